Context: an optimization exercise on an open-source flow, tuned for small area and a short achievable clock period. The choices shown serve that exercise and are no tape-out recipe.
RTL that was checked went through simulation tests only; none was proved equivalent to the original.
Order is by start time. A run may have started before the one above it ended, and the first run may already hold edits.
The series may have gaps, and a smaller design here may also do less where the tests do not look.
No functional check of the RTL was part of runs 2 to 4, 12, 13, 15, 16, 19 to 22, 28 and 29.
Power and IR drop assume default switching activity.

File: flow/config.mk
export PLATFORM = sky130hd
export DESIGN_NAME = Convolution_with_pipeline
export DESIGN_NICKNAME = Convolution_with_pipeline
export VERILOG_FILES = /design/flow/design.v
export SDC_FILE = /design/flow/constraint.sdc
export NUM_CORES = 4
export LEC_CHECK = 0
export CAP_MARGIN = 20
export CORE_MARGIN = 2
export CORE_UTILIZATION = 40
export SLEW_MARGIN = 20
File: flow/design.v
module Convolution_with_pipeline(
    clk,
    rst_n,
	in_valid,
	weight_valid,
	In_IFM_1,
	In_IFM_2,
	In_IFM_3,
	In_IFM_4,
    In_IFM_5,
	In_IFM_6,
	In_IFM_7,
	In_IFM_8,
	In_IFM_9,
    In_Weight_1,
    In_Weight_2,
    In_Weight_3,
	In_Weight_4,
    In_Weight_5,
    In_Weight_6,
    In_Weight_7,
    In_Weight_8,
    In_Weight_9,
    out_valid, 
	Out_OFM	
);
input clk, rst_n, in_valid, weight_valid;
input [7:0]In_IFM_1;
input [7:0]In_IFM_2;
input [7:0]In_IFM_3;
input [7:0]In_IFM_4;
input [7:0]In_IFM_5;
input [7:0]In_IFM_6;
input [7:0]In_IFM_7;
input [7:0]In_IFM_8;
input [7:0]In_IFM_9;		
input [7:0]In_Weight_1;
input [7:0]In_Weight_2;
input [7:0]In_Weight_3;
input [7:0]In_Weight_4;
input [7:0]In_Weight_5;
input [7:0]In_Weight_6;
input [7:0]In_Weight_7;
input [7:0]In_Weight_8;
input [7:0]In_Weight_9;
output reg out_valid;
output reg [20:0] Out_OFM;
reg [7:0]IFM_1;
reg [7:0]IFM_2;
reg [7:0]IFM_3;
reg [7:0]IFM_4;
reg [7:0]IFM_5;
reg [7:0]IFM_6;
reg [7:0]IFM_7;
reg [7:0]IFM_8;
reg [7:0]IFM_9;		
reg [7:0]Weight_1;
reg [7:0]Weight_2;
reg [7:0]Weight_3;
reg [7:0]Weight_4;
reg [7:0]Weight_5;
reg [7:0]Weight_6;
reg [7:0]Weight_7;
reg [7:0]Weight_8;
reg [7:0]Weight_9;
reg [16:0]multiple1;
reg [16:0]multiple2;
reg [16:0]multiple3;
reg [16:0]multiple4;
reg [16:0]multiple5;
reg [16:0]multiple6;
reg [16:0]multiple7;
reg [16:0]multiple8;
reg [16:0]multiple9;
reg [2:0] state_cs, state_ns;
parameter IDLE = 3'd0;
parameter IN_DATA = 3'd1;
parameter EXE = 3'd2;
reg [4:0] count_out;
always@(posedge clk or negedge rst_n) begin
	if(!rst_n)
		state_cs <= IDLE;
	else
		state_cs <= state_ns;
end
always@(*) begin
	case(state_cs)
		IDLE:
		begin
			if(in_valid)
				state_ns = IN_DATA;
			else
				state_ns = IDLE;
		end
		IN_DATA:
		begin
			begin
					state_ns = EXE;
			end
		end
		EXE:
		begin
			if(count_out == 24)
				state_ns = IDLE;
			else 
				state_ns = EXE;
		end
		default:
			state_ns = IDLE;
	endcase
end
always@(posedge clk or negedge rst_n) begin
	if(!rst_n) begin
		Weight_1 <= 0 ;
        Weight_2 <= 0 ;
        Weight_3 <= 0 ;
        Weight_4 <= 0 ;
		Weight_5 <= 0 ;
        Weight_6 <= 0 ;
        Weight_7 <= 0 ;
        Weight_8 <= 0 ;
		Weight_9 <= 0 ;
	end
	else if(weight_valid) begin
		Weight_1 <= In_Weight_1;
        Weight_2 <= In_Weight_2;
        Weight_3 <= In_Weight_3;
        Weight_4 <= In_Weight_4;
		Weight_5 <= In_Weight_5;
        Weight_6 <= In_Weight_6;
        Weight_7 <= In_Weight_7;
        Weight_8 <= In_Weight_8;
		Weight_9 <= In_Weight_9;
	end
end
always@(posedge clk or negedge rst_n) begin
	if(!rst_n) begin
		IFM_1  <= 0;
        IFM_2  <= 0;
        IFM_3  <= 0;
        IFM_4  <= 0;
		IFM_5  <= 0;
        IFM_6  <= 0;
        IFM_7  <= 0;
        IFM_8  <= 0;
		IFM_9  <= 0;
	end
	else if(in_valid) begin
		IFM_1  <= In_IFM_1 ;
        IFM_2  <= In_IFM_2 ;
        IFM_3  <= In_IFM_3 ;
        IFM_4  <= In_IFM_4 ;
		IFM_5  <= In_IFM_5 ;
        IFM_6  <= In_IFM_6 ;
        IFM_7  <= In_IFM_7 ;
        IFM_8  <= In_IFM_8 ;
		IFM_9  <= In_IFM_9 ;
	end
end
always@(posedge clk or negedge rst_n) begin
	if(!rst_n)
		count_out <= 0;
	else if(state_cs == EXE) begin
		count_out <= count_out + 1;
	end
	else
		count_out <= 0;
end
always@(posedge clk or negedge rst_n) begin
	if(!rst_n)
		out_valid <= 0;
	else if(state_cs == EXE)
		out_valid <= 1;
	else begin
		out_valid <= 0;
	end		
end
always@(posedge clk or negedge rst_n) begin
	if(!rst_n) begin
		multiple1 <= 0;
		multiple2 <= 0;
		multiple3 <= 0;
		multiple4 <= 0;
		multiple5 <= 0;
		multiple6 <= 0;
		multiple7 <= 0;
		multiple8 <= 0;
		multiple9 <= 0;	
	end
	else if(state_cs == IN_DATA) begin
		multiple1 <= IFM_1*Weight_1;
		multiple2 <= IFM_2*Weight_2;
		multiple3 <= IFM_3*Weight_3;
		multiple4 <= IFM_4*Weight_4;
		multiple5 <= IFM_5*Weight_5;
		multiple6 <= IFM_6*Weight_6;
		multiple7 <= IFM_7*Weight_7;
		multiple8 <= IFM_8*Weight_8;
		multiple9 <= IFM_9*Weight_9;
	end
	else if(state_cs == EXE) begin
		multiple1 <= IFM_1*Weight_1;
		multiple2 <= IFM_2*Weight_2;
		multiple3 <= IFM_3*Weight_3;
		multiple4 <= IFM_4*Weight_4;
		multiple5 <= IFM_5*Weight_5;
		multiple6 <= IFM_6*Weight_6;
		multiple7 <= IFM_7*Weight_7;
		multiple8 <= IFM_8*Weight_8;
		multiple9 <= IFM_9*Weight_9;
	end
	else begin
		multiple1 <= 0;
		multiple2 <= 0;
		multiple3 <= 0;
		multiple4 <= 0;
		multiple5 <= 0;
		multiple6 <= 0;
		multiple7 <= 0;
		multiple8 <= 0;
		multiple9 <= 0;	
	end
end
always@(posedge clk or negedge rst_n) begin
	if(!rst_n) begin
		Out_OFM <= 0;	
	end
	else if(state_cs == EXE) begin
		Out_OFM <= (multiple1+multiple2+multiple3+multiple4+multiple5+multiple6+multiple7+multiple8+multiple9);
	end
	else
		Out_OFM <= 0;
end
endmodule
File: flow/constraint.sdc
create_clock -name core_clock -period 5.0 [get_ports {clk}]
set_input_delay 1.0000 -clock core_clock [delete_from_list [all_inputs] [get_ports {clk}]]
set_output_delay 1.0000 -clock core_clock [all_outputs]
set_load 0.01 [all_outputs]
File: flow/run.sh
#!/bin/bash
# synth_recipe.tcl (not shown) runs the flow's synth.tcl, then flattens the netlist and writes it again
# the make line also repeats each setting of config.mk as NAME=value (left out here)
make -C /OpenROAD-flow-scripts/flow DESIGN_CONFIG=/design/flow/config.mk WORK_HOME=/design/flow/orfs CLKGATE_MAP_FILE= SYNTH_SCRIPT=/design/flow/synth_recipe.tcl finish
==> qor.csv, run 1 <==
metric,value,unit
clk_latency,0.59,ns
ctsResizeCount,0,
ys_async_sr_fraction,1.00,
synth_top_area_cell,sky130_fd_sc_hd__fa_1,
highest-signal-layer,met4,
cts.reportedPaths.clkPinSlew,0.06,ns
hold_path_class,in2async,
drtIter0Drc,878,
global_route_total_usage_across_every_layer,0.186,
final_hold_viol_count,0,
run_status,no timing/DRC/antenna violations,
top_level_ports,170,
final_common_cell,sky130_fd_sc_hd__inv_1,
tightest_slew,0.825,ns
multi_input_area,0.0225,mm^2
initial_utilization,0.405,
floorplan.die_area,0.0842,mm^2
cts_made_buffers,41,
sink_count,316,
finalSetupViolations,0,
clock-root-buffer,sky130_fd_sc_hd__clkbuf_16,
cts_htree_levels,2,
ctsLongestPathBuffers,3,
grt_first_pass_wirelength,126,mm
min_period_over_period,0.909,
rsz0062_at_grt,false,
drt.antenna.violating_nets,0,
route.layer.met1.wl,35.2,mm
synth-adder-area-share,0.398,
combinational_family_with_the_most_area_after_synthesis,adder cells,
antenna_found_initial,2,
synth_simple_gate_area_share,0.154,
fin_setup_tns,0,ns
synth_compound_area_frac,0.0600,
num-nets-final,4287,
synth.cell_area,0.0327,mm^2
antenna_cells_inserted,0,
post_synth_xor_area_fraction,0.0254,
layout_common_cells,"580 x sky130_fd_sc_hd__inv_1, 539 x sky130_fd_sc_hd__and2_1, 434 x sky130_fd_sc_hd__fa_1",
cp.arrival,5.04,ns
clock_skew,0.0177,ns
setup.worst_path.end_class,flip-flop,
final_max_slew_viol_count,0,
cts_tree,built,
post_synthesis_average_cell_area,10.3,um^2
synth_top_cell_area_share,0.265,
via_count,21700,
critical_path_class,reg2reg,
synth.lib_cells_used.distinct,70,
met2WireLength,36.7,mm
drt_pass1_iterations,5,
headroom_to_the_max_slew_limit,0.450,
met3WireLength,2.19,mm
critical_path_cell_sequence,"fa_1, fa_1, fa_1, inv_1, fa_1, inv_1, ha_1, inv_1, fa_1, nor2b_1, o31a_1, o221ai_2, nor4_1, nor4_1, nor3_1",
drt-wirelength-per-cell,16.9,um
cp_max_fanout,4,
timing.critical_path.slowest_stage_cell,sky130_fd_sc_hd__fa_1,
layout-drive-gt1-share,0.0740,
synthesis.instances,3167,
coreArea,0.0808,mm^2
max_cap_viol_count,0,
fmax,0.220,GHz
buffer_count_from_post_cts_setup_fixing,0,
hold_ws,0.337,ns
detail_route.vias_per_cell,4.88,
synth-main-ff-cell,sky130_fd_sc_hd__dfrtp_1,
setup.worst_path.start_class,flip-flop,
die-height,290,um
yosys_synthesis_warning_count,1,
detail_route.drc_violations,0,
first_global_vias,23200,
fill_cells,7586,
die_w,290,um
post-route-min-period,4.54,ns
buffer_ports.inserted,168,
syn_to_final_growth,13.7,%
aggregate_global_routing_overflow,0,
drt-total-wl,75.3,mm
dpl_hpwl,60.7,mm
cpPeakStageDelay,0.58,ns
grt_start_max_net_pins,130,
post_synth_edffs,0,
ys_seq_elements,316,
gp_congestion,0.867,
placement_rows,104,
post_synth_mux_area_share,0.0501,
path_common_cell,sky130_fd_sc_hd__fa_1,
holdBufCountCts,0,
synth.yosys.seq_area_share,0.242,
area.sequential,0.00791,mm^2
worstPathRequired,5.49,ns
ys_top_cells_by_area,"sky130_fd_sc_hd__fa_1 27%, sky130_fd_sc_hd__dfrtp_1 24%, sky130_fd_sc_hd__ha_1 13%",
-- path summary, 6_finish.rpt --
path | end | slack, ns | from | cells after the start
max in group asynchronous | IFM_8[6] | 3.51 | rst_n | 2
worst min register to register | state_cs[0] | 0.45 | state_cs[0] | 1
min in group core_clock | state_cs[0] | 0.45 | state_cs[0] | 1
worst max-delay path | Out_OFM[18] | 0.46 | multiple7[2] | 15
worst max register to register | Out_OFM[18] | 0.46 | multiple7[2] | 15
worst min-delay path | Weight_2[4] | 0.34 | rst_n | 1
-- layout make-up --
cell class	instances	share of cell area
inverters	581	0.0586
well taps	1060	0.0356
repair buffers	184	0.0491
flip-flops and latches	316	0.212
clock buffers	53	0.0304
clock inverters	23	0.00927
multi-input cells	2234	0.605
-- synthesized netlist by cell type, types with 18 or more instances --
cell type	number
sky130_fd_sc_hd__a21oi_1	75
sky130_fd_sc_hd__nand2_1	125
sky130_fd_sc_hd__o21ai_0	47
sky130_fd_sc_hd__clkbuf_1	32
sky130_fd_sc_hd__xor2_1	44
sky130_fd_sc_hd__dfrtp_1	316
sky130_fd_sc_hd__nor2_1	143
sky130_fd_sc_hd__a21o_1	25
sky130_fd_sc_hd__fa_1	434
sky130_fd_sc_hd__o21a_1	24
sky130_fd_sc_hd__o21bai_1	18
sky130_fd_sc_hd__ha_1	347
sky130_fd_sc_hd__mux2_2	144
sky130_fd_sc_hd__nor3_1	24
sky130_fd_sc_hd__and2_1	540
sky130_fd_sc_hd__xnor2_1	51
sky130_fd_sc_hd__inv_1	580
sky130_fd_sc_hd__a211oi_1	26
-- through the flow --
stage                util  instance area (um^2)  setup WS [ns]  instances
global placement    0.442                 35800          0.523       4375
finish              0.461                 37200          0.457       4451
floorplan               -                 32700          0.850       3167
global route        0.461                 37200          0.143       4451
detailed placement  0.442                 35800          0.482       4375
CTS                 0.461                 37200          0.473       4451
-- registers in the layout (all words and copies together) (netlist names), 16 cells and up --
register / flops
multiple8: 16
multiple3: 16
multiple4: 16
multiple1: 16
multiple2: 16
multiple9: 16
multiple7: 16
multiple6: 16
multiple5: 16
Out_OFM: 20
-- metal layers --
| metal | global-route usage | vias up |
|---|---|---|
| met1 | 0.259 | 11000 |
| li1 | - | 10400 |
| met3 | 0.0232 | 68 |
| met2 | 0.313 | 278 |
| met5 | 0 | - |
| met4 | 0.0391 | 0 |
-- kinds of logic after synthesis --
| logic type | after synthesis |
|---|---|
| XOR/XNOR | 95 |
| AND/OR/NAND/NOR | 916 |
| buffers and inverters | 617 |
| adder cells (fa/ha/maj) | 781 |
| AO/OA/AOI/OAI | 295 |
| multiplexers | 146 |
| flip-flops | 316 |
| other | 1 |
-- critical path: cells and delay by family (launching register included) --
| family | cells | cell delay, ns |
|---|---|---|
| adders and majority gates | 6 | 2.60 |
| and+or+nand+nor | 4 | 0.84 |
| AOI/OAI and AO/OA | 2 | 0.46 |
| DFF | 1 | 0.38 |
| buffers and inverters | 3 | 0.18 |
Power of run 1 is left out: the tool's default activity adds up to more than one toggle a clock period on the data nets, which glitch-free logic cannot reach.
--- run 2: outline of the changes from run 1 ---
flow/design.v: 234 -> 3030 lines; modules unchanged: 0
  Convolution_with_pipeline: edited, 234 -> 3030 lines, shown in part
==> module Convolution_with_pipeline as of run 2, first 30 of 3030 lines <==
module Convolution_with_pipeline(clk, rst_n, in_valid, weight_valid, In_IFM_1, In_IFM_2, In_IFM_3, In_IFM_4, In_IFM_5, In_IFM_6, In_IFM_7, In_IFM_8, In_IFM_9, In_Weight_1, In_Weight_2, In_Weight_3, In_Weight_4, In_Weight_5, In_Weight_6, In_Weight_7, In_Weight_8, In_Weight_9, out_valid, Out_OFM);
input clk, rst_n, in_valid, weight_valid;
input [7:0] In_IFM_1;
input [7:0] In_IFM_2;
input [7:0] In_IFM_3;
input [7:0] In_IFM_4;
input [7:0] In_IFM_5;
input [7:0] In_IFM_6;
input [7:0] In_IFM_7;
input [7:0] In_IFM_8;
input [7:0] In_IFM_9;
input [7:0] In_Weight_1;
input [7:0] In_Weight_2;
input [7:0] In_Weight_3;
input [7:0] In_Weight_4;
input [7:0] In_Weight_5;
input [7:0] In_Weight_6;
input [7:0] In_Weight_7;
input [7:0] In_Weight_8;
input [7:0] In_Weight_9;
output out_valid;
output [20:0] Out_OFM;
reg v1, v2, v3;
always @(posedge clk or negedge rst_n)
  if (!rst_n) begin v1 <= 1'b0; v2 <= 1'b0; v3 <= 1'b0; end
  else begin v1 <= in_valid; v2 <= v1; v3 <= v2; end
assign out_valid = v3;
reg [7:0] x0, w0;
reg [7:0] x1, w1;
reg [7:0] x2, w2;
==> run 2 against run 1 <==
  * Synthesized cell count down 36%
  * Global-route usage is 6.2 points higher
  * Final area down 26%
  * Highest routed layer unchanged
  * Utilization grew 0.80 points
  * Setup slack lost 0.12 ns
==> qor.csv, run 2 <==
metric,value,unit,change
p_clk_frac,0.163,,
synth_top_cells_by_count,"549 x sky130_fd_sc_hd__fa_1, 526 x sky130_fd_sc_hd__inv_1, 444 x sky130_fd_sc_hd__and2_1",,"was 580 x sky130_fd_sc_hd__inv_1, 540 x sky130_fd_sc_hd__and2_1, 434 x sky130_fd_sc_hd__fa_1"
post_synth_mux_area_share,0,,was 0.0501
syn_to_final_growth,16.5,%,was 13.7%
worstPathRequired,4.00,ns,was 5.49 ns
regToRegStartpoint,w3[2],,was multiple7[2]
final_design_area_no_fill,0.0275,mm^2,was 0.0372 mm^2
die-height,247,um,was 290 um
hold_path.startpoint,r2[0],,
finalSetupViolations,0,,unchanged
floorplan.die_area,0.0610,mm^2,was 0.0842 mm^2
synth_top_cell_area_share,0.466,,was 0.265
placement.cell_area,0.0262,mm^2,was 0.0358 mm^2
min_period_over_period,0.933,,was 0.909
ys_top_cells_by_area,"sky130_fd_sc_hd__fa_1 47%, sky130_fd_sc_hd__dfxtp_1 19%, sky130_fd_sc_hd__and2_1 12%",,"was sky130_fd_sc_hd__fa_1 27%, sky130_fd_sc_hd__dfrtp_1 24%, sky130_fd_sc_hd__ha_1 13%"
cts.reportedPaths.clkPinSlew,0.06,ns,about the same
rsz0062_at_grt,false,,unchanged
combinational_family_with_the_most_area_after_synthesis,adder cells,,unchanged
power_switching_share,0.436,,
first_global_vias,16300,,"was 23,200"
sink_count,304,,was 316
vdd.ir_drop.worst,0.545,mV,
ctsLongestPathBuffers,3,,unchanged
drtIter0Drc,910,,was 878
path_common_cell,sky130_fd_sc_hd__fa_1,,unchanged
final_common_cell,sky130_fd_sc_hd__fa_1,,was sky130_fd_sc_hd__inv_1
synth.yosys.seq_area_share,0.289,,was 0.242
synth_simple_gate_area_share,0.145,,was 0.154
clock-root-buffer,sky130_fd_sc_hd__clkbuf_16,,unchanged
synthesis.instances,2028,,"was 3,167"
drt_pass1_iterations,5,,unchanged
dpl_hpwl,59.8,mm,was 60.7 mm
layout_common_cells,"549 x sky130_fd_sc_hd__fa_1, 526 x sky130_fd_sc_hd__inv_1, 444 x sky130_fd_sc_hd__and2_1",,"was 580 x sky130_fd_sc_hd__inv_1, 539 x sky130_fd_sc_hd__and2_1, 434 x sky130_fd_sc_hd__fa_1"
post_synth_edffs,72,,was 0
grt_start_max_net_pins,44,,was 130
buffer_ports.inserted,168,,unchanged
comb_power_share,0.602,,
cts_tree,built,,unchanged
grt_first_pass_wirelength,107,mm,was 126 mm
synth_top_area_cell,sky130_fd_sc_hd__fa_1,,unchanged
aggregate_global_routing_overflow,0,,unchanged
synth-adder-area-share,0.470,,was 0.398
top_register,r2,,was Out_OFM
synth.cell_area,0.0236,mm^2,was 0.0327 mm^2
coreArea,0.0587,mm^2,was 0.0808 mm^2
cp.arrival,3.66,ns,was 5.04 ns
tightest_slew,0.686,ns,was 0.825 ns
cpPeakStageDelay,0.55,ns,was 0.58 ns
global_route_total_usage_across_every_layer,0.248,,was 0.186
clock_skew,0.0287,ns,was 0.0177 ns
post-route-min-period,4.66,ns,was 4.54 ns
antenna_found_initial,0,,was 2
fin_setup_tns,0,ns,unchanged
final_max_slew_viol_count,0,,unchanged
die_w,247,um,was 290 um
synth.lib_cells_used.distinct,33,,was 70
setup.worst_path.end_class,output port,,was flip-flop
power_density,624,mW/mm^2,
critical_path_class,reg2out,,was reg2reg
yosys_synthesis_warning_count,1,,unchanged
gp_congestion,0.975,,was 0.867
hold_ws,0.328,ns,was 0.337 ns
fmax,0.214,GHz,was 0.220 GHz
final_hold_viol_count,0,,unchanged
cp_max_fanout,3,,was 4
holdBufCountCts,0,,unchanged
setup.worst_path.start_class,flip-flop,,unchanged
fill_cells,5297,,"was 7,586"
reg_top3,"r2: 124 flops, r3: 33 flops",,
timing.critical_path.slowest_stage_cell,sky130_fd_sc_hd__clkdlybuf4s50_1,,was sky130_fd_sc_hd__fa_1
ys_seq_elements,304,,was 316
cts_made_buffers,37,,was 41
cts_htree_levels,2,,unchanged
crit_path_start,r3[16],,was multiple7[2]
internal-power,9670,uW,
utilization,0.469,,was 0.461
leakagePower,0.0124,uW,
clk_latency,0.58,ns,was 0.59 ns
critical_path_cell_sequence,"fa_1, fa_1, inv_1, ha_1, nor2b_1, and3_1, a311o_1, a22o_1, xnor2_1, clkdlybuf4s50_1",,"was fa_1, fa_1, fa_1, inv_1, fa_1, inv_1, ha_1, inv_1, fa_1, nor2b_1, o31a_1, o221ai_2, nor4_1, nor4_1, nor3_1"
placedCellCount,2968,,"was 4,375"
detail_route.vias_per_cell,4.71,,was 4.88
drt.antenna.violating_nets,0,,unchanged
initial_utilization,0.402,,was 0.405
final-instance-count-excl-fill,3036,,"was 4,451"
hold_path_class,reg2reg,,was in2async
cp_top_delay_family,adder cells,,unchanged
ys_async_sr_fraction,0.00987,,was 1.00
via_count,14300,,"was 21,700"
post_synth_xor_area_fraction,0.00594,,was 0.0254
layout-drive-gt1-share,0.0296,,was 0.0740
placement_rows,89,,was 104
run_status,no timing/DRC/antenna violations,,unchanged
buffer_count_from_post_cts_setup_fixing,0,,unchanged
total_switching_power,7480,uW,
detail_route.drc_violations,0,,unchanged
ctsResizeCount,0,,unchanged
post_synthesis_average_cell_area,11.6,um^2,was 10.3 um^2
largest_register_ffs,124,,was 20
synth.most_common_cell,sky130_fd_sc_hd__fa_1,,was sky130_fd_sc_hd__inv_1
num-nets-final,2940,,"was 4,287"
top_level_ports,170,,unchanged
max_cap_viol_count,0,,unchanged
power.share.sequential,0.235,,
headroom_to_the_max_slew_limit,0.543,,was 0.450
drt-wirelength-per-cell,23.5,um,was 16.9 um
synth-main-ff-cell,sky130_fd_sc_hd__dfxtp_1,,was sky130_fd_sc_hd__dfrtp_1
synth_compound_area_frac,0.00509,,was 0.0600
drt-total-wl,71.4,mm,was 75.3 mm
timing.critical_path.buf_inv,2,,was 3
-- run 2: changes by cell type after synthesis, sizes merged, moves of 96 or more --
| cell | delta |
|---|---|
| and2 | -96 |
| dfrtp | -313 |
| dfxtp | +229 |
| fa | +115 |
| ha | -338 |
| mux2 | -144 |
| nor2 | -136 |
-- run 2: per-stage QoR --
step / total power (uW) / setup slack, ns
2_1_floorplan: 10200 / 1.55
3_3_place_gp: 14400 / 0.913
3_5_place_dp: 14600 / 0.922
4_1_cts: 17400 / 0.296
5_1_grt: 19000 / 0.183
6_report: 17200 / 0.337
-- run 2: cells by family after synthesis --
family	after synthesis
XOR/XNOR	16
adder cells (fa/ha/maj)	558
other	1
flip-flops	304
buffers and inverters	528
AO/OA/AOI/OAI	18
AND/OR/NAND/NOR	603
-- run 2: final timing paths --
path,to,slack [ns],cells after the start
max in group asynchronous,v2,4.23,1
hold reg to reg,r3[0],0.33,0
setup reg to reg,r2[55],1.65,8
min in group asynchronous,v1,0.62,1
setup / recovery,Out_OFM[17],0.34,10
hold / removal,r3[0],0.33,0
-- run 2: worst register-to-register path, delay by kind of cell, from the launching register on --
family | cells | cell delay (ns)
buffers and inverters | 3 | 0.18
flip-flops | 1 | 0.64
adder cells (fa/ha/maj) | 4 | 2.10
AND/OR/NAND/NOR | 1 | 0.28
-- run 2: layer usage --
layer  global-route usage  share of wire
met1                0.321           0.41
met2                0.423           0.50
met3               0.0383          0.055
met4               0.0921          0.040
met5                    0              0
-- run 2: power by group through the flow --
stage | Sequential (uW) | Clock (uW) | Combinational [uW]
global route | 4100 | 2960 | 11900
global placement | 4060 | 0 | 10300
CTS | 4030 | 2870 | 10500
floorplan | 3840 | 0 | 6360
detailed placement | 4080 | 0 | 10500
finish | 4030 | 2800 | 10300
-- run 2: layout make-up --
| type | instances | area [um^2] | share of cell area |
|---|---|---|---|
| multi-input cells | 1196 | 14800 | 0.538 |
| flip-flops and latches | 304 | 6820 | 0.248 |
| inverters | 526 | 1970 | 0.0718 |
| repair buffers | 169 | 1690 | 0.0613 |
| clock buffers | 52 | 1090 | 0.0398 |
| well taps | 773 | 967 | 0.0352 |
| clock inverters | 15 | 163 | 0.00591 |
| diodes | 1 | 2.50 | 0.0000910 |
==> run 3: changes to the inputs <==
--- a/flow/design.v
+++ b/flow/design.v
@@ -1154,582 +1154,582 @@
 wire c1129;
 wire s1130;
 wire c1131;
-wire p0_0_0 = ~(x0[0] & w0[0]);
-wire p0_0_1 = ~(x0[0] & w0[1]);
-wire p0_0_2 = ~(x0[0] & w0[2]);
-wire p0_0_3 = ~(x0[0] & w0[3]);
-wire p0_0_4 = ~(x0[0] & w0[4]);
-wire p0_0_5 = ~(x0[0] & w0[5]);
-wire p0_0_6 = ~(x0[0] & w0[6]);
-wire p0_0_7 = ~(x0[0] & w0[7]);
-wire p0_1_0 = ~(x0[1] & w0[0]);
-wire p0_1_1 = ~(x0[1] & w0[1]);
-wire p0_1_2 = ~(x0[1] & w0[2]);
-wire p0_1_3 = ~(x0[1] & w0[3]);
-wire p0_1_4 = ~(x0[1] & w0[4]);
-wire p0_1_5 = ~(x0[1] & w0[5]);
-wire p0_1_6 = ~(x0[1] & w0[6]);
-wire p0_1_7 = ~(x0[1] & w0[7]);
-wire p0_2_0 = ~(x0[2] & w0[0]);
-wire p0_2_1 = ~(x0[2] & w0[1]);
-wire p0_2_2 = ~(x0[2] & w0[2]);
-wire p0_2_3 = ~(x0[2] & w0[3]);
-wire p0_2_4 = ~(x0[2] & w0[4]);
-wire p0_2_5 = ~(x0[2] & w0[5]);
-wire p0_2_6 = ~(x0[2] & w0[6]);
-wire p0_2_7 = ~(x0[2] & w0[7]);
-wire p0_3_0 = ~(x0[3] & w0[0]);
-wire p0_3_1 = ~(x0[3] & w0[1]);
-wire p0_3_2 = ~(x0[3] & w0[2]);
-wire p0_3_3 = ~(x0[3] & w0[3]);
-wire p0_3_4 = ~(x0[3] & w0[4]);
-wire p0_3_5 = ~(x0[3] & w0[5]);
-wire p0_3_6 = ~(x0[3] & w0[6]);
-wire p0_3_7 = ~(x0[3] & w0[7]);
-wire p0_4_0 = ~(x0[4] & w0[0]);
-wire p0_4_1 = ~(x0[4] & w0[1]);
-wire p0_4_2 = ~(x0[4] & w0[2]);
-wire p0_4_3 = ~(x0[4] & w0[3]);
-wire p0_4_4 = ~(x0[4] & w0[4]);
-wire p0_4_5 = ~(x0[4] & w0[5]);
-wire p0_4_6 = ~(x0[4] & w0[6]);
-wire p0_4_7 = ~(x0[4] & w0[7]);
-wire p0_5_0 = ~(x0[5] & w0[0]);
-wire p0_5_1 = ~(x0[5] & w0[1]);
-wire p0_5_2 = ~(x0[5] & w0[2]);
-wire p0_5_3 = ~(x0[5] & w0[3]);
-wire p0_5_4 = ~(x0[5] & w0[4]);
-wire p0_5_5 = ~(x0[5] & w0[5]);
-wire p0_5_6 = ~(x0[5] & w0[6]);
-wire p0_5_7 = ~(x0[5] & w0[7]);
-wire p0_6_0 = ~(x0[6] & w0[0]);
-wire p0_6_1 = ~(x0[6] & w0[1]);
-wire p0_6_2 = ~(x0[6] & w0[2]);
-wire p0_6_3 = ~(x0[6] & w0[3]);
-wire p0_6_4 = ~(x0[6] & w0[4]);
-wire p0_6_5 = ~(x0[6] & w0[5]);
-wire p0_6_6 = ~(x0[6] & w0[6]);
-wire p0_6_7 = ~(x0[6] & w0[7]);
-wire p0_7_0 = ~(x0[7] & w0[0]);
-wire p0_7_1 = ~(x0[7] & w0[1]);
-wire p0_7_2 = ~(x0[7] & w0[2]);
-wire p0_7_3 = ~(x0[7] & w0[3]);
-wire p0_7_4 = ~(x0[7] & w0[4]);
-wire p0_7_5 = ~(x0[7] & w0[5]);
-wire p0_7_6 = ~(x0[7] & w0[6]);
-wire p0_7_7 = ~(x0[7] & w0[7]);
-wire p1_0_0 = ~(x1[0] & w1[0]);
-wire p1_0_1 = ~(x1[0] & w1[1]);
-wire p1_0_2 = ~(x1[0] & w1[2]);
-wire p1_0_3 = ~(x1[0] & w1[3]);
-wire p1_0_4 = ~(x1[0] & w1[4]);
-wire p1_0_5 = ~(x1[0] & w1[5]);
-wire p1_0_6 = ~(x1[0] & w1[6]);
-wire p1_0_7 = ~(x1[0] & w1[7]);
-wire p1_1_0 = ~(x1[1] & w1[0]);
-wire p1_1_1 = ~(x1[1] & w1[1]);
-wire p1_1_2 = ~(x1[1] & w1[2]);
-wire p1_1_3 = ~(x1[1] & w1[3]);
-wire p1_1_4 = ~(x1[1] & w1[4]);
-wire p1_1_5 = ~(x1[1] & w1[5]);
-wire p1_1_6 = ~(x1[1] & w1[6]);
-wire p1_1_7 = ~(x1[1] & w1[7]);
-wire p1_2_0 = ~(x1[2] & w1[0]);
-wire p1_2_1 = ~(x1[2] & w1[1]);
-wire p1_2_2 = ~(x1[2] & w1[2]);
-wire p1_2_3 = ~(x1[2] & w1[3]);
-wire p1_2_4 = ~(x1[2] & w1[4]);
-wire p1_2_5 = ~(x1[2] & w1[5]);
-wire p1_2_6 = ~(x1[2] & w1[6]);
-wire p1_2_7 = ~(x1[2] & w1[7]);
-wire p1_3_0 = ~(x1[3] & w1[0]);
-wire p1_3_1 = ~(x1[3] & w1[1]);
-wire p1_3_2 = ~(x1[3] & w1[2]);
-wire p1_3_3 = ~(x1[3] & w1[3]);
-wire p1_3_4 = ~(x1[3] & w1[4]);
-wire p1_3_5 = ~(x1[3] & w1[5]);
-wire p1_3_6 = ~(x1[3] & w1[6]);
-wire p1_3_7 = ~(x1[3] & w1[7]);
-wire p1_4_0 = ~(x1[4] & w1[0]);
-wire p1_4_1 = ~(x1[4] & w1[1]);
-wire p1_4_2 = ~(x1[4] & w1[2]);
-wire p1_4_3 = ~(x1[4] & w1[3]);
-wire p1_4_4 = ~(x1[4] & w1[4]);
-wire p1_4_5 = ~(x1[4] & w1[5]);
-wire p1_4_6 = ~(x1[4] & w1[6]);
-wire p1_4_7 = ~(x1[4] & w1[7]);
-wire p1_5_0 = ~(x1[5] & w1[0]);
-wire p1_5_1 = ~(x1[5] & w1[1]);
-wire p1_5_2 = ~(x1[5] & w1[2]);
-wire p1_5_3 = ~(x1[5] & w1[3]);
-wire p1_5_4 = ~(x1[5] & w1[4]);
-wire p1_5_5 = ~(x1[5] & w1[5]);
-wire p1_5_6 = ~(x1[5] & w1[6]);
-wire p1_5_7 = ~(x1[5] & w1[7]);
-wire p1_6_0 = ~(x1[6] & w1[0]);
-wire p1_6_1 = ~(x1[6] & w1[1]);
-wire p1_6_2 = ~(x1[6] & w1[2]);
-wire p1_6_3 = ~(x1[6] & w1[3]);
-wire p1_6_4 = ~(x1[6] & w1[4]);
-wire p1_6_5 = ~(x1[6] & w1[5]);
-wire p1_6_6 = ~(x1[6] & w1[6]);
-wire p1_6_7 = ~(x1[6] & w1[7]);
-wire p1_7_0 = ~(x1[7] & w1[0]);
-wire p1_7_1 = ~(x1[7] & w1[1]);
-wire p1_7_2 = ~(x1[7] & w1[2]);
-wire p1_7_3 = ~(x1[7] & w1[3]);
-wire p1_7_4 = ~(x1[7] & w1[4]);
-wire p1_7_5 = ~(x1[7] & w1[5]);
-wire p1_7_6 = ~(x1[7] & w1[6]);
-wire p1_7_7 = ~(x1[7] & w1[7]);
-wire p2_0_0 = ~(x2[0] & w2[0]);
-wire p2_0_1 = ~(x2[0] & w2[1]);
-wire p2_0_2 = ~(x2[0] & w2[2]);
-wire p2_0_3 = ~(x2[0] & w2[3]);
-wire p2_0_4 = ~(x2[0] & w2[4]);
-wire p2_0_5 = ~(x2[0] & w2[5]);
-wire p2_0_6 = ~(x2[0] & w2[6]);
-wire p2_0_7 = ~(x2[0] & w2[7]);
-wire p2_1_0 = ~(x2[1] & w2[0]);
-wire p2_1_1 = ~(x2[1] & w2[1]);
-wire p2_1_2 = ~(x2[1] & w2[2]);
-wire p2_1_3 = ~(x2[1] & w2[3]);
-wire p2_1_4 = ~(x2[1] & w2[4]);
-wire p2_1_5 = ~(x2[1] & w2[5]);
-wire p2_1_6 = ~(x2[1] & w2[6]);
-wire p2_1_7 = ~(x2[1] & w2[7]);
-wire p2_2_0 = ~(x2[2] & w2[0]);
-wire p2_2_1 = ~(x2[2] & w2[1]);
-wire p2_2_2 = ~(x2[2] & w2[2]);
-wire p2_2_3 = ~(x2[2] & w2[3]);
-wire p2_2_4 = ~(x2[2] & w2[4]);
-wire p2_2_5 = ~(x2[2] & w2[5]);
-wire p2_2_6 = ~(x2[2] & w2[6]);
-wire p2_2_7 = ~(x2[2] & w2[7]);
-wire p2_3_0 = ~(x2[3] & w2[0]);
-wire p2_3_1 = ~(x2[3] & w2[1]);
-wire p2_3_2 = ~(x2[3] & w2[2]);
-wire p2_3_3 = ~(x2[3] & w2[3]);
-wire p2_3_4 = ~(x2[3] & w2[4]);
-wire p2_3_5 = ~(x2[3] & w2[5]);
-wire p2_3_6 = ~(x2[3] & w2[6]);
-wire p2_3_7 = ~(x2[3] & w2[7]);
-wire p2_4_0 = ~(x2[4] & w2[0]);
-wire p2_4_1 = ~(x2[4] & w2[1]);
-wire p2_4_2 = ~(x2[4] & w2[2]);
-wire p2_4_3 = ~(x2[4] & w2[3]);
-wire p2_4_4 = ~(x2[4] & w2[4]);
-wire p2_4_5 = ~(x2[4] & w2[5]);
-wire p2_4_6 = ~(x2[4] & w2[6]);
-wire p2_4_7 = ~(x2[4] & w2[7]);
-wire p2_5_0 = ~(x2[5] & w2[0]);
-wire p2_5_1 = ~(x2[5] & w2[1]);
-wire p2_5_2 = ~(x2[5] & w2[2]);
-wire p2_5_3 = ~(x2[5] & w2[3]);
-wire p2_5_4 = ~(x2[5] & w2[4]);
-wire p2_5_5 = ~(x2[5] & w2[5]);
-wire p2_5_6 = ~(x2[5] & w2[6]);
-wire p2_5_7 = ~(x2[5] & w2[7]);
-wire p2_6_0 = ~(x2[6] & w2[0]);
-wire p2_6_1 = ~(x2[6] & w2[1]);
-wire p2_6_2 = ~(x2[6] & w2[2]);
-wire p2_6_3 = ~(x2[6] & w2[3]);
-wire p2_6_4 = ~(x2[6] & w2[4]);
-wire p2_6_5 = ~(x2[6] & w2[5]);
-wire p2_6_6 = ~(x2[6] & w2[6]);
-wire p2_6_7 = ~(x2[6] & w2[7]);
-wire p2_7_0 = ~(x2[7] & w2[0]);
-wire p2_7_1 = ~(x2[7] & w2[1]);
-wire p2_7_2 = ~(x2[7] & w2[2]);
-wire p2_7_3 = ~(x2[7] & w2[3]);
-wire p2_7_4 = ~(x2[7] & w2[4]);
-wire p2_7_5 = ~(x2[7] & w2[5]);
-wire p2_7_6 = ~(x2[7] & w2[6]);
-wire p2_7_7 = ~(x2[7] & w2[7]);
-wire p3_0_0 = ~(x3[0] & w3[0]);
-wire p3_0_1 = ~(x3[0] & w3[1]);
-wire p3_0_2 = ~(x3[0] & w3[2]);
-wire p3_0_3 = ~(x3[0] & w3[3]);
-wire p3_0_4 = ~(x3[0] & w3[4]);
-wire p3_0_5 = ~(x3[0] & w3[5]);
-wire p3_0_6 = ~(x3[0] & w3[6]);
-wire p3_0_7 = ~(x3[0] & w3[7]);
-wire p3_1_0 = ~(x3[1] & w3[0]);
-wire p3_1_1 = ~(x3[1] & w3[1]);
-wire p3_1_2 = ~(x3[1] & w3[2]);
-wire p3_1_3 = ~(x3[1] & w3[3]);
-wire p3_1_4 = ~(x3[1] & w3[4]);
-wire p3_1_5 = ~(x3[1] & w3[5]);
-wire p3_1_6 = ~(x3[1] & w3[6]);
-wire p3_1_7 = ~(x3[1] & w3[7]);
-wire p3_2_0 = ~(x3[2] & w3[0]);
-wire p3_2_1 = ~(x3[2] & w3[1]);
-wire p3_2_2 = ~(x3[2] & w3[2]);
-wire p3_2_3 = ~(x3[2] & w3[3]);
-wire p3_2_4 = ~(x3[2] & w3[4]);
-wire p3_2_5 = ~(x3[2] & w3[5]);
-wire p3_2_6 = ~(x3[2] & w3[6]);
-wire p3_2_7 = ~(x3[2] & w3[7]);
-wire p3_3_0 = ~(x3[3] & w3[0]);
-wire p3_3_1 = ~(x3[3] & w3[1]);
-wire p3_3_2 = ~(x3[3] & w3[2]);
-wire p3_3_3 = ~(x3[3] & w3[3]);
-wire p3_3_4 = ~(x3[3] & w3[4]);
-wire p3_3_5 = ~(x3[3] & w3[5]);
-wire p3_3_6 = ~(x3[3] & w3[6]);
-wire p3_3_7 = ~(x3[3] & w3[7]);
-wire p3_4_0 = ~(x3[4] & w3[0]);
-wire p3_4_1 = ~(x3[4] & w3[1]);
-wire p3_4_2 = ~(x3[4] & w3[2]);
-wire p3_4_3 = ~(x3[4] & w3[3]);
-wire p3_4_4 = ~(x3[4] & w3[4]);
-wire p3_4_5 = ~(x3[4] & w3[5]);
-wire p3_4_6 = ~(x3[4] & w3[6]);
-wire p3_4_7 = ~(x3[4] & w3[7]);
-wire p3_5_0 = ~(x3[5] & w3[0]);
-wire p3_5_1 = ~(x3[5] & w3[1]);
-wire p3_5_2 = ~(x3[5] & w3[2]);
-wire p3_5_3 = ~(x3[5] & w3[3]);
-wire p3_5_4 = ~(x3[5] & w3[4]);
-wire p3_5_5 = ~(x3[5] & w3[5]);
-wire p3_5_6 = ~(x3[5] & w3[6]);
-wire p3_5_7 = ~(x3[5] & w3[7]);
-wire p3_6_0 = ~(x3[6] & w3[0]);
-wire p3_6_1 = ~(x3[6] & w3[1]);
-wire p3_6_2 = ~(x3[6] & w3[2]);
-wire p3_6_3 = ~(x3[6] & w3[3]);
-wire p3_6_4 = ~(x3[6] & w3[4]);
-wire p3_6_5 = ~(x3[6] & w3[5]);
-wire p3_6_6 = ~(x3[6] & w3[6]);
-wire p3_6_7 = ~(x3[6] & w3[7]);
-wire p3_7_0 = ~(x3[7] & w3[0]);
-wire p3_7_1 = ~(x3[7] & w3[1]);
-wire p3_7_2 = ~(x3[7] & w3[2]);
-wire p3_7_3 = ~(x3[7] & w3[3]);
-wire p3_7_4 = ~(x3[7] & w3[4]);
-wire p3_7_5 = ~(x3[7] & w3[5]);
-wire p3_7_6 = ~(x3[7] & w3[6]);
-wire p3_7_7 = ~(x3[7] & w3[7]);
-wire p4_0_0 = ~(x4[0] & w4[0]);
-wire p4_0_1 = ~(x4[0] & w4[1]);
-wire p4_0_2 = ~(x4[0] & w4[2]);
-wire p4_0_3 = ~(x4[0] & w4[3]);
-wire p4_0_4 = ~(x4[0] & w4[4]);
-wire p4_0_5 = ~(x4[0] & w4[5]);
-wire p4_0_6 = ~(x4[0] & w4[6]);
-wire p4_0_7 = ~(x4[0] & w4[7]);
-wire p4_1_0 = ~(x4[1] & w4[0]);
-wire p4_1_1 = ~(x4[1] & w4[1]);
-wire p4_1_2 = ~(x4[1] & w4[2]);
-wire p4_1_3 = ~(x4[1] & w4[3]);
-wire p4_1_4 = ~(x4[1] & w4[4]);
-wire p4_1_5 = ~(x4[1] & w4[5]);
-wire p4_1_6 = ~(x4[1] & w4[6]);
-wire p4_1_7 = ~(x4[1] & w4[7]);
-wire p4_2_0 = ~(x4[2] & w4[0]);
-wire p4_2_1 = ~(x4[2] & w4[1]);
-wire p4_2_2 = ~(x4[2] & w4[2]);
-wire p4_2_3 = ~(x4[2] & w4[3]);
-wire p4_2_4 = ~(x4[2] & w4[4]);
-wire p4_2_5 = ~(x4[2] & w4[5]);
-wire p4_2_6 = ~(x4[2] & w4[6]);
-wire p4_2_7 = ~(x4[2] & w4[7]);
-wire p4_3_0 = ~(x4[3] & w4[0]);
-wire p4_3_1 = ~(x4[3] & w4[1]);
-wire p4_3_2 = ~(x4[3] & w4[2]);
-wire p4_3_3 = ~(x4[3] & w4[3]);
-wire p4_3_4 = ~(x4[3] & w4[4]);
-wire p4_3_5 = ~(x4[3] & w4[5]);
-wire p4_3_6 = ~(x4[3] & w4[6]);
-wire p4_3_7 = ~(x4[3] & w4[7]);
-wire p4_4_0 = ~(x4[4] & w4[0]);
-wire p4_4_1 = ~(x4[4] & w4[1]);
-wire p4_4_2 = ~(x4[4] & w4[2]);
-wire p4_4_3 = ~(x4[4] & w4[3]);
-wire p4_4_4 = ~(x4[4] & w4[4]);
-wire p4_4_5 = ~(x4[4] & w4[5]);
-wire p4_4_6 = ~(x4[4] & w4[6]);
-wire p4_4_7 = ~(x4[4] & w4[7]);
-wire p4_5_0 = ~(x4[5] & w4[0]);
-wire p4_5_1 = ~(x4[5] & w4[1]);
-wire p4_5_2 = ~(x4[5] & w4[2]);
-wire p4_5_3 = ~(x4[5] & w4[3]);
-wire p4_5_4 = ~(x4[5] & w4[4]);
-wire p4_5_5 = ~(x4[5] & w4[5]);
-wire p4_5_6 = ~(x4[5] & w4[6]);
-wire p4_5_7 = ~(x4[5] & w4[7]);
-wire p4_6_0 = ~(x4[6] & w4[0]);
-wire p4_6_1 = ~(x4[6] & w4[1]);
-wire p4_6_2 = ~(x4[6] & w4[2]);
-wire p4_6_3 = ~(x4[6] & w4[3]);
-wire p4_6_4 = ~(x4[6] & w4[4]);
-wire p4_6_5 = ~(x4[6] & w4[5]);
-wire p4_6_6 = ~(x4[6] & w4[6]);
-wire p4_6_7 = ~(x4[6] & w4[7]);
-wire p4_7_0 = ~(x4[7] & w4[0]);
-wire p4_7_1 = ~(x4[7] & w4[1]);
-wire p4_7_2 = ~(x4[7] & w4[2]);
-wire p4_7_3 = ~(x4[7] & w4[3]);
-wire p4_7_4 = ~(x4[7] & w4[4]);
-wire p4_7_5 = ~(x4[7] & w4[5]);
-wire p4_7_6 = ~(x4[7] & w4[6]);
-wire p4_7_7 = ~(x4[7] & w4[7]);
-wire p5_0_0 = ~(x5[0] & w5[0]);
-wire p5_0_1 = ~(x5[0] & w5[1]);
-wire p5_0_2 = ~(x5[0] & w5[2]);
-wire p5_0_3 = ~(x5[0] & w5[3]);
-wire p5_0_4 = ~(x5[0] & w5[4]);
-wire p5_0_5 = ~(x5[0] & w5[5]);
-wire p5_0_6 = ~(x5[0] & w5[6]);
-wire p5_0_7 = ~(x5[0] & w5[7]);
-wire p5_1_0 = ~(x5[1] & w5[0]);
-wire p5_1_1 = ~(x5[1] & w5[1]);
-wire p5_1_2 = ~(x5[1] & w5[2]);
-wire p5_1_3 = ~(x5[1] & w5[3]);
-wire p5_1_4 = ~(x5[1] & w5[4]);
-wire p5_1_5 = ~(x5[1] & w5[5]);
-wire p5_1_6 = ~(x5[1] & w5[6]);
-wire p5_1_7 = ~(x5[1] & w5[7]);
-wire p5_2_0 = ~(x5[2] & w5[0]);
-wire p5_2_1 = ~(x5[2] & w5[1]);
-wire p5_2_2 = ~(x5[2] & w5[2]);
-wire p5_2_3 = ~(x5[2] & w5[3]);
-wire p5_2_4 = ~(x5[2] & w5[4]);
-wire p5_2_5 = ~(x5[2] & w5[5]);
-wire p5_2_6 = ~(x5[2] & w5[6]);
-wire p5_2_7 = ~(x5[2] & w5[7]);
-wire p5_3_0 = ~(x5[3] & w5[0]);
-wire p5_3_1 = ~(x5[3] & w5[1]);
-wire p5_3_2 = ~(x5[3] & w5[2]);
-wire p5_3_3 = ~(x5[3] & w5[3]);
-wire p5_3_4 = ~(x5[3] & w5[4]);
-wire p5_3_5 = ~(x5[3] & w5[5]);
-wire p5_3_6 = ~(x5[3] & w5[6]);
-wire p5_3_7 = ~(x5[3] & w5[7]);
-wire p5_4_0 = ~(x5[4] & w5[0]);
-wire p5_4_1 = ~(x5[4] & w5[1]);
-wire p5_4_2 = ~(x5[4] & w5[2]);
-wire p5_4_3 = ~(x5[4] & w5[3]);
-wire p5_4_4 = ~(x5[4] & w5[4]);
-wire p5_4_5 = ~(x5[4] & w5[5]);
-wire p5_4_6 = ~(x5[4] & w5[6]);
-wire p5_4_7 = ~(x5[4] & w5[7]);
-wire p5_5_0 = ~(x5[5] & w5[0]);
-wire p5_5_1 = ~(x5[5] & w5[1]);
-wire p5_5_2 = ~(x5[5] & w5[2]);
-wire p5_5_3 = ~(x5[5] & w5[3]);
-wire p5_5_4 = ~(x5[5] & w5[4]);
-wire p5_5_5 = ~(x5[5] & w5[5]);
-wire p5_5_6 = ~(x5[5] & w5[6]);
-wire p5_5_7 = ~(x5[5] & w5[7]);
-wire p5_6_0 = ~(x5[6] & w5[0]);
-wire p5_6_1 = ~(x5[6] & w5[1]);
-wire p5_6_2 = ~(x5[6] & w5[2]);
-wire p5_6_3 = ~(x5[6] & w5[3]);
-wire p5_6_4 = ~(x5[6] & w5[4]);
-wire p5_6_5 = ~(x5[6] & w5[5]);
-wire p5_6_6 = ~(x5[6] & w5[6]);
-wire p5_6_7 = ~(x5[6] & w5[7]);
-wire p5_7_0 = ~(x5[7] & w5[0]);
-wire p5_7_1 = ~(x5[7] & w5[1]);
-wire p5_7_2 = ~(x5[7] & w5[2]);
-wire p5_7_3 = ~(x5[7] & w5[3]);
-wire p5_7_4 = ~(x5[7] & w5[4]);
-wire p5_7_5 = ~(x5[7] & w5[5]);
-wire p5_7_6 = ~(x5[7] & w5[6]);
-wire p5_7_7 = ~(x5[7] & w5[7]);
-wire p6_0_0 = ~(x6[0] & w6[0]);
-wire p6_0_1 = ~(x6[0] & w6[1]);
-wire p6_0_2 = ~(x6[0] & w6[2]);
-wire p6_0_3 = ~(x6[0] & w6[3]);
-wire p6_0_4 = ~(x6[0] & w6[4]);
-wire p6_0_5 = ~(x6[0] & w6[5]);
-wire p6_0_6 = ~(x6[0] & w6[6]);
-wire p6_0_7 = ~(x6[0] & w6[7]);
-wire p6_1_0 = ~(x6[1] & w6[0]);
-wire p6_1_1 = ~(x6[1] & w6[1]);
-wire p6_1_2 = ~(x6[1] & w6[2]);
-wire p6_1_3 = ~(x6[1] & w6[3]);
-wire p6_1_4 = ~(x6[1] & w6[4]);
-wire p6_1_5 = ~(x6[1] & w6[5]);
-wire p6_1_6 = ~(x6[1] & w6[6]);
-wire p6_1_7 = ~(x6[1] & w6[7]);
-wire p6_2_0 = ~(x6[2] & w6[0]);
-wire p6_2_1 = ~(x6[2] & w6[1]);
-wire p6_2_2 = ~(x6[2] & w6[2]);
-wire p6_2_3 = ~(x6[2] & w6[3]);
-wire p6_2_4 = ~(x6[2] & w6[4]);
-wire p6_2_5 = ~(x6[2] & w6[5]);
-wire p6_2_6 = ~(x6[2] & w6[6]);
-wire p6_2_7 = ~(x6[2] & w6[7]);
-wire p6_3_0 = ~(x6[3] & w6[0]);
-wire p6_3_1 = ~(x6[3] & w6[1]);
-wire p6_3_2 = ~(x6[3] & w6[2]);
-wire p6_3_3 = ~(x6[3] & w6[3]);
-wire p6_3_4 = ~(x6[3] & w6[4]);
-wire p6_3_5 = ~(x6[3] & w6[5]);
-wire p6_3_6 = ~(x6[3] & w6[6]);
-wire p6_3_7 = ~(x6[3] & w6[7]);
-wire p6_4_0 = ~(x6[4] & w6[0]);
-wire p6_4_1 = ~(x6[4] & w6[1]);
-wire p6_4_2 = ~(x6[4] & w6[2]);
-wire p6_4_3 = ~(x6[4] & w6[3]);
-wire p6_4_4 = ~(x6[4] & w6[4]);
-wire p6_4_5 = ~(x6[4] & w6[5]);
-wire p6_4_6 = ~(x6[4] & w6[6]);
-wire p6_4_7 = ~(x6[4] & w6[7]);
-wire p6_5_0 = ~(x6[5] & w6[0]);
-wire p6_5_1 = ~(x6[5] & w6[1]);
-wire p6_5_2 = ~(x6[5] & w6[2]);
-wire p6_5_3 = ~(x6[5] & w6[3]);
-wire p6_5_4 = ~(x6[5] & w6[4]);
-wire p6_5_5 = ~(x6[5] & w6[5]);
-wire p6_5_6 = ~(x6[5] & w6[6]);
-wire p6_5_7 = ~(x6[5] & w6[7]);
-wire p6_6_0 = ~(x6[6] & w6[0]);
-wire p6_6_1 = ~(x6[6] & w6[1]);
-wire p6_6_2 = ~(x6[6] & w6[2]);
-wire p6_6_3 = ~(x6[6] & w6[3]);
-wire p6_6_4 = ~(x6[6] & w6[4]);
-wire p6_6_5 = ~(x6[6] & w6[5]);
-wire p6_6_6 = ~(x6[6] & w6[6]);
-wire p6_6_7 = ~(x6[6] & w6[7]);
-wire p6_7_0 = ~(x6[7] & w6[0]);
-wire p6_7_1 = ~(x6[7] & w6[1]);
-wire p6_7_2 = ~(x6[7] & w6[2]);
-wire p6_7_3 = ~(x6[7] & w6[3]);
-wire p6_7_4 = ~(x6[7] & w6[4]);
-wire p6_7_5 = ~(x6[7] & w6[5]);
-wire p6_7_6 = ~(x6[7] & w6[6]);
-wire p6_7_7 = ~(x6[7] & w6[7]);
-wire p7_0_0 = ~(x7[0] & w7[0]);
-wire p7_0_1 = ~(x7[0] & w7[1]);
-wire p7_0_2 = ~(x7[0] & w7[2]);
-wire p7_0_3 = ~(x7[0] & w7[3]);
-wire p7_0_4 = ~(x7[0] & w7[4]);
-wire p7_0_5 = ~(x7[0] & w7[5]);
-wire p7_0_6 = ~(x7[0] & w7[6]);
-wire p7_0_7 = ~(x7[0] & w7[7]);
-wire p7_1_0 = ~(x7[1] & w7[0]);
-wire p7_1_1 = ~(x7[1] & w7[1]);
-wire p7_1_2 = ~(x7[1] & w7[2]);
-wire p7_1_3 = ~(x7[1] & w7[3]);
-wire p7_1_4 = ~(x7[1] & w7[4]);
-wire p7_1_5 = ~(x7[1] & w7[5]);
-wire p7_1_6 = ~(x7[1] & w7[6]);
-wire p7_1_7 = ~(x7[1] & w7[7]);
-wire p7_2_0 = ~(x7[2] & w7[0]);
-wire p7_2_1 = ~(x7[2] & w7[1]);
-wire p7_2_2 = ~(x7[2] & w7[2]);
-wire p7_2_3 = ~(x7[2] & w7[3]);
-wire p7_2_4 = ~(x7[2] & w7[4]);
-wire p7_2_5 = ~(x7[2] & w7[5]);
-wire p7_2_6 = ~(x7[2] & w7[6]);
-wire p7_2_7 = ~(x7[2] & w7[7]);
-wire p7_3_0 = ~(x7[3] & w7[0]);
-wire p7_3_1 = ~(x7[3] & w7[1]);
-wire p7_3_2 = ~(x7[3] & w7[2]);
-wire p7_3_3 = ~(x7[3] & w7[3]);
-wire p7_3_4 = ~(x7[3] & w7[4]);
-wire p7_3_5 = ~(x7[3] & w7[5]);
-wire p7_3_6 = ~(x7[3] & w7[6]);
-wire p7_3_7 = ~(x7[3] & w7[7]);
-wire p7_4_0 = ~(x7[4] & w7[0]);
-wire p7_4_1 = ~(x7[4] & w7[1]);
-wire p7_4_2 = ~(x7[4] & w7[2]);
-wire p7_4_3 = ~(x7[4] & w7[3]);
-wire p7_4_4 = ~(x7[4] & w7[4]);
-wire p7_4_5 = ~(x7[4] & w7[5]);
-wire p7_4_6 = ~(x7[4] & w7[6]);
-wire p7_4_7 = ~(x7[4] & w7[7]);
-wire p7_5_0 = ~(x7[5] & w7[0]);
-wire p7_5_1 = ~(x7[5] & w7[1]);
-wire p7_5_2 = ~(x7[5] & w7[2]);
-wire p7_5_3 = ~(x7[5] & w7[3]);
-wire p7_5_4 = ~(x7[5] & w7[4]);
-wire p7_5_5 = ~(x7[5] & w7[5]);
-wire p7_5_6 = ~(x7[5] & w7[6]);
-wire p7_5_7 = ~(x7[5] & w7[7]);
-wire p7_6_0 = ~(x7[6] & w7[0]);
-wire p7_6_1 = ~(x7[6] & w7[1]);
-wire p7_6_2 = ~(x7[6] & w7[2]);
-wire p7_6_3 = ~(x7[6] & w7[3]);
-wire p7_6_4 = ~(x7[6] & w7[4]);
-wire p7_6_5 = ~(x7[6] & w7[5]);
-wire p7_6_6 = ~(x7[6] & w7[6]);
-wire p7_6_7 = ~(x7[6] & w7[7]);
-wire p7_7_0 = ~(x7[7] & w7[0]);
-wire p7_7_1 = ~(x7[7] & w7[1]);
-wire p7_7_2 = ~(x7[7] & w7[2]);
-wire p7_7_3 = ~(x7[7] & w7[3]);
-wire p7_7_4 = ~(x7[7] & w7[4]);
-wire p7_7_5 = ~(x7[7] & w7[5]);
-wire p7_7_6 = ~(x7[7] & w7[6]);
-wire p7_7_7 = ~(x7[7] & w7[7]);
-wire p8_0_0 = ~(x8[0] & w8[0]);
-wire p8_0_1 = ~(x8[0] & w8[1]);
-wire p8_0_2 = ~(x8[0] & w8[2]);
-wire p8_0_3 = ~(x8[0] & w8[3]);
-wire p8_0_4 = ~(x8[0] & w8[4]);
-wire p8_0_5 = ~(x8[0] & w8[5]);
-wire p8_0_6 = ~(x8[0] & w8[6]);
-wire p8_0_7 = ~(x8[0] & w8[7]);
-wire p8_1_0 = ~(x8[1] & w8[0]);
-wire p8_1_1 = ~(x8[1] & w8[1]);
-wire p8_1_2 = ~(x8[1] & w8[2]);
-wire p8_1_3 = ~(x8[1] & w8[3]);
-wire p8_1_4 = ~(x8[1] & w8[4]);
-wire p8_1_5 = ~(x8[1] & w8[5]);
-wire p8_1_6 = ~(x8[1] & w8[6]);
-wire p8_1_7 = ~(x8[1] & w8[7]);
-wire p8_2_0 = ~(x8[2] & w8[0]);
-wire p8_2_1 = ~(x8[2] & w8[1]);
-wire p8_2_2 = ~(x8[2] & w8[2]);
-wire p8_2_3 = ~(x8[2] & w8[3]);
-wire p8_2_4 = ~(x8[2] & w8[4]);
-wire p8_2_5 = ~(x8[2] & w8[5]);
-wire p8_2_6 = ~(x8[2] & w8[6]);
-wire p8_2_7 = ~(x8[2] & w8[7]);
-wire p8_3_0 = ~(x8[3] & w8[0]);
-wire p8_3_1 = ~(x8[3] & w8[1]);
-wire p8_3_2 = ~(x8[3] & w8[2]);
-wire p8_3_3 = ~(x8[3] & w8[3]);
-wire p8_3_4 = ~(x8[3] & w8[4]);
-wire p8_3_5 = ~(x8[3] & w8[5]);
-wire p8_3_6 = ~(x8[3] & w8[6]);
-wire p8_3_7 = ~(x8[3] & w8[7]);
-wire p8_4_0 = ~(x8[4] & w8[0]);
-wire p8_4_1 = ~(x8[4] & w8[1]);
-wire p8_4_2 = ~(x8[4] & w8[2]);
-wire p8_4_3 = ~(x8[4] & w8[3]);
-wire p8_4_4 = ~(x8[4] & w8[4]);
-wire p8_4_5 = ~(x8[4] & w8[5]);
-wire p8_4_6 = ~(x8[4] & w8[6]);
-wire p8_4_7 = ~(x8[4] & w8[7]);
-wire p8_5_0 = ~(x8[5] & w8[0]);
-wire p8_5_1 = ~(x8[5] & w8[1]);
-wire p8_5_2 = ~(x8[5] & w8[2]);
-wire p8_5_3 = ~(x8[5] & w8[3]);
-wire p8_5_4 = ~(x8[5] & w8[4]);
-wire p8_5_5 = ~(x8[5] & w8[5]);
-wire p8_5_6 = ~(x8[5] & w8[6]);
-wire p8_5_7 = ~(x8[5] & w8[7]);
-wire p8_6_0 = ~(x8[6] & w8[0]);
-wire p8_6_1 = ~(x8[6] & w8[1]);
-wire p8_6_2 = ~(x8[6] & w8[2]);
-wire p8_6_3 = ~(x8[6] & w8[3]);
-wire p8_6_4 = ~(x8[6] & w8[4]);
-wire p8_6_5 = ~(x8[6] & w8[5]);
-wire p8_6_6 = ~(x8[6] & w8[6]);
-wire p8_6_7 = ~(x8[6] & w8[7]);
-wire p8_7_0 = ~(x8[7] & w8[0]);
-wire p8_7_1 = ~(x8[7] & w8[1]);
-wire p8_7_2 = ~(x8[7] & w8[2]);
-wire p8_7_3 = ~(x8[7] & w8[3]);
-wire p8_7_4 = ~(x8[7] & w8[4]);
-wire p8_7_5 = ~(x8[7] & w8[5]);
-wire p8_7_6 = ~(x8[7] & w8[6]);
-wire p8_7_7 = ~(x8[7] & w8[7]);
+wire p0_0_0 = x0[0] & w0[0];
+wire p0_0_1 = x0[0] & w0[1];
+wire p0_0_2 = x0[0] & w0[2];
+wire p0_0_3 = x0[0] & w0[3];
+wire p0_0_4 = x0[0] & w0[4];
+wire p0_0_5 = x0[0] & w0[5];
+wire p0_0_6 = x0[0] & w0[6];
+wire p0_0_7 = x0[0] & w0[7];
+wire p0_1_0 = x0[1] & w0[0];
+wire p0_1_1 = x0[1] & w0[1];
+wire p0_1_2 = x0[1] & w0[2];
+wire p0_1_3 = x0[1] & w0[3];
+wire p0_1_4 = x0[1] & w0[4];
+wire p0_1_5 = x0[1] & w0[5];
+wire p0_1_6 = x0[1] & w0[6];
+wire p0_1_7 = x0[1] & w0[7];
+wire p0_2_0 = x0[2] & w0[0];
+wire p0_2_1 = x0[2] & w0[1];
+wire p0_2_2 = x0[2] & w0[2];
+wire p0_2_3 = x0[2] & w0[3];
+wire p0_2_4 = x0[2] & w0[4];
+wire p0_2_5 = x0[2] & w0[5];
+wire p0_2_6 = x0[2] & w0[6];
+wire p0_2_7 = x0[2] & w0[7];
+wire p0_3_0 = x0[3] & w0[0];
+wire p0_3_1 = x0[3] & w0[1];
+wire p0_3_2 = x0[3] & w0[2];
+wire p0_3_3 = x0[3] & w0[3];
+wire p0_3_4 = x0[3] & w0[4];
+wire p0_3_5 = x0[3] & w0[5];
+wire p0_3_6 = x0[3] & w0[6];
+wire p0_3_7 = x0[3] & w0[7];
+wire p0_4_0 = x0[4] & w0[0];
+wire p0_4_1 = x0[4] & w0[1];
+wire p0_4_2 = x0[4] & w0[2];
+wire p0_4_3 = x0[4] & w0[3];
+wire p0_4_4 = x0[4] & w0[4];
+wire p0_4_5 = x0[4] & w0[5];
+wire p0_4_6 = x0[4] & w0[6];
+wire p0_4_7 = x0[4] & w0[7];
+wire p0_5_0 = x0[5] & w0[0];
+wire p0_5_1 = x0[5] & w0[1];
+wire p0_5_2 = x0[5] & w0[2];
+wire p0_5_3 = x0[5] & w0[3];
+wire p0_5_4 = x0[5] & w0[4];
+wire p0_5_5 = x0[5] & w0[5];
+wire p0_5_6 = x0[5] & w0[6];
+wire p0_5_7 = x0[5] & w0[7];
+wire p0_6_0 = x0[6] & w0[0];
+wire p0_6_1 = x0[6] & w0[1];
+wire p0_6_2 = x0[6] & w0[2];
+wire p0_6_3 = x0[6] & w0[3];
+wire p0_6_4 = x0[6] & w0[4];
+wire p0_6_5 = x0[6] & w0[5];
+wire p0_6_6 = x0[6] & w0[6];
+wire p0_6_7 = x0[6] & w0[7];
+wire p0_7_0 = x0[7] & w0[0];
+wire p0_7_1 = x0[7] & w0[1];
+wire p0_7_2 = x0[7] & w0[2];
+wire p0_7_3 = x0[7] & w0[3];
+wire p0_7_4 = x0[7] & w0[4];
+wire p0_7_5 = x0[7] & w0[5];
+wire p0_7_6 = x0[7] & w0[6];
+wire p0_7_7 = x0[7] & w0[7];
+wire p1_0_0 = x1[0] & w1[0];
+wire p1_0_1 = x1[0] & w1[1];
+wire p1_0_2 = x1[0] & w1[2];
+wire p1_0_3 = x1[0] & w1[3];
+wire p1_0_4 = x1[0] & w1[4];
+wire p1_0_5 = x1[0] & w1[5];
+wire p1_0_6 = x1[0] & w1[6];
+wire p1_0_7 = x1[0] & w1[7];
+wire p1_1_0 = x1[1] & w1[0];
+wire p1_1_1 = x1[1] & w1[1];
+wire p1_1_2 = x1[1] & w1[2];
+wire p1_1_3 = x1[1] & w1[3];
+wire p1_1_4 = x1[1] & w1[4];
+wire p1_1_5 = x1[1] & w1[5];
+wire p1_1_6 = x1[1] & w1[6];
+wire p1_1_7 = x1[1] & w1[7];
+wire p1_2_0 = x1[2] & w1[0];
+wire p1_2_1 = x1[2] & w1[1];
+wire p1_2_2 = x1[2] & w1[2];
+wire p1_2_3 = x1[2] & w1[3];
+wire p1_2_4 = x1[2] & w1[4];
+wire p1_2_5 = x1[2] & w1[5];
+wire p1_2_6 = x1[2] & w1[6];
+wire p1_2_7 = x1[2] & w1[7];
+wire p1_3_0 = x1[3] & w1[0];
+wire p1_3_1 = x1[3] & w1[1];
+wire p1_3_2 = x1[3] & w1[2];
+wire p1_3_3 = x1[3] & w1[3];
+wire p1_3_4 = x1[3] & w1[4];
+wire p1_3_5 = x1[3] & w1[5];
+wire p1_3_6 = x1[3] & w1[6];
+wire p1_3_7 = x1[3] & w1[7];
+wire p1_4_0 = x1[4] & w1[0];
+wire p1_4_1 = x1[4] & w1[1];
+wire p1_4_2 = x1[4] & w1[2];
+wire p1_4_3 = x1[4] & w1[3];
+wire p1_4_4 = x1[4] & w1[4];
+wire p1_4_5 = x1[4] & w1[5];
+wire p1_4_6 = x1[4] & w1[6];
+wire p1_4_7 = x1[4] & w1[7];
+wire p1_5_0 = x1[5] & w1[0];
+wire p1_5_1 = x1[5] & w1[1];
+wire p1_5_2 = x1[5] & w1[2];
+wire p1_5_3 = x1[5] & w1[3];
+wire p1_5_4 = x1[5] & w1[4];
+wire p1_5_5 = x1[5] & w1[5];
+wire p1_5_6 = x1[5] & w1[6];
+wire p1_5_7 = x1[5] & w1[7];
+wire p1_6_0 = x1[6] & w1[0];
+wire p1_6_1 = x1[6] & w1[1];
+wire p1_6_2 = x1[6] & w1[2];
+wire p1_6_3 = x1[6] & w1[3];
+wire p1_6_4 = x1[6] & w1[4];
+wire p1_6_5 = x1[6] & w1[5];
+wire p1_6_6 = x1[6] & w1[6];
+wire p1_6_7 = x1[6] & w1[7];
+wire p1_7_0 = x1[7] & w1[0];
+wire p1_7_1 = x1[7] & w1[1];
+wire p1_7_2 = x1[7] & w1[2];
+wire p1_7_3 = x1[7] & w1[3];
+wire p1_7_4 = x1[7] & w1[4];
+wire p1_7_5 = x1[7] & w1[5];
+wire p1_7_6 = x1[7] & w1[6];
+wire p1_7_7 = x1[7] & w1[7];
+wire p2_0_0 = x2[0] & w2[0];
+wire p2_0_1 = x2[0] & w2[1];
+wire p2_0_2 = x2[0] & w2[2];
+wire p2_0_3 = x2[0] & w2[3];
+wire p2_0_4 = x2[0] & w2[4];
+wire p2_0_5 = x2[0] & w2[5];
+wire p2_0_6 = x2[0] & w2[6];
+wire p2_0_7 = x2[0] & w2[7];
+wire p2_1_0 = x2[1] & w2[0];
+wire p2_1_1 = x2[1] & w2[1];
+wire p2_1_2 = x2[1] & w2[2];
+wire p2_1_3 = x2[1] & w2[3];
+wire p2_1_4 = x2[1] & w2[4];
+wire p2_1_5 = x2[1] & w2[5];
+wire p2_1_6 = x2[1] & w2[6];
+wire p2_1_7 = x2[1] & w2[7];
+wire p2_2_0 = x2[2] & w2[0];
+wire p2_2_1 = x2[2] & w2[1];
+wire p2_2_2 = x2[2] & w2[2];
+wire p2_2_3 = x2[2] & w2[3];
+wire p2_2_4 = x2[2] & w2[4];
+wire p2_2_5 = x2[2] & w2[5];
+wire p2_2_6 = x2[2] & w2[6];
+wire p2_2_7 = x2[2] & w2[7];
+wire p2_3_0 = x2[3] & w2[0];
+wire p2_3_1 = x2[3] & w2[1];
+wire p2_3_2 = x2[3] & w2[2];
+wire p2_3_3 = x2[3] & w2[3];
+wire p2_3_4 = x2[3] & w2[4];
+wire p2_3_5 = x2[3] & w2[5];
+wire p2_3_6 = x2[3] & w2[6];
+wire p2_3_7 = x2[3] & w2[7];
+wire p2_4_0 = x2[4] & w2[0];
+wire p2_4_1 = x2[4] & w2[1];
+wire p2_4_2 = x2[4] & w2[2];
+wire p2_4_3 = x2[4] & w2[3];
+wire p2_4_4 = x2[4] & w2[4];
+wire p2_4_5 = x2[4] & w2[5];
+wire p2_4_6 = x2[4] & w2[6];
+wire p2_4_7 = x2[4] & w2[7];
+wire p2_5_0 = x2[5] & w2[0];
+wire p2_5_1 = x2[5] & w2[1];
+wire p2_5_2 = x2[5] & w2[2];
+wire p2_5_3 = x2[5] & w2[3];
+wire p2_5_4 = x2[5] & w2[4];
+wire p2_5_5 = x2[5] & w2[5];
+wire p2_5_6 = x2[5] & w2[6];
+wire p2_5_7 = x2[5] & w2[7];
+wire p2_6_0 = x2[6] & w2[0];
+wire p2_6_1 = x2[6] & w2[1];
+wire p2_6_2 = x2[6] & w2[2];
+wire p2_6_3 = x2[6] & w2[3];
+wire p2_6_4 = x2[6] & w2[4];
+wire p2_6_5 = x2[6] & w2[5];
+wire p2_6_6 = x2[6] & w2[6];
+wire p2_6_7 = x2[6] & w2[7];
+wire p2_7_0 = x2[7] & w2[0];
+wire p2_7_1 = x2[7] & w2[1];
+wire p2_7_2 = x2[7] & w2[2];
+wire p2_7_3 = x2[7] & w2[3];
+wire p2_7_4 = x2[7] & w2[4];
+wire p2_7_5 = x2[7] & w2[5];
+wire p2_7_6 = x2[7] & w2[6];
+wire p2_7_7 = x2[7] & w2[7];
+wire p3_0_0 = x3[0] & w3[0];
+wire p3_0_1 = x3[0] & w3[1];
+wire p3_0_2 = x3[0] & w3[2];
+wire p3_0_3 = x3[0] & w3[3];
+wire p3_0_4 = x3[0] & w3[4];
+wire p3_0_5 = x3[0] & w3[5];
+wire p3_0_6 = x3[0] & w3[6];
+wire p3_0_7 = x3[0] & w3[7];
+wire p3_1_0 = x3[1] & w3[0];
+wire p3_1_1 = x3[1] & w3[1];
+wire p3_1_2 = x3[1] & w3[2];
+wire p3_1_3 = x3[1] & w3[3];
+wire p3_1_4 = x3[1] & w3[4];
+wire p3_1_5 = x3[1] & w3[5];
+wire p3_1_6 = x3[1] & w3[6];
+wire p3_1_7 = x3[1] & w3[7];
+wire p3_2_0 = x3[2] & w3[0];
+wire p3_2_1 = x3[2] & w3[1];
+wire p3_2_2 = x3[2] & w3[2];
+wire p3_2_3 = x3[2] & w3[3];
+wire p3_2_4 = x3[2] & w3[4];
+wire p3_2_5 = x3[2] & w3[5];
+wire p3_2_6 = x3[2] & w3[6];
+wire p3_2_7 = x3[2] & w3[7];
+wire p3_3_0 = x3[3] & w3[0];
+wire p3_3_1 = x3[3] & w3[1];
+wire p3_3_2 = x3[3] & w3[2];
+wire p3_3_3 = x3[3] & w3[3];
+wire p3_3_4 = x3[3] & w3[4];
+wire p3_3_5 = x3[3] & w3[5];
+wire p3_3_6 = x3[3] & w3[6];
+wire p3_3_7 = x3[3] & w3[7];
+wire p3_4_0 = x3[4] & w3[0];
+wire p3_4_1 = x3[4] & w3[1];
+wire p3_4_2 = x3[4] & w3[2];
+wire p3_4_3 = x3[4] & w3[3];
+wire p3_4_4 = x3[4] & w3[4];
+wire p3_4_5 = x3[4] & w3[5];
+wire p3_4_6 = x3[4] & w3[6];
+wire p3_4_7 = x3[4] & w3[7];
+wire p3_5_0 = x3[5] & w3[0];
+wire p3_5_1 = x3[5] & w3[1];
+wire p3_5_2 = x3[5] & w3[2];
+wire p3_5_3 = x3[5] & w3[3];
+wire p3_5_4 = x3[5] & w3[4];
+wire p3_5_5 = x3[5] & w3[5];
+wire p3_5_6 = x3[5] & w3[6];
+wire p3_5_7 = x3[5] & w3[7];
+wire p3_6_0 = x3[6] & w3[0];
+wire p3_6_1 = x3[6] & w3[1];
+wire p3_6_2 = x3[6] & w3[2];
+wire p3_6_3 = x3[6] & w3[3];
+wire p3_6_4 = x3[6] & w3[4];
+wire p3_6_5 = x3[6] & w3[5];
+wire p3_6_6 = x3[6] & w3[6];
+wire p3_6_7 = x3[6] & w3[7];
+wire p3_7_0 = x3[7] & w3[0];
+wire p3_7_1 = x3[7] & w3[1];
+wire p3_7_2 = x3[7] & w3[2];
+wire p3_7_3 = x3[7] & w3[3];
+wire p3_7_4 = x3[7] & w3[4];
+wire p3_7_5 = x3[7] & w3[5];
+wire p3_7_6 = x3[7] & w3[6];
+wire p3_7_7 = x3[7] & w3[7];
+wire p4_0_0 = x4[0] & w4[0];
+wire p4_0_1 = x4[0] & w4[1];
+wire p4_0_2 = x4[0] & w4[2];
+wire p4_0_3 = x4[0] & w4[3];
+wire p4_0_4 = x4[0] & w4[4];
+wire p4_0_5 = x4[0] & w4[5];
+wire p4_0_6 = x4[0] & w4[6];
+wire p4_0_7 = x4[0] & w4[7];
+wire p4_1_0 = x4[1] & w4[0];
+wire p4_1_1 = x4[1] & w4[1];
+wire p4_1_2 = x4[1] & w4[2];
+wire p4_1_3 = x4[1] & w4[3];
+wire p4_1_4 = x4[1] & w4[4];
+wire p4_1_5 = x4[1] & w4[5];
+wire p4_1_6 = x4[1] & w4[6];
+wire p4_1_7 = x4[1] & w4[7];
+wire p4_2_0 = x4[2] & w4[0];
+wire p4_2_1 = x4[2] & w4[1];
+wire p4_2_2 = x4[2] & w4[2];
+wire p4_2_3 = x4[2] & w4[3];
+wire p4_2_4 = x4[2] & w4[4];
+wire p4_2_5 = x4[2] & w4[5];
+wire p4_2_6 = x4[2] & w4[6];
+wire p4_2_7 = x4[2] & w4[7];
+wire p4_3_0 = x4[3] & w4[0];
+wire p4_3_1 = x4[3] & w4[1];
+wire p4_3_2 = x4[3] & w4[2];
+wire p4_3_3 = x4[3] & w4[3];
+wire p4_3_4 = x4[3] & w4[4];
+wire p4_3_5 = x4[3] & w4[5];
+wire p4_3_6 = x4[3] & w4[6];
+wire p4_3_7 = x4[3] & w4[7];
+wire p4_4_0 = x4[4] & w4[0];
+wire p4_4_1 = x4[4] & w4[1];
+wire p4_4_2 = x4[4] & w4[2];
+wire p4_4_3 = x4[4] & w4[3];
+wire p4_4_4 = x4[4] & w4[4];
+wire p4_4_5 = x4[4] & w4[5];
+wire p4_4_6 = x4[4] & w4[6];
+wire p4_4_7 = x4[4] & w4[7];
+wire p4_5_0 = x4[5] & w4[0];
+wire p4_5_1 = x4[5] & w4[1];
+wire p4_5_2 = x4[5] & w4[2];
+wire p4_5_3 = x4[5] & w4[3];
+wire p4_5_4 = x4[5] & w4[4];
+wire p4_5_5 = x4[5] & w4[5];
+wire p4_5_6 = x4[5] & w4[6];
+wire p4_5_7 = x4[5] & w4[7];
+wire p4_6_0 = x4[6] & w4[0];
+wire p4_6_1 = x4[6] & w4[1];
+wire p4_6_2 = x4[6] & w4[2];
+wire p4_6_3 = x4[6] & w4[3];
+wire p4_6_4 = x4[6] & w4[4];
+wire p4_6_5 = x4[6] & w4[5];
+wire p4_6_6 = x4[6] & w4[6];
+wire p4_6_7 = x4[6] & w4[7];
+wire p4_7_0 = x4[7] & w4[0];
+wire p4_7_1 = x4[7] & w4[1];
+wire p4_7_2 = x4[7] & w4[2];
+wire p4_7_3 = x4[7] & w4[3];
+wire p4_7_4 = x4[7] & w4[4];
+wire p4_7_5 = x4[7] & w4[5];
+wire p4_7_6 = x4[7] & w4[6];
+wire p4_7_7 = x4[7] & w4[7];
+wire p5_0_0 = x5[0] & w5[0];
+wire p5_0_1 = x5[0] & w5[1];
+wire p5_0_2 = x5[0] & w5[2];
+wire p5_0_3 = x5[0] & w5[3];
+wire p5_0_4 = x5[0] & w5[4];
+wire p5_0_5 = x5[0] & w5[5];
+wire p5_0_6 = x5[0] & w5[6];
+wire p5_0_7 = x5[0] & w5[7];
+wire p5_1_0 = x5[1] & w5[0];
+wire p5_1_1 = x5[1] & w5[1];
+wire p5_1_2 = x5[1] & w5[2];
+wire p5_1_3 = x5[1] & w5[3];
+wire p5_1_4 = x5[1] & w5[4];
+wire p5_1_5 = x5[1] & w5[5];
+wire p5_1_6 = x5[1] & w5[6];
+wire p5_1_7 = x5[1] & w5[7];
+wire p5_2_0 = x5[2] & w5[0];
+wire p5_2_1 = x5[2] & w5[1];
+wire p5_2_2 = x5[2] & w5[2];
+wire p5_2_3 = x5[2] & w5[3];
+wire p5_2_4 = x5[2] & w5[4];
+wire p5_2_5 = x5[2] & w5[5];
+wire p5_2_6 = x5[2] & w5[6];
+wire p5_2_7 = x5[2] & w5[7];
+wire p5_3_0 = x5[3] & w5[0];
+wire p5_3_1 = x5[3] & w5[1];
+wire p5_3_2 = x5[3] & w5[2];
+wire p5_3_3 = x5[3] & w5[3];
+wire p5_3_4 = x5[3] & w5[4];
+wire p5_3_5 = x5[3] & w5[5];
+wire p5_3_6 = x5[3] & w5[6];
+wire p5_3_7 = x5[3] & w5[7];
+wire p5_4_0 = x5[4] & w5[0];
+wire p5_4_1 = x5[4] & w5[1];
+wire p5_4_2 = x5[4] & w5[2];
+wire p5_4_3 = x5[4] & w5[3];
+wire p5_4_4 = x5[4] & w5[4];
+wire p5_4_5 = x5[4] & w5[5];
+wire p5_4_6 = x5[4] & w5[6];
+wire p5_4_7 = x5[4] & w5[7];
+wire p5_5_0 = x5[5] & w5[0];
+wire p5_5_1 = x5[5] & w5[1];
+wire p5_5_2 = x5[5] & w5[2];
+wire p5_5_3 = x5[5] & w5[3];
+wire p5_5_4 = x5[5] & w5[4];
+wire p5_5_5 = x5[5] & w5[5];
+wire p5_5_6 = x5[5] & w5[6];
+wire p5_5_7 = x5[5] & w5[7];
+wire p5_6_0 = x5[6] & w5[0];
+wire p5_6_1 = x5[6] & w5[1];
+wire p5_6_2 = x5[6] & w5[2];
+wire p5_6_3 = x5[6] & w5[3];
+wire p5_6_4 = x5[6] & w5[4];
+wire p5_6_5 = x5[6] & w5[5];
+wire p5_6_6 = x5[6] & w5[6];
+wire p5_6_7 = x5[6] & w5[7];
+wire p5_7_0 = x5[7] & w5[0];
+wire p5_7_1 = x5[7] & w5[1];
+wire p5_7_2 = x5[7] & w5[2];
+wire p5_7_3 = x5[7] & w5[3];
+wire p5_7_4 = x5[7] & w5[4];
+wire p5_7_5 = x5[7] & w5[5];
+wire p5_7_6 = x5[7] & w5[6];
+wire p5_7_7 = x5[7] & w5[7];
+wire p6_0_0 = x6[0] & w6[0];
+wire p6_0_1 = x6[0] & w6[1];
+wire p6_0_2 = x6[0] & w6[2];
+wire p6_0_3 = x6[0] & w6[3];
+wire p6_0_4 = x6[0] & w6[4];
+wire p6_0_5 = x6[0] & w6[5];
+wire p6_0_6 = x6[0] & w6[6];
+wire p6_0_7 = x6[0] & w6[7];
+wire p6_1_0 = x6[1] & w6[0];
+wire p6_1_1 = x6[1] & w6[1];
+wire p6_1_2 = x6[1] & w6[2];
+wire p6_1_3 = x6[1] & w6[3];
+wire p6_1_4 = x6[1] & w6[4];
+wire p6_1_5 = x6[1] & w6[5];
+wire p6_1_6 = x6[1] & w6[6];
+wire p6_1_7 = x6[1] & w6[7];
+wire p6_2_0 = x6[2] & w6[0];
+wire p6_2_1 = x6[2] & w6[1];
+wire p6_2_2 = x6[2] & w6[2];
+wire p6_2_3 = x6[2] & w6[3];
+wire p6_2_4 = x6[2] & w6[4];
+wire p6_2_5 = x6[2] & w6[5];
+wire p6_2_6 = x6[2] & w6[6];
+wire p6_2_7 = x6[2] & w6[7];
+wire p6_3_0 = x6[3] & w6[0];
+wire p6_3_1 = x6[3] & w6[1];
+wire p6_3_2 = x6[3] & w6[2];
+wire p6_3_3 = x6[3] & w6[3];
+wire p6_3_4 = x6[3] & w6[4];
+wire p6_3_5 = x6[3] & w6[5];
+wire p6_3_6 = x6[3] & w6[6];
+wire p6_3_7 = x6[3] & w6[7];
+wire p6_4_0 = x6[4] & w6[0];
+wire p6_4_1 = x6[4] & w6[1];
+wire p6_4_2 = x6[4] & w6[2];
+wire p6_4_3 = x6[4] & w6[3];
+wire p6_4_4 = x6[4] & w6[4];
+wire p6_4_5 = x6[4] & w6[5];
+wire p6_4_6 = x6[4] & w6[6];
+wire p6_4_7 = x6[4] & w6[7];
+wire p6_5_0 = x6[5] & w6[0];
+wire p6_5_1 = x6[5] & w6[1];
+wire p6_5_2 = x6[5] & w6[2];
+wire p6_5_3 = x6[5] & w6[3];
+wire p6_5_4 = x6[5] & w6[4];
+wire p6_5_5 = x6[5] & w6[5];
+wire p6_5_6 = x6[5] & w6[6];
+wire p6_5_7 = x6[5] & w6[7];
+wire p6_6_0 = x6[6] & w6[0];
+wire p6_6_1 = x6[6] & w6[1];
+wire p6_6_2 = x6[6] & w6[2];
+wire p6_6_3 = x6[6] & w6[3];
+wire p6_6_4 = x6[6] & w6[4];
+wire p6_6_5 = x6[6] & w6[5];
+wire p6_6_6 = x6[6] & w6[6];
+wire p6_6_7 = x6[6] & w6[7];
+wire p6_7_0 = x6[7] & w6[0];
+wire p6_7_1 = x6[7] & w6[1];
+wire p6_7_2 = x6[7] & w6[2];
+wire p6_7_3 = x6[7] & w6[3];
+wire p6_7_4 = x6[7] & w6[4];
+wire p6_7_5 = x6[7] & w6[5];
+wire p6_7_6 = x6[7] & w6[6];
+wire p6_7_7 = x6[7] & w6[7];
+wire p7_0_0 = x7[0] & w7[0];
+wire p7_0_1 = x7[0] & w7[1];
+wire p7_0_2 = x7[0] & w7[2];
+wire p7_0_3 = x7[0] & w7[3];
+wire p7_0_4 = x7[0] & w7[4];
+wire p7_0_5 = x7[0] & w7[5];
+wire p7_0_6 = x7[0] & w7[6];
+wire p7_0_7 = x7[0] & w7[7];
+wire p7_1_0 = x7[1] & w7[0];
+wire p7_1_1 = x7[1] & w7[1];
+wire p7_1_2 = x7[1] & w7[2];
+wire p7_1_3 = x7[1] & w7[3];
+wire p7_1_4 = x7[1] & w7[4];
+wire p7_1_5 = x7[1] & w7[5];
+wire p7_1_6 = x7[1] & w7[6];
+wire p7_1_7 = x7[1] & w7[7];
+wire p7_2_0 = x7[2] & w7[0];
+wire p7_2_1 = x7[2] & w7[1];
+wire p7_2_2 = x7[2] & w7[2];
+wire p7_2_3 = x7[2] & w7[3];
+wire p7_2_4 = x7[2] & w7[4];
+wire p7_2_5 = x7[2] & w7[5];
+wire p7_2_6 = x7[2] & w7[6];
+wire p7_2_7 = x7[2] & w7[7];
+wire p7_3_0 = x7[3] & w7[0];
+wire p7_3_1 = x7[3] & w7[1];
+wire p7_3_2 = x7[3] & w7[2];
+wire p7_3_3 = x7[3] & w7[3];
+wire p7_3_4 = x7[3] & w7[4];
+wire p7_3_5 = x7[3] & w7[5];
+wire p7_3_6 = x7[3] & w7[6];
+wire p7_3_7 = x7[3] & w7[7];
+wire p7_4_0 = x7[4] & w7[0];
+wire p7_4_1 = x7[4] & w7[1];
+wire p7_4_2 = x7[4] & w7[2];
+wire p7_4_3 = x7[4] & w7[3];
+wire p7_4_4 = x7[4] & w7[4];
+wire p7_4_5 = x7[4] & w7[5];
+wire p7_4_6 = x7[4] & w7[6];
+wire p7_4_7 = x7[4] & w7[7];
+wire p7_5_0 = x7[5] & w7[0];
+wire p7_5_1 = x7[5] & w7[1];
+wire p7_5_2 = x7[5] & w7[2];
+wire p7_5_3 = x7[5] & w7[3];
+wire p7_5_4 = x7[5] & w7[4];
+wire p7_5_5 = x7[5] & w7[5];
+wire p7_5_6 = x7[5] & w7[6];
+wire p7_5_7 = x7[5] & w7[7];
+wire p7_6_0 = x7[6] & w7[0];
+wire p7_6_1 = x7[6] & w7[1];
+wire p7_6_2 = x7[6] & w7[2];
+wire p7_6_3 = x7[6] & w7[3];
+wire p7_6_4 = x7[6] & w7[4];
+wire p7_6_5 = x7[6] & w7[5];
+wire p7_6_6 = x7[6] & w7[6];
+wire p7_6_7 = x7[6] & w7[7];
+wire p7_7_0 = x7[7] & w7[0];
+wire p7_7_1 = x7[7] & w7[1];
+wire p7_7_2 = x7[7] & w7[2];
+wire p7_7_3 = x7[7] & w7[3];
+wire p7_7_4 = x7[7] & w7[4];
+wire p7_7_5 = x7[7] & w7[5];
+wire p7_7_6 = x7[7] & w7[6];
+wire p7_7_7 = x7[7] & w7[7];
+wire p8_0_0 = x8[0] & w8[0];
+wire p8_0_1 = x8[0] & w8[1];
+wire p8_0_2 = x8[0] & w8[2];
+wire p8_0_3 = x8[0] & w8[3];
+wire p8_0_4 = x8[0] & w8[4];
+wire p8_0_5 = x8[0] & w8[5];
+wire p8_0_6 = x8[0] & w8[6];
+wire p8_0_7 = x8[0] & w8[7];
+wire p8_1_0 = x8[1] & w8[0];
+wire p8_1_1 = x8[1] & w8[1];
+wire p8_1_2 = x8[1] & w8[2];
+wire p8_1_3 = x8[1] & w8[3];
+wire p8_1_4 = x8[1] & w8[4];
+wire p8_1_5 = x8[1] & w8[5];
+wire p8_1_6 = x8[1] & w8[6];
+wire p8_1_7 = x8[1] & w8[7];
+wire p8_2_0 = x8[2] & w8[0];
+wire p8_2_1 = x8[2] & w8[1];
+wire p8_2_2 = x8[2] & w8[2];
+wire p8_2_3 = x8[2] & w8[3];
+wire p8_2_4 = x8[2] & w8[4];
+wire p8_2_5 = x8[2] & w8[5];
+wire p8_2_6 = x8[2] & w8[6];
+wire p8_2_7 = x8[2] & w8[7];
+wire p8_3_0 = x8[3] & w8[0];
+wire p8_3_1 = x8[3] & w8[1];
+wire p8_3_2 = x8[3] & w8[2];
+wire p8_3_3 = x8[3] & w8[3];
+wire p8_3_4 = x8[3] & w8[4];
+wire p8_3_5 = x8[3] & w8[5];
+wire p8_3_6 = x8[3] & w8[6];
+wire p8_3_7 = x8[3] & w8[7];
+wire p8_4_0 = x8[4] & w8[0];
+wire p8_4_1 = x8[4] & w8[1];
+wire p8_4_2 = x8[4] & w8[2];
+wire p8_4_3 = x8[4] & w8[3];
+wire p8_4_4 = x8[4] & w8[4];
+wire p8_4_5 = x8[4] & w8[5];
+wire p8_4_6 = x8[4] & w8[6];
+wire p8_4_7 = x8[4] & w8[7];
+wire p8_5_0 = x8[5] & w8[0];
+wire p8_5_1 = x8[5] & w8[1];
+wire p8_5_2 = x8[5] & w8[2];
+wire p8_5_3 = x8[5] & w8[3];
+wire p8_5_4 = x8[5] & w8[4];
+wire p8_5_5 = x8[5] & w8[5];
+wire p8_5_6 = x8[5] & w8[6];
+wire p8_5_7 = x8[5] & w8[7];
+wire p8_6_0 = x8[6] & w8[0];
+wire p8_6_1 = x8[6] & w8[1];
+wire p8_6_2 = x8[6] & w8[2];
+wire p8_6_3 = x8[6] & w8[3];
+wire p8_6_4 = x8[6] & w8[4];
+wire p8_6_5 = x8[6] & w8[5];
+wire p8_6_6 = x8[6] & w8[6];
+wire p8_6_7 = x8[6] & w8[7];
+wire p8_7_0 = x8[7] & w8[0];
+wire p8_7_1 = x8[7] & w8[1];
+wire p8_7_2 = x8[7] & w8[2];
+wire p8_7_3 = x8[7] & w8[3];
+wire p8_7_4 = x8[7] & w8[4];
+wire p8_7_5 = x8[7] & w8[5];
+wire p8_7_6 = x8[7] & w8[6];
+wire p8_7_7 = x8[7] & w8[7];
 assign s1 = p0_0_0 ^ p1_0_0 ^ p2_0_0;
 assign c2 = (p0_0_0 & p1_0_0) | (p0_0_0 & p2_0_0) | (p1_0_0 & p2_0_0);
 assign s3 = p3_0_0 ^ p4_0_0 ^ p5_0_0;
@@ -2979,39 +2979,39 @@
   r3[31] <= c1084;
   r3[32] <= c1086;
 end
-wire t1087 = ~r3[0];
-wire t1088 = ~r3[1];
-wire t1089 = ~r3[2];
-wire t1090 = ~r3[3];
-wire t1091 = ~r3[4];
-wire t1092 = ~r3[5];
-wire t1093 = ~r3[6];
-wire t1094 = ~r3[7];
-wire t1095 = ~r3[8];
-wire t1096 = ~r3[9];
-wire t1097 = ~r3[10];
-wire t1098 = ~r3[11];
-wire t1099 = ~r3[12];
-wire t1100 = ~r3[13];
-wire t1101 = ~r3[14];
-wire t1102 = ~r3[15];
-wire t1103 = ~r3[16];
-wire t1104 = ~r3[17];
-wire t1105 = ~r3[18];
-wire t1106 = ~r3[19];
-wire t1107 = ~r3[20];
-wire t1108 = ~r3[21];
-wire t1109 = ~r3[22];
-wire t1110 = ~r3[23];
-wire t1111 = ~r3[24];
-wire t1112 = ~r3[25];
-wire t1113 = ~r3[26];
-wire t1114 = ~r3[27];
-wire t1115 = ~r3[28];
-wire t1116 = ~r3[29];
-wire t1117 = ~r3[30];
-wire t1118 = ~r3[31];
-wire t1119 = ~r3[32];
+wire t1087 = r3[0];
+wire t1088 = r3[1];
+wire t1089 = r3[2];
+wire t1090 = r3[3];
+wire t1091 = r3[4];
+wire t1092 = r3[5];
+wire t1093 = r3[6];
+wire t1094 = r3[7];
+wire t1095 = r3[8];
+wire t1096 = r3[9];
+wire t1097 = r3[10];
+wire t1098 = r3[11];
+wire t1099 = r3[12];
+wire t1100 = r3[13];
+wire t1101 = r3[14];
+wire t1102 = r3[15];
+wire t1103 = r3[16];
+wire t1104 = r3[17];
+wire t1105 = r3[18];
+wire t1106 = r3[19];
+wire t1107 = r3[20];
+wire t1108 = r3[21];
+wire t1109 = r3[22];
+wire t1110 = r3[23];
+wire t1111 = r3[24];
+wire t1112 = r3[25];
+wire t1113 = r3[26];
+wire t1114 = r3[27];
+wire t1115 = r3[28];
+wire t1116 = r3[29];
+wire t1117 = r3[30];
+wire t1118 = r3[31];
+wire t1119 = r3[32];
 assign s1120 = t1097 ^ t1098 ^ t1099;
 assign c1121 = (t1097 & t1098) | (t1097 & t1099) | (t1098 & t1099);
 assign s1122 = t1103 ^ t1104 ^ t1105;
==> run 3 against run 2 <==
  * Still clean
  * Clock power is 3% higher
  * Wire length is 7.6% lower
  * Global-route usage is 1.5 points lower
  * First-iteration DRC count is 11% lower
  * Final area is 1.9% lower
  * Maximum frequency is 5.3% higher
  * Critical path type unchanged
  * Largest cell class unchanged
  * Highest routed layer unchanged
==> qor.csv, run 3 <==
metric,value,unit,change
largest_register_ffs,124,,unchanged
die_w,244,um,was 247 um
finalSetupViolations,0,,unchanged
buffer_ports.inserted,168,,unchanged
place_ws,1.13,ns,was 0.922 ns
vdd.ir_drop.worst,0.736,mV,was 0.545 mV
placement_rows,88,,was 89
clock_skew,0.0116,ns,was 0.0287 ns
r2r_end,r2[40],,was r2[55]
antenna_cells_inserted,0,,was 1
fmax,0.226,GHz,was 0.214 GHz
ctsLongestPathBuffers,3,,unchanged
drt.antenna.violating_nets,0,,unchanged
crit_path_start,r3[16],,unchanged
sink_count,304,,unchanged
top_register,r2,,unchanged
die-height,244,um,was 247 um
hold_path_class,reg2reg,,unchanged
yosys_synthesis_warning_count,1,,unchanged
aggregate_global_routing_overflow,0,,unchanged
cts.reportedPaths.clkPinSlew,0.06,ns,about the same
drtIter0Drc,810,,was 910
drt-total-wl,66.0,mm,was 71.4 mm
global_route_total_usage_across_every_layer,0.234,,was 0.248
drt-wirelength-per-cell,21.8,um,was 23.5 um
reg2reg_depth,7,,was 8
synth.lib_cells_used.distinct,44,,was 33
fin_setup_tns,0,ns,unchanged
first_global_vias,16500,,"was 16,300"
final-instance-count-excl-fill,3022,,"was 3,036"
layout-drive-gt1-share,0.0332,,was 0.0296
syn_to_final_growth,16.8,%,was 16.5%
drt_pass1_iterations,5,,unchanged
cts_made_buffers,37,,unchanged
grt_start_max_net_pins,38,,was 44
clk_latency,0.56,ns,was 0.58 ns
buffer_count_from_post_cts_setup_fixing,0,,unchanged
timing.critical_path.depth,7,,was 10
post-route-min-period,4.43,ns,was 4.66 ns
headroom_to_the_max_slew_limit,0.601,,was 0.543
grt_first_pass_wirelength,102,mm,was 107 mm
placedCellCount,2954,,"was 2,968"
reg_top3,"r2: 124 flops, r3: 33 flops",,unchanged
top_level_ports,170,,unchanged
ys_async_sr_fraction,0.00987,,unchanged
cpPeakStageDelay,0.58,ns,was 0.55 ns
post_synth_edffs,72,,unchanged
post_synthesis_average_cell_area,11.3,um^2,was 11.6 um^2
timing.critical_path.buf_inv,1,,was 2
num-nets-final,2934,,"was 2,940"
fill_cells,5321,,"was 5,297"
setup.worst_path.end_class,output port,,unchanged
cts_tree,built,,unchanged
worstPathRequired,4.00,ns,about the same
synth.cell_area,0.0231,mm^2,was 0.0236 mm^2
layout_common_cells,"549 x sky130_fd_sc_hd__fa_1, 515 x sky130_fd_sc_hd__inv_1, 376 x sky130_fd_sc_hd__nand2_1",,"was 549 x sky130_fd_sc_hd__fa_1, 526 x sky130_fd_sc_hd__inv_1, 444 x sky130_fd_sc_hd__and2_1"
coreArea,0.0574,mm^2,was 0.0587 mm^2
synth_top_cells_by_count,"549 x sky130_fd_sc_hd__fa_1, 515 x sky130_fd_sc_hd__inv_1, 376 x sky130_fd_sc_hd__nand2_1",,"was 549 x sky130_fd_sc_hd__fa_1, 526 x sky130_fd_sc_hd__inv_1, 444 x sky130_fd_sc_hd__and2_1"
synth_top_area_cell,sky130_fd_sc_hd__fa_1,,unchanged
cp_top_delay_family,adder cells,,unchanged
rsz0062_at_grt,false,,unchanged
synth-main-ff-cell,sky130_fd_sc_hd__dfxtp_1,,unchanged
setup.worst_path.start_class,flip-flop,,unchanged
max_cap_viol_count,0,,unchanged
floorplan.die_area,0.0597,mm^2,was 0.0610 mm^2
timing.critical_path.slowest_stage_cell,sky130_fd_sc_hd__clkdlybuf4s50_1,,unchanged
holdBufCountCts,0,,unchanged
power_density,649,mW/mm^2,was 624 mW/mm^2
leakagePower,0.0122,uW,was 0.0124 uW
ys_top_cells_by_area,"sky130_fd_sc_hd__fa_1 48%, sky130_fd_sc_hd__dfxtp_1 20%, sky130_fd_sc_hd__edfxtp_1 9.4%",,"was sky130_fd_sc_hd__fa_1 47%, sky130_fd_sc_hd__dfxtp_1 19%, sky130_fd_sc_hd__and2_1 12%"
crit_end,Out_OFM[17],,unchanged
regToRegStartpoint,w3[5],,was w3[2]
synth.most_common_cell,sky130_fd_sc_hd__fa_1,,unchanged
final_common_cell,sky130_fd_sc_hd__fa_1,,unchanged
ctsResizeCount,0,,unchanged
run_status,no timing/DRC/antenna violations,,unchanged
antenna_found_initial,2,,was 0
final_max_slew_viol_count,0,,unchanged
gp_congestion,0.904,,was 0.975
ys_seq_elements,304,,unchanged
detail_route.drc_violations,0,,unchanged
via_count,14300,,about the same
tightest_slew,0.598,ns,was 0.686 ns
synthesis.instances,2036,,"was 2,028"
synth.yosys.seq_area_share,0.295,,was 0.289
r2r_setup_slk,1.79,ns,was 1.65 ns
critical_path_cell_sequence,"fa_1, ha_1, nand2_1, or4b_4, a31oi_1, xnor2_1, clkdlybuf4s50_1",,"was fa_1, fa_1, inv_1, ha_1, nor2b_1, and3_1, a311o_1, a22o_1, xnor2_1, clkdlybuf4s50_1"
cp_max_fanout,7,,was 3
dpl_hpwl,57.6,mm,was 59.8 mm
synth_top_cell_area_share,0.476,,was 0.466
cp.arrival,3.43,ns,was 3.66 ns
detail_route.vias_per_cell,4.73,,was 4.71
fin_ws,0.572,ns,was 0.337 ns
min_period_over_period,0.886,,was 0.933
clock-root-buffer,sky130_fd_sc_hd__clkbuf_16,,unchanged
cts_htree_levels,2,,unchanged
final_hold_viol_count,0,,unchanged
initial_utilization,0.403,,was 0.402
critical_path_class,reg2out,,unchanged
-- run 3: changes by cell type in the layout (fill, tap and decap cells not counted), sizes merged, moves of 2 or more --
cell and delta:
a31oi +2, nand2 +239, nand3 +4, nor2 -6, nor4 -2, and2 -239, inv -13, clkbuf +3
-- run 3: cell type report --
type / instances / area (um^2) / share of cell area
clock inverter: 13 / 156 / 0.00580
inverter: 515 / 1930 / 0.0717
clock buffer: 55 / 1160 / 0.0429
multi-input combinational: 1201 / 14300 / 0.529
timing repair buffer: 169 / 1690 / 0.0625
tap: 765 / 957 / 0.0355
sequential: 304 / 6820 / 0.253
-- run 3: worst min-delay path by stage --
stage,start,depth (start not counted),slack (ns),end
2_1_floorplan,r2[0],0,0.31,r3[0]
3_3_place_gp,r2[1],0,0.32,r3[1]
3_5_place_dp,r2[2],0,0.31,r3[2]
4_1_cts,r2[2],0,0.33,r3[2]
5_1_grt,r2[2],0,0.33,r3[2]
6_report,r2[2],0,0.33,r3[2]
-- run 3: logic make-up (layout without fill, tap and decap cells) --
kind of cell             count (synthesis)  after routing  synth area share
AND/OR/NAND/NOR                        599            599             0.122
flip-flops                             304            304             0.295
other                                    1              1          0.000162
adder cells (fa/ha/maj)                558            558             0.481
buffers and inverters                  531            752            0.0869
AO/OA/AOI/OAI                           28             28           0.00910
XOR/XNOR                                15             15           0.00569
-- run 3: worst reg2reg max path, cell delays in order (launching register included) --
cell and delay (ns):
sky130_fd_sc_hd__edfxtp_1 0.58, sky130_fd_sc_hd__and2_1 0.28, sky130_fd_sc_hd__fa_1 0.51, sky130_fd_sc_hd__inv_1 0.06, sky130_fd_sc_hd__fa_1 0.43, sky130_fd_sc_hd__fa_1 0.56
sky130_fd_sc_hd__inv_1 0.08, sky130_fd_sc_hd__fa_1 0.56
-- run 3: metrics by stage --
| stage | power, uW | hold WS (ns) | cell area (um^2) | util |
|---|---|---|---|---|
| floorplan | 10300 | 0.310 | 23100 | - |
| global placement | 14700 | 0.317 | 25700 | 0.447 |
| detailed placement | 14900 | 0.312 | 25700 | 0.447 |
| CTS | 17800 | 0.325 | 27000 | 0.470 |
| global route | 19300 | 0.333 | 27000 | 0.470 |
| finish | 17500 | 0.325 | 27000 | 0.470 |
-- run 3: metal layers --
layer  global-route usage  vias up  part of all wire  wire, um
met2                0.404      490              0.50     33300
li1                     -     6151                 -         -
met5                    0        -                 0         0
met3               0.0363      114             0.058      3840
met4               0.0646        0             0.027      1760
met1                0.306     7546              0.41     27100
-- run 3: where the power goes --
group | internal (uW) | total (uW) | switching, uW | leakage (uW)
Clock | 1760 | 2870 | 1110 | 0.000646
Sequential | 3490 | 4040 | 547 | 0.00266
Combinational | 4630 | 10600 | 5950 | 0.00892
--- run 4: outline of the changes from run 3 ---
flow/design.v: 3030 -> 1822 lines; modules unchanged: 0
  Convolution_with_pipeline: edited, 3030 -> 1818 lines, not shown
  cv_fa: new, 4 lines
==> module cv_fa as of run 4 <==
module cv_fa(input a, input b, input c, output s, output co);
assign s = a ^ b ^ c;
assign co = (a & b) | (a & c) | (b & c);
endmodule
--- a/flow/config.mk
+++ b/flow/config.mk
@@ -8,4 +8,6 @@
 export CAP_MARGIN = 20
 export CORE_MARGIN = 2
 export CORE_UTILIZATION = 40
+export SETUP_SLACK_MARGIN = 1.5
 export SLEW_MARGIN = 20
+export SYNTH_HIERARCHICAL = 1
==> run 4 against run 3 <==
  * Synthesized area is 14% lower
  * Maximum frequency is 17% higher
  * Synthesized cell count is 21% lower
  * Cell count is 19% lower
  * Critical path depth is 1 higher
  * Utilization is 5.0 points higher
  * Largest cell class unchanged
  * Setup slack better by 0.64 ns
  * Worst hold slack better by 0.028 ns
  * Wire length is 9.7% lower
  * Global-route usage is 0.95 points higher
  * Register-to-register slack worse by 0.58 ns
  * Sequential share of layout area is 3.6 points lower
==> qor.csv, run 4 <==
metric,value,unit,change
layout_common_cells,"518 x sky130_fd_sc_hd__nand2_1, 288 x sky130_fd_sc_hd__fa_2, 261 x sky130_fd_sc_hd__fa_1",,"was 549 x sky130_fd_sc_hd__fa_1, 515 x sky130_fd_sc_hd__inv_1, 376 x sky130_fd_sc_hd__nand2_1"
synthesis.instances,1613,,"was 2,036"
final_common_cell,sky130_fd_sc_hd__nand2_1,,was sky130_fd_sc_hd__fa_1
post-route-min-period,3.79,ns,was 4.43 ns
global_route_total_usage_across_every_layer,0.243,,was 0.234
detail_route.drc_violations,0,,unchanged
timing.critical_path.slowest_stage_cell,sky130_fd_sc_hd__fa_2,,was sky130_fd_sc_hd__clkdlybuf4s50_1
worstPathRequired,5.42,ns,was 4.00 ns
synth.yosys.seq_area_share,0.270,,was 0.295
r2r_setup_slk,1.21,ns,was 1.79 ns
min_period_over_period,0.758,,was 0.886
initial_utilization,0.405,,was 0.403
clock_skew,0.0270,ns,was 0.0116 ns
synth_top_cell_area_share,0.554,,was 0.476
grt_first_pass_wirelength,88.5,mm,was 102 mm
gp_congestion,0.967,,was 0.904
antenna_found_initial,0,,was 2
num-nets-final,2473,,"was 2,934"
setup.worst_path.start_class,flip-flop,,unchanged
antenna_cells_inserted,0,,unchanged
cts_htree_levels,1,,was 2
drt-total-wl,59.6,mm,was 66.0 mm
reg2reg_depth,8,,was 7
clk_latency,0.57,ns,was 0.56 ns
cts.reportedPaths.clkPinSlew,0.06,ns,about the same
synth_top_area_cell,sky130_fd_sc_hd__fa_1,,unchanged
layout-drive-gt1-share,0.330,,was 0.0332
holdBufCountCts,0,,unchanged
coreArea,0.0490,mm^2,was 0.0574 mm^2
cpPeakStageDelay,0.57,ns,was 0.58 ns
drtIter0Drc,1032,,was 810
dpl_hpwl,50.4,mm,was 57.6 mm
grt_start_max_net_pins,73,,was 38
post_synth_edffs,72,,unchanged
floorplan.die_area,0.0514,mm^2,was 0.0597 mm^2
post_synthesis_average_cell_area,12.3,um^2,was 11.3 um^2
ys_async_sr_fraction,0.0130,,was 0.00987
placement_rows,81,,was 88
ys_top_cells_by_area,"sky130_fd_sc_hd__fa_1 55%, sky130_fd_sc_hd__dfxtp_1 16%, sky130_fd_sc_hd__nand2_1 11%",,"was sky130_fd_sc_hd__fa_1 48%, sky130_fd_sc_hd__dfxtp_1 20%, sky130_fd_sc_hd__edfxtp_1 9.4%"
tightest_slew,0.803,ns,was 0.598 ns
final_hold_viol_count,0,,unchanged
cp.arrival,4.21,ns,was 3.43 ns
drt-wirelength-per-cell,24.3,um,was 21.8 um
synth.lib_cells_used.distinct,49,,was 44
crit_end,r2[6],,was Out_OFM[17]
hold_path_class,reg2reg,,unchanged
max_cap_viol_count,0,,unchanged
detail_route.vias_per_cell,5.07,,was 4.73
drt.antenna.violating_nets,0,,unchanged
synth-main-ff-cell,sky130_fd_sc_hd__dfxtp_1,,unchanged
syn_to_final_growth,28.4,%,was 16.8%
buffer_ports.inserted,168,,unchanged
clock-root-buffer,sky130_fd_sc_hd__clkbuf_16,,unchanged
top_level_ports,170,,unchanged
largest_register_ffs,64,,was 124
headroom_to_the_max_slew_limit,0.465,,was 0.601
fin_setup_tns,0,ns,unchanged
ys_seq_elements,231,,was 304
top_register,r2,,unchanged
run_status,no timing/DRC/antenna violations,,unchanged
synth.cell_area,0.0198,mm^2,was 0.0231 mm^2
cp_max_fanout,8,,was 7
setup.worst_path.end_class,flip-flop,,was output port
via_count,12400,,"was 14,300"
drt_pass1_iterations,5,,unchanged
critical_path_cell_sequence,"buf_12, nand2_1, fa_1, fa_1, fa_2, fa_2, fa_2, fa_1",,"was fa_1, ha_1, nand2_1, or4b_4, a31oi_1, xnor2_1, clkdlybuf4s50_1"
ctsLongestPathBuffers,3,,unchanged
sink_count,231,,was 304
final_max_slew_viol_count,0,,unchanged
regToRegStartpoint,w1[4],,was w3[5]
fmax,0.264,GHz,was 0.226 GHz
crit_path_start,w1[4],,was r3[16]
r2r_end,r2[6],,was r2[40]
synth_top_cells_by_count,"583 x sky130_fd_sc_hd__nand2_1, 549 x sky130_fd_sc_hd__fa_1, 156 x sky130_fd_sc_hd__dfxtp_1",,"was 549 x sky130_fd_sc_hd__fa_1, 515 x sky130_fd_sc_hd__inv_1, 376 x sky130_fd_sc_hd__nand2_1"
finalSetupViolations,0,,unchanged
synth.most_common_cell,sky130_fd_sc_hd__nand2_1,,was sky130_fd_sc_hd__fa_1
critical_path_class,reg2reg,,was reg2out
cts_made_buffers,27,,was 37
cts_tree,built,,unchanged
fill_cells,4162,,"was 5,321"
reg_top3,"r2: 64 flops, r3: 20 flops",,"was r2: 124 flops, r3: 33 flops"
rsz0062_at_grt,true,,was false
first_global_vias,14200,,"was 16,500"
die_w,227,um,was 244 um
aggregate_global_routing_overflow,0,,unchanged
yosys_synthesis_warning_count,7,,was 1
die-height,227,um,was 244 um
## run 4: cell count changes after synthesis, sizes merged, moves of 5 or more
cell and delta:
and2 -204, inv -492, nand2 +207, dfxtp -73, nor2 +5, clkbuf +131
## run 4: layout make-up
class	instances	area [um^2]	area share
repair buffers	272	3170	0.125
clock buffers	33	739	0.0291
clock inverters	17	183	0.00718
flip-flops and latches	231	5520	0.217
multi-input cells	1212	14900	0.586
inverters	23	86.3	0.00339
well taps	664	831	0.0327
## run 4: worst min path at each step
stage          startpoint  endpoint  slack (ns)  depth (start not counted)
4_1_cts                v1        v2        0.36                          0
3_5_place_dp           v1        v2        0.34                          0
6_report               v1        v2        0.35                          0
2_1_floorplan          v1        v2        0.33                          0
5_1_grt             r2[0]     r3[0]        0.37                          1
3_3_place_gp           v2        v3        0.34                          0
## run 4: Yosys stat by module, one instance, submodules excluded
module	cells inside	times used	flip-flops and latches
Convolution_with_pipeline	1064	1	231
cv_fa	1	549	0
## run 4: metrics by stage
step	setup WS [ns]	std cells	cell area (um^2)	utilization	hold WS, ns
finish	1.21	2452	25400	0.520	0.353
global route	1.14	2452	25400	0.520	0.374
CTS	1.26	2439	24800	0.506	0.356
detailed placement	1.05	2298	21800	0.445	0.338
global placement	1.09	2298	21800	0.445	0.338
floorplan	1.47	1613	20100	-	0.331
## run 4: cell families after synthesis
kind of cell / Yosys count / synth area share
adder cells (fa/ha/maj): 558 / 0.560
AO/OA/AOI/OAI: 25 / 0.00903
XOR/XNOR: 12 / 0.00530
flip-flops: 231 / 0.270
buffers and inverters: 170 / 0.0328
AND/OR/NAND/NOR: 616 / 0.122
other: 1 / 0.000189
## run 4: worst max-delay path: cells and delay by family (launching register included)
| kind | cells | cell delay, ns |
|---|---|---|
| buffers and inverters | 1 | 0.14 |
| and+or+nand+nor | 1 | 0.08 |
| DFF | 1 | 0.39 |
| adders and majority gates | 6 | 3.03 |
## run 4: layer usage
| layer | track usage | part of all wire | vias up |
|---|---|---|---|
| met5 | 0 | 0 | - |
| met2 | 0.411 | 0.50 | 574 |
| met3 | 0.0407 | 0.072 | 119 |
| met1 | 0.313 | 0.38 | 6563 |
| li1 | - | - | 5177 |
| met4 | 0.101 | 0.054 | 0 |
## run 4: what timing repair did
action,4_1_cts,5_1_grt
setup buffers,91,13
endpoints found under the hold margin,0,0
endpoints found under the setup margin,54,48
resized for setup,328,183
pin swaps,145,153
Power of run 4 is not shown: the default activity estimate is doubtful for this run.
==> run 5: too many edits to list; what changed since run 4 <==
flow/design.v: 1822 -> 1973 lines; modules unchanged: 1
  Convolution_with_pipeline: edited, 1818 -> 1969 lines, shown in part
==> module Convolution_with_pipeline as of run 5, first 22 of 1969 lines <==
module Convolution_with_pipeline(clk, rst_n, in_valid, weight_valid, In_IFM_1, In_IFM_2, In_IFM_3, In_IFM_4, In_IFM_5, In_IFM_6, In_IFM_7, In_IFM_8, In_IFM_9, In_Weight_1, In_Weight_2, In_Weight_3, In_Weight_4, In_Weight_5, In_Weight_6, In_Weight_7, In_Weight_8, In_Weight_9, out_valid, Out_OFM);
input clk, rst_n, in_valid, weight_valid;
input [7:0] In_IFM_1;
input [7:0] In_IFM_2;
input [7:0] In_IFM_3;
input [7:0] In_IFM_4;
input [7:0] In_IFM_5;
input [7:0] In_IFM_6;
input [7:0] In_IFM_7;
input [7:0] In_IFM_8;
input [7:0] In_IFM_9;
input [7:0] In_Weight_1;
input [7:0] In_Weight_2;
input [7:0] In_Weight_3;
input [7:0] In_Weight_4;
input [7:0] In_Weight_5;
input [7:0] In_Weight_6;
input [7:0] In_Weight_7;
input [7:0] In_Weight_8;
input [7:0] In_Weight_9;
output out_valid;
output [20:0] Out_OFM;
--- a/flow/config.mk
+++ b/flow/config.mk
@@ -8,6 +8,6 @@
 export CAP_MARGIN = 20
 export CORE_MARGIN = 2
 export CORE_UTILIZATION = 40
-export SETUP_SLACK_MARGIN = 1.5
+export SETUP_SLACK_MARGIN = 2.3
 export SLEW_MARGIN = 20
 export SYNTH_HIERARCHICAL = 1
==> run 5 against run 4 <==
  * Final area is 12% higher
  * Via count increased by 21%
  * Non-clock buffer count is 36 lower
  * Sequential share of layout area rose by 0.36 points
  * Maximum frequency grew 26%
  * Critical endpoint is now r1[66]
==> qor.csv, run 5 <==
metric,value,unit,change
rsz0062_at_grt,true,,unchanged
ys_seq_elements,310,,was 231
clk_latency,0.58,ns,was 0.57 ns
hold_path_class,reg2reg,,unchanged
post_synthesis_average_cell_area,12.5,um^2,was 12.3 um^2
synth.most_common_cell,sky130_fd_sc_hd__nand2_1,,unchanged
post-route-min-period,3.01,ns,was 3.79 ns
synth_top_area_cell,sky130_fd_sc_hd__fa_1,,unchanged
cts_tree,built,,unchanged
cts_made_buffers,39,,was 27
r2r_setup_slk,2.10,ns,was 1.21 ns
synth_top_cells_by_count,"583 x sky130_fd_sc_hd__nand2_1, 549 x sky130_fd_sc_hd__fa_1, 307 x sky130_fd_sc_hd__dfxtp_1",,"was 583 x sky130_fd_sc_hd__nand2_1, 549 x sky130_fd_sc_hd__fa_1, 156 x sky130_fd_sc_hd__dfxtp_1"
holdBufCountCts,0,,unchanged
ys_async_sr_fraction,0.00968,,was 0.0130
worstPathRequired,5.45,ns,was 5.42 ns
power_density,714,mW/mm^2,
reg2reg_depth,5,,was 8
post_synth_edffs,0,,was 72
path_common_cell,sky130_fd_sc_hd__fa_2,,
placement_rows,84,,was 81
critical_path_class,in2reg,,was reg2reg
fill_cells,4347,,"was 4,162"
largest_register_ffs,176,,was 64
layout_common_cells,"388 x sky130_fd_sc_hd__nand2_1, 339 x sky130_fd_sc_hd__fa_2, 285 x sky130_fd_sc_hd__dfxtp_1",,"was 518 x sky130_fd_sc_hd__nand2_1, 288 x sky130_fd_sc_hd__fa_2, 261 x sky130_fd_sc_hd__fa_1"
die-height,235,um,was 227 um
grt_first_pass_wirelength,115,mm,was 88.5 mm
top_level_ports,170,,unchanged
final_common_cell,sky130_fd_sc_hd__nand2_1,,unchanged
via_count,15100,,"was 12,400"
detail_route.drc_violations,0,,unchanged
ctsLongestPathBuffers,3,,unchanged
regToRegStartpoint,r1[70],,was w1[4]
crit_end,r1[66],,was r2[6]
synth.yosys.seq_area_share,0.293,,was 0.270
cts_htree_levels,2,,was 1
layout-drive-gt1-share,0.423,,was 0.330
coreArea,0.0526,mm^2,was 0.0490 mm^2
final_max_slew_viol_count,0,,unchanged
fmax,0.332,GHz,was 0.264 GHz
final_hold_viol_count,0,,unchanged
cp_max_fanout,6,,was 8
gp_congestion,0.921,,was 0.967
reg_top3,"r1: 176 flops, r2: 39 flops, r3: 20 flops",,"was r2: 64 flops, r3: 20 flops"
drtIter0Drc,1437,,"was 1,032"
vdd.ir_drop.worst,0.771,mV,
buffer_ports.inserted,168,,unchanged
clock_skew,0.0239,ns,was 0.0270 ns
cpPeakStageDelay,0.65,ns,was 0.57 ns
cp.arrival,3.46,ns,was 4.21 ns
fin_setup_tns,0,ns,unchanged
synth.lib_cells_used.distinct,50,,was 49
timing.critical_path.slowest_stage_cell,sky130_fd_sc_hd__fa_2,,unchanged
critical_path_cell_sequence,"buf_16, buf_8, buf_16, mux2_4, nand2_2, fa_2, fa_2, fa_2",,"was buf_12, nand2_1, fa_1, fa_1, fa_2, fa_2, fa_2, fa_1"
num-nets-final,2659,,"was 2,473"
antenna_cells_inserted,0,,unchanged
syn_to_final_growth,33.5,%,was 28.4%
drt_pass1_iterations,5,,unchanged
first_global_vias,17200,,"was 14,200"
headroom_to_the_max_slew_limit,0.244,,was 0.465
yosys_synthesis_warning_count,7,,unchanged
synth_top_cell_area_share,0.517,,was 0.554
synth.cell_area,0.0213,mm^2,was 0.0198 mm^2
drt.antenna.violating_nets,0,,unchanged
leakagePower,0.0104,uW,
max_cap_viol_count,0,,unchanged
min_period_over_period,0.602,,was 0.758
final-instance-count-excl-fill,2672,,"was 2,452"
synthesis.instances,1700,,"was 1,613"
initial_utilization,0.405,,about the same
run_status,no timing/DRC/antenna violations,,unchanged
floorplan.die_area,0.0550,mm^2,was 0.0514 mm^2
die_w,235,um,was 227 um
clock-root-buffer,sky130_fd_sc_hd__clkbuf_16,,unchanged
cts.reportedPaths.clkPinSlew,0.06,ns,about the same
aggregate_global_routing_overflow,0,,unchanged
finalSetupViolations,0,,unchanged
r2r_end,r2[16],,was r2[6]
synth-main-ff-cell,sky130_fd_sc_hd__dfxtp_1,,unchanged
crit_path_start,weight_valid,,was w1[4]
drt-wirelength-per-cell,29.9,um,was 24.3 um
ys_top_cells_by_area,"sky130_fd_sc_hd__fa_1 52%, sky130_fd_sc_hd__dfxtp_1 29%, sky130_fd_sc_hd__nand2_1 10%",,"was sky130_fd_sc_hd__fa_1 55%, sky130_fd_sc_hd__dfxtp_1 16%, sky130_fd_sc_hd__nand2_1 11%"
tightest_slew,1.13,ns,was 0.803 ns
dpl_hpwl,56.5,mm,was 50.4 mm
top_register,r1,,was r2
grt_start_max_net_pins,22,,was 73
drt-total-wl,79.9,mm,was 59.6 mm
antenna_found_initial,2,,was 0
placedCellCount,2475,,"was 2,298"
detail_route.vias_per_cell,5.63,,was 5.07
setup.worst_path.start_class,primary input,,was flip-flop
setup.worst_path.end_class,flip-flop,,unchanged
sink_count,310,,was 231
global_route_total_usage_across_every_layer,0.300,,was 0.243
-- run 5: cell count changes after synthesis --
cell / before / now
sky130_fd_sc_hd__mux2_2: 0 / 72
sky130_fd_sc_hd__buf_2: 0 / 7
sky130_fd_sc_hd__clkbuf_1: 142 / 1
sky130_fd_sc_hd__buf_1: 2 / 72
sky130_fd_sc_hd__edfxtp_1: 72 / 0
sky130_fd_sc_hd__dfxtp_1: 156 / 307
-- run 5: cell type report --
type	count	area [um^2]	area share
timing repair buffer	236	2540	0.0896
inverter	23	86.3	0.00304
multi-input combinational	1343	17300	0.609
tap	688	861	0.0303
clock buffer	52	1090	0.0386
sequential	310	6260	0.220
clock inverter	20	251	0.00886
-- run 5: stage by stage --
| step | power (uW) | area (um^2) | worst slack, ns | utilization | hold slack [ns] |
|---|---|---|---|---|---|
| 6_report | 20300 | 28400 | 1.99 | 0.540 | 0.326 |
| 5_1_grt | 22100 | 28400 | 2.01 | 0.540 | 0.327 |
| 4_1_cts | 19800 | 27700 | 2.04 | 0.528 | 0.326 |
| 3_5_place_dp | 16000 | 24200 | 0.981 | 0.460 | 0.312 |
| 3_3_place_gp | 15600 | 24200 | 1.00 | 0.460 | 0.315 |
| 2_1_floorplan | 11600 | 22000 | 1.73 | - | 0.310 |
-- run 5: cell families (layout without fill, tap and decap cells) --
logic type,count (synthesis),count (layout),share of synthesized area
adder cells (fa/ha/maj),558,558,0.522
AO/OA/AOI/OAI,25,25,0.00842
buffers and inverters,106,331,0.0197
flip-flops,310,310,0.293
other,1,1,0.000176
AND/OR/NAND/NOR,616,616,0.114
XOR/XNOR,12,12,0.00494
multiplexers,72,131,0.0381
-- run 5: routing by layer --
layer / global-route usage / wire length (um)
met5: 0 / 10
met4: 0.171 / 5960
met3: 0.0709 / 7290
met2: 0.490 / 37400
met1: 0.365 / 29200
-- run 5: worst max-delay path: cells and delay by family --
kind | cells | cell delay (ns)
fa+ha+maj | 3 | 1.57
buf+inv | 3 | 0.42
mux | 1 | 0.37
simple gates | 1 | 0.10
-- run 5: worst min path at each step --
stage | startpoint | slack [ns] | end | cells past startpoint
floorplan | r1[0] | 0.31 | r2[0] | 0
global placement | r1[1] | 0.32 | r2[1] | 0
detailed placement | r1[2] | 0.31 | r2[2] | 0
CTS | r1[2] | 0.33 | r2[2] | 0
global route | r1[2] | 0.33 | r2[2] | 0
finish | r1[2] | 0.33 | r2[2] | 0
-- run 5: repair_timing --
item,in CTS,in global routing
cloned,76,1
pin swaps,173,169
setup endpoints to repair,193,152
endpoints found under the hold margin,0,0
gates resized for setup,496,207
setup buffers,39,9
-- run 5: where the power goes --
| group | internal, uW | total (uW) | switching (uW) | leakage, uW |
|---|---|---|---|---|
| Sequential | 3750 | 4350 | 603 | 0.00261 |
| Combinational | 6110 | 12900 | 6820 | 0.00717 |
| Clock | 1770 | 2990 | 1220 | 0.000655 |
-- run 5: modules after synthesis, one instance, submodules excluded --
| module | cells | flip-flops and latches | copies in the design | area, um^2 |
|---|---|---|---|---|
| Convolution_with_pipeline | 1151 | 310 | 1 | 10300 |
| cv_fa | 1 | 0 | 549 | 20.0 |
==> run 6: changes to the inputs <==
==> flow/flow/run.sh (new file) <==
#!/bin/bash
# The standard layout, with plain buffers on the ports instead of the
# delay cells buffer_ports picks by default. Each tool's log stays in orfs/logs;
# make's own output goes to standard.log.
set -euo pipefail
export BUFFER_PORTS_ARGS="-buffer_cell sky130_fd_sc_hd__buf_2"
bash standard.sh > standard.log 2>&1
==> flow/standard.sh (new file) <==
#!/bin/bash
# synth_recipe.tcl (not shown) runs the flow's synth.tcl, then flattens the netlist and writes it again
# the make line also repeats each setting of config.mk as NAME=value (left out here)
make -C /OpenROAD-flow-scripts/flow DESIGN_CONFIG=/design/flow/config.mk WORK_HOME=/design/flow/orfs CLKGATE_MAP_FILE= SYNTH_SCRIPT=/design/flow/synth_recipe.tcl "${@:-finish}"
removed: flow/run.sh
==> run 6 against run 5 <==
  * Combinational power down 4%
  * Largest cell class unchanged
  * First-iteration DRC count down 14%
  * Non-clock buffer count down 6
  * Flip-flop and latch count unchanged
  * Utilization down 1.7 points
  * Sequential power about the same
==> qor.csv, run 6 <==
metric,value,unit,change
setup.worst_path.start_class,primary input,,unchanged
r2r_end,r2[16],,unchanged
headroom_to_the_max_slew_limit,0.317,,was 0.244
floorplan.die_area,0.0550,mm^2,unchanged
fin_ws,2.04,ns,was 1.99 ns
initial_utilization,0.405,,unchanged
worstPathRequired,5.45,ns,about the same
synth_top_cell_area_share,0.517,,unchanged
vdd.ir_drop.worst,0.476,mV,was 0.771 mV
synth.most_common_cell,sky130_fd_sc_hd__nand2_1,,unchanged
finalSetupViolations,0,,unchanged
placement.cell_area,0.0234,mm^2,was 0.0242 mm^2
cts_htree_levels,2,,unchanged
layout_common_cells,"368 x sky130_fd_sc_hd__nand2_1, 301 x sky130_fd_sc_hd__fa_2, 286 x sky130_fd_sc_hd__dfxtp_1",,"was 388 x sky130_fd_sc_hd__nand2_1, 339 x sky130_fd_sc_hd__fa_2, 285 x sky130_fd_sc_hd__dfxtp_1"
fin_setup_tns,0,ns,unchanged
hold_path_class,in2async,,was reg2reg
p_clk_frac,0.148,,was 0.147
global_route_total_usage_across_every_layer,0.295,,was 0.300
post_synth_edffs,0,,unchanged
drt_pass1_iterations,5,,unchanged
synthesis.instances,1700,,unchanged
clock_skew,0.0185,ns,was 0.0239 ns
cts_tree,built,,unchanged
placement_rows,84,,unchanged
die_w,235,um,unchanged
internal-power,11300,uW,"was 11,600 uW"
regToRegStartpoint,r1[69],,was r1[70]
num-nets-final,2647,,"was 2,659"
detail_route.vias_per_cell,5.55,,was 5.63
post_synthesis_average_cell_area,12.5,um^2,unchanged
power.share.sequential,0.220,,was 0.215
sink_count,310,,unchanged
drtIter0Drc,1231,,"was 1,437"
clock-root-buffer,sky130_fd_sc_hd__clkbuf_16,,unchanged
fmax,0.338,GHz,was 0.332 GHz
via_count,14700,,"was 15,100"
buffer_ports.inserted,168,,unchanged
ys_seq_elements,310,,unchanged
setup.worst_path.end_class,flip-flop,,unchanged
power_density,716,mW/mm^2,was 714 mW/mm^2
aggregate_global_routing_overflow,0,,unchanged
drt-total-wl,78.6,mm,was 79.9 mm
final_design_area_no_fill,0.0275,mm^2,was 0.0284 mm^2
leakagePower,0.0102,uW,was 0.0104 uW
final_hold_viol_count,0,,unchanged
synth-main-ff-cell,sky130_fd_sc_hd__dfxtp_1,,unchanged
cts.reportedPaths.clkPinSlew,0.06,ns,about the same
place_ws,0.981,ns,about the same
grt_start_max_net_pins,16,,was 22
reg2reg_depth,5,,unchanged
drt.antenna.violating_nets,0,,unchanged
drt-wirelength-per-cell,29.6,um,was 29.9 um
synth.cell_area,0.0213,mm^2,unchanged
synth_top_area_cell,sky130_fd_sc_hd__fa_1,,unchanged
top_register,r1,,unchanged
run_status,no timing/DRC/antenna violations,,unchanged
max_cap_viol_count,0,,unchanged
dpl_hpwl,56.2,mm,was 56.5 mm
cp_max_fanout,7,,was 6
antenna_found_initial,1,,was 2
rsz0062_at_grt,true,,unchanged
layout-drive-gt1-share,0.491,,was 0.423
min_period_over_period,0.592,,was 0.602
synth_top_cells_by_count,"583 x sky130_fd_sc_hd__nand2_1, 549 x sky130_fd_sc_hd__fa_1, 307 x sky130_fd_sc_hd__dfxtp_1",,unchanged
gp_congestion,0.920,,was 0.921
clk_latency,0.57,ns,was 0.58 ns
first_global_vias,16400,,"was 17,200"
critical_path_class,in2reg,,unchanged
synth.lib_cells_used.distinct,50,,unchanged
design_power,19700,uW,"was 20,300 uW"
ctsLongestPathBuffers,3,,unchanged
ys_top_cells_by_area,"sky130_fd_sc_hd__fa_1 52%, sky130_fd_sc_hd__dfxtp_1 29%, sky130_fd_sc_hd__nand2_1 10%",,unchanged
cp.arrival,3.41,ns,was 3.46 ns
reg_top3,"r1: 176 flops, r2: 39 flops, r3: 20 flops",,unchanged
crit_end,r1[66],,unchanged
largest_register_ffs,176,,unchanged
cts_made_buffers,38,,was 39
die-height,235,um,unchanged
detail_route.drc_violations,0,,unchanged
yosys_synthesis_warning_count,7,,unchanged
power_switching_share,0.425,,was 0.426
grt_first_pass_wirelength,112,mm,was 115 mm
coreArea,0.0526,mm^2,unchanged
r2r_setup_slk,2.13,ns,was 2.10 ns
final_max_slew_viol_count,0,,unchanged
synth.yosys.seq_area_share,0.293,,unchanged
ys_async_sr_fraction,0.00968,,unchanged
final_common_cell,sky130_fd_sc_hd__nand2_1,,unchanged
comb_power_share,0.632,,was 0.638
syn_to_final_growth,29.4,%,was 33.5%
post-route-min-period,2.96,ns,was 3.01 ns
total_switching_power,8380,uW,was 8640 uW
tightest_slew,1.02,ns,was 1.13 ns
crit_path_start,weight_valid,,unchanged
top_level_ports,170,,unchanged
run 6: stage by stage:
step	hold WS, ns	cells	utilization
final	0.214	2658	0.523
after global routing	0.204	2657	0.523
after CTS	0.192	2641	0.509
after detailed placement	0.313	2478	0.444
after global placement	0.312	2478	0.444
after floorplan	0.310	1700	-
run 6: worst max-delay path: stages:
cell and delay [ns]:
sky130_fd_sc_hd__buf_16 0.18, sky130_fd_sc_hd__buf_16 0.16, sky130_fd_sc_hd__mux2_4 0.36, sky130_fd_sc_hd__nand2_2 0.09
sky130_fd_sc_hd__fa_2 0.46, sky130_fd_sc_hd__fa_2 0.68, sky130_fd_sc_hd__fa_2 0.47
run 6: worst min-delay path by stage:
stage	endpoint	slack [ns]
after floorplan	r2[0]	0.31
after global placement	r2[1]	0.31
after detailed placement	r2[2]	0.31
after CTS	v2	0.19
after global routing	v2	0.20
final	v2	0.21
run 6: power groups by stage:
stage / Combinational (uW) / Clock [uW] / Sequential [uW]
3_5_place_dp: 11300 / 0 / 4340
3_3_place_gp: 11000 / 0 / 4330
6_report: 12400 / 2910 / 4340
4_1_cts: 12100 / 2940 / 4330
5_1_grt: 13800 / 3040 / 4430
2_1_floorplan: 7420 / 0 / 4180
run 6: layer usage:
metal | global-route usage | up-vias | wire length, um
met3 | 0.0541 | 285 | 6320
met4 | 0.168 | 0 | 5420
met5 | 0 | - | 0
met1 | 0.367 | 7740 | 29800
met2 | 0.486 | 926 | 37100
li1 | - | 5798 | -
run 6: cell type report:
type,count,area [um^2]
clock buffers,51,1080
diodes,1,2.50
repair buffers,230,1820
inverters,23,86.3
fillers,4345,25000
clock inverters,17,220
flip-flops and latches,310,6250
multi-input cells,1338,17200
well taps,688,861
run 6: kinds of logic after synthesis:
| group | Yosys count | synth area share |
|---|---|---|
| mux | 72 | 0.0381 |
| buf+inv | 106 | 0.0197 |
| fa+ha+maj | 558 | 0.522 |
| simple gates | 616 | 0.114 |
| compound gates | 25 | 0.00842 |
| flops | 310 | 0.293 |
| xor+xnor | 12 | 0.00494 |
| other cells | 1 | 0.000176 |
run 6: Yosys stat by module, one instance, submodules excluded:
module	area, um^2	flip-flops and latches
Convolution_with_pipeline	10300	310
cv_fa	20.0	0
run 6: what timing repair did:
| action | 4_1_cts | 5_1_grt |
|---|---|---|
| gates cloned | 68 | 2 |
| pin swaps | 145 | 181 |
| setup endpoints to repair | 191 | 130 |
| hold endpoints to repair | 0 | 0 |
| hold buffers | 0 | 0 |
| gates resized for setup | 315 | 196 |
| buffers inserted | 27 | 14 |
==> run 7: changes to the inputs <==
--- a/flow/config.mk
+++ b/flow/config.mk
@@ -5,9 +5,10 @@
 export SDC_FILE = /design/flow/constraint.sdc
 export NUM_CORES = 4
 export LEC_CHECK = 0
+export ABC_CLOCK_PERIOD_IN_PS = 2000
 export CAP_MARGIN = 20
 export CORE_MARGIN = 2
 export CORE_UTILIZATION = 40
-export SETUP_SLACK_MARGIN = 2.3
+export SETUP_SLACK_MARGIN = 2.1
 export SLEW_MARGIN = 20
 export SYNTH_HIERARCHICAL = 1
==> run 7 against run 6 <==
  * Die area unchanged
  * Largest power group unchanged
  * Sequential share of layout area is 1.5 points higher
  * Critical endpoint is now r1[23]
  * Largest cell class unchanged
  * Non-clock buffer count fell by 36
  * Still clean
  * Wire length down 6.9%
  * Synthesized area did not move
==> qor.csv, run 7 <==
metric,value,unit,change
run_status,no timing/DRC/antenna violations,,unchanged
global_route_total_usage_across_every_layer,0.265,,was 0.295
drt.antenna.violating_nets,0,,unchanged
synth.lib_cells_used.distinct,50,,unchanged
synth.cell_area,0.0213,mm^2,unchanged
post-route-min-period,2.94,ns,was 2.96 ns
yosys_synthesis_warning_count,7,,unchanged
syn_to_final_growth,20.9,%,was 29.4%
vdd.ir_drop.worst,0.568,mV,was 0.476 mV
hold_ws,0.219,ns,was 0.214 ns
drt-wirelength-per-cell,28.1,um,was 29.6 um
power_density,719,mW/mm^2,was 716 mW/mm^2
floorplan.die_area,0.0550,mm^2,unchanged
finalSetupViolations,0,,unchanged
post_synth_edffs,0,,unchanged
rsz0062_at_grt,true,,unchanged
ys_seq_elements,310,,unchanged
largest_register_ffs,176,,unchanged
die_w,235,um,unchanged
first_global_vias,15600,,"was 16,400"
cts_tree,built,,unchanged
cts_made_buffers,38,,unchanged
setup.worst_path.end_class,flip-flop,,unchanged
final_hold_viol_count,0,,unchanged
sink_count,310,,unchanged
die-height,235,um,unchanged
cp.arrival,3.38,ns,was 3.41 ns
clock-root-buffer,sky130_fd_sc_hd__clkbuf_16,,unchanged
drt-total-wl,73.2,mm,was 78.6 mm
ys_top_cells_by_area,"sky130_fd_sc_hd__fa_1 52%, sky130_fd_sc_hd__dfxtp_1 29%, sky130_fd_sc_hd__nand2_1 10%",,unchanged
clk_latency,0.57,ns,about the same
final_common_cell,sky130_fd_sc_hd__nand2_1,,unchanged
max_cap_viol_count,0,,unchanged
fmax,0.341,GHz,was 0.338 GHz
fin_setup_tns,0,ns,unchanged
buffer_ports.inserted,168,,unchanged
detail_route.drc_violations,0,,unchanged
ctsLongestPathBuffers,3,,unchanged
area.sequential,0.00623,mm^2,was 0.00625 mm^2
setup.worst_path.start_class,primary input,,unchanged
hold_path_class,in2async,,unchanged
final_max_slew_viol_count,0,,unchanged
gp_congestion,0.947,,was 0.920
critical_path_class,in2reg,,unchanged
post_synthesis_average_cell_area,12.5,um^2,unchanged
tightest_slew,1.09,ns,was 1.02 ns
fill_cells,4620,,"was 4,345"
ys_async_sr_fraction,0.00968,,unchanged
drt_pass1_iterations,5,,unchanged
initial_utilization,0.405,,unchanged
synth.yosys.seq_area_share,0.293,,unchanged
min_period_over_period,0.587,,was 0.592
layout-drive-gt1-share,0.305,,was 0.491
layout_common_cells,"517 x sky130_fd_sc_hd__nand2_1, 408 x sky130_fd_sc_hd__fa_1, 302 x sky130_fd_sc_hd__dfxtp_1",,"was 368 x sky130_fd_sc_hd__nand2_1, 301 x sky130_fd_sc_hd__fa_2, 286 x sky130_fd_sc_hd__dfxtp_1"
coreArea,0.0526,mm^2,unchanged
worstPathRequired,5.44,ns,was 5.45 ns
synth-main-ff-cell,sky130_fd_sc_hd__dfxtp_1,,unchanged
aggregate_global_routing_overflow,0,,unchanged
leakagePower,0.00954,uW,was 0.0102 uW
cts_htree_levels,2,,unchanged
top_register,r1,,unchanged
detail_route.vias_per_cell,5.38,,was 5.55
clock_skew,0.0278,ns,was 0.0185 ns
cp_max_fanout,6,,was 7
placement_rows,84,,unchanged
synthesis.instances,1700,,unchanged
dpl_hpwl,55.4,mm,was 56.2 mm
synth_top_area_cell,sky130_fd_sc_hd__fa_1,,unchanged
antenna_found_initial,2,,was 1
synth.most_common_cell,sky130_fd_sc_hd__nand2_1,,unchanged
synth_top_cell_area_share,0.517,,unchanged
drtIter0Drc,1208,,"was 1,231"
place_ws,1.23,ns,was 0.981 ns
reg_top3,"r1: 176 flops, r2: 39 flops, r3: 20 flops",,unchanged
via_count,14000,,"was 14,700"
multi_input_area,0.0158,mm^2,was 0.0172 mm^2
fin_ws,2.06,ns,was 2.04 ns
grt_first_pass_wirelength,103,mm,was 112 mm
synth_top_cells_by_count,"583 x sky130_fd_sc_hd__nand2_1, 549 x sky130_fd_sc_hd__fa_1, 307 x sky130_fd_sc_hd__dfxtp_1",,unchanged
utilization,0.489,,was 0.523
num-nets-final,2590,,"was 2,647"
cts.reportedPaths.clkPinSlew,0.06,ns,about the same
holdBufCountCts,0,,unchanged
design_power,18500,uW,"was 19,700 uW"
grt_start_max_net_pins,14,,was 16
top_level_ports,170,,unchanged
headroom_to_the_max_slew_limit,0.275,,was 0.317
-- run 7: cell counts after synthesis --
No cell type changed its count.
-- run 7: through the flow --
| stage | area (um^2) | instances |
|---|---|---|
| 2_1_floorplan | 22000 | 1700 |
| 3_3_place_gp | 23300 | 2476 |
| 3_5_place_dp | 23300 | 2476 |
| 4_1_cts | 25300 | 2582 |
| 5_1_grt | 25700 | 2602 |
| 6_report | 25700 | 2603 |
-- run 7: critical path, cell delays in order --
cell                      delay [ns]
sky130_fd_sc_hd__buf_16         0.16
sky130_fd_sc_hd__buf_16         0.17
sky130_fd_sc_hd__mux2_4         0.39
sky130_fd_sc_hd__nand2_1        0.12
sky130_fd_sc_hd__fa_1           0.46
sky130_fd_sc_hd__fa_1           0.61
sky130_fd_sc_hd__fa_1           0.43
-- run 7: timing repair --
action | in CTS | in global routing
endpoints found under the setup margin | 126 | 47
pin swaps | 16 | 43
gates cloned | 29 | 18
resized for setup | 48 | 50
setup buffers | 7 | 2
-- run 7: per-module statistics from Yosys, one instance, submodules excluded --
module                     flip-flops and latches  copies in the design  cells inside
cv_fa                                           0                   549             1
Convolution_with_pipeline                     310                     1          1151
-- run 7: layout make-up --
type | count | area share
sequential | 310 | 0.242
inverter | 23 | 0.00336
clock buffer | 54 | 0.0441
clock inverter | 16 | 0.00735
antenna | 1 | 0.0000974
tap | 688 | 0.0335
timing repair buffer | 194 | 0.0543
multi-input combinational | 1317 | 0.615
-- run 7: routing by layer --
metal | track usage | routed length, um | vias to the layer above
met5 | 0 | 20 | -
met4 | 0.0994 | 3950 | 2
met1 | 0.349 | 28700 | 7382
li1 | - | - | 5649
met2 | 0.432 | 34000 | 766
met3 | 0.0554 | 6540 | 217
-- run 7: kinds of logic (layout without fill, tap and decap cells) --
family,Yosys count,after routing,synth area share
other,1,2,0.000176
XOR/XNOR,12,12,0.00494
flip-flops,310,310,0.293
AND/OR/NAND/NOR,616,616,0.114
buffers and inverters,106,287,0.0197
multiplexers,72,105,0.0381
adder cells (fa/ha/maj),558,558,0.522
AO/OA/AOI/OAI,25,25,0.00842
-- run 7: path summary, 6_finish.rpt --
| check | from | end | slack [ns] | cells past startpoint |
|---|---|---|---|---|
| max | weight_valid | r1[23] | 2.06 | 7 |
| min | rst_n | v1 | 0.22 | 1 |
| max reg2reg | r1[51] | r2[13] | 2.14 | 5 |
| min reg2reg | r1[1] | r2[1] | 0.32 | 0 |
| max in group asynchronous | rst_n | v2 | 4.68 | 1 |
| min in group core_clock | r1[1] | r2[1] | 0.32 | 0 |
-- run 7: power by group --
| group | internal (uW) | leakage (uW) | total [uW] | switching, uW |
|---|---|---|---|---|
| logic | 5160 | 0.00628 | 11200 | 6040 |
| registers | 3730 | 0.00261 | 4340 | 606 |
| clock network | 1750 | 0.000648 | 2930 | 1180 |
| total | 10600 | 0.00954 | 18500 | 7830 |
==> run 8: changes to the inputs <==
--- a/flow/config.mk
+++ b/flow/config.mk
@@ -5,10 +5,11 @@
 export SDC_FILE = /design/flow/constraint.sdc
 export NUM_CORES = 4
 export LEC_CHECK = 0
-export ABC_CLOCK_PERIOD_IN_PS = 2000
 export CAP_MARGIN = 20
 export CORE_MARGIN = 2
 export CORE_UTILIZATION = 40
-export SETUP_SLACK_MARGIN = 2.1
+export CTS_BUF_LIST = sky130_fd_sc_hd__clkbuf_8
+export CTS_CLUSTER_SIZE = 30
+export SETUP_SLACK_MARGIN = 2.3
 export SLEW_MARGIN = 20
 export SYNTH_HIERARCHICAL = 1
==> run 8 against run 7 <==
  * Highest routed layer unchanged
  * Synthesized area unchanged
  * Final area rose by 3.5%
  * Largest power group unchanged
  * Via count increased by 4.1%
  * Sequential power is essentially flat
  * Synthesized cell count is the same
  * Largest cell class unchanged
==> qor.csv, run 8 <==
metric,value,unit,change
critical_path_class,in2reg,,unchanged
drt-total-wl,76.3,mm,was 73.2 mm
hold_path_class,in2async,,unchanged
finalSetupViolations,0,,unchanged
coreArea,0.0526,mm^2,unchanged
critical_path_cell_sequence,"buf_16, buf_12, buf_16, mux2_4, nand2_4, fa_2, fa_2, fa_2",,"was buf_16, buf_16, mux2_4, nand2_1, fa_1, fa_1, fa_1"
cp_max_fanout,8,,was 6
synth-main-ff-cell,sky130_fd_sc_hd__dfxtp_1,,unchanged
holdBufCountCts,0,,unchanged
synth_top_cell_area_share,0.517,,unchanged
comb_power_share,0.633,,was 0.606
sink_count,310,,unchanged
setup.worst_path.end_class,flip-flop,,unchanged
grt_start_max_net_pins,17,,was 14
power_density,722,mW/mm^2,was 719 mW/mm^2
syn_to_final_growth,25.1,%,was 20.9%
fill_cells,4455,,"was 4,620"
reg_top3,"r1: 176 flops, r2: 39 flops, r3: 20 flops",,unchanged
synth.cell_area,0.0213,mm^2,unchanged
largest_register_ffs,176,,unchanged
synth.yosys.seq_area_share,0.293,,unchanged
cp_top_delay_family,adder cells,,unchanged
utilization,0.506,,was 0.489
vdd.ir_drop.worst,0.479,mV,was 0.568 mV
drt-wirelength-per-cell,28.7,um,was 28.1 um
rsz0062_at_grt,true,,unchanged
power.share.sequential,0.226,,was 0.235
die-height,235,um,unchanged
run_status,no timing/DRC/antenna violations,,unchanged
timing.critical_path.slowest_stage_cell,sky130_fd_sc_hd__fa_2,,was sky130_fd_sc_hd__fa_1
fmax,0.344,GHz,was 0.341 GHz
cts.reportedPaths.clkPinSlew,0.06,ns,about the same
final_common_cell,sky130_fd_sc_hd__nand2_1,,unchanged
ctsLongestPathBuffers,3,,unchanged
grt_first_pass_wirelength,108,mm,was 103 mm
final_hold_viol_count,0,,unchanged
internal-power,11000,uW,"was 10,600 uW"
max_cap_viol_count,0,,unchanged
cts_made_buffers,57,,was 38
design_power,19200,uW,"was 18,500 uW"
floorplan.die_area,0.0550,mm^2,unchanged
num-nets-final,2638,,"was 2,590"
power_switching_share,0.429,,was 0.424
timing.critical_path.depth,8,,was 7
dpl_hpwl,56.2,mm,was 55.4 mm
drtIter0Drc,1197,,"was 1,208"
aggregate_global_routing_overflow,0,,unchanged
fin_setup_tns,0,ns,unchanged
min_period_over_period,0.581,,was 0.587
synthesis.instances,1700,,unchanged
ys_async_sr_fraction,0.00968,,unchanged
ys_seq_elements,310,,unchanged
synth.lib_cells_used.distinct,50,,unchanged
path_common_cell,sky130_fd_sc_hd__fa_2,,was sky130_fd_sc_hd__fa_1
total_switching_power,8240,uW,was 7830 uW
clock_skew,0.0460,ns,was 0.0278 ns
buffer_ports.inserted,168,,unchanged
antenna_cells_inserted,0,,was 1
setup.worst_path.start_class,primary input,,unchanged
layout-drive-gt1-share,0.414,,was 0.305
synth.most_common_cell,sky130_fd_sc_hd__nand2_1,,unchanged
worstPathRequired,5.56,ns,was 5.44 ns
gp_congestion,0.920,,was 0.947
first_global_vias,16100,,"was 15,600"
detail_route.drc_violations,0,,unchanged
antenna_found_initial,1,,was 2
initial_utilization,0.405,,unchanged
via_count,14600,,"was 14,000"
reg2reg_depth,5,,unchanged
drt_pass1_iterations,5,,unchanged
post_synth_edffs,0,,unchanged
leakagePower,0.00991,uW,was 0.00954 uW
hold_ws,0.0977,ns,was 0.219 ns
headroom_to_the_max_slew_limit,0.311,,was 0.275
clk_latency,0.69,ns,was 0.57 ns
synth_top_area_cell,sky130_fd_sc_hd__fa_1,,unchanged
post-route-min-period,2.90,ns,was 2.94 ns
global_route_total_usage_across_every_layer,0.282,,was 0.265
top_register,r1,,unchanged
drt.antenna.violating_nets,0,,unchanged
layout_common_cells,"444 x sky130_fd_sc_hd__nand2_1, 314 x sky130_fd_sc_hd__fa_1, 287 x sky130_fd_sc_hd__dfxtp_1",,"was 517 x sky130_fd_sc_hd__nand2_1, 408 x sky130_fd_sc_hd__fa_1, 302 x sky130_fd_sc_hd__dfxtp_1"
clock-root-buffer,sky130_fd_sc_hd__clkbuf_8,,was sky130_fd_sc_hd__clkbuf_16
tightest_slew,1.03,ns,was 1.09 ns
timing.critical_path.buf_inv,3,,was 2
post_synthesis_average_cell_area,12.5,um^2,unchanged
synth_top_cells_by_count,"583 x sky130_fd_sc_hd__nand2_1, 549 x sky130_fd_sc_hd__fa_1, 307 x sky130_fd_sc_hd__dfxtp_1",,unchanged
yosys_synthesis_warning_count,7,,unchanged
placement_rows,84,,unchanged
ys_top_cells_by_area,"sky130_fd_sc_hd__fa_1 52%, sky130_fd_sc_hd__dfxtp_1 29%, sky130_fd_sc_hd__nand2_1 10%",,unchanged
final_max_slew_viol_count,0,,unchanged
cp.arrival,3.47,ns,was 3.38 ns
detail_route.vias_per_cell,5.48,,was 5.38
cts_htree_levels,2,,unchanged
top_level_ports,170,,unchanged
cpPeakStageDelay,0.65,ns,was 0.61 ns
p_clk_frac,0.140,,was 0.159
cts_tree,built,,unchanged
die_w,235,um,unchanged
[run 8: metrics by stage]
| step | cell area [um^2] | setup WS, ns | cells |
|---|---|---|---|
| floorplan | 22000 | 1.73 | 1700 |
| global placement | 23400 | 0.995 | 2478 |
| detailed placement | 23400 | 0.981 | 2478 |
| CTS | 26000 | 2.15 | 2651 |
| global route | 26600 | 2.08 | 2662 |
| finish | 26600 | 2.10 | 2662 |
[run 8: routing by layer]
metal | wire length [um] | part of all wire | vias to the layer above | global-route usage
met4 | 4230 | 0.056 | 2 | 0.120
met3 | 6520 | 0.086 | 238 | 0.0524
li1 | - | - | 5781 | -
met1 | 29200 | 0.38 | 7701 | 0.361
met5 | 16 | 0.00021 | - | 0
met2 | 36300 | 0.48 | 873 | 0.472
[run 8: timing repair]
| action | in CTS | in global routing |
|---|---|---|
| setup buffers | 15 | 8 |
| endpoints found under the setup margin | 184 | 97 |
| resized for setup | 156 | 164 |
| pin swaps | 97 | 146 |
| gates cloned | 57 | 3 |
[run 8: worst reg2reg max path: stages, from the launching register on]
cell and delay (ns):
sky130_fd_sc_hd__dfxtp_2 0.33, sky130_fd_sc_hd__fa_2 0.43, sky130_fd_sc_hd__fa_1 0.53, sky130_fd_sc_hd__fa_1 0.45
sky130_fd_sc_hd__fa_2 0.57, sky130_fd_sc_hd__fa_2 0.45
[run 8: worst paths after layout]
path | start | end | slack [ns]
hold / removal | rst_n | v2 | 0.1
setup reg to reg | r1[70] | r2[16] | 2.11
max in group asynchronous | rst_n | v1 | 4.80
setup / recovery | weight_valid | r1[66] | 2.10
min in group core_clock | r1[1] | r2[1] | 0.33
hold reg to reg | r1[1] | r2[1] | 0.33
[run 8: kinds of logic (layout without fill, tap and decap cells)]
group	Yosys count	after routing	synth area share
and+or+nand+nor	616	616	0.114
xor gates and xnor gates	12	12	0.00494
buffers and inverters	106	334	0.0197
DFF	310	310	0.293
adders and majority gates	558	558	0.522
other	1	1	0.000176
AOI/OAI and AO/OA	25	25	0.00842
muxes	72	118	0.0381
[run 8: final cells by class]
class / instances / area [um^2] / area share
multi-input cells: 1330 / 16600 / 0.623
flip-flops and latches: 310 / 6250 / 0.235
repair buffers: 210 / 1590 / 0.0598
clock buffers: 70 / 963 / 0.0362
well taps: 688 / 861 / 0.0324
clock inverters: 31 / 279 / 0.0105
inverters: 23 / 86.3 / 0.00325
[run 8: Yosys stat by module, one instance, submodules excluded]
module	cell area [um^2]	flip-flops and latches	cells
cv_fa	20.0	0	1
Convolution_with_pipeline	10300	310	1151
[run 8: power by group through the flow]
stage               clock, uW  sequential [uW]  combinational [uW]
floorplan                   0             4180                7420
CTS                      2750             4320               11800
finish                   2700             4340               12200
global placement            0             4330               11000
global route             2850             4430               13500
detailed placement          0             4340               11300
==> run 9: changes to the inputs <==
--- a/flow/flow/run.sh
+++ b/flow/flow/run.sh
@@ -4,4 +4,5 @@
 # make's own output goes to standard.log.
 set -euo pipefail
 export BUFFER_PORTS_ARGS="-buffer_cell sky130_fd_sc_hd__buf_2"
+export CTS_ARGS="-sink_clustering_enable -repair_clock_nets -dont_use_dummy_load -sink_clustering_size 30 -sink_clustering_max_diameter 150"
 bash standard.sh > standard.log 2>&1
--- a/flow/config.mk
+++ b/flow/config.mk
@@ -8,8 +8,6 @@
 export CAP_MARGIN = 20
 export CORE_MARGIN = 2
 export CORE_UTILIZATION = 40
-export CTS_BUF_LIST = sky130_fd_sc_hd__clkbuf_8
-export CTS_CLUSTER_SIZE = 30
-export SETUP_SLACK_MARGIN = 2.3
+export SETUP_SLACK_MARGIN = 2.1
 export SLEW_MARGIN = 20
 export SYNTH_HIERARCHICAL = 1
==> run 9 against run 8 <==
  * Die area unchanged
  * Cell count decreased by 3.5%
  * Largest power group unchanged
  * Via count decreased by 2.2%
  * Sequential share of layout area increased by 1.1 points
  * Clock skew decreased by 0.0090 ns
  * Combinational power decreased by 7%
  * Utilization decreased by 2.4 points
  * Global-route usage decreased by 1.1 points
==> qor.csv, run 9 <==
metric,value,unit,change
cts_htree_levels,1,,was 2
critical_path_class,in2reg,,unchanged
largest_register_ffs,176,,unchanged
floorplan.die_area,0.0550,mm^2,unchanged
leakagePower,0.00934,uW,was 0.00991 uW
vdd.ir_drop.worst,0.627,mV,was 0.479 mV
synth.lib_cells_used.distinct,50,,unchanged
drtIter0Drc,1223,,"was 1,197"
clk_latency,0.54,ns,was 0.69 ns
met3WireLength,5.98,mm,was 6.52 mm
clock-root-buffer,sky130_fd_sc_hd__clkbuf_16,,was sky130_fd_sc_hd__clkbuf_8
top_level_ports,170,,unchanged
synth_top_area_cell,sky130_fd_sc_hd__fa_1,,unchanged
dpl_hpwl,55.4,mm,was 56.2 mm
global_route_total_usage_across_every_layer,0.271,,was 0.282
reg_top3,"r1: 176 flops, r2: 39 flops, r3: 20 flops",,unchanged
cp_max_fanout,7,,was 8
final_max_slew_viol_count,0,,unchanged
setup.worst_path.end_class,flip-flop,,unchanged
die_w,235,um,unchanged
finalSetupViolations,0,,unchanged
ys_top_cells_by_area,"sky130_fd_sc_hd__fa_1 52%, sky130_fd_sc_hd__dfxtp_1 29%, sky130_fd_sc_hd__nand2_1 10%",,unchanged
headroom_to_the_max_slew_limit,0.274,,was 0.311
sink_count,310,,unchanged
drt-total-wl,75.4,mm,was 76.3 mm
gp_congestion,0.947,,was 0.920
buffer_ports.inserted,168,,unchanged
synth_top_cells_by_count,"583 x sky130_fd_sc_hd__nand2_1, 549 x sky130_fd_sc_hd__fa_1, 307 x sky130_fd_sc_hd__dfxtp_1",,unchanged
final_common_cell,sky130_fd_sc_hd__nand2_1,,unchanged
fmax,0.330,GHz,was 0.344 GHz
cp.arrival,3.45,ns,was 3.47 ns
final_hold_viol_count,0,,unchanged
ys_seq_elements,310,,unchanged
met2WireLength,34.8,mm,was 36.3 mm
setup.worst_path.start_class,primary input,,unchanged
cts_made_buffers,14,,was 57
detail_route.vias_per_cell,5.55,,was 5.48
drt.antenna.violating_nets,0,,unchanged
detail_route.drc_violations,0,,unchanged
layout-drive-gt1-share,0.332,,was 0.414
post_synthesis_average_cell_area,12.5,um^2,unchanged
internal-power,9530,uW,"was 11,000 uW"
timing.critical_path.slowest_stage_cell,sky130_fd_sc_hd__fa_2,,unchanged
run_status,no timing/DRC/antenna violations,,unchanged
placement_rows,84,,unchanged
synth-main-ff-cell,sky130_fd_sc_hd__dfxtp_1,,unchanged
power_switching_share,0.442,,was 0.429
cts_tree,built,,unchanged
layout_common_cells,"484 x sky130_fd_sc_hd__nand2_1, 378 x sky130_fd_sc_hd__fa_1, 296 x sky130_fd_sc_hd__dfxtp_1",,"was 444 x sky130_fd_sc_hd__nand2_1, 314 x sky130_fd_sc_hd__fa_1, 287 x sky130_fd_sc_hd__dfxtp_1"
ctsLongestPathBuffers,3,,unchanged
power_density,675,mW/mm^2,was 722 mW/mm^2
cts.reportedPaths.clkPinSlew,0.11,ns,was 0.06 ns
comb_power_share,0.668,,was 0.633
syn_to_final_growth,19.1,%,was 25.1%
post-route-min-period,3.03,ns,was 2.90 ns
cp_top_delay_family,adder cells,,unchanged
drt_pass1_iterations,5,,unchanged
initial_utilization,0.405,,unchanged
synth_top_cell_area_share,0.517,,unchanged
fill_cells,4625,,"was 4,455"
synthesis.instances,1700,,unchanged
power.share.sequential,0.254,,was 0.226
synth.yosys.seq_area_share,0.293,,unchanged
grt_first_pass_wirelength,105,mm,was 108 mm
route.layer.met1.wl,29.3,mm,was 29.2 mm
ys_async_sr_fraction,0.00968,,unchanged
fin_ws,1.97,ns,was 2.10 ns
worstPathRequired,5.42,ns,was 5.56 ns
critical_path_cell_sequence,"buf_16, buf_12, buf_16, mux2_4, nand2_4, fa_2, fa_2, fa_1",,"was buf_16, buf_12, buf_16, mux2_4, nand2_4, fa_2, fa_2, fa_2"
timing.critical_path.buf_inv,3,,unchanged
p_clk_frac,0.078,,was 0.140
max_cap_viol_count,0,,unchanged
grt_start_max_net_pins,31,,was 17
top_register,r1,,unchanged
area.sequential,0.00624,mm^2,was 0.00625 mm^2
aggregate_global_routing_overflow,0,,unchanged
synth.cell_area,0.0213,mm^2,unchanged
synth.most_common_cell,sky130_fd_sc_hd__nand2_1,,unchanged
coreArea,0.0526,mm^2,unchanged
clock_skew,0.0370,ns,was 0.0460 ns
hold_path_class,in2async,,unchanged
drt-wirelength-per-cell,29.3,um,was 28.7 um
place_ws,1.23,ns,was 0.981 ns
rsz0062_at_grt,true,,unchanged
fin_setup_tns,0,ns,unchanged
num-nets-final,2589,,"was 2,638"
utilization,0.482,,was 0.506
yosys_synthesis_warning_count,7,,unchanged
highest-signal-layer,met4,,was met5
cpPeakStageDelay,0.64,ns,was 0.65 ns
min_period_over_period,0.606,,was 0.581
antenna_found_initial,1,,unchanged
die-height,235,um,unchanged
tightest_slew,1.09,ns,was 1.03 ns
via_count,14300,,"was 14,600"
post_synth_edffs,0,,unchanged
first_global_vias,15700,,"was 16,100"
total_switching_power,7560,uW,was 8240 uW
multi_input_area,0.0162,mm^2,was 0.0166 mm^2
run 9: cell count changes in the layout (fill, tap and decap cells not counted), sizes merged:
| cell | change |
|---|---|
| diode | +1 |
| mux2 | +1 |
| buf | -12 |
| bufinv | -5 |
| clkinv | -7 |
| inv | -19 |
| clkbuf | -51 |
run 9: cell type report:
cell class / instances / share of cell area
diodes: 1 / 0.0000988
clock buffers: 14 / 0.0138
inverters: 23 / 0.00341
multi-input cells: 1331 / 0.641
flip-flops and latches: 310 / 0.246
well taps: 688 / 0.0340
repair buffers: 203 / 0.0611
run 9: layer usage:
metal,track usage,vias to the layer above
li1,-,5637
met1,0.350,7476
met2,0.444,880
met3,0.0486,274
met4,0.131,0
met5,0,-
run 9: per-module statistics from Yosys (local to each module, per instance):
module                     cells  times used
Convolution_with_pipeline   1151           1
cv_fa                          1         549
run 9: logic make-up after synthesis:
group,synth area share
simple gates,0.114
xor+xnor,0.00494
mux,0.0381
buf+inv,0.0197
other cells,0.000176
compound gates,0.00842
flops,0.293
fa+ha+maj,0.522
run 9: repair_timing:
item                                    4_1_cts  5_1_grt
pin swaps                                    52       90
hold buffers                                  0        0
endpoints found under the setup margin      143       72
buffers inserted                             12        4
gates cloned                                 43       20
gates resized for setup                      86      115
run 9: worst paths after layout:
path | depth (start not counted) | endpoint | from | slack, ns
setup / recovery | 8 | r1[23] | weight_valid | 1.97
hold / removal | 1 | v3 | rst_n | 0.23
setup reg to reg | 5 | r2[13] | r1[57] | 2.13
hold reg to reg | 0 | r2[2] | r1[2] | 0.34
max in group asynchronous | 1 | v1 | rst_n | 4.66
min in group core_clock | 0 | r2[2] | r1[2] | 0.34
run 9: stage by stage:
| stage | hold WS [ns] | power [uW] | std cells | area [um^2] |
|---|---|---|---|---|
| after CTS | 0.216 | 16900 | 2545 | 24700 |
| after floorplan | 0.310 | 11500 | 1700 | 22000 |
| after global placement | 0.312 | 14900 | 2476 | 23300 |
| after global routing | 0.221 | 18800 | 2569 | 25300 |
| after detailed placement | 0.312 | 15300 | 2476 | 23300 |
| final | 0.234 | 17100 | 2570 | 25300 |
run 9: power groups by stage:
stage / Clock [uW] / Combinational [uW] / Sequential, uW
detailed placement: 0 / 10900 / 4350
CTS: 1370 / 11200 / 4320
floorplan: 0 / 7360 / 4180
finish: 1340 / 11400 / 4340
global route: 1450 / 12900 / 4430
global placement: 0 / 10600 / 4340
==> run 10: changes to the inputs <==
==> flow/flow/run.sh (replaced) <==
#!/bin/bash
# The standard layout, with plain buffers on the ports instead of the
# delay cells buffer_ports picks by default. Each tool's log stays in orfs/logs;
# make's own output goes to standard.log.
set -euo pipefail
export BUFFER_PORTS_ARGS="-buffer_cell sky130_fd_sc_hd__buf_2"
export CTS_ARGS="-sink_clustering_enable -repair_clock_nets -dont_use_dummy_load"
bash standard.sh > standard.log 2>&1
==> run 10 against run 9 <==
  * Flip-flop and latch count unchanged
  * Wire length decreased by 4.7%
  * Worst hold slack got worse by 0.016 ns
  * Sequential share of layout area decreased by 0.25 points
==> qor.csv, run 10 <==
metric,value,unit,change
leakagePower,0.00944,uW,was 0.00934 uW
fmax,0.327,GHz,was 0.330 GHz
die_w,235,um,unchanged
r2r_end,r2[22],,was r2[13]
cp_top_delay_family,adder cells,,unchanged
post_synth_edffs,0,,unchanged
hold_path_class,in2async,,unchanged
tightest_slew,1.09,ns,about the same
fin_setup_tns,0,ns,unchanged
via_count,14000,,"was 14,300"
headroom_to_the_max_slew_limit,0.274,,about the same
floorplan.die_area,0.0550,mm^2,unchanged
synthesis.instances,1700,,unchanged
placement.cell_area,0.0233,mm^2,unchanged
largest_register_ffs,176,,unchanged
syn_to_final_growth,20.1,%,was 19.1%
post-route-min-period,3.06,ns,was 3.03 ns
clk_latency,0.56,ns,was 0.54 ns
detail_route.drc_violations,0,,unchanged
synth.lib_cells_used.distinct,50,,unchanged
critical_path_cell_sequence,"buf_16, buf_8, buf_16, mux2_4, nand2_2, fa_2, fa_2, fa_2",,"was buf_16, buf_12, buf_16, mux2_4, nand2_4, fa_2, fa_2, fa_1"
vdd.ir_drop.worst,0.558,mV,was 0.627 mV
post_synthesis_average_cell_area,12.5,um^2,unchanged
cp.arrival,3.45,ns,about the same
sink_count,310,,unchanged
antenna_found_initial,2,,was 1
design_power,18000,uW,"was 17,100 uW"
setup.worst_path.end_class,flip-flop,,unchanged
first_global_vias,15700,,about the same
cts.reportedPaths.clkPinSlew,0.06,ns,was 0.11 ns
synth-main-ff-cell,sky130_fd_sc_hd__dfxtp_1,,unchanged
top_level_ports,170,,unchanged
ys_async_sr_fraction,0.00968,,unchanged
detail_route.vias_per_cell,5.43,,was 5.55
run_status,no timing/DRC/antenna violations,,unchanged
synth_top_cell_area_share,0.517,,unchanged
ys_seq_elements,310,,unchanged
min_period_over_period,0.612,,was 0.606
cp_max_fanout,14,,was 7
synth_top_area_cell,sky130_fd_sc_hd__fa_1,,unchanged
num-nets-final,2596,,"was 2,589"
final_max_slew_viol_count,0,,unchanged
final_hold_viol_count,0,,unchanged
aggregate_global_routing_overflow,0,,unchanged
path_common_cell,sky130_fd_sc_hd__fa_2,,
regToRegStartpoint,r1[108],,was r1[57]
synth.most_common_cell,sky130_fd_sc_hd__nand2_1,,unchanged
coreArea,0.0526,mm^2,unchanged
drtIter0Drc,1135,,"was 1,223"
fill_cells,4617,,"was 4,625"
drt_pass1_iterations,6,,was 5
final_design_area_no_fill,0.0255,mm^2,was 0.0253 mm^2
yosys_synthesis_warning_count,7,,unchanged
hold_ws,0.219,ns,was 0.234 ns
global_route_total_usage_across_every_layer,0.265,,was 0.271
timing.critical_path.slowest_stage_cell,sky130_fd_sc_hd__fa_2,,unchanged
cts_tree,built,,unchanged
timing.critical_path.buf_inv,3,,unchanged
critical_path_class,in2reg,,unchanged
reg_top3,"r1: 176 flops, r2: 39 flops, r3: 20 flops",,unchanged
dpl_hpwl,55.4,mm,unchanged
buffer_ports.inserted,168,,unchanged
synth.cell_area,0.0213,mm^2,unchanged
rsz0062_at_grt,true,,unchanged
layout_common_cells,"507 x sky130_fd_sc_hd__nand2_1, 357 x sky130_fd_sc_hd__fa_1, 302 x sky130_fd_sc_hd__dfxtp_1",,"was 484 x sky130_fd_sc_hd__nand2_1, 378 x sky130_fd_sc_hd__fa_1, 296 x sky130_fd_sc_hd__dfxtp_1"
worstPathRequired,5.39,ns,was 5.42 ns
ctsLongestPathBuffers,3,,unchanged
final_common_cell,sky130_fd_sc_hd__nand2_1,,unchanged
drt-wirelength-per-cell,27.9,um,was 29.3 um
layout-drive-gt1-share,0.331,,was 0.332
cts_htree_levels,2,,was 1
gp_congestion,0.947,,unchanged
grt_start_max_net_pins,15,,was 31
cpPeakStageDelay,0.57,ns,was 0.64 ns
synth_top_cells_by_count,"583 x sky130_fd_sc_hd__nand2_1, 549 x sky130_fd_sc_hd__fa_1, 307 x sky130_fd_sc_hd__dfxtp_1",,unchanged
synth.yosys.seq_area_share,0.293,,unchanged
drt-total-wl,71.9,mm,was 75.4 mm
r2r_setup_slk,2.10,ns,was 2.13 ns
clock_skew,0.0588,ns,was 0.0370 ns
setup.worst_path.start_class,primary input,,unchanged
top_register,r1,,unchanged
initial_utilization,0.405,,unchanged
finalSetupViolations,0,,unchanged
die-height,235,um,unchanged
ys_top_cells_by_area,"sky130_fd_sc_hd__fa_1 52%, sky130_fd_sc_hd__dfxtp_1 29%, sky130_fd_sc_hd__nand2_1 10%",,unchanged
max_cap_viol_count,0,,unchanged
utilization,0.486,,was 0.482
cts_made_buffers,38,,was 14
placement_rows,84,,unchanged
grt_first_pass_wirelength,103,mm,was 105 mm
power_density,704,mW/mm^2,was 675 mW/mm^2
timing.critical_path.depth,8,,unchanged
drt.antenna.violating_nets,0,,unchanged
reg2reg_depth,5,,unchanged
holdBufCountCts,0,,unchanged
clock-root-buffer,sky130_fd_sc_hd__clkbuf_16,,unchanged
-- run 10: cell counts after synthesis --
Identical to the previous run, type by type.
-- run 10: area by class of cell --
type,instances,area (um^2),share of cell area
multi-input combinational,1319,16100,0.630
sequential,310,6230,0.244
timing repair buffer,198,1330,0.0522
clock buffer,38,951,0.0372
tap,688,861,0.0337
inverter,23,86.3,0.00338
antenna,2,5.00,0.000196
-- run 10: worst max-delay path by stage --
stage                  from       to
5_1_grt        weight_valid   r1[86]
6_report       weight_valid  r1[161]
3_3_place_gp   weight_valid  r1[124]
3_5_place_dp   weight_valid  r1[124]
2_1_floorplan  weight_valid  r1[107]
4_1_cts        weight_valid   r1[13]
-- run 10: repair_timing --
action | in CTS | in global routing
gates cloned | 29 | 14
setup endpoints to repair | 135 | 104
pin swaps | 37 | 51
setup buffers | 15 | 4
gates resized for setup | 89 | 96
-- run 10: per-layer routing --
metal | vias to the layer above | wire length (um) | track usage
met5 | - | 0 | 0
met4 | 0 | 3530 | 0.103
met3 | 203 | 6100 | 0.0586
met2 | 749 | 34100 | 0.438
met1 | 7418 | 28100 | 0.341
li1 | 5639 | - | -
-- run 10: metrics by stage --
| stage | instances | setup WS (ns) |
|---|---|---|
| final | 2578 | 1.94 |
| after global routing | 2577 | 1.93 |
| after CTS | 2558 | 1.99 |
| after detailed placement | 2476 | 1.23 |
| after global placement | 2476 | 1.26 |
| after floorplan | 1700 | 1.73 |
-- run 10: cells by family after synthesis --
logic type / after synthesis / synth area share
buffers and inverters: 106 / 0.0197
other: 1 / 0.000176
xor gates and xnor gates: 12 / 0.00494
DFF: 310 / 0.293
adders and majority gates: 558 / 0.522
muxes: 72 / 0.0381
and+or+nand+nor: 616 / 0.114
AOI/OAI and AO/OA: 25 / 0.00842
-- run 10: worst register-to-register path, delay by kind of cell (launching register included) --
family | cells | cell delay (ns)
adder cells (fa/ha/maj) | 5 | 2.32
flip-flops | 1 | 0.47
-- run 10: report_power, final --
part           internal [uW]  leakage [uW]  switching [uW]
Clock                   1330      0.000468            1030
Combinational           5210       0.00636            6070
Sequential              3730       0.00261             604
-- run 10: per-module statistics from Yosys, one instance, submodules excluded --
module                     area (um^2)  times used  flip-flops and latches  cells
Convolution_with_pipeline        10300           1                     310   1151
cv_fa                             20.0         549                       0      1
==> run 11: changes to the inputs <==
--- a/flow/flow/run.sh
+++ b/flow/flow/run.sh
@@ -4,5 +4,5 @@
 # make's own output goes to standard.log.
 set -euo pipefail
 export BUFFER_PORTS_ARGS="-buffer_cell sky130_fd_sc_hd__buf_2"
-export CTS_ARGS="-sink_clustering_enable -repair_clock_nets -dont_use_dummy_load"
+export CTS_ARGS="-sink_clustering_enable -repair_clock_nets -dont_use_dummy_load -sink_clustering_size 20 -sink_clustering_max_diameter 100"
 bash standard.sh > standard.log 2>&1
--- a/flow/config.mk
+++ b/flow/config.mk
@@ -7,7 +7,8 @@
 export LEC_CHECK = 0
 export CAP_MARGIN = 20
 export CORE_MARGIN = 2
-export CORE_UTILIZATION = 40
+export CORE_UTILIZATION = 50
+export PLACE_DENSITY = 0.7
 export SETUP_SLACK_MARGIN = 2.1
 export SLEW_MARGIN = 20
 export SYNTH_HIERARCHICAL = 1
==> run 11 against run 10 <==
  * Die area is 20% lower
  * Register-to-register slack worse by 0.03 ns
  * Clock skew is 0.018 ns lower
  * Combinational power hardly changed
  * Synthesized cell count stayed put
  * Sequential share of layout area is 0.82 points higher
  * Final area is 3.3% lower
  * Largest cell class unchanged
==> qor.csv, run 11 <==
metric,value,unit,change
drt.antenna.violating_nets,0,,unchanged
ys_seq_elements,310,,unchanged
reg2reg_depth,5,,unchanged
initial_utilization,0.507,,was 0.405
r2r_end,r2[16],,was r2[22]
final_max_slew_viol_count,0,,unchanged
hold_ws,0.235,ns,was 0.219 ns
drtIter0Drc,1424,,"was 1,135"
r2r_setup_slk,2.07,ns,was 2.10 ns
post_synth_edffs,0,,unchanged
tightest_slew,1.01,ns,was 1.09 ns
synth-main-ff-cell,sky130_fd_sc_hd__dfxtp_1,,unchanged
ys_top_cells_by_area,"sky130_fd_sc_hd__fa_1 52%, sky130_fd_sc_hd__dfxtp_1 29%, sky130_fd_sc_hd__nand2_1 10%",,unchanged
post-route-min-period,2.98,ns,was 3.06 ns
die-height,210,um,was 235 um
sink_count,310,,unchanged
fmax,0.336,GHz,was 0.327 GHz
placement_rows,75,,was 84
clock-root-buffer,sky130_fd_sc_hd__clkbuf_16,,unchanged
grt_start_max_net_pins,21,,was 15
final-instance-count-excl-fill,2406,,"was 2,578"
top_level_ports,170,,unchanged
hold_path_class,in2async,,unchanged
ys_async_sr_fraction,0.00968,,unchanged
setup.worst_path.end_class,flip-flop,,unchanged
via_count,14200,,"was 14,000"
final_hold_viol_count,0,,unchanged
cts_tree,built,,unchanged
global_route_total_usage_across_every_layer,0.306,,was 0.265
vdd.ir_drop.worst,0.674,mV,was 0.558 mV
buffer_ports.inserted,168,,unchanged
synth.cell_area,0.0213,mm^2,unchanged
layout_common_cells,"511 x sky130_fd_sc_hd__nand2_1, 402 x sky130_fd_sc_hd__fa_1, 303 x sky130_fd_sc_hd__dfxtp_1",,"was 507 x sky130_fd_sc_hd__nand2_1, 357 x sky130_fd_sc_hd__fa_1, 302 x sky130_fd_sc_hd__dfxtp_1"
num-nets-final,2575,,"was 2,596"
worstPathRequired,5.39,ns,about the same
drt_pass1_iterations,5,,was 6
holdBufCountCts,0,,unchanged
critical_path_class,in2reg,,unchanged
layout-drive-gt1-share,0.295,,was 0.331
internal-power,9630,uW,"was 10,300 uW"
cp.arrival,3.37,ns,was 3.45 ns
total_switching_power,7560,uW,was 7700 uW
coreArea,0.0419,mm^2,was 0.0526 mm^2
final_common_cell,sky130_fd_sc_hd__nand2_1,,unchanged
drt-total-wl,70.2,mm,was 71.9 mm
synth.most_common_cell,sky130_fd_sc_hd__nand2_1,,unchanged
crit_end,r1[87],,was r1[161]
syn_to_final_growth,16.2,%,was 20.1%
detail_route.vias_per_cell,5.91,,was 5.43
setup.worst_path.start_class,primary input,,unchanged
design_power,17200,uW,"was 18,000 uW"
first_global_vias,15100,,"was 15,700"
synth.yosys.seq_area_share,0.293,,unchanged
grt_first_pass_wirelength,96.7,mm,was 103 mm
antenna_found_initial,1,,was 2
power_density,696,mW/mm^2,was 704 mW/mm^2
gp_congestion,0.964,,was 0.947
synth_top_area_cell,sky130_fd_sc_hd__fa_1,,unchanged
crit_path_start,weight_valid,,unchanged
regToRegStartpoint,r1[69],,was r1[108]
largest_register_ffs,176,,unchanged
fin_setup_tns,0,ns,unchanged
ctsLongestPathBuffers,3,,unchanged
synth_top_cell_area_share,0.517,,unchanged
top_register,r1,,unchanged
clk_latency,0.54,ns,was 0.56 ns
rsz0062_at_grt,true,,unchanged
yosys_synthesis_warning_count,7,,unchanged
power_switching_share,0.440,,was 0.429
die_w,210,um,was 235 um
finalSetupViolations,0,,unchanged
power.share.sequential,0.250,,was 0.241
leakagePower,0.00916,uW,was 0.00944 uW
comb_power_share,0.659,,was 0.627
synth_top_cells_by_count,"583 x sky130_fd_sc_hd__nand2_1, 549 x sky130_fd_sc_hd__fa_1, 307 x sky130_fd_sc_hd__dfxtp_1",,unchanged
floorplan.die_area,0.0442,mm^2,was 0.0550 mm^2
detail_route.drc_violations,0,,unchanged
run_status,no timing/DRC/antenna violations,,unchanged
cts.reportedPaths.clkPinSlew,0.09,ns,was 0.06 ns
aggregate_global_routing_overflow,0,,unchanged
max_cap_viol_count,0,,unchanged
clock_skew,0.0406,ns,was 0.0588 ns
reg_top3,"r1: 176 flops, r2: 39 flops, r3: 20 flops",,unchanged
cts_made_buffers,20,,was 38
synthesis.instances,1700,,unchanged
placedCellCount,2327,,"was 2,476"
cts_htree_levels,1,,was 2
headroom_to_the_max_slew_limit,0.325,,was 0.274
cp_max_fanout,8,,was 14
antenna_cells_inserted,0,,was 2
dpl_hpwl,52.5,mm,was 55.4 mm
min_period_over_period,0.595,,was 0.612
post_synthesis_average_cell_area,12.5,um^2,unchanged
drt-wirelength-per-cell,29.2,um,was 27.9 um
p_clk_frac,0.091,,was 0.131
synth.lib_cells_used.distinct,50,,unchanged
run 11: cell counts after synthesis:
Identical to the previous run, type by type.
run 11: layer usage:
layer / share of wire / vias to the layer above / track usage / wire (um)
li1: - / 5568 / - / -
met4: 0.053 / 4 / 0.0981 / 3690
met2: 0.46 / 999 / 0.486 / 32500
met5: 0.0020 / - / 0 / 138
met1: 0.37 / 7460 / 0.418 / 26200
met3: 0.11 / 199 / 0.0766 / 7720
run 11: logic make-up (layout without fill, tap and decap cells):
| group | count (synthesis) | count (layout) | share of synthesized area |
|---|---|---|---|
| simple gates | 616 | 616 | 0.114 |
| fa+ha+maj | 558 | 558 | 0.522 |
| flops | 310 | 310 | 0.293 |
| buf+inv | 106 | 241 | 0.0197 |
| mux | 72 | 104 | 0.0381 |
| compound gates | 25 | 25 | 0.00842 |
| xor+xnor | 12 | 12 | 0.00494 |
| other cells | 1 | 1 | 0.000176 |
run 11: final cells by class:
cell class              instances  area (um^2)
flip-flops and latches        310         6230
well taps                     539          674
clock buffers                  20          500
multi-input cells            1316        15800
inverters                      23         86.3
repair buffers                198         1390
fillers                      3316        17200
run 11: power by group through the flow:
| stage | clock network, uW | registers [uW] | logic (uW) |
|---|---|---|---|
| 2_1_floorplan | 0 | 4180 | 7360 |
| 3_3_place_gp | 0 | 4300 | 10600 |
| 3_5_place_dp | 0 | 4310 | 11000 |
| 4_1_cts | 1600 | 4270 | 11200 |
| 5_1_grt | 1690 | 4370 | 12700 |
| 6_report | 1570 | 4290 | 11300 |
run 11: what timing repair did:
item | in CTS | in global routing
pin swaps | 16 | 56
hold endpoints to repair | 0 | 0
endpoints found under the setup margin | 165 | 46
resized for setup | 37 | 71
setup buffers | 13 | 2
cloned | 15 | 29
run 11: modules after synthesis (local to each module, per instance):
module	cells	flops+latches	cell area, um^2
Convolution_with_pipeline	1151	310	10300
cv_fa	1	0	20.0
run 11: worst min path at each step:
stage            end  slack [ns]  start  cells past startpoint
6_report          v1        0.23  rst_n                      1
5_1_grt           v1        0.22  rst_n                      1
4_1_cts           v1        0.22  rst_n                      1
3_5_place_dp   r2[0]        0.32  r1[0]                      0
3_3_place_gp   r2[1]        0.31  r1[1]                      0
2_1_floorplan  r2[0]        0.31  r1[0]                      0
run 11: through the flow:
step,setup WS [ns],utilization,area (um^2)
after global placement,1.12,0.551,23100
after detailed placement,1.08,0.551,23100
after global routing,2.03,0.589,24700
final,2.02,0.589,24700
after CTS,2.01,0.575,24100
after floorplan,1.73,-,22000
run 11: worst max-delay path: stages:
cell and delay [ns]:
sky130_fd_sc_hd__buf_16 0.14, sky130_fd_sc_hd__buf_16 0.17, sky130_fd_sc_hd__mux2_4 0.33, sky130_fd_sc_hd__nand2_4 0.07
sky130_fd_sc_hd__fa_2 0.62, sky130_fd_sc_hd__fa_2 0.46, sky130_fd_sc_hd__fa_1 0.53
## Run 12: large edit since run 11, in outline
flow/design.v: 1973 -> 1853 lines; modules unchanged: 1
  Convolution_with_pipeline: edited, 1969 -> 1849 lines, shown in part
==> module Convolution_with_pipeline as of run 12, first 17 of 1849 lines <==
module Convolution_with_pipeline(clk, rst_n, in_valid, weight_valid, In_IFM_1, In_IFM_2, In_IFM_3, In_IFM_4, In_IFM_5, In_IFM_6, In_IFM_7, In_IFM_8, In_IFM_9, In_Weight_1, In_Weight_2, In_Weight_3, In_Weight_4, In_Weight_5, In_Weight_6, In_Weight_7, In_Weight_8, In_Weight_9, out_valid, Out_OFM);
input clk, rst_n, in_valid, weight_valid;
input [7:0] In_IFM_1;
input [7:0] In_IFM_2;
input [7:0] In_IFM_3;
input [7:0] In_IFM_4;
input [7:0] In_IFM_5;
input [7:0] In_IFM_6;
input [7:0] In_IFM_7;
input [7:0] In_IFM_8;
input [7:0] In_IFM_9;
input [7:0] In_Weight_1;
input [7:0] In_Weight_2;
input [7:0] In_Weight_3;
input [7:0] In_Weight_4;
input [7:0] In_Weight_5;
input [7:0] In_Weight_6;
--- a/flow/config.mk
+++ b/flow/config.mk
@@ -7,8 +7,8 @@
 export LEC_CHECK = 0
 export CAP_MARGIN = 20
 export CORE_MARGIN = 2
-export CORE_UTILIZATION = 50
-export PLACE_DENSITY = 0.7
-export SETUP_SLACK_MARGIN = 2.1
+export CORE_UTILIZATION = 60
+export PLACE_DENSITY = 0.75
+export SETUP_SLACK_MARGIN = 1.7
 export SLEW_MARGIN = 20
 export SYNTH_HIERARCHICAL = 1
==> run 12 against run 11 <==
  * Critical path depth unchanged
  * Clock power fell by 15%
  * Sequential power decreased by about 20%
  * Utilization rose by 11 points
  * Clock skew increased by 0.0044 ns
  * Synthesized area shrank 3.9%
  * Critical endpoint is now r2[63]
  * Sequential share of layout area grew 0.68 points
  * First-iteration DRC count decreased by 4.7%
  * Still clean
  * Highest routed layer is now met4
==> qor.csv, run 12 <==
metric,value,unit,change
cp_max_fanout,4,,was 8
utilization,0.699,,was 0.589
met2WireLength,27.4,mm,was 32.5 mm
design_power,14500,uW,"was 17,200 uW"
min_period_over_period,0.670,,was 0.595
synth-main-ff-cell,sky130_fd_sc_hd__dfxtp_1,,unchanged
ys_seq_elements,262,,was 310
fin_setup_tns,0,ns,unchanged
drt_pass1_iterations,6,,was 5
first_global_vias,14400,,"was 15,100"
coreArea,0.0335,mm^2,was 0.0419 mm^2
leakagePower,0.00852,uW,was 0.00916 uW
sink_count,262,,was 310
synthesis.instances,1644,,"was 1,700"
run_status,no timing/DRC/antenna violations,,unchanged
via_count,13200,,"was 14,200"
cts_made_buffers,17,,was 20
initial_utilization,0.610,,was 0.507
cts_htree_levels,1,,unchanged
die_w,189,um,was 210 um
fmax,0.298,GHz,was 0.336 GHz
route.layer.met1.wl,19.3,mm,was 26.2 mm
power_density,617,mW/mm^2,was 696 mW/mm^2
top_level_ports,170,,unchanged
reg_top3,"r2: 88 flops, r3: 27 flops",,"was r1: 176 flops, r2: 39 flops, r3: 20 flops"
p_clk_frac,0.092,,was 0.091
num-nets-final,2494,,"was 2,575"
cts_tree,built,,unchanged
tightest_slew,0.759,ns,was 1.01 ns
post_synthesis_average_cell_area,12.4,um^2,was 12.5 um^2
placement_rows,67,,was 75
grt_start_max_net_pins,46,,was 21
comb_power_share,0.670,,was 0.659
critical_path_cell_sequence,"buf_4, nand2_1, fa_1, fa_2, fa_1, fa_1, fa_1",,"was buf_16, buf_16, mux2_4, nand2_4, fa_2, fa_2, fa_1"
setup.worst_path.end_class,flip-flop,,unchanged
post-route-min-period,3.35,ns,was 2.98 ns
rsz0062_at_grt,true,,unchanged
floorplan.die_area,0.0356,mm^2,was 0.0442 mm^2
buffer_ports.inserted,168,,unchanged
layout-drive-gt1-share,0.253,,was 0.295
hold_ws,0.268,ns,was 0.235 ns
finalSetupViolations,0,,unchanged
dpl_hpwl,46.5,mm,was 52.5 mm
internal-power,8120,uW,was 9630 uW
global_route_total_usage_across_every_layer,0.333,,was 0.306
total_switching_power,6350,uW,was 7560 uW
final_max_slew_viol_count,0,,unchanged
holdBufCountCts,0,,unchanged
layout_common_cells,"578 x sky130_fd_sc_hd__nand2_1, 493 x sky130_fd_sc_hd__fa_1, 167 x sky130_fd_sc_hd__buf_2",,"was 511 x sky130_fd_sc_hd__nand2_1, 402 x sky130_fd_sc_hd__fa_1, 303 x sky130_fd_sc_hd__dfxtp_1"
antenna_found_initial,1,,unchanged
ys_top_cells_by_area,"sky130_fd_sc_hd__fa_1 54%, sky130_fd_sc_hd__dfxtp_1 18%, sky130_fd_sc_hd__nand2_1 11%",,"was sky130_fd_sc_hd__fa_1 52%, sky130_fd_sc_hd__dfxtp_1 29%, sky130_fd_sc_hd__nand2_1 10%"
synth.most_common_cell,sky130_fd_sc_hd__nand2_1,,unchanged
power.share.sequential,0.238,,was 0.250
syn_to_final_growth,14.6,%,was 16.2%
timing.critical_path.slowest_stage_cell,sky130_fd_sc_hd__fa_1,,was sky130_fd_sc_hd__fa_2
final_common_cell,sky130_fd_sc_hd__nand2_1,,unchanged
drt-wirelength-per-cell,25.4,um,was 29.2 um
top_register,r2,,was r1
max_cap_viol_count,0,,unchanged
detail_route.drc_violations,0,,unchanged
synth.lib_cells_used.distinct,49,,was 50
cts.reportedPaths.clkPinSlew,0.09,ns,about the same
grt_first_pass_wirelength,85.4,mm,was 96.7 mm
fill_cells,2307,,"was 3,316"
critical_path_class,reg2reg,,was in2reg
aggregate_global_routing_overflow,0,,unchanged
yosys_synthesis_warning_count,7,,unchanged
synth_top_area_cell,sky130_fd_sc_hd__fa_1,,unchanged
synth_top_cell_area_share,0.538,,was 0.517
synth.cell_area,0.0204,mm^2,was 0.0213 mm^2
highest-signal-layer,met4,,was met5
ctsLongestPathBuffers,3,,unchanged
synth.yosys.seq_area_share,0.293,,about the same
clk_latency,0.51,ns,was 0.54 ns
detail_route.vias_per_cell,5.89,,was 5.91
antenna_cells_inserted,0,,unchanged
drt-total-wl,56.8,mm,was 70.2 mm
post_synth_edffs,72,,was 0
met3WireLength,6.17,mm,was 7.72 mm
drtIter0Drc,1357,,"was 1,424"
vdd.ir_drop.worst,0.663,mV,was 0.674 mV
cp.arrival,3.74,ns,was 3.37 ns
drt.antenna.violating_nets,0,,unchanged
clock_skew,0.0450,ns,was 0.0406 ns
ys_async_sr_fraction,0.0115,,was 0.00968
final_hold_viol_count,0,,unchanged
path_common_cell,sky130_fd_sc_hd__fa_1,,
gp_congestion,1.00,,was 0.964
hold_path_class,in2async,,unchanged
cpPeakStageDelay,0.58,ns,was 0.62 ns
power_switching_share,0.439,,was 0.440
setup.worst_path.start_class,flip-flop,,was primary input
worstPathRequired,5.39,ns,about the same
largest_register_ffs,88,,was 176
synth_top_cells_by_count,"583 x sky130_fd_sc_hd__nand2_1, 549 x sky130_fd_sc_hd__fa_1, 187 x sky130_fd_sc_hd__dfxtp_1",,"was 583 x sky130_fd_sc_hd__nand2_1, 549 x sky130_fd_sc_hd__fa_1, 307 x sky130_fd_sc_hd__dfxtp_1"
clock-root-buffer,sky130_fd_sc_hd__clkbuf_16,,unchanged
headroom_to_the_max_slew_limit,0.494,,was 0.325
die-height,189,um,was 210 um
==> run 12: changes by cell type after synthesis, sizes merged <==
cell    change
buf        -77
clkbuf    +141
dfxtp     -120
edfxtp     +72
mux2       -72
==> run 12: repair_timing <==
item | in CTS | in global routing
setup endpoints to repair | 44 | 52
setup buffers | 66 | 37
resized for setup | 79 | 99
pin swaps | 14 | 60
==> run 12: kinds of logic after synthesis <==
family | count (synthesis) | share of synthesized area
and+or+nand+nor | 616 | 0.118
adders and majority gates | 558 | 0.543
DFF | 262 | 0.293
buffers and inverters | 170 | 0.0318
AOI/OAI and AO/OA | 25 | 0.00875
xor gates and xnor gates | 12 | 0.00514
other | 1 | 0.000183
==> run 12: cell type report <==
cell class	count	area (um^2)	share of cell area
repair buffers	272	2090	0.0893
clock buffers	17	425	0.0182
well taps	448	561	0.0239
inverters	23	86.3	0.00368
multi-input cells	1212	14200	0.606
flip-flops and latches	262	6070	0.259
==> run 12: power groups by stage <==
stage	clock [uW]	sequential (uW)	combinational, uW
after detailed placement	0	3540	8630
after CTS	1350	3430	9100
final	1330	3440	9700
after global routing	1420	3500	10600
after floorplan	0	3250	5520
after global placement	0	3520	8160
==> run 12: per-layer routing <==
metal	GRT usage	up-vias
met5	0	-
met4	0.177	0
met3	0.0615	171
met2	0.531	976
met1	0.443	6787
li1	-	5218
==> run 12: path summary, 6_finish.rpt <==
check | start | endpoint | slack, ns | cells past startpoint
setup / recovery | w1[6] | r2[63] | 1.65 | 7
setup reg to reg | w1[6] | r2[63] | 1.65 | 7
max in group asynchronous | rst_n | v1 | 4.63 | 1
hold reg to reg | r2[4] | r3[4] | 0.33 | 0
hold / removal | rst_n | v3 | 0.27 | 1
min in group core_clock | r2[4] | r3[4] | 0.33 | 0
==> run 12: worst max-delay path: cells and delay by family (launching register included) <==
| family | cells | cell delay, ns |
|---|---|---|
| simple gates | 1 | 0.08 |
| flops | 1 | 0.53 |
| buf+inv | 1 | 0.18 |
| fa+ha+maj | 5 | 2.44 |
==> run 12: Yosys stat by module (local to each module, per instance) <==
module                     cells  area [um^2]  copies in the design  flops+latches
Convolution_with_pipeline   1095         9450                     1            262
cv_fa                          1         20.0                   549              0
==> run 12: metrics by stage <==
step,cells,worst slack [ns],cell area (um^2)
2_1_floorplan,1644,1.83,20400
3_3_place_gp,2114,1.54,21300
3_5_place_dp,2114,1.49,21300
4_1_cts,2197,1.68,22800
5_1_grt,2234,1.58,23400
6_report,2234,1.65,23400
==> run 13: changes to the inputs <==
--- a/flow/config.mk
+++ b/flow/config.mk
@@ -9,6 +9,6 @@
 export CORE_MARGIN = 2
 export CORE_UTILIZATION = 60
 export PLACE_DENSITY = 0.75
-export SETUP_SLACK_MARGIN = 1.7
+export SETUP_SLACK_MARGIN = 1.9
 export SLEW_MARGIN = 20
 export SYNTH_HIERARCHICAL = 1
==> run 13 against run 12 <==
  * Setup slack worse by 0.042 ns
  * Worst hold slack worse by 0.0052 ns
  * Final area up 5.8%
  * Largest power group unchanged
==> qor.csv, run 13 <==
metric,value,unit,change
run_status,no timing/DRC/antenna violations,,unchanged
synth_compound_area_frac,0.00875,,unchanged
first_global_vias,15100,,"was 14,400"
num-nets-final,2529,,"was 2,494"
area.sequential,0.00612,mm^2,was 0.00607 mm^2
layout_common_cells,"514 x sky130_fd_sc_hd__nand2_1, 290 x sky130_fd_sc_hd__fa_1, 259 x sky130_fd_sc_hd__fa_2",,"was 578 x sky130_fd_sc_hd__nand2_1, 493 x sky130_fd_sc_hd__fa_1, 167 x sky130_fd_sc_hd__buf_2"
cts_tree,built,,unchanged
detail_route.drc_violations,0,,unchanged
cts.reportedPaths.clkPinSlew,0.08,ns,was 0.09 ns
drtIter0Drc,1582,,"was 1,357"
fill_cells,1998,,"was 2,307"
post_synth_edffs,72,,unchanged
setup.worst_path.end_class,output port,,was flip-flop
min_period_over_period,0.679,,was 0.670
vdd.ir_drop.worst,0.862,mV,was 0.663 mV
final_design_area_no_fill,0.0248,mm^2,was 0.0234 mm^2
ctsLongestPathBuffers,3,,unchanged
timing.critical_path.slowest_stage_cell,sky130_fd_sc_hd__dfxtp_4,,was sky130_fd_sc_hd__fa_1
die-height,189,um,unchanged
final_hold_viol_count,0,,unchanged
fmax,0.295,GHz,was 0.298 GHz
antenna_found_initial,0,,was 1
post-route-min-period,3.39,ns,was 3.35 ns
drt-wirelength-per-cell,27.4,um,was 25.4 um
grt_start_max_net_pins,53,,was 46
power.share.sequential,0.227,,was 0.238
ys_seq_elements,262,,unchanged
aggregate_global_routing_overflow,0,,unchanged
final_max_slew_viol_count,0,,unchanged
clk_latency,0.52,ns,was 0.51 ns
drt.antenna.violating_nets,0,,unchanged
combinational_family_with_the_most_area_after_synthesis,adder cells,,unchanged
max_cap_viol_count,0,,unchanged
synthesis.instances,1644,,unchanged
placement_rows,67,,unchanged
dpl_hpwl,45.9,mm,was 46.5 mm
finalSetupViolations,0,,unchanged
reg_top3,"r2: 88 flops, r3: 27 flops",,unchanged
final_common_cell,sky130_fd_sc_hd__nand2_1,,unchanged
clock_skew,0.0335,ns,was 0.0450 ns
post_synthesis_average_cell_area,12.4,um^2,unchanged
post_synth_mux_area_share,0,,unchanged
critical_path_class,reg2out,,was reg2reg
synth-main-ff-cell,sky130_fd_sc_hd__dfxtp_1,,unchanged
synth.cell_area,0.0204,mm^2,unchanged
yosys_synthesis_warning_count,7,,unchanged
cpPeakStageDelay,0.40,ns,was 0.58 ns
syn_to_final_growth,21.2,%,was 14.6%
sink_count,262,,unchanged
synth.yosys.seq_area_share,0.293,,unchanged
synth_top_area_cell,sky130_fd_sc_hd__fa_1,,unchanged
synth_top_cells_by_count,"583 x sky130_fd_sc_hd__nand2_1, 549 x sky130_fd_sc_hd__fa_1, 187 x sky130_fd_sc_hd__dfxtp_1",,unchanged
comb_power_share,0.686,,was 0.670
initial_utilization,0.610,,unchanged
cts_made_buffers,17,,unchanged
headroom_to_the_max_slew_limit,0.415,,was 0.494
synth_simple_gate_area_share,0.118,,unchanged
global_route_total_usage_across_every_layer,0.345,,was 0.333
holdBufCountCts,0,,unchanged
gp_congestion,0.997,,was 1.00
total_switching_power,6720,uW,was 6350 uW
detail_route.vias_per_cell,6.01,,was 5.89
leakagePower,0.00884,uW,was 0.00852 uW
ys_async_sr_fraction,0.0115,,unchanged
ys_top_cells_by_area,"sky130_fd_sc_hd__fa_1 54%, sky130_fd_sc_hd__dfxtp_1 18%, sky130_fd_sc_hd__nand2_1 11%",,unchanged
drt-total-wl,62.1,mm,was 56.8 mm
top_level_ports,170,,unchanged
power_switching_share,0.439,,about the same
layout-drive-gt1-share,0.431,,was 0.253
via_count,13600,,"was 13,200"
reg2reg_depth,6,,was 7
fin_setup_tns,0,ns,unchanged
synth_top_cell_area_share,0.538,,unchanged
rsz0062_at_grt,true,,unchanged
synth.lib_cells_used.distinct,49,,unchanged
antenna_cells_inserted,0,,unchanged
buffer_ports.inserted,168,,unchanged
fin_ws,1.61,ns,was 1.65 ns
synth.most_common_cell,sky130_fd_sc_hd__nand2_1,,unchanged
placement.cell_area,0.0213,mm^2,unchanged
grt_first_pass_wirelength,88.9,mm,was 85.4 mm
p_clk_frac,0.087,,was 0.092
floorplan.die_area,0.0356,mm^2,unchanged
coreArea,0.0335,mm^2,unchanged
place_ws,1.57,ns,was 1.49 ns
critical_path_cell_sequence,"inv_2, ha_4, buf_6, inv_2, o32ai_4, buf_6, or3_1, o221ai_1, buf_2",,"was buf_4, nand2_1, fa_1, fa_2, fa_1, fa_1, fa_1"
die_w,189,um,unchanged
clock-root-buffer,sky130_fd_sc_hd__clkbuf_16,,unchanged
cp_max_fanout,7,,was 4
cts_htree_levels,1,,unchanged
multi_input_area,0.0151,mm^2,was 0.0142 mm^2
post_synth_xor_area_fraction,0.00514,,unchanged
setup.worst_path.start_class,flip-flop,,unchanged
drt_pass1_iterations,8,,was 6
tightest_slew,0.878,ns,was 0.759 ns
internal-power,8590,uW,was 8120 uW
power_density,618,mW/mm^2,was 617 mW/mm^2
hold_path_class,in2async,,unchanged
largest_register_ffs,88,,unchanged
cp.arrival,2.39,ns,was 3.74 ns
top_register,r2,,unchanged
synth-adder-area-share,0.543,,unchanged
worstPathRequired,4.00,ns,was 5.39 ns
run 13: cell types whose count changed in the layout (fill, tap and decap cells not counted), moves of 13 or more:
cell and delta:
sky130_fd_sc_hd__nand2_4 +18, sky130_fd_sc_hd__nand2_1 -64, sky130_fd_sc_hd__buf_6 +29, sky130_fd_sc_hd__dfxtp_1 -13, sky130_fd_sc_hd__nand2_2 +46, sky130_fd_sc_hd__fa_2 +203, sky130_fd_sc_hd__fa_1 -203, sky130_fd_sc_hd__dfxtp_4 +15
run 13: logic make-up after synthesis:
family,after synthesis
DFF,262
and+or+nand+nor,616
adders and majority gates,558
AOI/OAI and AO/OA,25
xor gates and xnor gates,12
other,1
buffers and inverters,170
run 13: final cells by class:
type                            count  share of cell area
Clock buffer                       17              0.0172
Inverter                           23             0.00348
Multi-Input combinational cell   1212               0.608
Sequential cell                   262               0.247
Tap cell                          448              0.0226
Timing Repair Buffer              307               0.102
run 13: worst max-delay path: cells and delay by family (launching register included):
kind,cells,cell delay (ns)
and+or+nand+nor,1,0.34
adders and majority gates,1,0.25
DFF,1,0.40
buffers and inverters,5,0.59
AOI/OAI and AO/OA,2,0.31
run 13: timing repair:
item,4_1_cts,5_1_grt
pin swaps,131,174
gates resized for setup,308,234
setup endpoints to repair,87,76
setup buffers,110,28
run 13: stage by stage:
stage           util  hold slack [ns]  std cells  total power [uW]
2_1_floorplan      -            0.310       1644              8790
3_3_place_gp   0.635            0.312       2114             11700
3_5_place_dp   0.635            0.312       2114             12100
4_1_cts        0.710            0.248       2241             14300
5_1_grt        0.739            0.263       2269             16400
6_report       0.739            0.263       2269             15300
run 13: path summary, 6_finish.rpt:
path | start | end | slack [ns]
setup / recovery | r3[23] | Out_OFM[16] | 1.61
hold / removal | rst_n | v1 | 0.26
min in group core_clock | r2[5] | r3[5] | 0.33
setup reg to reg | w5[2] | r2[27] | 1.61
hold reg to reg | r2[5] | r3[5] | 0.33
max in group asynchronous | rst_n | v3 | 4.63
run 13: per-module statistics from Yosys, one instance, submodules excluded:
module / area (um^2) / flip-flops and latches / times used
Convolution_with_pipeline: 9450 / 262 / 1
cv_fa: 20.0 / 0 / 549
run 13: power by group through the flow:
| stage | clock network, uW | registers, uW | logic [uW] |
|---|---|---|---|
| CTS | 1340 | 3420 | 9550 |
| finish | 1330 | 3480 | 10500 |
| global route | 1410 | 3520 | 11500 |
| global placement | 0 | 3520 | 8130 |
| detailed placement | 0 | 3550 | 8520 |
| floorplan | 0 | 3250 | 5530 |
run 13: metal layers:
| layer | global-route usage | part of all wire |
|---|---|---|
| met1 | 0.435 | 0.32 |
| met2 | 0.556 | 0.48 |
| met3 | 0.0717 | 0.11 |
| met4 | 0.212 | 0.085 |
| met5 | 0 | 0 |
==> run 14: changes to the inputs <==
==> flow/design.v: back to that of run 5 <==
--- a/flow/config.mk
+++ b/flow/config.mk
@@ -9,6 +9,6 @@
 export CORE_MARGIN = 2
 export CORE_UTILIZATION = 60
 export PLACE_DENSITY = 0.75
-export SETUP_SLACK_MARGIN = 1.9
+export SETUP_SLACK_MARGIN = 2.1
 export SLEW_MARGIN = 20
 export SYNTH_HIERARCHICAL = 1
==> run 14 against run 13 <==
  * Critical path depth down 2
  * Largest power group unchanged
  * Die area up 3.9%
  * Final area down 0.52%
  * Combinational power up 13%
  * Still clean on timing, DRC and antenna
  * Critical endpoint is now r1[124]
  * Worst hold slack worse by 0.014 ns
  * Highest routed layer is now met5
  * Critical path type is now in2reg
  * First-iteration DRC count down 9.1%
  * Flip-flop and latch count up 48
  * Sequential share of layout area up 0.55 points
==> qor.csv, run 14 <==
metric,value,unit,change
drt-total-wl,69.6,mm,was 62.1 mm
worstPathRequired,5.41,ns,was 4.00 ns
final_common_cell,sky130_fd_sc_hd__nand2_1,,unchanged
ys_seq_elements,310,,was 262
antenna_cells_inserted,0,,unchanged
via_count,14600,,"was 13,600"
setup.worst_path.start_class,primary input,,was flip-flop
ys_top_cells_by_area,"sky130_fd_sc_hd__fa_1 52%, sky130_fd_sc_hd__dfxtp_1 29%, sky130_fd_sc_hd__nand2_1 10%",,"was sky130_fd_sc_hd__fa_1 54%, sky130_fd_sc_hd__dfxtp_1 18%, sky130_fd_sc_hd__nand2_1 11%"
drtIter0Drc,1438,,"was 1,582"
ys_async_sr_fraction,0.00968,,was 0.0115
final_hold_viol_count,0,,unchanged
cp_max_fanout,9,,was 7
coreArea,0.0347,mm^2,was 0.0335 mm^2
post_synth_edffs,0,,was 72
layout_common_cells,"511 x sky130_fd_sc_hd__nand2_1, 411 x sky130_fd_sc_hd__fa_1, 304 x sky130_fd_sc_hd__dfxtp_1",,"was 514 x sky130_fd_sc_hd__nand2_1, 290 x sky130_fd_sc_hd__fa_1, 259 x sky130_fd_sc_hd__fa_2"
reg_top3,"r1: 176 flops, r2: 39 flops, r3: 20 flops",,"was r2: 88 flops, r3: 27 flops"
clock_skew,0.0226,ns,was 0.0335 ns
synth_top_area_cell,sky130_fd_sc_hd__fa_1,,unchanged
antenna_found_initial,1,,was 0
drt-wirelength-per-cell,29.9,um,was 27.4 um
synth_top_cells_by_count,"583 x sky130_fd_sc_hd__nand2_1, 549 x sky130_fd_sc_hd__fa_1, 307 x sky130_fd_sc_hd__dfxtp_1",,"was 583 x sky130_fd_sc_hd__nand2_1, 549 x sky130_fd_sc_hd__fa_1, 187 x sky130_fd_sc_hd__dfxtp_1"
min_period_over_period,0.589,,was 0.679
synthesis.instances,1700,,"was 1,644"
aggregate_global_routing_overflow,0,,unchanged
grt_start_max_net_pins,21,,was 53
dpl_hpwl,51.3,mm,was 45.9 mm
fin_setup_tns,0,ns,unchanged
vdd.ir_drop.worst,0.714,mV,was 0.862 mV
max_cap_viol_count,0,,unchanged
top_level_ports,170,,unchanged
drt_pass1_iterations,6,,was 8
global_route_total_usage_across_every_layer,0.382,,was 0.345
buffer_ports.inserted,168,,unchanged
drt.antenna.violating_nets,0,,unchanged
cts.reportedPaths.clkPinSlew,0.08,ns,about the same
synth-main-ff-cell,sky130_fd_sc_hd__dfxtp_1,,unchanged
num-nets-final,2583,,"was 2,529"
fmax,0.340,GHz,was 0.295 GHz
synth.yosys.seq_area_share,0.293,,about the same
layout-drive-gt1-share,0.293,,was 0.431
power_density,720,mW/mm^2,was 618 mW/mm^2
cp.arrival,3.35,ns,was 2.39 ns
post-route-min-period,2.94,ns,was 3.39 ns
initial_utilization,0.613,,was 0.610
ctsLongestPathBuffers,3,,unchanged
design_power,17800,uW,"was 15,300 uW"
crit_path_start,weight_valid,,was r3[23]
largest_register_ffs,176,,was 88
headroom_to_the_max_slew_limit,0.271,,was 0.415
yosys_synthesis_warning_count,7,,unchanged
synth.most_common_cell,sky130_fd_sc_hd__nand2_1,,unchanged
first_global_vias,15800,,"was 15,100"
top_register,r1,,was r2
clock-root-buffer,sky130_fd_sc_hd__clkbuf_16,,unchanged
cts_tree,built,,unchanged
sink_count,310,,was 262
critical_path_class,in2reg,,was reg2out
synth_top_cell_area_share,0.517,,was 0.538
gp_congestion,0.980,,was 0.997
placement_rows,68,,was 67
post_synthesis_average_cell_area,12.5,um^2,was 12.4 um^2
final_max_slew_viol_count,0,,unchanged
hold_path_class,in2async,,unchanged
syn_to_final_growth,16.0,%,was 21.2%
setup.worst_path.end_class,flip-flop,,was output port
finalSetupViolations,0,,unchanged
run_status,no timing/DRC/antenna violations,,unchanged
synth.lib_cells_used.distinct,50,,was 49
rsz0062_at_grt,true,,unchanged
final_design_area_no_fill,0.0247,mm^2,was 0.0248 mm^2
detail_route.vias_per_cell,6.27,,was 6.01
cts_htree_levels,1,,unchanged
placement.cell_area,0.0230,mm^2,was 0.0213 mm^2
tightest_slew,1.09,ns,was 0.878 ns
grt_first_pass_wirelength,99.7,mm,was 88.9 mm
clk_latency,0.53,ns,was 0.52 ns
cts_made_buffers,19,,was 17
synth.cell_area,0.0213,mm^2,was 0.0204 mm^2
floorplan.die_area,0.0370,mm^2,was 0.0356 mm^2
die-height,192,um,was 189 um
die_w,192,um,was 189 um
detail_route.drc_violations,0,,unchanged
leakagePower,0.00920,uW,was 0.00884 uW
regToRegStartpoint,r1[69],,was w5[2]
run 14: power breakdown:
part	switching (uW)	internal, uW
sequential	582	3720
combinational	6490	5440
clock	844	678
total	7920	9840
run 14: repair_timing:
item                                    in CTS  in global routing
hold buffers                                 0                  0
pin swaps                                   35                 44
endpoints found under the hold margin        0                  0
gates resized for setup                     58                 48
endpoints found under the setup margin     166                 43
setup buffers                               20                  5
cloned                                      27                 16
run 14: kinds of logic after synthesis:
kind of cell | Yosys count | synth area share
AND/OR/NAND/NOR | 616 | 0.114
flip-flops | 310 | 0.293
multiplexers | 72 | 0.0381
buffers and inverters | 106 | 0.0197
AO/OA/AOI/OAI | 25 | 0.00842
XOR/XNOR | 12 | 0.00494
adder cells (fa/ha/maj) | 558 | 0.522
other | 1 | 0.000176
run 14: layout make-up:
cell class	instances	area, um^2
fill	2316	10100
timing repair buffer	208	1480
multi-input combinational	1315	15800
clock buffer	19	475
tap	455	569
sequential	310	6220
inverter	23	86.3
run 14: final timing paths:
kind / end / slack (ns) / depth (start not counted)
max reg2reg: r2[16] / 2.07 / 5
min reg2reg: r2[0] / 0.33 / 0
max in group asynchronous: v2 / 4.65 / 1
min in group core_clock: r2[0] / 0.33 / 0
max: r1[124] / 2.06 / 7
min: v1 / 0.25 / 1
run 14: modules after synthesis (local to each module, per instance):
module / copies in the design / flops+latches
Convolution_with_pipeline: 1 / 310
cv_fa: 549 / 0
run 14: critical path, cell delays in order:
cell and delay (ns):
sky130_fd_sc_hd__buf_16 0.15, sky130_fd_sc_hd__buf_8 0.17, sky130_fd_sc_hd__mux2_4 0.40, sky130_fd_sc_hd__nand2_1 0.15
sky130_fd_sc_hd__fa_1 0.47, sky130_fd_sc_hd__fa_2 0.59, sky130_fd_sc_hd__fa_1 0.41
run 14: per-stage QoR:
step	utilization	worst slack, ns	cells	hold WS [ns]
floorplan	-	1.73	1700	0.310
global placement	0.663	1.03	2243	0.310
detailed placement	0.663	1.03	2243	0.313
CTS	0.700	2.09	2309	0.230
global route	0.710	2.05	2330	0.239
finish	0.710	2.06	2330	0.249
run 14: routing by layer:
| layer | global-route usage | up-vias | part of all wire |
|---|---|---|---|
| li1 | - | 5595 | - |
| met1 | 0.510 | 7527 | 0.36 |
| met2 | 0.604 | 1149 | 0.45 |
| met3 | 0.0849 | 328 | 0.11 |
| met4 | 0.182 | 2 | 0.077 |
| met5 | 0 | - | 0.00016 |
==> run 15: too many edits to list; what changed since run 14 <==
flow/design.v: 1973 -> 2103 lines; modules unchanged: 1
  Convolution_with_pipeline: edited, 1969 -> 2099 lines, shown in part
==> module Convolution_with_pipeline as of run 15, first 22 of 2099 lines <==
module Convolution_with_pipeline(clk, rst_n, in_valid, weight_valid, In_IFM_1, In_IFM_2, In_IFM_3, In_IFM_4, In_IFM_5, In_IFM_6, In_IFM_7, In_IFM_8, In_IFM_9, In_Weight_1, In_Weight_2, In_Weight_3, In_Weight_4, In_Weight_5, In_Weight_6, In_Weight_7, In_Weight_8, In_Weight_9, out_valid, Out_OFM);
input clk, rst_n, in_valid, weight_valid;
input [7:0] In_IFM_1;
input [7:0] In_IFM_2;
input [7:0] In_IFM_3;
input [7:0] In_IFM_4;
input [7:0] In_IFM_5;
input [7:0] In_IFM_6;
input [7:0] In_IFM_7;
input [7:0] In_IFM_8;
input [7:0] In_IFM_9;
input [7:0] In_Weight_1;
input [7:0] In_Weight_2;
input [7:0] In_Weight_3;
input [7:0] In_Weight_4;
input [7:0] In_Weight_5;
input [7:0] In_Weight_6;
input [7:0] In_Weight_7;
input [7:0] In_Weight_8;
input [7:0] In_Weight_9;
output out_valid;
output [20:0] Out_OFM;
--- a/flow/config.mk
+++ b/flow/config.mk
@@ -9,6 +9,6 @@
 export CORE_MARGIN = 2
 export CORE_UTILIZATION = 60
 export PLACE_DENSITY = 0.75
-export SETUP_SLACK_MARGIN = 2.1
+export SETUP_SLACK_MARGIN = 2.3
 export SLEW_MARGIN = 20
 export SYNTH_HIERARCHICAL = 1
==> run 15 against run 14 <==
  * Still clean
  * Setup slack got worse by 0.58 ns
  * Total power grew 0.52%
  * Worst hold slack got worse by 0.022 ns
  * Largest power group unchanged
==> qor.csv, run 15 <==
metric,value,unit,change
timing.critical_path.slowest_stage_cell,sky130_fd_sc_hd__fa_2,,unchanged
synthesis.instances,1793,,"was 1,700"
layout-drive-gt1-share,0.235,,was 0.293
synth_top_cell_area_share,0.466,,was 0.517
top_register,r1,,unchanged
post_synth_edffs,0,,unchanged
post-route-min-period,3.52,ns,was 2.94 ns
worstPathRequired,4.00,ns,was 5.41 ns
yosys_synthesis_warning_count,7,,unchanged
via_count,13600,,"was 14,600"
setup.worst_path.end_class,output port,,was flip-flop
detail_route.vias_per_cell,5.62,,was 6.27
sink_count,439,,was 310
die-height,203,um,was 192 um
design_power,17900,uW,"was 17,800 uW"
internal-power,10600,uW,was 9840 uW
synth_simple_gate_area_share,0.0952,,was 0.114
area.sequential,0.00881,mm^2,was 0.00622 mm^2
cts.reportedPaths.clkPinSlew,0.09,ns,was 0.08 ns
placement_rows,72,,was 68
buffer_ports.inserted,168,,unchanged
antenna_cells_inserted,0,,unchanged
combinational_family_with_the_most_area_after_synthesis,adder cells,,unchanged
dpl_hpwl,52.8,mm,was 51.3 mm
final_common_cell,sky130_fd_sc_hd__fa_1,,was sky130_fd_sc_hd__nand2_1
critical_path_class,reg2out,,was in2reg
syn_to_final_growth,10.9,%,was 16.0%
final_max_slew_viol_count,0,,unchanged
route.layer.met1.wl,24.6,mm,was 25.0 mm
cpPeakStageDelay,0.43,ns,was 0.59 ns
reg_top3,"r1: 256 flops, r2: 83 flops, r3: 25 flops",,"was r1: 176 flops, r2: 39 flops, r3: 20 flops"
critical_path_cell_sequence,"inv_2, fa_2, fa_2, a221oi_4, nor3_2, xnor2_1, buf_2",,"was buf_16, buf_8, mux2_4, nand2_1, fa_1, fa_2, fa_1"
synth.most_common_cell,sky130_fd_sc_hd__nand2_1,,unchanged
detail_route.drc_violations,0,,unchanged
ys_async_sr_fraction,0.00683,,was 0.00968
cts_made_buffers,25,,was 19
coreArea,0.0387,mm^2,was 0.0347 mm^2
grt_first_pass_wirelength,98.5,mm,was 99.7 mm
drt_pass1_iterations,5,,was 6
global_route_total_usage_across_every_layer,0.335,,was 0.382
antenna_found_initial,3,,was 1
min_period_over_period,0.705,,was 0.589
post_synth_xor_area_fraction,0.00518,,was 0.00494
drt-wirelength-per-cell,26.6,um,was 29.9 um
die_w,203,um,was 192 um
first_global_vias,15900,,"was 15,800"
ys_seq_elements,439,,was 310
initial_utilization,0.610,,was 0.613
power_density,681,mW/mm^2,was 720 mW/mm^2
synth-adder-area-share,0.471,,was 0.522
num-nets-final,2610,,"was 2,583"
synth.yosys.seq_area_share,0.372,,was 0.293
r2r_setup_slk,2.05,ns,was 2.07 ns
timing.critical_path.buf_inv,2,,unchanged
layout_common_cells,"527 x sky130_fd_sc_hd__fa_1, 446 x sky130_fd_sc_hd__nand2_1, 430 x sky130_fd_sc_hd__dfxtp_1",,"was 511 x sky130_fd_sc_hd__nand2_1, 411 x sky130_fd_sc_hd__fa_1, 304 x sky130_fd_sc_hd__dfxtp_1"
path_common_cell,sky130_fd_sc_hd__fa_2,,was sky130_fd_sc_hd__fa_1
synth.lib_cells_used.distinct,27,,was 50
run_status,no timing/DRC/antenna violations,,unchanged
synth_top_area_cell,sky130_fd_sc_hd__fa_1,,unchanged
power.share.sequential,0.321,,was 0.242
post_synthesis_average_cell_area,13.2,um^2,was 12.5 um^2
holdBufCountCts,0,,unchanged
multi_input_area,0.0151,mm^2,was 0.0158 mm^2
gp_congestion,0.908,,was 0.980
synth-main-ff-cell,sky130_fd_sc_hd__dfxtp_1,,unchanged
drtIter0Drc,1086,,"was 1,438"
clock-root-buffer,sky130_fd_sc_hd__clkbuf_16,,unchanged
setup.worst_path.start_class,flip-flop,,was primary input
largest_register_ffs,256,,was 176
drt.antenna.violating_nets,0,,unchanged
cp.arrival,2.52,ns,was 3.35 ns
met2WireLength,31.0,mm,was 31.3 mm
ys_top_cells_by_area,"sky130_fd_sc_hd__fa_1 47%, sky130_fd_sc_hd__dfxtp_1 37%, sky130_fd_sc_hd__nand2_1 9.2%",,"was sky130_fd_sc_hd__fa_1 52%, sky130_fd_sc_hd__dfxtp_1 29%, sky130_fd_sc_hd__nand2_1 10%"
post_synth_mux_area_share,0.0343,,was 0.0381
cp_max_fanout,2,,was 9
clock_skew,0.0381,ns,was 0.0226 ns
power_switching_share,0.404,,was 0.446
synth_compound_area_frac,0.00280,,was 0.00841
floorplan.die_area,0.0410,mm^2,was 0.0370 mm^2
fill_cells,2758,,"was 2,316"
total_switching_power,7210,uW,was 7920 uW
clk_latency,0.58,ns,was 0.53 ns
comb_power_share,0.565,,was 0.672
final_hold_viol_count,0,,unchanged
fmax,0.284,GHz,was 0.340 GHz
vdd.ir_drop.worst,0.881,mV,was 0.714 mV
max_cap_viol_count,0,,unchanged
reg2reg_depth,7,,was 5
synth_top_cells_by_count,"577 x sky130_fd_sc_hd__nand2_1, 551 x sky130_fd_sc_hd__fa_1, 436 x sky130_fd_sc_hd__dfxtp_1",,"was 583 x sky130_fd_sc_hd__nand2_1, 549 x sky130_fd_sc_hd__fa_1, 307 x sky130_fd_sc_hd__dfxtp_1"
aggregate_global_routing_overflow,0,,unchanged
ctsLongestPathBuffers,3,,unchanged
hold_path_class,in2async,,unchanged
leakagePower,0.00986,uW,was 0.00920 uW
cp_top_delay_family,adder cells,,unchanged
cts_tree,built,,unchanged
met3WireLength,6.27,mm,was 7.85 mm
fin_setup_tns,0,ns,unchanged
top_level_ports,170,,unchanged
regToRegStartpoint,r2[9],,was r1[69]
drt-total-wl,64.4,mm,was 69.6 mm
rsz0062_at_grt,true,,unchanged
grt_start_max_net_pins,25,,was 21
finalSetupViolations,0,,unchanged
highest-signal-layer,met4,,was met5
p_clk_frac,0.114,,was 0.086
cts_htree_levels,1,,unchanged
r2r_end,r3[8],,was r2[16]
synth.cell_area,0.0236,mm^2,was 0.0213 mm^2
## run 15: cell count changes after synthesis, moves of 3 or more
cell / previous run / this run
sky130_fd_sc_hd__nor3_1: 4 / 1
sky130_fd_sc_hd__nand2_1: 583 / 577
sky130_fd_sc_hd__o221ai_1: 3 / 0
sky130_fd_sc_hd__inv_1: 23 / 18
sky130_fd_sc_hd__xnor2_1: 7 / 10
sky130_fd_sc_hd__nor2_1: 7 / 4
sky130_fd_sc_hd__buf_4: 1 / 11
sky130_fd_sc_hd__dfxtp_1: 307 / 436
sky130_fd_sc_hd__or3_1: 3 / 0
sky130_fd_sc_hd__a21oi_1: 7 / 2
## run 15: kinds of logic after synthesis
family	after synthesis
buffers and inverters	109
and+or+nand+nor	590
AOI/OAI and AO/OA	9
muxes	72
adders and majority gates	559
xor gates and xnor gates	14
other	1
DFF	439
## run 15: how the worst max path moves through the flow
stage / startpoint / to / slack (ns) / cells past startpoint
4_1_cts: r3[10] / Out_OFM[18] / 1.41 / 6
5_1_grt: r3[10] / Out_OFM[18] / 1.35 / 6
3_5_place_dp: weight_valid / r1[39] / 1.51 / 6
2_1_floorplan: r2[9] / r3[8] / 2.19 / 7
6_report: r3[20] / Out_OFM[18] / 1.48 / 7
3_3_place_gp: weight_valid / r1[250] / 1.53 / 6
## run 15: power groups by stage
stage / Combinational (uW) / Sequential [uW] / Clock, uW
floorplan: 6490 / 5460 / 0
global placement: 9190 / 5760 / 0
detailed placement: 9670 / 5790 / 0
CTS: 10100 / 5730 / 2070
global route: 11500 / 5850 / 2200
finish: 10100 / 5730 / 2040
## run 15: cell type report
type                       instances  share of cell area
multi-input combinational       1245               0.576
sequential                       439               0.336
timing repair buffer             174              0.0364
tap                              518              0.0247
clock buffer                      25              0.0239
inverter                          18             0.00258
## run 15: metrics by stage
step | setup WS [ns] | std cells | hold slack (ns) | utilization | area (um^2)
finish | 1.48 | 2419 | 0.227 | 0.677 | 26200
global route | 1.35 | 2419 | 0.214 | 0.677 | 26200
CTS | 1.41 | 2418 | 0.204 | 0.676 | 26200
detailed placement | 1.51 | 2390 | 0.312 | 0.656 | 25400
global placement | 1.53 | 2390 | 0.310 | 0.656 | 25400
floorplan | 2.19 | 1793 | 0.310 | - | 24400
## run 15: metal layers
metal / up-vias / GRT usage
li1: 5603 / -
met1: 7191 / 0.436
met2: 658 / 0.551
met3: 144 / 0.0926
met4: 0 / 0.111
met5: - / 0
## run 15: repair_timing
action	in CTS	in global routing
cloned	1	0
pin swaps	15	11
gates resized for setup	29	7
setup endpoints to repair	83	31
buffers inserted	2	1
## run 15: modules after synthesis, one instance, submodules excluded
module,cells,cell area (um^2),copies in the design
Convolution_with_pipeline,1244,12700,1
cv_fa,1,20.0,549
--- run 16: outline of the changes from run 15 ---
flow/design.v: 2103 -> 1988 lines; modules unchanged: 1
  Convolution_with_pipeline: edited, 2099 -> 1984 lines, shown in part
==> module Convolution_with_pipeline as of run 16, first 22 of 1984 lines <==
module Convolution_with_pipeline(clk, rst_n, in_valid, weight_valid, In_IFM_1, In_IFM_2, In_IFM_3, In_IFM_4, In_IFM_5, In_IFM_6, In_IFM_7, In_IFM_8, In_IFM_9, In_Weight_1, In_Weight_2, In_Weight_3, In_Weight_4, In_Weight_5, In_Weight_6, In_Weight_7, In_Weight_8, In_Weight_9, out_valid, Out_OFM);
input clk, rst_n, in_valid, weight_valid;
input [7:0] In_IFM_1;
input [7:0] In_IFM_2;
input [7:0] In_IFM_3;
input [7:0] In_IFM_4;
input [7:0] In_IFM_5;
input [7:0] In_IFM_6;
input [7:0] In_IFM_7;
input [7:0] In_IFM_8;
input [7:0] In_IFM_9;
input [7:0] In_Weight_1;
input [7:0] In_Weight_2;
input [7:0] In_Weight_3;
input [7:0] In_Weight_4;
input [7:0] In_Weight_5;
input [7:0] In_Weight_6;
input [7:0] In_Weight_7;
input [7:0] In_Weight_8;
input [7:0] In_Weight_9;
output out_valid;
output [20:0] Out_OFM;
--- a/flow/config.mk
+++ b/flow/config.mk
@@ -9,6 +9,6 @@
 export CORE_MARGIN = 2
 export CORE_UTILIZATION = 60
 export PLACE_DENSITY = 0.75
-export SETUP_SLACK_MARGIN = 2.3
+export SETUP_SLACK_MARGIN = 2.2
 export SLEW_MARGIN = 20
 export SYNTH_HIERARCHICAL = 1
==> run 16 against run 15 <==
  * Die area is 9.5% lower
  * Worst hold slack gained 0.041 ns
  * Largest power group unchanged
  * Clock skew is 0.0070 ns higher
  * Critical path type unchanged
  * Global-route usage grew 12 points
  * Via count increased by 15%
  * Flip-flop and latch count fell by 115
  * Wire length grew 25%
==> qor.csv, run 16 <==
metric,value,unit,change
run_status,no timing/DRC/antenna violations,,unchanged
final_common_cell,sky130_fd_sc_hd__fa_2,,was sky130_fd_sc_hd__fa_1
placement_rows,69,,was 72
finalSetupViolations,0,,unchanged
clock-root-buffer,sky130_fd_sc_hd__clkbuf_16,,unchanged
num-nets-final,2631,,"was 2,610"
synth_top_cells_by_count,"577 x sky130_fd_sc_hd__nand2_1, 551 x sky130_fd_sc_hd__fa_1, 321 x sky130_fd_sc_hd__dfxtp_1",,"was 577 x sky130_fd_sc_hd__nand2_1, 551 x sky130_fd_sc_hd__fa_1, 436 x sky130_fd_sc_hd__dfxtp_1"
clk_latency,0.55,ns,was 0.58 ns
ctsLongestPathBuffers,3,,unchanged
layout-drive-gt1-share,0.530,,was 0.235
drt-wirelength-per-cell,33.8,um,was 26.6 um
ys_seq_elements,324,,was 439
largest_register_ffs,176,,was 256
via_count,15600,,"was 13,600"
final_max_slew_viol_count,0,,unchanged
worstPathRequired,4.00,ns,about the same
dpl_hpwl,50.5,mm,was 52.8 mm
utilization,0.768,,was 0.677
cts.reportedPaths.clkPinSlew,0.10,ns,was 0.09 ns
ys_top_cells_by_area,"sky130_fd_sc_hd__fa_1 52%, sky130_fd_sc_hd__dfxtp_1 30%, sky130_fd_sc_hd__nand2_1 10%",,"was sky130_fd_sc_hd__fa_1 47%, sky130_fd_sc_hd__dfxtp_1 37%, sky130_fd_sc_hd__nand2_1 9.2%"
post_synth_mux_area_share,0.0380,,was 0.0343
antenna_found_initial,3,,unchanged
first_global_vias,17500,,"was 15,900"
drt_pass1_iterations,6,,was 5
critical_path_class,reg2out,,unchanged
global_route_total_usage_across_every_layer,0.455,,was 0.335
aggregate_global_routing_overflow,0,,unchanged
die-height,193,um,was 203 um
synth_compound_area_frac,0.00311,,was 0.00280
post_synth_edffs,0,,unchanged
max_cap_viol_count,0,,unchanged
setup.worst_path.end_class,output port,,unchanged
yosys_synthesis_warning_count,7,,unchanged
power_density,597,mW/mm^2,was 681 mW/mm^2
drt.antenna.violating_nets,0,,unchanged
synth.lib_cells_used.distinct,27,,unchanged
top_level_ports,170,,unchanged
synth_simple_gate_area_share,0.105,,was 0.0952
floorplan.die_area,0.0371,mm^2,was 0.0410 mm^2
grt_first_pass_wirelength,116,mm,was 98.5 mm
die_w,193,um,was 203 um
drtIter0Drc,1790,,"was 1,086"
setup.worst_path.start_class,flip-flop,,unchanged
cp_max_fanout,2,,unchanged
fin_setup_tns,0,ns,unchanged
synthesis.instances,1678,,"was 1,793"
gp_congestion,0.970,,was 0.908
fmax,0.277,GHz,was 0.284 GHz
min_period_over_period,0.723,,was 0.705
detail_route.vias_per_cell,6.53,,was 5.62
ys_async_sr_fraction,0.00926,,was 0.00683
synth-main-ff-cell,sky130_fd_sc_hd__dfxtp_1,,unchanged
hold_ws,0.268,ns,was 0.227 ns
combinational_family_with_the_most_area_after_synthesis,adder cells,,unchanged
cts_htree_levels,1,,unchanged
synth.cell_area,0.0213,mm^2,was 0.0236 mm^2
post_synth_xor_area_fraction,0.00574,,was 0.00518
syn_to_final_growth,27.1,%,was 10.9%
synth.most_common_cell,sky130_fd_sc_hd__nand2_1,,unchanged
top_register,r1,,unchanged
post-route-min-period,3.62,ns,was 3.52 ns
detail_route.drc_violations,0,,unchanged
clock_skew,0.0451,ns,was 0.0381 ns
synth-adder-area-share,0.521,,was 0.471
leakagePower,0.0102,uW,was 0.00986 uW
synth.yosys.seq_area_share,0.305,,was 0.372
cp.arrival,2.62,ns,was 2.52 ns
final_hold_viol_count,0,,unchanged
reg_top3,"r1: 176 flops, r2: 48 flops, r3: 25 flops",,"was r1: 256 flops, r2: 83 flops, r3: 25 flops"
hold_path_class,in2async,,unchanged
post_synthesis_average_cell_area,12.7,um^2,was 13.2 um^2
cts_made_buffers,20,,was 25
sink_count,324,,was 439
coreArea,0.0353,mm^2,was 0.0387 mm^2
grt_start_max_net_pins,21,,was 25
buffer_ports.inserted,168,,unchanged
vdd.ir_drop.worst,0.593,mV,was 0.881 mV
cts_tree,built,,unchanged
drt-total-wl,80.6,mm,was 64.4 mm
rsz0062_at_grt,true,,unchanged
synth_top_cell_area_share,0.517,,was 0.466
layout_common_cells,"347 x sky130_fd_sc_hd__fa_2, 324 x sky130_fd_sc_hd__nand2_1, 320 x sky130_fd_sc_hd__dfxtp_1",,"was 527 x sky130_fd_sc_hd__fa_1, 446 x sky130_fd_sc_hd__nand2_1, 430 x sky130_fd_sc_hd__dfxtp_1"
initial_utilization,0.605,,was 0.610
synth_top_area_cell,sky130_fd_sc_hd__fa_1,,unchanged
==> run 16: layer usage <==
| layer | global-route usage | up-vias | part of all wire |
|---|---|---|---|
| met5 | 0.00687 | - | 0.00035 |
| met1 | 0.528 | 7876 | 0.32 |
| li1 | - | 5676 | - |
| met2 | 0.704 | 1421 | 0.45 |
| met4 | 0.345 | 4 | 0.11 |
| met3 | 0.149 | 596 | 0.13 |
==> run 16: cell type report <==
cell class | instances | area [um^2]
clock buffers | 20 | 500
flip-flops and latches | 324 | 6500
diodes | 1 | 2.50
fillers | 1988 | 8180
multi-input cells | 1304 | 17300
inverters | 18 | 67.6
repair buffers | 256 | 2160
well taps | 461 | 577
==> run 16: what timing repair did <==
item | CTS | global route
endpoints found under the setup margin | 171 | 154
hold buffers | 0 | 0
cloned | 78 | 1
setup buffers | 51 | 16
resized for setup | 442 | 136
hold endpoints to repair | 0 | 0
pin swaps | 269 | 147
==> run 16: final timing paths <==
check	startpoint	endpoint	slack, ns	cells after the start
min	rst_n	v3	0.27	1
max reg2reg	r1[69]	r2[19]	2.36	4
min in group core_clock	r1[1]	r2[1]	0.34	0
max in group asynchronous	rst_n	v1	4.63	1
min reg2reg	r1[1]	r2[1]	0.34	0
max	r3[20]	Out_OFM[16]	1.38	7
==> run 16: power breakdown <==
group	switching [uW]	internal, uW
combinational	5380	4670
clock	909	715
sequential	679	3830
==> run 16: cells by family (layout without fill, tap and decap cells) <==
kind of cell,after synthesis,in the layout
compound gates,9,9
xor+xnor,14,14
fa+ha+maj,559,559
buf+inv,109,294
flops,324,324
mux,72,131
other cells,1,2
simple gates,590,590
==> run 16: metrics by stage <==
stage                     cells  setup slack [ns]  cell area, um^2  total power, uW
final                      2384              1.38            27100            16200
after global routing       2383              1.36            27100            17200
after CTS                  2366              1.43            26500            15400
after detailed placement   2217              1.12            23100            13100
after global placement     2217              1.16            23100            12700
after floorplan            1678              1.76            22200            10000
==> run 16: Yosys stat by module (local to each module, per instance) <==
| module | flip-flops and latches | copies in the design | cells inside | cell area [um^2] |
|---|---|---|---|---|
| cv_fa | 0 | 549 | 1 | 20.0 |
| Convolution_with_pipeline | 324 | 1 | 1129 | 10400 |
==> run 16: worst max-delay path, cell delays in order (launching register included) <==
cell,delay (ns)
sky130_fd_sc_hd__dfxtp_4,0.38
sky130_fd_sc_hd__inv_2,0.04
sky130_fd_sc_hd__fa_2,0.43
sky130_fd_sc_hd__fa_2,0.41
sky130_fd_sc_hd__a221oi_4,0.36
sky130_fd_sc_hd__buf_4,0.17
sky130_fd_sc_hd__xor2_1,0.13
sky130_fd_sc_hd__buf_2,0.15
==> run 17: changes to the inputs <==
==> flow/design.v: back to that of run 5 <==
--- a/flow/flow/run.sh
+++ b/flow/flow/run.sh
@@ -5,4 +5,5 @@
 set -euo pipefail
 export BUFFER_PORTS_ARGS="-buffer_cell sky130_fd_sc_hd__buf_2"
 export CTS_ARGS="-sink_clustering_enable -repair_clock_nets -dont_use_dummy_load -sink_clustering_size 20 -sink_clustering_max_diameter 100"
+export RECOVER_POWER=100
 bash standard.sh > standard.log 2>&1
--- a/flow/config.mk
+++ b/flow/config.mk
@@ -9,6 +9,6 @@
 export CORE_MARGIN = 2
 export CORE_UTILIZATION = 60
 export PLACE_DENSITY = 0.75
-export SETUP_SLACK_MARGIN = 2.2
+export SETUP_SLACK_MARGIN = 2.1
 export SLEW_MARGIN = 20
 export SYNTH_HIERARCHICAL = 1
==> run 17 against run 16 <==
  * Die area is 0.38% lower
  * Clock skew is 0.023 ns lower
  * Register-to-register slack worse by 0.42 ns
  * First-iteration DRC count is 18% lower
  * Flip-flop and latch count is 14 lower
  * Combinational power is 15% higher
  * Setup slack worse by 0.13 ns
  * Clock power is 6% lower
==> qor.csv, run 17 <==
metric,value,unit,change
r2r_end,r3[17],,was r2[19]
worstPathRequired,5.41,ns,was 4.00 ns
cts_tree,built,,unchanged
fin_ws,1.25,ns,was 1.38 ns
fmax,0.267,GHz,was 0.277 GHz
coreArea,0.0347,mm^2,was 0.0353 mm^2
path_common_cell,sky130_fd_sc_hd__fa_1,,was sky130_fd_sc_hd__fa_2
critical_path_cell_sequence,"buf_16, clkbuf_1, mux2_1, clkbuf_4, nand2_1, fa_1, fa_1, fa_1",,"was inv_2, fa_2, fa_2, a221oi_4, buf_4, xor2_1, buf_2"
final-instance-count-excl-fill,2330,,"was 2,384"
regToRegStartpoint,r2[23],,was r1[69]
design_power,17400,uW,"was 16,200 uW"
syn_to_final_growth,13.8,%,was 27.1%
synthesis.instances,1700,,"was 1,678"
top_level_ports,170,,unchanged
cts.reportedPaths.clkPinSlew,0.08,ns,was 0.10 ns
headroom_to_the_max_slew_limit,0.339,,
drt.antenna.violating_nets,0,,unchanged
critical_path_class,in2reg,,was reg2out
die-height,192,um,was 193 um
timing.critical_path.slowest_stage_cell,sky130_fd_sc_hd__clkbuf_1,,was sky130_fd_sc_hd__fa_2
antenna_cells_inserted,0,,was 1
largest_register_ffs,176,,unchanged
drtIter0Drc,1475,,"was 1,790"
run_status,no timing/DRC/antenna violations,,unchanged
final_max_slew_viol_count,0,,unchanged
layout_common_cells,"514 x sky130_fd_sc_hd__nand2_1, 445 x sky130_fd_sc_hd__fa_1, 304 x sky130_fd_sc_hd__dfxtp_1",,"was 347 x sky130_fd_sc_hd__fa_2, 324 x sky130_fd_sc_hd__nand2_1, 320 x sky130_fd_sc_hd__dfxtp_1"
finalSetupViolations,0,,unchanged
aggregate_global_routing_overflow,0,,unchanged
ys_seq_elements,310,,was 324
drt-total-wl,69.5,mm,was 80.6 mm
cp_max_fanout,8,,was 2
synth.yosys.seq_area_share,0.293,,was 0.305
layout-drive-gt1-share,0.216,,was 0.530
post_synthesis_average_cell_area,12.5,um^2,was 12.7 um^2
gp_congestion,0.980,,was 0.970
leakagePower,0.00886,uW,was 0.0102 uW
antenna_found_initial,1,,was 3
grt_start_max_net_pins,21,,unchanged
cts_htree_levels,1,,unchanged
cts_made_buffers,19,,was 20
crit_path_start,weight_valid,,was r3[20]
vdd.ir_drop.worst,0.685,mV,was 0.593 mV
fin_setup_tns,0,ns,unchanged
power_density,721,mW/mm^2,was 597 mW/mm^2
synth.most_common_cell,sky130_fd_sc_hd__nand2_1,,unchanged
synth-main-ff-cell,sky130_fd_sc_hd__dfxtp_1,,unchanged
detail_route.vias_per_cell,6.27,,was 6.53
placement.cell_area,0.0230,mm^2,was 0.0231 mm^2
place_ws,1.03,ns,was 1.12 ns
dpl_hpwl,51.3,mm,was 50.5 mm
synth.cell_area,0.0213,mm^2,about the same
synth.lib_cells_used.distinct,50,,was 27
drt_pass1_iterations,5,,was 6
ys_async_sr_fraction,0.00968,,was 0.00926
buffer_ports.inserted,168,,unchanged
max_cap_viol_count,0,,unchanged
setup.worst_path.end_class,flip-flop,,was output port
ctsLongestPathBuffers,3,,unchanged
crit_end,r1[12],,was Out_OFM[16]
final_hold_viol_count,0,,unchanged
cpPeakStageDelay,0.65,ns,was 0.43 ns
grt_first_pass_wirelength,99.7,mm,was 116 mm
final_common_cell,sky130_fd_sc_hd__nand2_1,,was sky130_fd_sc_hd__fa_2
r2r_setup_slk,1.94,ns,was 2.36 ns
die_w,192,um,was 193 um
clock-root-buffer,sky130_fd_sc_hd__clkbuf_16,,unchanged
reg2reg_depth,8,,was 4
floorplan.die_area,0.0370,mm^2,was 0.0371 mm^2
post_synth_edffs,0,,unchanged
num-nets-final,2583,,"was 2,631"
holdBufCountCts,0,,unchanged
detail_route.drc_violations,0,,unchanged
ys_top_cells_by_area,"sky130_fd_sc_hd__fa_1 52%, sky130_fd_sc_hd__dfxtp_1 29%, sky130_fd_sc_hd__nand2_1 10%",,"was sky130_fd_sc_hd__fa_1 52%, sky130_fd_sc_hd__dfxtp_1 30%, sky130_fd_sc_hd__nand2_1 10%"
reg_top3,"r1: 176 flops, r2: 39 flops, r3: 20 flops",,"was r1: 176 flops, r2: 48 flops, r3: 25 flops"
min_period_over_period,0.750,,was 0.723
initial_utilization,0.613,,was 0.605
first_global_vias,15800,,"was 17,500"
placement_rows,68,,was 69
fill_cells,2436,,"was 1,988"
sink_count,310,,was 324
drt-wirelength-per-cell,29.8,um,was 33.8 um
post-route-min-period,3.75,ns,was 3.62 ns
clock_skew,0.0220,ns,was 0.0451 ns
rsz0062_at_grt,true,,unchanged
global_route_total_usage_across_every_layer,0.382,,was 0.455
cp.arrival,4.16,ns,was 2.62 ns
setup.worst_path.start_class,primary input,,was flip-flop
synth_top_cell_area_share,0.517,,about the same
top_register,r1,,unchanged
tightest_slew,0.991,ns,
hold_path_class,in2async,,unchanged
clk_latency,0.53,ns,was 0.55 ns
synth_top_area_cell,sky130_fd_sc_hd__fa_1,,unchanged
final_design_area_no_fill,0.0242,mm^2,was 0.0271 mm^2
synth_top_cells_by_count,"583 x sky130_fd_sc_hd__nand2_1, 549 x sky130_fd_sc_hd__fa_1, 307 x sky130_fd_sc_hd__dfxtp_1",,"was 577 x sky130_fd_sc_hd__nand2_1, 551 x sky130_fd_sc_hd__fa_1, 321 x sky130_fd_sc_hd__dfxtp_1"
yosys_synthesis_warning_count,7,,unchanged
via_count,14600,,"was 15,600"
placedCellCount,2243,,"was 2,217"
==> run 17: kinds of logic (layout without fill, tap and decap cells) <==
family / count (synthesis) / in the layout / synth area share
and+or+nand+nor: 616 / 616 / 0.114
adders and majority gates: 558 / 558 / 0.522
DFF: 310 / 310 / 0.293
buffers and inverters: 106 / 250 / 0.0197
muxes: 72 / 103 / 0.0381
AOI/OAI and AO/OA: 25 / 25 / 0.00842
xor gates and xnor gates: 12 / 12 / 0.00494
other: 1 / 1 / 0.000176
==> run 17: repair_timing <==
action	4_1_cts	5_1_grt
buffers inserted	20	5
gates cloned	27	16
pin swaps	35	44
setup endpoints to repair	166	43
gates resized for setup	58	48
==> run 17: cell type report <==
cell class / count / area, um^2 / area share
repair buffers: 208 / 1340 / 0.0552
multi-input cells: 1315 / 15500 / 0.641
flip-flops and latches: 310 / 6220 / 0.257
well taps: 455 / 569 / 0.0235
clock buffers: 19 / 475 / 0.0197
inverters: 23 / 86.3 / 0.00357
==> run 17: worst min path at each step <==
stage | endpoint | slack [ns] | start | cells past startpoint
final | v1 | 0.26 | rst_n | 1
after global routing | v1 | 0.26 | rst_n | 1
after CTS | v1 | 0.23 | rst_n | 1
after detailed placement | r2[1] | 0.31 | r1[1] | 0
after global placement | r2[0] | 0.31 | r1[0] | 0
after floorplan | r2[0] | 0.31 | r1[0] | 0
==> run 17: per-stage QoR <==
step,utilization,hold WS (ns)
6_report,0.697,0.261
5_1_grt,0.697,0.265
4_1_cts,0.700,0.230
3_5_place_dp,0.663,0.313
3_3_place_gp,0.663,0.310
2_1_floorplan,-,0.310
==> run 17: report_power, final <==
| part | internal [uW] | switching [uW] | total, uW | leakage, uW |
|---|---|---|---|---|
| combinational | 5240 | 6380 | 11600 | 0.00602 |
| clock | 678 | 838 | 1520 | 0.000234 |
| sequential | 3720 | 582 | 4300 | 0.00261 |
==> run 17: Yosys stat by module, one instance, submodules excluded <==
module                     copies in the design  cells
Convolution_with_pipeline                     1   1151
cv_fa                                       549      1
==> run 17: layer usage <==
metal,vias up,track usage,share of wire
met5,-,0,0.00016
met4,2,0.182,0.077
met3,332,0.0849,0.12
met2,1163,0.604,0.45
met1,7518,0.510,0.35
li1,5601,-,-
==> run 17: critical path, delay by kind of cell <==
| kind | cells | cell delay [ns] |
|---|---|---|
| buf+inv | 3 | 1.01 |
| simple gates | 1 | 0.08 |
| fa+ha+maj | 3 | 1.52 |
| mux | 1 | 0.52 |
==> run 18: changes to the inputs <==
==> flow/flow/run.sh (replaced) <==
#!/bin/bash
# The standard layout, with plain buffers on the ports instead of the
# delay cells buffer_ports picks by default. Each tool's log stays in orfs/logs;
# make's own output goes to standard.log.
set -euo pipefail
export BUFFER_PORTS_ARGS="-buffer_cell sky130_fd_sc_hd__buf_1"
export CTS_ARGS="-sink_clustering_enable -repair_clock_nets -dont_use_dummy_load -sink_clustering_size 20 -sink_clustering_max_diameter 100"
bash standard.sh > standard.log 2>&1
==> run 18 against run 17 <==
  * Flip-flop and latch count stayed put
  * Worst hold slack better by 0.0065 ns
  * Wire length rose by 6.6%
  * Critical path depth down 3
  * Cell count rose by 0.69%
  * Highest routed layer is now met4
  * Global-route usage increased by 1.0 points
  * Die area did not move
  * Largest cell class unchanged
  * Clock power is essentially flat
  * Combinational power rose by 4%
  * Largest power group unchanged
  * First-iteration DRC count grew 9.3%
  * Non-clock buffer count shrank 6
  * Still clean
==> qor.csv, run 18 <==
metric,value,unit,change
top_register,r1,,unchanged
final_hold_viol_count,0,,unchanged
fin_ws,1.91,ns,was 1.25 ns
clk_latency,0.53,ns,about the same
drt.antenna.violating_nets,0,,unchanged
reg_top3,"r1: 176 flops, r2: 39 flops, r3: 20 flops",,unchanged
cts_htree_levels,1,,unchanged
drtIter0Drc,1612,,"was 1,475"
tightest_slew,1.02,ns,was 0.991 ns
die_w,192,um,unchanged
synth.cell_area,0.0213,mm^2,unchanged
final_common_cell,sky130_fd_sc_hd__nand2_1,,unchanged
synth-main-ff-cell,sky130_fd_sc_hd__dfxtp_1,,unchanged
leakagePower,0.00888,uW,was 0.00886 uW
cp_top_delay_family,adder cells,,unchanged
clock-root-buffer,sky130_fd_sc_hd__clkbuf_16,,unchanged
ctsLongestPathBuffers,3,,unchanged
place_ws,1.16,ns,was 1.03 ns
headroom_to_the_max_slew_limit,0.318,,was 0.339
reg2reg_depth,5,,was 8
timing.critical_path.slowest_stage_cell,sky130_fd_sc_hd__buf_1,,was sky130_fd_sc_hd__clkbuf_1
ys_async_sr_fraction,0.00968,,unchanged
synth_top_area_cell,sky130_fd_sc_hd__fa_1,,unchanged
synthesis.instances,1700,,unchanged
rsz0062_at_grt,true,,unchanged
worstPathRequired,5.40,ns,was 5.41 ns
ys_seq_elements,310,,unchanged
initial_utilization,0.613,,unchanged
post_synthesis_average_cell_area,12.5,um^2,unchanged
hold_ws,0.268,ns,was 0.261 ns
gp_congestion,0.971,,was 0.980
r2r_end,r2[13],,was r3[17]
crit_end,r1[7],,was r1[12]
top_level_ports,170,,unchanged
finalSetupViolations,0,,unchanged
floorplan.die_area,0.0370,mm^2,unchanged
first_global_vias,15900,,"was 15,800"
max_cap_viol_count,0,,unchanged
largest_register_ffs,176,,unchanged
placement_rows,68,,unchanged
critical_path_cell_sequence,"buf_1, nand2_1, fa_1, fa_2, fa_1",,"was buf_16, clkbuf_1, mux2_1, clkbuf_4, nand2_1, fa_1, fa_1, fa_1"
cts.reportedPaths.clkPinSlew,0.08,ns,about the same
cp.arrival,3.49,ns,was 4.16 ns
regToRegStartpoint,r1[60],,was r2[23]
cts_tree,built,,unchanged
ys_top_cells_by_area,"sky130_fd_sc_hd__fa_1 52%, sky130_fd_sc_hd__dfxtp_1 29%, sky130_fd_sc_hd__nand2_1 10%",,unchanged
run_status,no timing/DRC/antenna violations,,unchanged
crit_path_start,In_IFM_1[1],,was weight_valid
hold_path_class,in2async,,unchanged
post_synth_edffs,0,,unchanged
dpl_hpwl,51.7,mm,was 51.3 mm
layout_common_cells,"507 x sky130_fd_sc_hd__nand2_1, 394 x sky130_fd_sc_hd__fa_1, 297 x sky130_fd_sc_hd__dfxtp_1",,"was 514 x sky130_fd_sc_hd__nand2_1, 445 x sky130_fd_sc_hd__fa_1, 304 x sky130_fd_sc_hd__dfxtp_1"
coreArea,0.0347,mm^2,unchanged
fin_setup_tns,0,ns,unchanged
final_max_slew_viol_count,0,,unchanged
detail_route.vias_per_cell,6.37,,was 6.27
synth_top_cells_by_count,"583 x sky130_fd_sc_hd__nand2_1, 549 x sky130_fd_sc_hd__fa_1, 307 x sky130_fd_sc_hd__dfxtp_1",,unchanged
synth.yosys.seq_area_share,0.293,,unchanged
power_density,724,mW/mm^2,was 721 mW/mm^2
holdBufCountCts,0,,unchanged
setup.worst_path.start_class,primary input,,unchanged
aggregate_global_routing_overflow,0,,unchanged
buffer_ports.inserted,168,,unchanged
timing.critical_path.depth,5,,was 8
drt-total-wl,74.0,mm,was 69.5 mm
via_count,15000,,"was 14,600"
final_design_area_no_fill,0.0248,mm^2,was 0.0242 mm^2
setup.worst_path.end_class,flip-flop,,unchanged
drt_pass1_iterations,6,,was 5
placement.cell_area,0.0228,mm^2,was 0.0230 mm^2
sink_count,310,,unchanged
clock_skew,0.0196,ns,was 0.0220 ns
die-height,192,um,unchanged
detail_route.drc_violations,0,,unchanged
global_route_total_usage_across_every_layer,0.392,,was 0.382
cpPeakStageDelay,0.66,ns,was 0.65 ns
timing.critical_path.buf_inv,1,,was 3
cp_max_fanout,8,,unchanged
grt_first_pass_wirelength,101,mm,was 99.7 mm
fmax,0.324,GHz,was 0.267 GHz
design_power,18000,uW,"was 17,400 uW"
layout-drive-gt1-share,0.226,,was 0.216
path_common_cell,sky130_fd_sc_hd__fa_1,,unchanged
drt-wirelength-per-cell,31.6,um,was 29.8 um
syn_to_final_growth,16.6,%,was 13.8%
vdd.ir_drop.worst,0.682,mV,was 0.685 mV
cts_made_buffers,19,,unchanged
antenna_found_initial,2,,was 1
post-route-min-period,3.09,ns,was 3.75 ns
yosys_synthesis_warning_count,7,,unchanged
min_period_over_period,0.618,,was 0.750
synth.lib_cells_used.distinct,50,,unchanged
synth_top_cell_area_share,0.517,,unchanged
critical_path_class,in2reg,,unchanged
grt_start_max_net_pins,21,,unchanged
num-nets-final,2597,,"was 2,583"
r2r_setup_slk,2.10,ns,was 1.94 ns
synth.most_common_cell,sky130_fd_sc_hd__nand2_1,,unchanged
==> run 18: cell count changes in the layout (fill, tap and decap cells not counted), moves of 26 or more <==
cell | before | now
sky130_fd_sc_hd__mux2_1 | 72 | 0
sky130_fd_sc_hd__clkbuf_1 | 32 | 0
sky130_fd_sc_hd__mux2_2 | 0 | 26
sky130_fd_sc_hd__mux2_4 | 31 | 97
sky130_fd_sc_hd__fa_2 | 104 | 155
sky130_fd_sc_hd__fa_1 | 445 | 394
sky130_fd_sc_hd__buf_2 | 145 | 0
sky130_fd_sc_hd__buf_1 | 0 | 166
==> run 18: area by class of cell <==
| cell class | instances | area [um^2] |
|---|---|---|
| well taps | 455 | 569 |
| repair buffers | 202 | 1270 |
| diodes | 2 | 5.00 |
| fillers | 2351 | 9920 |
| inverters | 23 | 86.3 |
| clock buffers | 19 | 475 |
| flip-flops and latches | 310 | 6230 |
| multi-input cells | 1335 | 16200 |
==> run 18: logic make-up after synthesis <==
kind of cell / count (synthesis) / synth area share
AOI/OAI and AO/OA: 25 / 0.00842
xor gates and xnor gates: 12 / 0.00494
adders and majority gates: 558 / 0.522
buffers and inverters: 106 / 0.0197
DFF: 310 / 0.293
muxes: 72 / 0.0381
other: 1 / 0.000176
and+or+nand+nor: 616 / 0.114
==> run 18: power breakdown <==
part / total, uW / internal, uW / switching, uW
clock: 1540 / 679 / 862
combinational: 12100 / 5470 / 6620
sequential: 4320 / 3730 / 594
==> run 18: what timing repair did <==
item | 4_1_cts | 5_1_grt
setup buffers | 5 | 9
resized for setup | 73 | 72
pin swaps | 32 | 60
setup endpoints to repair | 151 | 97
gates cloned | 37 | 32
==> run 18: metrics by stage <==
step,cells,util
2_1_floorplan,1700,-
4_1_cts,2303,0.693
3_5_place_dp,2242,0.657
3_3_place_gp,2242,0.657
5_1_grt,2345,0.714
6_report,2346,0.714
==> run 18: metal layers <==
layer	routed length (um)	part of all wire	vias to the layer above	global-route usage
met4	6810	0.092	0	0.220
met3	9620	0.13	407	0.0980
met2	32300	0.44	1315	0.606
met1	25300	0.34	7574	0.513
met5	0	0	-	0
li1	-	-	5655	-
==> run 18: Yosys stat by module (local to each module, per instance) <==
| module | area, um^2 | times used | flops+latches |
|---|---|---|---|
| cv_fa | 20.0 | 549 | 0 |
| Convolution_with_pipeline | 10300 | 1 | 310 |
==> run 18: how the worst min path moves through the flow <==
stage | from | to | slack [ns] | depth (start not counted)
after floorplan | r1[0] | r2[0] | 0.31 | 0
after global placement | r1[1] | r2[1] | 0.31 | 0
after detailed placement | r1[1] | r2[1] | 0.31 | 0
after CTS | rst_n | v2 | 0.26 | 1
after global routing | rst_n | v2 | 0.27 | 1
final | rst_n | v2 | 0.27 | 1
--- run 19: outline of the changes from run 18 ---
flow/design.v: 1973 -> 2336 lines; modules unchanged: 1
  Convolution_with_pipeline: edited, 1969 -> 2326 lines, not shown
  cv_g: new, 3 lines
  cv_p: new, 3 lines
==> module cv_g as of run 19 <==
module cv_g(input an, input bn, output g);
assign g = ~(an | bn);
endmodule
==> module cv_p as of run 19 <==
module cv_p(input an, input bn, output p);
assign p = an ^ bn;
endmodule
==> flow/flow/run.sh (replaced) <==
#!/bin/bash
# The standard layout, with plain buffers on the ports instead of the
# delay cells buffer_ports picks by default. Each tool's log stays in orfs/logs;
# make's own output goes to standard.log.
set -euo pipefail
export BUFFER_PORTS_ARGS="-buffer_cell sky130_fd_sc_hd__buf_2"
export CTS_ARGS="-sink_clustering_enable -repair_clock_nets -dont_use_dummy_load -sink_clustering_size 20 -sink_clustering_max_diameter 100"
bash standard.sh > standard.log 2>&1
--- a/flow/config.mk
+++ b/flow/config.mk
@@ -9,6 +9,6 @@
 export CORE_MARGIN = 2
 export CORE_UTILIZATION = 60
 export PLACE_DENSITY = 0.75
-export SETUP_SLACK_MARGIN = 2.1
+export SETUP_SLACK_MARGIN = 2.3
 export SLEW_MARGIN = 20
 export SYNTH_HIERARCHICAL = 1
==> run 19 against run 18 <==
  * Cell count up 7.8%
  * Clock skew down 0.0028 ns
  * Non-clock buffer count down 20
  * Worst hold slack worse by 0.062 ns
  * Final area up 8.4%
==> qor.csv, run 19 <==
metric,value,unit,change
run_status,no timing/DRC/antenna violations,,unchanged
max_cap_viol_count,0,,unchanged
worstPathRequired,4.00,ns,was 5.40 ns
cp_max_fanout,3,,was 8
buffer_ports.inserted,168,,unchanged
synth_top_area_cell,sky130_fd_sc_hd__fa_1,,unchanged
initial_utilization,0.607,,was 0.613
syn_to_final_growth,11.8,%,was 16.6%
synth.lib_cells_used.distinct,46,,was 50
detail_route.drc_violations,0,,unchanged
cts_made_buffers,25,,was 19
finalSetupViolations,0,,unchanged
floorplan.die_area,0.0417,mm^2,was 0.0370 mm^2
top_register,r1,,unchanged
headroom_to_the_max_slew_limit,0.627,,was 0.318
synth_top_cells_by_count,"587 x sky130_fd_sc_hd__nand2_1, 549 x sky130_fd_sc_hd__fa_1, 436 x sky130_fd_sc_hd__dfxtp_1",,"was 583 x sky130_fd_sc_hd__nand2_1, 549 x sky130_fd_sc_hd__fa_1, 307 x sky130_fd_sc_hd__dfxtp_1"
placement_rows,73,,was 68
antenna_cells_inserted,0,,was 2
cts.reportedPaths.clkPinSlew,0.08,ns,about the same
drt.antenna.violating_nets,0,,unchanged
timing.critical_path.slowest_stage_cell,sky130_fd_sc_hd__dfxtp_2,,was sky130_fd_sc_hd__buf_1
fin_ws,1.25,ns,was 1.91 ns
grt_start_max_net_pins,38,,was 21
largest_register_ffs,256,,was 176
cts_htree_levels,1,,unchanged
post_synth_edffs,0,,unchanged
global_route_total_usage_across_every_layer,0.334,,was 0.392
top_level_ports,170,,unchanged
met3WireLength,5.35,mm,was 9.62 mm
rsz0062_at_grt,true,,unchanged
route.layer.met1.wl,26.6,mm,was 25.3 mm
gp_congestion,0.958,,was 0.971
highest-signal-layer,met4,,unchanged
via_count,14500,,"was 15,000"
layout_common_cells,"528 x sky130_fd_sc_hd__fa_1, 471 x sky130_fd_sc_hd__nand2_1, 427 x sky130_fd_sc_hd__dfxtp_1",,"was 507 x sky130_fd_sc_hd__nand2_1, 394 x sky130_fd_sc_hd__fa_1, 297 x sky130_fd_sc_hd__dfxtp_1"
synth.most_common_cell,sky130_fd_sc_hd__nand2_1,,unchanged
ys_top_cells_by_area,"sky130_fd_sc_hd__fa_1 46%, sky130_fd_sc_hd__dfxtp_1 36%, sky130_fd_sc_hd__nand2_1 9.2%",,"was sky130_fd_sc_hd__fa_1 52%, sky130_fd_sc_hd__dfxtp_1 29%, sky130_fd_sc_hd__nand2_1 10%"
aggregate_global_routing_overflow,0,,unchanged
die_w,204,um,was 192 um
synthesis.instances,1865,,"was 1,700"
dpl_hpwl,54.2,mm,was 51.7 mm
ys_async_sr_fraction,0.00683,,was 0.00968
cts_tree,built,,unchanged
synth.cell_area,0.0241,mm^2,was 0.0213 mm^2
die-height,204,um,was 192 um
num-nets-final,2707,,"was 2,597"
setup.worst_path.end_class,output port,,was flip-flop
synth_top_cell_area_share,0.457,,was 0.517
ctsLongestPathBuffers,3,,unchanged
layout-drive-gt1-share,0.230,,was 0.226
tightest_slew,0.558,ns,was 1.02 ns
post-route-min-period,3.75,ns,was 3.09 ns
yosys_synthesis_warning_count,7,,unchanged
final_max_slew_viol_count,0,,unchanged
synth-main-ff-cell,sky130_fd_sc_hd__dfxtp_1,,unchanged
reg_top3,"r1: 256 flops, r2: 83 flops, r3: 25 flops",,"was r1: 176 flops, r2: 39 flops, r3: 20 flops"
fin_setup_tns,0,ns,unchanged
fmax,0.267,GHz,was 0.324 GHz
first_global_vias,16100,,"was 15,900"
sink_count,439,,was 310
critical_path_cell_sequence,"xor2_1, ha_2, or2_4, ha_4, o21a_1, nor2_4, o211ai_2, nor4b_1, or3_1, buf_2",,"was buf_1, nand2_1, fa_1, fa_2, fa_1"
coreArea,0.0396,mm^2,was 0.0347 mm^2
met2WireLength,32.0,mm,was 32.3 mm
drt-total-wl,66.7,mm,was 74.0 mm
clock-root-buffer,sky130_fd_sc_hd__clkbuf_16,,unchanged
cp.arrival,2.75,ns,was 3.49 ns
critical_path_class,reg2out,,was in2reg
detail_route.vias_per_cell,5.73,,was 6.37
post_synthesis_average_cell_area,12.9,um^2,was 12.5 um^2
drtIter0Drc,1141,,"was 1,612"
antenna_found_initial,2,,unchanged
clk_latency,0.58,ns,was 0.53 ns
min_period_over_period,0.749,,was 0.618
cpPeakStageDelay,0.33,ns,was 0.66 ns
setup.worst_path.start_class,flip-flop,,was primary input
final_hold_viol_count,0,,unchanged
ys_seq_elements,439,,was 310
place_ws,1.38,ns,was 1.16 ns
grt_first_pass_wirelength,100,mm,was 101 mm
clock_skew,0.0169,ns,was 0.0196 ns
holdBufCountCts,0,,unchanged
synth.yosys.seq_area_share,0.366,,was 0.293
drt_pass1_iterations,5,,was 6
hold_path_class,in2async,,unchanged
drt-wirelength-per-cell,26.3,um,was 31.6 um
final_common_cell,sky130_fd_sc_hd__fa_1,,was sky130_fd_sc_hd__nand2_1
-- run 19: logic make-up after synthesis --
logic type / count (synthesis) / share of synthesized area
other cells: 2 / 0.000312
xor+xnor: 34 / 0.0124
buf+inv: 98 / 0.0175
simple gates: 633 / 0.101
mux: 74 / 0.0345
compound gates: 33 / 0.0104
flops: 439 / 0.366
fa+ha+maj: 552 / 0.458
-- run 19: final timing paths --
path | startpoint | to | slack [ns] | depth (start not counted)
setup reg to reg | r2[11] | r3[10] | 1.60 | 11
min in group core_clock | v1 | v2 | 0.36 | 0
max in group asynchronous | rst_n | v1 | 4.69 | 1
setup / recovery | r3[11] | Out_OFM[18] | 1.25 | 10
hold / removal | rst_n | v3 | 0.21 | 1
hold reg to reg | v1 | v2 | 0.36 | 0
-- run 19: what timing repair did --
item,CTS,global route
gates cloned,0,1
pin swaps,22,19
setup buffers,6,6
endpoints found under the setup margin,217,28
gates resized for setup,42,19
-- run 19: final cells by class --
class / count / area, um^2
Multi-Input combinational cell: 1353 / 15700
Sequential cell: 439 / 8810
Timing Repair Buffer: 182 / 1020
Fill cell: 2821 / 12800
Clock buffer: 25 / 626
Inverter: 6 / 22.5
Tap cell: 525 / 657
-- run 19: stage by stage --
stage / instance area, um^2 / utilization / instances / hold slack (ns)
final: 26900 / 0.678 / 2530 / 0.206
after global routing: 26900 / 0.678 / 2530 / 0.199
after CTS: 26700 / 0.674 / 2523 / 0.195
after detailed placement: 25900 / 0.653 / 2492 / 0.342
after global placement: 25900 / 0.653 / 2492 / 0.340
after floorplan: 24900 / - / 1890 / 0.310
-- run 19: worst max-delay path: cells and delay by family, from the launching register on --
family                     cells  cell delay (ns)
and+or+nand+nor                4             0.87
AOI/OAI and AO/OA              2             0.34
adders and majority gates      2             0.34
DFF                            1             0.33
xor gates and xnor gates       1             0.16
buffers and inverters          1             0.15
-- run 19: Yosys stat by module, one instance, submodules excluded --
| module | cells | flip-flops and latches |
|---|---|---|
| Convolution_with_pipeline | 1276 | 439 |
| cv_p | 1 | 0 |
| cv_fa | 1 | 0 |
| cv_g | 1 | 0 |
-- run 19: layer usage --
layer  track usage  up-vias
li1              -     5893
met1         0.464     7688
met2         0.549      756
met3        0.0534      157
met4         0.106        0
met5             0        -
Power of run 19 is not shown: the default activity estimate is doubtful for this run.
--- run 20: outline of the changes from run 19 ---
flow/design.v: 2336 -> 2246 lines; modules unchanged: 3
  Convolution_with_pipeline: edited, 2326 -> 2236 lines, shown in part
==> module Convolution_with_pipeline, changes in run 20, first 40 of 2082 lines <==
@@ -585,15 +585,15 @@
 wire g1116, p1117;
 wire g1118, p1119;
 wire g1120, p1121;
-wire G1122, P1123;
-wire G1124, P1125;
-wire G1126, P1127;
-wire G1128, P1129;
-wire G1130, P1131;
-wire G1132, P1133;
-wire G1134, P1135;
-wire G1136, P1137;
-wire G1138, P1139;
+wire g1122, p1123;
+wire g1124, p1125;
+wire g1126, p1127;
+wire g1128, p1129;
+wire g1130, p1131;
+wire g1132, p1133;
+wire g1134, p1135;
+wire g1136, p1137;
+wire g1138, p1139;
 wire G1140, P1141;
 wire G1142, P1143;
 wire G1144, P1145;
@@ -614,17 +614,17 @@
 wire G1174, P1175;
 wire G1176, P1177;
 wire G1178, P1179;
-wire g1181, p1182;
-wire g1183, p1184;
-wire g1185, p1186;
-wire g1187, p1188;
-wire g1189, p1190;
-wire g1191, p1192;
-wire g1193, p1194;
-wire g1195, p1196;
-wire g1197, p1198;
-wire g1199, p1200;
-wire g1201;
--- a/flow/config.mk
+++ b/flow/config.mk
@@ -9,6 +9,6 @@
 export CORE_MARGIN = 2
 export CORE_UTILIZATION = 60
 export PLACE_DENSITY = 0.75
-export SETUP_SLACK_MARGIN = 2.3
+export SETUP_SLACK_MARGIN = 2.1
 export SLEW_MARGIN = 20
 export SYNTH_HIERARCHICAL = 1
==> run 20 against run 19 <==
  * Flip-flop and latch count down 129
  * Die area decreased by 11%
  * First-iteration DRC count decreased by 4.5%
  * Utilization is 2.4 points higher
  * Synthesized cell count shrank 7.2%
  * Still clean on timing, DRC and antenna
  * Cell count fell by 6.1%
  * Clock skew increased by 0.0048 ns
  * Critical path depth decreased by 2
  * Global-route usage grew 5.7 points
  * Critical path type is now in2reg
  * Sequential share of layout area decreased by 7.7 points
  * Critical endpoint is now r1[7]
  * Via count down 0.13%
==> qor.csv, run 20 <==
metric,value,unit,change
run_status,no timing/DRC/antenna violations,,unchanged
finalSetupViolations,0,,unchanged
cts_tree,built,,unchanged
r2r_setup_slk,2.11,ns,was 1.60 ns
setup.worst_path.start_class,primary input,,was flip-flop
layout-drive-gt1-share,0.290,,was 0.230
drtIter0Drc,1090,,"was 1,141"
clock_skew,0.0216,ns,was 0.0169 ns
setup.worst_path.end_class,flip-flop,,was output port
leakagePower,0.00923,uW,
vdd.ir_drop.worst,0.788,mV,
hold_path_class,in2async,,unchanged
detail_route.drc_violations,0,,unchanged
synth.cell_area,0.0214,mm^2,was 0.0241 mm^2
fmax,0.324,GHz,was 0.267 GHz
reg2reg_depth,5,,was 11
r2r_end,r2[22],,was r3[10]
syn_to_final_growth,15.8,%,was 11.8%
drt_pass1_iterations,8,,was 5
max_cap_viol_count,0,,unchanged
tightest_slew,0.548,ns,was 0.558 ns
synth-main-ff-cell,sky130_fd_sc_hd__dfxtp_1,,unchanged
drt-total-wl,69.3,mm,was 66.7 mm
clk_latency,0.53,ns,was 0.58 ns
global_route_total_usage_across_every_layer,0.392,,was 0.334
cts_htree_levels,1,,unchanged
ys_seq_elements,310,,was 439
fin_ws,1.91,ns,was 1.25 ns
drt.antenna.violating_nets,0,,unchanged
regToRegStartpoint,r1[75],,was r2[11]
min_period_over_period,0.618,,was 0.749
die-height,193,um,was 204 um
die_w,193,um,was 204 um
num-nets-final,2613,,"was 2,707"
post-route-min-period,3.09,ns,was 3.75 ns
post_synthesis_average_cell_area,12.4,um^2,was 12.9 um^2
antenna_found_initial,2,,unchanged
ctsLongestPathBuffers,3,,unchanged
timing.critical_path.slowest_stage_cell,sky130_fd_sc_hd__fa_2,,was sky130_fd_sc_hd__dfxtp_2
synth_top_cell_area_share,0.514,,was 0.457
rsz0062_at_grt,true,,unchanged
largest_register_ffs,176,,was 256
synthesis.instances,1731,,"was 1,865"
synth.yosys.seq_area_share,0.291,,was 0.366
cp_max_fanout,6,,was 3
final_common_cell,sky130_fd_sc_hd__nand2_1,,was sky130_fd_sc_hd__fa_1
synth_top_area_cell,sky130_fd_sc_hd__fa_1,,unchanged
grt_most_used_layer,met2,,unchanged
critical_path_class,in2reg,,was reg2out
crit_end,r1[7],,was Out_OFM[18]
cpPeakStageDelay,0.66,ns,was 0.33 ns
aggregate_global_routing_overflow,0,,unchanged
final_max_slew_viol_count,0,,unchanged
gr-usage-met1,0.517,,was 0.464
dpl_hpwl,52.7,mm,was 54.2 mm
first_global_vias,15900,,"was 16,100"
ys_async_sr_fraction,0.00968,,was 0.00683
gp_congestion,0.961,,was 0.958
sink_count,310,,was 439
top_register,r1,,unchanged
top_level_ports,170,,unchanged
final-instance-count-excl-fill,2376,,"was 2,530"
clock-root-buffer,sky130_fd_sc_hd__clkbuf_16,,unchanged
reg_top3,"r1: 176 flops, r2: 39 flops, r3: 20 flops",,"was r1: 256 flops, r2: 83 flops, r3: 25 flops"
coreArea,0.0353,mm^2,was 0.0396 mm^2
headroom_to_the_max_slew_limit,0.633,,was 0.627
fin_setup_tns,0,ns,unchanged
grtUsageMet2,0.615,,was 0.549
groute.layer.met3.usage,0.107,,was 0.0534
synth.most_common_cell,sky130_fd_sc_hd__nand2_1,,unchanged
ys_top_cells_by_area,"sky130_fd_sc_hd__fa_1 51%, sky130_fd_sc_hd__dfxtp_1 29%, sky130_fd_sc_hd__nand2_1 10%",,"was sky130_fd_sc_hd__fa_1 46%, sky130_fd_sc_hd__dfxtp_1 36%, sky130_fd_sc_hd__nand2_1 9.2%"
crit_path_start,weight_valid,,was r3[11]
post_synth_edffs,0,,unchanged
place_ws,1.02,ns,was 1.38 ns
detail_route.vias_per_cell,6.09,,was 5.73
critical_path_cell_sequence,"buf_16, buf_16, buf_6, mux2_4, nand2_2, fa_1, fa_2, fa_1",,"was xor2_1, ha_2, or2_4, ha_4, o21a_1, nor2_4, o211ai_2, nor4b_1, or3_1, buf_2"
grt_start_max_net_pins,21,,was 38
placedCellCount,2305,,"was 2,492"
yosys_synthesis_warning_count,7,,unchanged
cp.arrival,3.49,ns,was 2.75 ns
synth_top_cells_by_count,"585 x sky130_fd_sc_hd__nand2_1, 549 x sky130_fd_sc_hd__fa_1, 307 x sky130_fd_sc_hd__dfxtp_1",,"was 587 x sky130_fd_sc_hd__nand2_1, 549 x sky130_fd_sc_hd__fa_1, 436 x sky130_fd_sc_hd__dfxtp_1"
floorplan.die_area,0.0372,mm^2,was 0.0417 mm^2
final_hold_viol_count,0,,unchanged
synth.lib_cells_used.distinct,39,,was 46
worstPathRequired,5.40,ns,was 4.00 ns
cts_made_buffers,19,,was 25
buffer_ports.inserted,168,,unchanged
power_density,719,mW/mm^2,
layout_common_cells,"521 x sky130_fd_sc_hd__nand2_1, 388 x sky130_fd_sc_hd__fa_1, 304 x sky130_fd_sc_hd__dfxtp_1",,"was 528 x sky130_fd_sc_hd__fa_1, 471 x sky130_fd_sc_hd__nand2_1, 427 x sky130_fd_sc_hd__dfxtp_1"
via_count,14500,,about the same
cts.reportedPaths.clkPinSlew,0.09,ns,was 0.08 ns
initial_utilization,0.606,,was 0.607
drt-wirelength-per-cell,29.2,um,was 26.3 um
placement_rows,69,,was 73
grt_first_pass_wirelength,102,mm,was 100 mm
run 20: through the flow:
stage	utilization	cell area [um^2]	hold WS, ns	total power [uW]
finish	0.702	24800	0.243	17800
global route	0.702	24800	0.232	19400
CTS	0.695	24500	0.231	17500
detailed placement	0.657	23200	0.315	15700
global placement	0.657	23200	0.311	15200
floorplan	-	22200	0.310	12000
run 20: cell families (layout without fill, tap and decap cells):
| logic type | count (synthesis) | in the layout | share of synthesized area |
|---|---|---|---|
| AOI/OAI and AO/OA | 47 | 47 | 0.0147 |
| xor gates and xnor gates | 36 | 36 | 0.0147 |
| adders and majority gates | 550 | 550 | 0.514 |
| buffers and inverters | 84 | 219 | 0.0150 |
| DFF | 310 | 310 | 0.291 |
| muxes | 72 | 96 | 0.0379 |
| other | 2 | 27 | 0.000351 |
| and+or+nand+nor | 630 | 630 | 0.113 |
run 20: power breakdown:
part	total (uW)	switching, uW	leakage (uW)	internal [uW]
Sequential	4320	580	0.00261	3750
Combinational	11900	6520	0.00638	5420
Clock	1550	870	0.000234	679
run 20: worst max-delay path, delay by kind of cell:
family	cells	cell delay, ns
adders and majority gates	3	1.59
buffers and inverters	3	0.44
and+or+nand+nor	1	0.09
muxes	1	0.36
run 20: cell type report:
| cell class | instances | area [um^2] |
|---|---|---|
| clock buffers | 19 | 475 |
| diodes | 2 | 5.00 |
| inverters | 2 | 7.51 |
| repair buffers | 198 | 1340 |
| well taps | 461 | 577 |
| fillers | 2440 | 10500 |
| multi-input cells | 1384 | 16200 |
| flip-flops and latches | 310 | 6220 |
run 20: per-module statistics from Yosys (local to each module, per instance):
module,flip-flops and latches,cell area (um^2),times used
Convolution_with_pipeline,310,10200,1
cv_fa,0,20.0,549
cv_g,0,3.75,19
cv_p,0,8.76,20
run 20: timing repair:
action,in CTS,in global routing
gates cloned,27,4
hold buffers,0,0
setup buffers,18,1
endpoints found under the setup margin,168,101
pin swaps,37,64
gates resized for setup,97,60
run 20: how the worst min path moves through the flow:
stage                from     to  cells after the start
CTS                 rst_n     v1                      1
global route        rst_n     v1                      1
detailed placement  r1[1]  r2[1]                      0
finish              rst_n     v1                      1
global placement    r1[1]  r2[1]                      0
floorplan           r1[0]  r2[0]                      0
run 20: per-layer routing:
| layer | routed length, um | part of all wire |
|---|---|---|
| met3 | 7850 | 0.11 |
| met1 | 25700 | 0.37 |
| met5 | 0 | 0 |
| met4 | 4030 | 0.058 |
| met2 | 31700 | 0.46 |
## Run 21: large edit since run 20, in outline
flow/design.v: 2246 -> 2379 lines; modules unchanged: 3
  Convolution_with_pipeline: edited, 2236 -> 2366 lines, shown in part
  cv_x: new, 3 lines
==> module Convolution_with_pipeline, changes in run 21, first 27 of 2122 lines <==
@@ -585,15 +585,15 @@
 wire g1116, p1117;
 wire g1118, p1119;
 wire g1120, p1121;
-wire g1122, p1123;
-wire g1124, p1125;
-wire g1126, p1127;
-wire g1128, p1129;
-wire g1130, p1131;
-wire g1132, p1133;
-wire g1134, p1135;
-wire g1136, p1137;
-wire g1138, p1139;
+wire G1122, P1123;
+wire G1124, P1125;
+wire G1126, P1127;
+wire G1128, P1129;
+wire G1130, P1131;
+wire G1132, P1133;
+wire G1134, P1135;
+wire G1136, P1137;
+wire G1138, P1139;
 wire G1140, P1141;
 wire G1142, P1143;
 wire G1144, P1145;
@@ -614,22 +614,27 @@
 wire G1174, P1175;
==> module cv_x as of run 21 <==
module cv_x(input a, input b, output y);
assign y = a ^ b;
endmodule
--- a/flow/config.mk
+++ b/flow/config.mk
@@ -5,10 +5,11 @@
 export SDC_FILE = /design/flow/constraint.sdc
 export NUM_CORES = 4
 export LEC_CHECK = 0
+export ABC_CLOCK_PERIOD_IN_PS = 1000
 export CAP_MARGIN = 20
 export CORE_MARGIN = 2
 export CORE_UTILIZATION = 60
 export PLACE_DENSITY = 0.75
-export SETUP_SLACK_MARGIN = 2.1
+export SETUP_SLACK_MARGIN = 2.3
 export SLEW_MARGIN = 20
 export SYNTH_HIERARCHICAL = 1
==> run 21 against run 20 <==
  * Combinational power fell by 5%
  * Via count is 2.8% lower
  * Setup slack got worse by 0.35 ns
  * Critical path type is now reg2out
  * Die area is 12% higher
  * First-iteration DRC count shrank 0.55%
  * Still clean
  * Largest cell class unchanged
  * Cell count grew 5.0%
  * Sequential power grew 33%
==> qor.csv, run 21 <==
metric,value,unit,change
post-route-min-period,3.44,ns,was 3.09 ns
hold_ws,0.215,ns,was 0.243 ns
detail_route.drc_violations,0,,unchanged
cp.arrival,2.44,ns,was 3.49 ns
die_w,204,um,was 193 um
aggregate_global_routing_overflow,0,,unchanged
ys_async_sr_fraction,0.00683,,was 0.00968
ctsLongestPathBuffers,3,,unchanged
antenna_found_initial,3,,was 2
detail_route.vias_per_cell,5.64,,was 6.09
synth_top_cells_by_count,"577 x sky130_fd_sc_hd__nand2_1, 549 x sky130_fd_sc_hd__fa_1, 436 x sky130_fd_sc_hd__dfxtp_1",,"was 585 x sky130_fd_sc_hd__nand2_1, 549 x sky130_fd_sc_hd__fa_1, 307 x sky130_fd_sc_hd__dfxtp_1"
drt-wirelength-per-cell,25.5,um,was 29.2 um
synth.cell_area,0.0239,mm^2,was 0.0214 mm^2
holdBufCountCts,0,,unchanged
synth_top_cell_area_share,0.459,,was 0.514
cts_htree_levels,1,,unchanged
clock-root-buffer,sky130_fd_sc_hd__clkbuf_16,,unchanged
via_count,14100,,"was 14,500"
post_synthesis_average_cell_area,13.0,um^2,was 12.4 um^2
die-height,204,um,was 193 um
global_route_total_usage_across_every_layer,0.325,,was 0.392
drtIter0Drc,1084,,"was 1,090"
cts_made_buffers,25,,was 19
drt.antenna.violating_nets,0,,unchanged
fmax,0.291,GHz,was 0.324 GHz
grt_first_pass_wirelength,96.6,mm,was 102 mm
syn_to_final_growth,10.7,%,was 15.8%
first_global_vias,15900,,about the same
setup.worst_path.end_class,output port,,was flip-flop
synth.yosys.seq_area_share,0.368,,was 0.291
sink_count,439,,was 310
r2r_setup_slk,1.84,ns,was 2.11 ns
setup.worst_path.start_class,flip-flop,,was primary input
drt-total-wl,63.7,mm,was 69.3 mm
layout_common_cells,"529 x sky130_fd_sc_hd__fa_1, 454 x sky130_fd_sc_hd__nand2_1, 429 x sky130_fd_sc_hd__dfxtp_1",,"was 521 x sky130_fd_sc_hd__nand2_1, 388 x sky130_fd_sc_hd__fa_1, 304 x sky130_fd_sc_hd__dfxtp_1"
layout-drive-gt1-share,0.223,,was 0.290
hold_path_class,in2async,,unchanged
worstPathRequired,4.00,ns,was 5.40 ns
power_density,721,mW/mm^2,was 719 mW/mm^2
final_hold_viol_count,0,,unchanged
cts_tree,built,,unchanged
grt_start_max_net_pins,23,,was 21
crit_path_start,r3[11],,was weight_valid
r2r_end,r3[9],,was r2[22]
crit_end,Out_OFM[17],,was r1[7]
num-nets-final,2667,,"was 2,613"
highest-signal-layer,met5,,was met4
route.layer.met1.wl,23.7,mm,was 25.7 mm
met2WireLength,31.8,mm,was 31.7 mm
final_common_cell,sky130_fd_sc_hd__fa_1,,was sky130_fd_sc_hd__nand2_1
synth.most_common_cell,sky130_fd_sc_hd__nand2_1,,unchanged
run_status,no timing/DRC/antenna violations,,unchanged
critical_path_class,reg2out,,was in2reg
final_max_slew_viol_count,0,,unchanged
synthesis.instances,1839,,"was 1,731"
clock_skew,0.0254,ns,was 0.0216 ns
synth-main-ff-cell,sky130_fd_sc_hd__dfxtp_1,,unchanged
fin_setup_tns,0,ns,unchanged
clk_latency,0.57,ns,was 0.53 ns
ys_seq_elements,439,,was 310
synth_top_area_cell,sky130_fd_sc_hd__fa_1,,unchanged
placement_rows,73,,was 69
gp_congestion,0.913,,was 0.961
rsz0062_at_grt,true,,unchanged
ys_top_cells_by_area,"sky130_fd_sc_hd__fa_1 46%, sky130_fd_sc_hd__dfxtp_1 36%, sky130_fd_sc_hd__nand2_1 9.0%",,"was sky130_fd_sc_hd__fa_1 51%, sky130_fd_sc_hd__dfxtp_1 29%, sky130_fd_sc_hd__nand2_1 10%"
vdd.ir_drop.worst,0.745,mV,was 0.788 mV
buffer_ports.inserted,168,,unchanged
min_period_over_period,0.687,,was 0.618
synth.lib_cells_used.distinct,26,,was 39
largest_register_ffs,256,,was 176
drt_pass1_iterations,5,,was 8
dpl_hpwl,52.6,mm,was 52.7 mm
cts.reportedPaths.clkPinSlew,0.09,ns,about the same
top_register,r1,,unchanged
coreArea,0.0395,mm^2,was 0.0353 mm^2
max_cap_viol_count,0,,unchanged
met3WireLength,5.31,mm,was 7.85 mm
post_synth_edffs,0,,unchanged
cp_max_fanout,3,,was 6
leakagePower,0.0101,uW,was 0.00923 uW
finalSetupViolations,0,,unchanged
floorplan.die_area,0.0415,mm^2,was 0.0372 mm^2
initial_utilization,0.606,,about the same
top_level_ports,170,,unchanged
reg_top3,"r1: 256 flops, r2: 83 flops, r3: 25 flops",,"was r1: 176 flops, r2: 39 flops, r3: 20 flops"
reg2reg_depth,10,,was 5
yosys_synthesis_warning_count,7,,unchanged
regToRegStartpoint,r2[11],,was r1[75]
==> run 21: changes by cell type after synthesis, moves of 4 or more <==
cell	before	now
sky130_fd_sc_hd__dfxtp_1	307	436
sky130_fd_sc_hd__buf_4	1	21
sky130_fd_sc_hd__xor2_1	25	41
sky130_fd_sc_hd__a21oi_1	16	3
sky130_fd_sc_hd__xnor2_1	11	0
sky130_fd_sc_hd__nand2_1	585	577
sky130_fd_sc_hd__buf_2	1	8
sky130_fd_sc_hd__a21o_1	5	11
sky130_fd_sc_hd__buf_1	78	72
sky130_fd_sc_hd__nor2_1	26	21
sky130_fd_sc_hd__o21ai_0	9	4
sky130_fd_sc_hd__nand3_1	4	0
==> run 21: per-module statistics from Yosys (local to each module, per instance) <==
| module | copies in the design | area [um^2] | cells | flip-flops and latches |
|---|---|---|---|---|
| cv_g | 19 | 3.75 | 1 | 0 |
| cv_fa | 549 | 20.0 | 1 | 0 |
| Convolution_with_pipeline | 1 | 12500 | 1230 | 439 |
| cv_p | 21 | 8.76 | 1 | 0 |
| cv_x | 20 | 8.76 | 1 | 0 |
==> run 21: worst min path at each step <==
stage	depth (start not counted)	slack (ns)	endpoint
3_3_place_gp	0	0.31	r2[1]
4_1_cts	1	0.20	v1
3_5_place_dp	0	0.33	r2[1]
2_1_floorplan	0	0.31	r2[0]
5_1_grt	1	0.20	v1
6_report	1	0.21	v1
==> run 21: layer usage <==
layer,track usage,vias to the layer above
met4,0.122,4
met3,0.0554,129
met2,0.548,705
met1,0.427,7453
met5,0,-
li1,-,5779
==> run 21: repair_timing <==
action,4_1_cts,5_1_grt
setup endpoints to repair,103,19
setup buffers,6,3
pin swaps,17,8
gates resized for setup,22,7
gates cloned,1,0
==> run 21: per-stage QoR <==
step | area [um^2] | setup WS (ns) | utilization | cells | power (uW)
3_3_place_gp | 25700 | 1.51 | 0.650 | 2458 | 16200
5_1_grt | 26500 | 1.47 | 0.671 | 2494 | 20700
3_5_place_dp | 25700 | 1.50 | 0.650 | 2458 | 16700
4_1_cts | 26500 | 1.55 | 0.669 | 2490 | 19000
6_report | 26500 | 1.56 | 0.671 | 2494 | 19100
2_1_floorplan | 24800 | 2.12 | - | 1864 | 13100
==> run 21: layout make-up <==
type | count | area (um^2)
well taps | 525 | 657
multi-input cells | 1322 | 15400
flip-flops and latches | 439 | 8810
inverters | 2 | 7.51
diodes | 1 | 2.50
repair buffers | 180 | 992
fillers | 2830 | 13000
clock buffers | 25 | 626
==> run 21: logic make-up after synthesis <==
group,share of synthesized area
AOI/OAI and AO/OA,0.00951
xor gates and xnor gates,0.0150
adders and majority gates,0.459
buffers and inverters,0.0199
DFF,0.368
muxes,0.0339
other,0.000314
and+or+nand+nor,0.0950
==> run 21: worst max-delay path, stage by stage (launching register included) <==
cell,delay (ns)
sky130_fd_sc_hd__dfxtp_2,0.34
sky130_fd_sc_hd__xor2_2,0.19
sky130_fd_sc_hd__a211oi_2,0.21
sky130_fd_sc_hd__nor2_2,0.05
sky130_fd_sc_hd__buf_6,0.14
sky130_fd_sc_hd__o41a_1,0.37
sky130_fd_sc_hd__a31o_1,0.25
sky130_fd_sc_hd__xor2_1,0.17
sky130_fd_sc_hd__buf_2,0.16
==> run 21: power by group <==
group / switching, uW / internal, uW / total (uW)
Combinational: 5930 / 5390 / 11300
Clock: 1140 / 889 / 2030
Sequential: 802 / 4960 / 5760
Total: 7880 / 11200 / 19100
## Run 22: large edit since run 21, in outline
flow/design.v: 2379 -> 2287 lines; modules unchanged: 4
  Convolution_with_pipeline: edited, 2366 -> 2274 lines, shown in part
==> module Convolution_with_pipeline, changes in run 22, first 43 of 2160 lines <==
@@ -585,15 +585,15 @@
 wire g1116, p1117;
 wire g1118, p1119;
 wire g1120, p1121;
-wire G1122, P1123;
-wire G1124, P1125;
-wire G1126, P1127;
-wire G1128, P1129;
-wire G1130, P1131;
-wire G1132, P1133;
-wire G1134, P1135;
-wire G1136, P1137;
-wire G1138, P1139;
+wire g1122, p1123;
+wire g1124, p1125;
+wire g1126, p1127;
+wire g1128, p1129;
+wire g1130, p1131;
+wire g1132, p1133;
+wire g1134, p1135;
+wire g1136, p1137;
+wire g1138, p1139;
 wire G1140, P1141;
 wire G1142, P1143;
 wire G1144, P1145;
@@ -614,27 +614,22 @@
 wire G1174, P1175;
 wire G1176, P1177;
 wire G1178, P1179;
-wire x1180;
-wire x1181;
-wire x1182;
-wire x1183;
-wire x1184;
-wire x1185;
-wire x1186;
-wire x1187;
-wire x1188;
-wire x1189;
-wire g1191, p1192;
-wire g1193, p1194;
-wire g1195, p1196;
-wire g1197, p1198;
--- a/flow/config.mk
+++ b/flow/config.mk
@@ -10,6 +10,6 @@
 export CORE_MARGIN = 2
 export CORE_UTILIZATION = 60
 export PLACE_DENSITY = 0.75
-export SETUP_SLACK_MARGIN = 2.3
+export SETUP_SLACK_MARGIN = 2.1
 export SLEW_MARGIN = 20
 export SYNTH_HIERARCHICAL = 1
==> run 22 against run 21 <==
  * Die area down 11%
  * Critical path depth down 1
  * Maximum frequency up 16%
  * Still clean on timing, DRC and antenna
==> qor.csv, run 22 <==
metric,value,unit,change
tightest_slew,0.648,ns,
cp.arrival,3.36,ns,was 2.44 ns
drt.antenna.violating_nets,0,,unchanged
drt-total-wl,69.0,mm,was 63.7 mm
fin_setup_tns,0,ns,unchanged
largest_register_ffs,176,,was 256
final_max_slew_viol_count,0,,unchanged
first_global_vias,15500,,"was 15,900"
layout_common_cells,"517 x sky130_fd_sc_hd__nand2_1, 400 x sky130_fd_sc_hd__fa_1, 296 x sky130_fd_sc_hd__dfxtp_1",,"was 529 x sky130_fd_sc_hd__fa_1, 454 x sky130_fd_sc_hd__nand2_1, 429 x sky130_fd_sc_hd__dfxtp_1"
detail_route.drc_violations,0,,unchanged
sink_count,310,,was 439
leakagePower,0.00939,uW,was 0.0101 uW
post_synthesis_average_cell_area,12.5,um^2,was 13.0 um^2
num-nets-final,2605,,"was 2,667"
layout-drive-gt1-share,0.297,,was 0.223
total_switching_power,8050,uW,was 7880 uW
worstPathRequired,5.40,ns,was 4.00 ns
aggregate_global_routing_overflow,0,,unchanged
comb_power_share,0.673,,was 0.592
placement_rows,69,,was 73
top_register,r1,,unchanged
cp_max_fanout,8,,was 3
holdBufCountCts,0,,unchanged
ctsLongestPathBuffers,3,,unchanged
synth_top_cells_by_count,"581 x sky130_fd_sc_hd__nand2_1, 549 x sky130_fd_sc_hd__fa_1, 307 x sky130_fd_sc_hd__dfxtp_1",,"was 577 x sky130_fd_sc_hd__nand2_1, 549 x sky130_fd_sc_hd__fa_1, 436 x sky130_fd_sc_hd__dfxtp_1"
max_cap_viol_count,0,,unchanged
antenna_found_initial,2,,was 3
power.share.sequential,0.242,,was 0.302
grt_start_max_net_pins,21,,was 23
critical_path_class,in2reg,,was reg2out
synth_top_area_cell,sky130_fd_sc_hd__fa_1,,unchanged
via_count,14400,,"was 14,100"
gp_congestion,0.939,,was 0.913
drt-wirelength-per-cell,29.1,um,was 25.5 um
synth.cell_area,0.0213,mm^2,was 0.0239 mm^2
internal-power,10000,uW,"was 11,200 uW"
synthesis.instances,1707,,"was 1,839"
reg_top3,"r1: 176 flops, r2: 39 flops, r3: 20 flops",,"was r1: 256 flops, r2: 83 flops, r3: 25 flops"
die_w,192,um,was 204 um
detail_route.vias_per_cell,6.09,,was 5.64
r2r_setup_slk,2.11,ns,was 1.84 ns
dpl_hpwl,50.5,mm,was 52.6 mm
rsz0062_at_grt,true,,unchanged
drtIter0Drc,1370,,"was 1,084"
power_density,723,mW/mm^2,was 721 mW/mm^2
ys_async_sr_fraction,0.00968,,was 0.00683
post-route-min-period,2.96,ns,was 3.44 ns
headroom_to_the_max_slew_limit,0.566,,
run_status,no timing/DRC/antenna violations,,unchanged
drt_pass1_iterations,5,,unchanged
fmax,0.338,GHz,was 0.291 GHz
cts.reportedPaths.clkPinSlew,0.08,ns,was 0.09 ns
final_hold_viol_count,0,,unchanged
placement.cell_area,0.0231,mm^2,was 0.0257 mm^2
ys_seq_elements,310,,was 439
cts_made_buffers,19,,was 25
synth.lib_cells_used.distinct,35,,was 26
initial_utilization,0.605,,was 0.606
finalSetupViolations,0,,unchanged
top_level_ports,170,,unchanged
setup.worst_path.end_class,flip-flop,,was output port
post_synth_edffs,0,,unchanged
final_design_area_no_fill,0.0250,mm^2,was 0.0265 mm^2
clk_latency,0.54,ns,was 0.57 ns
grt_first_pass_wirelength,96.8,mm,was 96.6 mm
cts_htree_levels,1,,unchanged
yosys_synthesis_warning_count,7,,unchanged
coreArea,0.0352,mm^2,was 0.0395 mm^2
synth-main-ff-cell,sky130_fd_sc_hd__dfxtp_1,,unchanged
global_route_total_usage_across_every_layer,0.372,,was 0.325
p_clk_frac,0.085,,was 0.106
cts_tree,built,,unchanged
clock-root-buffer,sky130_fd_sc_hd__clkbuf_16,,unchanged
power_switching_share,0.446,,was 0.412
vdd.ir_drop.worst,0.811,mV,was 0.745 mV
synth.yosys.seq_area_share,0.292,,was 0.368
clock_skew,0.0256,ns,was 0.0254 ns
hold_path_class,in2async,,unchanged
min_period_over_period,0.592,,was 0.687
die-height,192,um,was 204 um
fill_cells,2392,,"was 2,830"
ys_top_cells_by_area,"sky130_fd_sc_hd__fa_1 52%, sky130_fd_sc_hd__dfxtp_1 29%, sky130_fd_sc_hd__nand2_1 10%",,"was sky130_fd_sc_hd__fa_1 46%, sky130_fd_sc_hd__dfxtp_1 36%, sky130_fd_sc_hd__nand2_1 9.0%"
final_common_cell,sky130_fd_sc_hd__nand2_1,,was sky130_fd_sc_hd__fa_1
setup.worst_path.start_class,primary input,,was flip-flop
floorplan.die_area,0.0370,mm^2,was 0.0415 mm^2
syn_to_final_growth,17.2,%,was 10.7%
buffer_ports.inserted,168,,unchanged
synth.most_common_cell,sky130_fd_sc_hd__nand2_1,,unchanged
synth_top_cell_area_share,0.516,,was 0.459
[run 22: cell count changes after synthesis, moves of 3 or more]
cell	delta
sky130_fd_sc_hd__a21o_1	+3
sky130_fd_sc_hd__a21oi_1	+3
sky130_fd_sc_hd__buf_4	-20
sky130_fd_sc_hd__dfxtp_1	-129
sky130_fd_sc_hd__nand2_1	+4
[run 22: modules after synthesis, one instance, submodules excluded]
module	area [um^2]	times used
cv_fa	20.0	549
cv_g	3.75	19
cv_x	8.76	19
Convolution_with_pipeline	9900	1
cv_p	8.76	20
[run 22: timing repair]
action	4_1_cts	5_1_grt
gates resized for setup	72	86
setup endpoints to repair	178	52
cloned	30	22
buffers inserted	13	2
pin swaps	41	48
[run 22: per-layer routing]
layer / global-route usage / up-vias / share of wire
li1: - / 5651 / -
met1: 0.497 / 7406 / 0.35
met2: 0.592 / 1092 / 0.46
met3: 0.0975 / 280 / 0.12
met4: 0.141 / 2 / 0.064
met5: 0 / - / 0.00020
[run 22: layout make-up]
cell class	instances	area [um^2]	area share
inverters	2	7.51	0.000301
clock buffers	19	475	0.0190
repair buffers	198	1410	0.0566
diodes	1	2.50	0.000100
well taps	461	577	0.0231
flip-flops and latches	310	6240	0.250
multi-input cells	1377	16300	0.651
[run 22: final timing paths]
check | start | to | depth (start not counted)
setup / recovery | weight_valid | r1[23] | 7
hold / removal | rst_n | v3 | 1
setup reg to reg | r1[51] | r2[13] | 5
min in group core_clock | r1[0] | r2[0] | 0
max in group asynchronous | rst_n | v2 | 1
hold reg to reg | r1[0] | r2[0] | 0
[run 22: logic make-up (layout without fill, tap and decap cells)]
kind of cell,after synthesis,in the layout,share of synthesized area
simple gates,615,615,0.110
buf+inv,83,219,0.0152
flops,310,310,0.292
fa+ha+maj,549,549,0.516
xor+xnor,39,39,0.0160
compound gates,37,37,0.0125
other cells,2,26,0.000353
mux,72,112,0.0381
[run 22: stage by stage]
step                cells  hold slack, ns   util  setup slack (ns)  total power, uW
finish               2368           0.255  0.709              2.04            18000
global route         2367           0.250  0.709              2.04            19400
CTS                  2343           0.252  0.692              2.04            17500
detailed placement   2281           0.313  0.656             0.945            15600
global placement     2281           0.310  0.656             0.987            15000
floorplan            1730           0.310      -              1.73            11700
[run 22: worst max-delay path: stages]
cell and delay (ns):
sky130_fd_sc_hd__buf_16 0.15, sky130_fd_sc_hd__buf_16 0.17, sky130_fd_sc_hd__mux2_4 0.40, sky130_fd_sc_hd__nand2_2 0.10, sky130_fd_sc_hd__fa_1 0.45, sky130_fd_sc_hd__fa_1 0.63, sky130_fd_sc_hd__fa_1 0.45
[run 22: power by group through the flow]
stage	clock network, uW	registers [uW]	logic [uW]
6_report	1540	4360	12100
5_1_grt	1630	4440	13300
4_1_cts	1540	4330	11600
3_5_place_dp	0	4360	11300
3_3_place_gp	0	4340	10700
2_1_floorplan	0	4210	7490
==> run 23: changes to the inputs <==
==> flow/design.v: back to that of run 5 <==
--- a/flow/config.mk
+++ b/flow/config.mk
@@ -5,11 +5,10 @@
 export SDC_FILE = /design/flow/constraint.sdc
 export NUM_CORES = 4
 export LEC_CHECK = 0
-export ABC_CLOCK_PERIOD_IN_PS = 1000
 export CAP_MARGIN = 20
 export CORE_MARGIN = 2
 export CORE_UTILIZATION = 60
 export PLACE_DENSITY = 0.75
-export SETUP_SLACK_MARGIN = 2.1
+export SETUP_SLACK_MARGIN = 2.2
 export SLEW_MARGIN = 20
 export SYNTH_HIERARCHICAL = 1
==> run 23 against run 22 <==
  * Setup slack lost 0.025 ns
  * Sequential power shrank 0.9%
  * Critical path type unchanged
  * Final area grew 0.78%
  * Register-to-register slack lost 0.02 ns
  * Clock power is essentially flat
  * Clock skew grew 0.0018 ns
  * Synthesized cell count shrank 0.41%
  * Combinational power is essentially flat
  * Worst hold slack lost 0.010 ns
  * Utilization grew 1.6 points
  * Wire length grew 4.2%
  * Synthesized area shrank 0.18%
==> qor.csv, run 23 <==
metric,value,unit,change
run_status,no timing/DRC/antenna violations,,unchanged
num-nets-final,2598,,"was 2,605"
clock-root-buffer,sky130_fd_sc_hd__clkbuf_16,,unchanged
headroom_to_the_max_slew_limit,0.265,,was 0.566
ctsLongestPathBuffers,3,,unchanged
layout-drive-gt1-share,0.354,,was 0.297
ys_top_cells_by_area,"sky130_fd_sc_hd__fa_1 52%, sky130_fd_sc_hd__dfxtp_1 29%, sky130_fd_sc_hd__nand2_1 10%",,unchanged
largest_register_ffs,176,,unchanged
reg2reg_depth,5,,unchanged
path_common_cell,sky130_fd_sc_hd__fa_2,,was sky130_fd_sc_hd__fa_1
leakagePower,0.00932,uW,was 0.00939 uW
cts.reportedPaths.clkPinSlew,0.08,ns,about the same
rsz0062_at_grt,true,,unchanged
vdd.ir_drop.worst,0.713,mV,was 0.811 mV
die_w,192,um,about the same
detail_route.drc_violations,0,,unchanged
critical_path_class,in2reg,,unchanged
regToRegStartpoint,r1[69],,was r1[51]
setup.worst_path.start_class,primary input,,unchanged
sink_count,310,,unchanged
cp_top_delay_family,adder cells,,unchanged
yosys_synthesis_warning_count,7,,unchanged
r2r_setup_slk,2.09,ns,was 2.11 ns
critical_path_cell_sequence,"buf_16, buf_8, mux2_4, nand2_1, fa_2, fa_2, fa_1",,"was buf_16, buf_16, mux2_4, nand2_2, fa_1, fa_1, fa_1"
r2r_end,r2[16],,was r2[13]
synth.most_common_cell,sky130_fd_sc_hd__nand2_1,,unchanged
synth.lib_cells_used.distinct,50,,was 35
cts_made_buffers,19,,unchanged
power_density,723,mW/mm^2,about the same
antenna_cells_inserted,0,,was 1
p_clk_frac,0.084,,was 0.085
total_switching_power,8080,uW,was 8050 uW
gp_congestion,0.980,,was 0.939
dpl_hpwl,51.3,mm,was 50.5 mm
die-height,192,um,about the same
first_global_vias,16600,,"was 15,500"
drt_pass1_iterations,6,,was 5
coreArea,0.0347,mm^2,was 0.0352 mm^2
timing.critical_path.slowest_stage_cell,sky130_fd_sc_hd__fa_2,,was sky130_fd_sc_hd__fa_1
hold_path_class,in2async,,unchanged
grt_start_max_net_pins,21,,unchanged
fmax,0.335,GHz,was 0.338 GHz
global_route_total_usage_across_every_layer,0.411,,was 0.372
floorplan.die_area,0.0370,mm^2,about the same
initial_utilization,0.613,,was 0.605
power_switching_share,0.444,,was 0.446
clk_latency,0.53,ns,was 0.54 ns
cp_max_fanout,7,,was 8
cpPeakStageDelay,0.67,ns,was 0.63 ns
post-route-min-period,2.99,ns,was 2.96 ns
comb_power_share,0.679,,was 0.673
synthesis.instances,1700,,"was 1,707"
detail_route.vias_per_cell,6.32,,was 6.09
final_hold_viol_count,0,,unchanged
top_level_ports,170,,unchanged
drt.antenna.violating_nets,0,,unchanged
aggregate_global_routing_overflow,0,,unchanged
min_period_over_period,0.597,,was 0.592
buffer_ports.inserted,168,,unchanged
setup.worst_path.end_class,flip-flop,,unchanged
post_synth_edffs,0,,unchanged
drt-wirelength-per-cell,30.7,um,was 29.1 um
placement_rows,68,,was 69
fin_setup_tns,0,ns,unchanged
fin_ws,2.01,ns,was 2.04 ns
synth_top_cells_by_count,"583 x sky130_fd_sc_hd__nand2_1, 549 x sky130_fd_sc_hd__fa_1, 307 x sky130_fd_sc_hd__dfxtp_1",,"was 581 x sky130_fd_sc_hd__nand2_1, 549 x sky130_fd_sc_hd__fa_1, 307 x sky130_fd_sc_hd__dfxtp_1"
post_synthesis_average_cell_area,12.5,um^2,about the same
synth-main-ff-cell,sky130_fd_sc_hd__dfxtp_1,,unchanged
tightest_slew,1.10,ns,was 0.648 ns
max_cap_viol_count,0,,unchanged
ys_seq_elements,310,,unchanged
internal-power,10100,uW,was 10000 uW
placedCellCount,2243,,"was 2,281"
clock_skew,0.0273,ns,was 0.0256 ns
synth_top_cell_area_share,0.517,,was 0.516
reg_top3,"r1: 176 flops, r2: 39 flops, r3: 20 flops",,unchanged
synth_top_area_cell,sky130_fd_sc_hd__fa_1,,unchanged
cts_tree,built,,unchanged
drtIter0Drc,1635,,"was 1,370"
place_ws,1.03,ns,was 0.945 ns
grt_first_pass_wirelength,106,mm,was 96.8 mm
fill_cells,2265,,"was 2,392"
ys_async_sr_fraction,0.00968,,unchanged
synth.cell_area,0.0213,mm^2,about the same
final_common_cell,sky130_fd_sc_hd__nand2_1,,unchanged
final-instance-count-excl-fill,2345,,"was 2,368"
synth.yosys.seq_area_share,0.293,,was 0.292
design_power,18200,uW,"was 18,000 uW"
antenna_found_initial,0,,was 2
cts_htree_levels,1,,unchanged
drt-total-wl,71.9,mm,was 69.0 mm
timing.critical_path.buf_inv,2,,unchanged
layout_common_cells,"486 x sky130_fd_sc_hd__nand2_1, 343 x sky130_fd_sc_hd__fa_1, 295 x sky130_fd_sc_hd__dfxtp_1",,"was 517 x sky130_fd_sc_hd__nand2_1, 400 x sky130_fd_sc_hd__fa_1, 296 x sky130_fd_sc_hd__dfxtp_1"
top_register,r1,,unchanged
finalSetupViolations,0,,unchanged
via_count,14800,,"was 14,400"
hold_ws,0.245,ns,was 0.255 ns
cp.arrival,3.38,ns,was 3.36 ns
worstPathRequired,5.40,ns,about the same
final_max_slew_viol_count,0,,unchanged
syn_to_final_growth,18.3,%,was 17.2%
power.share.sequential,0.237,,was 0.242
[run 23: changes by cell type in the layout (fill, tap and decap cells not counted), moves of 4 or more]
cell                        before  now
sky130_fd_sc_hd__xnor2_1         0    7
sky130_fd_sc_hd__clkbuf_16      23   19
sky130_fd_sc_hd__fa_2          149  206
sky130_fd_sc_hd__buf_6           3   10
sky130_fd_sc_hd__nand2_1       517  486
sky130_fd_sc_hd__ha_1            0    7
sky130_fd_sc_hd__xor2_1         35    5
sky130_fd_sc_hd__a21o_1         14    0
sky130_fd_sc_hd__nand2_2        61   93
sky130_fd_sc_hd__conb_1         25    1
sky130_fd_sc_hd__buf_4           9   16
sky130_fd_sc_hd__fa_1          400  343
sky130_fd_sc_hd__nor2_1         23    7
sky130_fd_sc_hd__inv_1           2   23
[run 23: worst max-delay path by stage]
stage / startpoint / to / depth (start not counted)
after global routing: weight_valid / r1[48] / 7
after detailed placement: weight_valid / r1[13] / 7
after floorplan: weight_valid / r1[107] / 7
final: weight_valid / r1[66] / 7
after CTS: weight_valid / r1[48] / 7
after global placement: weight_valid / r1[13] / 7
[run 23: area by class of cell]
class / count / area, um^2 / area share
inverter: 23 / 86.3 / 0.00343
timing repair buffer: 213 / 1560 / 0.0619
sequential: 310 / 6240 / 0.248
tap: 455 / 569 / 0.0226
multi-input combinational: 1325 / 16200 / 0.645
clock buffer: 19 / 475 / 0.0189
[run 23: logic make-up after synthesis]
family / Yosys count / share of synthesized area
other: 1 / 0.000176
buffers and inverters: 106 / 0.0197
muxes: 72 / 0.0381
adders and majority gates: 558 / 0.522
DFF: 310 / 0.293
xor gates and xnor gates: 12 / 0.00494
AOI/OAI and AO/OA: 25 / 0.00842
and+or+nand+nor: 616 / 0.114
[run 23: Yosys stat by module, one instance, submodules excluded]
module | copies in the design | area, um^2
Convolution_with_pipeline | 1 | 10300
cv_fa | 549 | 20.0
[run 23: through the flow]
step / util / instance area [um^2]
final: 0.725 / 25200
after global routing: 0.725 / 25200
after global placement: 0.663 / 23000
after CTS: 0.717 / 24900
after floorplan: - / 22000
after detailed placement: 0.663 / 23000
[run 23: per-layer routing]
metal  part of all wire  global-route usage  vias up  wire length [um]
met1               0.34               0.511     7610             24600
met3               0.12               0.112      383              8650
met5                  0                   0        -                 0
li1                   -                   -     5636                 -
met2               0.45               0.648     1201             32600
met4              0.084               0.251        0              6040
[run 23: timing repair]
item	CTS	global route
gates cloned	52	0
setup buffers	28	3
resized for setup	148	89
pin swaps	92	67
hold endpoints to repair	0	0
setup endpoints to repair	185	101
hold buffers	0	0
[run 23: power by group through the flow]
stage / clock (uW) / sequential, uW / combinational (uW)
floorplan: 0 / 4180 / 7360
global placement: 0 / 4290 / 10800
detailed placement: 0 / 4310 / 11300
CTS: 1540 / 4290 / 11900
global route: 1600 / 4390 / 13600
finish: 1520 / 4320 / 12400
==> run 24: changes to the inputs <==
--- a/flow/config.mk
+++ b/flow/config.mk
@@ -9,6 +9,6 @@
 export CORE_MARGIN = 2
 export CORE_UTILIZATION = 60
 export PLACE_DENSITY = 0.75
-export SETUP_SLACK_MARGIN = 2.2
+export SETUP_SLACK_MARGIN = 1.8
 export SLEW_MARGIN = 20
 export SYNTH_HIERARCHICAL = 1
==> run 24 against run 23 <==
  * Non-clock buffer count down 42
  * Wire length down 15%
  * First-iteration DRC count down 21%
  * Critical path type unchanged
  * Final area down 7.5%
  * Still clean on timing, DRC and antenna
  * Sequential share of layout area up 1.9 points
  * Largest cell class unchanged
==> qor.csv, run 24 <==
metric,value,unit,change
gp_congestion,0.976,,was 0.980
ys_seq_elements,310,,unchanged
setup.worst_path.start_class,primary input,,unchanged
post-route-min-period,3.13,ns,was 2.99 ns
final_hold_viol_count,0,,unchanged
top_level_ports,170,,unchanged
post_synth_xor_area_fraction,0.00494,,unchanged
clock_skew,0.0152,ns,was 0.0273 ns
worstPathRequired,5.41,ns,was 5.40 ns
placement_rows,68,,unchanged
reg2reg_depth,5,,unchanged
synth_simple_gate_area_share,0.114,,unchanged
final_design_area_no_fill,0.0233,mm^2,was 0.0252 mm^2
clock-root-buffer,sky130_fd_sc_hd__clkbuf_16,,unchanged
tightest_slew,0.954,ns,was 1.10 ns
post_synth_edffs,0,,unchanged
cts_tree,built,,unchanged
synth.lib_cells_used.distinct,50,,unchanged
layout_common_cells,"554 x sky130_fd_sc_hd__nand2_1, 538 x sky130_fd_sc_hd__fa_1, 307 x sky130_fd_sc_hd__dfxtp_1",,"was 486 x sky130_fd_sc_hd__nand2_1, 343 x sky130_fd_sc_hd__fa_1, 295 x sky130_fd_sc_hd__dfxtp_1"
drt_pass1_iterations,7,,was 6
max_cap_viol_count,0,,unchanged
area.sequential,0.00622,mm^2,was 0.00624 mm^2
ys_async_sr_fraction,0.00968,,unchanged
yosys_synthesis_warning_count,7,,unchanged
cp.arrival,3.54,ns,was 3.38 ns
r2r_end,r2[18],,was r2[16]
placement.cell_area,0.0227,mm^2,was 0.0230 mm^2
via_count,13500,,"was 14,800"
top_register,r1,,unchanged
finalSetupViolations,0,,unchanged
synth.most_common_cell,sky130_fd_sc_hd__nand2_1,,unchanged
cts.reportedPaths.clkPinSlew,0.08,ns,about the same
sink_count,310,,unchanged
headroom_to_the_max_slew_limit,0.364,,was 0.265
power_density,738,mW/mm^2,was 723 mW/mm^2
reg_top3,"r1: 176 flops, r2: 39 flops, r3: 20 flops",,unchanged
hold_path_class,in2async,,unchanged
fill_cells,2566,,"was 2,265"
synth_top_cell_area_share,0.517,,unchanged
layout-drive-gt1-share,0.170,,was 0.354
final_max_slew_viol_count,0,,unchanged
synth_compound_area_frac,0.00841,,unchanged
cts_made_buffers,19,,unchanged
post_synthesis_average_cell_area,12.5,um^2,unchanged
final_common_cell,sky130_fd_sc_hd__nand2_1,,unchanged
synth.yosys.seq_area_share,0.293,,unchanged
grt_first_pass_wirelength,92.7,mm,was 106 mm
min_period_over_period,0.626,,was 0.597
fin_setup_tns,0,ns,unchanged
synth-adder-area-share,0.522,,unchanged
combinational_family_with_the_most_area_after_synthesis,adder cells,,unchanged
drtIter0Drc,1290,,"was 1,635"
syn_to_final_growth,9.42,%,was 18.3%
met2WireLength,28.5,mm,was 32.6 mm
highest-signal-layer,met4,,unchanged
global_route_total_usage_across_every_layer,0.354,,was 0.411
vdd.ir_drop.worst,0.889,mV,was 0.713 mV
buffer_count_from_post_cts_setup_fixing,0,,was 28
met3WireLength,6.77,mm,was 8.65 mm
clk_latency,0.53,ns,about the same
cts_htree_levels,1,,unchanged
synth_top_cells_by_count,"583 x sky130_fd_sc_hd__nand2_1, 549 x sky130_fd_sc_hd__fa_1, 307 x sky130_fd_sc_hd__dfxtp_1",,unchanged
synth-main-ff-cell,sky130_fd_sc_hd__dfxtp_1,,unchanged
detail_route.vias_per_cell,5.97,,was 6.32
critical_path_class,in2reg,,unchanged
ctsLongestPathBuffers,3,,unchanged
coreArea,0.0347,mm^2,unchanged
drt.antenna.violating_nets,0,,unchanged
synthesis.instances,1700,,unchanged
dpl_hpwl,51.7,mm,was 51.3 mm
buffer_ports.inserted,168,,unchanged
drt-total-wl,61.3,mm,was 71.9 mm
run_status,no timing/DRC/antenna violations,,unchanged
num-nets-final,2515,,"was 2,598"
leakagePower,0.00873,uW,was 0.00932 uW
detail_route.drc_violations,0,,unchanged
route.layer.met1.wl,23.5,mm,was 24.6 mm
fmax,0.320,GHz,was 0.335 GHz
aggregate_global_routing_overflow,0,,unchanged
synth_top_area_cell,sky130_fd_sc_hd__fa_1,,unchanged
cp_max_fanout,28,,was 7
post_synth_mux_area_share,0.0381,,unchanged
synth.cell_area,0.0213,mm^2,unchanged
antenna_found_initial,0,,unchanged
grt_start_max_net_pins,29,,was 21
multi_input_area,0.0150,mm^2,was 0.0162 mm^2
floorplan.die_area,0.0370,mm^2,unchanged
die-height,192,um,unchanged
setup.worst_path.end_class,flip-flop,,unchanged
initial_utilization,0.613,,unchanged
die_w,192,um,unchanged
drt-wirelength-per-cell,27.1,um,was 30.7 um
rsz0062_at_grt,false,,was true
first_global_vias,15100,,"was 16,600"
r2r_setup_slk,1.90,ns,was 2.09 ns
largest_register_ffs,176,,unchanged
regToRegStartpoint,r1[69],,unchanged
ys_top_cells_by_area,"sky130_fd_sc_hd__fa_1 52%, sky130_fd_sc_hd__dfxtp_1 29%, sky130_fd_sc_hd__nand2_1 10%",,unchanged
antenna_cells_inserted,0,,unchanged
==> run 24: changes by cell type in the layout (fill, tap and decap cells not counted), moves of 4 or more <==
cell                      delta
sky130_fd_sc_hd__fa_1      +195
sky130_fd_sc_hd__fa_2      -195
sky130_fd_sc_hd__nand2_1    +68
sky130_fd_sc_hd__nand2_2    -64
sky130_fd_sc_hd__mux2_4     -24
sky130_fd_sc_hd__mux2_2     -17
sky130_fd_sc_hd__buf_4      -16
sky130_fd_sc_hd__dfxtp_1    +12
sky130_fd_sc_hd__dfxtp_2    -11
sky130_fd_sc_hd__buf_16     -10
sky130_fd_sc_hd__buf_6      -10
sky130_fd_sc_hd__buf_12      -4
sky130_fd_sc_hd__nand2_4     -4
==> run 24: layout make-up <==
class | count | share of cell area
multi-input cells | 1284 | 0.644
flip-flops and latches | 310 | 0.267
repair buffers | 171 | 0.0403
well taps | 455 | 0.0245
clock buffers | 19 | 0.0204
inverters | 23 | 0.00371
==> run 24: Yosys stat by module (local to each module, per instance) <==
module / cells inside / times used
cv_fa: 1 / 549
Convolution_with_pipeline: 1151 / 1
==> run 24: power by group <==
group,switching (uW),internal (uW)
sequential,576,3720
clock,854,679
combinational,6260,5090
==> run 24: worst max path at each step <==
stage                       startpoint  endpoint  slack (ns)  depth (start not counted)
after detailed placement  weight_valid    r1[13]        1.04                          7
after floorplan           weight_valid   r1[107]        1.73                          7
final                     weight_valid   r1[124]        1.87                          7
after CTS                 weight_valid   r1[124]        1.83                          7
after global placement    weight_valid     r1[5]        1.08                          7
after global routing      weight_valid   r1[161]        1.83                          6
==> run 24: critical path, stage by stage <==
cell                      delay (ns)
sky130_fd_sc_hd__buf_16         0.21
sky130_fd_sc_hd__buf_16         0.22
sky130_fd_sc_hd__mux2_4         0.39
sky130_fd_sc_hd__nand2_1        0.10
sky130_fd_sc_hd__fa_1           0.43
sky130_fd_sc_hd__fa_1           0.70
sky130_fd_sc_hd__fa_1           0.43
==> run 24: per-layer routing <==
layer	vias up	GRT usage
li1	5378	-
met1	7039	0.488
met2	921	0.561
met3	162	0.0826
met4	0	0.127
met5	-	0
==> run 24: through the flow <==
step	worst slack, ns	power [uW]	util	hold slack (ns)	instances
floorplan	1.73	11500	-	0.310	1700
global placement	1.08	15100	0.655	0.315	2242
detailed placement	1.04	15700	0.655	0.312	2242
CTS	1.83	17300	0.670	0.228	2262
global route	1.83	18700	0.670	0.235	2262
finish	1.87	17200	0.670	0.244	2262
==> run 24: timing repair <==
action                                  CTS  global route
hold endpoints to repair                  0             0
hold buffers                              0             0
gates cloned                              1             0
gates resized for setup                   4             4
endpoints found under the setup margin   83            13
==> run 24: cells by family (layout without fill, tap and decap cells) <==
kind of cell,after synthesis,in the layout
fa+ha+maj,558,558
flops,310,310
other cells,1,1
buf+inv,106,213
compound gates,25,25
simple gates,616,616
mux,72,72
xor+xnor,12,12
==> run 25: changes to the inputs <==
--- a/flow/config.mk
+++ b/flow/config.mk
@@ -9,6 +9,6 @@
 export CORE_MARGIN = 2
 export CORE_UTILIZATION = 60
 export PLACE_DENSITY = 0.75
-export SETUP_SLACK_MARGIN = 1.8
+export SETUP_SLACK_MARGIN = 1.9
 export SLEW_MARGIN = 20
 export SYNTH_HIERARCHICAL = 1
==> run 25 against run 24 <==
  * Still clean
  * Non-clock buffer count rose by 4
  * Utilization increased by 0.80 points
  * Clock skew rose by 0.027 ns
  * Clock power hardly changed
  * Sequential power fell by 0.9%
  * Via count fell by 0.64%
==> qor.csv, run 25 <==
metric,value,unit,change
run_status,no timing/DRC/antenna violations,,unchanged
top_level_ports,170,,unchanged
yosys_synthesis_warning_count,7,,unchanged
ys_top_cells_by_area,"sky130_fd_sc_hd__fa_1 52%, sky130_fd_sc_hd__dfxtp_1 29%, sky130_fd_sc_hd__nand2_1 10%",,unchanged
reg2reg_depth,5,,unchanged
hold_path_class,in2async,,unchanged
top_register,r1,,unchanged
antenna_found_initial,0,,unchanged
regToRegStartpoint,r1[69],,unchanged
drt_pass1_iterations,6,,was 7
tightest_slew,1.01,ns,was 0.954 ns
min_period_over_period,0.628,,was 0.626
drtIter0Drc,1454,,"was 1,290"
grt_start_max_net_pins,22,,was 29
finalSetupViolations,0,,unchanged
sink_count,310,,unchanged
synth.cell_area,0.0213,mm^2,unchanged
global_route_total_usage_across_every_layer,0.348,,was 0.354
cpPeakStageDelay,0.68,ns,was 0.70 ns
floorplan.die_area,0.0370,mm^2,unchanged
reg_top3,"r1: 176 flops, r2: 39 flops, r3: 20 flops",,unchanged
grt_most_used_layer,met2,,unchanged
fin_ws,1.86,ns,was 1.87 ns
groute.layer.met3.usage,0.0838,,was 0.0826
cp_max_fanout,11,,was 28
timing.critical_path.depth,7,,unchanged
clock_skew,0.0426,ns,was 0.0152 ns
comb_power_share,0.657,,was 0.661
timing.critical_path.buf_inv,2,,unchanged
synthesis.instances,1700,,unchanged
first_global_vias,14800,,"was 15,100"
synth_top_cells_by_count,"583 x sky130_fd_sc_hd__nand2_1, 549 x sky130_fd_sc_hd__fa_1, 307 x sky130_fd_sc_hd__dfxtp_1",,unchanged
cts.reportedPaths.clkPinSlew,0.08,ns,about the same
die_w,192,um,unchanged
detail_route.drc_violations,0,,unchanged
power_density,717,mW/mm^2,was 738 mW/mm^2
total_switching_power,7440,uW,was 7690 uW
vdd.ir_drop.worst,0.515,mV,was 0.889 mV
cp_top_delay_family,adder cells,,unchanged
clk_latency,0.54,ns,was 0.53 ns
syn_to_final_growth,10.7,%,was 9.42%
initial_utilization,0.613,,unchanged
final_max_slew_viol_count,0,,unchanged
place_ws,1.09,ns,was 1.04 ns
setup.worst_path.start_class,primary input,,unchanged
num-nets-final,2519,,"was 2,515"
synth.lib_cells_used.distinct,50,,unchanged
holdBufCountCts,0,,unchanged
ctsLongestPathBuffers,3,,unchanged
cts_tree,built,,unchanged
area.sequential,0.00622,mm^2,unchanged
ys_seq_elements,310,,unchanged
via_count,13400,,"was 13,500"
worstPathRequired,5.40,ns,was 5.41 ns
synth_top_cell_area_share,0.517,,unchanged
critical_path_class,in2reg,,unchanged
r2r_end,r2[16],,was r2[18]
leakagePower,0.00879,uW,was 0.00873 uW
cts_made_buffers,19,,unchanged
final_common_cell,sky130_fd_sc_hd__nand2_1,,unchanged
buffer_ports.inserted,168,,unchanged
fmax,0.319,GHz,was 0.320 GHz
p_clk_frac,0.090,,was 0.089
post_synthesis_average_cell_area,12.5,um^2,unchanged
synth-main-ff-cell,sky130_fd_sc_hd__dfxtp_1,,unchanged
path_common_cell,sky130_fd_sc_hd__fa_1,,unchanged
clock-root-buffer,sky130_fd_sc_hd__clkbuf_16,,unchanged
detail_route.vias_per_cell,5.92,,was 5.97
multi_input_area,0.0151,mm^2,was 0.0150 mm^2
layout_common_cells,"543 x sky130_fd_sc_hd__nand2_1, 484 x sky130_fd_sc_hd__fa_1, 307 x sky130_fd_sc_hd__dfxtp_1",,"was 554 x sky130_fd_sc_hd__nand2_1, 538 x sky130_fd_sc_hd__fa_1, 307 x sky130_fd_sc_hd__dfxtp_1"
placement_rows,68,,unchanged
timing.critical_path.slowest_stage_cell,sky130_fd_sc_hd__fa_1,,unchanged
headroom_to_the_max_slew_limit,0.324,,was 0.364
synth.most_common_cell,sky130_fd_sc_hd__nand2_1,,unchanged
power.share.sequential,0.253,,was 0.250
cts_htree_levels,1,,unchanged
dpl_hpwl,51.2,mm,was 51.7 mm
synth_top_area_cell,sky130_fd_sc_hd__fa_1,,unchanged
synth.yosys.seq_area_share,0.293,,unchanged
r2r_setup_slk,1.99,ns,was 1.90 ns
largest_register_ffs,176,,unchanged
rsz0062_at_grt,false,,unchanged
ys_async_sr_fraction,0.00968,,unchanged
aggregate_global_routing_overflow,0,,unchanged
power_switching_share,0.441,,was 0.448
crit_path_start,weight_valid,,unchanged
gp_congestion,0.950,,was 0.976
fill_cells,2526,,"was 2,566"
cp.arrival,3.54,ns,about the same
crit_end,r1[68],,was r1[124]
internal-power,9440,uW,was 9490 uW
final_hold_viol_count,0,,unchanged
coreArea,0.0347,mm^2,unchanged
critical_path_cell_sequence,"buf_16, clkbuf_16, mux2_4, nand2_1, fa_2, fa_1, fa_1",,"was buf_16, buf_16, mux2_4, nand2_1, fa_1, fa_1, fa_1"
fin_setup_tns,0,ns,unchanged
gr-usage-met1,0.486,,was 0.488
grt_first_pass_wirelength,91.3,mm,was 92.7 mm
antenna_cells_inserted,0,,unchanged
drt-total-wl,61.8,mm,was 61.3 mm
max_cap_viol_count,0,,unchanged
grtUsageMet2,0.547,,was 0.561
post_synth_edffs,0,,unchanged
die-height,192,um,unchanged
buffer_count_from_post_cts_setup_fixing,0,,unchanged
post-route-min-period,3.14,ns,was 3.13 ns
drt.antenna.violating_nets,0,,unchanged
setup.worst_path.end_class,flip-flop,,unchanged
layout-drive-gt1-share,0.208,,was 0.170
drt-wirelength-per-cell,27.3,um,was 27.1 um
==> run 25: cell counts after synthesis <==
No cell type changed its count.
==> run 25: cells by family after synthesis <==
kind of cell,Yosys count,share of synthesized area
simple gates,616,0.114
fa+ha+maj,558,0.522
flops,310,0.293
buf+inv,106,0.0197
mux,72,0.0381
compound gates,25,0.00842
xor+xnor,12,0.00494
other cells,1,0.000176
==> run 25: what timing repair did <==
action,in CTS,in global routing
gates cloned,1,4
resized for setup,11,4
setup endpoints to repair,145,10
==> run 25: layout make-up <==
cell class                 count  area share
inverter                      23     0.00367
clock buffer                  19      0.0202
tap                          455      0.0242
sequential                   310       0.264
multi-input combinational   1284       0.643
timing repair buffer         175      0.0444
==> run 25: stage by stage <==
stage                     total power (uW)  std cells  cell area (um^2)  utilization  hold slack, ns
after global placement               14900       2242             22900        0.659           0.312
final                                16900       2266             23500        0.678           0.241
after CTS                            17000       2262             23400        0.675           0.224
after detailed placement             15400       2242             22900        0.659           0.313
after global routing                 18500       2266             23500        0.678           0.234
after floorplan                      11500       1700             21900            -           0.310
==> run 25: Yosys stat by module, one instance, submodules excluded <==
module,cells inside,flops+latches
Convolution_with_pipeline,1151,310
cv_fa,1,0
==> run 25: power groups by stage <==
stage	clock, uW	sequential (uW)	combinational, uW
after floorplan	0	4180	7340
final	1520	4260	11100
after CTS	1540	4270	11100
after global routing	1620	4350	12600
after detailed placement	0	4320	11100
after global placement	0	4300	10600
==> run 25: how the worst min path moves through the flow <==
stage	to	depth (start not counted)	slack [ns]	startpoint
after floorplan	r2[0]	0	0.31	r1[0]
after global routing	v2	1	0.23	rst_n
final	v2	1	0.24	rst_n
after CTS	v2	1	0.22	rst_n
after detailed placement	r2[1]	0	0.31	r1[1]
after global placement	r2[1]	0	0.31	r1[1]
==> run 25: routing by layer <==
metal  wire, um  part of all wire
met3       7270              0.12
met1      23700              0.38
met5          0                 0
met2      28400              0.46
met4       2390             0.039
==> run 26: changes to the inputs <==
--- a/flow/config.mk
+++ b/flow/config.mk
@@ -9,6 +9,6 @@
 export CORE_MARGIN = 2
 export CORE_UTILIZATION = 60
 export PLACE_DENSITY = 0.75
-export SETUP_SLACK_MARGIN = 1.9
+export SETUP_SLACK_MARGIN = 2.0
 export SLEW_MARGIN = 20
 export SYNTH_HIERARCHICAL = 1
==> run 26 against run 25 <==
  * Critical endpoint is now r2[16]
  * Setup slack improved by 0.16 ns
  * Still clean on timing, DRC and antenna
  * Largest cell class unchanged
  * Clock skew is 0.020 ns lower
  * Synthesized cell count is the same
  * Total power increased by 1.7%
  * Worst hold slack better by 0.015 ns
  * Via count is 2.3% higher
  * Wire length rose by 1.8%
==> qor.csv, run 26 <==
metric,value,unit,change
top_register,r1,,unchanged
timing.critical_path.depth,5,,was 7
clock_skew,0.0225,ns,was 0.0426 ns
headroom_to_the_max_slew_limit,0.303,,was 0.324
final_design_area_no_fill,0.0238,mm^2,was 0.0235 mm^2
layout_common_cells,"537 x sky130_fd_sc_hd__nand2_1, 442 x sky130_fd_sc_hd__fa_1, 307 x sky130_fd_sc_hd__dfxtp_1",,"was 543 x sky130_fd_sc_hd__nand2_1, 484 x sky130_fd_sc_hd__fa_1, 307 x sky130_fd_sc_hd__dfxtp_1"
die_w,192,um,unchanged
post_synthesis_average_cell_area,12.5,um^2,unchanged
max_cap_viol_count,0,,unchanged
vdd.ir_drop.worst,0.611,mV,was 0.515 mV
buffer_ports.inserted,168,,unchanged
layout-drive-gt1-share,0.240,,was 0.208
r2r_setup_slk,2.02,ns,was 1.99 ns
hold_path_class,in2async,,unchanged
fill_cells,2481,,"was 2,526"
met2WireLength,29.5,mm,was 28.4 mm
run_status,no timing/DRC/antenna violations,,unchanged
design_power,17200,uW,"was 16,900 uW"
multi_input_area,0.0154,mm^2,was 0.0151 mm^2
route.layer.met1.wl,23.9,mm,was 23.7 mm
reg2reg_depth,5,,unchanged
floorplan.die_area,0.0370,mm^2,unchanged
aggregate_global_routing_overflow,0,,unchanged
clk_latency,0.54,ns,about the same
crit_end,r2[16],,was r1[68]
post-route-min-period,2.98,ns,was 3.14 ns
leakagePower,0.00888,uW,was 0.00879 uW
synth.cell_area,0.0213,mm^2,unchanged
top_level_ports,170,,unchanged
largest_register_ffs,176,,unchanged
drtIter0Drc,1294,,"was 1,454"
cts_made_buffers,19,,unchanged
syn_to_final_growth,12.1,%,was 10.7%
sink_count,310,,unchanged
tightest_slew,1.05,ns,was 1.01 ns
drt_pass1_iterations,6,,unchanged
fmax,0.336,GHz,was 0.319 GHz
cp_top_delay_family,adder cells,,unchanged
ctsLongestPathBuffers,3,,unchanged
placement.cell_area,0.0230,mm^2,was 0.0229 mm^2
gp_congestion,0.981,,was 0.950
timing.critical_path.slowest_stage_cell,sky130_fd_sc_hd__fa_2,,was sky130_fd_sc_hd__fa_1
cp_max_fanout,1,,was 11
num-nets-final,2532,,"was 2,519"
drt.antenna.violating_nets,0,,unchanged
power_switching_share,0.444,,was 0.441
dpl_hpwl,51.2,mm,about the same
final_common_cell,sky130_fd_sc_hd__nand2_1,,unchanged
timing.critical_path.buf_inv,0,,was 2
synthesis.instances,1700,,unchanged
post_synth_edffs,0,,unchanged
synth.yosys.seq_area_share,0.293,,unchanged
ys_async_sr_fraction,0.00968,,unchanged
coreArea,0.0347,mm^2,unchanged
area.sequential,0.00622,mm^2,unchanged
yosys_synthesis_warning_count,7,,unchanged
synth_top_cells_by_count,"583 x sky130_fd_sc_hd__nand2_1, 549 x sky130_fd_sc_hd__fa_1, 307 x sky130_fd_sc_hd__dfxtp_1",,unchanged
power_density,720,mW/mm^2,was 717 mW/mm^2
total_switching_power,7620,uW,was 7440 uW
setup.worst_path.end_class,flip-flop,,unchanged
ys_top_cells_by_area,"sky130_fd_sc_hd__fa_1 52%, sky130_fd_sc_hd__dfxtp_1 29%, sky130_fd_sc_hd__nand2_1 10%",,unchanged
cp.arrival,3.39,ns,was 3.54 ns
met3WireLength,7.02,mm,was 7.27 mm
finalSetupViolations,0,,unchanged
fin_setup_tns,0,ns,unchanged
r2r_end,r2[16],,unchanged
placement_rows,68,,unchanged
grt_first_pass_wirelength,94.0,mm,was 91.3 mm
final_hold_viol_count,0,,unchanged
initial_utilization,0.613,,unchanged
ys_seq_elements,310,,unchanged
critical_path_cell_sequence,"fa_2, fa_1, fa_1, fa_2, fa_2",,"was buf_16, clkbuf_16, mux2_4, nand2_1, fa_2, fa_1, fa_1"
final_max_slew_viol_count,0,,unchanged
p_clk_frac,0.090,,about the same
worstPathRequired,5.41,ns,was 5.40 ns
setup.worst_path.start_class,flip-flop,,was primary input
drt-wirelength-per-cell,27.6,um,was 27.3 um
grt_start_max_net_pins,21,,was 22
cts_htree_levels,1,,unchanged
cpPeakStageDelay,0.60,ns,was 0.68 ns
detail_route.drc_violations,0,,unchanged
first_global_vias,15100,,"was 14,800"
min_period_over_period,0.596,,was 0.628
detail_route.vias_per_cell,6.02,,was 5.92
rsz0062_at_grt,true,,was false
highest-signal-layer,met4,,unchanged
path_common_cell,sky130_fd_sc_hd__fa_2,,was sky130_fd_sc_hd__fa_1
synth-main-ff-cell,sky130_fd_sc_hd__dfxtp_1,,unchanged
global_route_total_usage_across_every_layer,0.357,,was 0.348
synth.lib_cells_used.distinct,50,,unchanged
clock-root-buffer,sky130_fd_sc_hd__clkbuf_16,,unchanged
reg_top3,"r1: 176 flops, r2: 39 flops, r3: 20 flops",,unchanged
antenna_cells_inserted,0,,unchanged
synth_top_area_cell,sky130_fd_sc_hd__fa_1,,unchanged
synth.most_common_cell,sky130_fd_sc_hd__nand2_1,,unchanged
die-height,192,um,unchanged
antenna_found_initial,1,,was 0
via_count,13700,,"was 13,400"
regToRegStartpoint,r1[69],,unchanged
cts_tree,built,,unchanged
power.share.sequential,0.248,,was 0.253
critical_path_class,reg2reg,,was in2reg
synth_top_cell_area_share,0.517,,unchanged
cts.reportedPaths.clkPinSlew,0.09,ns,was 0.08 ns
comb_power_share,0.662,,was 0.657
internal-power,9550,uW,was 9440 uW
drt-total-wl,62.9,mm,was 61.8 mm
crit_path_start,r1[69],,was weight_valid
[run 26: cell counts after synthesis]
Identical to the previous run, type by type.
[run 26: layout make-up]
type                            count  share of cell area
Timing Repair Buffer              180              0.0467
Sequential cell                   310               0.261
Inverter                           23             0.00362
Multi-Input combinational cell   1292               0.645
Tap cell                          455              0.0239
Clock buffer                       19              0.0200
[run 26: metal layers]
metal | up-vias | track usage
li1 | 5440 | -
met4 | 0 | 0.104
met3 | 179 | 0.0862
met5 | - | 0
met1 | 7238 | 0.491
met2 | 858 | 0.573
[run 26: repair_timing]
item                       CTS  global route
cloned                       6             9
setup buffers                2             1
pin swaps                    5             7
resized for setup           18             4
setup endpoints to repair  132            21
hold buffers                 0             0
[run 26: worst register-to-register path, stage by stage (launching register included)]
cell                      delay (ns)
sky130_fd_sc_hd__dfxtp_1        0.36
sky130_fd_sc_hd__fa_2           0.43
sky130_fd_sc_hd__fa_1           0.55
sky130_fd_sc_hd__fa_1           0.48
sky130_fd_sc_hd__fa_2           0.60
sky130_fd_sc_hd__fa_2           0.43
[run 26: worst min path at each step]
stage          slack [ns]  cells after the start  startpoint    end
2_1_floorplan        0.31                      0       r1[0]  r2[0]
3_3_place_gp         0.31                      0       r1[1]  r2[1]
3_5_place_dp         0.31                      0       r1[1]  r2[1]
4_1_cts              0.25                      1       rst_n     v1
5_1_grt              0.25                      1       rst_n     v3
6_report             0.26                      1       rst_n     v3
[run 26: through the flow]
stage	instances	setup slack [ns]	util	hold slack [ns]
3_5_place_dp	2242	1.12	0.663	0.315
4_1_cts	2269	2.00	0.682	0.249
6_report	2279	2.02	0.687	0.256
3_3_place_gp	2242	1.15	0.663	0.312
2_1_floorplan	1700	1.73	-	0.310
5_1_grt	2279	2.00	0.687	0.249
[run 26: kinds of logic after synthesis]
family	count (synthesis)	synth area share
flip-flops	310	0.293
AND/OR/NAND/NOR	616	0.114
other	1	0.000176
XOR/XNOR	12	0.00494
buffers and inverters	106	0.0197
multiplexers	72	0.0381
AO/OA/AOI/OAI	25	0.00842
adder cells (fa/ha/maj)	558	0.522
[run 26: modules after synthesis (local to each module, per instance)]
module	cells inside	cell area, um^2	flip-flops and latches
Convolution_with_pipeline	1151	10300	310
cv_fa	1	20.0	0
[run 26: power by group through the flow]
stage                     Combinational (uW)  Sequential [uW]  Clock (uW)
after floorplan                         7360             4180           0
after global placement                 10700             4300           0
after detailed placement               11300             4310           0
after CTS                              11400             4270        1550
after global routing                   12800             4360        1620
final                                  11400             4260        1540
==> run 27: changes to the inputs <==
--- a/flow/config.mk
+++ b/flow/config.mk
@@ -8,6 +8,7 @@
 export CAP_MARGIN = 20
 export CORE_MARGIN = 2
 export CORE_UTILIZATION = 60
+export GPL_ROUTABILITY_DRIVEN = 0
 export PLACE_DENSITY = 0.75
 export SETUP_SLACK_MARGIN = 2.0
 export SLEW_MARGIN = 20
==> run 27 against run 26 <==
  * Still clean
  * Flip-flop and latch count did not move
  * Cell count barely moved
  * Sequential share of layout area barely moved
  * Via count rose by 0.89%
  * Clock power barely moved
  * Die area did not move
  * First-iteration DRC count rose by 6.3%
  * Clock skew rose by 0.0053 ns
  * Combinational power barely moved
  * Critical path depth rose by 2
  * Maximum frequency fell by 0.85%
  * Largest power group unchanged
==> qor.csv, run 27 <==
metric,value,unit,change
setup.worst_path.end_class,flip-flop,,unchanged
timing.critical_path.slowest_stage_cell,sky130_fd_sc_hd__fa_2,,unchanged
synth.most_common_cell,sky130_fd_sc_hd__nand2_1,,unchanged
ys_top_cells_by_area,"sky130_fd_sc_hd__fa_1 52%, sky130_fd_sc_hd__dfxtp_1 29%, sky130_fd_sc_hd__nand2_1 10%",,unchanged
r2r_setup_slk,2.00,ns,was 2.02 ns
buffer_ports.inserted,168,,unchanged
detail_route.vias_per_cell,6.07,,was 6.02
coreArea,0.0347,mm^2,unchanged
clk_latency,0.53,ns,was 0.54 ns
dpl_hpwl,51.5,mm,was 51.2 mm
critical_path_class,in2reg,,was reg2reg
largest_register_ffs,176,,unchanged
cpPeakStageDelay,0.65,ns,was 0.60 ns
multi_input_area,0.0153,mm^2,was 0.0154 mm^2
final-instance-count-excl-fill,2280,,"was 2,279"
top_level_ports,170,,unchanged
placement_rows,68,,unchanged
finalSetupViolations,0,,unchanged
synthesis.instances,1700,,unchanged
synth_top_area_cell,sky130_fd_sc_hd__fa_1,,unchanged
layout_common_cells,"536 x sky130_fd_sc_hd__nand2_1, 441 x sky130_fd_sc_hd__fa_1, 305 x sky130_fd_sc_hd__dfxtp_1",,"was 537 x sky130_fd_sc_hd__nand2_1, 442 x sky130_fd_sc_hd__fa_1, 307 x sky130_fd_sc_hd__dfxtp_1"
antenna_cells_inserted,0,,unchanged
die-height,192,um,unchanged
worstPathRequired,5.40,ns,was 5.41 ns
die_w,192,um,unchanged
layout-drive-gt1-share,0.243,,was 0.240
post_synth_edffs,0,,unchanged
post_synthesis_average_cell_area,12.5,um^2,unchanged
cts_tree,built,,unchanged
fill_cells,2457,,"was 2,481"
synth_top_cell_area_share,0.517,,unchanged
regToRegStartpoint,r1[88],,was r1[69]
comb_power_share,0.666,,was 0.662
r2r_end,r2[19],,was r2[16]
synth.lib_cells_used.distinct,50,,unchanged
power_density,730,mW/mm^2,was 720 mW/mm^2
max_cap_viol_count,0,,unchanged
drt_pass1_iterations,8,,was 6
grt_first_pass_wirelength,94.6,mm,was 94.0 mm
drt-wirelength-per-cell,27.7,um,was 27.6 um
ys_async_sr_fraction,0.00968,,unchanged
cts_htree_levels,1,,unchanged
reg_top3,"r1: 176 flops, r2: 39 flops, r3: 20 flops",,unchanged
ys_seq_elements,310,,unchanged
clock_skew,0.0278,ns,was 0.0225 ns
cts.reportedPaths.clkPinSlew,0.08,ns,was 0.09 ns
utilization,0.687,,about the same
synth-main-ff-cell,sky130_fd_sc_hd__dfxtp_1,,unchanged
holdBufCountCts,0,,unchanged
tightest_slew,1.01,ns,was 1.05 ns
global_route_total_usage_across_every_layer,0.359,,was 0.357
yosys_synthesis_warning_count,7,,unchanged
initial_utilization,0.613,,unchanged
power.share.sequential,0.247,,was 0.248
headroom_to_the_max_slew_limit,0.325,,was 0.303
cts_made_buffers,19,,unchanged
top_register,r1,,unchanged
first_global_vias,15300,,"was 15,100"
via_count,13800,,"was 13,700"
synth_top_cells_by_count,"583 x sky130_fd_sc_hd__nand2_1, 549 x sky130_fd_sc_hd__fa_1, 307 x sky130_fd_sc_hd__dfxtp_1",,unchanged
path_common_cell,sky130_fd_sc_hd__fa_2,,unchanged
syn_to_final_growth,12.2,%,was 12.1%
final_hold_viol_count,0,,unchanged
drt.antenna.violating_nets,0,,unchanged
aggregate_global_routing_overflow,0,,unchanged
vdd.ir_drop.worst,0.832,mV,was 0.611 mV
cp_max_fanout,9,,was 1
detail_route.drc_violations,0,,unchanged
sink_count,310,,unchanged
ctsLongestPathBuffers,3,,unchanged
clock-root-buffer,sky130_fd_sc_hd__clkbuf_16,,unchanged
total_switching_power,7750,uW,was 7620 uW
setup.worst_path.start_class,primary input,,was flip-flop
antenna_found_initial,0,,was 1
placedCellCount,2243,,"was 2,242"
grt_start_max_net_pins,21,,unchanged
critical_path_cell_sequence,"buf_16, buf_4, mux2_4, nand2_1, fa_2, fa_2, fa_1",,"was fa_2, fa_1, fa_1, fa_2, fa_2"
min_period_over_period,0.601,,was 0.596
floorplan.die_area,0.0370,mm^2,unchanged
internal-power,9660,uW,was 9550 uW
area.sequential,0.00622,mm^2,about the same
post-route-min-period,3.00,ns,was 2.98 ns
power_switching_share,0.445,,was 0.444
run_status,no timing/DRC/antenna violations,,unchanged
hold_path_class,in2async,,unchanged
cp.arrival,3.41,ns,was 3.39 ns
drtIter0Drc,1376,,"was 1,294"
fin_setup_tns,0,ns,unchanged
synth.yosys.seq_area_share,0.293,,unchanged
final_max_slew_viol_count,0,,unchanged
final_common_cell,sky130_fd_sc_hd__nand2_1,,unchanged
num-nets-final,2533,,"was 2,532"
fmax,0.333,GHz,was 0.336 GHz
p_clk_frac,0.088,,was 0.090
rsz0062_at_grt,true,,unchanged
leakagePower,0.00890,uW,was 0.00888 uW
reg2reg_depth,5,,unchanged
drt-total-wl,63.2,mm,was 62.9 mm
synth.cell_area,0.0213,mm^2,unchanged
## run 27: cell counts after synthesis
Identical to the previous run, type by type.
## run 27: per-module statistics from Yosys, one instance, submodules excluded
module                     cells inside  cell area (um^2)  flops+latches
Convolution_with_pipeline          1151             10300            310
cv_fa                                 1              20.0              0
## run 27: power by group through the flow
stage          logic [uW]  clock network [uW]  registers [uW]
2_1_floorplan        7360                   0            4180
3_3_place_gp        10700                   0            4300
3_5_place_dp        11300                   0            4330
4_1_cts             11400                1540            4290
5_1_grt             13000                1630            4380
6_report            11600                1530            4290
## run 27: cell type report
| class | count | share of cell area |
|---|---|---|
| clock buffers | 19 | 0.0199 |
| inverters | 23 | 0.00362 |
| multi-input cells | 1286 | 0.642 |
| flip-flops and latches | 310 | 0.261 |
| well taps | 455 | 0.0239 |
| repair buffers | 187 | 0.0501 |
## run 27: logic make-up after synthesis
family | after synthesis | synth area share
multiplexers | 72 | 0.0381
AO/OA/AOI/OAI | 25 | 0.00842
flip-flops | 310 | 0.293
buffers and inverters | 106 | 0.0197
XOR/XNOR | 12 | 0.00494
AND/OR/NAND/NOR | 616 | 0.114
other | 1 | 0.000176
adder cells (fa/ha/maj) | 558 | 0.522
## run 27: how the worst max path moves through the flow
stage	end	cells after the start	slack, ns	from
2_1_floorplan	r1[107]	7	1.73	weight_valid
3_3_place_gp	r1[13]	7	1.03	weight_valid
3_5_place_dp	r1[13]	7	0.98	weight_valid
4_1_cts	r1[13]	7	1.96	weight_valid
5_1_grt	r1[66]	7	1.98	weight_valid
6_report	r1[66]	7	2.00	weight_valid
## run 27: what timing repair did
action | in CTS | in global routing
pin swaps | 2 | 6
cloned | 3 | 7
endpoints found under the setup margin | 153 | 34
resized for setup | 15 | 12
setup buffers | 0 | 8
## run 27: per-stage QoR
stage | hold slack [ns] | cell area [um^2] | power, uW | setup slack (ns)
finish | 0.237 | 23900 | 17400 | 2.00
global route | 0.232 | 23900 | 19000 | 1.98
CTS | 0.232 | 23600 | 17300 | 1.96
detailed placement | 0.316 | 23000 | 15600 | 0.978
global placement | 0.312 | 23000 | 15000 | 1.03
floorplan | 0.310 | 22000 | 11500 | 1.73
## run 27: layer usage
metal,part of all wire,track usage,vias up
met1,0.37,0.488,7219
met2,0.46,0.570,986
met5,0,0,-
met4,0.050,0.130,0
li1,-,-,5423
met3,0.12,0.0893,209
## run 27: worst max-delay path, delay by kind of cell
| kind | cells | cell delay [ns] |
|---|---|---|
| buffers and inverters | 2 | 0.31 |
| multiplexers | 1 | 0.38 |
| adder cells (fa/ha/maj) | 3 | 1.59 |
| AND/OR/NAND/NOR | 1 | 0.12 |
==> run 28: changes to the inputs <==
--- a/flow/design.v
+++ b/flow/design.v
@@ -575,602 +575,746 @@
 wire s1095, c1096;
 wire s1097, c1098;
 reg [7:0] w0, w1, w2, w3, w4, w5, w6, w7, w8;
-always @(posedge clk) if (weight_valid) begin
-  w0 <= In_Weight_1;
-  w1 <= In_Weight_2;
-  w2 <= In_Weight_3;
-  w3 <= In_Weight_4;
-  w4 <= In_Weight_5;
-  w5 <= In_Weight_6;
-  w6 <= In_Weight_7;
-  w7 <= In_Weight_8;
-  w8 <= In_Weight_9;
+wire [7:0] wen0, xn0;
+cv_sel us0_0 (.s(weight_valid), .a(In_Weight_1[0]), .b(w0[0]), .yn(wen0[0]));
+cv_inv ui0_0 (.a(In_IFM_1[0]), .y(xn0[0]));
+cv_sel us0_1 (.s(weight_valid), .a(In_Weight_1[1]), .b(w0[1]), .yn(wen0[1]));
+cv_inv ui0_1 (.a(In_IFM_1[1]), .y(xn0[1]));
+cv_sel us0_2 (.s(weight_valid), .a(In_Weight_1[2]), .b(w0[2]), .yn(wen0[2]));
+cv_inv ui0_2 (.a(In_IFM_1[2]), .y(xn0[2]));
+cv_sel us0_3 (.s(weight_valid), .a(In_Weight_1[3]), .b(w0[3]), .yn(wen0[3]));
+cv_inv ui0_3 (.a(In_IFM_1[3]), .y(xn0[3]));
+cv_sel us0_4 (.s(weight_valid), .a(In_Weight_1[4]), .b(w0[4]), .yn(wen0[4]));
+cv_inv ui0_4 (.a(In_IFM_1[4]), .y(xn0[4]));
+cv_sel us0_5 (.s(weight_valid), .a(In_Weight_1[5]), .b(w0[5]), .yn(wen0[5]));
+cv_inv ui0_5 (.a(In_IFM_1[5]), .y(xn0[5]));
+cv_sel us0_6 (.s(weight_valid), .a(In_Weight_1[6]), .b(w0[6]), .yn(wen0[6]));
+cv_inv ui0_6 (.a(In_IFM_1[6]), .y(xn0[6]));
+cv_sel us0_7 (.s(weight_valid), .a(In_Weight_1[7]), .b(w0[7]), .yn(wen0[7]));
+cv_inv ui0_7 (.a(In_IFM_1[7]), .y(xn0[7]));
+wire [7:0] wen1, xn1;
+cv_sel us1_0 (.s(weight_valid), .a(In_Weight_2[0]), .b(w1[0]), .yn(wen1[0]));
+cv_inv ui1_0 (.a(In_IFM_2[0]), .y(xn1[0]));
+cv_sel us1_1 (.s(weight_valid), .a(In_Weight_2[1]), .b(w1[1]), .yn(wen1[1]));
+cv_inv ui1_1 (.a(In_IFM_2[1]), .y(xn1[1]));
+cv_sel us1_2 (.s(weight_valid), .a(In_Weight_2[2]), .b(w1[2]), .yn(wen1[2]));
+cv_inv ui1_2 (.a(In_IFM_2[2]), .y(xn1[2]));
+cv_sel us1_3 (.s(weight_valid), .a(In_Weight_2[3]), .b(w1[3]), .yn(wen1[3]));
+cv_inv ui1_3 (.a(In_IFM_2[3]), .y(xn1[3]));
+cv_sel us1_4 (.s(weight_valid), .a(In_Weight_2[4]), .b(w1[4]), .yn(wen1[4]));
+cv_inv ui1_4 (.a(In_IFM_2[4]), .y(xn1[4]));
+cv_sel us1_5 (.s(weight_valid), .a(In_Weight_2[5]), .b(w1[5]), .yn(wen1[5]));
+cv_inv ui1_5 (.a(In_IFM_2[5]), .y(xn1[5]));
+cv_sel us1_6 (.s(weight_valid), .a(In_Weight_2[6]), .b(w1[6]), .yn(wen1[6]));
+cv_inv ui1_6 (.a(In_IFM_2[6]), .y(xn1[6]));
+cv_sel us1_7 (.s(weight_valid), .a(In_Weight_2[7]), .b(w1[7]), .yn(wen1[7]));
+cv_inv ui1_7 (.a(In_IFM_2[7]), .y(xn1[7]));
+wire [7:0] wen2, xn2;
+cv_sel us2_0 (.s(weight_valid), .a(In_Weight_3[0]), .b(w2[0]), .yn(wen2[0]));
+cv_inv ui2_0 (.a(In_IFM_3[0]), .y(xn2[0]));
+cv_sel us2_1 (.s(weight_valid), .a(In_Weight_3[1]), .b(w2[1]), .yn(wen2[1]));
+cv_inv ui2_1 (.a(In_IFM_3[1]), .y(xn2[1]));
+cv_sel us2_2 (.s(weight_valid), .a(In_Weight_3[2]), .b(w2[2]), .yn(wen2[2]));
+cv_inv ui2_2 (.a(In_IFM_3[2]), .y(xn2[2]));
+cv_sel us2_3 (.s(weight_valid), .a(In_Weight_3[3]), .b(w2[3]), .yn(wen2[3]));
+cv_inv ui2_3 (.a(In_IFM_3[3]), .y(xn2[3]));
+cv_sel us2_4 (.s(weight_valid), .a(In_Weight_3[4]), .b(w2[4]), .yn(wen2[4]));
+cv_inv ui2_4 (.a(In_IFM_3[4]), .y(xn2[4]));
+cv_sel us2_5 (.s(weight_valid), .a(In_Weight_3[5]), .b(w2[5]), .yn(wen2[5]));
+cv_inv ui2_5 (.a(In_IFM_3[5]), .y(xn2[5]));
+cv_sel us2_6 (.s(weight_valid), .a(In_Weight_3[6]), .b(w2[6]), .yn(wen2[6]));
+cv_inv ui2_6 (.a(In_IFM_3[6]), .y(xn2[6]));
+cv_sel us2_7 (.s(weight_valid), .a(In_Weight_3[7]), .b(w2[7]), .yn(wen2[7]));
+cv_inv ui2_7 (.a(In_IFM_3[7]), .y(xn2[7]));
+wire [7:0] wen3, xn3;
+cv_sel us3_0 (.s(weight_valid), .a(In_Weight_4[0]), .b(w3[0]), .yn(wen3[0]));
+cv_inv ui3_0 (.a(In_IFM_4[0]), .y(xn3[0]));
+cv_sel us3_1 (.s(weight_valid), .a(In_Weight_4[1]), .b(w3[1]), .yn(wen3[1]));
+cv_inv ui3_1 (.a(In_IFM_4[1]), .y(xn3[1]));
+cv_sel us3_2 (.s(weight_valid), .a(In_Weight_4[2]), .b(w3[2]), .yn(wen3[2]));
+cv_inv ui3_2 (.a(In_IFM_4[2]), .y(xn3[2]));
+cv_sel us3_3 (.s(weight_valid), .a(In_Weight_4[3]), .b(w3[3]), .yn(wen3[3]));
+cv_inv ui3_3 (.a(In_IFM_4[3]), .y(xn3[3]));
+cv_sel us3_4 (.s(weight_valid), .a(In_Weight_4[4]), .b(w3[4]), .yn(wen3[4]));
+cv_inv ui3_4 (.a(In_IFM_4[4]), .y(xn3[4]));
+cv_sel us3_5 (.s(weight_valid), .a(In_Weight_4[5]), .b(w3[5]), .yn(wen3[5]));
+cv_inv ui3_5 (.a(In_IFM_4[5]), .y(xn3[5]));
+cv_sel us3_6 (.s(weight_valid), .a(In_Weight_4[6]), .b(w3[6]), .yn(wen3[6]));
+cv_inv ui3_6 (.a(In_IFM_4[6]), .y(xn3[6]));
+cv_sel us3_7 (.s(weight_valid), .a(In_Weight_4[7]), .b(w3[7]), .yn(wen3[7]));
+cv_inv ui3_7 (.a(In_IFM_4[7]), .y(xn3[7]));
+wire [7:0] wen4, xn4;
+cv_sel us4_0 (.s(weight_valid), .a(In_Weight_5[0]), .b(w4[0]), .yn(wen4[0]));
+cv_inv ui4_0 (.a(In_IFM_5[0]), .y(xn4[0]));
+cv_sel us4_1 (.s(weight_valid), .a(In_Weight_5[1]), .b(w4[1]), .yn(wen4[1]));
+cv_inv ui4_1 (.a(In_IFM_5[1]), .y(xn4[1]));
+cv_sel us4_2 (.s(weight_valid), .a(In_Weight_5[2]), .b(w4[2]), .yn(wen4[2]));
+cv_inv ui4_2 (.a(In_IFM_5[2]), .y(xn4[2]));
+cv_sel us4_3 (.s(weight_valid), .a(In_Weight_5[3]), .b(w4[3]), .yn(wen4[3]));
+cv_inv ui4_3 (.a(In_IFM_5[3]), .y(xn4[3]));
+cv_sel us4_4 (.s(weight_valid), .a(In_Weight_5[4]), .b(w4[4]), .yn(wen4[4]));
+cv_inv ui4_4 (.a(In_IFM_5[4]), .y(xn4[4]));
+cv_sel us4_5 (.s(weight_valid), .a(In_Weight_5[5]), .b(w4[5]), .yn(wen4[5]));
+cv_inv ui4_5 (.a(In_IFM_5[5]), .y(xn4[5]));
+cv_sel us4_6 (.s(weight_valid), .a(In_Weight_5[6]), .b(w4[6]), .yn(wen4[6]));
+cv_inv ui4_6 (.a(In_IFM_5[6]), .y(xn4[6]));
+cv_sel us4_7 (.s(weight_valid), .a(In_Weight_5[7]), .b(w4[7]), .yn(wen4[7]));
+cv_inv ui4_7 (.a(In_IFM_5[7]), .y(xn4[7]));
+wire [7:0] wen5, xn5;
+cv_sel us5_0 (.s(weight_valid), .a(In_Weight_6[0]), .b(w5[0]), .yn(wen5[0]));
+cv_inv ui5_0 (.a(In_IFM_6[0]), .y(xn5[0]));
+cv_sel us5_1 (.s(weight_valid), .a(In_Weight_6[1]), .b(w5[1]), .yn(wen5[1]));
+cv_inv ui5_1 (.a(In_IFM_6[1]), .y(xn5[1]));
+cv_sel us5_2 (.s(weight_valid), .a(In_Weight_6[2]), .b(w5[2]), .yn(wen5[2]));
+cv_inv ui5_2 (.a(In_IFM_6[2]), .y(xn5[2]));
+cv_sel us5_3 (.s(weight_valid), .a(In_Weight_6[3]), .b(w5[3]), .yn(wen5[3]));
+cv_inv ui5_3 (.a(In_IFM_6[3]), .y(xn5[3]));
+cv_sel us5_4 (.s(weight_valid), .a(In_Weight_6[4]), .b(w5[4]), .yn(wen5[4]));
+cv_inv ui5_4 (.a(In_IFM_6[4]), .y(xn5[4]));
+cv_sel us5_5 (.s(weight_valid), .a(In_Weight_6[5]), .b(w5[5]), .yn(wen5[5]));
+cv_inv ui5_5 (.a(In_IFM_6[5]), .y(xn5[5]));
+cv_sel us5_6 (.s(weight_valid), .a(In_Weight_6[6]), .b(w5[6]), .yn(wen5[6]));
+cv_inv ui5_6 (.a(In_IFM_6[6]), .y(xn5[6]));
+cv_sel us5_7 (.s(weight_valid), .a(In_Weight_6[7]), .b(w5[7]), .yn(wen5[7]));
+cv_inv ui5_7 (.a(In_IFM_6[7]), .y(xn5[7]));
+wire [7:0] wen6, xn6;
+cv_sel us6_0 (.s(weight_valid), .a(In_Weight_7[0]), .b(w6[0]), .yn(wen6[0]));
+cv_inv ui6_0 (.a(In_IFM_7[0]), .y(xn6[0]));
+cv_sel us6_1 (.s(weight_valid), .a(In_Weight_7[1]), .b(w6[1]), .yn(wen6[1]));
+cv_inv ui6_1 (.a(In_IFM_7[1]), .y(xn6[1]));
+cv_sel us6_2 (.s(weight_valid), .a(In_Weight_7[2]), .b(w6[2]), .yn(wen6[2]));
+cv_inv ui6_2 (.a(In_IFM_7[2]), .y(xn6[2]));
+cv_sel us6_3 (.s(weight_valid), .a(In_Weight_7[3]), .b(w6[3]), .yn(wen6[3]));
+cv_inv ui6_3 (.a(In_IFM_7[3]), .y(xn6[3]));
+cv_sel us6_4 (.s(weight_valid), .a(In_Weight_7[4]), .b(w6[4]), .yn(wen6[4]));
+cv_inv ui6_4 (.a(In_IFM_7[4]), .y(xn6[4]));
+cv_sel us6_5 (.s(weight_valid), .a(In_Weight_7[5]), .b(w6[5]), .yn(wen6[5]));
+cv_inv ui6_5 (.a(In_IFM_7[5]), .y(xn6[5]));
+cv_sel us6_6 (.s(weight_valid), .a(In_Weight_7[6]), .b(w6[6]), .yn(wen6[6]));
+cv_inv ui6_6 (.a(In_IFM_7[6]), .y(xn6[6]));
+cv_sel us6_7 (.s(weight_valid), .a(In_Weight_7[7]), .b(w6[7]), .yn(wen6[7]));
+cv_inv ui6_7 (.a(In_IFM_7[7]), .y(xn6[7]));
+wire [7:0] wen7, xn7;
+cv_sel us7_0 (.s(weight_valid), .a(In_Weight_8[0]), .b(w7[0]), .yn(wen7[0]));
+cv_inv ui7_0 (.a(In_IFM_8[0]), .y(xn7[0]));
+cv_sel us7_1 (.s(weight_valid), .a(In_Weight_8[1]), .b(w7[1]), .yn(wen7[1]));
+cv_inv ui7_1 (.a(In_IFM_8[1]), .y(xn7[1]));
+cv_sel us7_2 (.s(weight_valid), .a(In_Weight_8[2]), .b(w7[2]), .yn(wen7[2]));
+cv_inv ui7_2 (.a(In_IFM_8[2]), .y(xn7[2]));
+cv_sel us7_3 (.s(weight_valid), .a(In_Weight_8[3]), .b(w7[3]), .yn(wen7[3]));
+cv_inv ui7_3 (.a(In_IFM_8[3]), .y(xn7[3]));
+cv_sel us7_4 (.s(weight_valid), .a(In_Weight_8[4]), .b(w7[4]), .yn(wen7[4]));
+cv_inv ui7_4 (.a(In_IFM_8[4]), .y(xn7[4]));
+cv_sel us7_5 (.s(weight_valid), .a(In_Weight_8[5]), .b(w7[5]), .yn(wen7[5]));
+cv_inv ui7_5 (.a(In_IFM_8[5]), .y(xn7[5]));
+cv_sel us7_6 (.s(weight_valid), .a(In_Weight_8[6]), .b(w7[6]), .yn(wen7[6]));
+cv_inv ui7_6 (.a(In_IFM_8[6]), .y(xn7[6]));
+cv_sel us7_7 (.s(weight_valid), .a(In_Weight_8[7]), .b(w7[7]), .yn(wen7[7]));
+cv_inv ui7_7 (.a(In_IFM_8[7]), .y(xn7[7]));
+wire [7:0] wen8, xn8;
+cv_sel us8_0 (.s(weight_valid), .a(In_Weight_9[0]), .b(w8[0]), .yn(wen8[0]));
+cv_inv ui8_0 (.a(In_IFM_9[0]), .y(xn8[0]));
+cv_sel us8_1 (.s(weight_valid), .a(In_Weight_9[1]), .b(w8[1]), .yn(wen8[1]));
+cv_inv ui8_1 (.a(In_IFM_9[1]), .y(xn8[1]));
+cv_sel us8_2 (.s(weight_valid), .a(In_Weight_9[2]), .b(w8[2]), .yn(wen8[2]));
+cv_inv ui8_2 (.a(In_IFM_9[2]), .y(xn8[2]));
+cv_sel us8_3 (.s(weight_valid), .a(In_Weight_9[3]), .b(w8[3]), .yn(wen8[3]));
+cv_inv ui8_3 (.a(In_IFM_9[3]), .y(xn8[3]));
+cv_sel us8_4 (.s(weight_valid), .a(In_Weight_9[4]), .b(w8[4]), .yn(wen8[4]));
+cv_inv ui8_4 (.a(In_IFM_9[4]), .y(xn8[4]));
+cv_sel us8_5 (.s(weight_valid), .a(In_Weight_9[5]), .b(w8[5]), .yn(wen8[5]));
+cv_inv ui8_5 (.a(In_IFM_9[5]), .y(xn8[5]));
+cv_sel us8_6 (.s(weight_valid), .a(In_Weight_9[6]), .b(w8[6]), .yn(wen8[6]));
+cv_inv ui8_6 (.a(In_IFM_9[6]), .y(xn8[6]));
+cv_sel us8_7 (.s(weight_valid), .a(In_Weight_9[7]), .b(w8[7]), .yn(wen8[7]));
+cv_inv ui8_7 (.a(In_IFM_9[7]), .y(xn8[7]));
+always @(posedge clk) begin
+  w0 <= ~wen0;
+  w1 <= ~wen1;
+  w2 <= ~wen2;
+  w3 <= ~wen3;
+  w4 <= ~wen4;
+  w5 <= ~wen5;
+  w6 <= ~wen6;
+  w7 <= ~wen7;
+  w8 <= ~wen8;
 end
-wire [7:0] we0 = weight_valid ? In_Weight_1 : w0;
-wire [7:0] we1 = weight_valid ? In_Weight_2 : w1;
-wire [7:0] we2 = weight_valid ? In_Weight_3 : w2;
-wire [7:0] we3 = weight_valid ? In_Weight_4 : w3;
-wire [7:0] we4 = weight_valid ? In_Weight_5 : w4;
-wire [7:0] we5 = weight_valid ? In_Weight_6 : w5;
-wire [7:0] we6 = weight_valid ? In_Weight_7 : w6;
-wire [7:0] we7 = weight_valid ? In_Weight_8 : w7;
-wire [7:0] we8 = weight_valid ? In_Weight_9 : w8;
-wire p0_0_0 = ~(In_IFM_1[0] & we0[0]);
-wire p0_0_1 = ~(In_IFM_1[0] & we0[1]);
-wire p0_0_2 = ~(In_IFM_1[0] & we0[2]);
-wire p0_0_3 = ~(In_IFM_1[0] & we0[3]);
-wire p0_0_4 = ~(In_IFM_1[0] & we0[4]);
-wire p0_0_5 = ~(In_IFM_1[0] & we0[5]);
-wire p0_0_6 = ~(In_IFM_1[0] & we0[6]);
-wire p0_0_7 = ~(In_IFM_1[0] & we0[7]);
-wire p0_1_0 = ~(In_IFM_1[1] & we0[0]);
-wire p0_1_1 = ~(In_IFM_1[1] & we0[1]);
-wire p0_1_2 = ~(In_IFM_1[1] & we0[2]);
-wire p0_1_3 = ~(In_IFM_1[1] & we0[3]);
-wire p0_1_4 = ~(In_IFM_1[1] & we0[4]);
-wire p0_1_5 = ~(In_IFM_1[1] & we0[5]);
-wire p0_1_6 = ~(In_IFM_1[1] & we0[6]);
-wire p0_1_7 = ~(In_IFM_1[1] & we0[7]);
-wire p0_2_0 = ~(In_IFM_1[2] & we0[0]);
-wire p0_2_1 = ~(In_IFM_1[2] & we0[1]);
-wire p0_2_2 = ~(In_IFM_1[2] & we0[2]);
-wire p0_2_3 = ~(In_IFM_1[2] & we0[3]);
-wire p0_2_4 = ~(In_IFM_1[2] & we0[4]);
-wire p0_2_5 = ~(In_IFM_1[2] & we0[5]);
-wire p0_2_6 = ~(In_IFM_1[2] & we0[6]);
-wire p0_2_7 = ~(In_IFM_1[2] & we0[7]);
-wire p0_3_0 = ~(In_IFM_1[3] & we0[0]);
-wire p0_3_1 = ~(In_IFM_1[3] & we0[1]);
-wire p0_3_2 = ~(In_IFM_1[3] & we0[2]);
-wire p0_3_3 = ~(In_IFM_1[3] & we0[3]);
-wire p0_3_4 = ~(In_IFM_1[3] & we0[4]);
-wire p0_3_5 = ~(In_IFM_1[3] & we0[5]);
-wire p0_3_6 = ~(In_IFM_1[3] & we0[6]);
-wire p0_3_7 = ~(In_IFM_1[3] & we0[7]);
-wire p0_4_0 = ~(In_IFM_1[4] & we0[0]);
-wire p0_4_1 = ~(In_IFM_1[4] & we0[1]);
-wire p0_4_2 = ~(In_IFM_1[4] & we0[2]);
-wire p0_4_3 = ~(In_IFM_1[4] & we0[3]);
-wire p0_4_4 = ~(In_IFM_1[4] & we0[4]);
-wire p0_4_5 = ~(In_IFM_1[4] & we0[5]);
-wire p0_4_6 = ~(In_IFM_1[4] & we0[6]);
-wire p0_4_7 = ~(In_IFM_1[4] & we0[7]);
-wire p0_5_0 = ~(In_IFM_1[5] & we0[0]);
-wire p0_5_1 = ~(In_IFM_1[5] & we0[1]);
-wire p0_5_2 = ~(In_IFM_1[5] & we0[2]);
-wire p0_5_3 = ~(In_IFM_1[5] & we0[3]);
-wire p0_5_4 = ~(In_IFM_1[5] & we0[4]);
-wire p0_5_5 = ~(In_IFM_1[5] & we0[5]);
-wire p0_5_6 = ~(In_IFM_1[5] & we0[6]);
-wire p0_5_7 = ~(In_IFM_1[5] & we0[7]);
-wire p0_6_0 = ~(In_IFM_1[6] & we0[0]);
-wire p0_6_1 = ~(In_IFM_1[6] & we0[1]);
-wire p0_6_2 = ~(In_IFM_1[6] & we0[2]);
-wire p0_6_3 = ~(In_IFM_1[6] & we0[3]);
-wire p0_6_4 = ~(In_IFM_1[6] & we0[4]);
-wire p0_6_5 = ~(In_IFM_1[6] & we0[5]);
-wire p0_6_6 = ~(In_IFM_1[6] & we0[6]);
-wire p0_6_7 = ~(In_IFM_1[6] & we0[7]);
-wire p0_7_0 = ~(In_IFM_1[7] & we0[0]);
-wire p0_7_1 = ~(In_IFM_1[7] & we0[1]);
-wire p0_7_2 = ~(In_IFM_1[7] & we0[2]);
-wire p0_7_3 = ~(In_IFM_1[7] & we0[3]);
-wire p0_7_4 = ~(In_IFM_1[7] & we0[4]);
-wire p0_7_5 = ~(In_IFM_1[7] & we0[5]);
-wire p0_7_6 = ~(In_IFM_1[7] & we0[6]);
-wire p0_7_7 = ~(In_IFM_1[7] & we0[7]);
-wire p1_0_0 = ~(In_IFM_2[0] & we1[0]);
-wire p1_0_1 = ~(In_IFM_2[0] & we1[1]);
-wire p1_0_2 = ~(In_IFM_2[0] & we1[2]);
-wire p1_0_3 = ~(In_IFM_2[0] & we1[3]);
-wire p1_0_4 = ~(In_IFM_2[0] & we1[4]);
-wire p1_0_5 = ~(In_IFM_2[0] & we1[5]);
-wire p1_0_6 = ~(In_IFM_2[0] & we1[6]);
-wire p1_0_7 = ~(In_IFM_2[0] & we1[7]);
-wire p1_1_0 = ~(In_IFM_2[1] & we1[0]);
-wire p1_1_1 = ~(In_IFM_2[1] & we1[1]);
-wire p1_1_2 = ~(In_IFM_2[1] & we1[2]);
-wire p1_1_3 = ~(In_IFM_2[1] & we1[3]);
-wire p1_1_4 = ~(In_IFM_2[1] & we1[4]);
-wire p1_1_5 = ~(In_IFM_2[1] & we1[5]);
-wire p1_1_6 = ~(In_IFM_2[1] & we1[6]);
-wire p1_1_7 = ~(In_IFM_2[1] & we1[7]);
-wire p1_2_0 = ~(In_IFM_2[2] & we1[0]);
-wire p1_2_1 = ~(In_IFM_2[2] & we1[1]);
-wire p1_2_2 = ~(In_IFM_2[2] & we1[2]);
-wire p1_2_3 = ~(In_IFM_2[2] & we1[3]);
-wire p1_2_4 = ~(In_IFM_2[2] & we1[4]);
-wire p1_2_5 = ~(In_IFM_2[2] & we1[5]);
-wire p1_2_6 = ~(In_IFM_2[2] & we1[6]);
-wire p1_2_7 = ~(In_IFM_2[2] & we1[7]);
-wire p1_3_0 = ~(In_IFM_2[3] & we1[0]);
-wire p1_3_1 = ~(In_IFM_2[3] & we1[1]);
-wire p1_3_2 = ~(In_IFM_2[3] & we1[2]);
-wire p1_3_3 = ~(In_IFM_2[3] & we1[3]);
-wire p1_3_4 = ~(In_IFM_2[3] & we1[4]);
-wire p1_3_5 = ~(In_IFM_2[3] & we1[5]);
-wire p1_3_6 = ~(In_IFM_2[3] & we1[6]);
-wire p1_3_7 = ~(In_IFM_2[3] & we1[7]);
-wire p1_4_0 = ~(In_IFM_2[4] & we1[0]);
-wire p1_4_1 = ~(In_IFM_2[4] & we1[1]);
-wire p1_4_2 = ~(In_IFM_2[4] & we1[2]);
-wire p1_4_3 = ~(In_IFM_2[4] & we1[3]);
-wire p1_4_4 = ~(In_IFM_2[4] & we1[4]);
-wire p1_4_5 = ~(In_IFM_2[4] & we1[5]);
-wire p1_4_6 = ~(In_IFM_2[4] & we1[6]);
-wire p1_4_7 = ~(In_IFM_2[4] & we1[7]);
-wire p1_5_0 = ~(In_IFM_2[5] & we1[0]);
-wire p1_5_1 = ~(In_IFM_2[5] & we1[1]);
-wire p1_5_2 = ~(In_IFM_2[5] & we1[2]);
-wire p1_5_3 = ~(In_IFM_2[5] & we1[3]);
-wire p1_5_4 = ~(In_IFM_2[5] & we1[4]);
-wire p1_5_5 = ~(In_IFM_2[5] & we1[5]);
-wire p1_5_6 = ~(In_IFM_2[5] & we1[6]);
-wire p1_5_7 = ~(In_IFM_2[5] & we1[7]);
-wire p1_6_0 = ~(In_IFM_2[6] & we1[0]);
-wire p1_6_1 = ~(In_IFM_2[6] & we1[1]);
-wire p1_6_2 = ~(In_IFM_2[6] & we1[2]);
-wire p1_6_3 = ~(In_IFM_2[6] & we1[3]);
-wire p1_6_4 = ~(In_IFM_2[6] & we1[4]);
-wire p1_6_5 = ~(In_IFM_2[6] & we1[5]);
-wire p1_6_6 = ~(In_IFM_2[6] & we1[6]);
-wire p1_6_7 = ~(In_IFM_2[6] & we1[7]);
-wire p1_7_0 = ~(In_IFM_2[7] & we1[0]);
-wire p1_7_1 = ~(In_IFM_2[7] & we1[1]);
-wire p1_7_2 = ~(In_IFM_2[7] & we1[2]);
-wire p1_7_3 = ~(In_IFM_2[7] & we1[3]);
-wire p1_7_4 = ~(In_IFM_2[7] & we1[4]);
-wire p1_7_5 = ~(In_IFM_2[7] & we1[5]);
-wire p1_7_6 = ~(In_IFM_2[7] & we1[6]);
-wire p1_7_7 = ~(In_IFM_2[7] & we1[7]);
-wire p2_0_0 = ~(In_IFM_3[0] & we2[0]);
-wire p2_0_1 = ~(In_IFM_3[0] & we2[1]);
-wire p2_0_2 = ~(In_IFM_3[0] & we2[2]);
-wire p2_0_3 = ~(In_IFM_3[0] & we2[3]);
-wire p2_0_4 = ~(In_IFM_3[0] & we2[4]);
-wire p2_0_5 = ~(In_IFM_3[0] & we2[5]);
-wire p2_0_6 = ~(In_IFM_3[0] & we2[6]);
-wire p2_0_7 = ~(In_IFM_3[0] & we2[7]);
-wire p2_1_0 = ~(In_IFM_3[1] & we2[0]);
-wire p2_1_1 = ~(In_IFM_3[1] & we2[1]);
-wire p2_1_2 = ~(In_IFM_3[1] & we2[2]);
-wire p2_1_3 = ~(In_IFM_3[1] & we2[3]);
-wire p2_1_4 = ~(In_IFM_3[1] & we2[4]);
-wire p2_1_5 = ~(In_IFM_3[1] & we2[5]);
-wire p2_1_6 = ~(In_IFM_3[1] & we2[6]);
-wire p2_1_7 = ~(In_IFM_3[1] & we2[7]);
-wire p2_2_0 = ~(In_IFM_3[2] & we2[0]);
-wire p2_2_1 = ~(In_IFM_3[2] & we2[1]);
-wire p2_2_2 = ~(In_IFM_3[2] & we2[2]);
-wire p2_2_3 = ~(In_IFM_3[2] & we2[3]);
-wire p2_2_4 = ~(In_IFM_3[2] & we2[4]);
-wire p2_2_5 = ~(In_IFM_3[2] & we2[5]);
-wire p2_2_6 = ~(In_IFM_3[2] & we2[6]);
-wire p2_2_7 = ~(In_IFM_3[2] & we2[7]);
-wire p2_3_0 = ~(In_IFM_3[3] & we2[0]);
-wire p2_3_1 = ~(In_IFM_3[3] & we2[1]);
-wire p2_3_2 = ~(In_IFM_3[3] & we2[2]);
-wire p2_3_3 = ~(In_IFM_3[3] & we2[3]);
-wire p2_3_4 = ~(In_IFM_3[3] & we2[4]);
-wire p2_3_5 = ~(In_IFM_3[3] & we2[5]);
-wire p2_3_6 = ~(In_IFM_3[3] & we2[6]);
-wire p2_3_7 = ~(In_IFM_3[3] & we2[7]);
-wire p2_4_0 = ~(In_IFM_3[4] & we2[0]);
-wire p2_4_1 = ~(In_IFM_3[4] & we2[1]);
-wire p2_4_2 = ~(In_IFM_3[4] & we2[2]);
-wire p2_4_3 = ~(In_IFM_3[4] & we2[3]);
-wire p2_4_4 = ~(In_IFM_3[4] & we2[4]);
-wire p2_4_5 = ~(In_IFM_3[4] & we2[5]);
-wire p2_4_6 = ~(In_IFM_3[4] & we2[6]);
-wire p2_4_7 = ~(In_IFM_3[4] & we2[7]);
-wire p2_5_0 = ~(In_IFM_3[5] & we2[0]);
-wire p2_5_1 = ~(In_IFM_3[5] & we2[1]);
-wire p2_5_2 = ~(In_IFM_3[5] & we2[2]);
-wire p2_5_3 = ~(In_IFM_3[5] & we2[3]);
-wire p2_5_4 = ~(In_IFM_3[5] & we2[4]);
-wire p2_5_5 = ~(In_IFM_3[5] & we2[5]);
-wire p2_5_6 = ~(In_IFM_3[5] & we2[6]);
-wire p2_5_7 = ~(In_IFM_3[5] & we2[7]);
-wire p2_6_0 = ~(In_IFM_3[6] & we2[0]);
-wire p2_6_1 = ~(In_IFM_3[6] & we2[1]);
-wire p2_6_2 = ~(In_IFM_3[6] & we2[2]);
-wire p2_6_3 = ~(In_IFM_3[6] & we2[3]);
-wire p2_6_4 = ~(In_IFM_3[6] & we2[4]);
-wire p2_6_5 = ~(In_IFM_3[6] & we2[5]);
-wire p2_6_6 = ~(In_IFM_3[6] & we2[6]);
-wire p2_6_7 = ~(In_IFM_3[6] & we2[7]);
-wire p2_7_0 = ~(In_IFM_3[7] & we2[0]);
-wire p2_7_1 = ~(In_IFM_3[7] & we2[1]);
-wire p2_7_2 = ~(In_IFM_3[7] & we2[2]);
-wire p2_7_3 = ~(In_IFM_3[7] & we2[3]);
-wire p2_7_4 = ~(In_IFM_3[7] & we2[4]);
-wire p2_7_5 = ~(In_IFM_3[7] & we2[5]);
-wire p2_7_6 = ~(In_IFM_3[7] & we2[6]);
-wire p2_7_7 = ~(In_IFM_3[7] & we2[7]);
-wire p3_0_0 = ~(In_IFM_4[0] & we3[0]);
-wire p3_0_1 = ~(In_IFM_4[0] & we3[1]);
-wire p3_0_2 = ~(In_IFM_4[0] & we3[2]);
-wire p3_0_3 = ~(In_IFM_4[0] & we3[3]);
-wire p3_0_4 = ~(In_IFM_4[0] & we3[4]);
-wire p3_0_5 = ~(In_IFM_4[0] & we3[5]);
-wire p3_0_6 = ~(In_IFM_4[0] & we3[6]);
-wire p3_0_7 = ~(In_IFM_4[0] & we3[7]);
-wire p3_1_0 = ~(In_IFM_4[1] & we3[0]);
-wire p3_1_1 = ~(In_IFM_4[1] & we3[1]);
-wire p3_1_2 = ~(In_IFM_4[1] & we3[2]);
-wire p3_1_3 = ~(In_IFM_4[1] & we3[3]);
-wire p3_1_4 = ~(In_IFM_4[1] & we3[4]);
-wire p3_1_5 = ~(In_IFM_4[1] & we3[5]);
-wire p3_1_6 = ~(In_IFM_4[1] & we3[6]);
-wire p3_1_7 = ~(In_IFM_4[1] & we3[7]);
-wire p3_2_0 = ~(In_IFM_4[2] & we3[0]);
-wire p3_2_1 = ~(In_IFM_4[2] & we3[1]);
-wire p3_2_2 = ~(In_IFM_4[2] & we3[2]);
-wire p3_2_3 = ~(In_IFM_4[2] & we3[3]);
-wire p3_2_4 = ~(In_IFM_4[2] & we3[4]);
-wire p3_2_5 = ~(In_IFM_4[2] & we3[5]);
-wire p3_2_6 = ~(In_IFM_4[2] & we3[6]);
-wire p3_2_7 = ~(In_IFM_4[2] & we3[7]);
-wire p3_3_0 = ~(In_IFM_4[3] & we3[0]);
-wire p3_3_1 = ~(In_IFM_4[3] & we3[1]);
-wire p3_3_2 = ~(In_IFM_4[3] & we3[2]);
-wire p3_3_3 = ~(In_IFM_4[3] & we3[3]);
-wire p3_3_4 = ~(In_IFM_4[3] & we3[4]);
-wire p3_3_5 = ~(In_IFM_4[3] & we3[5]);
-wire p3_3_6 = ~(In_IFM_4[3] & we3[6]);
-wire p3_3_7 = ~(In_IFM_4[3] & we3[7]);
-wire p3_4_0 = ~(In_IFM_4[4] & we3[0]);
-wire p3_4_1 = ~(In_IFM_4[4] & we3[1]);
-wire p3_4_2 = ~(In_IFM_4[4] & we3[2]);
-wire p3_4_3 = ~(In_IFM_4[4] & we3[3]);
-wire p3_4_4 = ~(In_IFM_4[4] & we3[4]);
-wire p3_4_5 = ~(In_IFM_4[4] & we3[5]);
-wire p3_4_6 = ~(In_IFM_4[4] & we3[6]);
-wire p3_4_7 = ~(In_IFM_4[4] & we3[7]);
-wire p3_5_0 = ~(In_IFM_4[5] & we3[0]);
-wire p3_5_1 = ~(In_IFM_4[5] & we3[1]);
-wire p3_5_2 = ~(In_IFM_4[5] & we3[2]);
-wire p3_5_3 = ~(In_IFM_4[5] & we3[3]);
-wire p3_5_4 = ~(In_IFM_4[5] & we3[4]);
-wire p3_5_5 = ~(In_IFM_4[5] & we3[5]);
-wire p3_5_6 = ~(In_IFM_4[5] & we3[6]);
-wire p3_5_7 = ~(In_IFM_4[5] & we3[7]);
-wire p3_6_0 = ~(In_IFM_4[6] & we3[0]);
-wire p3_6_1 = ~(In_IFM_4[6] & we3[1]);
-wire p3_6_2 = ~(In_IFM_4[6] & we3[2]);
-wire p3_6_3 = ~(In_IFM_4[6] & we3[3]);
-wire p3_6_4 = ~(In_IFM_4[6] & we3[4]);
-wire p3_6_5 = ~(In_IFM_4[6] & we3[5]);
-wire p3_6_6 = ~(In_IFM_4[6] & we3[6]);
-wire p3_6_7 = ~(In_IFM_4[6] & we3[7]);
-wire p3_7_0 = ~(In_IFM_4[7] & we3[0]);
-wire p3_7_1 = ~(In_IFM_4[7] & we3[1]);
-wire p3_7_2 = ~(In_IFM_4[7] & we3[2]);
-wire p3_7_3 = ~(In_IFM_4[7] & we3[3]);
-wire p3_7_4 = ~(In_IFM_4[7] & we3[4]);
-wire p3_7_5 = ~(In_IFM_4[7] & we3[5]);
-wire p3_7_6 = ~(In_IFM_4[7] & we3[6]);
-wire p3_7_7 = ~(In_IFM_4[7] & we3[7]);
-wire p4_0_0 = ~(In_IFM_5[0] & we4[0]);
-wire p4_0_1 = ~(In_IFM_5[0] & we4[1]);
-wire p4_0_2 = ~(In_IFM_5[0] & we4[2]);
-wire p4_0_3 = ~(In_IFM_5[0] & we4[3]);
-wire p4_0_4 = ~(In_IFM_5[0] & we4[4]);
-wire p4_0_5 = ~(In_IFM_5[0] & we4[5]);
-wire p4_0_6 = ~(In_IFM_5[0] & we4[6]);
-wire p4_0_7 = ~(In_IFM_5[0] & we4[7]);
-wire p4_1_0 = ~(In_IFM_5[1] & we4[0]);
-wire p4_1_1 = ~(In_IFM_5[1] & we4[1]);
-wire p4_1_2 = ~(In_IFM_5[1] & we4[2]);
-wire p4_1_3 = ~(In_IFM_5[1] & we4[3]);
-wire p4_1_4 = ~(In_IFM_5[1] & we4[4]);
-wire p4_1_5 = ~(In_IFM_5[1] & we4[5]);
-wire p4_1_6 = ~(In_IFM_5[1] & we4[6]);
-wire p4_1_7 = ~(In_IFM_5[1] & we4[7]);
-wire p4_2_0 = ~(In_IFM_5[2] & we4[0]);
-wire p4_2_1 = ~(In_IFM_5[2] & we4[1]);
-wire p4_2_2 = ~(In_IFM_5[2] & we4[2]);
-wire p4_2_3 = ~(In_IFM_5[2] & we4[3]);
-wire p4_2_4 = ~(In_IFM_5[2] & we4[4]);
-wire p4_2_5 = ~(In_IFM_5[2] & we4[5]);
-wire p4_2_6 = ~(In_IFM_5[2] & we4[6]);
-wire p4_2_7 = ~(In_IFM_5[2] & we4[7]);
-wire p4_3_0 = ~(In_IFM_5[3] & we4[0]);
-wire p4_3_1 = ~(In_IFM_5[3] & we4[1]);
-wire p4_3_2 = ~(In_IFM_5[3] & we4[2]);
-wire p4_3_3 = ~(In_IFM_5[3] & we4[3]);
-wire p4_3_4 = ~(In_IFM_5[3] & we4[4]);
-wire p4_3_5 = ~(In_IFM_5[3] & we4[5]);
-wire p4_3_6 = ~(In_IFM_5[3] & we4[6]);
-wire p4_3_7 = ~(In_IFM_5[3] & we4[7]);
-wire p4_4_0 = ~(In_IFM_5[4] & we4[0]);
-wire p4_4_1 = ~(In_IFM_5[4] & we4[1]);
-wire p4_4_2 = ~(In_IFM_5[4] & we4[2]);
-wire p4_4_3 = ~(In_IFM_5[4] & we4[3]);
-wire p4_4_4 = ~(In_IFM_5[4] & we4[4]);
-wire p4_4_5 = ~(In_IFM_5[4] & we4[5]);
-wire p4_4_6 = ~(In_IFM_5[4] & we4[6]);
-wire p4_4_7 = ~(In_IFM_5[4] & we4[7]);
-wire p4_5_0 = ~(In_IFM_5[5] & we4[0]);
-wire p4_5_1 = ~(In_IFM_5[5] & we4[1]);
-wire p4_5_2 = ~(In_IFM_5[5] & we4[2]);
-wire p4_5_3 = ~(In_IFM_5[5] & we4[3]);
-wire p4_5_4 = ~(In_IFM_5[5] & we4[4]);
-wire p4_5_5 = ~(In_IFM_5[5] & we4[5]);
-wire p4_5_6 = ~(In_IFM_5[5] & we4[6]);
-wire p4_5_7 = ~(In_IFM_5[5] & we4[7]);
-wire p4_6_0 = ~(In_IFM_5[6] & we4[0]);
-wire p4_6_1 = ~(In_IFM_5[6] & we4[1]);
-wire p4_6_2 = ~(In_IFM_5[6] & we4[2]);
-wire p4_6_3 = ~(In_IFM_5[6] & we4[3]);
-wire p4_6_4 = ~(In_IFM_5[6] & we4[4]);
-wire p4_6_5 = ~(In_IFM_5[6] & we4[5]);
-wire p4_6_6 = ~(In_IFM_5[6] & we4[6]);
-wire p4_6_7 = ~(In_IFM_5[6] & we4[7]);
-wire p4_7_0 = ~(In_IFM_5[7] & we4[0]);
-wire p4_7_1 = ~(In_IFM_5[7] & we4[1]);
-wire p4_7_2 = ~(In_IFM_5[7] & we4[2]);
-wire p4_7_3 = ~(In_IFM_5[7] & we4[3]);
-wire p4_7_4 = ~(In_IFM_5[7] & we4[4]);
-wire p4_7_5 = ~(In_IFM_5[7] & we4[5]);
-wire p4_7_6 = ~(In_IFM_5[7] & we4[6]);
-wire p4_7_7 = ~(In_IFM_5[7] & we4[7]);
-wire p5_0_0 = ~(In_IFM_6[0] & we5[0]);
-wire p5_0_1 = ~(In_IFM_6[0] & we5[1]);
-wire p5_0_2 = ~(In_IFM_6[0] & we5[2]);
-wire p5_0_3 = ~(In_IFM_6[0] & we5[3]);
-wire p5_0_4 = ~(In_IFM_6[0] & we5[4]);
-wire p5_0_5 = ~(In_IFM_6[0] & we5[5]);
-wire p5_0_6 = ~(In_IFM_6[0] & we5[6]);
-wire p5_0_7 = ~(In_IFM_6[0] & we5[7]);
-wire p5_1_0 = ~(In_IFM_6[1] & we5[0]);
-wire p5_1_1 = ~(In_IFM_6[1] & we5[1]);
-wire p5_1_2 = ~(In_IFM_6[1] & we5[2]);
-wire p5_1_3 = ~(In_IFM_6[1] & we5[3]);
-wire p5_1_4 = ~(In_IFM_6[1] & we5[4]);
-wire p5_1_5 = ~(In_IFM_6[1] & we5[5]);
-wire p5_1_6 = ~(In_IFM_6[1] & we5[6]);
-wire p5_1_7 = ~(In_IFM_6[1] & we5[7]);
-wire p5_2_0 = ~(In_IFM_6[2] & we5[0]);
-wire p5_2_1 = ~(In_IFM_6[2] & we5[1]);
-wire p5_2_2 = ~(In_IFM_6[2] & we5[2]);
-wire p5_2_3 = ~(In_IFM_6[2] & we5[3]);
-wire p5_2_4 = ~(In_IFM_6[2] & we5[4]);
-wire p5_2_5 = ~(In_IFM_6[2] & we5[5]);
-wire p5_2_6 = ~(In_IFM_6[2] & we5[6]);
-wire p5_2_7 = ~(In_IFM_6[2] & we5[7]);
-wire p5_3_0 = ~(In_IFM_6[3] & we5[0]);
-wire p5_3_1 = ~(In_IFM_6[3] & we5[1]);
-wire p5_3_2 = ~(In_IFM_6[3] & we5[2]);
-wire p5_3_3 = ~(In_IFM_6[3] & we5[3]);
-wire p5_3_4 = ~(In_IFM_6[3] & we5[4]);
-wire p5_3_5 = ~(In_IFM_6[3] & we5[5]);
-wire p5_3_6 = ~(In_IFM_6[3] & we5[6]);
-wire p5_3_7 = ~(In_IFM_6[3] & we5[7]);
-wire p5_4_0 = ~(In_IFM_6[4] & we5[0]);
-wire p5_4_1 = ~(In_IFM_6[4] & we5[1]);
-wire p5_4_2 = ~(In_IFM_6[4] & we5[2]);
-wire p5_4_3 = ~(In_IFM_6[4] & we5[3]);
-wire p5_4_4 = ~(In_IFM_6[4] & we5[4]);
-wire p5_4_5 = ~(In_IFM_6[4] & we5[5]);
-wire p5_4_6 = ~(In_IFM_6[4] & we5[6]);
-wire p5_4_7 = ~(In_IFM_6[4] & we5[7]);
-wire p5_5_0 = ~(In_IFM_6[5] & we5[0]);
-wire p5_5_1 = ~(In_IFM_6[5] & we5[1]);
-wire p5_5_2 = ~(In_IFM_6[5] & we5[2]);
-wire p5_5_3 = ~(In_IFM_6[5] & we5[3]);
-wire p5_5_4 = ~(In_IFM_6[5] & we5[4]);
-wire p5_5_5 = ~(In_IFM_6[5] & we5[5]);
-wire p5_5_6 = ~(In_IFM_6[5] & we5[6]);
-wire p5_5_7 = ~(In_IFM_6[5] & we5[7]);
-wire p5_6_0 = ~(In_IFM_6[6] & we5[0]);
-wire p5_6_1 = ~(In_IFM_6[6] & we5[1]);
-wire p5_6_2 = ~(In_IFM_6[6] & we5[2]);
-wire p5_6_3 = ~(In_IFM_6[6] & we5[3]);
-wire p5_6_4 = ~(In_IFM_6[6] & we5[4]);
-wire p5_6_5 = ~(In_IFM_6[6] & we5[5]);
-wire p5_6_6 = ~(In_IFM_6[6] & we5[6]);
-wire p5_6_7 = ~(In_IFM_6[6] & we5[7]);
-wire p5_7_0 = ~(In_IFM_6[7] & we5[0]);
-wire p5_7_1 = ~(In_IFM_6[7] & we5[1]);
-wire p5_7_2 = ~(In_IFM_6[7] & we5[2]);
-wire p5_7_3 = ~(In_IFM_6[7] & we5[3]);
-wire p5_7_4 = ~(In_IFM_6[7] & we5[4]);
-wire p5_7_5 = ~(In_IFM_6[7] & we5[5]);
-wire p5_7_6 = ~(In_IFM_6[7] & we5[6]);
-wire p5_7_7 = ~(In_IFM_6[7] & we5[7]);
-wire p6_0_0 = ~(In_IFM_7[0] & we6[0]);
-wire p6_0_1 = ~(In_IFM_7[0] & we6[1]);
-wire p6_0_2 = ~(In_IFM_7[0] & we6[2]);
-wire p6_0_3 = ~(In_IFM_7[0] & we6[3]);
-wire p6_0_4 = ~(In_IFM_7[0] & we6[4]);
-wire p6_0_5 = ~(In_IFM_7[0] & we6[5]);
-wire p6_0_6 = ~(In_IFM_7[0] & we6[6]);
-wire p6_0_7 = ~(In_IFM_7[0] & we6[7]);
-wire p6_1_0 = ~(In_IFM_7[1] & we6[0]);
-wire p6_1_1 = ~(In_IFM_7[1] & we6[1]);
-wire p6_1_2 = ~(In_IFM_7[1] & we6[2]);
-wire p6_1_3 = ~(In_IFM_7[1] & we6[3]);
-wire p6_1_4 = ~(In_IFM_7[1] & we6[4]);
-wire p6_1_5 = ~(In_IFM_7[1] & we6[5]);
-wire p6_1_6 = ~(In_IFM_7[1] & we6[6]);
-wire p6_1_7 = ~(In_IFM_7[1] & we6[7]);
-wire p6_2_0 = ~(In_IFM_7[2] & we6[0]);
-wire p6_2_1 = ~(In_IFM_7[2] & we6[1]);
-wire p6_2_2 = ~(In_IFM_7[2] & we6[2]);
-wire p6_2_3 = ~(In_IFM_7[2] & we6[3]);
-wire p6_2_4 = ~(In_IFM_7[2] & we6[4]);
-wire p6_2_5 = ~(In_IFM_7[2] & we6[5]);
-wire p6_2_6 = ~(In_IFM_7[2] & we6[6]);
-wire p6_2_7 = ~(In_IFM_7[2] & we6[7]);
-wire p6_3_0 = ~(In_IFM_7[3] & we6[0]);
-wire p6_3_1 = ~(In_IFM_7[3] & we6[1]);
-wire p6_3_2 = ~(In_IFM_7[3] & we6[2]);
-wire p6_3_3 = ~(In_IFM_7[3] & we6[3]);
-wire p6_3_4 = ~(In_IFM_7[3] & we6[4]);
-wire p6_3_5 = ~(In_IFM_7[3] & we6[5]);
-wire p6_3_6 = ~(In_IFM_7[3] & we6[6]);
-wire p6_3_7 = ~(In_IFM_7[3] & we6[7]);
-wire p6_4_0 = ~(In_IFM_7[4] & we6[0]);
-wire p6_4_1 = ~(In_IFM_7[4] & we6[1]);
-wire p6_4_2 = ~(In_IFM_7[4] & we6[2]);
-wire p6_4_3 = ~(In_IFM_7[4] & we6[3]);
-wire p6_4_4 = ~(In_IFM_7[4] & we6[4]);
-wire p6_4_5 = ~(In_IFM_7[4] & we6[5]);
-wire p6_4_6 = ~(In_IFM_7[4] & we6[6]);
-wire p6_4_7 = ~(In_IFM_7[4] & we6[7]);
-wire p6_5_0 = ~(In_IFM_7[5] & we6[0]);
-wire p6_5_1 = ~(In_IFM_7[5] & we6[1]);
-wire p6_5_2 = ~(In_IFM_7[5] & we6[2]);
-wire p6_5_3 = ~(In_IFM_7[5] & we6[3]);
-wire p6_5_4 = ~(In_IFM_7[5] & we6[4]);
-wire p6_5_5 = ~(In_IFM_7[5] & we6[5]);
-wire p6_5_6 = ~(In_IFM_7[5] & we6[6]);
-wire p6_5_7 = ~(In_IFM_7[5] & we6[7]);
-wire p6_6_0 = ~(In_IFM_7[6] & we6[0]);
-wire p6_6_1 = ~(In_IFM_7[6] & we6[1]);
-wire p6_6_2 = ~(In_IFM_7[6] & we6[2]);
-wire p6_6_3 = ~(In_IFM_7[6] & we6[3]);
-wire p6_6_4 = ~(In_IFM_7[6] & we6[4]);
-wire p6_6_5 = ~(In_IFM_7[6] & we6[5]);
-wire p6_6_6 = ~(In_IFM_7[6] & we6[6]);
-wire p6_6_7 = ~(In_IFM_7[6] & we6[7]);
-wire p6_7_0 = ~(In_IFM_7[7] & we6[0]);
-wire p6_7_1 = ~(In_IFM_7[7] & we6[1]);
-wire p6_7_2 = ~(In_IFM_7[7] & we6[2]);
-wire p6_7_3 = ~(In_IFM_7[7] & we6[3]);
-wire p6_7_4 = ~(In_IFM_7[7] & we6[4]);
-wire p6_7_5 = ~(In_IFM_7[7] & we6[5]);
-wire p6_7_6 = ~(In_IFM_7[7] & we6[6]);
-wire p6_7_7 = ~(In_IFM_7[7] & we6[7]);
-wire p7_0_0 = ~(In_IFM_8[0] & we7[0]);
-wire p7_0_1 = ~(In_IFM_8[0] & we7[1]);
-wire p7_0_2 = ~(In_IFM_8[0] & we7[2]);
-wire p7_0_3 = ~(In_IFM_8[0] & we7[3]);
-wire p7_0_4 = ~(In_IFM_8[0] & we7[4]);
-wire p7_0_5 = ~(In_IFM_8[0] & we7[5]);
-wire p7_0_6 = ~(In_IFM_8[0] & we7[6]);
-wire p7_0_7 = ~(In_IFM_8[0] & we7[7]);
-wire p7_1_0 = ~(In_IFM_8[1] & we7[0]);
-wire p7_1_1 = ~(In_IFM_8[1] & we7[1]);
-wire p7_1_2 = ~(In_IFM_8[1] & we7[2]);
-wire p7_1_3 = ~(In_IFM_8[1] & we7[3]);
-wire p7_1_4 = ~(In_IFM_8[1] & we7[4]);
-wire p7_1_5 = ~(In_IFM_8[1] & we7[5]);
-wire p7_1_6 = ~(In_IFM_8[1] & we7[6]);
-wire p7_1_7 = ~(In_IFM_8[1] & we7[7]);
-wire p7_2_0 = ~(In_IFM_8[2] & we7[0]);
-wire p7_2_1 = ~(In_IFM_8[2] & we7[1]);
-wire p7_2_2 = ~(In_IFM_8[2] & we7[2]);
-wire p7_2_3 = ~(In_IFM_8[2] & we7[3]);
-wire p7_2_4 = ~(In_IFM_8[2] & we7[4]);
-wire p7_2_5 = ~(In_IFM_8[2] & we7[5]);
-wire p7_2_6 = ~(In_IFM_8[2] & we7[6]);
-wire p7_2_7 = ~(In_IFM_8[2] & we7[7]);
-wire p7_3_0 = ~(In_IFM_8[3] & we7[0]);
-wire p7_3_1 = ~(In_IFM_8[3] & we7[1]);
-wire p7_3_2 = ~(In_IFM_8[3] & we7[2]);
-wire p7_3_3 = ~(In_IFM_8[3] & we7[3]);
-wire p7_3_4 = ~(In_IFM_8[3] & we7[4]);
-wire p7_3_5 = ~(In_IFM_8[3] & we7[5]);
-wire p7_3_6 = ~(In_IFM_8[3] & we7[6]);
-wire p7_3_7 = ~(In_IFM_8[3] & we7[7]);
-wire p7_4_0 = ~(In_IFM_8[4] & we7[0]);
-wire p7_4_1 = ~(In_IFM_8[4] & we7[1]);
-wire p7_4_2 = ~(In_IFM_8[4] & we7[2]);
-wire p7_4_3 = ~(In_IFM_8[4] & we7[3]);
-wire p7_4_4 = ~(In_IFM_8[4] & we7[4]);
-wire p7_4_5 = ~(In_IFM_8[4] & we7[5]);
-wire p7_4_6 = ~(In_IFM_8[4] & we7[6]);
-wire p7_4_7 = ~(In_IFM_8[4] & we7[7]);
-wire p7_5_0 = ~(In_IFM_8[5] & we7[0]);
-wire p7_5_1 = ~(In_IFM_8[5] & we7[1]);
-wire p7_5_2 = ~(In_IFM_8[5] & we7[2]);
-wire p7_5_3 = ~(In_IFM_8[5] & we7[3]);
-wire p7_5_4 = ~(In_IFM_8[5] & we7[4]);
-wire p7_5_5 = ~(In_IFM_8[5] & we7[5]);
-wire p7_5_6 = ~(In_IFM_8[5] & we7[6]);
-wire p7_5_7 = ~(In_IFM_8[5] & we7[7]);
-wire p7_6_0 = ~(In_IFM_8[6] & we7[0]);
-wire p7_6_1 = ~(In_IFM_8[6] & we7[1]);
-wire p7_6_2 = ~(In_IFM_8[6] & we7[2]);
-wire p7_6_3 = ~(In_IFM_8[6] & we7[3]);
-wire p7_6_4 = ~(In_IFM_8[6] & we7[4]);
-wire p7_6_5 = ~(In_IFM_8[6] & we7[5]);
-wire p7_6_6 = ~(In_IFM_8[6] & we7[6]);
-wire p7_6_7 = ~(In_IFM_8[6] & we7[7]);
-wire p7_7_0 = ~(In_IFM_8[7] & we7[0]);
-wire p7_7_1 = ~(In_IFM_8[7] & we7[1]);
-wire p7_7_2 = ~(In_IFM_8[7] & we7[2]);
-wire p7_7_3 = ~(In_IFM_8[7] & we7[3]);
-wire p7_7_4 = ~(In_IFM_8[7] & we7[4]);
-wire p7_7_5 = ~(In_IFM_8[7] & we7[5]);
-wire p7_7_6 = ~(In_IFM_8[7] & we7[6]);
-wire p7_7_7 = ~(In_IFM_8[7] & we7[7]);
-wire p8_0_0 = ~(In_IFM_9[0] & we8[0]);
-wire p8_0_1 = ~(In_IFM_9[0] & we8[1]);
-wire p8_0_2 = ~(In_IFM_9[0] & we8[2]);
-wire p8_0_3 = ~(In_IFM_9[0] & we8[3]);
-wire p8_0_4 = ~(In_IFM_9[0] & we8[4]);
-wire p8_0_5 = ~(In_IFM_9[0] & we8[5]);
-wire p8_0_6 = ~(In_IFM_9[0] & we8[6]);
-wire p8_0_7 = ~(In_IFM_9[0] & we8[7]);
-wire p8_1_0 = ~(In_IFM_9[1] & we8[0]);
-wire p8_1_1 = ~(In_IFM_9[1] & we8[1]);
-wire p8_1_2 = ~(In_IFM_9[1] & we8[2]);
-wire p8_1_3 = ~(In_IFM_9[1] & we8[3]);
-wire p8_1_4 = ~(In_IFM_9[1] & we8[4]);
-wire p8_1_5 = ~(In_IFM_9[1] & we8[5]);
-wire p8_1_6 = ~(In_IFM_9[1] & we8[6]);
-wire p8_1_7 = ~(In_IFM_9[1] & we8[7]);
-wire p8_2_0 = ~(In_IFM_9[2] & we8[0]);
-wire p8_2_1 = ~(In_IFM_9[2] & we8[1]);
-wire p8_2_2 = ~(In_IFM_9[2] & we8[2]);
-wire p8_2_3 = ~(In_IFM_9[2] & we8[3]);
-wire p8_2_4 = ~(In_IFM_9[2] & we8[4]);
-wire p8_2_5 = ~(In_IFM_9[2] & we8[5]);
-wire p8_2_6 = ~(In_IFM_9[2] & we8[6]);
-wire p8_2_7 = ~(In_IFM_9[2] & we8[7]);
-wire p8_3_0 = ~(In_IFM_9[3] & we8[0]);
-wire p8_3_1 = ~(In_IFM_9[3] & we8[1]);
-wire p8_3_2 = ~(In_IFM_9[3] & we8[2]);
-wire p8_3_3 = ~(In_IFM_9[3] & we8[3]);
-wire p8_3_4 = ~(In_IFM_9[3] & we8[4]);
-wire p8_3_5 = ~(In_IFM_9[3] & we8[5]);
-wire p8_3_6 = ~(In_IFM_9[3] & we8[6]);
-wire p8_3_7 = ~(In_IFM_9[3] & we8[7]);
-wire p8_4_0 = ~(In_IFM_9[4] & we8[0]);
-wire p8_4_1 = ~(In_IFM_9[4] & we8[1]);
-wire p8_4_2 = ~(In_IFM_9[4] & we8[2]);
-wire p8_4_3 = ~(In_IFM_9[4] & we8[3]);
-wire p8_4_4 = ~(In_IFM_9[4] & we8[4]);
-wire p8_4_5 = ~(In_IFM_9[4] & we8[5]);
-wire p8_4_6 = ~(In_IFM_9[4] & we8[6]);
-wire p8_4_7 = ~(In_IFM_9[4] & we8[7]);
-wire p8_5_0 = ~(In_IFM_9[5] & we8[0]);
-wire p8_5_1 = ~(In_IFM_9[5] & we8[1]);
-wire p8_5_2 = ~(In_IFM_9[5] & we8[2]);
-wire p8_5_3 = ~(In_IFM_9[5] & we8[3]);
-wire p8_5_4 = ~(In_IFM_9[5] & we8[4]);
-wire p8_5_5 = ~(In_IFM_9[5] & we8[5]);
-wire p8_5_6 = ~(In_IFM_9[5] & we8[6]);
-wire p8_5_7 = ~(In_IFM_9[5] & we8[7]);
-wire p8_6_0 = ~(In_IFM_9[6] & we8[0]);
-wire p8_6_1 = ~(In_IFM_9[6] & we8[1]);
-wire p8_6_2 = ~(In_IFM_9[6] & we8[2]);
-wire p8_6_3 = ~(In_IFM_9[6] & we8[3]);
-wire p8_6_4 = ~(In_IFM_9[6] & we8[4]);
-wire p8_6_5 = ~(In_IFM_9[6] & we8[5]);
-wire p8_6_6 = ~(In_IFM_9[6] & we8[6]);
-wire p8_6_7 = ~(In_IFM_9[6] & we8[7]);
-wire p8_7_0 = ~(In_IFM_9[7] & we8[0]);
-wire p8_7_1 = ~(In_IFM_9[7] & we8[1]);
-wire p8_7_2 = ~(In_IFM_9[7] & we8[2]);
-wire p8_7_3 = ~(In_IFM_9[7] & we8[3]);
-wire p8_7_4 = ~(In_IFM_9[7] & we8[4]);
-wire p8_7_5 = ~(In_IFM_9[7] & we8[5]);
-wire p8_7_6 = ~(In_IFM_9[7] & we8[6]);
-wire p8_7_7 = ~(In_IFM_9[7] & we8[7]);
+wire p0_0_0 = ~(xn0[0] | wen0[0]);
+wire p0_0_1 = ~(xn0[0] | wen0[1]);
+wire p0_0_2 = ~(xn0[0] | wen0[2]);
+wire p0_0_3 = ~(xn0[0] | wen0[3]);
+wire p0_0_4 = ~(xn0[0] | wen0[4]);
+wire p0_0_5 = ~(xn0[0] | wen0[5]);
+wire p0_0_6 = ~(xn0[0] | wen0[6]);
+wire p0_0_7 = ~(xn0[0] | wen0[7]);
+wire p0_1_0 = ~(xn0[1] | wen0[0]);
+wire p0_1_1 = ~(xn0[1] | wen0[1]);
+wire p0_1_2 = ~(xn0[1] | wen0[2]);
+wire p0_1_3 = ~(xn0[1] | wen0[3]);
+wire p0_1_4 = ~(xn0[1] | wen0[4]);
+wire p0_1_5 = ~(xn0[1] | wen0[5]);
+wire p0_1_6 = ~(xn0[1] | wen0[6]);
+wire p0_1_7 = ~(xn0[1] | wen0[7]);
+wire p0_2_0 = ~(xn0[2] | wen0[0]);
+wire p0_2_1 = ~(xn0[2] | wen0[1]);
+wire p0_2_2 = ~(xn0[2] | wen0[2]);
+wire p0_2_3 = ~(xn0[2] | wen0[3]);
+wire p0_2_4 = ~(xn0[2] | wen0[4]);
+wire p0_2_5 = ~(xn0[2] | wen0[5]);
+wire p0_2_6 = ~(xn0[2] | wen0[6]);
+wire p0_2_7 = ~(xn0[2] | wen0[7]);
+wire p0_3_0 = ~(xn0[3] | wen0[0]);
+wire p0_3_1 = ~(xn0[3] | wen0[1]);
+wire p0_3_2 = ~(xn0[3] | wen0[2]);
+wire p0_3_3 = ~(xn0[3] | wen0[3]);
+wire p0_3_4 = ~(xn0[3] | wen0[4]);
+wire p0_3_5 = ~(xn0[3] | wen0[5]);
+wire p0_3_6 = ~(xn0[3] | wen0[6]);
+wire p0_3_7 = ~(xn0[3] | wen0[7]);
+wire p0_4_0 = ~(xn0[4] | wen0[0]);
+wire p0_4_1 = ~(xn0[4] | wen0[1]);
+wire p0_4_2 = ~(xn0[4] | wen0[2]);
+wire p0_4_3 = ~(xn0[4] | wen0[3]);
+wire p0_4_4 = ~(xn0[4] | wen0[4]);
+wire p0_4_5 = ~(xn0[4] | wen0[5]);
+wire p0_4_6 = ~(xn0[4] | wen0[6]);
+wire p0_4_7 = ~(xn0[4] | wen0[7]);
+wire p0_5_0 = ~(xn0[5] | wen0[0]);
+wire p0_5_1 = ~(xn0[5] | wen0[1]);
+wire p0_5_2 = ~(xn0[5] | wen0[2]);
+wire p0_5_3 = ~(xn0[5] | wen0[3]);
+wire p0_5_4 = ~(xn0[5] | wen0[4]);
+wire p0_5_5 = ~(xn0[5] | wen0[5]);
+wire p0_5_6 = ~(xn0[5] | wen0[6]);
+wire p0_5_7 = ~(xn0[5] | wen0[7]);
+wire p0_6_0 = ~(xn0[6] | wen0[0]);
+wire p0_6_1 = ~(xn0[6] | wen0[1]);
+wire p0_6_2 = ~(xn0[6] | wen0[2]);
+wire p0_6_3 = ~(xn0[6] | wen0[3]);
+wire p0_6_4 = ~(xn0[6] | wen0[4]);
+wire p0_6_5 = ~(xn0[6] | wen0[5]);
+wire p0_6_6 = ~(xn0[6] | wen0[6]);
+wire p0_6_7 = ~(xn0[6] | wen0[7]);
+wire p0_7_0 = ~(xn0[7] | wen0[0]);
+wire p0_7_1 = ~(xn0[7] | wen0[1]);
+wire p0_7_2 = ~(xn0[7] | wen0[2]);
+wire p0_7_3 = ~(xn0[7] | wen0[3]);
+wire p0_7_4 = ~(xn0[7] | wen0[4]);
+wire p0_7_5 = ~(xn0[7] | wen0[5]);
+wire p0_7_6 = ~(xn0[7] | wen0[6]);
+wire p0_7_7 = ~(xn0[7] | wen0[7]);
+wire p1_0_0 = ~(xn1[0] | wen1[0]);
+wire p1_0_1 = ~(xn1[0] | wen1[1]);
+wire p1_0_2 = ~(xn1[0] | wen1[2]);
+wire p1_0_3 = ~(xn1[0] | wen1[3]);
+wire p1_0_4 = ~(xn1[0] | wen1[4]);
+wire p1_0_5 = ~(xn1[0] | wen1[5]);
+wire p1_0_6 = ~(xn1[0] | wen1[6]);
+wire p1_0_7 = ~(xn1[0] | wen1[7]);
+wire p1_1_0 = ~(xn1[1] | wen1[0]);
+wire p1_1_1 = ~(xn1[1] | wen1[1]);
+wire p1_1_2 = ~(xn1[1] | wen1[2]);
+wire p1_1_3 = ~(xn1[1] | wen1[3]);
+wire p1_1_4 = ~(xn1[1] | wen1[4]);
+wire p1_1_5 = ~(xn1[1] | wen1[5]);
+wire p1_1_6 = ~(xn1[1] | wen1[6]);
+wire p1_1_7 = ~(xn1[1] | wen1[7]);
+wire p1_2_0 = ~(xn1[2] | wen1[0]);
+wire p1_2_1 = ~(xn1[2] | wen1[1]);
+wire p1_2_2 = ~(xn1[2] | wen1[2]);
+wire p1_2_3 = ~(xn1[2] | wen1[3]);
+wire p1_2_4 = ~(xn1[2] | wen1[4]);
+wire p1_2_5 = ~(xn1[2] | wen1[5]);
+wire p1_2_6 = ~(xn1[2] | wen1[6]);
+wire p1_2_7 = ~(xn1[2] | wen1[7]);
+wire p1_3_0 = ~(xn1[3] | wen1[0]);
+wire p1_3_1 = ~(xn1[3] | wen1[1]);
+wire p1_3_2 = ~(xn1[3] | wen1[2]);
+wire p1_3_3 = ~(xn1[3] | wen1[3]);
+wire p1_3_4 = ~(xn1[3] | wen1[4]);
+wire p1_3_5 = ~(xn1[3] | wen1[5]);
+wire p1_3_6 = ~(xn1[3] | wen1[6]);
+wire p1_3_7 = ~(xn1[3] | wen1[7]);
+wire p1_4_0 = ~(xn1[4] | wen1[0]);
+wire p1_4_1 = ~(xn1[4] | wen1[1]);
+wire p1_4_2 = ~(xn1[4] | wen1[2]);
+wire p1_4_3 = ~(xn1[4] | wen1[3]);
+wire p1_4_4 = ~(xn1[4] | wen1[4]);
+wire p1_4_5 = ~(xn1[4] | wen1[5]);
+wire p1_4_6 = ~(xn1[4] | wen1[6]);
+wire p1_4_7 = ~(xn1[4] | wen1[7]);
+wire p1_5_0 = ~(xn1[5] | wen1[0]);
+wire p1_5_1 = ~(xn1[5] | wen1[1]);
+wire p1_5_2 = ~(xn1[5] | wen1[2]);
+wire p1_5_3 = ~(xn1[5] | wen1[3]);
+wire p1_5_4 = ~(xn1[5] | wen1[4]);
+wire p1_5_5 = ~(xn1[5] | wen1[5]);
+wire p1_5_6 = ~(xn1[5] | wen1[6]);
+wire p1_5_7 = ~(xn1[5] | wen1[7]);
+wire p1_6_0 = ~(xn1[6] | wen1[0]);
+wire p1_6_1 = ~(xn1[6] | wen1[1]);
+wire p1_6_2 = ~(xn1[6] | wen1[2]);
+wire p1_6_3 = ~(xn1[6] | wen1[3]);
+wire p1_6_4 = ~(xn1[6] | wen1[4]);
+wire p1_6_5 = ~(xn1[6] | wen1[5]);
+wire p1_6_6 = ~(xn1[6] | wen1[6]);
+wire p1_6_7 = ~(xn1[6] | wen1[7]);
+wire p1_7_0 = ~(xn1[7] | wen1[0]);
+wire p1_7_1 = ~(xn1[7] | wen1[1]);
+wire p1_7_2 = ~(xn1[7] | wen1[2]);
+wire p1_7_3 = ~(xn1[7] | wen1[3]);
+wire p1_7_4 = ~(xn1[7] | wen1[4]);
+wire p1_7_5 = ~(xn1[7] | wen1[5]);
+wire p1_7_6 = ~(xn1[7] | wen1[6]);
+wire p1_7_7 = ~(xn1[7] | wen1[7]);
+wire p2_0_0 = ~(xn2[0] | wen2[0]);
+wire p2_0_1 = ~(xn2[0] | wen2[1]);
+wire p2_0_2 = ~(xn2[0] | wen2[2]);
+wire p2_0_3 = ~(xn2[0] | wen2[3]);
+wire p2_0_4 = ~(xn2[0] | wen2[4]);
+wire p2_0_5 = ~(xn2[0] | wen2[5]);
+wire p2_0_6 = ~(xn2[0] | wen2[6]);
+wire p2_0_7 = ~(xn2[0] | wen2[7]);
+wire p2_1_0 = ~(xn2[1] | wen2[0]);
+wire p2_1_1 = ~(xn2[1] | wen2[1]);
+wire p2_1_2 = ~(xn2[1] | wen2[2]);
+wire p2_1_3 = ~(xn2[1] | wen2[3]);
+wire p2_1_4 = ~(xn2[1] | wen2[4]);
+wire p2_1_5 = ~(xn2[1] | wen2[5]);
+wire p2_1_6 = ~(xn2[1] | wen2[6]);
+wire p2_1_7 = ~(xn2[1] | wen2[7]);
+wire p2_2_0 = ~(xn2[2] | wen2[0]);
+wire p2_2_1 = ~(xn2[2] | wen2[1]);
+wire p2_2_2 = ~(xn2[2] | wen2[2]);
+wire p2_2_3 = ~(xn2[2] | wen2[3]);
+wire p2_2_4 = ~(xn2[2] | wen2[4]);
+wire p2_2_5 = ~(xn2[2] | wen2[5]);
+wire p2_2_6 = ~(xn2[2] | wen2[6]);
+wire p2_2_7 = ~(xn2[2] | wen2[7]);
+wire p2_3_0 = ~(xn2[3] | wen2[0]);
+wire p2_3_1 = ~(xn2[3] | wen2[1]);
+wire p2_3_2 = ~(xn2[3] | wen2[2]);
+wire p2_3_3 = ~(xn2[3] | wen2[3]);
+wire p2_3_4 = ~(xn2[3] | wen2[4]);
+wire p2_3_5 = ~(xn2[3] | wen2[5]);
+wire p2_3_6 = ~(xn2[3] | wen2[6]);
+wire p2_3_7 = ~(xn2[3] | wen2[7]);
+wire p2_4_0 = ~(xn2[4] | wen2[0]);
+wire p2_4_1 = ~(xn2[4] | wen2[1]);
+wire p2_4_2 = ~(xn2[4] | wen2[2]);
+wire p2_4_3 = ~(xn2[4] | wen2[3]);
+wire p2_4_4 = ~(xn2[4] | wen2[4]);
+wire p2_4_5 = ~(xn2[4] | wen2[5]);
+wire p2_4_6 = ~(xn2[4] | wen2[6]);
+wire p2_4_7 = ~(xn2[4] | wen2[7]);
+wire p2_5_0 = ~(xn2[5] | wen2[0]);
+wire p2_5_1 = ~(xn2[5] | wen2[1]);
+wire p2_5_2 = ~(xn2[5] | wen2[2]);
+wire p2_5_3 = ~(xn2[5] | wen2[3]);
+wire p2_5_4 = ~(xn2[5] | wen2[4]);
+wire p2_5_5 = ~(xn2[5] | wen2[5]);
+wire p2_5_6 = ~(xn2[5] | wen2[6]);
+wire p2_5_7 = ~(xn2[5] | wen2[7]);
+wire p2_6_0 = ~(xn2[6] | wen2[0]);
+wire p2_6_1 = ~(xn2[6] | wen2[1]);
+wire p2_6_2 = ~(xn2[6] | wen2[2]);
+wire p2_6_3 = ~(xn2[6] | wen2[3]);
+wire p2_6_4 = ~(xn2[6] | wen2[4]);
+wire p2_6_5 = ~(xn2[6] | wen2[5]);
+wire p2_6_6 = ~(xn2[6] | wen2[6]);
+wire p2_6_7 = ~(xn2[6] | wen2[7]);
+wire p2_7_0 = ~(xn2[7] | wen2[0]);
+wire p2_7_1 = ~(xn2[7] | wen2[1]);
+wire p2_7_2 = ~(xn2[7] | wen2[2]);
+wire p2_7_3 = ~(xn2[7] | wen2[3]);
+wire p2_7_4 = ~(xn2[7] | wen2[4]);
+wire p2_7_5 = ~(xn2[7] | wen2[5]);
+wire p2_7_6 = ~(xn2[7] | wen2[6]);
+wire p2_7_7 = ~(xn2[7] | wen2[7]);
+wire p3_0_0 = ~(xn3[0] | wen3[0]);
+wire p3_0_1 = ~(xn3[0] | wen3[1]);
+wire p3_0_2 = ~(xn3[0] | wen3[2]);
+wire p3_0_3 = ~(xn3[0] | wen3[3]);
+wire p3_0_4 = ~(xn3[0] | wen3[4]);
+wire p3_0_5 = ~(xn3[0] | wen3[5]);
+wire p3_0_6 = ~(xn3[0] | wen3[6]);
+wire p3_0_7 = ~(xn3[0] | wen3[7]);
+wire p3_1_0 = ~(xn3[1] | wen3[0]);
+wire p3_1_1 = ~(xn3[1] | wen3[1]);
+wire p3_1_2 = ~(xn3[1] | wen3[2]);
+wire p3_1_3 = ~(xn3[1] | wen3[3]);
+wire p3_1_4 = ~(xn3[1] | wen3[4]);
+wire p3_1_5 = ~(xn3[1] | wen3[5]);
+wire p3_1_6 = ~(xn3[1] | wen3[6]);
+wire p3_1_7 = ~(xn3[1] | wen3[7]);
+wire p3_2_0 = ~(xn3[2] | wen3[0]);
+wire p3_2_1 = ~(xn3[2] | wen3[1]);
+wire p3_2_2 = ~(xn3[2] | wen3[2]);
+wire p3_2_3 = ~(xn3[2] | wen3[3]);
+wire p3_2_4 = ~(xn3[2] | wen3[4]);
+wire p3_2_5 = ~(xn3[2] | wen3[5]);
+wire p3_2_6 = ~(xn3[2] | wen3[6]);
+wire p3_2_7 = ~(xn3[2] | wen3[7]);
+wire p3_3_0 = ~(xn3[3] | wen3[0]);
+wire p3_3_1 = ~(xn3[3] | wen3[1]);
+wire p3_3_2 = ~(xn3[3] | wen3[2]);
+wire p3_3_3 = ~(xn3[3] | wen3[3]);
+wire p3_3_4 = ~(xn3[3] | wen3[4]);
+wire p3_3_5 = ~(xn3[3] | wen3[5]);
+wire p3_3_6 = ~(xn3[3] | wen3[6]);
+wire p3_3_7 = ~(xn3[3] | wen3[7]);
+wire p3_4_0 = ~(xn3[4] | wen3[0]);
+wire p3_4_1 = ~(xn3[4] | wen3[1]);
+wire p3_4_2 = ~(xn3[4] | wen3[2]);
+wire p3_4_3 = ~(xn3[4] | wen3[3]);
+wire p3_4_4 = ~(xn3[4] | wen3[4]);
+wire p3_4_5 = ~(xn3[4] | wen3[5]);
+wire p3_4_6 = ~(xn3[4] | wen3[6]);
+wire p3_4_7 = ~(xn3[4] | wen3[7]);
+wire p3_5_0 = ~(xn3[5] | wen3[0]);
+wire p3_5_1 = ~(xn3[5] | wen3[1]);
+wire p3_5_2 = ~(xn3[5] | wen3[2]);
+wire p3_5_3 = ~(xn3[5] | wen3[3]);
+wire p3_5_4 = ~(xn3[5] | wen3[4]);
+wire p3_5_5 = ~(xn3[5] | wen3[5]);
+wire p3_5_6 = ~(xn3[5] | wen3[6]);
+wire p3_5_7 = ~(xn3[5] | wen3[7]);
+wire p3_6_0 = ~(xn3[6] | wen3[0]);
+wire p3_6_1 = ~(xn3[6] | wen3[1]);
+wire p3_6_2 = ~(xn3[6] | wen3[2]);
+wire p3_6_3 = ~(xn3[6] | wen3[3]);
+wire p3_6_4 = ~(xn3[6] | wen3[4]);
+wire p3_6_5 = ~(xn3[6] | wen3[5]);
+wire p3_6_6 = ~(xn3[6] | wen3[6]);
+wire p3_6_7 = ~(xn3[6] | wen3[7]);
+wire p3_7_0 = ~(xn3[7] | wen3[0]);
+wire p3_7_1 = ~(xn3[7] | wen3[1]);
+wire p3_7_2 = ~(xn3[7] | wen3[2]);
+wire p3_7_3 = ~(xn3[7] | wen3[3]);
+wire p3_7_4 = ~(xn3[7] | wen3[4]);
+wire p3_7_5 = ~(xn3[7] | wen3[5]);
+wire p3_7_6 = ~(xn3[7] | wen3[6]);
+wire p3_7_7 = ~(xn3[7] | wen3[7]);
+wire p4_0_0 = ~(xn4[0] | wen4[0]);
+wire p4_0_1 = ~(xn4[0] | wen4[1]);
+wire p4_0_2 = ~(xn4[0] | wen4[2]);
+wire p4_0_3 = ~(xn4[0] | wen4[3]);
+wire p4_0_4 = ~(xn4[0] | wen4[4]);
+wire p4_0_5 = ~(xn4[0] | wen4[5]);
+wire p4_0_6 = ~(xn4[0] | wen4[6]);
+wire p4_0_7 = ~(xn4[0] | wen4[7]);
+wire p4_1_0 = ~(xn4[1] | wen4[0]);
+wire p4_1_1 = ~(xn4[1] | wen4[1]);
+wire p4_1_2 = ~(xn4[1] | wen4[2]);
+wire p4_1_3 = ~(xn4[1] | wen4[3]);
+wire p4_1_4 = ~(xn4[1] | wen4[4]);
+wire p4_1_5 = ~(xn4[1] | wen4[5]);
+wire p4_1_6 = ~(xn4[1] | wen4[6]);
+wire p4_1_7 = ~(xn4[1] | wen4[7]);
+wire p4_2_0 = ~(xn4[2] | wen4[0]);
+wire p4_2_1 = ~(xn4[2] | wen4[1]);
+wire p4_2_2 = ~(xn4[2] | wen4[2]);
+wire p4_2_3 = ~(xn4[2] | wen4[3]);
+wire p4_2_4 = ~(xn4[2] | wen4[4]);
+wire p4_2_5 = ~(xn4[2] | wen4[5]);
+wire p4_2_6 = ~(xn4[2] | wen4[6]);
+wire p4_2_7 = ~(xn4[2] | wen4[7]);
+wire p4_3_0 = ~(xn4[3] | wen4[0]);
+wire p4_3_1 = ~(xn4[3] | wen4[1]);
+wire p4_3_2 = ~(xn4[3] | wen4[2]);
+wire p4_3_3 = ~(xn4[3] | wen4[3]);
+wire p4_3_4 = ~(xn4[3] | wen4[4]);
+wire p4_3_5 = ~(xn4[3] | wen4[5]);
+wire p4_3_6 = ~(xn4[3] | wen4[6]);
+wire p4_3_7 = ~(xn4[3] | wen4[7]);
+wire p4_4_0 = ~(xn4[4] | wen4[0]);
+wire p4_4_1 = ~(xn4[4] | wen4[1]);
+wire p4_4_2 = ~(xn4[4] | wen4[2]);
+wire p4_4_3 = ~(xn4[4] | wen4[3]);
+wire p4_4_4 = ~(xn4[4] | wen4[4]);
+wire p4_4_5 = ~(xn4[4] | wen4[5]);
+wire p4_4_6 = ~(xn4[4] | wen4[6]);
+wire p4_4_7 = ~(xn4[4] | wen4[7]);
+wire p4_5_0 = ~(xn4[5] | wen4[0]);
+wire p4_5_1 = ~(xn4[5] | wen4[1]);
+wire p4_5_2 = ~(xn4[5] | wen4[2]);
+wire p4_5_3 = ~(xn4[5] | wen4[3]);
+wire p4_5_4 = ~(xn4[5] | wen4[4]);
+wire p4_5_5 = ~(xn4[5] | wen4[5]);
+wire p4_5_6 = ~(xn4[5] | wen4[6]);
+wire p4_5_7 = ~(xn4[5] | wen4[7]);
+wire p4_6_0 = ~(xn4[6] | wen4[0]);
+wire p4_6_1 = ~(xn4[6] | wen4[1]);
+wire p4_6_2 = ~(xn4[6] | wen4[2]);
+wire p4_6_3 = ~(xn4[6] | wen4[3]);
+wire p4_6_4 = ~(xn4[6] | wen4[4]);
+wire p4_6_5 = ~(xn4[6] | wen4[5]);
+wire p4_6_6 = ~(xn4[6] | wen4[6]);
+wire p4_6_7 = ~(xn4[6] | wen4[7]);
+wire p4_7_0 = ~(xn4[7] | wen4[0]);
+wire p4_7_1 = ~(xn4[7] | wen4[1]);
+wire p4_7_2 = ~(xn4[7] | wen4[2]);
+wire p4_7_3 = ~(xn4[7] | wen4[3]);
+wire p4_7_4 = ~(xn4[7] | wen4[4]);
+wire p4_7_5 = ~(xn4[7] | wen4[5]);
+wire p4_7_6 = ~(xn4[7] | wen4[6]);
+wire p4_7_7 = ~(xn4[7] | wen4[7]);
+wire p5_0_0 = ~(xn5[0] | wen5[0]);
+wire p5_0_1 = ~(xn5[0] | wen5[1]);
+wire p5_0_2 = ~(xn5[0] | wen5[2]);
+wire p5_0_3 = ~(xn5[0] | wen5[3]);
+wire p5_0_4 = ~(xn5[0] | wen5[4]);
+wire p5_0_5 = ~(xn5[0] | wen5[5]);
+wire p5_0_6 = ~(xn5[0] | wen5[6]);
+wire p5_0_7 = ~(xn5[0] | wen5[7]);
+wire p5_1_0 = ~(xn5[1] | wen5[0]);
+wire p5_1_1 = ~(xn5[1] | wen5[1]);
+wire p5_1_2 = ~(xn5[1] | wen5[2]);
+wire p5_1_3 = ~(xn5[1] | wen5[3]);
+wire p5_1_4 = ~(xn5[1] | wen5[4]);
+wire p5_1_5 = ~(xn5[1] | wen5[5]);
+wire p5_1_6 = ~(xn5[1] | wen5[6]);
+wire p5_1_7 = ~(xn5[1] | wen5[7]);
+wire p5_2_0 = ~(xn5[2] | wen5[0]);
+wire p5_2_1 = ~(xn5[2] | wen5[1]);
+wire p5_2_2 = ~(xn5[2] | wen5[2]);
+wire p5_2_3 = ~(xn5[2] | wen5[3]);
+wire p5_2_4 = ~(xn5[2] | wen5[4]);
+wire p5_2_5 = ~(xn5[2] | wen5[5]);
+wire p5_2_6 = ~(xn5[2] | wen5[6]);
+wire p5_2_7 = ~(xn5[2] | wen5[7]);
+wire p5_3_0 = ~(xn5[3] | wen5[0]);
+wire p5_3_1 = ~(xn5[3] | wen5[1]);
+wire p5_3_2 = ~(xn5[3] | wen5[2]);
+wire p5_3_3 = ~(xn5[3] | wen5[3]);
+wire p5_3_4 = ~(xn5[3] | wen5[4]);
+wire p5_3_5 = ~(xn5[3] | wen5[5]);
+wire p5_3_6 = ~(xn5[3] | wen5[6]);
+wire p5_3_7 = ~(xn5[3] | wen5[7]);
+wire p5_4_0 = ~(xn5[4] | wen5[0]);
+wire p5_4_1 = ~(xn5[4] | wen5[1]);
+wire p5_4_2 = ~(xn5[4] | wen5[2]);
+wire p5_4_3 = ~(xn5[4] | wen5[3]);
+wire p5_4_4 = ~(xn5[4] | wen5[4]);
+wire p5_4_5 = ~(xn5[4] | wen5[5]);
+wire p5_4_6 = ~(xn5[4] | wen5[6]);
+wire p5_4_7 = ~(xn5[4] | wen5[7]);
+wire p5_5_0 = ~(xn5[5] | wen5[0]);
+wire p5_5_1 = ~(xn5[5] | wen5[1]);
+wire p5_5_2 = ~(xn5[5] | wen5[2]);
+wire p5_5_3 = ~(xn5[5] | wen5[3]);
+wire p5_5_4 = ~(xn5[5] | wen5[4]);
+wire p5_5_5 = ~(xn5[5] | wen5[5]);
+wire p5_5_6 = ~(xn5[5] | wen5[6]);
+wire p5_5_7 = ~(xn5[5] | wen5[7]);
+wire p5_6_0 = ~(xn5[6] | wen5[0]);
+wire p5_6_1 = ~(xn5[6] | wen5[1]);
+wire p5_6_2 = ~(xn5[6] | wen5[2]);
+wire p5_6_3 = ~(xn5[6] | wen5[3]);
+wire p5_6_4 = ~(xn5[6] | wen5[4]);
+wire p5_6_5 = ~(xn5[6] | wen5[5]);
+wire p5_6_6 = ~(xn5[6] | wen5[6]);
+wire p5_6_7 = ~(xn5[6] | wen5[7]);
+wire p5_7_0 = ~(xn5[7] | wen5[0]);
+wire p5_7_1 = ~(xn5[7] | wen5[1]);
+wire p5_7_2 = ~(xn5[7] | wen5[2]);
+wire p5_7_3 = ~(xn5[7] | wen5[3]);
+wire p5_7_4 = ~(xn5[7] | wen5[4]);
+wire p5_7_5 = ~(xn5[7] | wen5[5]);
+wire p5_7_6 = ~(xn5[7] | wen5[6]);
+wire p5_7_7 = ~(xn5[7] | wen5[7]);
+wire p6_0_0 = ~(xn6[0] | wen6[0]);
+wire p6_0_1 = ~(xn6[0] | wen6[1]);
+wire p6_0_2 = ~(xn6[0] | wen6[2]);
+wire p6_0_3 = ~(xn6[0] | wen6[3]);
+wire p6_0_4 = ~(xn6[0] | wen6[4]);
+wire p6_0_5 = ~(xn6[0] | wen6[5]);
+wire p6_0_6 = ~(xn6[0] | wen6[6]);
+wire p6_0_7 = ~(xn6[0] | wen6[7]);
+wire p6_1_0 = ~(xn6[1] | wen6[0]);
+wire p6_1_1 = ~(xn6[1] | wen6[1]);
+wire p6_1_2 = ~(xn6[1] | wen6[2]);
+wire p6_1_3 = ~(xn6[1] | wen6[3]);
+wire p6_1_4 = ~(xn6[1] | wen6[4]);
+wire p6_1_5 = ~(xn6[1] | wen6[5]);
+wire p6_1_6 = ~(xn6[1] | wen6[6]);
+wire p6_1_7 = ~(xn6[1] | wen6[7]);
+wire p6_2_0 = ~(xn6[2] | wen6[0]);
+wire p6_2_1 = ~(xn6[2] | wen6[1]);
+wire p6_2_2 = ~(xn6[2] | wen6[2]);
+wire p6_2_3 = ~(xn6[2] | wen6[3]);
+wire p6_2_4 = ~(xn6[2] | wen6[4]);
+wire p6_2_5 = ~(xn6[2] | wen6[5]);
+wire p6_2_6 = ~(xn6[2] | wen6[6]);
+wire p6_2_7 = ~(xn6[2] | wen6[7]);
+wire p6_3_0 = ~(xn6[3] | wen6[0]);
+wire p6_3_1 = ~(xn6[3] | wen6[1]);
+wire p6_3_2 = ~(xn6[3] | wen6[2]);
+wire p6_3_3 = ~(xn6[3] | wen6[3]);
+wire p6_3_4 = ~(xn6[3] | wen6[4]);
+wire p6_3_5 = ~(xn6[3] | wen6[5]);
+wire p6_3_6 = ~(xn6[3] | wen6[6]);
+wire p6_3_7 = ~(xn6[3] | wen6[7]);
+wire p6_4_0 = ~(xn6[4] | wen6[0]);
+wire p6_4_1 = ~(xn6[4] | wen6[1]);
+wire p6_4_2 = ~(xn6[4] | wen6[2]);
+wire p6_4_3 = ~(xn6[4] | wen6[3]);
+wire p6_4_4 = ~(xn6[4] | wen6[4]);
+wire p6_4_5 = ~(xn6[4] | wen6[5]);
+wire p6_4_6 = ~(xn6[4] | wen6[6]);
+wire p6_4_7 = ~(xn6[4] | wen6[7]);
+wire p6_5_0 = ~(xn6[5] | wen6[0]);
+wire p6_5_1 = ~(xn6[5] | wen6[1]);
+wire p6_5_2 = ~(xn6[5] | wen6[2]);
+wire p6_5_3 = ~(xn6[5] | wen6[3]);
+wire p6_5_4 = ~(xn6[5] | wen6[4]);
+wire p6_5_5 = ~(xn6[5] | wen6[5]);
+wire p6_5_6 = ~(xn6[5] | wen6[6]);
+wire p6_5_7 = ~(xn6[5] | wen6[7]);
+wire p6_6_0 = ~(xn6[6] | wen6[0]);
+wire p6_6_1 = ~(xn6[6] | wen6[1]);
+wire p6_6_2 = ~(xn6[6] | wen6[2]);
+wire p6_6_3 = ~(xn6[6] | wen6[3]);
+wire p6_6_4 = ~(xn6[6] | wen6[4]);
+wire p6_6_5 = ~(xn6[6] | wen6[5]);
+wire p6_6_6 = ~(xn6[6] | wen6[6]);
+wire p6_6_7 = ~(xn6[6] | wen6[7]);
+wire p6_7_0 = ~(xn6[7] | wen6[0]);
+wire p6_7_1 = ~(xn6[7] | wen6[1]);
+wire p6_7_2 = ~(xn6[7] | wen6[2]);
+wire p6_7_3 = ~(xn6[7] | wen6[3]);
+wire p6_7_4 = ~(xn6[7] | wen6[4]);
+wire p6_7_5 = ~(xn6[7] | wen6[5]);
+wire p6_7_6 = ~(xn6[7] | wen6[6]);
+wire p6_7_7 = ~(xn6[7] | wen6[7]);
+wire p7_0_0 = ~(xn7[0] | wen7[0]);
+wire p7_0_1 = ~(xn7[0] | wen7[1]);
+wire p7_0_2 = ~(xn7[0] | wen7[2]);
+wire p7_0_3 = ~(xn7[0] | wen7[3]);
+wire p7_0_4 = ~(xn7[0] | wen7[4]);
+wire p7_0_5 = ~(xn7[0] | wen7[5]);
+wire p7_0_6 = ~(xn7[0] | wen7[6]);
+wire p7_0_7 = ~(xn7[0] | wen7[7]);
+wire p7_1_0 = ~(xn7[1] | wen7[0]);
+wire p7_1_1 = ~(xn7[1] | wen7[1]);
+wire p7_1_2 = ~(xn7[1] | wen7[2]);
+wire p7_1_3 = ~(xn7[1] | wen7[3]);
+wire p7_1_4 = ~(xn7[1] | wen7[4]);
+wire p7_1_5 = ~(xn7[1] | wen7[5]);
+wire p7_1_6 = ~(xn7[1] | wen7[6]);
+wire p7_1_7 = ~(xn7[1] | wen7[7]);
+wire p7_2_0 = ~(xn7[2] | wen7[0]);
+wire p7_2_1 = ~(xn7[2] | wen7[1]);
+wire p7_2_2 = ~(xn7[2] | wen7[2]);
+wire p7_2_3 = ~(xn7[2] | wen7[3]);
+wire p7_2_4 = ~(xn7[2] | wen7[4]);
+wire p7_2_5 = ~(xn7[2] | wen7[5]);
+wire p7_2_6 = ~(xn7[2] | wen7[6]);
+wire p7_2_7 = ~(xn7[2] | wen7[7]);
+wire p7_3_0 = ~(xn7[3] | wen7[0]);
+wire p7_3_1 = ~(xn7[3] | wen7[1]);
+wire p7_3_2 = ~(xn7[3] | wen7[2]);
+wire p7_3_3 = ~(xn7[3] | wen7[3]);
+wire p7_3_4 = ~(xn7[3] | wen7[4]);
+wire p7_3_5 = ~(xn7[3] | wen7[5]);
+wire p7_3_6 = ~(xn7[3] | wen7[6]);
+wire p7_3_7 = ~(xn7[3] | wen7[7]);
+wire p7_4_0 = ~(xn7[4] | wen7[0]);
+wire p7_4_1 = ~(xn7[4] | wen7[1]);
+wire p7_4_2 = ~(xn7[4] | wen7[2]);
+wire p7_4_3 = ~(xn7[4] | wen7[3]);
+wire p7_4_4 = ~(xn7[4] | wen7[4]);
+wire p7_4_5 = ~(xn7[4] | wen7[5]);
+wire p7_4_6 = ~(xn7[4] | wen7[6]);
+wire p7_4_7 = ~(xn7[4] | wen7[7]);
+wire p7_5_0 = ~(xn7[5] | wen7[0]);
+wire p7_5_1 = ~(xn7[5] | wen7[1]);
+wire p7_5_2 = ~(xn7[5] | wen7[2]);
+wire p7_5_3 = ~(xn7[5] | wen7[3]);
+wire p7_5_4 = ~(xn7[5] | wen7[4]);
+wire p7_5_5 = ~(xn7[5] | wen7[5]);
+wire p7_5_6 = ~(xn7[5] | wen7[6]);
+wire p7_5_7 = ~(xn7[5] | wen7[7]);
+wire p7_6_0 = ~(xn7[6] | wen7[0]);
+wire p7_6_1 = ~(xn7[6] | wen7[1]);
+wire p7_6_2 = ~(xn7[6] | wen7[2]);
+wire p7_6_3 = ~(xn7[6] | wen7[3]);
+wire p7_6_4 = ~(xn7[6] | wen7[4]);
+wire p7_6_5 = ~(xn7[6] | wen7[5]);
+wire p7_6_6 = ~(xn7[6] | wen7[6]);
+wire p7_6_7 = ~(xn7[6] | wen7[7]);
+wire p7_7_0 = ~(xn7[7] | wen7[0]);
+wire p7_7_1 = ~(xn7[7] | wen7[1]);
+wire p7_7_2 = ~(xn7[7] | wen7[2]);
+wire p7_7_3 = ~(xn7[7] | wen7[3]);
+wire p7_7_4 = ~(xn7[7] | wen7[4]);
+wire p7_7_5 = ~(xn7[7] | wen7[5]);
+wire p7_7_6 = ~(xn7[7] | wen7[6]);
+wire p7_7_7 = ~(xn7[7] | wen7[7]);
+wire p8_0_0 = ~(xn8[0] | wen8[0]);
+wire p8_0_1 = ~(xn8[0] | wen8[1]);
+wire p8_0_2 = ~(xn8[0] | wen8[2]);
+wire p8_0_3 = ~(xn8[0] | wen8[3]);
+wire p8_0_4 = ~(xn8[0] | wen8[4]);
+wire p8_0_5 = ~(xn8[0] | wen8[5]);
+wire p8_0_6 = ~(xn8[0] | wen8[6]);
+wire p8_0_7 = ~(xn8[0] | wen8[7]);
+wire p8_1_0 = ~(xn8[1] | wen8[0]);
+wire p8_1_1 = ~(xn8[1] | wen8[1]);
+wire p8_1_2 = ~(xn8[1] | wen8[2]);
+wire p8_1_3 = ~(xn8[1] | wen8[3]);
+wire p8_1_4 = ~(xn8[1] | wen8[4]);
+wire p8_1_5 = ~(xn8[1] | wen8[5]);
+wire p8_1_6 = ~(xn8[1] | wen8[6]);
+wire p8_1_7 = ~(xn8[1] | wen8[7]);
+wire p8_2_0 = ~(xn8[2] | wen8[0]);
+wire p8_2_1 = ~(xn8[2] | wen8[1]);
+wire p8_2_2 = ~(xn8[2] | wen8[2]);
+wire p8_2_3 = ~(xn8[2] | wen8[3]);
+wire p8_2_4 = ~(xn8[2] | wen8[4]);
+wire p8_2_5 = ~(xn8[2] | wen8[5]);
+wire p8_2_6 = ~(xn8[2] | wen8[6]);
+wire p8_2_7 = ~(xn8[2] | wen8[7]);
+wire p8_3_0 = ~(xn8[3] | wen8[0]);
+wire p8_3_1 = ~(xn8[3] | wen8[1]);
+wire p8_3_2 = ~(xn8[3] | wen8[2]);
+wire p8_3_3 = ~(xn8[3] | wen8[3]);
+wire p8_3_4 = ~(xn8[3] | wen8[4]);
+wire p8_3_5 = ~(xn8[3] | wen8[5]);
+wire p8_3_6 = ~(xn8[3] | wen8[6]);
+wire p8_3_7 = ~(xn8[3] | wen8[7]);
+wire p8_4_0 = ~(xn8[4] | wen8[0]);
+wire p8_4_1 = ~(xn8[4] | wen8[1]);
+wire p8_4_2 = ~(xn8[4] | wen8[2]);
+wire p8_4_3 = ~(xn8[4] | wen8[3]);
+wire p8_4_4 = ~(xn8[4] | wen8[4]);
+wire p8_4_5 = ~(xn8[4] | wen8[5]);
+wire p8_4_6 = ~(xn8[4] | wen8[6]);
+wire p8_4_7 = ~(xn8[4] | wen8[7]);
+wire p8_5_0 = ~(xn8[5] | wen8[0]);
+wire p8_5_1 = ~(xn8[5] | wen8[1]);
+wire p8_5_2 = ~(xn8[5] | wen8[2]);
+wire p8_5_3 = ~(xn8[5] | wen8[3]);
+wire p8_5_4 = ~(xn8[5] | wen8[4]);
+wire p8_5_5 = ~(xn8[5] | wen8[5]);
+wire p8_5_6 = ~(xn8[5] | wen8[6]);
+wire p8_5_7 = ~(xn8[5] | wen8[7]);
+wire p8_6_0 = ~(xn8[6] | wen8[0]);
+wire p8_6_1 = ~(xn8[6] | wen8[1]);
+wire p8_6_2 = ~(xn8[6] | wen8[2]);
+wire p8_6_3 = ~(xn8[6] | wen8[3]);
+wire p8_6_4 = ~(xn8[6] | wen8[4]);
+wire p8_6_5 = ~(xn8[6] | wen8[5]);
+wire p8_6_6 = ~(xn8[6] | wen8[6]);
+wire p8_6_7 = ~(xn8[6] | wen8[7]);
+wire p8_7_0 = ~(xn8[7] | wen8[0]);
+wire p8_7_1 = ~(xn8[7] | wen8[1]);
+wire p8_7_2 = ~(xn8[7] | wen8[2]);
+wire p8_7_3 = ~(xn8[7] | wen8[3]);
+wire p8_7_4 = ~(xn8[7] | wen8[4]);
+wire p8_7_5 = ~(xn8[7] | wen8[5]);
+wire p8_7_6 = ~(xn8[7] | wen8[6]);
+wire p8_7_7 = ~(xn8[7] | wen8[7]);
 cv_fa u1 (.a(p0_0_0), .b(p1_0_0), .c(p2_0_0), .s(s1), .co(c2));
 cv_fa u3 (.a(p3_0_0), .b(p4_0_0), .c(p5_0_0), .s(s3), .co(c4));
 cv_fa u5 (.a(p6_0_0), .b(p7_0_0), .c(p8_0_0), .s(s5), .co(c6));
@@ -1941,7 +2085,7 @@
 cv_fa u1093 (.a(r2[32]), .b(r2[33]), .c(r2[34]), .s(s1093), .co(c1094));
 cv_fa u1095 (.a(r2[35]), .b(r2[36]), .c(c1094), .s(s1095), .co(c1096));
 cv_fa u1097 (.a(r2[37]), .b(r2[38]), .c(c1096), .s(s1097), .co(c1098));
-wire [19:0] sum1099 = ~{1'b1, c1098, s1097, s1095, c1092, c1090, c1088, s1087, c1082, c1080, c1078, s1077, s1075, r2[8], r2[7], r2[6], r2[4], r2[3], r2[1], r2[0]} + ~{1'b1, 1'b1, 1'b1, 1'b1, s1093, s1091, s1089, 1'b1, s1083, s1081, s1079, 1'b1, 1'b1, 1'b1, 1'b1, 1'b1, r2[5], 1'b1, r2[2], 1'b1};
+wire [19:0] sum1099 = {1'b0, c1098, s1097, s1095, c1092, c1090, c1088, s1087, c1082, c1080, c1078, s1077, s1075, r2[8], r2[7], r2[6], r2[4], r2[3], r2[1], r2[0]} + {1'b0, 1'b0, 1'b0, 1'b0, s1093, s1091, s1089, 1'b0, s1083, s1081, s1079, 1'b0, 1'b0, 1'b0, 1'b0, 1'b0, r2[5], 1'b0, r2[2], 1'b0};
 reg [19:0] r3;
 always @(posedge clk) begin
   r3[0] <= sum1099[0];
@@ -1971,3 +2115,9 @@
 assign s = a ^ b ^ c;
 assign co = (a & b) | (a & c) | (b & c);
 endmodule
+module cv_sel(input s, input a, input b, output yn);
+assign yn = ~((a & s) | (b & ~s));
+endmodule
+module cv_inv(input a, output y);
+assign y = ~a;
+endmodule
==> flow/flow/run.sh (replaced) <==
#!/bin/bash
# The standard layout, with plain buffers on the ports instead of the
# delay cells buffer_ports picks by default. Each tool's log stays in orfs/logs;
# make's own output goes to standard.log.
set -euo pipefail
export BUFFER_PORTS_ARGS="-buffer_cell sky130_fd_sc_hd__buf_2"
export CTS_ARGS="-sink_clustering_enable -repair_clock_nets -dont_use_dummy_load -sink_clustering_size 12 -sink_clustering_max_diameter 60 -buf_list sky130_fd_sc_hd__clkbuf_8"
bash standard.sh > standard.log 2>&1
--- a/flow/config.mk
+++ b/flow/config.mk
@@ -8,7 +8,6 @@
 export CAP_MARGIN = 20
 export CORE_MARGIN = 2
 export CORE_UTILIZATION = 60
-export GPL_ROUTABILITY_DRIVEN = 0
 export PLACE_DENSITY = 0.75
 export SETUP_SLACK_MARGIN = 2.0
 export SLEW_MARGIN = 20
==> run 28 against run 27 <==
  * Still clean on timing, DRC and antenna
  * Worst hold slack got worse by 0.035 ns
  * Utilization is 0.32 points higher
  * Maximum frequency is 3.1% lower
  * Synthesized cell count is 10% higher
  * Critical endpoint is now r1[23]
  * Largest cell class unchanged
==> qor.csv, run 28 <==
metric,value,unit,change
final_hold_viol_count,0,,unchanged
synthesis.instances,1872,,"was 1,700"
p_clk_frac,0.095,,was 0.088
placement_rows,69,,was 68
critical_path_class,in2reg,,unchanged
gp_congestion,0.931,,
synth_top_area_cell,sky130_fd_sc_hd__fa_1,,unchanged
leakagePower,0.0116,uW,was 0.00890 uW
post-route-min-period,3.10,ns,was 3.00 ns
synth-adder-area-share,0.511,,was 0.522
dpl_hpwl,52.9,mm,was 51.5 mm
cts_made_buffers,38,,was 19
run_status,no timing/DRC/antenna violations,,unchanged
clock-root-buffer,sky130_fd_sc_hd__clkbuf_8,,was sky130_fd_sc_hd__clkbuf_16
power.share.sequential,0.257,,was 0.247
area.sequential,0.00622,mm^2,about the same
post_synth_mux_area_share,0.0332,,was 0.0381
final-instance-count-excl-fill,2505,,"was 2,280"
yosys_synthesis_warning_count,7,,unchanged
internal-power,9360,uW,was 9660 uW
headroom_to_the_max_slew_limit,0.250,,was 0.325
ys_async_sr_fraction,0.00968,,unchanged
antenna_cells_inserted,0,,unchanged
cp.arrival,3.59,ns,was 3.41 ns
drtIter0Drc,1386,,"was 1,376"
coreArea,0.0357,mm^2,was 0.0347 mm^2
num-nets-final,2752,,"was 2,533"
fmax,0.323,GHz,was 0.333 GHz
hold_path_class,in2async,,unchanged
min_period_over_period,0.620,,was 0.601
synth.cell_area,0.0217,mm^2,was 0.0213 mm^2
ys_seq_elements,310,,unchanged
cp_max_fanout,8,,was 9
total_switching_power,7350,uW,was 7750 uW
layout-drive-gt1-share,0.198,,was 0.243
final_max_slew_viol_count,0,,unchanged
detail_route.vias_per_cell,5.77,,was 6.07
final_common_cell,sky130_fd_sc_hd__nor2_1,,was sky130_fd_sc_hd__nand2_1
power_density,679,mW/mm^2,was 730 mW/mm^2
layout_common_cells,"569 x sky130_fd_sc_hd__nor2_1, 505 x sky130_fd_sc_hd__fa_1, 307 x sky130_fd_sc_hd__dfxtp_1",,"was 536 x sky130_fd_sc_hd__nand2_1, 441 x sky130_fd_sc_hd__fa_1, 305 x sky130_fd_sc_hd__dfxtp_1"
finalSetupViolations,0,,unchanged
holdBufCountCts,0,,unchanged
multi_input_area,0.0148,mm^2,was 0.0153 mm^2
setup.worst_path.end_class,flip-flop,,unchanged
clock_skew,0.0659,ns,was 0.0278 ns
max_cap_viol_count,0,,unchanged
synth.yosys.seq_area_share,0.286,,was 0.293
top_register,r1,,unchanged
initial_utilization,0.610,,was 0.613
clk_latency,0.62,ns,was 0.53 ns
fin_setup_tns,0,ns,unchanged
ys_top_cells_by_area,"sky130_fd_sc_hd__fa_1 51%, sky130_fd_sc_hd__dfxtp_1 28%, sky130_fd_sc_hd__nor2_1 10%",,"was sky130_fd_sc_hd__fa_1 52%, sky130_fd_sc_hd__dfxtp_1 29%, sky130_fd_sc_hd__nand2_1 10%"
ctsLongestPathBuffers,3,,unchanged
global_route_total_usage_across_every_layer,0.358,,was 0.359
die-height,194,um,was 192 um
cts_htree_levels,2,,was 1
first_global_vias,15700,,"was 15,300"
post_synthesis_average_cell_area,11.6,um^2,was 12.5 um^2
drt-wirelength-per-cell,26.2,um,was 27.7 um
synth_compound_area_frac,0.00743,,was 0.00841
synth-main-ff-cell,sky130_fd_sc_hd__dfxtp_1,,unchanged
detail_route.drc_violations,0,,unchanged
fill_cells,2544,,"was 2,457"
rsz0062_at_grt,true,,unchanged
aggregate_global_routing_overflow,0,,unchanged
grt_first_pass_wirelength,96.4,mm,was 94.6 mm
comb_power_share,0.648,,was 0.666
floorplan.die_area,0.0378,mm^2,was 0.0370 mm^2
synth_top_cells_by_count,"584 x sky130_fd_sc_hd__nor2_1, 549 x sky130_fd_sc_hd__fa_1, 307 x sky130_fd_sc_hd__dfxtp_1",,"was 583 x sky130_fd_sc_hd__nand2_1, 549 x sky130_fd_sc_hd__fa_1, 307 x sky130_fd_sc_hd__dfxtp_1"
utilization,0.690,,was 0.687
tightest_slew,1.12,ns,was 1.01 ns
crit_path_start,weight_valid,,unchanged
drt.antenna.violating_nets,0,,unchanged
drt_pass1_iterations,24,,was 8
place_ws,0.713,ns,was 0.978 ns
antenna_found_initial,1,,was 0
cts.reportedPaths.clkPinSlew,0.07,ns,was 0.08 ns
synth_top_cell_area_share,0.506,,was 0.517
syn_to_final_growth,13.3,%,was 12.2%
placement.cell_area,0.0232,mm^2,was 0.0230 mm^2
buffer_ports.inserted,168,,unchanged
top_level_ports,170,,unchanged
worstPathRequired,5.49,ns,was 5.40 ns
synth.lib_cells_used.distinct,37,,was 50
post_synth_xor_area_fraction,0.00604,,was 0.00494
vdd.ir_drop.worst,0.592,mV,was 0.832 mV
synth.most_common_cell,sky130_fd_sc_hd__nor2_1,,was sky130_fd_sc_hd__nand2_1
grt_start_max_net_pins,17,,was 21
synth_simple_gate_area_share,0.106,,was 0.114
reg_top3,"r1: 176 flops, r2: 39 flops, r3: 20 flops",,unchanged
cts_tree,built,,unchanged
final_design_area_no_fill,0.0246,mm^2,was 0.0239 mm^2
power_switching_share,0.440,,was 0.445
via_count,14500,,"was 13,800"
drt-total-wl,65.6,mm,was 63.2 mm
sink_count,310,,unchanged
post_synth_edffs,0,,unchanged
combinational_family_with_the_most_area_after_synthesis,adder cells,,unchanged
placedCellCount,2425,,"was 2,243"
setup.worst_path.start_class,primary input,,unchanged
largest_register_ffs,176,,unchanged
fin_ws,1.90,ns,was 2.00 ns
die_w,194,um,was 192 um
regToRegStartpoint,r2[9],,was r1[88]
run 28: worst max-delay path, stage by stage:
cell and delay (ns):
sky130_fd_sc_hd__buf_16 0.14, sky130_fd_sc_hd__buf_12 0.13, sky130_fd_sc_hd__buf_16 0.16, sky130_fd_sc_hd__mux2i_4 0.27, sky130_fd_sc_hd__buf_4 0.19, sky130_fd_sc_hd__nor2_2 0.06, sky130_fd_sc_hd__fa_1 0.59, sky130_fd_sc_hd__fa_1 0.50
sky130_fd_sc_hd__fa_1 0.52
run 28: cell families after synthesis:
group | after synthesis
XOR/XNOR | 15
flip-flops | 310
multiplexers | 72
adder cells (fa/ha/maj) | 558
AO/OA/AOI/OAI | 22
buffers and inverters | 292
other | 1
AND/OR/NAND/NOR | 602
run 28: modules after synthesis, one instance, submodules excluded:
module | flip-flops and latches | cells
cv_inv | 0 | 1
Convolution_with_pipeline | 310 | 1179
cv_fa | 0 | 1
cv_sel | 0 | 1
run 28: area by class of cell:
type / count / share of cell area
Multi-Input combinational cell: 1271 / 0.602
Sequential cell: 310 / 0.253
Timing Repair Buffer: 278 / 0.0785
Tap cell: 461 / 0.0234
Inverter: 147 / 0.0224
Clock buffer: 38 / 0.0212
run 28: stage by stage:
stage                     hold slack (ns)  total power [uW]
after floorplan                     0.310             11200
after global placement              0.310             14400
after detailed placement            0.316             15000
after CTS                           0.166             16600
after global routing                0.187             18400
final                               0.202             16700
run 28: metal layers:
metal,up-vias,share of wire,track usage
met5,-,0.00012,0
met4,2,0.054,0.156
met1,7424,0.37,0.480
met2,962,0.45,0.555
li1,5821,-,-
met3,247,0.12,0.102
run 28: repair_timing:
action,CTS,global route
cloned,4,7
gates resized for setup,36,88
setup endpoints to repair,162,96
pin swaps,6,46
buffers inserted,12,19
run 28: worst paths after layout:
kind                            slack (ns)      to  depth (start not counted)
worst max-delay path                  1.90  r1[23]                          9
worst min-delay path                  0.20      v2                          1
worst max register to register        2.06  r3[17]                          8
worst min register to register        0.33   r2[1]                          0
max in group asynchronous             4.69      v1                          1
min in group core_clock               0.33   r2[1]                          0
run 28: power groups by stage:
| stage | sequential, uW | clock (uW) | combinational (uW) |
|---|---|---|---|
| after floorplan | 4180 | 0 | 7050 |
| after global placement | 4310 | 0 | 10100 |
| after detailed placement | 4330 | 0 | 10600 |
| after CTS | 4290 | 1620 | 10700 |
| after global routing | 4380 | 1690 | 12400 |
| final | 4290 | 1580 | 10800 |
==> run 29: changes to the inputs <==
--- a/flow/design.v
+++ b/flow/design.v
@@ -1924,114 +1924,106 @@
 cv_fa u855 (.a(s847), .b(s849), .c(c832), .s(s855), .co(c856));
 cv_fa u857 (.a(c834), .b(s851), .c(s853), .s(s857), .co(c858));
 cv_fa u859 (.a(c836), .b(s855), .c(c838), .s(s859), .co(c860));
-cv_fa u861 (.a(s857), .b(s859), .c(c840), .s(s861), .co(c862));
-cv_fa u863 (.a(r1[51]), .b(r1[52]), .c(r1[53]), .s(s863), .co(c864));
-cv_fa u865 (.a(r1[54]), .b(r1[55]), .c(r1[56]), .s(s865), .co(c866));
-cv_fa u867 (.a(r1[57]), .b(r1[58]), .c(r1[59]), .s(s867), .co(c868));
-cv_fa u869 (.a(r1[60]), .b(r1[61]), .c(r1[62]), .s(s869), .co(c870));
-cv_fa u871 (.a(r1[63]), .b(r1[64]), .c(r1[65]), .s(s871), .co(c872));
-cv_fa u873 (.a(r1[66]), .b(r1[67]), .c(r1[68]), .s(s873), .co(c874));
-cv_fa u875 (.a(c842), .b(c844), .c(c846), .s(s875), .co(c876));
-cv_fa u877 (.a(c848), .b(s863), .c(s865), .s(s877), .co(c878));
-cv_fa u879 (.a(s867), .b(s869), .c(s871), .s(s879), .co(c880));
-cv_fa u881 (.a(s873), .b(c850), .c(c852), .s(s881), .co(c882));
-cv_fa u883 (.a(c854), .b(s875), .c(s877), .s(s883), .co(c884));
-cv_fa u885 (.a(s879), .b(c856), .c(s881), .s(s885), .co(c886));
-cv_fa u887 (.a(c858), .b(s883), .c(c860), .s(s887), .co(c888));
-cv_fa u889 (.a(r1[69]), .b(r1[70]), .c(r1[71]), .s(s889), .co(c890));
-cv_fa u891 (.a(r1[72]), .b(r1[73]), .c(r1[74]), .s(s891), .co(c892));
-cv_fa u893 (.a(r1[75]), .b(r1[76]), .c(r1[77]), .s(s893), .co(c894));
-cv_fa u895 (.a(r1[78]), .b(r1[79]), .c(r1[80]), .s(s895), .co(c896));
-cv_fa u897 (.a(r1[81]), .b(r1[82]), .c(r1[83]), .s(s897), .co(c898));
-cv_fa u899 (.a(r1[84]), .b(r1[85]), .c(r1[86]), .s(s899), .co(c900));
-cv_fa u901 (.a(r1[87]), .b(c864), .c(c866), .s(s901), .co(c902));
-cv_fa u903 (.a(c868), .b(c870), .c(c872), .s(s903), .co(c904));
-cv_fa u905 (.a(c874), .b(s889), .c(s891), .s(s905), .co(c906));
-cv_fa u907 (.a(s893), .b(s895), .c(s897), .s(s907), .co(c908));
-cv_fa u909 (.a(s899), .b(c876), .c(c878), .s(s909), .co(c910));
-cv_fa u911 (.a(c880), .b(s901), .c(s903), .s(s911), .co(c912));
-cv_fa u913 (.a(s905), .b(s907), .c(c882), .s(s913), .co(c914));
-cv_fa u915 (.a(c884), .b(s909), .c(s911), .s(s915), .co(c916));
-cv_fa u917 (.a(s913), .b(c886), .c(s915), .s(s917), .co(c918));
-cv_fa u919 (.a(r1[88]), .b(r1[89]), .c(r1[90]), .s(s919), .co(c920));
-cv_fa u921 (.a(r1[91]), .b(r1[92]), .c(r1[93]), .s(s921), .co(c922));
-cv_fa u923 (.a(r1[94]), .b(r1[95]), .c(r1[96]), .s(s923), .co(c924));
-cv_fa u925 (.a(r1[97]), .b(r1[98]), .c(r1[99]), .s(s925), .co(c926));
-cv_fa u927 (.a(r1[100]), .b(r1[101]), .c(r1[102]), .s(s927), .co(c928));
-cv_fa u929 (.a(r1[103]), .b(r1[104]), .c(r1[105]), .s(s929), .co(c930));
-cv_fa u931 (.a(r1[106]), .b(r1[107]), .c(c890), .s(s931), .co(c932));
-cv_fa u933 (.a(c892), .b(c894), .c(c896), .s(s933), .co(c934));
-cv_fa u935 (.a(c898), .b(c900), .c(s919), .s(s935), .co(c936));
-cv_fa u937 (.a(s921), .b(s923), .c(s925), .s(s937), .co(c938));
-cv_fa u939 (.a(s927), .b(s929), .c(s931), .s(s939), .co(c940));
-cv_fa u941 (.a(c902), .b(c904), .c(c906), .s(s941), .co(c942));
-cv_fa u943 (.a(c908), .b(s933), .c(s935), .s(s943), .co(c944));
-cv_fa u945 (.a(s937), .b(s939), .c(c910), .s(s945), .co(c946));
-cv_fa u947 (.a(c912), .b(s941), .c(s943), .s(s947), .co(c948));
-cv_fa u949 (.a(c914), .b(s945), .c(c916), .s(s949), .co(c950));
-cv_fa u951 (.a(r1[108]), .b(r1[109]), .c(r1[110]), .s(s951), .co(c952));
-cv_fa u953 (.a(r1[111]), .b(r1[112]), .c(r1[113]), .s(s953), .co(c954));
-cv_fa u955 (.a(r1[114]), .b(r1[115]), .c(r1[116]), .s(s955), .co(c956));
-cv_fa u957 (.a(r1[117]), .b(r1[118]), .c(r1[119]), .s(s957), .co(c958));
-cv_fa u959 (.a(r1[120]), .b(r1[121]), .c(r1[122]), .s(s959), .co(c960));
-cv_fa u961 (.a(r1[123]), .b(r1[124]), .c(c920), .s(s961), .co(c962));
-cv_fa u963 (.a(c922), .b(c924), .c(c926), .s(s963), .co(c964));
-cv_fa u965 (.a(c928), .b(c930), .c(s951), .s(s965), .co(c966));
-cv_fa u967 (.a(s953), .b(s955), .c(s957), .s(s967), .co(c968));
-cv_fa u969 (.a(s959), .b(c932), .c(s961), .s(s969), .co(c970));
-cv_fa u971 (.a(c934), .b(c936), .c(c938), .s(s971), .co(c972));
-cv_fa u973 (.a(s963), .b(s965), .c(s967), .s(s973), .co(c974));
-cv_fa u975 (.a(c940), .b(s969), .c(c942), .s(s975), .co(c976));
-cv_fa u977 (.a(c944), .b(s971), .c(s973), .s(s977), .co(c978));
-cv_fa u979 (.a(c946), .b(s975), .c(c948), .s(s979), .co(c980));
-cv_fa u981 (.a(r1[125]), .b(r1[126]), .c(r1[127]), .s(s981), .co(c982));
-cv_fa u983 (.a(r1[128]), .b(r1[129]), .c(r1[130]), .s(s983), .co(c984));
-cv_fa u985 (.a(r1[131]), .b(r1[132]), .c(r1[133]), .s(s985), .co(c986));
-cv_fa u987 (.a(r1[134]), .b(r1[135]), .c(r1[136]), .s(s987), .co(c988));
-cv_fa u989 (.a(r1[137]), .b(r1[138]), .c(r1[139]), .s(s989), .co(c990));
-cv_fa u991 (.a(r1[140]), .b(c952), .c(c954), .s(s991), .co(c992));
-cv_fa u993 (.a(c956), .b(c958), .c(c960), .s(s993), .co(c994));
-cv_fa u995 (.a(s981), .b(s983), .c(s985), .s(s995), .co(c996));
-cv_fa u997 (.a(s987), .b(s989), .c(c962), .s(s997), .co(c998));
-cv_fa u999 (.a(c964), .b(c966), .c(c968), .s(s999), .co(c1000));
-cv_fa u1001 (.a(s991), .b(s993), .c(s995), .s(s1001), .co(c1002));
-cv_fa u1003 (.a(s997), .b(c970), .c(c972), .s(s1003), .co(c1004));
-cv_fa u1005 (.a(c974), .b(s999), .c(s1001), .s(s1005), .co(c1006));
-cv_fa u1007 (.a(c976), .b(s1003), .c(c978), .s(s1007), .co(c1008));
-cv_fa u1009 (.a(r1[141]), .b(r1[142]), .c(r1[143]), .s(s1009), .co(c1010));
-cv_fa u1011 (.a(r1[144]), .b(r1[145]), .c(r1[146]), .s(s1011), .co(c1012));
-cv_fa u1013 (.a(r1[147]), .b(r1[148]), .c(r1[149]), .s(s1013), .co(c1014));
-cv_fa u1015 (.a(r1[150]), .b(r1[151]), .c(r1[152]), .s(s1015), .co(c1016));
-cv_fa u1017 (.a(c982), .b(c984), .c(c986), .s(s1017), .co(c1018));
-cv_fa u1019 (.a(c988), .b(c990), .c(s1009), .s(s1019), .co(c1020));
-cv_fa u1021 (.a(s1011), .b(s1013), .c(s1015), .s(s1021), .co(c1022));
-cv_fa u1023 (.a(c992), .b(c994), .c(c996), .s(s1023), .co(c1024));
-cv_fa u1025 (.a(s1017), .b(s1019), .c(s1021), .s(s1025), .co(c1026));
-cv_fa u1027 (.a(c998), .b(c1000), .c(c1002), .s(s1027), .co(c1028));
-cv_fa u1029 (.a(s1023), .b(s1025), .c(c1004), .s(s1029), .co(c1030));
-cv_fa u1031 (.a(r1[153]), .b(r1[154]), .c(r1[155]), .s(s1031), .co(c1032));
-cv_fa u1033 (.a(r1[156]), .b(r1[157]), .c(r1[158]), .s(s1033), .co(c1034));
-cv_fa u1035 (.a(r1[159]), .b(r1[160]), .c(r1[161]), .s(s1035), .co(c1036));
-cv_fa u1037 (.a(c1010), .b(c1012), .c(c1014), .s(s1037), .co(c1038));
-cv_fa u1039 (.a(c1016), .b(s1031), .c(s1033), .s(s1039), .co(c1040));
-cv_fa u1041 (.a(s1035), .b(c1018), .c(c1020), .s(s1041), .co(c1042));
-cv_fa u1043 (.a(c1022), .b(s1037), .c(s1039), .s(s1043), .co(c1044));
-cv_fa u1045 (.a(c1024), .b(c1026), .c(s1041), .s(s1045), .co(c1046));
-cv_fa u1047 (.a(s1043), .b(c1028), .c(s1045), .s(s1047), .co(c1048));
-cv_fa u1049 (.a(r1[162]), .b(r1[163]), .c(r1[164]), .s(s1049), .co(c1050));
-cv_fa u1051 (.a(r1[165]), .b(r1[166]), .c(r1[167]), .s(s1051), .co(c1052));
-cv_fa u1053 (.a(r1[168]), .b(r1[169]), .c(c1032), .s(s1053), .co(c1054));
-cv_fa u1055 (.a(c1034), .b(c1036), .c(s1049), .s(s1055), .co(c1056));
-cv_fa u1057 (.a(s1051), .b(s1053), .c(c1038), .s(s1057), .co(c1058));
-cv_fa u1059 (.a(c1040), .b(s1055), .c(s1057), .s(s1059), .co(c1060));
-cv_fa u1061 (.a(c1042), .b(c1044), .c(s1059), .s(s1061), .co(c1062));
-cv_fa u1063 (.a(r1[170]), .b(r1[171]), .c(r1[172]), .s(s1063), .co(c1064));
-cv_fa u1065 (.a(r1[173]), .b(c1050), .c(c1052), .s(s1065), .co(c1066));
-cv_fa u1067 (.a(s1063), .b(c1054), .c(c1056), .s(s1067), .co(c1068));
-cv_fa u1069 (.a(s1065), .b(c1058), .c(s1067), .s(s1069), .co(c1070));
-cv_fa u1071 (.a(r1[174]), .b(r1[175]), .c(c1064), .s(s1071), .co(c1072));
-cv_fa u1073 (.a(s1071), .b(c1066), .c(c1068), .s(s1073), .co(c1074));
-reg [38:0] r2;
+cv_fa u861 (.a(r1[51]), .b(r1[52]), .c(r1[53]), .s(s861), .co(c862));
+cv_fa u863 (.a(r1[54]), .b(r1[55]), .c(r1[56]), .s(s863), .co(c864));
+cv_fa u865 (.a(r1[57]), .b(r1[58]), .c(r1[59]), .s(s865), .co(c866));
+cv_fa u867 (.a(r1[60]), .b(r1[61]), .c(r1[62]), .s(s867), .co(c868));
+cv_fa u869 (.a(r1[63]), .b(r1[64]), .c(r1[65]), .s(s869), .co(c870));
+cv_fa u871 (.a(r1[66]), .b(r1[67]), .c(r1[68]), .s(s871), .co(c872));
+cv_fa u873 (.a(c842), .b(c844), .c(c846), .s(s873), .co(c874));
+cv_fa u875 (.a(c848), .b(s861), .c(s863), .s(s875), .co(c876));
+cv_fa u877 (.a(s865), .b(s867), .c(s869), .s(s877), .co(c878));
+cv_fa u879 (.a(s871), .b(c850), .c(c852), .s(s879), .co(c880));
+cv_fa u881 (.a(c854), .b(s873), .c(s875), .s(s881), .co(c882));
+cv_fa u883 (.a(s877), .b(c856), .c(s879), .s(s883), .co(c884));
+cv_fa u885 (.a(r1[69]), .b(r1[70]), .c(r1[71]), .s(s885), .co(c886));
+cv_fa u887 (.a(r1[72]), .b(r1[73]), .c(r1[74]), .s(s887), .co(c888));
+cv_fa u889 (.a(r1[75]), .b(r1[76]), .c(r1[77]), .s(s889), .co(c890));
+cv_fa u891 (.a(r1[78]), .b(r1[79]), .c(r1[80]), .s(s891), .co(c892));
+cv_fa u893 (.a(r1[81]), .b(r1[82]), .c(r1[83]), .s(s893), .co(c894));
+cv_fa u895 (.a(r1[84]), .b(r1[85]), .c(r1[86]), .s(s895), .co(c896));
+cv_fa u897 (.a(r1[87]), .b(c862), .c(c864), .s(s897), .co(c898));
+cv_fa u899 (.a(c866), .b(c868), .c(c870), .s(s899), .co(c900));
+cv_fa u901 (.a(c872), .b(s885), .c(s887), .s(s901), .co(c902));
+cv_fa u903 (.a(s889), .b(s891), .c(s893), .s(s903), .co(c904));
+cv_fa u905 (.a(s895), .b(c874), .c(c876), .s(s905), .co(c906));
+cv_fa u907 (.a(c878), .b(s897), .c(s899), .s(s907), .co(c908));
+cv_fa u909 (.a(s901), .b(s903), .c(c880), .s(s909), .co(c910));
+cv_fa u911 (.a(c882), .b(s905), .c(s907), .s(s911), .co(c912));
+cv_fa u913 (.a(r1[88]), .b(r1[89]), .c(r1[90]), .s(s913), .co(c914));
+cv_fa u915 (.a(r1[91]), .b(r1[92]), .c(r1[93]), .s(s915), .co(c916));
+cv_fa u917 (.a(r1[94]), .b(r1[95]), .c(r1[96]), .s(s917), .co(c918));
+cv_fa u919 (.a(r1[97]), .b(r1[98]), .c(r1[99]), .s(s919), .co(c920));
+cv_fa u921 (.a(r1[100]), .b(r1[101]), .c(r1[102]), .s(s921), .co(c922));
+cv_fa u923 (.a(r1[103]), .b(r1[104]), .c(r1[105]), .s(s923), .co(c924));
+cv_fa u925 (.a(r1[106]), .b(r1[107]), .c(c886), .s(s925), .co(c926));
+cv_fa u927 (.a(c888), .b(c890), .c(c892), .s(s927), .co(c928));
+cv_fa u929 (.a(c894), .b(c896), .c(s913), .s(s929), .co(c930));
+cv_fa u931 (.a(s915), .b(s917), .c(s919), .s(s931), .co(c932));
+cv_fa u933 (.a(s921), .b(s923), .c(s925), .s(s933), .co(c934));
+cv_fa u935 (.a(c898), .b(c900), .c(c902), .s(s935), .co(c936));
+cv_fa u937 (.a(c904), .b(s927), .c(s929), .s(s937), .co(c938));
+cv_fa u939 (.a(s931), .b(s933), .c(c906), .s(s939), .co(c940));
+cv_fa u941 (.a(c908), .b(s935), .c(s937), .s(s941), .co(c942));
+cv_fa u943 (.a(r1[108]), .b(r1[109]), .c(r1[110]), .s(s943), .co(c944));
+cv_fa u945 (.a(r1[111]), .b(r1[112]), .c(r1[113]), .s(s945), .co(c946));
+cv_fa u947 (.a(r1[114]), .b(r1[115]), .c(r1[116]), .s(s947), .co(c948));
+cv_fa u949 (.a(r1[117]), .b(r1[118]), .c(r1[119]), .s(s949), .co(c950));
+cv_fa u951 (.a(r1[120]), .b(r1[121]), .c(r1[122]), .s(s951), .co(c952));
+cv_fa u953 (.a(r1[123]), .b(r1[124]), .c(c914), .s(s953), .co(c954));
+cv_fa u955 (.a(c916), .b(c918), .c(c920), .s(s955), .co(c956));
+cv_fa u957 (.a(c922), .b(c924), .c(s943), .s(s957), .co(c958));
+cv_fa u959 (.a(s945), .b(s947), .c(s949), .s(s959), .co(c960));
+cv_fa u961 (.a(s951), .b(c926), .c(s953), .s(s961), .co(c962));
+cv_fa u963 (.a(c928), .b(c930), .c(c932), .s(s963), .co(c964));
+cv_fa u965 (.a(s955), .b(s957), .c(s959), .s(s965), .co(c966));
+cv_fa u967 (.a(c934), .b(s961), .c(c936), .s(s967), .co(c968));
+cv_fa u969 (.a(c938), .b(s963), .c(s965), .s(s969), .co(c970));
+cv_fa u971 (.a(r1[125]), .b(r1[126]), .c(r1[127]), .s(s971), .co(c972));
+cv_fa u973 (.a(r1[128]), .b(r1[129]), .c(r1[130]), .s(s973), .co(c974));
+cv_fa u975 (.a(r1[131]), .b(r1[132]), .c(r1[133]), .s(s975), .co(c976));
+cv_fa u977 (.a(r1[134]), .b(r1[135]), .c(r1[136]), .s(s977), .co(c978));
+cv_fa u979 (.a(r1[137]), .b(r1[138]), .c(r1[139]), .s(s979), .co(c980));
+cv_fa u981 (.a(r1[140]), .b(c944), .c(c946), .s(s981), .co(c982));
+cv_fa u983 (.a(c948), .b(c950), .c(c952), .s(s983), .co(c984));
+cv_fa u985 (.a(s971), .b(s973), .c(s975), .s(s985), .co(c986));
+cv_fa u987 (.a(s977), .b(s979), .c(c954), .s(s987), .co(c988));
+cv_fa u989 (.a(c956), .b(c958), .c(c960), .s(s989), .co(c990));
+cv_fa u991 (.a(s981), .b(s983), .c(s985), .s(s991), .co(c992));
+cv_fa u993 (.a(s987), .b(c962), .c(c964), .s(s993), .co(c994));
+cv_fa u995 (.a(c966), .b(s989), .c(s991), .s(s995), .co(c996));
+cv_fa u997 (.a(r1[141]), .b(r1[142]), .c(r1[143]), .s(s997), .co(c998));
+cv_fa u999 (.a(r1[144]), .b(r1[145]), .c(r1[146]), .s(s999), .co(c1000));
+cv_fa u1001 (.a(r1[147]), .b(r1[148]), .c(r1[149]), .s(s1001), .co(c1002));
+cv_fa u1003 (.a(r1[150]), .b(r1[151]), .c(r1[152]), .s(s1003), .co(c1004));
+cv_fa u1005 (.a(c972), .b(c974), .c(c976), .s(s1005), .co(c1006));
+cv_fa u1007 (.a(c978), .b(c980), .c(s997), .s(s1007), .co(c1008));
+cv_fa u1009 (.a(s999), .b(s1001), .c(s1003), .s(s1009), .co(c1010));
+cv_fa u1011 (.a(c982), .b(c984), .c(c986), .s(s1011), .co(c1012));
+cv_fa u1013 (.a(s1005), .b(s1007), .c(s1009), .s(s1013), .co(c1014));
+cv_fa u1015 (.a(c988), .b(c990), .c(c992), .s(s1015), .co(c1016));
+cv_fa u1017 (.a(r1[153]), .b(r1[154]), .c(r1[155]), .s(s1017), .co(c1018));
+cv_fa u1019 (.a(r1[156]), .b(r1[157]), .c(r1[158]), .s(s1019), .co(c1020));
+cv_fa u1021 (.a(r1[159]), .b(r1[160]), .c(r1[161]), .s(s1021), .co(c1022));
+cv_fa u1023 (.a(c998), .b(c1000), .c(c1002), .s(s1023), .co(c1024));
+cv_fa u1025 (.a(c1004), .b(s1017), .c(s1019), .s(s1025), .co(c1026));
+cv_fa u1027 (.a(s1021), .b(c1006), .c(c1008), .s(s1027), .co(c1028));
+cv_fa u1029 (.a(c1010), .b(s1023), .c(s1025), .s(s1029), .co(c1030));
+cv_fa u1031 (.a(c1012), .b(c1014), .c(s1027), .s(s1031), .co(c1032));
+cv_fa u1033 (.a(r1[162]), .b(r1[163]), .c(r1[164]), .s(s1033), .co(c1034));
+cv_fa u1035 (.a(r1[165]), .b(r1[166]), .c(r1[167]), .s(s1035), .co(c1036));
+cv_fa u1037 (.a(r1[168]), .b(r1[169]), .c(c1018), .s(s1037), .co(c1038));
+cv_fa u1039 (.a(c1020), .b(c1022), .c(s1033), .s(s1039), .co(c1040));
+cv_fa u1041 (.a(s1035), .b(s1037), .c(c1024), .s(s1041), .co(c1042));
+cv_fa u1043 (.a(c1026), .b(s1039), .c(s1041), .s(s1043), .co(c1044));
+cv_fa u1045 (.a(c1028), .b(c1030), .c(s1043), .s(s1045), .co(c1046));
+cv_fa u1047 (.a(r1[170]), .b(r1[171]), .c(r1[172]), .s(s1047), .co(c1048));
+cv_fa u1049 (.a(r1[173]), .b(c1034), .c(c1036), .s(s1049), .co(c1050));
+cv_fa u1051 (.a(s1047), .b(c1038), .c(c1040), .s(s1051), .co(c1052));
+cv_fa u1053 (.a(s1049), .b(c1042), .c(s1051), .s(s1053), .co(c1054));
+cv_fa u1055 (.a(r1[174]), .b(r1[175]), .c(c1048), .s(s1055), .co(c1056));
+cv_fa u1057 (.a(s1055), .b(c1050), .c(c1052), .s(s1057), .co(c1058));
+reg [46:0] r2;
 always @(posedge clk) begin
   r2[0] <= r1[0];
   r2[1] <= r1[1];
@@ -2041,51 +2033,67 @@
   r2[5] <= s809;
   r2[6] <= s821;
   r2[7] <= s839;
-  r2[8] <= s861;
-  r2[9] <= s885;
-  r2[10] <= c862;
-  r2[11] <= s887;
-  r2[12] <= c888;
-  r2[13] <= s917;
-  r2[14] <= s947;
-  r2[15] <= c918;
-  r2[16] <= s949;
-  r2[17] <= s977;
-  r2[18] <= c950;
-  r2[19] <= s979;
-  r2[20] <= s1005;
-  r2[21] <= c980;
-  r2[22] <= s1007;
-  r2[23] <= c1006;
-  r2[24] <= s1027;
-  r2[25] <= c1008;
-  r2[26] <= s1029;
-  r2[27] <= c1030;
-  r2[28] <= s1047;
-  r2[29] <= c1046;
-  r2[30] <= c1048;
-  r2[31] <= s1061;
-  r2[32] <= c1060;
-  r2[33] <= c1062;
-  r2[34] <= s1069;
-  r2[35] <= c1070;
-  r2[36] <= s1073;
-  r2[37] <= c1072;
-  r2[38] <= c1074;
+  r2[8] <= s857;
+  r2[9] <= c840;
+  r2[10] <= s859;
+  r2[11] <= c858;
+  r2[12] <= s881;
+  r2[13] <= c860;
+  r2[14] <= s883;
+  r2[15] <= s909;
+  r2[16] <= c884;
+  r2[17] <= s911;
+  r2[18] <= c910;
+  r2[19] <= s939;
+  r2[20] <= c912;
+  r2[21] <= s941;
+  r2[22] <= c940;
+  r2[23] <= s967;
+  r2[24] <= c942;
+  r2[25] <= s969;
+  r2[26] <= c968;
+  r2[27] <= s993;
+  r2[28] <= c970;
+  r2[29] <= s995;
+  r2[30] <= s1011;
+  r2[31] <= s1013;
+  r2[32] <= c994;
+  r2[33] <= c996;
+  r2[34] <= s1015;
+  r2[35] <= s1029;
+  r2[36] <= c1016;
+  r2[37] <= s1031;
+  r2[38] <= c1032;
+  r2[39] <= s1045;
+  r2[40] <= c1044;
+  r2[41] <= c1046;
+  r2[42] <= s1053;
+  r2[43] <= c1054;
+  r2[44] <= s1057;
+  r2[45] <= c1056;
+  r2[46] <= c1058;
 end
-cv_fa u1075 (.a(r2[9]), .b(r2[10]), .c(r2[11]), .s(s1075), .co(c1076));
-cv_fa u1077 (.a(r2[12]), .b(r2[13]), .c(c1076), .s(s1077), .co(c1078));
-cv_fa u1079 (.a(r2[14]), .b(r2[15]), .c(r2[16]), .s(s1079), .co(c1080));
-cv_fa u1081 (.a(r2[17]), .b(r2[18]), .c(r2[19]), .s(s1081), .co(c1082));
-cv_fa u1083 (.a(r2[20]), .b(r2[21]), .c(r2[22]), .s(s1083), .co(c1084));
-cv_fa u1085 (.a(r2[23]), .b(r2[24]), .c(r2[25]), .s(s1085), .co(c1086));
-cv_fa u1087 (.a(r2[26]), .b(c1084), .c(s1085), .s(s1087), .co(c1088));
-cv_fa u1089 (.a(r2[27]), .b(r2[28]), .c(c1086), .s(s1089), .co(c1090));
-cv_fa u1091 (.a(r2[29]), .b(r2[30]), .c(r2[31]), .s(s1091), .co(c1092));
-cv_fa u1093 (.a(r2[32]), .b(r2[33]), .c(r2[34]), .s(s1093), .co(c1094));
-cv_fa u1095 (.a(r2[35]), .b(r2[36]), .c(c1094), .s(s1095), .co(c1096));
-cv_fa u1097 (.a(r2[37]), .b(r2[38]), .c(c1096), .s(s1097), .co(c1098));
-wire [19:0] sum1099 = {1'b0, c1098, s1097, s1095, c1092, c1090, c1088, s1087, c1082, c1080, c1078, s1077, s1075, r2[8], r2[7], r2[6], r2[4], r2[3], r2[1], r2[0]} + {1'b0, 1'b0, 1'b0, 1'b0, s1093, s1091, s1089, 1'b0, s1083, s1081, s1079, 1'b0, 1'b0, 1'b0, 1'b0, 1'b0, r2[5], 1'b0, r2[2], 1'b0};
+cv_fa u1059 (.a(r2[8]), .b(r2[9]), .c(r2[10]), .s(s1059), .co(c1060));
+cv_fa u1061 (.a(r2[11]), .b(r2[12]), .c(r2[13]), .s(s1061), .co(c1062));
+cv_fa u1063 (.a(r2[14]), .b(c1060), .c(s1061), .s(s1063), .co(c1064));
+cv_fa u1065 (.a(r2[15]), .b(r2[16]), .c(r2[17]), .s(s1065), .co(c1066));
+cv_fa u1067 (.a(c1062), .b(s1065), .c(c1064), .s(s1067), .co(c1068));
+cv_fa u1069 (.a(r2[18]), .b(r2[19]), .c(r2[20]), .s(s1069), .co(c1070));
+cv_fa u1071 (.a(r2[21]), .b(c1066), .c(s1069), .s(s1071), .co(c1072));
+cv_fa u1073 (.a(r2[22]), .b(r2[23]), .c(r2[24]), .s(s1073), .co(c1074));
+cv_fa u1075 (.a(r2[25]), .b(c1070), .c(s1073), .s(s1075), .co(c1076));
+cv_fa u1077 (.a(r2[26]), .b(r2[27]), .c(r2[28]), .s(s1077), .co(c1078));
+cv_fa u1079 (.a(r2[29]), .b(c1074), .c(s1077), .s(s1079), .co(c1080));
+cv_fa u1081 (.a(r2[30]), .b(r2[31]), .c(r2[32]), .s(s1081), .co(c1082));
+cv_fa u1083 (.a(r2[33]), .b(r2[34]), .c(c1078), .s(s1083), .co(c1084));
+cv_fa u1085 (.a(s1081), .b(s1083), .c(c1080), .s(s1085), .co(c1086));
+cv_fa u1087 (.a(r2[35]), .b(r2[36]), .c(r2[37]), .s(s1087), .co(c1088));
+cv_fa u1089 (.a(c1082), .b(s1087), .c(c1084), .s(s1089), .co(c1090));
+cv_fa u1091 (.a(r2[38]), .b(r2[39]), .c(c1088), .s(s1091), .co(c1092));
+cv_fa u1093 (.a(r2[40]), .b(r2[41]), .c(r2[42]), .s(s1093), .co(c1094));
+cv_fa u1095 (.a(r2[43]), .b(r2[44]), .c(c1094), .s(s1095), .co(c1096));
+cv_fa u1097 (.a(r2[45]), .b(r2[46]), .c(c1096), .s(s1097), .co(c1098));
+wire [19:0] sum1099 = {1'b0, c1098, s1097, s1095, c1092, c1090, c1086, s1085, c1076, c1072, c1068, s1067, s1063, s1059, r2[7], r2[6], r2[4], r2[3], r2[1], r2[0]} + {1'b0, 1'b0, 1'b0, 1'b0, s1093, s1091, s1089, 1'b0, s1079, s1075, s1071, 1'b0, 1'b0, 1'b0, 1'b0, 1'b0, r2[5], 1'b0, r2[2], 1'b0};
 reg [19:0] r3;
 always @(posedge clk) begin
   r3[0] <= sum1099[0];
--- a/flow/config.mk
+++ b/flow/config.mk
@@ -9,6 +9,6 @@
 export CORE_MARGIN = 2
 export CORE_UTILIZATION = 60
 export PLACE_DENSITY = 0.75
-export SETUP_SLACK_MARGIN = 2.0
+export SETUP_SLACK_MARGIN = 2.1
 export SLEW_MARGIN = 20
 export SYNTH_HIERARCHICAL = 1
==> run 29 against run 28 <==
  * Critical endpoint is now r1[152]
  * Clock skew shrank 0.0082 ns
  * Non-clock buffer count grew 41
  * Sequential share of layout area decreased by 0.62 points
  * Via count increased by 2.7%
  * Global-route usage is 1.5 points higher
  * Largest cell class unchanged
  * Wire length grew 4.9%
  * Final area grew 5.2%
  * Count of clock-buffer cells in the layout is 2 lower
  * Combinational power about the same
==> qor.csv, run 29 <==
metric,value,unit,change
run_status,no timing/DRC/antenna violations,,unchanged
worstPathRequired,5.56,ns,was 5.49 ns
gp_congestion,0.970,,was 0.931
tightest_slew,0.977,ns,was 1.12 ns
finalSetupViolations,0,,unchanged
floorplan.die_area,0.0380,mm^2,was 0.0378 mm^2
critical_path_class,in2reg,,unchanged
clock_skew,0.0577,ns,was 0.0659 ns
layout_common_cells,"510 x sky130_fd_sc_hd__nor2_1, 425 x sky130_fd_sc_hd__fa_1, 314 x sky130_fd_sc_hd__dfxtp_1",,"was 569 x sky130_fd_sc_hd__nor2_1, 505 x sky130_fd_sc_hd__fa_1, 307 x sky130_fd_sc_hd__dfxtp_1"
ys_async_sr_fraction,0.00943,,was 0.00968
cp_max_fanout,7,,was 8
layout-drive-gt1-share,0.286,,was 0.198
placement_rows,69,,unchanged
crit_path_start,weight_valid,,unchanged
max_cap_viol_count,0,,unchanged
headroom_to_the_max_slew_limit,0.346,,was 0.250
setup.worst_path.end_class,flip-flop,,unchanged
drt_pass1_iterations,6,,was 24
cts_htree_levels,2,,unchanged
sink_count,318,,was 310
cts_made_buffers,36,,was 38
drt-total-wl,68.9,mm,was 65.6 mm
antenna_cells_inserted,0,,unchanged
post-route-min-period,3.10,ns,about the same
hold_path_class,in2async,,unchanged
initial_utilization,0.613,,was 0.610
drt-wirelength-per-cell,27.0,um,was 26.2 um
rsz0062_at_grt,true,,unchanged
buffer_ports.inserted,168,,unchanged
leakagePower,0.0118,uW,was 0.0116 uW
internal-power,9570,uW,was 9360 uW
grt_first_pass_wirelength,102,mm,was 96.4 mm
synth_top_cell_area_share,0.502,,was 0.506
cp.arrival,3.66,ns,was 3.59 ns
via_count,14800,,"was 14,500"
final-instance-count-excl-fill,2552,,"was 2,505"
vdd.ir_drop.worst,0.766,mV,was 0.592 mV
ys_top_cells_by_area,"sky130_fd_sc_hd__fa_1 50%, sky130_fd_sc_hd__dfxtp_1 29%, sky130_fd_sc_hd__nor2_1 10%",,"was sky130_fd_sc_hd__fa_1 51%, sky130_fd_sc_hd__dfxtp_1 28%, sky130_fd_sc_hd__nor2_1 10%"
synth.cell_area,0.0219,mm^2,was 0.0217 mm^2
cts_tree,built,,unchanged
num-nets-final,2799,,"was 2,752"
clk_latency,0.62,ns,about the same
top_register,r1,,unchanged
cts.reportedPaths.clkPinSlew,0.08,ns,was 0.07 ns
yosys_synthesis_warning_count,7,,unchanged
syn_to_final_growth,18.2,%,was 13.3%
final_design_area_no_fill,0.0259,mm^2,was 0.0246 mm^2
largest_register_ffs,176,,unchanged
die_w,195,um,was 194 um
final_hold_viol_count,0,,unchanged
synth_top_area_cell,sky130_fd_sc_hd__fa_1,,unchanged
synth.lib_cells_used.distinct,37,,unchanged
power_switching_share,0.438,,was 0.440
synth.most_common_cell,sky130_fd_sc_hd__nor2_1,,unchanged
antenna_found_initial,0,,was 1
synth-main-ff-cell,sky130_fd_sc_hd__dfxtp_1,,unchanged
ys_seq_elements,318,,was 310
design_power,17000,uW,"was 16,700 uW"
total_switching_power,7450,uW,was 7350 uW
setup.worst_path.start_class,primary input,,unchanged
post_synth_edffs,0,,unchanged
post_synthesis_average_cell_area,11.6,um^2,about the same
comb_power_share,0.650,,was 0.648
placedCellCount,2438,,"was 2,425"
synth.yosys.seq_area_share,0.291,,was 0.286
first_global_vias,16300,,"was 15,700"
fin_setup_tns,0,ns,unchanged
min_period_over_period,0.620,,about the same
grt_start_max_net_pins,16,,was 17
power.share.sequential,0.258,,was 0.257
final_max_slew_viol_count,0,,unchanged
synthesis.instances,1880,,"was 1,872"
ctsLongestPathBuffers,3,,unchanged
placement.cell_area,0.0236,mm^2,was 0.0232 mm^2
dpl_hpwl,52.9,mm,about the same
regToRegStartpoint,r2[11],,was r2[9]
die-height,195,um,was 194 um
coreArea,0.0357,mm^2,about the same
synth_top_cells_by_count,"584 x sky130_fd_sc_hd__nor2_1, 549 x sky130_fd_sc_hd__fa_1, 315 x sky130_fd_sc_hd__dfxtp_1",,"was 584 x sky130_fd_sc_hd__nor2_1, 549 x sky130_fd_sc_hd__fa_1, 307 x sky130_fd_sc_hd__dfxtp_1"
drtIter0Drc,1547,,"was 1,386"
detail_route.vias_per_cell,5.82,,was 5.77
drt.antenna.violating_nets,0,,unchanged
top_level_ports,170,,unchanged
clock-root-buffer,sky130_fd_sc_hd__clkbuf_8,,unchanged
detail_route.drc_violations,0,,unchanged
reg_top3,"r1: 176 flops, r2: 47 flops, r3: 20 flops",,"was r1: 176 flops, r2: 39 flops, r3: 20 flops"
fmax,0.322,GHz,was 0.323 GHz
aggregate_global_routing_overflow,0,,unchanged
power_density,658,mW/mm^2,was 679 mW/mm^2
p_clk_frac,0.092,,was 0.095
final_common_cell,sky130_fd_sc_hd__nor2_1,,unchanged
global_route_total_usage_across_every_layer,0.374,,was 0.358
run 29: path summary, 6_finish.rpt:
kind / end / slack [ns] / cells after the start
max in group asynchronous: v3 / 4.73 / 1
hold / removal: v1 / 0.17 / 1
setup reg to reg: r3[17] / 1.91 / 9
setup / recovery: r1[152] / 1.90 / 11
hold reg to reg: r2[1] / 0.33 / 0
min in group core_clock: r2[1] / 0.33 / 0
run 29: timing repair:
| item | 4_1_cts | 5_1_grt |
|---|---|---|
| pin swaps | 74 | 58 |
| resized for setup | 157 | 138 |
| setup buffers | 38 | 20 |
| hold endpoints to repair | 0 | 0 |
| endpoints found under the setup margin | 176 | 90 |
| cloned | 11 | 9 |
| hold buffers | 0 | 0 |
run 29: worst max-delay path, cell delays in order:
cell and delay (ns):
sky130_fd_sc_hd__buf_16 0.12, sky130_fd_sc_hd__buf_6 0.11, sky130_fd_sc_hd__buf_12 0.13, sky130_fd_sc_hd__buf_12 0.11, sky130_fd_sc_hd__mux2i_4 0.25, sky130_fd_sc_hd__buf_8 0.19, sky130_fd_sc_hd__buf_6 0.14, sky130_fd_sc_hd__nor2_4 0.04
sky130_fd_sc_hd__fa_2 0.58, sky130_fd_sc_hd__fa_2 0.45, sky130_fd_sc_hd__fa_2 0.52
run 29: area by class of cell:
class	instances	area [um^2]
Inverter	147	552
Clock buffer	36	495
Multi-Input combinational cell	1271	15500
Tap cell	461	577
Timing Repair Buffer	319	2400
Sequential cell	318	6380
Fill cell	2394	9860
run 29: kinds of logic (layout without fill, tap and decap cells):
group                    Yosys count  after routing  share of synthesized area
XOR/XNOR                          15             15                    0.00600
other                              1              1                   0.000171
flip-flops                       318            318                      0.291
AND/OR/NAND/NOR                  602            602                      0.105
buffers and inverters            292            502                     0.0502
AO/OA/AOI/OAI                     22             22                    0.00737
adder cells (fa/ha/maj)          558            558                      0.507
multiplexers                      72             73                     0.0329
run 29: per-module statistics from Yosys (local to each module, per instance):
module | cells | area, um^2 | flops+latches
Convolution_with_pipeline | 1187 | 9910 | 318
cv_fa | 1 | 20.0 | 0
cv_inv | 1 | 3.75 | 0
cv_sel | 1 | 10.0 | 0
run 29: power groups by stage:
stage | registers (uW) | logic, uW | clock network [uW]
floorplan | 4250 | 6880 | 0
global placement | 4400 | 9570 | 0
detailed placement | 4420 | 10100 | 0
CTS | 4380 | 10700 | 1590
global route | 4480 | 12300 | 1680
finish | 4390 | 11100 | 1570
run 29: per-stage QoR:
step / util / hold WS [ns] / worst slack, ns
6_report: 0.724 / 0.168 / 1.90
5_1_grt: 0.724 / 0.157 / 1.84
4_1_cts: 0.705 / 0.143 / 1.92
3_5_place_dp: 0.660 / 0.313 / 0.696
3_3_place_gp: 0.660 / 0.310 / 0.776
2_1_floorplan: - / 0.310 / 2.00
run 29: per-layer routing:
metal  GRT usage  wire length [um]  share of wire
met5           0                 0              0
met4       0.146              3680          0.053
met3      0.0972              8080           0.12
met2       0.584             31400           0.46
met1       0.510             25700           0.37
==> run 30: changes to the inputs <==
==> flow/design.v: back to that of run 5 <==
--- a/flow/config.mk
+++ b/flow/config.mk
@@ -7,8 +7,8 @@
 export LEC_CHECK = 0
 export CAP_MARGIN = 20
 export CORE_MARGIN = 2
-export CORE_UTILIZATION = 60
-export PLACE_DENSITY = 0.75
-export SETUP_SLACK_MARGIN = 2.1
+export CORE_UTILIZATION = 65
+export PLACE_DENSITY = 0.8
+export SETUP_SLACK_MARGIN = 2.0
 export SLEW_MARGIN = 20
 export SYNTH_HIERARCHICAL = 1
==> run 30 against run 29 <==
  * Largest power group unchanged
  * Final area shrank 8.3%
  * Highest routed layer unchanged
  * Via count shrank 7.2%
  * Cell count shrank 11%
  * Largest cell class unchanged
  * Combinational power grew 4%
  * Critical endpoint is now r1[68]
==> qor.csv, run 30 <==
metric,value,unit,change
final_design_area_no_fill,0.0237,mm^2,was 0.0259 mm^2
clock-root-buffer,sky130_fd_sc_hd__clkbuf_8,,unchanged
post_synthesis_average_cell_area,12.5,um^2,was 11.6 um^2
placedCellCount,2229,,"was 2,438"
max_cap_viol_count,0,,unchanged
critical_path_class,in2reg,,unchanged
hold_ws,0.224,ns,was 0.168 ns
regToRegStartpoint,r1[70],,was r2[11]
antenna_found_initial,0,,unchanged
floorplan.die_area,0.0342,mm^2,was 0.0380 mm^2
initial_utilization,0.657,,was 0.613
final-instance-count-excl-fill,2274,,"was 2,552"
synth-main-ff-cell,sky130_fd_sc_hd__dfxtp_1,,unchanged
ys_top_cells_by_area,"sky130_fd_sc_hd__fa_1 52%, sky130_fd_sc_hd__dfxtp_1 29%, sky130_fd_sc_hd__nand2_1 10%",,"was sky130_fd_sc_hd__fa_1 50%, sky130_fd_sc_hd__dfxtp_1 29%, sky130_fd_sc_hd__nor2_1 10%"
fill_cells,2129,,"was 2,394"
top_register,r1,,unchanged
final_max_slew_viol_count,0,,unchanged
ctsLongestPathBuffers,3,,unchanged
synth.cell_area,0.0213,mm^2,was 0.0219 mm^2
via_count,13800,,"was 14,800"
top_level_ports,170,,unchanged
ys_seq_elements,310,,was 318
layout_common_cells,"537 x sky130_fd_sc_hd__nand2_1, 443 x sky130_fd_sc_hd__fa_1, 306 x sky130_fd_sc_hd__dfxtp_1",,"was 510 x sky130_fd_sc_hd__nor2_1, 425 x sky130_fd_sc_hd__fa_1, 314 x sky130_fd_sc_hd__dfxtp_1"
aggregate_global_routing_overflow,0,,unchanged
detail_route.vias_per_cell,6.06,,was 5.82
placement.cell_area,0.0230,mm^2,was 0.0236 mm^2
worstPathRequired,5.41,ns,was 5.56 ns
area.sequential,0.00622,mm^2,was 0.00638 mm^2
synth_compound_area_frac,0.00841,,was 0.00737
drt-wirelength-per-cell,27.0,um,about the same
cts_made_buffers,35,,was 36
die-height,185,um,was 195 um
antenna_cells_inserted,0,,unchanged
drt_pass1_iterations,5,,was 6
post-route-min-period,3.02,ns,was 3.10 ns
synth_top_area_cell,sky130_fd_sc_hd__fa_1,,unchanged
syn_to_final_growth,11.7,%,was 18.2%
coreArea,0.0324,mm^2,was 0.0357 mm^2
clock_skew,0.0378,ns,was 0.0577 ns
synth.yosys.seq_area_share,0.293,,was 0.291
run_status,no timing/DRC/antenna violations,,unchanged
cp.arrival,3.43,ns,was 3.66 ns
global_route_total_usage_across_every_layer,0.383,,was 0.374
holdBufCountCts,0,,unchanged
vdd.ir_drop.worst,0.575,mV,was 0.766 mV
first_global_vias,15300,,"was 16,300"
setup.worst_path.start_class,primary input,,unchanged
timing.critical_path.slowest_stage_cell,sky130_fd_sc_hd__fa_1,,was sky130_fd_sc_hd__fa_2
synth-adder-area-share,0.522,,was 0.507
fin_setup_tns,0,ns,unchanged
drt.antenna.violating_nets,0,,unchanged
synth_top_cell_area_share,0.517,,was 0.502
yosys_synthesis_warning_count,7,,unchanged
synth_simple_gate_area_share,0.114,,was 0.105
placement_rows,66,,was 69
power_density,729,mW/mm^2,was 658 mW/mm^2
cpPeakStageDelay,0.60,ns,was 0.58 ns
drtIter0Drc,1384,,"was 1,547"
die_w,185,um,was 195 um
multi_input_area,0.0153,mm^2,was 0.0155 mm^2
cts_tree,built,,unchanged
buffer_ports.inserted,168,,unchanged
dpl_hpwl,51.0,mm,was 52.9 mm
setup.worst_path.end_class,flip-flop,,unchanged
detail_route.drc_violations,0,,unchanged
clk_latency,0.56,ns,was 0.62 ns
sink_count,310,,was 318
cp_max_fanout,11,,was 7
hold_path_class,in2async,,unchanged
critical_path_cell_sequence,"buf_16, buf_16, mux2_4, nand2_1, fa_1, fa_1, fa_1",,"was buf_16, buf_6, buf_12, buf_12, mux2i_4, buf_8, buf_6, nor2_4, fa_2, fa_2, fa_2"
cts.reportedPaths.clkPinSlew,0.08,ns,about the same
post_synth_edffs,0,,unchanged
synthesis.instances,1700,,"was 1,880"
rsz0062_at_grt,true,,unchanged
drt-total-wl,61.5,mm,was 68.9 mm
synth_top_cells_by_count,"583 x sky130_fd_sc_hd__nand2_1, 549 x sky130_fd_sc_hd__fa_1, 307 x sky130_fd_sc_hd__dfxtp_1",,"was 584 x sky130_fd_sc_hd__nor2_1, 549 x sky130_fd_sc_hd__fa_1, 315 x sky130_fd_sc_hd__dfxtp_1"
gp_congestion,0.965,,was 0.970
min_period_over_period,0.604,,was 0.620
largest_register_ffs,176,,unchanged
r2r_end,r2[16],,was r3[17]
num-nets-final,2540,,"was 2,799"
grt_first_pass_wirelength,92.7,mm,was 102 mm
headroom_to_the_max_slew_limit,0.349,,was 0.346
path_common_cell,sky130_fd_sc_hd__fa_1,,was sky130_fd_sc_hd__fa_2
ys_async_sr_fraction,0.00968,,was 0.00943
tightest_slew,0.976,ns,was 0.977 ns
final_hold_viol_count,0,,unchanged
post_synth_xor_area_fraction,0.00494,,was 0.00600
combinational_family_with_the_most_area_after_synthesis,adder cells,,unchanged
r2r_setup_slk,2.02,ns,was 1.91 ns
synth.lib_cells_used.distinct,50,,was 37
leakagePower,0.00887,uW,was 0.0118 uW
reg_top3,"r1: 176 flops, r2: 39 flops, r3: 20 flops",,"was r1: 176 flops, r2: 47 flops, r3: 20 flops"
fmax,0.331,GHz,was 0.322 GHz
synth.most_common_cell,sky130_fd_sc_hd__nand2_1,,was sky130_fd_sc_hd__nor2_1
reg2reg_depth,5,,was 9
finalSetupViolations,0,,unchanged
cts_htree_levels,2,,unchanged
grt_start_max_net_pins,17,,was 16
post_synth_mux_area_share,0.0381,,was 0.0329
final_common_cell,sky130_fd_sc_hd__nand2_1,,was sky130_fd_sc_hd__nor2_1
layout-drive-gt1-share,0.243,,was 0.286
-- run 30: kinds of logic after synthesis --
family / count (synthesis)
fa+ha+maj: 558
xor+xnor: 12
compound gates: 25
mux: 72
other cells: 1
simple gates: 616
flops: 310
buf+inv: 106
-- run 30: report_power, final --
group | switching [uW] | internal, uW
clock | 874 | 626
sequential | 553 | 3720
combinational | 6300 | 5230
-- run 30: cell type report --
cell class	instances	share of cell area
clock buffer	35	0.0203
inverter	23	0.00364
multi-input combinational	1284	0.643
sequential	310	0.262
tap	442	0.0233
timing repair buffer	180	0.0474
-- run 30: stage by stage --
step / power, uW / utilization / setup slack (ns)
CTS: 17200 / 0.730 / 1.98
finish: 17300 / 0.733 / 1.98
global placement: 15000 / 0.710 / 1.10
global route: 18600 / 0.733 / 1.98
floorplan: 11500 / - / 1.73
detailed placement: 15700 / 0.710 / 1.06
-- run 30: worst max path at each step --
stage / slack, ns / start / to
floorplan: 1.73 / weight_valid / r1[107]
global placement: 1.10 / weight_valid / r1[13]
detailed placement: 1.06 / weight_valid / r1[13]
CTS: 1.98 / r1[69] / r2[16]
global route: 1.98 / r1[70] / r2[16]
finish: 1.98 / weight_valid / r1[68]
-- run 30: critical path, delay by kind of cell --
| family | cells | cell delay, ns |
|---|---|---|
| buffers and inverters | 2 | 0.35 |
| muxes | 1 | 0.38 |
| and+or+nand+nor | 1 | 0.14 |
| adders and majority gates | 3 | 1.53 |
-- run 30: modules after synthesis (local to each module, per instance) --
| module | cells | flops+latches | area [um^2] |
|---|---|---|---|
| Convolution_with_pipeline | 1151 | 310 | 10300 |
| cv_fa | 1 | 0 | 20.0 |
-- run 30: per-layer routing --
layer | GRT usage | up-vias | share of wire
met5 | 0 | - | 0
met4 | 0.158 | 0 | 0.055
met3 | 0.0961 | 219 | 0.11
met2 | 0.603 | 971 | 0.46
met1 | 0.517 | 7153 | 0.37
li1 | - | 5429 | -
-- run 30: repair_timing --
| action | in CTS | in global routing |
|---|---|---|
| buffers inserted | 0 | 4 |
| pin swaps | 1 | 9 |
| setup endpoints to repair | 146 | 11 |
| resized for setup | 16 | 8 |
| cloned | 4 | 2 |
==> run 31: changes to the inputs <==
--- a/flow/config.mk
+++ b/flow/config.mk
@@ -7,8 +7,8 @@
 export LEC_CHECK = 0
 export CAP_MARGIN = 20
 export CORE_MARGIN = 2
-export CORE_UTILIZATION = 65
-export PLACE_DENSITY = 0.8
-export SETUP_SLACK_MARGIN = 2.0
+export CORE_UTILIZATION = 60
+export PLACE_DENSITY = 0.75
+export SETUP_SLACK_MARGIN = 2.05
 export SLEW_MARGIN = 20
 export SYNTH_HIERARCHICAL = 1
==> run 31 against run 30 <==
  * Sequential power is essentially flat
  * Worst hold slack got worse by 0.033 ns
  * First-iteration DRC count shrank 1.4%
  * Highest routed layer unchanged
  * Via count increased by 0.49%
  * Largest cell class unchanged
  * Still clean
  * Wire length rose by 2.9%
  * Combinational power about the same
==> qor.csv, run 31 <==
metric,value,unit,change
cts.reportedPaths.clkPinSlew,0.08,ns,about the same
ys_async_sr_fraction,0.00968,,unchanged
ys_seq_elements,310,,unchanged
clock_skew,0.0501,ns,was 0.0378 ns
fill_cells,2506,,"was 2,129"
antenna_cells_inserted,0,,unchanged
holdBufCountCts,0,,unchanged
vdd.ir_drop.worst,0.573,mV,was 0.575 mV
regToRegStartpoint,r1[70],,unchanged
reg_top3,"r1: 176 flops, r2: 39 flops, r3: 20 flops",,unchanged
ctsLongestPathBuffers,3,,unchanged
finalSetupViolations,0,,unchanged
cts_made_buffers,35,,unchanged
detail_route.vias_per_cell,6.02,,was 6.06
comb_power_share,0.663,,was 0.666
synth_top_cells_by_count,"583 x sky130_fd_sc_hd__nand2_1, 549 x sky130_fd_sc_hd__fa_1, 307 x sky130_fd_sc_hd__dfxtp_1",,unchanged
dpl_hpwl,51.4,mm,was 51.0 mm
headroom_to_the_max_slew_limit,0.361,,was 0.349
hold_path_class,in2async,,unchanged
timing.critical_path.buf_inv,0,,was 2
layout-drive-gt1-share,0.252,,was 0.243
rsz0062_at_grt,true,,unchanged
synth.lib_cells_used.distinct,50,,unchanged
top_register,r1,,unchanged
power_density,722,mW/mm^2,was 729 mW/mm^2
floorplan.die_area,0.0370,mm^2,was 0.0342 mm^2
worstPathRequired,5.43,ns,was 5.41 ns
post-route-min-period,2.93,ns,was 3.02 ns
setup.worst_path.start_class,flip-flop,,was primary input
crit_path_start,r1[70],,was weight_valid
initial_utilization,0.613,,was 0.657
placement_rows,68,,was 66
p_clk_frac,0.088,,was 0.087
first_global_vias,15200,,"was 15,300"
run_status,no timing/DRC/antenna violations,,unchanged
cp.arrival,3.37,ns,was 3.43 ns
post_synthesis_average_cell_area,12.5,um^2,unchanged
final_common_cell,sky130_fd_sc_hd__nand2_1,,unchanged
final_hold_viol_count,0,,unchanged
setup.worst_path.end_class,flip-flop,,unchanged
antenna_found_initial,0,,unchanged
grt_start_max_net_pins,16,,was 17
synth.cell_area,0.0213,mm^2,unchanged
total_switching_power,7670,uW,was 7730 uW
cts_htree_levels,2,,unchanged
clk_latency,0.59,ns,was 0.56 ns
final_max_slew_viol_count,0,,unchanged
top_level_ports,170,,unchanged
largest_register_ffs,176,,unchanged
utilization,0.688,,was 0.733
reg2reg_depth,5,,unchanged
drtIter0Drc,1365,,"was 1,384"
cp_max_fanout,1,,was 11
timing.critical_path.slowest_stage_cell,sky130_fd_sc_hd__fa_2,,was sky130_fd_sc_hd__fa_1
cts_tree,built,,unchanged
path_common_cell,sky130_fd_sc_hd__fa_2,,was sky130_fd_sc_hd__fa_1
clock-root-buffer,sky130_fd_sc_hd__clkbuf_8,,unchanged
detail_route.drc_violations,0,,unchanged
tightest_slew,0.959,ns,was 0.976 ns
min_period_over_period,0.587,,was 0.604
synth-main-ff-cell,sky130_fd_sc_hd__dfxtp_1,,unchanged
aggregate_global_routing_overflow,0,,unchanged
layout_common_cells,"537 x sky130_fd_sc_hd__nand2_1, 438 x sky130_fd_sc_hd__fa_1, 303 x sky130_fd_sc_hd__dfxtp_1",,"was 537 x sky130_fd_sc_hd__nand2_1, 443 x sky130_fd_sc_hd__fa_1, 306 x sky130_fd_sc_hd__dfxtp_1"
syn_to_final_growth,12.4,%,was 11.7%
via_count,13800,,about the same
max_cap_viol_count,0,,unchanged
synth.yosys.seq_area_share,0.293,,unchanged
timing.critical_path.depth,5,,was 7
drt-wirelength-per-cell,27.5,um,was 27.0 um
design_power,17200,uW,"was 17,300 uW"
coreArea,0.0347,mm^2,was 0.0324 mm^2
highest-signal-layer,met4,,unchanged
power_switching_share,0.445,,was 0.447
cp_top_delay_family,adder cells,,unchanged
ys_top_cells_by_area,"sky130_fd_sc_hd__fa_1 52%, sky130_fd_sc_hd__dfxtp_1 29%, sky130_fd_sc_hd__nand2_1 10%",,unchanged
die_w,192,um,was 185 um
cpPeakStageDelay,0.62,ns,was 0.60 ns
buffer_ports.inserted,168,,unchanged
critical_path_class,reg2reg,,was in2reg
yosys_synthesis_warning_count,7,,unchanged
leakagePower,0.00892,uW,was 0.00887 uW
sink_count,310,,unchanged
grt_first_pass_wirelength,93.5,mm,was 92.7 mm
gp_congestion,0.959,,was 0.965
synth.most_common_cell,sky130_fd_sc_hd__nand2_1,,unchanged
critical_path_cell_sequence,"fa_2, fa_1, fa_1, fa_2, fa_2",,"was buf_16, buf_16, mux2_4, nand2_1, fa_1, fa_1, fa_1"
drt.antenna.violating_nets,0,,unchanged
fmax,0.341,GHz,was 0.331 GHz
internal-power,9570,uW,was 9580 uW
hold_ws,0.190,ns,was 0.224 ns
post_synth_edffs,0,,unchanged
drt-total-wl,63.2,mm,was 61.5 mm
met3WireLength,7.58,mm,was 6.87 mm
global_route_total_usage_across_every_layer,0.358,,was 0.383
synth_top_cell_area_share,0.517,,unchanged
die-height,192,um,was 185 um
power.share.sequential,0.249,,was 0.247
synthesis.instances,1700,,unchanged
met2WireLength,28.8,mm,was 28.2 mm
synth_top_area_cell,sky130_fd_sc_hd__fa_1,,unchanged
fin_setup_tns,0,ns,unchanged
place_ws,0.994,ns,was 1.06 ns
num-nets-final,2551,,"was 2,540"
fin_ws,2.07,ns,was 1.98 ns
drt_pass1_iterations,6,,was 5
route.layer.met1.wl,23.7,mm,was 23.0 mm
## run 31: cell counts after synthesis
Identical to the previous run, type by type.
## run 31: metrics by stage
step / instances / instance area, um^2
after floorplan: 1700 / 22000
after detailed placement: 2243 / 23000
after global routing: 2298 / 23900
after CTS: 2281 / 23600
final: 2298 / 23900
after global placement: 2243 / 23000
## run 31: final cells by class
class,count,area [um^2],area share
Inverter,23,86.3,0.00361
Clock buffer,35,482,0.0202
Timing Repair Buffer,187,1200,0.0502
Tap cell,455,569,0.0238
Multi-Input combinational cell,1288,15300,0.642
Sequential cell,310,6230,0.261
## run 31: repair_timing
action / 4_1_cts / 5_1_grt
setup buffers: 0 / 8
cloned: 3 / 9
endpoints found under the setup margin: 153 / 23
pin swaps: 8 / 6
gates resized for setup: 21 / 8
## run 31: worst paths after layout
kind | to | slack [ns]
max | r2[16] | 2.07
min | v3 | 0.19
max reg2reg | r2[16] | 2.07
min reg2reg | r2[0] | 0.32
max in group asynchronous | v2 | 4.70
min in group core_clock | r2[0] | 0.32
## run 31: Yosys stat by module, one instance, submodules excluded
module | flops+latches | times used | cells
cv_fa | 0 | 549 | 1
Convolution_with_pipeline | 310 | 1 | 1151
## run 31: layer usage
metal	track usage	vias to the layer above
met5	0	-
met4	0.128	0
met3	0.0862	219
met2	0.563	953
met1	0.493	7210
li1	-	5458
## run 31: cell families (layout without fill, tap and decap cells)
family / count (synthesis) / count (layout) / share of synthesized area
XOR/XNOR: 12 / 12 / 0.00494
buffers and inverters: 106 / 245 / 0.0197
other: 1 / 1 / 0.000176
adder cells (fa/ha/maj): 558 / 558 / 0.522
flip-flops: 310 / 310 / 0.293
AO/OA/AOI/OAI: 25 / 25 / 0.00842
multiplexers: 72 / 76 / 0.0381
AND/OR/NAND/NOR: 616 / 616 / 0.114
## run 31: power groups by stage
stage          combinational (uW)  sequential [uW]  clock, uW
5_1_grt                     12800             4380       1630
4_1_cts                     11400             4290       1550
2_1_floorplan                7360             4180          0
3_5_place_dp                11200             4340          0
6_report                    11400             4290       1520
3_3_place_gp                10800             4300          0
==> run 32: changes to the inputs <==
--- a/flow/config.mk
+++ b/flow/config.mk
@@ -9,6 +9,6 @@
 export CORE_MARGIN = 2
 export CORE_UTILIZATION = 60
 export PLACE_DENSITY = 0.75
-export SETUP_SLACK_MARGIN = 2.05
+export SETUP_SLACK_MARGIN = 2.0
 export SLEW_MARGIN = 20
 export SYNTH_HIERARCHICAL = 1
==> run 32 against run 31 <==
  * Still clean on timing, DRC and antenna
  * Combinational power hardly changed
  * Via count down 2.4%
  * Clock skew increased by 0.0069 ns
  * Setup slack got worse by 0.022 ns
  * Final area decreased by 0.85%
  * Flip-flop and latch count stayed put
  * Critical path type is now in2reg
==> qor.csv, run 32 <==
metric,value,unit,change
place_ws,1.12,ns,was 0.994 ns
floorplan.die_area,0.0370,mm^2,unchanged
grtUsageMet2,0.556,,was 0.563
synth_top_cells_by_count,"583 x sky130_fd_sc_hd__nand2_1, 549 x sky130_fd_sc_hd__fa_1, 307 x sky130_fd_sc_hd__dfxtp_1",,unchanged
cts_tree,built,,unchanged
path_common_cell,sky130_fd_sc_hd__fa_1,,was sky130_fd_sc_hd__fa_2
cp.arrival,3.41,ns,was 3.37 ns
first_global_vias,15100,,"was 15,200"
final_design_area_no_fill,0.0237,mm^2,was 0.0239 mm^2
cts_htree_levels,2,,unchanged
aggregate_global_routing_overflow,0,,unchanged
cp_top_delay_family,adder cells,,unchanged
finalSetupViolations,0,,unchanged
initial_utilization,0.613,,unchanged
total_switching_power,7620,uW,was 7670 uW
run_status,no timing/DRC/antenna violations,,unchanged
gp_congestion,0.981,,was 0.959
detail_route.drc_violations,0,,unchanged
fmax,0.338,GHz,was 0.341 GHz
vdd.ir_drop.worst,0.603,mV,was 0.573 mV
headroom_to_the_max_slew_limit,0.305,,was 0.361
top_register,r1,,unchanged
power.share.sequential,0.249,,about the same
comb_power_share,0.663,,about the same
hold_path_class,in2async,,unchanged
final_common_cell,sky130_fd_sc_hd__nand2_1,,unchanged
drtIter0Drc,1274,,"was 1,365"
post_synth_edffs,0,,unchanged
multi_input_area,0.0153,mm^2,about the same
internal-power,9490,uW,was 9570 uW
drt-total-wl,61.2,mm,was 63.2 mm
rsz0062_at_grt,true,,unchanged
dpl_hpwl,51.2,mm,was 51.4 mm
num-nets-final,2535,,"was 2,551"
setup.worst_path.end_class,flip-flop,,unchanged
setup.worst_path.start_class,primary input,,was flip-flop
ys_top_cells_by_area,"sky130_fd_sc_hd__fa_1 52%, sky130_fd_sc_hd__dfxtp_1 29%, sky130_fd_sc_hd__nand2_1 10%",,unchanged
global_route_total_usage_across_every_layer,0.355,,was 0.358
power_density,723,mW/mm^2,was 722 mW/mm^2
regToRegStartpoint,r1[60],,was r1[70]
timing.critical_path.slowest_stage_cell,sky130_fd_sc_hd__fa_2,,unchanged
ys_seq_elements,310,,unchanged
max_cap_viol_count,0,,unchanged
sink_count,310,,unchanged
drt_pass1_iterations,6,,unchanged
placement.cell_area,0.0230,mm^2,unchanged
fin_setup_tns,0,ns,unchanged
groute.layer.met3.usage,0.0967,,was 0.0862
yosys_synthesis_warning_count,7,,unchanged
synth_top_cell_area_share,0.517,,unchanged
p_clk_frac,0.088,,about the same
placement_rows,68,,unchanged
worstPathRequired,5.46,ns,was 5.43 ns
post_synthesis_average_cell_area,12.5,um^2,unchanged
gr-usage-met1,0.486,,was 0.493
drt-wirelength-per-cell,26.8,um,was 27.5 um
reg_top3,"r1: 176 flops, r2: 39 flops, r3: 20 flops",,unchanged
cts.reportedPaths.clkPinSlew,0.08,ns,about the same
area.sequential,0.00622,mm^2,was 0.00623 mm^2
die-height,192,um,unchanged
cpPeakStageDelay,0.62,ns,about the same
ys_async_sr_fraction,0.00968,,unchanged
power_switching_share,0.445,,about the same
via_count,13500,,"was 13,800"
holdBufCountCts,0,,unchanged
detail_route.vias_per_cell,5.91,,was 6.02
die_w,192,um,unchanged
reg2reg_depth,5,,unchanged
utilization,0.682,,was 0.688
coreArea,0.0347,mm^2,unchanged
fill_cells,2517,,"was 2,506"
grt_first_pass_wirelength,92.8,mm,was 93.5 mm
r2r_end,r2[19],,was r2[16]
clock-root-buffer,sky130_fd_sc_hd__clkbuf_8,,unchanged
r2r_setup_slk,2.04,ns,was 2.07 ns
synth.most_common_cell,sky130_fd_sc_hd__nand2_1,,unchanged
clock_skew,0.0569,ns,was 0.0501 ns
cp_max_fanout,12,,was 1
final_max_slew_viol_count,0,,unchanged
leakagePower,0.00883,uW,was 0.00892 uW
final_hold_viol_count,0,,unchanged
syn_to_final_growth,11.4,%,was 12.4%
min_period_over_period,0.591,,was 0.587
synth.cell_area,0.0213,mm^2,unchanged
top_level_ports,170,,unchanged
critical_path_cell_sequence,"buf_16, clkbuf_16, mux2_4, nand2_1, fa_1, fa_2, fa_1",,"was fa_2, fa_1, fa_1, fa_2, fa_2"
layout-drive-gt1-share,0.241,,was 0.252
buffer_count_from_post_cts_setup_fixing,0,,unchanged
timing.critical_path.buf_inv,2,,was 0
clk_latency,0.61,ns,was 0.59 ns
buffer_ports.inserted,168,,unchanged
ctsLongestPathBuffers,3,,unchanged
synthesis.instances,1700,,unchanged
drt.antenna.violating_nets,0,,unchanged
tightest_slew,1.04,ns,was 0.959 ns
fin_ws,2.04,ns,was 2.07 ns
post-route-min-period,2.96,ns,was 2.93 ns
synth-main-ff-cell,sky130_fd_sc_hd__dfxtp_1,,unchanged
critical_path_class,in2reg,,was reg2reg
synth.lib_cells_used.distinct,50,,unchanged
layout_common_cells,"537 x sky130_fd_sc_hd__nand2_1, 442 x sky130_fd_sc_hd__fa_1, 307 x sky130_fd_sc_hd__dfxtp_1",,"was 537 x sky130_fd_sc_hd__nand2_1, 438 x sky130_fd_sc_hd__fa_1, 303 x sky130_fd_sc_hd__dfxtp_1"
design_power,17100,uW,"was 17,200 uW"
synth.yosys.seq_area_share,0.293,,unchanged
cts_made_buffers,35,,unchanged
grt_most_used_layer,met2,,unchanged
antenna_found_initial,1,,was 0
largest_register_ffs,176,,unchanged
grt_start_max_net_pins,26,,was 16
synth_top_area_cell,sky130_fd_sc_hd__fa_1,,unchanged
run 32: cell counts after synthesis:
Identical to the previous run, type by type.
run 32: power by group through the flow:
stage,combinational [uW],sequential (uW),clock [uW]
global route,12800,4350,1630
floorplan,7360,4180,0
CTS,11400,4260,1540
finish,11300,4260,1510
detailed placement,11300,4310,0
global placement,10700,4300,0
run 32: logic make-up after synthesis:
group,share of synthesized area
adder cells (fa/ha/maj),0.522
AND/OR/NAND/NOR,0.114
AO/OA/AOI/OAI,0.00842
flip-flops,0.293
multiplexers,0.0381
XOR/XNOR,0.00494
buffers and inverters,0.0197
other,0.000176
run 32: area by class of cell:
type                            count  share of cell area
Clock buffer                       35              0.0203
Multi-Input combinational cell   1284               0.645
Sequential cell                   310               0.263
Tap cell                          455              0.0240
Timing Repair Buffer              175              0.0442
Inverter                           23             0.00365
Antenna cell                        2            0.000211
run 32: metal layers:
metal,wire length (um),share of wire,vias to the layer above
met5,12,0.00020,-
met4,2360,0.039,2
met3,7300,0.12,152
met2,28300,0.46,859
met1,23200,0.38,7067
li1,-,-,5428
run 32: through the flow:
| step | hold slack [ns] | cells |
|---|---|---|
| 2_1_floorplan | 0.310 | 1700 |
| 3_3_place_gp | 0.312 | 2242 |
| 3_5_place_dp | 0.315 | 2242 |
| 4_1_cts | 0.136 | 2278 |
| 5_1_grt | 0.139 | 2282 |
| 6_report | 0.180 | 2284 |
run 32: Yosys stat by module, one instance, submodules excluded:
module                     cells inside  flip-flops and latches  copies in the design
cv_fa                                 1                       0                   549
Convolution_with_pipeline          1151                     310                     1
run 32: worst register-to-register path, stage by stage, from the launching register on:
cell and delay, ns:
sky130_fd_sc_hd__dfxtp_1 0.34, sky130_fd_sc_hd__fa_1 0.52, sky130_fd_sc_hd__fa_1 0.44, sky130_fd_sc_hd__fa_1 0.48
sky130_fd_sc_hd__fa_1 0.51, sky130_fd_sc_hd__fa_1 0.49
run 32: timing repair:
item | 4_1_cts | 5_1_grt
cloned | 1 | 4
pin swaps | 0 | 1
endpoints found under the setup margin | 83 | 21
resized for setup | 10 | 9
run 32: how the worst max path moves through the flow:
stage	cells after the start	end	slack, ns	from
global placement	7	r1[13]	1.15	weight_valid
finish	7	r1[49]	2.04	weight_valid
CTS	7	r1[13]	1.99	weight_valid
floorplan	7	r1[107]	1.73	weight_valid
global route	5	r2[19]	2.00	r1[57]
detailed placement	7	r1[13]	1.12	weight_valid
==> run 33: changes to the inputs <==
--- a/flow/config.mk
+++ b/flow/config.mk
@@ -12,3 +12,4 @@
 export SETUP_SLACK_MARGIN = 2.0
 export SLEW_MARGIN = 20
 export SYNTH_HIERARCHICAL = 1
+export TNS_END_PERCENT = 5
==> run 33 against run 32 <==
  * Maximum frequency is 3.4% lower
  * Global-route usage is 0.17 points higher
  * Synthesized area stayed put
  * Sequential share of layout area is 0.47 points higher
  * Sequential power hardly changed
  * Combinational power hardly changed
  * Highest routed layer is now met4
  * Worst hold slack worse by 0.018 ns
  * Clock skew is 0.019 ns higher
  * First-iteration DRC count is 11% lower
  * Still clean
  * Critical path type unchanged
  * Register-to-register slack worse by 0.07 ns
  * Synthesized cell count stayed put
  * Largest power group unchanged
==> qor.csv, run 33 <==
metric,value,unit,change
r2r_setup_slk,1.97,ns,was 2.04 ns
num-nets-final,2534,,"was 2,535"
synth-main-ff-cell,sky130_fd_sc_hd__dfxtp_1,,unchanged
synth_top_cells_by_count,"583 x sky130_fd_sc_hd__nand2_1, 549 x sky130_fd_sc_hd__fa_1, 307 x sky130_fd_sc_hd__dfxtp_1",,unchanged
power_switching_share,0.445,,about the same
rsz0062_at_grt,true,,unchanged
reg_top3,"r1: 176 flops, r2: 39 flops, r3: 20 flops",,unchanged
internal-power,9310,uW,was 9490 uW
timing.critical_path.slowest_stage_cell,sky130_fd_sc_hd__fa_1,,was sky130_fd_sc_hd__fa_2
synth.cell_area,0.0213,mm^2,unchanged
max_cap_viol_count,0,,unchanged
largest_register_ffs,176,,unchanged
post_synthesis_average_cell_area,12.5,um^2,unchanged
path_common_cell,sky130_fd_sc_hd__fa_1,,unchanged
first_global_vias,14900,,"was 15,100"
yosys_synthesis_warning_count,7,,unchanged
cp.arrival,3.52,ns,was 3.41 ns
clock_skew,0.0757,ns,was 0.0569 ns
fin_setup_tns,0,ns,unchanged
final_max_slew_viol_count,0,,unchanged
sink_count,310,,unchanged
drt-total-wl,61.8,mm,was 61.2 mm
final_common_cell,sky130_fd_sc_hd__nand2_1,,unchanged
synthesis.instances,1700,,unchanged
setup.worst_path.start_class,primary input,,unchanged
buffer_count_from_post_cts_setup_fixing,0,,unchanged
drt_pass1_iterations,8,,was 6
cts_made_buffers,36,,was 35
ys_async_sr_fraction,0.00968,,unchanged
final_hold_viol_count,0,,unchanged
aggregate_global_routing_overflow,0,,unchanged
ys_seq_elements,310,,unchanged
drtIter0Drc,1134,,"was 1,274"
power_density,721,mW/mm^2,was 723 mW/mm^2
clock-root-buffer,sky130_fd_sc_hd__clkbuf_8,,unchanged
syn_to_final_growth,9.44,%,was 11.4%
top_level_ports,170,,unchanged
synth_top_area_cell,sky130_fd_sc_hd__fa_1,,unchanged
worstPathRequired,5.45,ns,was 5.46 ns
power.share.sequential,0.255,,was 0.249
tightest_slew,0.914,ns,was 1.04 ns
cpPeakStageDelay,0.61,ns,was 0.62 ns
post-route-min-period,3.06,ns,was 2.96 ns
via_count,13500,,about the same
leakagePower,0.00878,uW,was 0.00883 uW
placedCellCount,2244,,"was 2,242"
dpl_hpwl,52.0,mm,was 51.2 mm
post_synth_edffs,0,,unchanged
cts_tree,built,,unchanged
regToRegStartpoint,r1[69],,was r1[60]
gp_congestion,0.979,,was 0.981
total_switching_power,7460,uW,was 7620 uW
grt_first_pass_wirelength,92.8,mm,about the same
synth.lib_cells_used.distinct,50,,unchanged
final-instance-count-excl-fill,2282,,"was 2,284"
coreArea,0.0347,mm^2,unchanged
hold_path_class,in2async,,unchanged
cts_htree_levels,2,,unchanged
layout_common_cells,"569 x sky130_fd_sc_hd__nand2_1, 540 x sky130_fd_sc_hd__fa_1, 307 x sky130_fd_sc_hd__dfxtp_1",,"was 537 x sky130_fd_sc_hd__nand2_1, 442 x sky130_fd_sc_hd__fa_1, 307 x sky130_fd_sc_hd__dfxtp_1"
fmax,0.327,GHz,was 0.338 GHz
antenna_found_initial,0,,was 1
cts.reportedPaths.clkPinSlew,0.07,ns,was 0.08 ns
detail_route.drc_violations,0,,unchanged
holdBufCountCts,0,,unchanged
cp_max_fanout,28,,was 12
top_register,r1,,unchanged
ys_top_cells_by_area,"sky130_fd_sc_hd__fa_1 52%, sky130_fd_sc_hd__dfxtp_1 29%, sky130_fd_sc_hd__nand2_1 10%",,unchanged
floorplan.die_area,0.0370,mm^2,unchanged
clk_latency,0.62,ns,was 0.61 ns
die_w,192,um,unchanged
die-height,192,um,unchanged
min_period_over_period,0.612,,was 0.591
headroom_to_the_max_slew_limit,0.391,,was 0.305
synth.yosys.seq_area_share,0.293,,unchanged
detail_route.vias_per_cell,5.90,,was 5.91
drt.antenna.violating_nets,0,,unchanged
r2r_end,r2[18],,was r2[19]
finalSetupViolations,0,,unchanged
fill_cells,2550,,"was 2,517"
initial_utilization,0.613,,unchanged
reg2reg_depth,5,,unchanged
grt_start_max_net_pins,28,,was 26
critical_path_cell_sequence,"buf_16, clkbuf_16, mux2_4, nand2_1, fa_1, fa_1, fa_1",,"was buf_16, clkbuf_16, mux2_4, nand2_1, fa_1, fa_2, fa_1"
placement_rows,68,,unchanged
ctsLongestPathBuffers,3,,unchanged
setup.worst_path.end_class,flip-flop,,unchanged
comb_power_share,0.654,,was 0.663
critical_path_class,in2reg,,unchanged
p_clk_frac,0.092,,was 0.088
buffer_ports.inserted,168,,unchanged
layout-drive-gt1-share,0.170,,was 0.241
global_route_total_usage_across_every_layer,0.357,,was 0.355
synth.most_common_cell,sky130_fd_sc_hd__nand2_1,,unchanged
vdd.ir_drop.worst,0.525,mV,was 0.603 mV
synth_top_cell_area_share,0.517,,unchanged
drt-wirelength-per-cell,27.1,um,was 26.8 um
run_status,no timing/DRC/antenna violations,,unchanged
==> run 33: cells by family (layout without fill, tap and decap cells) <==
family          count (synthesis)  after routing  share of synthesized area
simple gates                  616            616                      0.114
flops                         310            310                      0.293
other cells                     1              2                   0.000176
fa+ha+maj                     558            558                      0.522
compound gates                 25             25                    0.00842
xor+xnor                       12             12                    0.00494
buf+inv                       106            232                     0.0197
mux                            72             72                     0.0381
==> run 33: how the worst max path moves through the flow <==
| stage | startpoint | end | slack (ns) | cells after the start |
|---|---|---|---|---|
| 3_5_place_dp | weight_valid | r1[124] | 1.03 | 7 |
| 4_1_cts | weight_valid | r1[107] | 1.97 | 7 |
| 2_1_floorplan | weight_valid | r1[107] | 1.73 | 7 |
| 3_3_place_gp | weight_valid | r1[124] | 1.06 | 7 |
| 5_1_grt | weight_valid | r1[152] | 1.92 | 7 |
| 6_report | weight_valid | r1[107] | 1.94 | 7 |
==> run 33: Yosys stat by module, one instance, submodules excluded <==
module                     flip-flops and latches  cells  copies in the design  cell area, um^2
cv_fa                                           0      1                   549             20.0
Convolution_with_pipeline                     310   1151                     1            10300
==> run 33: per-stage QoR <==
step	instance area (um^2)	hold slack [ns]	utilization	worst slack, ns	total power [uW]
2_1_floorplan	21600	0.310	-	1.73	11500
4_1_cts	23200	0.135	0.669	1.97	16800
3_5_place_dp	22700	0.319	0.653	1.03	15200
6_report	23300	0.162	0.670	1.94	16800
5_1_grt	23300	0.142	0.670	1.92	18500
3_3_place_gp	22700	0.316	0.653	1.06	14600
==> run 33: what timing repair did <==
| item | CTS | global route |
|---|---|---|
| resized for setup | 11 | 10 |
| setup endpoints to repair | 151 | 50 |
| cloned | 0 | 1 |
==> run 33: power groups by stage <==
stage	Clock, uW	Combinational (uW)	Sequential (uW)
after floorplan	0	7290	4180
after global placement	0	10400	4290
after detailed placement	0	10900	4320
after CTS	1570	10900	4270
after global routing	1660	12500	4350
final	1540	11000	4270
==> run 33: critical path: cells and delay by family <==
kind	cells	cell delay (ns)
fa+ha+maj	3	1.49
buf+inv	2	0.48
mux	1	0.38
simple gates	1	0.13
==> run 33: area by class of cell <==
class | count | area (um^2) | share of cell area
multi-input cells | 1284 | 14900 | 0.642
flip-flops and latches | 310 | 6220 | 0.267
repair buffers | 173 | 953 | 0.0410
well taps | 455 | 569 | 0.0245
clock buffers | 36 | 495 | 0.0213
inverters | 23 | 86.3 | 0.00371
diodes | 1 | 2.50 | 0.000108
==> run 33: metal layers <==
| metal | GRT usage | part of all wire | vias up |
|---|---|---|---|
| li1 | - | - | 5415 |
| met4 | 0.111 | 0.034 | 0 |
| met1 | 0.489 | 0.39 | 7110 |
| met2 | 0.560 | 0.46 | 809 |
| met5 | 0 | 0 | - |
| met3 | 0.102 | 0.12 | 130 |
==> run 34: changes to the inputs <==
--- a/flow/config.mk
+++ b/flow/config.mk
@@ -9,7 +9,7 @@
 export CORE_MARGIN = 2
 export CORE_UTILIZATION = 60
 export PLACE_DENSITY = 0.75
-export SETUP_SLACK_MARGIN = 2.0
+export SETUP_SLACK_MARGIN = 2.1
 export SLEW_MARGIN = 20
 export SYNTH_HIERARCHICAL = 1
-export TNS_END_PERCENT = 5
+export TNS_END_PERCENT = 20
==> run 34 against run 33 <==
  * Still clean on timing, DRC and antenna
  * Synthesized cell count stayed put
  * Count of clock-buffer cells in the layout is 1 higher
  * Utilization is 2.0 points higher
  * Synthesized area stayed put
  * Maximum frequency is 1.8% higher
  * Flip-flop and latch count stayed put
  * Final area is 2.9% higher
  * Register-to-register slack better by 0.06 ns
  * First-iteration DRC count is 28% higher
  * Critical endpoint is now r1[13]
  * Largest power group unchanged
==> qor.csv, run 34 <==
metric,value,unit,change
buffer_ports.inserted,168,,unchanged
post-route-min-period,3.01,ns,was 3.06 ns
headroom_to_the_max_slew_limit,0.310,,was 0.391
design_power,17100,uW,"was 16,800 uW"
ys_seq_elements,310,,unchanged
floorplan.die_area,0.0370,mm^2,unchanged
ctsLongestPathBuffers,3,,unchanged
power_switching_share,0.446,,was 0.445
cp_top_delay_family,adder cells,,unchanged
final_design_area_no_fill,0.0240,mm^2,was 0.0233 mm^2
power_density,715,mW/mm^2,was 721 mW/mm^2
clock-root-buffer,sky130_fd_sc_hd__clkbuf_8,,unchanged
critical_path_class,in2reg,,unchanged
post_synth_edffs,0,,unchanged
cts_made_buffers,37,,was 36
setup.worst_path.end_class,flip-flop,,unchanged
post_synthesis_average_cell_area,12.5,um^2,unchanged
reg_top3,"r1: 176 flops, r2: 39 flops, r3: 20 flops",,unchanged
timing.critical_path.buf_inv,3,,was 2
clk_latency,0.58,ns,was 0.62 ns
drt_pass1_iterations,6,,was 8
placedCellCount,2242,,"was 2,244"
crit_path_start,weight_valid,,unchanged
synth_top_cells_by_count,"583 x sky130_fd_sc_hd__nand2_1, 549 x sky130_fd_sc_hd__fa_1, 307 x sky130_fd_sc_hd__dfxtp_1",,unchanged
top_level_ports,170,,unchanged
setup.worst_path.start_class,primary input,,unchanged
reg2reg_depth,5,,unchanged
antenna_found_initial,0,,unchanged
p_clk_frac,0.091,,was 0.092
sink_count,310,,unchanged
placement_rows,68,,unchanged
finalSetupViolations,0,,unchanged
cp.arrival,3.47,ns,was 3.52 ns
timing.critical_path.slowest_stage_cell,sky130_fd_sc_hd__fa_2,,was sky130_fd_sc_hd__fa_1
grt_start_max_net_pins,26,,was 28
synth.cell_area,0.0213,mm^2,unchanged
global_route_total_usage_across_every_layer,0.361,,was 0.357
min_period_over_period,0.601,,was 0.612
syn_to_final_growth,12.7,%,was 9.44%
initial_utilization,0.613,,unchanged
max_cap_viol_count,0,,unchanged
leakagePower,0.00905,uW,was 0.00878 uW
total_switching_power,7650,uW,was 7460 uW
gp_congestion,0.970,,was 0.979
synthesis.instances,1700,,unchanged
drt.antenna.violating_nets,0,,unchanged
drtIter0Drc,1457,,"was 1,134"
run_status,no timing/DRC/antenna violations,,unchanged
crit_end,r1[13],,was r1[107]
synth.yosys.seq_area_share,0.293,,unchanged
hold_path_class,in2async,,unchanged
antenna_cells_inserted,0,,was 1
num-nets-final,2568,,"was 2,534"
placement.cell_area,0.0227,mm^2,about the same
internal-power,9490,uW,was 9310 uW
final_hold_viol_count,0,,unchanged
cp_max_fanout,8,,was 28
die_w,192,um,unchanged
cpPeakStageDelay,0.64,ns,was 0.61 ns
aggregate_global_routing_overflow,0,,unchanged
power.share.sequential,0.250,,was 0.255
drt-total-wl,65.7,mm,was 61.8 mm
grt_first_pass_wirelength,94.4,mm,was 92.8 mm
yosys_synthesis_warning_count,7,,unchanged
synth.most_common_cell,sky130_fd_sc_hd__nand2_1,,unchanged
cts.reportedPaths.clkPinSlew,0.08,ns,was 0.07 ns
synth_top_area_cell,sky130_fd_sc_hd__fa_1,,unchanged
final_max_slew_viol_count,0,,unchanged
top_register,r1,,unchanged
fin_setup_tns,0,ns,unchanged
layout-drive-gt1-share,0.212,,was 0.170
timing.critical_path.depth,8,,was 7
r2r_end,r2[16],,was r2[18]
ys_top_cells_by_area,"sky130_fd_sc_hd__fa_1 52%, sky130_fd_sc_hd__dfxtp_1 29%, sky130_fd_sc_hd__nand2_1 10%",,unchanged
r2r_setup_slk,2.03,ns,was 1.97 ns
final-instance-count-excl-fill,2315,,"was 2,282"
detail_route.drc_violations,0,,unchanged
dpl_hpwl,51.0,mm,was 52.0 mm
die-height,192,um,unchanged
detail_route.vias_per_cell,6.10,,was 5.90
holdBufCountCts,0,,unchanged
synth-main-ff-cell,sky130_fd_sc_hd__dfxtp_1,,unchanged
comb_power_share,0.659,,was 0.654
worstPathRequired,5.46,ns,was 5.45 ns
via_count,14100,,"was 13,500"
fmax,0.333,GHz,was 0.327 GHz
cts_htree_levels,2,,unchanged
critical_path_cell_sequence,"buf_16, buf_16, clkbuf_16, mux2_4, nand2_2, fa_1, fa_2, fa_1",,"was buf_16, clkbuf_16, mux2_4, nand2_1, fa_1, fa_1, fa_1"
layout_common_cells,"545 x sky130_fd_sc_hd__nand2_1, 514 x sky130_fd_sc_hd__fa_1, 306 x sky130_fd_sc_hd__dfxtp_1",,"was 569 x sky130_fd_sc_hd__nand2_1, 540 x sky130_fd_sc_hd__fa_1, 307 x sky130_fd_sc_hd__dfxtp_1"
coreArea,0.0347,mm^2,unchanged
cts_tree,built,,unchanged
largest_register_ffs,176,,unchanged
final_common_cell,sky130_fd_sc_hd__nand2_1,,unchanged
drt-wirelength-per-cell,28.4,um,was 27.1 um
hold_ws,0.198,ns,was 0.162 ns
rsz0062_at_grt,true,,unchanged
regToRegStartpoint,r1[69],,unchanged
clock_skew,0.0444,ns,was 0.0757 ns
synth_top_cell_area_share,0.517,,unchanged
first_global_vias,15300,,"was 14,900"
vdd.ir_drop.worst,0.683,mV,was 0.525 mV
synth.lib_cells_used.distinct,50,,unchanged
ys_async_sr_fraction,0.00968,,unchanged
tightest_slew,1.03,ns,was 0.914 ns
[run 34: cell count changes in the layout (fill, tap and decap cells not counted), sizes merged]
cell and delta:
mux2 +15, buf +13, clkbuf +6, diode -1
[run 34: cell families after synthesis]
group	synth area share
other cells	0.000176
mux	0.0381
buf+inv	0.0197
flops	0.293
compound gates	0.00842
fa+ha+maj	0.522
xor+xnor	0.00494
simple gates	0.114
[run 34: stage by stage]
stage / worst slack [ns] / util
after detailed placement: 1.26 / 0.654
after floorplan: 1.73 / -
after global placement: 1.30 / 0.654
final: 1.99 / 0.690
after global routing: 1.99 / 0.690
after CTS: 2.03 / 0.677
[run 34: power by group through the flow]
stage,combinational [uW],sequential (uW),clock [uW]
after floorplan,7300,4180,0
after global placement,10500,4300,0
after detailed placement,11000,4320,0
after CTS,11100,4270,1570
after global routing,12600,4370,1670
final,11300,4280,1560
[run 34: how the worst min path moves through the flow]
stage                from     to  slack (ns)  cells after the start
finish              rst_n     v1        0.20                      1
global route        rst_n     v1        0.19                      1
floorplan           r1[0]  r2[0]        0.31                      0
global placement    r1[0]  r2[0]        0.31                      0
detailed placement  r1[2]  r2[2]        0.31                      0
CTS                 rst_n     v1        0.18                      1
[run 34: area by class of cell]
type	count	area [um^2]
tap	455	569
multi-input combinational	1299	15300
sequential	310	6220
fill	2471	10800
inverter	23	86.3
timing repair buffer	191	1290
clock buffer	37	509
[run 34: repair_timing]
item / CTS / global route
endpoints found under the setup margin: 132 / 90
pin swaps: 10 / 32
resized for setup: 31 / 34
gates cloned: 8 / 17
setup buffers: 4 / 7
[run 34: per-layer routing]
metal,track usage,wire length [um],vias up
met1,0.489,24400,7322
li1,-,-,5515
met5,0,51,-
met3,0.0984,7850,254
met2,0.564,29900,1033
met4,0.139,3480,2
[run 34: Yosys stat by module (local to each module, per instance)]
module                     flops+latches  times used  cells  area (um^2)
cv_fa                                  0         549      1         20.0
Convolution_with_pipeline            310           1   1151        10300

==> static timing again, ports no longer ideal <==
The results above use ideal ports. As a check the final layouts listed here were re-extracted and re-timed, cells and wires unchanged. Step 1 sets driving cells, clkbuf_16 on the clock port and buf_2 on the other inputs (assumed; they add their load-dependent delay and slew). Step 2, shift: input delay + t, output delay - t, t = (earliest + latest rising clock arrival at the registers) / 2. This alone moves slack from input paths to output paths. a / b / c = ideal ports / drivers / drivers and shift; a / b = the first two.
run	shift t [ns]	setup WS [ns]	clock arrival spread, ns	pins driven straight from the clock port
run 1	0.643	0.457 / 0.457 / 0.457	0.019 / 0.019	1
run 2	0.631	0.337 / 0.276 / 0.908	0.029 / 0.029	1
run 3	0.615	0.572 / 0.511 / 1.126	0.011 / 0.012	1
run 4	0.611	1.208 / 1.208 / 1.208	0.027 / 0.027	1
run 5	0.627	1.988 / 1.700 / 1.073	0.025 / 0.025	1
run 6	0.623	2.038 / 1.684 / 1.061	0.019 / 0.019	1
run 7	0.615	2.064 / 1.880 / 1.265	0.028 / 0.028	1
run 8	0.724	2.095 / 1.758 / 1.035	0.046 / 0.047	1
run 9	0.578	1.972 / 1.782 / 1.204	0.038 / 0.038	1
run 10	0.589	1.938 / 1.907 / 1.319	0.065 / 0.065	1
run 11	0.578	2.023 / 1.789 / 1.212	0.041 / 0.041	1
run 12	0.540	1.648 / 1.648 / 1.648	0.045 / 0.045	1
run 13	0.558	1.606 / 1.552 / 1.610	0.033 / 0.034	1
run 14	0.574	2.057 / 1.743 / 1.169	0.023 / 0.022	1
run 15	0.619	1.477 / 1.422 / 1.727	0.039 / 0.039	1
run 16	0.579	1.385 / 1.332 / 1.116	0.046 / 0.046	1
run 17	0.574	1.251 / 0.928 / 0.354	0.022 / 0.022	1
run 18	0.577	1.910 / 1.653 / 1.076	0.020 / 0.020	1
run 19	0.623	1.253 / 1.199 / 1.602	0.018 / 0.017	1
run 20	0.577	1.911 / 1.771 / 1.194	0.024 / 0.024	1
run 21	0.611	1.564 / 1.508 / 1.675	0.026 / 0.026	1
run 22	0.581	2.039 / 1.703 / 1.122	0.026 / 0.026	1
run 23	0.576	2.015 / 1.666 / 1.090	0.027 / 0.028	1
run 24	0.581	1.871 / 1.843 / 1.262	0.015 / 0.016	1
run 25	0.571	1.862 / 1.762 / 1.191	0.045 / 0.045	1
run 26	0.579	2.022 / 1.906 / 1.328	0.023 / 0.023	1
run 27	0.576	1.996 / 1.872 / 1.296	0.030 / 0.029	1
run 28	0.638	1.901 / 1.669 / 1.031	0.066 / 0.066	1
run 29	0.639	1.899 / 1.567 / 0.928	0.060 / 0.060	1
run 30	0.587	1.982 / 1.921 / 1.335	0.039 / 0.039	1
run 31	0.619	2.066 / 1.942 / 1.323	0.050 / 0.050	1
run 32	0.637	2.044 / 1.939 / 1.302	0.057 / 0.056	1
run 33	0.639	1.940 / 1.907 / 1.268	0.084 / 0.083	1
run 34	0.613	1.995 / 1.890 / 1.277	0.045 / 0.045	1
After both steps setup and hold are still met in every run listed. The setup slack of run 8, which loses most, moves by -0.337 ns with the drivers and by -1.060 ns with both steps.
